Context: an optimization exercise on an open-source flow, tuned for small area and a short achievable clock period. The choices shown serve that exercise and are no tape-out recipe. At most, simulation tests tie the RTL to the original design; equivalence was not proved. The runs stand in the order in which they began. Some may have run side by side, so a run need not build on the results above it, and the first need not be the original design. Some runs may be left out. An edit can pass the tests and still lose a function that they never use. For runs 1, 4, 5 and 13, only the layout was checked, not whether the RTL still works.

### flow/run.sh
#!/bin/bash
# synth_recipe.tcl (not shown) runs the flow's synth.tcl, then flattens the netlist and writes it again
# the make line also repeats each setting of config.mk as NAME=value (left out here)
make -C /OpenROAD-flow-scripts/flow DESIGN_CONFIG=/design/flow/config.mk WORK_HOME=/design/flow/orfs CLKGATE_MAP_FILE= SYNTH_SCRIPT=/design/flow/synth_recipe.tcl finish
### flow/config.mk
export PLATFORM = sky130hd
export DESIGN_NAME = fma
export DESIGN_NICKNAME = fma
export VERILOG_FILES = /design/flow/design.v
export SDC_FILE = /design/flow/constraint.sdc
export NUM_CORES = 4
export LEC_CHECK = 0
export CAP_MARGIN = 20
export CORE_MARGIN = 2
export CORE_UTILIZATION = 40
export SLEW_MARGIN = 20
### flow/constraint.sdc
create_clock -name core_clock -period 55.0 [get_ports {clk}]
set_input_delay 11.0000 -clock core_clock [delete_from_list [all_inputs] [get_ports {clk}]]
set_output_delay 11.0000 -clock core_clock [all_outputs]
set_load 0.01 [all_outputs]
### flow/design.v
module flop #(
                parameter int DATA_WIDTH = 32
            )(
                input logic clk,
                input logic [DATA_WIDTH - 1 : 0] data_i,
                output logic [DATA_WIDTH - 1 : 0] data_o
            );
            always_ff @(posedge clk) data_o <= data_i;
endmodule
module delay    #(
                    parameter int DATA_WIDTH    = 32,
                    parameter int DELAY         = 1
                )(
                    input logic clk,
                    input logic [DATA_WIDTH - 1 : 0] data_i,
                    output logic [DATA_WIDTH - 1 : 0] data_o
                );
    logic [DELAY : 0][DATA_WIDTH - 1 : 0] data;
    genvar i;
    generate
        assign data_o = data[DELAY];
        assign data[0] = data_i;
        if (DELAY > 0) begin
            for (i = 0; i < DELAY; ++i) begin
                flop #(.DATA_WIDTH(DATA_WIDTH)) flop (.clk(clk), .data_i(data[i]), .data_o(data[i + 1]));
            end
        end else begin
            assign data_o = data_i;
        end
    endgenerate
endmodule
module fpre #(
                parameter int FW = 23,
                parameter int EW = 8
            )(
                input logic clk,
                input logic [EW + FW : 0]  opA,
                input logic [EW + FW : 0]  opB,
                input logic [EW + FW : 0]  opC,
                input logic [3:0] op,
                output logic sign1,
                output logic sign2,
                output logic sign3,
                output logic [EW - 1 : 0] exponent1,
                output logic [EW - 1 : 0] exponent2,
                output logic [EW - 1 : 0] exponent3,
                output logic [FW : 0] significant1,
                output logic [FW : 0] significant2,
                output logic [FW : 0] significant3,
                output logic inf1,
                output logic inf2,
                output logic inf3,
                output logic nan1,
                output logic nan2,
                output logic nan3,
                output logic zero1,
                output logic zero2,
                output logic zero3
            );
    localparam BIAS = 2**(EW - 1) - 1;
    logic [EW + FW : 0] op1;  
    logic [EW + FW : 0] op2;  
    logic [EW + FW : 0] op3;  
    always_comb begin
        case (op[1:0])
            2'b01: begin
                op1 = opA;
                op2 = op[2] ? {~opB[EW + FW], opB[EW + FW - 1:0]} : opB;
                op3 = 0;
            end
            2'b10: begin
                op1 = {1'b0, 1'b0, {(EW - 1){1'b1}}, {FW{1'b0}}};
                op2 = opA;
                op3 = op[3] ? {~opB[EW + FW], opB[EW + FW - 1:0]} : opB;
            end
            2'b11: begin
                op1 = opA;
                op2 = op[2] ? {~opB[EW + FW], opB[EW + FW - 1:0]} : opB;
                op3 = op[3] ? {~opC[EW + FW], opC[EW + FW - 1:0]} : opC;
            end
            default: begin
                op1 = 0;
                op2 = 0;
                op3 = 0;
            end
        endcase
    end
    logic sign1_temp;
    logic sign2_temp;
    logic sign3_temp;
    logic [EW - 1 : 0] exponent1_temp;
    logic [EW - 1 : 0] exponent2_temp;
    logic [EW - 1 : 0] exponent3_temp;
    logic [FW - 1 : 0] fraction1;
    logic [FW - 1 : 0] fraction2;
    logic [FW - 1 : 0] fraction3;
    assign {sign1_temp, exponent1_temp, fraction1} = op1;
    assign {sign2_temp, exponent2_temp, fraction2} = op2;
    assign {sign3_temp, exponent3_temp, fraction3} = op3;
    always_comb begin
        sign1 = sign1_temp;
        sign2 = sign2_temp;
        sign3 = sign3_temp;
        exponent1 = exponent1_temp;
        exponent2 = exponent2_temp;
        exponent3 = exponent3_temp;
        significant1 = {|exponent1_temp, fraction1};
        significant2 = {|exponent2_temp, fraction2};
        significant3 = {|exponent3_temp, fraction3};
        inf1 = &exponent1_temp & ~|fraction1;
        inf2 = &exponent2_temp & ~|fraction2;
        inf3 = &exponent3_temp & ~|fraction3;
        nan1 = &exponent1_temp & |fraction1;
        nan2 = &exponent2_temp & |fraction2;
        nan3 = &exponent3_temp & |fraction3;
        zero1 = ~|exponent1_temp & ~|fraction1;
        zero2 = ~|exponent2_temp & ~|fraction2;
        zero3 = ~|exponent3_temp & ~|fraction3;
    end
endmodule
module fmul #(
                parameter int FW = 23,
                parameter int EW = 8
            )(
                input logic clk,
                input logic [EW - 1 : 0]    exponentA,
                input logic [FW : 0]        significantA,
                input logic signA,
                input logic infA,
                input logic nanA,
                input logic zeroA,
                input logic [EW - 1 : 0]    exponentB,
                input logic [FW : 0]        significantB,
                input logic signB,
                input logic infB,
                input logic nanB,
                input logic zeroB,
                output logic [EW + 1 : 0]    exponentR,
                output logic [2*FW + 1 : 0]  significantR,
                output logic signR,
                output logic infR,
                output logic nanR,
                output logic zeroR
            );
    localparam BIAS = 2**(EW - 1) - 1;
    logic [EW + 1 : 0]    exponent_temp;
    logic [2*FW + 1 : 0]  significant_temp;
    assign exponent_temp = {2'b0, exponentA} + {2'b0, exponentB} - {2'b0, (EW)'(BIAS)};
    assign significant_temp = significantA*significantB;
    always_ff @( posedge clk ) begin
        nanR <= nanA | nanB | (zeroA & infB) | (infA & zeroB);
        infR <= (infA & ~(zeroB | nanB)) | (infB & ~(zeroA | nanA));
        zeroR <= (zeroA & ~(infB | nanB)) | (zeroB & ~(infA | nanA));
        signR <= signA ^ signB;
        exponentR <= exponent_temp + significant_temp[2*FW + 1];
        significantR <= significant_temp[2*FW + 1] ? significant_temp : {significant_temp[2*FW : 0], 1'b0};
    end
endmodule
module fexp #(
                parameter int FW1   = 23,
                parameter int FW2   = 40,
                parameter int EW1    = 8,
                parameter int EW2    = 10
            )(
                input logic clk,
                input logic [EW1 - 1 : 0]   exponentA,
                input logic [FW1 : 0]       significantA,
                input logic signA,
                input logic infA,
                input logic nanA,
                input logic zeroA,
                output logic [EW2 - 1 : 0]   exponentR,
                output logic [FW2 : 0]       significantR,
                output logic signR,
                output logic infR,
                output logic nanR,
                output logic zeroR
            );
    always_ff @( posedge clk ) begin
        significantR    <= {significantA, {FW2 - FW1{1'b0}}};
        exponentR       <= {{EW2 - EW1{1'b0}}, exponentA};
        signR           <= signA;
        infR            <= infA;
        nanR            <= nanA;
        zeroR           <= zeroA;
    end
endmodule
module fadd #(
                parameter int FW = 23,
                parameter int EW = 8
            )(
                input logic clk,
                input logic [EW - 1 : 0]    exponentA,
                input logic [FW : 0]        significantA,
                input logic signA,
                input logic infA,
                input logic nanA,
                input logic zeroA,
                input logic [EW - 1 : 0]    exponentB,
                input logic [FW : 0]        significantB,
                input logic signB,
                input logic infB,
                input logic nanB,
                input logic zeroB,
                output logic [EW - 1 : 0]   exponentR,
                output logic [FW  : 0]      significantR,
                output logic signR,
                output logic infR,
                output logic nanR,
                output logic zeroR
            );
    logic comp;
    assign comp = exponentA > exponentB;
    logic [EW : 0] shamt;
    assign shamt = comp ? exponentA - exponentB : exponentB - exponentA;
    logic [FW : 0] shifted_signigicantA;
    logic [FW : 0] shifted_signigicantB;
    assign shifted_signigicantA = comp ? significantA : significantA >> shamt;
    assign shifted_signigicantB = comp ? significantB >> shamt : significantB;
    logic [FW + 1 : 0] add_signigicant;
    logic [FW + 1 : 0] sub_signigicant;
    assign add_signigicant = shifted_signigicantA + shifted_signigicantB;
    logic a_ge_b;
    assign a_ge_b = shifted_signigicantA >= shifted_signigicantB;
    assign sub_signigicant = a_ge_b ? shifted_signigicantA - shifted_signigicantB : shifted_signigicantB - shifted_signigicantA;
    logic [FW + 1: 0] significant_temp;
    logic [EW - 1 : 0] exponent_temp;
    assign significant_temp = signA ^ signB ? sub_signigicant : add_signigicant;
    assign exponent_temp = comp ? exponentA : exponentB;
    always_ff @( posedge clk ) begin
        nanR            <= nanA | nanB | (infA & infB & (signA ^ signB));
        infR            <= (infA | infB) & ~(nanA | nanB | (infA & infB & (signA ^ signB)));
        zeroR           <= (zeroA & zeroB) | (~|significant_temp & ~(nanA | nanB));
        signR           <= (signA ^ signB) ? (a_ge_b ? signA : signB) : signA;
        exponentR <= exponent_temp + significant_temp[FW + 1];
        significantR <= significant_temp[FW + 1] ? significant_temp[FW + 1:1] : significant_temp[FW:0];
    end
endmodule
module fnorm #(
                parameter int FW1   = 26,
                parameter int FW2   = 23,
                parameter int EW1   = 10,
                parameter int EW2   = 8
            )(
                input logic clk,
                input logic [2 : 0] rm,
                input logic [EW1 - 1 : 0]   exponentA,
                input logic [FW1 : 0]       significantA,
                input logic signA,
                input logic infA,
                input logic nanA,
                input logic zeroA,
                output logic [EW2 - 1 : 0]   exponentR,
                output logic [FW2 : 0]       significantR,
                output logic signR,
                output logic infR,
                output logic nanR,
                output logic zeroR
            );
    logic [FW1 : 0] norm_significant;
    logic [EW1 : 0] exponent_temp;
    always_comb begin : arbiter
        exponent_temp       = exponentA;
        norm_significant    = significantA;
        for (int i = 0; i < FW1 + 1; i++) begin
            if (!norm_significant[FW1] && exponent_temp != 0) begin
                exponent_temp       -= 1;
                norm_significant    <<= 1;
            end
        end
    end
    logic [FW1 - FW2 - 3 : 0] sticky_temp;
    logic [FW2 : 0] significant_temp;
    logic guard;
    logic round;
    logic sticky;
    assign {significant_temp, guard, round, sticky_temp} = norm_significant;
    assign sticky = |sticky_temp;
    logic plus_one;
    assign plus_one =   (rm == 3'b000 && guard && (round  || sticky || significant_temp[0])) ||
                        (rm == 3'b010 && signA && (guard  || round  || sticky)) ||
                        (rm == 3'b011 && !signA && (guard || round  || sticky)) ||
                        (rm == 3'b100 && guard);
    always_ff @( posedge clk ) begin
        significantR    <= significant_temp + plus_one;
        exponentR       <= exponent_temp[EW2 - 1:0];
        signR           <= signA;
        infR            <= infA;
        nanR            <= nanA;
        zeroR           <= zeroA;
    end
endmodule
module fpost #(
                parameter int FW   = 23,
                parameter int EW   = 8
            )(
                input logic [EW - 1 : 0]   exponentA,
                input logic [FW : 0]       significantA,
                input logic signA,
                input logic infA,
                input logic nanA,
                input logic zeroA,
                output logic [EW + FW : 0]  result
            );
    assign result = nanA    ? {signA, {EW + FW{1'b1}}} :
                    infA    ? {signA, {EW{1'b1}}, {FW{1'b0}}} :
                    zeroA   ? {signA, {EW + FW{1'b0}}} :
                    {signA,  exponentA, significantA[FW - 1 : 0]};
endmodule
module fma #(
                parameter int FW = 23,
                parameter int EW = 8
            )(
                input logic clk,
                input logic [2 : 0] rm,
                input logic [3:0] op,
                input logic [EW + FW : 0]  opA,
                input logic [EW + FW : 0]  opB,
                input logic [EW + FW : 0]  opC,
                output logic [EW + FW : 0]  result
            );
    logic sign1_pre;
    logic sign2_pre;
    logic sign3_pre;
    logic [EW - 1 : 0] exponent1_pre;
    logic [EW - 1 : 0] exponent2_pre;
    logic [EW - 1 : 0] exponent3_pre;
    logic [FW : 0] significant1_pre;
    logic [FW : 0] significant2_pre;
    logic [FW : 0] significant3_pre;
    logic inf1_pre;
    logic inf2_pre;
    logic inf3_pre;
    logic nan1_pre;
    logic nan2_pre;
    logic nan3_pre;
    logic zero1_pre;
    logic zero2_pre;
    logic zero3_pre;
    logic [2 : 0] rm_o;
    delay #(.DATA_WIDTH(3), .DELAY(2)) delay (.clk(clk), .data_i(rm), .data_o(rm_o));
    fpre #(.FW(FW),.EW(EW)) fpre    (
                                        .clk            (clk),
                                        .opA            (opA),
                                        .opB            (opB),
                                        .opC            (opC),
                                        .op             (op),
                                        .sign1          (sign1_pre),
                                        .sign2          (sign2_pre),
                                        .sign3          (sign3_pre),
                                        .exponent1      (exponent1_pre),
                                        .exponent2      (exponent2_pre),
                                        .exponent3      (exponent3_pre),
                                        .significant1   (significant1_pre),
                                        .significant2   (significant2_pre),
                                        .significant3   (significant3_pre),
                                        .inf1           (inf1_pre),
                                        .inf2           (inf2_pre),
                                        .inf3           (inf3_pre),
                                        .nan1           (nan1_pre),
                                        .nan2           (nan2_pre),
                                        .nan3           (nan3_pre),
                                        .zero1          (zero1_pre),
                                        .zero2          (zero2_pre),
                                        .zero3          (zero3_pre)
                                    );
    logic [EW + 1 : 0]    exponent_mul;
    logic [2*FW + 1 : 0]  significant_mul;
    logic sign_mul;
    logic inf_mul;
    logic nan_mul;
    logic zero_mul;
    fmul #(.FW(FW),.EW(EW)) fmul    (
                                        .clk            (clk),
                                        .exponentA      (exponent1_pre),
                                        .significantA   (significant1_pre),
                                        .signA          (sign1_pre),
                                        .infA           (inf1_pre),
                                        .nanA           (nan1_pre),
                                        .zeroA          (zero1_pre),
                                        .exponentB      (exponent2_pre),
                                        .significantB   (significant2_pre),
                                        .signB          (sign2_pre),
                                        .infB           (inf2_pre),
                                        .nanB           (nan2_pre),
                                        .zeroB          (zero2_pre),
                                        .exponentR      (exponent_mul),
                                        .significantR   (significant_mul),
                                        .signR          (sign_mul),
                                        .infR           (inf_mul),
                                        .nanR           (nan_mul),
                                        .zeroR          (zero_mul)
                                    );
    logic [EW + 1 : 0]    exponent_exp;
    logic [2*FW + 1 : 0]  significant_exp;
    logic sign_exp;
    logic inf_exp;
    logic nan_exp;
    logic zero_exp;
    fexp #(.FW1(FW),.FW2(2*FW + 1),.EW1(EW),.EW2(EW + 2)) fexp  (
                                                                    .clk            (clk),
                                                                    .exponentA      (exponent3_pre),
                                                                    .significantA   (significant3_pre),
                                                                    .signA          (sign3_pre),
                                                                    .infA           (inf3_pre),
                                                                    .nanA           (nan3_pre),
                                                                    .zeroA          (zero3_pre),
                                                                    .exponentR      (exponent_exp),
                                                                    .significantR   (significant_exp),
                                                                    .signR          (sign_exp),
                                                                    .infR           (inf_exp),
                                                                    .nanR           (nan_exp),
                                                                    .zeroR          (zero_exp)
                                                                );
    logic [EW + 1 : 0]      exponent_add;
    logic [2*FW + 1: 0]     significant_add;
    logic sign_add;
    logic inf_add;
    logic nan_add;
    logic zero_add;
    fadd #(.FW(2*FW + 1),.EW(EW + 2)) fadd  (
                                                .clk            (clk),
                                                .exponentA      (exponent_mul),
                                                .significantA   (significant_mul),
                                                .signA          (sign_mul),
                                                .infA           (inf_mul),
                                                .nanA           (nan_mul),
                                                .zeroA          (zero_mul),
                                                .exponentB      (exponent_exp),
                                                .significantB   (significant_exp),
                                                .signB          (sign_exp),
                                                .infB           (inf_exp),
                                                .nanB           (nan_exp),
                                                .zeroB          (zero_exp),
                                                .exponentR      (exponent_add),
                                                .significantR   (significant_add),
                                                .signR          (sign_add),
                                                .infR           (inf_add),
                                                .nanR           (nan_add),
                                                .zeroR          (zero_add)
                                            );
    logic sign_norm;
    logic [EW - 1 : 0] exponent_norm;
    logic [FW : 0] significant_norm;
    logic inf_norm;
    logic nan_norm;
    logic zero_norm;
    fnorm #(.FW1(2*FW + 1),.FW2(FW),.EW1(EW + 2),.EW2(EW)) fnorm    (
                                                                                .clk            (clk),
                                                                                .rm             (rm_o),
                                                                                .exponentA      (exponent_add),
                                                                                .significantA   (significant_add),
                                                                                .signA          (sign_add),
                                                                                .infA           (inf_add),
                                                                                .nanA           (nan_add),
                                                                                .zeroA          (zero_add),
                                                                                .exponentR      (exponent_norm),
                                                                                .significantR   (significant_norm),
                                                                                .signR          (sign_norm),
                                                                                .infR           (inf_norm),
                                                                                .nanR           (nan_norm),
                                                                                .zeroR          (zero_norm)
                                                                            );
fpost #(.FW(FW),.EW(EW)) fpost  (
                                    .exponentA      (exponent_norm),
                                    .significantA   (significant_norm),
                                    .signA          (sign_norm),
                                    .infA           (inf_norm),
                                    .nanA           (nan_norm),
                                    .zeroA          (zero_norm),
                                    .result         (result)
                                );
endmodule
==> results of run 1 <==
-- synth_stat cells (28+ instances only) --
master        n
o31ai_1      59
o21ai_1      49
nand2b_1     28
nor4_2       28
o21a_1       39
nand2_1    1562
nor3_1      164
buf_6        86
or2_2        36
a31oi_1      75
and2_2       41
mux2i_1    1489
and2_1       89
o21bai_1    121
xor2_1       98
a21o_2       39
a211oi_1     79
a21oi_1     756
a21oi_2      35
xnor2_1     234
dfxtp_1     201
o22ai_1      28
mux2_2      183
a21o_1      107
or3_1        43
ha_1        373
nor2_1     1281
o2111ai_1    32
o211ai_1     71
or4_1        32
buf_1        95
and3_1       74
clkbuf_1    447
nand3_1     208
fa_1        488
nand4_1      73
o21ai_0     463
inv_1       799
a22o_1       57
a222oi_1     44
nor4_1       73
-- area by class of cell --
cell class	count	area, µm²	area share, %
Antenna cell	11	27.5	0.0286
Sequential cell	201	4030	4.18
Clock inverter	14	193	0.200
Timing Repair Buffer	773	6230	6.46
Inverter	810	3080	3.19
Clock buffer	33	727	0.754
Tap cell	2838	3550	3.68
Multi-Input combinational cell	9852	78500	81.5
-- routing by layer --
layer | vias up | share of wire (%) | wire [µm] | global-route usage [%]
met2 | 3349 | 43 | 141000 | 43.5
met1 | 42300 | 45 | 149000 | 40.1
met5 | - | 0.057 | 188 | 0
met4 | 28 | 3.6 | 12000 | 8.95
li1 | 41300 | - | - | -
met3 | 495 | 8.2 | 27000 | 4.74
-- worst max-delay path: cells and delay by family (launching register included) --
family | cells | cell delay [ns]
buffers and inverters | 29 | 3.71
adders and majority gates | 24 | 4.66
DFF | 1 | 0.37
and+or+nand+nor | 88 | 20.81
muxes | 7 | 1.80
xor gates and xnor gates | 13 | 2.57
AOI/OAI and AO/OA | 93 | 19.19
-- registers in the layout, summed over array words and instances, names as in the netlist, 6 cells and up --
signal	cells
fexp.exponentR	8
fadd.exponentR	10
fmul.significantR	48
fnorm.significantR	23
fmul.exponentR	10
fadd.significantR	48
delay.genblk1.genblk1.flop.data_o	6
fexp.significantR	24
fnorm.exponentR	8
-- worst min path at each step --
stage | from | to | slack [ns] | cells after the start
after floorplan | delay.genblk1.genblk1[0].flop.data_o[0] | delay.genblk1.genblk1[1].flop.data_o[0] | 0.31 | 0
after global placement | fadd.nanR | fnorm.nanR | 0.32 | 0
after detailed placement | fadd.nanR | fnorm.nanR | 0.32 | 0
after CTS | fadd.nanR | fnorm.nanR | 0.34 | 0
after global routing | delay.genblk1.genblk1[0].flop.data_o[1] | delay.genblk1.genblk1[1].flop.data_o[1] | 0.35 | 0
final | delay.genblk1.genblk1[0].flop.data_o[2] | delay.genblk1.genblk1[1].flop.data_o[2] | 0.34 | 0
-- logic make-up (layout without fill, tap and decap cells) --
logic type / count (synthesis) / in the layout
AO/OA/AOI/OAI: 2729 / 2733
flip-flops: 201 / 201
multiplexers: 1711 / 1711
other: 0 / 11
XOR/XNOR: 365 / 365
buffers and inverters: 1509 / 1630
adder cells (fa/ha/maj): 863 / 863
AND/OR/NAND/NOR: 4177 / 4180
-- metrics by stage --
stage | worst slack [ns] | std cells | TNS [ns] | util, % | hold slack (ns)
after floorplan | 0.00474 | 11600 | 0 | - | 0.310
after global placement | -0.791 | 14300 | -8.58 | 43.2 | 0.316
after detailed placement | -1.80 | 14300 | -29.03 | 43.2 | 0.319
after CTS | 0.0277 | 14400 | 0 | 43.8 | 0.340
after global routing | -0.352 | 14500 | -2.20 | 44.8 | 0.346
final | 1.70 | 14500 | 0 | 44.8 | 0.338
-- repair_timing --
item,CTS,global route
endpoints found under the hold margin,0,0
cloned,5,3
resized for setup,23,181
endpoints found under the setup margin,23,31
setup buffers,5,157
pin swaps,9,149
==> flow_metrics.env, run 1 <==
export IMPL_synth_top_family_by_area="simple AND/OR/NAND/NOR gates"
export IMPL_crit_reg2reg_capture="fnorm.significantR[22]"
export IMPL_finalCritPeriodShare_pct=96.9
export IMPL_arrival_ns=53.79
export IMPL_min_period_ns=53.30
export IMPL_clock_sinks=201
export IMPL_critPathCaptureType="flop"
export IMPL_synth_area_leader_cell="mux2i_1"
export IMPL_grt_pass1_wl_um=502000
export IMPL_drcViolationCount=0
export IMPL_insertion_delay_ns=0.63
export IMPL_ys_async_sr_fraction_pct=0
export IMPL_hold_viol_final=0
export IMPL_path_clk_slew_ns=0.06
export IMPL_yosysSeqAreaShare_pct=4.64
export IMPL_postPlaceCellArea_um2=93000
export IMPL_synth_top_cell_area_share_pct=17.2
export IMPL_grt_pass1_vias=83700
export IMPL_r2r_start="fadd.exponentR[7]"
export IMPL_finalWirelength_um=329000
export IMPL_final_cell_mix="nand2_1 (1554), mux2i_1 (1479), nor2_1 (1267)"
export IMPL_syn_area_um2=86800
export IMPL_slew_headroom_pct=24.6
export IMPL_drt_antenna_violating_nets=0
export IMPL_cts_tree="yes"
export IMPL_muxShareOfSynthArea_pct=20.2
export IMPL_final_area_um2=96400
export IMPL_ctsHtreeMaxLevel=1
export IMPL_synth_edf_count=0
export IMPL_hold_buffers=0
export IMPL_clk_path_buf_depth=3
export IMPL_routabilityCongestion=1.00
export IMPL_synthAdderAreaFrac_pct=16.7
export IMPL_vias=87400
export IMPL_die_area_um2=221000
export IMPL_slew_violations=0
export IMPL_fillers=21700
export IMPL_fmax_mhz=18.8
export IMPL_yosys_area_share_simple_pct=23.4
export IMPL_dp_hpwl_um=266000
export IMPL_ys_flop_type="dfxtp_1"
export IMPL_overflow=0
export IMPL_avgViaCountPerCell=6.02
export IMPL_first_iter_violations=8501
export IMPL_rrSetupSlack_ns=1.70
export IMPL_num_io_pins=136
export IMPL_area_growth_pct=11.1
export IMPL_ys_ff_latch=201
export IMPL_crit_type="flop to flop"
export IMPL_crit_slowest_cell="or4_4"
export IMPL_drtPass1Iterations=10
export IMPL_start_util_pct=40.4
export IMPL_r2r_cells=254
export IMPL_final_nets=12600
export IMPL_cap_violations=0
export IMPL_crit_end="fnorm.significantR[22]"
export IMPL_setup_violations=0
export IMPL_ys_types=218
export IMPL_required_ns=55.49
export IMPL_die_h_um=470
export IMPL_synth_xor_area_share_pct=4.01
export IMPL_layout_commonest_cell="nand2_1"
export IMPL_critPathLaunch="fadd.exponentR[7]"
export IMPL_worst_pin_slew_ns=1.12
export IMPL_syn_avg_cell_area_um2=7.51
export IMPL_hp_class="flop to flop"
export IMPL_crit_top_cell="ha_4"
export IMPL_cts_root_buf="clkbuf_16"
export IMPL_rows=170
export IMPL_core_area_um2=215000
export IMPL_synthCells=11600
export IMPL_io_buffers=135
export IMPL_run_status="finished clean"
export IMPL_synth_compound_area_share_pct=23.1
export IMPL_fp_dieW_um=470
export IMPL_antenna_found_initial=30
export IMPL_grt_max_degree=93
export IMPL_cp_max_fo=32
export IMPL_slowest_delay_ns=0.60
export IMPL_synth_area_leaders="mux2i_1 (17%), fa_1 (11%), nand2_1 (6.8%)"
export IMPL_globalRouteTotalUtil_pct=28.3
export IMPL_ys_warn_count=6
export IMPL_skew_ns=0.0512
export IMPL_wire_per_inst_um=22.6
export IMPL_tritoncts_num_buffers=26
export IMPL_drive_gt1_share_pct=17.4
export IMPL_crit_path_start_kind="flop"
Power of run 1 is not shown: default switching activity piles up to over one toggle a cycle in this logic, so the estimate is an artifact.
==> run 2, diff against run 1 <==
==> flow/design.v (replaced) <==
module fma #(
                parameter int FW = 23,
                parameter int EW = 8
            )(
                input logic clk,
                input logic [2 : 0] rm,
                input logic [3:0] op,
                input logic [EW + FW : 0]  opA,
                input logic [EW + FW : 0]  opB,
                input logic [EW + FW : 0]  opC,
                output logic [EW + FW : 0]  result
            );
    logic [2:0]  rm1;
    logic [3:0]  op1r;
    logic [31:0] a1, b1, c1;
    always_ff @(posedge clk) begin
        rm1  <= rm;
        op1r <= op;
        a1   <= opA;
        b1   <= opB;
        c1   <= opC;
    end
    logic [31:0] x1, x2, x3;
    always_comb begin
        case (op1r[1:0])
            2'b01: begin
                x1 = a1;
                x2 = {b1[31] ^ op1r[2], b1[30:0]};
                x3 = 32'h0;
            end
            2'b10: begin
                x1 = 32'h3f800000;
                x2 = a1;
                x3 = {b1[31] ^ op1r[3], b1[30:0]};
            end
            2'b11: begin
                x1 = a1;
                x2 = {b1[31] ^ op1r[2], b1[30:0]};
                x3 = {c1[31] ^ op1r[3], c1[30:0]};
            end
            default: begin
                x1 = 32'h0;
                x2 = 32'h0;
                x3 = 32'h0;
            end
        endcase
    end
    logic [7:0] e1, e2, e3;
    logic [22:0] f1, f2, f3;
    assign e1 = x1[30:23];
    assign e2 = x2[30:23];
    assign e3 = x3[30:23];
    assign f1 = x1[22:0];
    assign f2 = x2[22:0];
    assign f3 = x3[22:0];
    logic ez1, ez2, ez3, eo1, eo2, eo3, fz1, fz2, fz3;
    assign ez1 = ~|e1;  assign eo1 = &e1;  assign fz1 = ~|f1;
    assign ez2 = ~|e2;  assign eo2 = &e2;  assign fz2 = ~|f2;
    assign ez3 = ~|e3;  assign eo3 = &e3;  assign fz3 = ~|f3;
    logic inf1, inf2, inf3, nan1, nan2, nan3, zero1, zero2, zero3;
    assign inf1 = eo1 & fz1;  assign nan1 = eo1 & ~fz1;  assign zero1 = ez1 & fz1;
    assign inf2 = eo2 & fz2;  assign nan2 = eo2 & ~fz2;  assign zero2 = ez2 & fz2;
    assign inf3 = eo3 & fz3;  assign nan3 = eo3 & ~fz3;  assign zero3 = ez3 & fz3;
    logic nanM, infM, zeroM, sM, s3;
    assign nanM  = nan1 | nan2 | (zero1 & inf2) | (inf1 & zero2);
    assign infM  = (inf1 & ~(zero2 | nan2)) | (inf2 & ~(zero1 | nan1));
    assign zeroM = (zero1 & ~(inf2 | nan2)) | (zero2 & ~(inf1 | nan1));
    assign sM    = x1[31] ^ x2[31];
    assign s3    = x3[31];
    logic [47:0] prod;
    assign prod = {~ez1, f1} * {~ez2, f2};
    logic pm;
    assign pm = prod[47];
    logic [9:0] e12, expM, expC;
    assign e12  = {2'b0, e1} + {2'b0, e2} - 10'd127;
    assign expM = e12 + {9'd0, pm};
    assign expC = {2'b0, e3};
    logic [47:0] sigM, sigC;
    assign sigM = pm ? prod : {prod[46:0], 1'b0};
    assign sigC = {~ez3, f3, 24'd0};
    logic comp;
    logic [9:0] shamt;
    assign comp  = expM > expC;
    assign shamt = comp ? expM - expC : expC - expM;
    logic [47:0] big, sml0, sml;
    assign big    = comp ? sigM : sigC;
    assign sml0 = comp ? sigC : sigM;
    assign sml  = (shamt >= 10'd48) ? 48'd0 : sml0 >> shamt[5:0];
    logic eff, gt, ge, a_ge_b;
    logic [47:0] mag;
    logic [48:0] sum;
    assign eff    = sM ^ s3;
    assign gt     = big > sml;
    assign ge     = big >= sml;
    assign a_ge_b = comp ? ge : ~gt;
    assign mag    = gt ? big - sml : sml - big;
    assign sum    = eff ? {1'b0, mag} : {1'b0, big} + {1'b0, sml};
    logic [9:0] expT;
    assign expT = comp ? expM : expC;
    logic sign2, nan2r, inf2r, zp2;
    assign sign2 = eff ? (a_ge_b ? sM : s3) : sM;
    assign nan2r = nanM | nan3 | (infM & inf3 & eff);
    assign inf2r = infM | inf3;
    assign zp2   = zeroM & zero3;
    logic [48:0] S;
    logic [9:0]  E;
    logic        sgn, nanq, infq, zpq;
    logic [2:0]  rm2;
    always_ff @(posedge clk) begin
        S    <= sum;
        E    <= expT;
        sgn  <= sign2;
        nanq <= nan2r;
        infq <= inf2r;
        zpq  <= zp2;
        rm2  <= rm1;
    end
    logic [48:0] Sx, T;
    assign Sx = {S[48:1], S[0] & ~S[48]};
    logic [47:0] sent;
    assign sent = (E < 10'd48) ? (48'd1 << (6'd47 - E[5:0])) : 48'd0;
    assign T = Sx | {1'b0, sent};
    logic [5:0] lz;
    always_comb begin
        lz = 6'd49;
        for (int i = 0; i < 49; i++)
            if (T[i]) lz = 6'(48 - i);
    end
    logic [48:0] N;
    assign N = Sx << lz;
    logic guard, rnd, sticky, lsb, plus_one;
    assign lsb    = N[25];
    assign guard  = N[24];
    assign rnd    = N[23];
    assign sticky = |N[22:0];
    assign plus_one = (rm2 == 3'b000 && guard && (rnd || sticky || lsb)) ||
                      (rm2 == 3'b010 && sgn && (guard || rnd || sticky)) ||
                      (rm2 == 3'b011 && !sgn && (guard || rnd || sticky)) ||
                      (rm2 == 3'b100 && guard);
    logic [22:0] frac;
    logic [7:0]  expo;
    assign frac = N[47:25] + {22'd0, plus_one};
    assign expo = E[7:0] + 8'd1 - {2'b0, lz};
    logic zero3r;
    assign zero3r = zpq | ~|S;
    logic [31:0] res;
    assign res = nanq   ? {sgn, 31'h7fffffff} :
                 infq   ? {sgn, 8'hff, 23'h0} :
                 zero3r ? {sgn, 31'h0} :
                          {sgn, expo, frac};
    always_ff @(posedge clk) result <= res;
endmodule
==> flow_metrics.env, run 2 <==
export IMPL_synth_area_leaders="fa_1 (22%), ha_1 (10%), dfxtp_1 (9.1%)"
export IMPL_num_io_pins=136
export IMPL_vias=43600
export IMPL_synth_edf_count=0
export IMPL_tritoncts_num_buffers=24
export IMPL_synth_area_leader_cell="fa_1"
export IMPL_overflow=0
export IMPL_required_ns=55.50
export IMPL_fp_dieW_um=336
export IMPL_finalCritPeriodShare_pct=43.7
export IMPL_ys_warn_count=1
export IMPL_cap_violations=0
export IMPL_globalRouteTotalUtil_pct=31.8
export IMPL_skew_ns=0.0213
export IMPL_final_nets=6628
export IMPL_cts_setup_buffers=0
export IMPL_grt_pass1_wl_um=273000
export IMPL_muxShareOfSynthArea_pct=6.71
export IMPL_ys_async_sr_fraction_pct=0
export IMPL_crit_family="simple AND/OR/NAND/NOR gates"
export IMPL_layout_commonest_cell="nand2_1"
export IMPL_critPathCaptureType="flop"
export IMPL_ys_types=110
export IMPL_clk_path_buf_depth=3
export IMPL_critPathBufInv=13
export IMPL_routabilityCongestion=1.04
export IMPL_cts_resized=0
export IMPL_drt_antenna_violating_nets=0
export IMPL_arrival_ns=24.51
export IMPL_drcViolationCount=0
export IMPL_final_setup_tns_ns=0
export IMPL_synth_top_family_by_area="adder cells"
export IMPL_grt_pass1_vias=42600
export IMPL_yosys_area_share_simple_pct=20.1
export IMPL_synthCells=5753
export IMPL_yosysSeqAreaShare_pct=9.11
export IMPL_hold_viol_final=0
export IMPL_crit_slowest_cell="and2_1"
export IMPL_clock_sinks=201
export IMPL_synth_xor_area_share_pct=2.42
export IMPL_ctsHtreeMaxLevel=1
export IMPL_final_cell_mix="nand2_1 (763), inv_1 (704), nor2_1 (531)"
export IMPL_dp_hpwl_um=148000
export IMPL_rows=121
export IMPL_path_clk_slew_ns=0.08
export IMPL_yosysMostFrequentCell="nand2_1"
export IMPL_regMostFlops="S"
export IMPL_drive_gt1_share_pct=5.57
export IMPL_crit_type="flop to flop"
export IMPL_slowest_delay_ns=0.98
export IMPL_syn_area_um2=44200
export IMPL_hold_buffers=0
export IMPL_antenna_found_initial=5
export IMPL_worst_pin_slew_ns=1.20
export IMPL_rrSetupSlack_ns=30.99
export IMPL_run_status="finished clean"
export IMPL_grt_max_degree=79
export IMPL_cp_max_fo=78
export IMPL_hp_class="flop to flop"
export IMPL_fmax_mhz=41.6
export IMPL_ys_flop_type="dfxtp_1"
export IMPL_die_h_um=336
export IMPL_slew_violations=0
export IMPL_finalWirelength_um=183000
export IMPL_drtPass1Iterations=9
export IMPL_first_iter_violations=5114
export IMPL_synth_compound_area_share_pct=20.0
export IMPL_synthAdderAreaFrac_pct=32.5
export IMPL_io_buffers=135
export IMPL_ys_ff_latch=201
export IMPL_core_area_um2=109000
export IMPL_min_period_ns=24.01
export IMPL_syn_avg_cell_area_um2=7.68
export IMPL_crit_path_start_kind="flop"
export IMPL_cts_root_buf="clkbuf_16"
export IMPL_cts_tree="yes"
export IMPL_netlist_top_cells_count="nand2_1 (763), inv_1 (704), nor2_1 (532)"
export IMPL_utilization_pct=43.8
export IMPL_setup_violations=0
export IMPL_start_util_pct=40.5
export IMPL_area_growth_pct=8.30
export IMPL_insertion_delay_ns=0.59
export IMPL_die_area_um2=113000
export IMPL_rsz0062_at_grt="false"
export IMPL_synth_top_cell_area_share_pct=22.2
export IMPL_avgViaCountPerCell=6.08
export IMPL_largest_reg_flops=49
export IMPL_wire_per_inst_um=25.5
export IMPL_slew_headroom_pct=19.8
run 2: cell count changes after synthesis, moves of 95 or more:
cell | previous run | this run
clkbuf_1 | 447 | 279
mux2_2 | 183 | 63
mux2i_1 | 1489 | 201
o21ai_0 | 463 | 228
a21oi_1 | 756 | 311
nor2_1 | 1281 | 532
xnor2_1 | 234 | 88
nand2_1 | 1562 | 763
inv_1 | 799 | 704
nand3_1 | 208 | 104
run 2: metal layers:
metal,vias up,wire length [µm],GRT usage (%)
met1,21200,72700,40.9
li1,19500,-,-
met3,433,18500,6.83
met5,-,47,0
met4,6,9970,14.6
met2,2486,81400,51.1
run 2: stage by stage:
step,hold WS [ns],instance area [µm²],std cells,setup WS (ns)
6_report,0.342,47800,7166,30.99
2_1_floorplan,0.310,44200,5753,35.94
4_1_cts,0.344,47800,7164,31.54
3_3_place_gp,0.316,46900,7120,32.11
5_1_grt,0.347,47800,7164,30.01
3_5_place_dp,0.319,46900,7120,31.60
run 2: area by class of cell:
type	instances	area, µm²
Fill cell	11100	61300
Clock inverter	19	287
Sequential cell	201	4030
Timing Repair Buffer	235	2100
Inverter	712	2680
Clock buffer	25	604
Antenna cell	2	5.00
Multi-Input combinational cell	4496	36300
Tap cell	1476	1850
run 2: kinds of logic (layout without fill, tap and decap cells):
logic type	Yosys count	count (layout)
DFF	201	201
AOI/OAI and AO/OA	1292	1292
xor gates and xnor gates	122	122
and+or+nand+nor	1952	1952
muxes	276	276
other	0	2
adders and majority gates	854	854
buffers and inverters	1056	991
run 2: path summary, 6_finish.rpt:
kind                               from      to  cells past startpoint
worst max-delay path            op1r[0]   S[45]                     66
worst min-delay path             rm1[2]  rm2[2]                      0
worst max register to register  op1r[0]   S[45]                     66
worst min register to register   rm1[2]  rm2[2]                      0
Power of run 2 is left out for the same reason.
==> run 3, diff against run 2 <==
==> flow/design.v (replaced) <==
module mul24 (
    input  logic [23:0] a,
    input  logic [23:0] b,
    output logic [47:0] p
);
    logic pp1, pp2, pp3, pp4, pp5, pp6, pp7, pp8;
    logic pp9, pp10, pp11, pp12, pp13, pp14, pp15, pp16;
    logic pp17, pp18, pp19, pp20, pp21, pp22, pp23, pp24;
    logic pp25, nn26, pp27, pp28, pp29, pp30, pp31, pp32;
    logic pp33, pp34, pp35, pp36, pp37, pp38, pp39, pp40;
    logic pp41, pp42, pp43, pp44, pp45, pp46, pp47, pp48;
    logic pp49, pp50, pp51, nn52, pp53, pp54, pp55, pp56;
    logic pp57, pp58, pp59, pp60, pp61, pp62, pp63, pp64;
    logic pp65, pp66, pp67, pp68, pp69, pp70, pp71, pp72;
    logic pp73, pp74, pp75, pp76, pp77, nn78, pp79, pp80;
    logic pp81, pp82, pp83, pp84, pp85, pp86, pp87, pp88;
    logic pp89, pp90, pp91, pp92, pp93, pp94, pp95, pp96;
    logic pp97, pp98, pp99, pp100, pp101, pp102, pp103, nn104;
    logic pp105, pp106, pp107, pp108, pp109, pp110, pp111, pp112;
    logic pp113, pp114, pp115, pp116, pp117, pp118, pp119, pp120;
    logic pp121, pp122, pp123, pp124, pp125, pp126, pp127, pp128;
    logic pp129, nn130, pp131, pp132, pp133, pp134, pp135, pp136;
    logic pp137, pp138, pp139, pp140, pp141, pp142, pp143, pp144;
    logic pp145, pp146, pp147, pp148, pp149, pp150, pp151, pp152;
    logic pp153, pp154, pp155, nn156, pp157, pp158, pp159, pp160;
    logic pp161, pp162, pp163, pp164, pp165, pp166, pp167, pp168;
    logic pp169, pp170, pp171, pp172, pp173, pp174, pp175, pp176;
    logic pp177, pp178, pp179, pp180, pp181, nn182, pp183, pp184;
    logic pp185, pp186, pp187, pp188, pp189, pp190, pp191, pp192;
    logic pp193, pp194, pp195, pp196, pp197, pp198, pp199, pp200;
    logic pp201, pp202, pp203, pp204, pp205, pp206, pp207, nn208;
    logic pp209, pp210, pp211, pp212, pp213, pp214, pp215, pp216;
    logic pp217, pp218, pp219, pp220, pp221, pp222, pp223, pp224;
    logic pp225, pp226, pp227, pp228, pp229, pp230, pp231, pp232;
    logic pp233, nn234, pp235, pp236, pp237, pp238, pp239, pp240;
    logic pp241, pp242, pp243, pp244, pp245, pp246, pp247, pp248;
    logic pp249, pp250, pp251, pp252, pp253, pp254, pp255, pp256;
    logic pp257, pp258, pp259, nn260, pp261, pp262, pp263, pp264;
    logic pp265, pp266, pp267, pp268, pp269, pp270, pp271, pp272;
    logic pp273, pp274, pp275, pp276, pp277, pp278, pp279, pp280;
    logic pp281, pp282, pp283, pp284, pp285, nn286, pp287, pp288;
    logic pp289, pp290, pp291, pp292, pp293, pp294, pp295, pp296;
    logic pp297, pp298, pp299, pp300, pp301, pp302, pp303, pp304;
    logic pp305, pp306, pp307, pp308, pp309, pp310, pp311, nn312;
    logic pp313, pp314, pp315, pp316, pp317, pp318, pp319, pp320;
    logic pp321, pp322, pp323, pp324, pp325, pp326, pp327, pp328;
    logic pp329, pp330, pp331, pp332, pp333, pp334, pp335, pp336;
    logic s337, c338, s339, c340, s341, c342, s343, c344;
    logic s345, c346, s347, c348, s349, c350, s351, c352;
    logic s353, c354, s355, c356, s357, c358, s359, c360;
    logic s361, c362, s363, c364, s365, c366, s367, c368;
    logic s369, c370, s371, c372, s373, c374, s375, c376;
    logic s377, c378, s379, c380, s381, c382, s383, c384;
    logic s385, c386, s387, c388, s389, c390, s391, c392;
    logic s393, c394, s395, c396, s397, c398, s399, c400;
    logic s401, c402, s403, c404, s405, c406, s407, c408;
    logic s409, c410, s411, c412, s413, c414, s415, c416;
    logic s417, c418, s419, c420, s421, c422, s423, c424;
    logic s425, c426, s427, c428, s429, c430, s431, c432;
    logic s433, c434, s435, c436, s437, c438, s439, c440;
    logic s441, c442, s443, c444, s445, c446, s447, c448;
    logic s449, c450, s451, c452, s453, c454, s455, c456;
    logic s457, c458, s459, c460, s461, c462, s463, c464;
    logic s465, c466, s467, c468, s469, c470, s471, c472;
    logic s473, c474, s475, c476, s477, c478, s479, c480;
    logic s481, c482, s483, c484, s485, c486, s487, c488;
    logic s489, c490, s491, c492, s493, c494, s495, c496;
    logic s497, c498, s499, c500, s501, c502, s503, c504;
    logic s505, c506, s507, c508, s509, c510, s511, c512;
    logic s513, c514, s515, c516, s517, c518, s519, c520;
    logic s521, c522, s523, c524, s525, c526, s527, c528;
    logic s529, c530, s531, c532, s533, c534, s535, c536;
    logic s537, c538, s539, c540, s541, c542, s543, c544;
    logic s545, c546, s547, c548, s549, c550, s551, c552;
    logic s553, c554, s555, c556, s557, c558, s559, c560;
    logic s561, c562, s563, c564, s565, c566, s567, c568;
    logic s569, c570, s571, c572, s573, c574, s575, c576;
    logic s577, c578, s579, c580, s581, c582, s583, c584;
    logic s585, c586, s587, c588, s589, c590, s591, c592;
    logic s593, c594, s595, c596, s597, c598, s599, c600;
    logic s601, c602, s603, c604, s605, c606, s607, c608;
    logic s609, c610, s611, c612, s613, c614, s615, c616;
    logic s617, c618, s619, c620, s621, c622, s623, c624;
    logic s625, c626, s627, c628, s629, c630, s631, c632;
    logic s633, c634, s635, c636, s637, c638, s639, c640;
    logic s641, c642, s643, c644, s645, c646, s647, c648;
    logic s649, c650, s651, c652, s653, c654, s655, c656;
    logic s657, c658, s659, c660, s661, c662, s663, c664;
    logic s665, c666, s667, c668, s669, c670, s671, c672;
    logic s673, c674, s675, c676, s677, c678, s679, c680;
    logic s681, c682, s683, c684, s685, c686, s687, c688;
    logic s689, c690, s691, c692, s693, c694, s695, c696;
    logic s697, c698, s699, c700, s701, c702, s703, c704;
    logic s705, c706, s707, c708, s709, c710, s711, c712;
    logic s713, c714, s715, c716, s717, c718, s719, c720;
    logic s721, c722, s723, c724, s725, c726, s727, c728;
    logic s729, c730, s731, c732, s733, c734, s735, c736;
    logic s737, c738, s739, c740, s741, c742, s743, c744;
    logic s745, c746, s747, c748, s749, c750, s751, c752;
    logic s753, c754, s755, c756, s757, c758, s759, c760;
    logic s761, c762, s763, c764, s765, c766, s767, c768;
    logic s769, c770, s771, c772, s773, c774, s775, c776;
    logic s777, c778, s779, c780, s781, c782, s783, c784;
    logic s785, c786, s787, c788, s789, c790, s791, c792;
    logic s793, c794, s795, c796, s797, c798, s799, c800;
    logic s801, c802, s803, c804, s805, c806, s807, c808;
    logic s809, c810, s811, c812, s813, c814, s815, c816;
    logic s817, c818, s819, c820, s821, c822, s823, c824;
    logic s825, c826, s827, c828, s829, c830, s831, c832;
    logic s833, c834, s835, c836, s837, c838, s839, c840;
    logic s841, c842, s843, c844, s845, c846, s847, c848;
    logic s849, c850, s851, c852, s853, c854, s855, c856;
    logic s857, c858, s859, c860, s861, c862, s863, c864;
    logic s865, c866, s867, c868, s869, c870, s871, c872;
    logic s873, c874, s875, c876, s877, c878, s879, c880;
    logic s881, c882, s883, c884, s885, c886, s887, c888;
    logic s889, c890, s891, c892, s893, c894, s895, c896;
    logic s897, c898, s899, c900, s901, c902, s903, c904;
    logic s905, c906, s907, c908, s909, c910, s911, c912;
    logic s913, c914, s915, c916, s917, c918, s919, c920;
    logic s921, c922, s923, c924, s925, c926, s927, c928;
    logic s929, c930, s931, c932;
    logic [25:0] bx;
    assign bx = {2'b00, b, 1'b0};
    logic neg0, one0, two0;
    assign neg0 = bx[2];
    assign one0 = bx[1] ^ bx[0];
    assign two0 = (bx[2] & ~bx[1] & ~bx[0]) | (~bx[2] & bx[1] & bx[0]);
    assign pp1 = ((one0 & a[0]) | 1'b0) ^ neg0;
    assign pp2 = ((one0 & a[1]) | (two0 & a[0])) ^ neg0;
    assign pp3 = ((one0 & a[2]) | (two0 & a[1])) ^ neg0;
    assign pp4 = ((one0 & a[3]) | (two0 & a[2])) ^ neg0;
    assign pp5 = ((one0 & a[4]) | (two0 & a[3])) ^ neg0;
    assign pp6 = ((one0 & a[5]) | (two0 & a[4])) ^ neg0;
    assign pp7 = ((one0 & a[6]) | (two0 & a[5])) ^ neg0;
    assign pp8 = ((one0 & a[7]) | (two0 & a[6])) ^ neg0;
    assign pp9 = ((one0 & a[8]) | (two0 & a[7])) ^ neg0;
    assign pp10 = ((one0 & a[9]) | (two0 & a[8])) ^ neg0;
    assign pp11 = ((one0 & a[10]) | (two0 & a[9])) ^ neg0;
    assign pp12 = ((one0 & a[11]) | (two0 & a[10])) ^ neg0;
    assign pp13 = ((one0 & a[12]) | (two0 & a[11])) ^ neg0;
    assign pp14 = ((one0 & a[13]) | (two0 & a[12])) ^ neg0;
    assign pp15 = ((one0 & a[14]) | (two0 & a[13])) ^ neg0;
    assign pp16 = ((one0 & a[15]) | (two0 & a[14])) ^ neg0;
    assign pp17 = ((one0 & a[16]) | (two0 & a[15])) ^ neg0;
    assign pp18 = ((one0 & a[17]) | (two0 & a[16])) ^ neg0;
    assign pp19 = ((one0 & a[18]) | (two0 & a[17])) ^ neg0;
    assign pp20 = ((one0 & a[19]) | (two0 & a[18])) ^ neg0;
    assign pp21 = ((one0 & a[20]) | (two0 & a[19])) ^ neg0;
    assign pp22 = ((one0 & a[21]) | (two0 & a[20])) ^ neg0;
    assign pp23 = ((one0 & a[22]) | (two0 & a[21])) ^ neg0;
    assign pp24 = ((one0 & a[23]) | (two0 & a[22])) ^ neg0;
    assign pp25 = (1'b0 | (two0 & a[23])) ^ neg0;
    assign nn26 = ~neg0;
    logic neg1, one1, two1;
    assign neg1 = bx[4];
    assign one1 = bx[3] ^ bx[2];
    assign two1 = (bx[4] & ~bx[3] & ~bx[2]) | (~bx[4] & bx[3] & bx[2]);
    assign pp27 = ((one1 & a[0]) | 1'b0) ^ neg1;
    assign pp28 = ((one1 & a[1]) | (two1 & a[0])) ^ neg1;
    assign pp29 = ((one1 & a[2]) | (two1 & a[1])) ^ neg1;
    assign pp30 = ((one1 & a[3]) | (two1 & a[2])) ^ neg1;
    assign pp31 = ((one1 & a[4]) | (two1 & a[3])) ^ neg1;
    assign pp32 = ((one1 & a[5]) | (two1 & a[4])) ^ neg1;
    assign pp33 = ((one1 & a[6]) | (two1 & a[5])) ^ neg1;
    assign pp34 = ((one1 & a[7]) | (two1 & a[6])) ^ neg1;
    assign pp35 = ((one1 & a[8]) | (two1 & a[7])) ^ neg1;
    assign pp36 = ((one1 & a[9]) | (two1 & a[8])) ^ neg1;
    assign pp37 = ((one1 & a[10]) | (two1 & a[9])) ^ neg1;
    assign pp38 = ((one1 & a[11]) | (two1 & a[10])) ^ neg1;
    assign pp39 = ((one1 & a[12]) | (two1 & a[11])) ^ neg1;
    assign pp40 = ((one1 & a[13]) | (two1 & a[12])) ^ neg1;
    assign pp41 = ((one1 & a[14]) | (two1 & a[13])) ^ neg1;
    assign pp42 = ((one1 & a[15]) | (two1 & a[14])) ^ neg1;
    assign pp43 = ((one1 & a[16]) | (two1 & a[15])) ^ neg1;
    assign pp44 = ((one1 & a[17]) | (two1 & a[16])) ^ neg1;
    assign pp45 = ((one1 & a[18]) | (two1 & a[17])) ^ neg1;
    assign pp46 = ((one1 & a[19]) | (two1 & a[18])) ^ neg1;
    assign pp47 = ((one1 & a[20]) | (two1 & a[19])) ^ neg1;
    assign pp48 = ((one1 & a[21]) | (two1 & a[20])) ^ neg1;
    assign pp49 = ((one1 & a[22]) | (two1 & a[21])) ^ neg1;
    assign pp50 = ((one1 & a[23]) | (two1 & a[22])) ^ neg1;
    assign pp51 = (1'b0 | (two1 & a[23])) ^ neg1;
    assign nn52 = ~neg1;
    logic neg2, one2, two2;
    assign neg2 = bx[6];
    assign one2 = bx[5] ^ bx[4];
    assign two2 = (bx[6] & ~bx[5] & ~bx[4]) | (~bx[6] & bx[5] & bx[4]);
    assign pp53 = ((one2 & a[0]) | 1'b0) ^ neg2;
    assign pp54 = ((one2 & a[1]) | (two2 & a[0])) ^ neg2;
    assign pp55 = ((one2 & a[2]) | (two2 & a[1])) ^ neg2;
    assign pp56 = ((one2 & a[3]) | (two2 & a[2])) ^ neg2;
    assign pp57 = ((one2 & a[4]) | (two2 & a[3])) ^ neg2;
    assign pp58 = ((one2 & a[5]) | (two2 & a[4])) ^ neg2;
    assign pp59 = ((one2 & a[6]) | (two2 & a[5])) ^ neg2;
    assign pp60 = ((one2 & a[7]) | (two2 & a[6])) ^ neg2;
    assign pp61 = ((one2 & a[8]) | (two2 & a[7])) ^ neg2;
    assign pp62 = ((one2 & a[9]) | (two2 & a[8])) ^ neg2;
    assign pp63 = ((one2 & a[10]) | (two2 & a[9])) ^ neg2;
    assign pp64 = ((one2 & a[11]) | (two2 & a[10])) ^ neg2;
    assign pp65 = ((one2 & a[12]) | (two2 & a[11])) ^ neg2;
    assign pp66 = ((one2 & a[13]) | (two2 & a[12])) ^ neg2;
    assign pp67 = ((one2 & a[14]) | (two2 & a[13])) ^ neg2;
    assign pp68 = ((one2 & a[15]) | (two2 & a[14])) ^ neg2;
    assign pp69 = ((one2 & a[16]) | (two2 & a[15])) ^ neg2;
    assign pp70 = ((one2 & a[17]) | (two2 & a[16])) ^ neg2;
    assign pp71 = ((one2 & a[18]) | (two2 & a[17])) ^ neg2;
    assign pp72 = ((one2 & a[19]) | (two2 & a[18])) ^ neg2;
    assign pp73 = ((one2 & a[20]) | (two2 & a[19])) ^ neg2;
    assign pp74 = ((one2 & a[21]) | (two2 & a[20])) ^ neg2;
    assign pp75 = ((one2 & a[22]) | (two2 & a[21])) ^ neg2;
    assign pp76 = ((one2 & a[23]) | (two2 & a[22])) ^ neg2;
    assign pp77 = (1'b0 | (two2 & a[23])) ^ neg2;
    assign nn78 = ~neg2;
    logic neg3, one3, two3;
    assign neg3 = bx[8];
    assign one3 = bx[7] ^ bx[6];
    assign two3 = (bx[8] & ~bx[7] & ~bx[6]) | (~bx[8] & bx[7] & bx[6]);
    assign pp79 = ((one3 & a[0]) | 1'b0) ^ neg3;
    assign pp80 = ((one3 & a[1]) | (two3 & a[0])) ^ neg3;
    assign pp81 = ((one3 & a[2]) | (two3 & a[1])) ^ neg3;
    assign pp82 = ((one3 & a[3]) | (two3 & a[2])) ^ neg3;
    assign pp83 = ((one3 & a[4]) | (two3 & a[3])) ^ neg3;
    assign pp84 = ((one3 & a[5]) | (two3 & a[4])) ^ neg3;
    assign pp85 = ((one3 & a[6]) | (two3 & a[5])) ^ neg3;
    assign pp86 = ((one3 & a[7]) | (two3 & a[6])) ^ neg3;
    assign pp87 = ((one3 & a[8]) | (two3 & a[7])) ^ neg3;
    assign pp88 = ((one3 & a[9]) | (two3 & a[8])) ^ neg3;
    assign pp89 = ((one3 & a[10]) | (two3 & a[9])) ^ neg3;
    assign pp90 = ((one3 & a[11]) | (two3 & a[10])) ^ neg3;
    assign pp91 = ((one3 & a[12]) | (two3 & a[11])) ^ neg3;
    assign pp92 = ((one3 & a[13]) | (two3 & a[12])) ^ neg3;
    assign pp93 = ((one3 & a[14]) | (two3 & a[13])) ^ neg3;
    assign pp94 = ((one3 & a[15]) | (two3 & a[14])) ^ neg3;
    assign pp95 = ((one3 & a[16]) | (two3 & a[15])) ^ neg3;
    assign pp96 = ((one3 & a[17]) | (two3 & a[16])) ^ neg3;
    assign pp97 = ((one3 & a[18]) | (two3 & a[17])) ^ neg3;
    assign pp98 = ((one3 & a[19]) | (two3 & a[18])) ^ neg3;
    assign pp99 = ((one3 & a[20]) | (two3 & a[19])) ^ neg3;
    assign pp100 = ((one3 & a[21]) | (two3 & a[20])) ^ neg3;
    assign pp101 = ((one3 & a[22]) | (two3 & a[21])) ^ neg3;
    assign pp102 = ((one3 & a[23]) | (two3 & a[22])) ^ neg3;
    assign pp103 = (1'b0 | (two3 & a[23])) ^ neg3;
    assign nn104 = ~neg3;
    logic neg4, one4, two4;
    assign neg4 = bx[10];
    assign one4 = bx[9] ^ bx[8];
    assign two4 = (bx[10] & ~bx[9] & ~bx[8]) | (~bx[10] & bx[9] & bx[8]);
    assign pp105 = ((one4 & a[0]) | 1'b0) ^ neg4;
    assign pp106 = ((one4 & a[1]) | (two4 & a[0])) ^ neg4;
    assign pp107 = ((one4 & a[2]) | (two4 & a[1])) ^ neg4;
    assign pp108 = ((one4 & a[3]) | (two4 & a[2])) ^ neg4;
    assign pp109 = ((one4 & a[4]) | (two4 & a[3])) ^ neg4;
    assign pp110 = ((one4 & a[5]) | (two4 & a[4])) ^ neg4;
    assign pp111 = ((one4 & a[6]) | (two4 & a[5])) ^ neg4;
    assign pp112 = ((one4 & a[7]) | (two4 & a[6])) ^ neg4;
    assign pp113 = ((one4 & a[8]) | (two4 & a[7])) ^ neg4;
    assign pp114 = ((one4 & a[9]) | (two4 & a[8])) ^ neg4;
    assign pp115 = ((one4 & a[10]) | (two4 & a[9])) ^ neg4;
    assign pp116 = ((one4 & a[11]) | (two4 & a[10])) ^ neg4;
    assign pp117 = ((one4 & a[12]) | (two4 & a[11])) ^ neg4;
    assign pp118 = ((one4 & a[13]) | (two4 & a[12])) ^ neg4;
    assign pp119 = ((one4 & a[14]) | (two4 & a[13])) ^ neg4;
    assign pp120 = ((one4 & a[15]) | (two4 & a[14])) ^ neg4;
    assign pp121 = ((one4 & a[16]) | (two4 & a[15])) ^ neg4;
    assign pp122 = ((one4 & a[17]) | (two4 & a[16])) ^ neg4;
    assign pp123 = ((one4 & a[18]) | (two4 & a[17])) ^ neg4;
    assign pp124 = ((one4 & a[19]) | (two4 & a[18])) ^ neg4;
    assign pp125 = ((one4 & a[20]) | (two4 & a[19])) ^ neg4;
    assign pp126 = ((one4 & a[21]) | (two4 & a[20])) ^ neg4;
    assign pp127 = ((one4 & a[22]) | (two4 & a[21])) ^ neg4;
    assign pp128 = ((one4 & a[23]) | (two4 & a[22])) ^ neg4;
    assign pp129 = (1'b0 | (two4 & a[23])) ^ neg4;
    assign nn130 = ~neg4;
    logic neg5, one5, two5;
    assign neg5 = bx[12];
    assign one5 = bx[11] ^ bx[10];
    assign two5 = (bx[12] & ~bx[11] & ~bx[10]) | (~bx[12] & bx[11] & bx[10]);
    assign pp131 = ((one5 & a[0]) | 1'b0) ^ neg5;
    assign pp132 = ((one5 & a[1]) | (two5 & a[0])) ^ neg5;
    assign pp133 = ((one5 & a[2]) | (two5 & a[1])) ^ neg5;
    assign pp134 = ((one5 & a[3]) | (two5 & a[2])) ^ neg5;
    assign pp135 = ((one5 & a[4]) | (two5 & a[3])) ^ neg5;
    assign pp136 = ((one5 & a[5]) | (two5 & a[4])) ^ neg5;
    assign pp137 = ((one5 & a[6]) | (two5 & a[5])) ^ neg5;
    assign pp138 = ((one5 & a[7]) | (two5 & a[6])) ^ neg5;
    assign pp139 = ((one5 & a[8]) | (two5 & a[7])) ^ neg5;
    assign pp140 = ((one5 & a[9]) | (two5 & a[8])) ^ neg5;
    assign pp141 = ((one5 & a[10]) | (two5 & a[9])) ^ neg5;
    assign pp142 = ((one5 & a[11]) | (two5 & a[10])) ^ neg5;
    assign pp143 = ((one5 & a[12]) | (two5 & a[11])) ^ neg5;
    assign pp144 = ((one5 & a[13]) | (two5 & a[12])) ^ neg5;
    assign pp145 = ((one5 & a[14]) | (two5 & a[13])) ^ neg5;
    assign pp146 = ((one5 & a[15]) | (two5 & a[14])) ^ neg5;
    assign pp147 = ((one5 & a[16]) | (two5 & a[15])) ^ neg5;
    assign pp148 = ((one5 & a[17]) | (two5 & a[16])) ^ neg5;
    assign pp149 = ((one5 & a[18]) | (two5 & a[17])) ^ neg5;
    assign pp150 = ((one5 & a[19]) | (two5 & a[18])) ^ neg5;
    assign pp151 = ((one5 & a[20]) | (two5 & a[19])) ^ neg5;
    assign pp152 = ((one5 & a[21]) | (two5 & a[20])) ^ neg5;
    assign pp153 = ((one5 & a[22]) | (two5 & a[21])) ^ neg5;
    assign pp154 = ((one5 & a[23]) | (two5 & a[22])) ^ neg5;
    assign pp155 = (1'b0 | (two5 & a[23])) ^ neg5;
    assign nn156 = ~neg5;
    logic neg6, one6, two6;
    assign neg6 = bx[14];
    assign one6 = bx[13] ^ bx[12];
    assign two6 = (bx[14] & ~bx[13] & ~bx[12]) | (~bx[14] & bx[13] & bx[12]);
    assign pp157 = ((one6 & a[0]) | 1'b0) ^ neg6;
    assign pp158 = ((one6 & a[1]) | (two6 & a[0])) ^ neg6;
    assign pp159 = ((one6 & a[2]) | (two6 & a[1])) ^ neg6;
    assign pp160 = ((one6 & a[3]) | (two6 & a[2])) ^ neg6;
    assign pp161 = ((one6 & a[4]) | (two6 & a[3])) ^ neg6;
    assign pp162 = ((one6 & a[5]) | (two6 & a[4])) ^ neg6;
    assign pp163 = ((one6 & a[6]) | (two6 & a[5])) ^ neg6;
    assign pp164 = ((one6 & a[7]) | (two6 & a[6])) ^ neg6;
    assign pp165 = ((one6 & a[8]) | (two6 & a[7])) ^ neg6;
    assign pp166 = ((one6 & a[9]) | (two6 & a[8])) ^ neg6;
    assign pp167 = ((one6 & a[10]) | (two6 & a[9])) ^ neg6;
    assign pp168 = ((one6 & a[11]) | (two6 & a[10])) ^ neg6;
    assign pp169 = ((one6 & a[12]) | (two6 & a[11])) ^ neg6;
    assign pp170 = ((one6 & a[13]) | (two6 & a[12])) ^ neg6;
    assign pp171 = ((one6 & a[14]) | (two6 & a[13])) ^ neg6;
    assign pp172 = ((one6 & a[15]) | (two6 & a[14])) ^ neg6;
    assign pp173 = ((one6 & a[16]) | (two6 & a[15])) ^ neg6;
    assign pp174 = ((one6 & a[17]) | (two6 & a[16])) ^ neg6;
    assign pp175 = ((one6 & a[18]) | (two6 & a[17])) ^ neg6;
    assign pp176 = ((one6 & a[19]) | (two6 & a[18])) ^ neg6;
    assign pp177 = ((one6 & a[20]) | (two6 & a[19])) ^ neg6;
    assign pp178 = ((one6 & a[21]) | (two6 & a[20])) ^ neg6;
    assign pp179 = ((one6 & a[22]) | (two6 & a[21])) ^ neg6;
    assign pp180 = ((one6 & a[23]) | (two6 & a[22])) ^ neg6;
    assign pp181 = (1'b0 | (two6 & a[23])) ^ neg6;
    assign nn182 = ~neg6;
    logic neg7, one7, two7;
    assign neg7 = bx[16];
    assign one7 = bx[15] ^ bx[14];
    assign two7 = (bx[16] & ~bx[15] & ~bx[14]) | (~bx[16] & bx[15] & bx[14]);
    assign pp183 = ((one7 & a[0]) | 1'b0) ^ neg7;
    assign pp184 = ((one7 & a[1]) | (two7 & a[0])) ^ neg7;
    assign pp185 = ((one7 & a[2]) | (two7 & a[1])) ^ neg7;
    assign pp186 = ((one7 & a[3]) | (two7 & a[2])) ^ neg7;
    assign pp187 = ((one7 & a[4]) | (two7 & a[3])) ^ neg7;
    assign pp188 = ((one7 & a[5]) | (two7 & a[4])) ^ neg7;
    assign pp189 = ((one7 & a[6]) | (two7 & a[5])) ^ neg7;
    assign pp190 = ((one7 & a[7]) | (two7 & a[6])) ^ neg7;
    assign pp191 = ((one7 & a[8]) | (two7 & a[7])) ^ neg7;
    assign pp192 = ((one7 & a[9]) | (two7 & a[8])) ^ neg7;
    assign pp193 = ((one7 & a[10]) | (two7 & a[9])) ^ neg7;
    assign pp194 = ((one7 & a[11]) | (two7 & a[10])) ^ neg7;
    assign pp195 = ((one7 & a[12]) | (two7 & a[11])) ^ neg7;
    assign pp196 = ((one7 & a[13]) | (two7 & a[12])) ^ neg7;
    assign pp197 = ((one7 & a[14]) | (two7 & a[13])) ^ neg7;
    assign pp198 = ((one7 & a[15]) | (two7 & a[14])) ^ neg7;
    assign pp199 = ((one7 & a[16]) | (two7 & a[15])) ^ neg7;
    assign pp200 = ((one7 & a[17]) | (two7 & a[16])) ^ neg7;
    assign pp201 = ((one7 & a[18]) | (two7 & a[17])) ^ neg7;
    assign pp202 = ((one7 & a[19]) | (two7 & a[18])) ^ neg7;
    assign pp203 = ((one7 & a[20]) | (two7 & a[19])) ^ neg7;
    assign pp204 = ((one7 & a[21]) | (two7 & a[20])) ^ neg7;
    assign pp205 = ((one7 & a[22]) | (two7 & a[21])) ^ neg7;
    assign pp206 = ((one7 & a[23]) | (two7 & a[22])) ^ neg7;
    assign pp207 = (1'b0 | (two7 & a[23])) ^ neg7;
    assign nn208 = ~neg7;
    logic neg8, one8, two8;
    assign neg8 = bx[18];
    assign one8 = bx[17] ^ bx[16];
    assign two8 = (bx[18] & ~bx[17] & ~bx[16]) | (~bx[18] & bx[17] & bx[16]);
    assign pp209 = ((one8 & a[0]) | 1'b0) ^ neg8;
    assign pp210 = ((one8 & a[1]) | (two8 & a[0])) ^ neg8;
    assign pp211 = ((one8 & a[2]) | (two8 & a[1])) ^ neg8;
    assign pp212 = ((one8 & a[3]) | (two8 & a[2])) ^ neg8;
    assign pp213 = ((one8 & a[4]) | (two8 & a[3])) ^ neg8;
    assign pp214 = ((one8 & a[5]) | (two8 & a[4])) ^ neg8;
    assign pp215 = ((one8 & a[6]) | (two8 & a[5])) ^ neg8;
    assign pp216 = ((one8 & a[7]) | (two8 & a[6])) ^ neg8;
    assign pp217 = ((one8 & a[8]) | (two8 & a[7])) ^ neg8;
    assign pp218 = ((one8 & a[9]) | (two8 & a[8])) ^ neg8;
    assign pp219 = ((one8 & a[10]) | (two8 & a[9])) ^ neg8;
    assign pp220 = ((one8 & a[11]) | (two8 & a[10])) ^ neg8;
    assign pp221 = ((one8 & a[12]) | (two8 & a[11])) ^ neg8;
    assign pp222 = ((one8 & a[13]) | (two8 & a[12])) ^ neg8;
    assign pp223 = ((one8 & a[14]) | (two8 & a[13])) ^ neg8;
    assign pp224 = ((one8 & a[15]) | (two8 & a[14])) ^ neg8;
    assign pp225 = ((one8 & a[16]) | (two8 & a[15])) ^ neg8;
    assign pp226 = ((one8 & a[17]) | (two8 & a[16])) ^ neg8;
    assign pp227 = ((one8 & a[18]) | (two8 & a[17])) ^ neg8;
    assign pp228 = ((one8 & a[19]) | (two8 & a[18])) ^ neg8;
    assign pp229 = ((one8 & a[20]) | (two8 & a[19])) ^ neg8;
    assign pp230 = ((one8 & a[21]) | (two8 & a[20])) ^ neg8;
    assign pp231 = ((one8 & a[22]) | (two8 & a[21])) ^ neg8;
    assign pp232 = ((one8 & a[23]) | (two8 & a[22])) ^ neg8;
    assign pp233 = (1'b0 | (two8 & a[23])) ^ neg8;
    assign nn234 = ~neg8;
    logic neg9, one9, two9;
    assign neg9 = bx[20];
    assign one9 = bx[19] ^ bx[18];
    assign two9 = (bx[20] & ~bx[19] & ~bx[18]) | (~bx[20] & bx[19] & bx[18]);
    assign pp235 = ((one9 & a[0]) | 1'b0) ^ neg9;
    assign pp236 = ((one9 & a[1]) | (two9 & a[0])) ^ neg9;
    assign pp237 = ((one9 & a[2]) | (two9 & a[1])) ^ neg9;
    assign pp238 = ((one9 & a[3]) | (two9 & a[2])) ^ neg9;
    assign pp239 = ((one9 & a[4]) | (two9 & a[3])) ^ neg9;
    assign pp240 = ((one9 & a[5]) | (two9 & a[4])) ^ neg9;
    assign pp241 = ((one9 & a[6]) | (two9 & a[5])) ^ neg9;
    assign pp242 = ((one9 & a[7]) | (two9 & a[6])) ^ neg9;
    assign pp243 = ((one9 & a[8]) | (two9 & a[7])) ^ neg9;
    assign pp244 = ((one9 & a[9]) | (two9 & a[8])) ^ neg9;
    assign pp245 = ((one9 & a[10]) | (two9 & a[9])) ^ neg9;
    assign pp246 = ((one9 & a[11]) | (two9 & a[10])) ^ neg9;
    assign pp247 = ((one9 & a[12]) | (two9 & a[11])) ^ neg9;
    assign pp248 = ((one9 & a[13]) | (two9 & a[12])) ^ neg9;
    assign pp249 = ((one9 & a[14]) | (two9 & a[13])) ^ neg9;
    assign pp250 = ((one9 & a[15]) | (two9 & a[14])) ^ neg9;
    assign pp251 = ((one9 & a[16]) | (two9 & a[15])) ^ neg9;
    assign pp252 = ((one9 & a[17]) | (two9 & a[16])) ^ neg9;
    assign pp253 = ((one9 & a[18]) | (two9 & a[17])) ^ neg9;
    assign pp254 = ((one9 & a[19]) | (two9 & a[18])) ^ neg9;
    assign pp255 = ((one9 & a[20]) | (two9 & a[19])) ^ neg9;
    assign pp256 = ((one9 & a[21]) | (two9 & a[20])) ^ neg9;
    assign pp257 = ((one9 & a[22]) | (two9 & a[21])) ^ neg9;
    assign pp258 = ((one9 & a[23]) | (two9 & a[22])) ^ neg9;
    assign pp259 = (1'b0 | (two9 & a[23])) ^ neg9;
    assign nn260 = ~neg9;
    logic neg10, one10, two10;
    assign neg10 = bx[22];
    assign one10 = bx[21] ^ bx[20];
    assign two10 = (bx[22] & ~bx[21] & ~bx[20]) | (~bx[22] & bx[21] & bx[20]);
    assign pp261 = ((one10 & a[0]) | 1'b0) ^ neg10;
    assign pp262 = ((one10 & a[1]) | (two10 & a[0])) ^ neg10;
    assign pp263 = ((one10 & a[2]) | (two10 & a[1])) ^ neg10;
    assign pp264 = ((one10 & a[3]) | (two10 & a[2])) ^ neg10;
    assign pp265 = ((one10 & a[4]) | (two10 & a[3])) ^ neg10;
    assign pp266 = ((one10 & a[5]) | (two10 & a[4])) ^ neg10;
    assign pp267 = ((one10 & a[6]) | (two10 & a[5])) ^ neg10;
    assign pp268 = ((one10 & a[7]) | (two10 & a[6])) ^ neg10;
    assign pp269 = ((one10 & a[8]) | (two10 & a[7])) ^ neg10;
    assign pp270 = ((one10 & a[9]) | (two10 & a[8])) ^ neg10;
    assign pp271 = ((one10 & a[10]) | (two10 & a[9])) ^ neg10;
    assign pp272 = ((one10 & a[11]) | (two10 & a[10])) ^ neg10;
    assign pp273 = ((one10 & a[12]) | (two10 & a[11])) ^ neg10;
    assign pp274 = ((one10 & a[13]) | (two10 & a[12])) ^ neg10;
    assign pp275 = ((one10 & a[14]) | (two10 & a[13])) ^ neg10;
    assign pp276 = ((one10 & a[15]) | (two10 & a[14])) ^ neg10;
    assign pp277 = ((one10 & a[16]) | (two10 & a[15])) ^ neg10;
    assign pp278 = ((one10 & a[17]) | (two10 & a[16])) ^ neg10;
    assign pp279 = ((one10 & a[18]) | (two10 & a[17])) ^ neg10;
    assign pp280 = ((one10 & a[19]) | (two10 & a[18])) ^ neg10;
    assign pp281 = ((one10 & a[20]) | (two10 & a[19])) ^ neg10;
    assign pp282 = ((one10 & a[21]) | (two10 & a[20])) ^ neg10;
    assign pp283 = ((one10 & a[22]) | (two10 & a[21])) ^ neg10;
    assign pp284 = ((one10 & a[23]) | (two10 & a[22])) ^ neg10;
    assign pp285 = (1'b0 | (two10 & a[23])) ^ neg10;
    assign nn286 = ~neg10;
    logic neg11, one11, two11;
    assign neg11 = bx[24];
    assign one11 = bx[23] ^ bx[22];
    assign two11 = (bx[24] & ~bx[23] & ~bx[22]) | (~bx[24] & bx[23] & bx[22]);
    assign pp287 = ((one11 & a[0]) | 1'b0) ^ neg11;
    assign pp288 = ((one11 & a[1]) | (two11 & a[0])) ^ neg11;
    assign pp289 = ((one11 & a[2]) | (two11 & a[1])) ^ neg11;
    assign pp290 = ((one11 & a[3]) | (two11 & a[2])) ^ neg11;
    assign pp291 = ((one11 & a[4]) | (two11 & a[3])) ^ neg11;
    assign pp292 = ((one11 & a[5]) | (two11 & a[4])) ^ neg11;
    assign pp293 = ((one11 & a[6]) | (two11 & a[5])) ^ neg11;
    assign pp294 = ((one11 & a[7]) | (two11 & a[6])) ^ neg11;
    assign pp295 = ((one11 & a[8]) | (two11 & a[7])) ^ neg11;
    assign pp296 = ((one11 & a[9]) | (two11 & a[8])) ^ neg11;
    assign pp297 = ((one11 & a[10]) | (two11 & a[9])) ^ neg11;
    assign pp298 = ((one11 & a[11]) | (two11 & a[10])) ^ neg11;
    assign pp299 = ((one11 & a[12]) | (two11 & a[11])) ^ neg11;
    assign pp300 = ((one11 & a[13]) | (two11 & a[12])) ^ neg11;
    assign pp301 = ((one11 & a[14]) | (two11 & a[13])) ^ neg11;
    assign pp302 = ((one11 & a[15]) | (two11 & a[14])) ^ neg11;
    assign pp303 = ((one11 & a[16]) | (two11 & a[15])) ^ neg11;
    assign pp304 = ((one11 & a[17]) | (two11 & a[16])) ^ neg11;
    assign pp305 = ((one11 & a[18]) | (two11 & a[17])) ^ neg11;
    assign pp306 = ((one11 & a[19]) | (two11 & a[18])) ^ neg11;
    assign pp307 = ((one11 & a[20]) | (two11 & a[19])) ^ neg11;
    assign pp308 = ((one11 & a[21]) | (two11 & a[20])) ^ neg11;
    assign pp309 = ((one11 & a[22]) | (two11 & a[21])) ^ neg11;
    assign pp310 = ((one11 & a[23]) | (two11 & a[22])) ^ neg11;
    assign pp311 = (1'b0 | (two11 & a[23])) ^ neg11;
    assign nn312 = ~neg11;
    assign pp313 = a[0] & b[23];
    assign pp314 = a[1] & b[23];
    assign pp315 = a[2] & b[23];
    assign pp316 = a[3] & b[23];
    assign pp317 = a[4] & b[23];
    assign pp318 = a[5] & b[23];
    assign pp319 = a[6] & b[23];
    assign pp320 = a[7] & b[23];
    assign pp321 = a[8] & b[23];
    assign pp322 = a[9] & b[23];
    assign pp323 = a[10] & b[23];
    assign pp324 = a[11] & b[23];
    assign pp325 = a[12] & b[23];
    assign pp326 = a[13] & b[23];
    assign pp327 = a[14] & b[23];
    assign pp328 = a[15] & b[23];
    assign pp329 = a[16] & b[23];
    assign pp330 = a[17] & b[23];
    assign pp331 = a[18] & b[23];
    assign pp332 = a[19] & b[23];
    assign pp333 = a[20] & b[23];
    assign pp334 = a[21] & b[23];
    assign pp335 = a[22] & b[23];
    assign pp336 = a[23] & b[23];
    ha2 us337 (.a(nn26), .b(pp50), .s(s337), .co(c338));
    ha2 us339 (.a(pp51), .b(pp75), .s(s339), .co(c340));
    ha2 us341 (.a(pp17), .b(pp41), .s(s341), .co(c342));
    ha2 us343 (.a(pp18), .b(pp42), .s(s343), .co(c344));
    fa3 us345 (.a(pp19), .b(pp43), .c(pp67), .s(s345), .co(c346));
    ha2 us347 (.a(pp91), .b(pp115), .s(s347), .co(c348));
    fa3 us349 (.a(pp20), .b(pp44), .c(pp68), .s(s349), .co(c350));
    ha2 us351 (.a(pp92), .b(pp116), .s(s351), .co(c352));
    fa3 us353 (.a(pp21), .b(pp45), .c(pp69), .s(s353), .co(c354));
    fa3 us355 (.a(pp93), .b(pp117), .c(pp141), .s(s355), .co(c356));
    ha2 us357 (.a(pp165), .b(pp189), .s(s357), .co(c358));
    fa3 us359 (.a(pp22), .b(pp46), .c(pp70), .s(s359), .co(c360));
    fa3 us361 (.a(pp94), .b(pp118), .c(pp142), .s(s361), .co(c362));
    ha2 us363 (.a(pp166), .b(pp190), .s(s363), .co(c364));
    fa3 us365 (.a(pp23), .b(pp47), .c(pp71), .s(s365), .co(c366));
    fa3 us367 (.a(pp95), .b(pp119), .c(pp143), .s(s367), .co(c368));
    fa3 us369 (.a(pp167), .b(pp191), .c(pp215), .s(s369), .co(c370));
    ha2 us371 (.a(pp239), .b(pp263), .s(s371), .co(c372));
    fa3 us373 (.a(pp24), .b(pp48), .c(pp72), .s(s373), .co(c374));
    fa3 us375 (.a(pp96), .b(pp120), .c(pp144), .s(s375), .co(c376));
    fa3 us377 (.a(pp168), .b(pp192), .c(pp216), .s(s377), .co(c378));
    ha2 us379 (.a(pp240), .b(pp264), .s(s379), .co(c380));
    fa3 us381 (.a(pp25), .b(pp49), .c(pp73), .s(s381), .co(c382));
    fa3 us383 (.a(pp97), .b(pp121), .c(pp145), .s(s383), .co(c384));
    fa3 us385 (.a(pp169), .b(pp193), .c(pp217), .s(s385), .co(c386));
    fa3 us387 (.a(pp241), .b(pp265), .c(pp289), .s(s387), .co(c388));
    fa3 us389 (.a(s337), .b(pp74), .c(pp98), .s(s389), .co(c390));
    fa3 us391 (.a(pp122), .b(pp146), .c(pp170), .s(s391), .co(c392));
    fa3 us393 (.a(pp194), .b(pp218), .c(pp242), .s(s393), .co(c394));
    fa3 us395 (.a(pp266), .b(pp290), .c(pp314), .s(s395), .co(c396));
    fa3 us397 (.a(c338), .b(s339), .c(pp99), .s(s397), .co(c398));
    fa3 us399 (.a(pp123), .b(pp147), .c(pp171), .s(s399), .co(c400));
    fa3 us401 (.a(pp195), .b(pp219), .c(pp243), .s(s401), .co(c402));
    fa3 us403 (.a(pp267), .b(pp291), .c(pp315), .s(s403), .co(c404));
    fa3 us405 (.a(c340), .b(nn52), .c(pp76), .s(s405), .co(c406));
    fa3 us407 (.a(pp100), .b(pp124), .c(pp148), .s(s407), .co(c408));
    fa3 us409 (.a(pp172), .b(pp196), .c(pp220), .s(s409), .co(c410));
    fa3 us411 (.a(pp244), .b(pp268), .c(pp292), .s(s411), .co(c412));
    fa3 us413 (.a(pp77), .b(pp101), .c(pp125), .s(s413), .co(c414));
    fa3 us415 (.a(pp149), .b(pp173), .c(pp197), .s(s415), .co(c416));
    fa3 us417 (.a(pp221), .b(pp245), .c(pp269), .s(s417), .co(c418));
    ha2 us419 (.a(pp293), .b(pp317), .s(s419), .co(c420));
    fa3 us421 (.a(nn78), .b(pp102), .c(pp126), .s(s421), .co(c422));
    fa3 us423 (.a(pp150), .b(pp174), .c(pp198), .s(s423), .co(c424));
    fa3 us425 (.a(pp222), .b(pp246), .c(pp270), .s(s425), .co(c426));
    fa3 us427 (.a(pp103), .b(pp127), .c(pp151), .s(s427), .co(c428));
    fa3 us429 (.a(pp175), .b(pp199), .c(pp223), .s(s429), .co(c430));
    ha2 us431 (.a(pp247), .b(pp271), .s(s431), .co(c432));
    fa3 us433 (.a(nn104), .b(pp128), .c(pp152), .s(s433), .co(c434));
    fa3 us435 (.a(pp176), .b(pp200), .c(pp224), .s(s435), .co(c436));
    fa3 us437 (.a(pp129), .b(pp153), .c(pp177), .s(s437), .co(c438));
    ha2 us439 (.a(pp201), .b(pp225), .s(s439), .co(c440));
    fa3 us441 (.a(nn130), .b(pp154), .c(pp178), .s(s441), .co(c442));
    ha2 us443 (.a(pp155), .b(pp179), .s(s443), .co(c444));
    ha2 us445 (.a(pp11), .b(pp35), .s(s445), .co(c446));
    ha2 us447 (.a(pp12), .b(pp36), .s(s447), .co(c448));
    fa3 us449 (.a(pp13), .b(pp37), .c(pp61), .s(s449), .co(c450));
    ha2 us451 (.a(pp85), .b(pp109), .s(s451), .co(c452));
    fa3 us453 (.a(pp14), .b(pp38), .c(pp62), .s(s453), .co(c454));
    ha2 us455 (.a(pp86), .b(pp110), .s(s455), .co(c456));
    fa3 us457 (.a(pp15), .b(pp39), .c(pp63), .s(s457), .co(c458));
    fa3 us459 (.a(pp87), .b(pp111), .c(pp135), .s(s459), .co(c460));
    ha2 us461 (.a(pp159), .b(pp183), .s(s461), .co(c462));
    fa3 us463 (.a(pp16), .b(pp40), .c(pp64), .s(s463), .co(c464));
    fa3 us465 (.a(pp88), .b(pp112), .c(pp136), .s(s465), .co(c466));
    ha2 us467 (.a(pp160), .b(pp184), .s(s467), .co(c468));
    fa3 us469 (.a(s341), .b(pp65), .c(pp89), .s(s469), .co(c470));
    fa3 us471 (.a(pp113), .b(pp137), .c(pp161), .s(s471), .co(c472));
    fa3 us473 (.a(pp185), .b(pp209), .c(neg8), .s(s473), .co(c474));
    fa3 us475 (.a(c342), .b(s343), .c(pp66), .s(s475), .co(c476));
    fa3 us477 (.a(pp90), .b(pp114), .c(pp138), .s(s477), .co(c478));
    fa3 us479 (.a(pp162), .b(pp186), .c(pp210), .s(s479), .co(c480));
    fa3 us481 (.a(c344), .b(s345), .c(s347), .s(s481), .co(c482));
    fa3 us483 (.a(pp139), .b(pp163), .c(pp187), .s(s483), .co(c484));
    fa3 us485 (.a(pp211), .b(pp235), .c(neg9), .s(s485), .co(c486));
    fa3 us487 (.a(c346), .b(c348), .c(s349), .s(s487), .co(c488));
    fa3 us489 (.a(s351), .b(pp140), .c(pp164), .s(s489), .co(c490));
    fa3 us491 (.a(pp188), .b(pp212), .c(pp236), .s(s491), .co(c492));
    fa3 us493 (.a(c350), .b(c352), .c(s353), .s(s493), .co(c494));
    fa3 us495 (.a(s355), .b(s357), .c(pp213), .s(s495), .co(c496));
    fa3 us497 (.a(pp237), .b(pp261), .c(neg10), .s(s497), .co(c498));
    fa3 us499 (.a(c354), .b(c356), .c(c358), .s(s499), .co(c500));
    fa3 us501 (.a(s359), .b(s361), .c(s363), .s(s501), .co(c502));
    fa3 us503 (.a(pp214), .b(pp238), .c(pp262), .s(s503), .co(c504));
    fa3 us505 (.a(c360), .b(c362), .c(c364), .s(s505), .co(c506));
    fa3 us507 (.a(s365), .b(s367), .c(s369), .s(s507), .co(c508));
    fa3 us509 (.a(s371), .b(pp287), .c(neg11), .s(s509), .co(c510));
    fa3 us511 (.a(c366), .b(c368), .c(c370), .s(s511), .co(c512));
    fa3 us513 (.a(c372), .b(s373), .c(s375), .s(s513), .co(c514));
    fa3 us515 (.a(s377), .b(s379), .c(pp288), .s(s515), .co(c516));
    fa3 us517 (.a(c374), .b(c376), .c(c378), .s(s517), .co(c518));
    fa3 us519 (.a(c380), .b(s381), .c(s383), .s(s519), .co(c520));
    fa3 us521 (.a(s385), .b(s387), .c(pp313), .s(s521), .co(c522));
    fa3 us523 (.a(c382), .b(c384), .c(c386), .s(s523), .co(c524));
    fa3 us525 (.a(c388), .b(s389), .c(s391), .s(s525), .co(c526));
    fa3 us527 (.a(s393), .b(s395), .c(1'b1), .s(s527), .co(c528));
    fa3 us529 (.a(c390), .b(c392), .c(c394), .s(s529), .co(c530));
    fa3 us531 (.a(c396), .b(s397), .c(s399), .s(s531), .co(c532));
    fa3 us533 (.a(s401), .b(s403), .c(1'b1), .s(s533), .co(c534));
    fa3 us535 (.a(c398), .b(c400), .c(c402), .s(s535), .co(c536));
    fa3 us537 (.a(c404), .b(s405), .c(s407), .s(s537), .co(c538));
    fa3 us539 (.a(s409), .b(s411), .c(pp316), .s(s539), .co(c540));
    fa3 us541 (.a(c406), .b(c408), .c(c410), .s(s541), .co(c542));
    fa3 us543 (.a(c412), .b(s413), .c(s415), .s(s543), .co(c544));
    fa3 us545 (.a(s417), .b(s419), .c(1'b1), .s(s545), .co(c546));
    fa3 us547 (.a(c414), .b(c416), .c(c418), .s(s547), .co(c548));
    fa3 us549 (.a(c420), .b(s421), .c(s423), .s(s549), .co(c550));
    fa3 us551 (.a(s425), .b(pp294), .c(pp318), .s(s551), .co(c552));
    fa3 us553 (.a(c422), .b(c424), .c(c426), .s(s553), .co(c554));
    fa3 us555 (.a(s427), .b(s429), .c(s431), .s(s555), .co(c556));
    fa3 us557 (.a(pp295), .b(pp319), .c(1'b1), .s(s557), .co(c558));
    fa3 us559 (.a(c428), .b(c430), .c(c432), .s(s559), .co(c560));
    fa3 us561 (.a(s433), .b(s435), .c(pp248), .s(s561), .co(c562));
    fa3 us563 (.a(pp272), .b(pp296), .c(pp320), .s(s563), .co(c564));
    fa3 us565 (.a(c434), .b(c436), .c(s437), .s(s565), .co(c566));
    fa3 us567 (.a(s439), .b(pp249), .c(pp273), .s(s567), .co(c568));
    fa3 us569 (.a(pp297), .b(pp321), .c(1'b1), .s(s569), .co(c570));
    fa3 us571 (.a(c438), .b(c440), .c(s441), .s(s571), .co(c572));
    fa3 us573 (.a(pp202), .b(pp226), .c(pp250), .s(s573), .co(c574));
    fa3 us575 (.a(pp274), .b(pp298), .c(pp322), .s(s575), .co(c576));
    fa3 us577 (.a(c442), .b(s443), .c(pp203), .s(s577), .co(c578));
    fa3 us579 (.a(pp227), .b(pp251), .c(pp275), .s(s579), .co(c580));
    fa3 us581 (.a(pp299), .b(pp323), .c(1'b1), .s(s581), .co(c582));
    fa3 us583 (.a(c444), .b(nn156), .c(pp180), .s(s583), .co(c584));
    fa3 us585 (.a(pp204), .b(pp228), .c(pp252), .s(s585), .co(c586));
    fa3 us587 (.a(pp276), .b(pp300), .c(pp324), .s(s587), .co(c588));
    fa3 us589 (.a(pp181), .b(pp205), .c(pp229), .s(s589), .co(c590));
    fa3 us591 (.a(pp253), .b(pp277), .c(pp301), .s(s591), .co(c592));
    ha2 us593 (.a(pp325), .b(1'b1), .s(s593), .co(c594));
    fa3 us595 (.a(nn182), .b(pp206), .c(pp230), .s(s595), .co(c596));
    fa3 us597 (.a(pp254), .b(pp278), .c(pp302), .s(s597), .co(c598));
    fa3 us599 (.a(pp207), .b(pp231), .c(pp255), .s(s599), .co(c600));
    ha2 us601 (.a(pp279), .b(pp303), .s(s601), .co(c602));
    fa3 us603 (.a(nn208), .b(pp232), .c(pp256), .s(s603), .co(c604));
    ha2 us605 (.a(pp233), .b(pp257), .s(s605), .co(c606));
    ha2 us607 (.a(pp7), .b(pp31), .s(s607), .co(c608));
    ha2 us609 (.a(pp8), .b(pp32), .s(s609), .co(c610));
    fa3 us611 (.a(pp9), .b(pp33), .c(pp57), .s(s611), .co(c612));
    ha2 us613 (.a(pp81), .b(pp105), .s(s613), .co(c614));
    fa3 us615 (.a(pp10), .b(pp34), .c(pp58), .s(s615), .co(c616));
    ha2 us617 (.a(pp82), .b(pp106), .s(s617), .co(c618));
    fa3 us619 (.a(s445), .b(pp59), .c(pp83), .s(s619), .co(c620));
    fa3 us621 (.a(pp107), .b(pp131), .c(neg5), .s(s621), .co(c622));
    fa3 us623 (.a(c446), .b(s447), .c(pp60), .s(s623), .co(c624));
    fa3 us625 (.a(pp84), .b(pp108), .c(pp132), .s(s625), .co(c626));
    fa3 us627 (.a(c448), .b(s449), .c(s451), .s(s627), .co(c628));
    fa3 us629 (.a(pp133), .b(pp157), .c(neg6), .s(s629), .co(c630));
    fa3 us631 (.a(c450), .b(c452), .c(s453), .s(s631), .co(c632));
    fa3 us633 (.a(s455), .b(pp134), .c(pp158), .s(s633), .co(c634));
    fa3 us635 (.a(c454), .b(c456), .c(s457), .s(s635), .co(c636));
    fa3 us637 (.a(s459), .b(s461), .c(neg7), .s(s637), .co(c638));
    fa3 us639 (.a(c458), .b(c460), .c(c462), .s(s639), .co(c640));
    fa3 us641 (.a(s463), .b(s465), .c(s467), .s(s641), .co(c642));
    fa3 us643 (.a(c464), .b(c466), .c(c468), .s(s643), .co(c644));
    fa3 us645 (.a(s469), .b(s471), .c(s473), .s(s645), .co(c646));
    fa3 us647 (.a(c470), .b(c472), .c(c474), .s(s647), .co(c648));
    fa3 us649 (.a(s475), .b(s477), .c(s479), .s(s649), .co(c650));
    fa3 us651 (.a(c476), .b(c478), .c(c480), .s(s651), .co(c652));
    fa3 us653 (.a(s481), .b(s483), .c(s485), .s(s653), .co(c654));
    fa3 us655 (.a(c482), .b(c484), .c(c486), .s(s655), .co(c656));
    fa3 us657 (.a(s487), .b(s489), .c(s491), .s(s657), .co(c658));
    fa3 us659 (.a(c488), .b(c490), .c(c492), .s(s659), .co(c660));
    fa3 us661 (.a(s493), .b(s495), .c(s497), .s(s661), .co(c662));
    fa3 us663 (.a(c494), .b(c496), .c(c498), .s(s663), .co(c664));
    fa3 us665 (.a(s499), .b(s501), .c(s503), .s(s665), .co(c666));
    fa3 us667 (.a(c500), .b(c502), .c(c504), .s(s667), .co(c668));
    fa3 us669 (.a(s505), .b(s507), .c(s509), .s(s669), .co(c670));
    fa3 us671 (.a(c506), .b(c508), .c(c510), .s(s671), .co(c672));
    fa3 us673 (.a(s511), .b(s513), .c(s515), .s(s673), .co(c674));
    fa3 us675 (.a(c512), .b(c514), .c(c516), .s(s675), .co(c676));
    fa3 us677 (.a(s517), .b(s519), .c(s521), .s(s677), .co(c678));
    fa3 us679 (.a(c518), .b(c520), .c(c522), .s(s679), .co(c680));
    fa3 us681 (.a(s523), .b(s525), .c(s527), .s(s681), .co(c682));
    fa3 us683 (.a(c524), .b(c526), .c(c528), .s(s683), .co(c684));
    fa3 us685 (.a(s529), .b(s531), .c(s533), .s(s685), .co(c686));
    fa3 us687 (.a(c530), .b(c532), .c(c534), .s(s687), .co(c688));
    fa3 us689 (.a(s535), .b(s537), .c(s539), .s(s689), .co(c690));
    fa3 us691 (.a(c536), .b(c538), .c(c540), .s(s691), .co(c692));
    fa3 us693 (.a(s541), .b(s543), .c(s545), .s(s693), .co(c694));
    fa3 us695 (.a(c542), .b(c544), .c(c546), .s(s695), .co(c696));
    fa3 us697 (.a(s547), .b(s549), .c(s551), .s(s697), .co(c698));
    fa3 us699 (.a(c548), .b(c550), .c(c552), .s(s699), .co(c700));
    fa3 us701 (.a(s553), .b(s555), .c(s557), .s(s701), .co(c702));
    fa3 us703 (.a(c554), .b(c556), .c(c558), .s(s703), .co(c704));
    fa3 us705 (.a(s559), .b(s561), .c(s563), .s(s705), .co(c706));
    fa3 us707 (.a(c560), .b(c562), .c(c564), .s(s707), .co(c708));
    fa3 us709 (.a(s565), .b(s567), .c(s569), .s(s709), .co(c710));
    fa3 us711 (.a(c566), .b(c568), .c(c570), .s(s711), .co(c712));
    fa3 us713 (.a(s571), .b(s573), .c(s575), .s(s713), .co(c714));
    fa3 us715 (.a(c572), .b(c574), .c(c576), .s(s715), .co(c716));
    fa3 us717 (.a(s577), .b(s579), .c(s581), .s(s717), .co(c718));
    fa3 us719 (.a(c578), .b(c580), .c(c582), .s(s719), .co(c720));
    fa3 us721 (.a(s583), .b(s585), .c(s587), .s(s721), .co(c722));
    fa3 us723 (.a(c584), .b(c586), .c(c588), .s(s723), .co(c724));
    fa3 us725 (.a(s589), .b(s591), .c(s593), .s(s725), .co(c726));
    fa3 us727 (.a(c590), .b(c592), .c(c594), .s(s727), .co(c728));
    fa3 us729 (.a(s595), .b(s597), .c(pp326), .s(s729), .co(c730));
    fa3 us731 (.a(c596), .b(c598), .c(s599), .s(s731), .co(c732));
    fa3 us733 (.a(s601), .b(pp327), .c(1'b1), .s(s733), .co(c734));
    fa3 us735 (.a(c600), .b(c602), .c(s603), .s(s735), .co(c736));
    fa3 us737 (.a(pp280), .b(pp304), .c(pp328), .s(s737), .co(c738));
    fa3 us739 (.a(c604), .b(s605), .c(pp281), .s(s739), .co(c740));
    fa3 us741 (.a(pp305), .b(pp329), .c(1'b1), .s(s741), .co(c742));
    fa3 us743 (.a(c606), .b(nn234), .c(pp258), .s(s743), .co(c744));
    fa3 us745 (.a(pp282), .b(pp306), .c(pp330), .s(s745), .co(c746));
    fa3 us747 (.a(pp259), .b(pp283), .c(pp307), .s(s747), .co(c748));
    ha2 us749 (.a(pp331), .b(1'b1), .s(s749), .co(c750));
    fa3 us751 (.a(nn260), .b(pp284), .c(pp308), .s(s751), .co(c752));
    ha2 us753 (.a(pp285), .b(pp309), .s(s753), .co(c754));
    ha2 us755 (.a(pp5), .b(pp29), .s(s755), .co(c756));
    ha2 us757 (.a(pp6), .b(pp30), .s(s757), .co(c758));
    fa3 us759 (.a(s607), .b(pp55), .c(pp79), .s(s759), .co(c760));
    fa3 us761 (.a(c608), .b(s609), .c(pp56), .s(s761), .co(c762));
    fa3 us763 (.a(c610), .b(s611), .c(s613), .s(s763), .co(c764));
    fa3 us765 (.a(c612), .b(c614), .c(s615), .s(s765), .co(c766));
    fa3 us767 (.a(c616), .b(c618), .c(s619), .s(s767), .co(c768));
    fa3 us769 (.a(c620), .b(c622), .c(s623), .s(s769), .co(c770));
    fa3 us771 (.a(c624), .b(c626), .c(s627), .s(s771), .co(c772));
    fa3 us773 (.a(c628), .b(c630), .c(s631), .s(s773), .co(c774));
    fa3 us775 (.a(c632), .b(c634), .c(s635), .s(s775), .co(c776));
    fa3 us777 (.a(c636), .b(c638), .c(s639), .s(s777), .co(c778));
    fa3 us779 (.a(c640), .b(c642), .c(s643), .s(s779), .co(c780));
    fa3 us781 (.a(c644), .b(c646), .c(s647), .s(s781), .co(c782));
    fa3 us783 (.a(c648), .b(c650), .c(s651), .s(s783), .co(c784));
    fa3 us785 (.a(c652), .b(c654), .c(s655), .s(s785), .co(c786));
    fa3 us787 (.a(c656), .b(c658), .c(s659), .s(s787), .co(c788));
    fa3 us789 (.a(c660), .b(c662), .c(s663), .s(s789), .co(c790));
    fa3 us791 (.a(c664), .b(c666), .c(s667), .s(s791), .co(c792));
    fa3 us793 (.a(c668), .b(c670), .c(s671), .s(s793), .co(c794));
    fa3 us795 (.a(c672), .b(c674), .c(s675), .s(s795), .co(c796));
    fa3 us797 (.a(c676), .b(c678), .c(s679), .s(s797), .co(c798));
    fa3 us799 (.a(c680), .b(c682), .c(s683), .s(s799), .co(c800));
    fa3 us801 (.a(c684), .b(c686), .c(s687), .s(s801), .co(c802));
    fa3 us803 (.a(c688), .b(c690), .c(s691), .s(s803), .co(c804));
    fa3 us805 (.a(c692), .b(c694), .c(s695), .s(s805), .co(c806));
    fa3 us807 (.a(c696), .b(c698), .c(s699), .s(s807), .co(c808));
    fa3 us809 (.a(c700), .b(c702), .c(s703), .s(s809), .co(c810));
    fa3 us811 (.a(c704), .b(c706), .c(s707), .s(s811), .co(c812));
    fa3 us813 (.a(c708), .b(c710), .c(s711), .s(s813), .co(c814));
    fa3 us815 (.a(c712), .b(c714), .c(s715), .s(s815), .co(c816));
    fa3 us817 (.a(c716), .b(c718), .c(s719), .s(s817), .co(c818));
    fa3 us819 (.a(c720), .b(c722), .c(s723), .s(s819), .co(c820));
    fa3 us821 (.a(c724), .b(c726), .c(s727), .s(s821), .co(c822));
    fa3 us823 (.a(c728), .b(c730), .c(s731), .s(s823), .co(c824));
    fa3 us825 (.a(c732), .b(c734), .c(s735), .s(s825), .co(c826));
    fa3 us827 (.a(c736), .b(c738), .c(s739), .s(s827), .co(c828));
    fa3 us829 (.a(c740), .b(c742), .c(s743), .s(s829), .co(c830));
    fa3 us831 (.a(c744), .b(c746), .c(s747), .s(s831), .co(c832));
    fa3 us833 (.a(c748), .b(c750), .c(s751), .s(s833), .co(c834));
    fa3 us835 (.a(c752), .b(s753), .c(pp333), .s(s835), .co(c836));
    fa3 us837 (.a(c754), .b(nn286), .c(pp310), .s(s837), .co(c838));
    ha2 us839 (.a(pp311), .b(pp335), .s(s839), .co(c840));
    ha2 us841 (.a(pp3), .b(pp27), .s(s841), .co(c842));
    ha2 us843 (.a(pp4), .b(pp28), .s(s843), .co(c844));
    fa3 us845 (.a(s755), .b(pp53), .c(neg2), .s(s845), .co(c846));
    fa3 us847 (.a(c756), .b(s757), .c(pp54), .s(s847), .co(c848));
    fa3 us849 (.a(c758), .b(s759), .c(neg3), .s(s849), .co(c850));
    fa3 us851 (.a(c760), .b(s761), .c(pp80), .s(s851), .co(c852));
    fa3 us853 (.a(c762), .b(s763), .c(neg4), .s(s853), .co(c854));
    fa3 us855 (.a(c764), .b(s765), .c(s617), .s(s855), .co(c856));
    fa3 us857 (.a(c766), .b(s767), .c(s621), .s(s857), .co(c858));
    fa3 us859 (.a(c768), .b(s769), .c(s625), .s(s859), .co(c860));
    fa3 us861 (.a(c770), .b(s771), .c(s629), .s(s861), .co(c862));
    fa3 us863 (.a(c772), .b(s773), .c(s633), .s(s863), .co(c864));
    fa3 us865 (.a(c774), .b(s775), .c(s637), .s(s865), .co(c866));
    fa3 us867 (.a(c776), .b(s777), .c(s641), .s(s867), .co(c868));
    fa3 us869 (.a(c778), .b(s779), .c(s645), .s(s869), .co(c870));
    fa3 us871 (.a(c780), .b(s781), .c(s649), .s(s871), .co(c872));
    fa3 us873 (.a(c782), .b(s783), .c(s653), .s(s873), .co(c874));
    fa3 us875 (.a(c784), .b(s785), .c(s657), .s(s875), .co(c876));
    fa3 us877 (.a(c786), .b(s787), .c(s661), .s(s877), .co(c878));
    fa3 us879 (.a(c788), .b(s789), .c(s665), .s(s879), .co(c880));
    fa3 us881 (.a(c790), .b(s791), .c(s669), .s(s881), .co(c882));
    fa3 us883 (.a(c792), .b(s793), .c(s673), .s(s883), .co(c884));
    fa3 us885 (.a(c794), .b(s795), .c(s677), .s(s885), .co(c886));
    fa3 us887 (.a(c796), .b(s797), .c(s681), .s(s887), .co(c888));
    fa3 us889 (.a(c798), .b(s799), .c(s685), .s(s889), .co(c890));
    fa3 us891 (.a(c800), .b(s801), .c(s689), .s(s891), .co(c892));
    fa3 us893 (.a(c802), .b(s803), .c(s693), .s(s893), .co(c894));
    fa3 us895 (.a(c804), .b(s805), .c(s697), .s(s895), .co(c896));
    fa3 us897 (.a(c806), .b(s807), .c(s701), .s(s897), .co(c898));
    fa3 us899 (.a(c808), .b(s809), .c(s705), .s(s899), .co(c900));
    fa3 us901 (.a(c810), .b(s811), .c(s709), .s(s901), .co(c902));
    fa3 us903 (.a(c812), .b(s813), .c(s713), .s(s903), .co(c904));
    fa3 us905 (.a(c814), .b(s815), .c(s717), .s(s905), .co(c906));
    fa3 us907 (.a(c816), .b(s817), .c(s721), .s(s907), .co(c908));
    fa3 us909 (.a(c818), .b(s819), .c(s725), .s(s909), .co(c910));
    fa3 us911 (.a(c820), .b(s821), .c(s729), .s(s911), .co(c912));
    fa3 us913 (.a(c822), .b(s823), .c(s733), .s(s913), .co(c914));
    fa3 us915 (.a(c824), .b(s825), .c(s737), .s(s915), .co(c916));
    fa3 us917 (.a(c826), .b(s827), .c(s741), .s(s917), .co(c918));
    fa3 us919 (.a(c828), .b(s829), .c(s745), .s(s919), .co(c920));
    fa3 us921 (.a(c830), .b(s831), .c(s749), .s(s921), .co(c922));
    fa3 us923 (.a(c832), .b(s833), .c(pp332), .s(s923), .co(c924));
    fa3 us925 (.a(c834), .b(s835), .c(1'b1), .s(s925), .co(c926));
    fa3 us927 (.a(c836), .b(s837), .c(pp334), .s(s927), .co(c928));
    fa3 us929 (.a(c838), .b(s839), .c(1'b1), .s(s929), .co(c930));
    fa3 us931 (.a(c840), .b(nn312), .c(pp336), .s(s931), .co(c932));
    logic [47:0] ra, rb;
    assign ra = {c930, c928, c926, c924, c922, c920, c918, c916, c914, c912, c910, c908, c906, c904, c902, c900, c898, c896, c894, c892, c890, c888, c886, c884, c882, c880, c878, c876, c874, c872, c870, c868, c866, c864, c862, c860, c858, c856, c854, c852, c850, c848, c846, c844, c842, s841, pp2, pp1};
    assign rb = {s931, s929, s927, s925, s923, s921, s919, s917, s915, s913, s911, s909, s907, s905, s903, s901, s899, s897, s895, s893, s891, s889, s887, s885, s883, s881, s879, s877, s875, s873, s871, s869, s867, s865, s863, s861, s859, s857, s855, s853, s851, s849, s847, s845, s843, neg1, 1'b0, neg0};
    logic [47:0] g, t, G, P;
    assign g = ra & rb;
    assign t = ra ^ rb;
    always_comb begin
        G = g;
        P = t;
        for (int l = 0; l < 6; l++)
            for (int i = 0; i < 48; i++)
                if (((i + 1) % (2 << l)) == 0) begin
                    G[i] = G[i] | (P[i] & G[i - (1 << l)]);
                    P[i] = P[i] & P[i - (1 << l)];
                end
        for (int l = 4; l >= 0; l--)
            for (int i = 0; i < 48; i++)
                if (((i + 1) % (2 << l)) == (1 << l) && i >= (2 << l)) begin
                    G[i] = G[i] | (P[i] & G[i - (1 << l)]);
                    P[i] = P[i] & P[i - (1 << l)];
                end
    end
    assign p = t ^ {G[46:0], 1'b0};
endmodule
module fa3 (input logic a, b, c, output logic s, co);
    assign s  = a ^ b ^ c;
    assign co = (a & b) | (a & c) | (b & c);
endmodule
module ha2 (input logic a, b, output logic s, co);
    assign s  = a ^ b;
    assign co = a & b;
endmodule
module fma #(
                parameter int FW = 23,
                parameter int EW = 8
            )(
                input logic clk,
                input logic [2 : 0] rm,
                input logic [3:0] op,
                input logic [EW + FW : 0]  opA,
                input logic [EW + FW : 0]  opB,
                input logic [EW + FW : 0]  opC,
                output logic [EW + FW : 0]  result
            );
    logic [2:0]  rm1;
    logic [3:0]  op1r;
    logic [31:0] a1, b1, c1;
    always_ff @(posedge clk) begin
        rm1  <= rm;
        op1r <= op;
        a1   <= opA;
        b1   <= opB;
        c1   <= opC;
    end
    logic [31:0] x1, x2, x3;
    always_comb begin
        case (op1r[1:0])
            2'b01: begin
                x1 = a1;
                x2 = {b1[31] ^ op1r[2], b1[30:0]};
                x3 = 32'h0;
            end
            2'b10: begin
                x1 = 32'h3f800000;
                x2 = a1;
                x3 = {b1[31] ^ op1r[3], b1[30:0]};
            end
            2'b11: begin
                x1 = a1;
                x2 = {b1[31] ^ op1r[2], b1[30:0]};
                x3 = {c1[31] ^ op1r[3], c1[30:0]};
            end
            default: begin
                x1 = 32'h0;
                x2 = 32'h0;
                x3 = 32'h0;
            end
        endcase
    end
    logic [7:0] e1, e2, e3;
    logic [22:0] f1, f2, f3;
    assign e1 = x1[30:23];
    assign e2 = x2[30:23];
    assign e3 = x3[30:23];
    assign f1 = x1[22:0];
    assign f2 = x2[22:0];
    assign f3 = x3[22:0];
    logic ez1, ez2, ez3, eo1, eo2, eo3, fz1, fz2, fz3;
    assign ez1 = ~|e1;  assign eo1 = &e1;  assign fz1 = ~|f1;
    assign ez2 = ~|e2;  assign eo2 = &e2;  assign fz2 = ~|f2;
    assign ez3 = ~|e3;  assign eo3 = &e3;  assign fz3 = ~|f3;
    logic inf1, inf2, inf3, nan1, nan2, nan3, zero1, zero2, zero3;
    assign inf1 = eo1 & fz1;  assign nan1 = eo1 & ~fz1;  assign zero1 = ez1 & fz1;
    assign inf2 = eo2 & fz2;  assign nan2 = eo2 & ~fz2;  assign zero2 = ez2 & fz2;
    assign inf3 = eo3 & fz3;  assign nan3 = eo3 & ~fz3;  assign zero3 = ez3 & fz3;
    logic nanM, infM, zeroM, sM, s3;
    assign nanM  = nan1 | nan2 | (zero1 & inf2) | (inf1 & zero2);
    assign infM  = (inf1 & ~(zero2 | nan2)) | (inf2 & ~(zero1 | nan1));
    assign zeroM = (zero1 & ~(inf2 | nan2)) | (zero2 & ~(inf1 | nan1));
    assign sM    = x1[31] ^ x2[31];
    assign s3    = x3[31];
    logic [47:0] prod;
    mul24 u_mul (.a({~ez1, f1}), .b({~ez2, f2}), .p(prod));
    logic pm;
    assign pm = prod[47];
    logic [9:0] e12, e12p, expC;
    assign e12  = {2'b0, e1} + {2'b0, e2} - 10'd127;
    assign e12p = e12 + 10'd1;
    assign expC = {2'b0, e3};
    logic comp0, comp1;
    logic [9:0] d0, d1;
    assign comp0 = e12 > expC;
    assign comp1 = e12p > expC;
    assign d0 = comp0 ? e12 - expC : expC - e12;
    assign d1 = comp1 ? e12p - expC : expC - e12p;
    logic comp;
    logic [9:0] shamt, expM;
    assign comp  = pm ? comp1 : comp0;
    assign shamt = pm ? d1 : d0;
    assign expM  = pm ? e12p : e12;
    logic [47:0] sigM;
    assign sigM = pm ? prod : {prod[46:0], 1'b0};
    logic [47:0] M2;
    logic [23:0] C2;
    logic [5:0]  sh2;
    logic        shz2, comp2, sM2, s32, nan2q, inf2q, zp2;
    logic [9:0]  E2;
    logic [2:0]  rm2;
    always_ff @(posedge clk) begin
        M2    <= sigM;
        C2    <= {~ez3, f3};
        sh2   <= shamt[5:0];
        shz2  <= shamt >= 10'd48;
        comp2 <= comp;
        E2    <= comp ? expM : expC;
        sM2   <= sM;
        s32   <= s3;
        nan2q <= nanM | nan3 | (infM & inf3 & (sM ^ s3));
        inf2q <= infM | inf3;
        zp2   <= zeroM & zero3;
        rm2   <= rm1;
    end
    logic eff;
    assign eff = sM2 ^ s32;
    logic [47:0] big, sml0;
    assign big  = comp2 ? M2 : {C2, 24'd0};
    assign sml0 = comp2 ? {C2, 24'd0} : M2;
    logic [47:0] rs [0:6];
    assign rs[0] = sml0;
    genvar k;
    generate
        for (k = 0; k < 6; k++) begin : g_rs
            assign rs[k + 1] = sh2[k] ? (rs[k] >> (1 << k)) : rs[k];
        end
    endgenerate
    logic [47:0] y, g, p, G, P;
    assign y = (rs[6] & {48{~shz2}}) ^ {48{eff}};
    assign g = big & y;
    assign p = big ^ y;
    always_comb begin
        G = g;
        P = p;
        for (int l = 0; l < 6; l++)
            for (int i = 0; i < 48; i++)
                if (((i + 1) % (2 << l)) == 0) begin
                    G[i] = G[i] | (P[i] & G[i - (1 << l)]);
                    P[i] = P[i] & P[i - (1 << l)];
                end
        for (int l = 4; l >= 0; l--)
            for (int i = 0; i < 48; i++)
                if (((i + 1) % (2 << l)) == (1 << l) && i >= (2 << l)) begin
                    G[i] = G[i] | (P[i] & G[i - (1 << l)]);
                    P[i] = P[i] & P[i - (1 << l)];
                end
    end
    logic gt, ge, a_ge_b;
    assign gt = G[47];
    assign ge = G[47] | P[47];
    assign a_ge_b = comp2 ? ge : ~gt;
    logic [47:0] cy0, cy1, cs;
    assign cy0 = {G[46:0], 1'b0};
    assign cy1 = {G[46:0] | P[46:0], 1'b1};
    assign cs = eff ? (gt ? cy1 : ~cy0) : cy0;
    logic [48:0] S;
    assign S = {~eff & G[47], p ^ cs};
    logic sgn;
    assign sgn = eff ? (a_ge_b ? sM2 : s32) : sM2;
    logic [48:0] Sx, T;
    assign Sx = {S[48:1], S[0] & ~S[48]};
    logic [47:0] sent;
    assign sent = (E2 < 10'd48) ? (48'd1 << (6'd47 - E2[5:0])) : 48'd0;
    assign T = Sx | {1'b0, sent};
    logic [63:0] t64;
    assign t64 = {T, 1'b1, 14'd0};
    logic [6:0] lzt [0:31];
    always_comb begin
        for (int i = 0; i < 32; i++)
            lzt[i] = t64[63 - 2 * i] ? 7'd0 : (t64[62 - 2 * i] ? 7'd1 : 7'd2);
        for (int l = 1; l < 6; l++)
            for (int i = 0; i < (32 >> l); i++)
                lzt[i] = ~lzt[2 * i][l] ? lzt[2 * i] :
                       lzt[2 * i + 1][l] ? 7'(2 << l) : 7'((1 << l) | lzt[2 * i + 1]);
    end
    logic [5:0] lz;
    assign lz = lzt[0][5:0];
    logic [48:0] ls [0:6];
    assign ls[6] = Sx;
    generate
        for (k = 5; k >= 0; k--) begin : g_ls
            assign ls[k] = lz[k] ? (ls[k + 1] << (1 << k)) : ls[k + 1];
        end
    endgenerate
    logic [22:0] po;
    always_comb begin
        po = Sx[22:0];
        for (int l = 0; l < 5; l++)
            for (int i = 0; i < 23; i++)
                if ((i >> l) & 1)
                    po[i] = po[i] | po[((i >> l) << l) - 1];
    end
    logic sticky;
    assign sticky = (lz <= 6'd22) ? po[5'd22 - lz[4:0]] : 1'b0;
    logic guard, rnd, lsb, plus_one;
    assign lsb    = ls[0][25];
    assign guard  = ls[0][24];
    assign rnd    = ls[0][23];
    assign plus_one = (rm2 == 3'b000 && guard && (rnd || sticky || lsb)) ||
                      (rm2 == 3'b010 && sgn && (guard || rnd || sticky)) ||
                      (rm2 == 3'b011 && !sgn && (guard || rnd || sticky)) ||
                      (rm2 == 3'b100 && guard);
    logic [22:0] fr, ap;
    assign fr = ls[0][47:25];
    always_comb begin
        ap = {fr[21:0], 1'b1};
        for (int l = 0; l < 5; l++)
            for (int i = 0; i < 23; i++)
                if ((i >> l) & 1)
                    ap[i] = ap[i] & ap[((i >> l) << l) - 1];
    end
    logic [22:0] frac;
    assign frac = fr ^ (ap & {23{plus_one}});
    logic [7:0] expo;
    assign expo = E2[7:0] + 8'd1 - {2'b0, lz};
    logic zero3r;
    assign zero3r = zp2 | ~|S;
    logic [31:0] res;
    assign res = nan2q  ? {sgn, 31'h7fffffff} :
                 inf2q  ? {sgn, 8'hff, 23'h0} :
                 zero3r ? {sgn, 31'h0} :
                          {sgn, expo, frac};
    always_ff @(posedge clk) result <= res;
endmodule
--- a/flow/config.mk
+++ b/flow/config.mk
@@ -5,7 +5,10 @@
 export SDC_FILE = /design/flow/constraint.sdc
 export NUM_CORES = 4
 export LEC_CHECK = 0
+export ABC_AREA = 1
 export CAP_MARGIN = 20
 export CORE_MARGIN = 2
 export CORE_UTILIZATION = 40
 export SLEW_MARGIN = 20
+export SYNTH_HIERARCHICAL = 1
+export SYNTH_MINIMUM_KEEP_SIZE = 0
==> flow_metrics.env, run 3 <==
export IMPL_core_area_um2=88000
export IMPL_ys_types=70
export IMPL_crit_slowest_cell="clkdlybuf4s50_1"
export IMPL_run_status="finished clean"
export IMPL_synth_area_leaders="fa_1 (17%), nand2_1 (15%), dfxtp_1 (13%)"
export IMPL_area_growth_pct=8.57
export IMPL_cts_setup_buffers=0
export IMPL_place_ws_ns=43.16
export IMPL_regMostFlops="M2"
export IMPL_yosysSeqAreaShare_pct=13.2
export IMPL_overflow=0
export IMPL_hp_class="flop to flop"
export IMPL_path_clk_slew_ns=0.07
export IMPL_fp_dieW_um=301
export IMPL_hold_viol_final=0
export IMPL_synth_edf_count=0
export IMPL_insertion_delay_ns=0.61
export IMPL_slew_headroom_pct=23.6
export IMPL_min_delay_start="rm1[1]"
export IMPL_ys_async_sr_fraction_pct=0
export IMPL_slew_violations=0
export IMPL_rsz0062_at_grt="false"
export IMPL_postPlaceCellArea_um2=37400
export IMPL_crit_type="flop to output port"
export IMPL_cts_resized=0
export IMPL_synth_compound_area_share_pct=14.7
export IMPL_tritoncts_num_buffers=28
export IMPL_crit_path_start_kind="flop"
export IMPL_drive_gt1_share_pct=6.04
export IMPL_synthAdderAreaFrac_pct=23.4
export IMPL_wire_per_inst_um=19.7
export IMPL_grt_pass1_vias=34000
export IMPL_ys_warn_count=11
export IMPL_routabilityCongestion=1.01
export IMPL_start_util_pct=40.2
export IMPL_vias=34900
export IMPL_drt_antenna_violating_nets=0
export IMPL_crit_chain="clkdlybuf4s50_1"
export IMPL_synth_xor_area_share_pct=9.56
export IMPL_skew_ns=0.0316
export IMPL_antenna_found_initial=0
export IMPL_utilization_pct=43.7
export IMPL_synth_top_family_by_area="simple AND/OR/NAND/NOR gates"
export IMPL_grt_pass1_wl_um=195000
export IMPL_r2r_start="comp2"
export IMPL_antenna_cells=0
export IMPL_clock_sinks=233
export IMPL_critPathCaptureType="output port"
export IMPL_slowest_delay_ns=0.54
export IMPL_die_area_um2=90800
export IMPL_final_area_um2=38400
export IMPL_synth_top_cell_area_share_pct=16.6
export IMPL_arrival_ns=1.46
export IMPL_fin_ws_ns=42.54
export IMPL_io_buffers=135
export IMPL_num_io_pins=136
export IMPL_drtPass1Iterations=6
export IMPL_layout_commonest_cell="nand2_1"
export IMPL_multiInputGateArea_um2=27300
export IMPL_final_cell_mix="nand2_1 (1409), inv_1 (551), xor2_1 (365)"
export IMPL_muxShareOfSynthArea_pct=0.651
export IMPL_ys_ff_latch=233
export IMPL_rows=109
export IMPL_synth_area_leader_cell="fa_1"
export IMPL_syn_avg_cell_area_um2=6.80
export IMPL_min_period_ns=12.46
export IMPL_critPathBufInv=1
export IMPL_seq_area_um2=4670
export IMPL_cap_violations=0
export IMPL_clk_path_buf_depth=3
export IMPL_hold_buffers=0
export IMPL_final_setup_tns_ns=0
export IMPL_globalRouteTotalUtil_pct=27.3
export IMPL_ctsHtreeMaxLevel=1
export IMPL_crit_family="buffers and inverters"
export IMPL_cts_tree="yes"
export IMPL_finalWirelength_um=125000
export IMPL_grt_max_degree=74
export IMPL_setup_violations=0
export IMPL_fillers=9284
export IMPL_syn_area_um2=35400
export IMPL_critPathLaunch="result[22]"
export IMPL_worst_pin_slew_ns=1.12
export IMPL_required_ns=44.00
export IMPL_finalCritPeriodShare_pct=22.7
export IMPL_final_nets=5738
export IMPL_die_h_um=301
export IMPL_dp_hpwl_um=96000
export IMPL_drcViolationCount=0
export IMPL_cts_root_buf="clkbuf_16"
export IMPL_yosysMostFrequentCell="nand2_1"
export IMPL_synthCells=5204
export IMPL_yosys_area_share_simple_pct=28.1
export IMPL_netlist_top_cells_count="nand2_1 (1411), inv_1 (555), xor2_1 (365)"
export IMPL_ys_flop_type="dfxtp_1"
export IMPL_fmax_mhz=80.2
export IMPL_first_iter_violations=3538
export IMPL_avgViaCountPerCell=5.51
export IMPL_cp_max_fo=1
export IMPL_largest_reg_flops=48
-- run 3: cell types whose count changed after synthesis, moves of 137 or more --
cell      delta
clkbuf_1   -137
nand3_1    +245
ha_1       -171
mux2i_1    -178
a21oi_1    -172
o22ai_1    +262
inv_1      -149
xor2_1     +331
fa_1       -196
nand2_1    +648
nor2_1     -277
-- run 3: layout make-up --
cell class                      count  share of cell area [%]
Timing Repair Buffer              198                    4.82
Multi-Input combinational cell   4094                    71.0
Tap cell                         1165                    3.80
Inverter                          592                    5.82
Sequential cell                   233                    12.2
Clock inverter                     19                   0.593
Clock buffer                       31                    1.85
-- run 3: cell families after synthesis --
| logic type | Yosys count |
|---|---|
| mux | 23 |
| other cells | 1 |
| flops | 233 |
| xor+xnor | 386 |
| fa+ha+maj | 487 |
| simple gates | 2292 |
| buf+inv | 888 |
| compound gates | 894 |
-- run 3: through the flow --
step / hold slack [ns] / instances
final: 0.334 / 6332
after detailed placement: 0.323 / 6280
after floorplan: 0.310 / 5215
after global placement: 0.325 / 6280
after global routing: 0.353 / 6332
after CTS: 0.343 / 6330
-- run 3: worst paths after layout --
path / to / slack, ns / cells past startpoint
setup / recovery: result[22] / 42.54 / 1
hold / removal: rm2[1] / 0.33 / 0
hold reg to reg: rm2[1] / 0.33 / 0
setup reg to reg: result[1] / 43.52 / 56
-- run 3: per-layer routing --
metal	wire, µm	GRT usage, %
met1	54100	36.2
met2	55800	44.1
met3	9100	4.05
met4	5620	11.6
met5	0	0
-- run 3: per-module statistics from Yosys (local to each module, per instance) --
module  area [µm²]  flops+latches  cells  times used
fma          21800            233   3724           1
mul24         7830              0   1182           1
fa3           20.0              0      1         264
ha2           12.5              0      1          34
Power of run 3 is left out for the same reason.
==> run 4, diff against run 3 <==
--- a/flow/design.v
+++ b/flow/design.v
@@ -836,6 +836,149 @@
     assign s  = a ^ b;
     assign co = a & b;
 endmodule
+module falign (
+    input  logic [47:0] M,       
+    input  logic [23:0] C,       
+    input  logic        comp,    
+    input  logic [5:0]  sh,
+    input  logic        shz,     
+    output logic [47:0] big,
+    output logic [47:0] sml
+);
+    logic [47:0] s0;
+    assign big = comp ? M : {C, 24'd0};
+    assign s0  = comp ? {C, 24'd0} : M;
+    logic [47:0] rs [0:6];
+    assign rs[0] = s0;
+    genvar k;
+    generate
+        for (k = 0; k < 6; k++) begin : g_rs
+            assign rs[k + 1] = sh[k] ? (rs[k] >> (1 << k)) : rs[k];
+        end
+    endgenerate
+    assign sml = rs[6] & {48{~shz}};
+endmodule
+module faddsub (
+    input  logic [47:0] big,
+    input  logic [47:0] sml,
+    input  logic        sub,
+    output logic [48:0] S,
+    output logic        gt,      
+    output logic        ge       
+);
+    logic [47:0] y, g, p, G, P;
+    assign y = sml ^ {48{sub}};
+    assign g = big & y;
+    assign p = big ^ y;
+    always_comb begin
+        G = g;
+        P = p;
+        for (int l = 0; l < 6; l++)
+            for (int i = 0; i < 48; i++)
+                if (((i + 1) % (2 << l)) == 0) begin
+                    G[i] = G[i] | (P[i] & G[i - (1 << l)]);
+                    P[i] = P[i] & P[i - (1 << l)];
+                end
+        for (int l = 4; l >= 0; l--)
+            for (int i = 0; i < 48; i++)
+                if (((i + 1) % (2 << l)) == (1 << l) && i >= (2 << l)) begin
+                    G[i] = G[i] | (P[i] & G[i - (1 << l)]);
+                    P[i] = P[i] & P[i - (1 << l)];
+                end
+    end
+    assign gt = G[47];
+    assign ge = G[47] | P[47];
+    logic [47:0] cy0, cy1, cs;
+    assign cy0 = {G[46:0], 1'b0};
+    assign cy1 = {G[46:0] | P[46:0], 1'b1};
+    assign cs  = sub ? (gt ? cy1 : ~cy0) : cy0;
+    assign S   = {~sub & G[47], p ^ cs};
+endmodule
+module fnorm (
+    input  logic [48:0] Sx,
+    input  logic [9:0]  E,       
+    output logic [5:0]  lz,
+    output logic [22:0] fr,      
+    output logic        lsb,
+    output logic        guard,
+    output logic        rnd,
+    output logic        sticky
+);
+    logic [47:0] sent;
+    logic [48:0] T;
+    assign sent = (E < 10'd48) ? (48'd1 << (6'd47 - E[5:0])) : 48'd0;
+    assign T = Sx | {1'b0, sent};
+    logic [63:0] t64;
+    assign t64 = {T, 1'b1, 14'd0};
+    logic [6:0] lzt [0:31];
+    always_comb begin
+        for (int i = 0; i < 32; i++)
+            lzt[i] = t64[63 - 2 * i] ? 7'd0 : (t64[62 - 2 * i] ? 7'd1 : 7'd2);
+        for (int l = 1; l < 6; l++)
+            for (int i = 0; i < (32 >> l); i++)
+                lzt[i] = ~lzt[2 * i][l] ? lzt[2 * i] :
+                         lzt[2 * i + 1][l] ? 7'(2 << l) : 7'((1 << l) | lzt[2 * i + 1]);
+    end
+    assign lz = lzt[0][5:0];
+    logic [48:0] ls [0:6];
+    assign ls[6] = Sx;
+    genvar k;
+    generate
+        for (k = 5; k >= 0; k--) begin : g_ls
+            assign ls[k] = lz[k] ? (ls[k + 1] << (1 << k)) : ls[k + 1];
+        end
+    endgenerate
+    logic [22:0] po;
+    always_comb begin
+        po = Sx[22:0];
+        for (int l = 0; l < 5; l++)
+            for (int i = 0; i < 23; i++)
+                if ((i >> l) & 1)
+                    po[i] = po[i] | po[((i >> l) << l) - 1];
+    end
+    assign sticky = (lz <= 6'd22) ? po[5'd22 - lz[4:0]] : 1'b0;
+    assign fr    = ls[0][47:25];
+    assign lsb   = ls[0][25];
+    assign guard = ls[0][24];
+    assign rnd   = ls[0][23];
+endmodule
+module fpost (
+    input  logic [22:0] fr,
+    input  logic        lsb,
+    input  logic        guard,
+    input  logic        rnd,
+    input  logic        sticky,
+    input  logic [2:0]  rm,
+    input  logic        sgn,
+    input  logic [7:0]  E,
+    input  logic [5:0]  lz,
+    input  logic        nan,
+    input  logic        inf,
+    input  logic        zero,
+    output logic [31:0] res
+);
+    logic plus_one;
+    assign plus_one = (rm == 3'b000 && guard && (rnd || sticky || lsb)) ||
+                      (rm == 3'b010 && sgn && (guard || rnd || sticky)) ||
+                      (rm == 3'b011 && !sgn && (guard || rnd || sticky)) ||
+                      (rm == 3'b100 && guard);
+    logic [22:0] ap;
+    always_comb begin
+        ap = {fr[21:0], 1'b1};
+        for (int l = 0; l < 5; l++)
+            for (int i = 0; i < 23; i++)
+                if ((i >> l) & 1)
+                    ap[i] = ap[i] & ap[((i >> l) << l) - 1];
+    end
+    logic [22:0] frac;
+    assign frac = fr ^ (ap & {23{plus_one}});
+    logic [7:0] expo;
+    assign expo = E + 8'd1 - {2'b0, lz};
+    assign res = nan  ? {sgn, 31'h7fffffff} :
+                 inf  ? {sgn, 8'hff, 23'h0} :
+                 zero ? {sgn, 31'h0} :
+                        {sgn, expo, frac};
+endmodule
 module fma #(
                 parameter int FW = 23,
                 parameter int EW = 8
@@ -848,33 +991,23 @@
                 input logic [EW + FW : 0]  opC,
                 output logic [EW + FW : 0]  result
             );
-    logic [2:0]  rm1;
-    logic [3:0]  op1r;
-    logic [31:0] a1, b1, c1;
-    always_ff @(posedge clk) begin
-        rm1  <= rm;
-        op1r <= op;
-        a1   <= opA;
-        b1   <= opB;
-        c1   <= opC;
-    end
     logic [31:0] x1, x2, x3;
     always_comb begin
-        case (op1r[1:0])
+        case (op[1:0])
             2'b01: begin
-                x1 = a1;
-                x2 = {b1[31] ^ op1r[2], b1[30:0]};
+                x1 = opA;
+                x2 = {opB[31] ^ op[2], opB[30:0]};
                 x3 = 32'h0;
             end
             2'b10: begin
                 x1 = 32'h3f800000;
-                x2 = a1;
-                x3 = {b1[31] ^ op1r[3], b1[30:0]};
+                x2 = opA;
+                x3 = {opB[31] ^ op[3], opB[30:0]};
             end
             2'b11: begin
-                x1 = a1;
-                x2 = {b1[31] ^ op1r[2], b1[30:0]};
-                x3 = {c1[31] ^ op1r[3], c1[30:0]};
+                x1 = opA;
+                x2 = {opB[31] ^ op[2], opB[30:0]};
+                x3 = {opC[31] ^ op[3], opC[30:0]};
             end
             default: begin
                 x1 = 32'h0;
@@ -883,14 +1016,25 @@
             end
         endcase
     end
+    logic [2:0]  rm1;
+    logic        sM1;
+    logic [30:0] a1, b1;
+    logic [31:0] c1;
+    always_ff @(posedge clk) begin
+        rm1 <= rm;
+        sM1 <= x1[31] ^ x2[31];
+        a1  <= x1[30:0];
+        b1  <= x2[30:0];
+        c1  <= x3;
+    end
     logic [7:0] e1, e2, e3;
     logic [22:0] f1, f2, f3;
-    assign e1 = x1[30:23];
-    assign e2 = x2[30:23];
-    assign e3 = x3[30:23];
-    assign f1 = x1[22:0];
-    assign f2 = x2[22:0];
-    assign f3 = x3[22:0];
+    assign e1 = a1[30:23];
+    assign e2 = b1[30:23];
+    assign e3 = c1[30:23];
+    assign f1 = a1[22:0];
+    assign f2 = b1[22:0];
+    assign f3 = c1[22:0];
     logic ez1, ez2, ez3, eo1, eo2, eo3, fz1, fz2, fz3;
     assign ez1 = ~|e1;  assign eo1 = &e1;  assign fz1 = ~|f1;
     assign ez2 = ~|e2;  assign eo2 = &e2;  assign fz2 = ~|f2;
@@ -899,30 +1043,31 @@
     assign inf1 = eo1 & fz1;  assign nan1 = eo1 & ~fz1;  assign zero1 = ez1 & fz1;
     assign inf2 = eo2 & fz2;  assign nan2 = eo2 & ~fz2;  assign zero2 = ez2 & fz2;
     assign inf3 = eo3 & fz3;  assign nan3 = eo3 & ~fz3;  assign zero3 = ez3 & fz3;
-    logic nanM, infM, zeroM, sM, s3;
+    logic nanM, infM, zeroM, s3;
     assign nanM  = nan1 | nan2 | (zero1 & inf2) | (inf1 & zero2);
     assign infM  = (inf1 & ~(zero2 | nan2)) | (inf2 & ~(zero1 | nan1));
     assign zeroM = (zero1 & ~(inf2 | nan2)) | (zero2 & ~(inf1 | nan1));
-    assign sM    = x1[31] ^ x2[31];
-    assign s3    = x3[31];
+    assign s3    = c1[31];
     logic [47:0] prod;
     mul24 u_mul (.a({~ez1, f1}), .b({~ez2, f2}), .p(prod));
     logic pm;
     assign pm = prod[47];
-    logic [9:0] e12, e12p, expC;
-    assign e12  = {2'b0, e1} + {2'b0, e2} - 10'd127;
+    logic [9:0] e12, e12p;
+    assign e12  = {2'b0, e1} + {2'b0, e2} + 10'd897;
     assign e12p = e12 + 10'd1;
-    assign expC = {2'b0, e3};
-    logic comp0, comp1;
-    logic [9:0] d0, d1;
-    assign comp0 = e12 > expC;
-    assign comp1 = e12p > expC;
-    assign d0 = comp0 ? e12 - expC : expC - e12;
-    assign d1 = comp1 ? e12p - expC : expC - e12p;
+    logic [10:0] d;                  
+    assign d = {1'b0, e12} - {3'b0, e3};
+    logic dneg, dz, wrap;
+    assign dneg = d[10];
+    assign dz   = ~|d;
+    assign wrap = &e12;              
+    logic [9:0] u, u1;
+    assign u  = d[9:0] ^ {10{dneg}};
+    assign u1 = u + 10'd1;
     logic comp;
     logic [9:0] shamt, expM;
-    assign comp  = pm ? comp1 : comp0;
-    assign shamt = pm ? d1 : d0;
+    assign comp  = pm ? (~dneg & ~wrap) : (~dneg & ~dz);
+    assign shamt = (pm & wrap) ? {2'b0, e3} : ((pm ^ dneg) ? u1 : u);
     assign expM  = pm ? e12p : e12;
     logic [47:0] sigM;
     assign sigM = pm ? prod : {prod[46:0], 1'b0};
@@ -938,121 +1083,32 @@
         sh2   <= shamt[5:0];
         shz2  <= shamt >= 10'd48;
         comp2 <= comp;
-        E2    <= comp ? expM : expC;
-        sM2   <= sM;
+        E2    <= comp ? expM : {2'b0, e3};
+        sM2   <= sM1;
         s32   <= s3;
-        nan2q <= nanM | nan3 | (infM & inf3 & (sM ^ s3));
+        nan2q <= nanM | nan3 | (infM & inf3 & (sM1 ^ s3));
         inf2q <= infM | inf3;
         zp2   <= zeroM & zero3;
         rm2   <= rm1;
     end
     logic eff;
     assign eff = sM2 ^ s32;
-    logic [47:0] big, sml0;
-    assign big  = comp2 ? M2 : {C2, 24'd0};
-    assign sml0 = comp2 ? {C2, 24'd0} : M2;
-    logic [47:0] rs [0:6];
-    assign rs[0] = sml0;
-    genvar k;
-    generate
-        for (k = 0; k < 6; k++) begin : g_rs
-            assign rs[k + 1] = sh2[k] ? (rs[k] >> (1 << k)) : rs[k];
-        end
-    endgenerate
-    logic [47:0] y, g, p, G, P;
-    assign y = (rs[6] & {48{~shz2}}) ^ {48{eff}};
-    assign g = big & y;
-    assign p = big ^ y;
-    always_comb begin
-        G = g;
-        P = p;
-        for (int l = 0; l < 6; l++)
-            for (int i = 0; i < 48; i++)
-                if (((i + 1) % (2 << l)) == 0) begin
-                    G[i] = G[i] | (P[i] & G[i - (1 << l)]);
-                    P[i] = P[i] & P[i - (1 << l)];
-                end
-        for (int l = 4; l >= 0; l--)
-            for (int i = 0; i < 48; i++)
-                if (((i + 1) % (2 << l)) == (1 << l) && i >= (2 << l)) begin
-                    G[i] = G[i] | (P[i] & G[i - (1 << l)]);
-                    P[i] = P[i] & P[i - (1 << l)];
-                end
-    end
-    logic gt, ge, a_ge_b;
-    assign gt = G[47];
-    assign ge = G[47] | P[47];
-    assign a_ge_b = comp2 ? ge : ~gt;
-    logic [47:0] cy0, cy1, cs;
-    assign cy0 = {G[46:0], 1'b0};
-    assign cy1 = {G[46:0] | P[46:0], 1'b1};
-    assign cs = eff ? (gt ? cy1 : ~cy0) : cy0;
+    logic [47:0] big, sml;
+    falign u_align (.M(M2), .C(C2), .comp(comp2), .sh(sh2), .shz(shz2), .big(big), .sml(sml));
     logic [48:0] S;
-    assign S = {~eff & G[47], p ^ cs};
-    logic sgn;
+    logic gt, ge;
+    faddsub u_add (.big(big), .sml(sml), .sub(eff), .S(S), .gt(gt), .ge(ge));
+    logic a_ge_b, sgn;
+    assign a_ge_b = comp2 ? ge : ~gt;
     assign sgn = eff ? (a_ge_b ? sM2 : s32) : sM2;
-    logic [48:0] Sx, T;
+    logic [48:0] Sx;
     assign Sx = {S[48:1], S[0] & ~S[48]};
-    logic [47:0] sent;
-    assign sent = (E2 < 10'd48) ? (48'd1 << (6'd47 - E2[5:0])) : 48'd0;
-    assign T = Sx | {1'b0, sent};
-    logic [63:0] t64;
-    assign t64 = {T, 1'b1, 14'd0};
-    logic [6:0] lzt [0:31];
-    always_comb begin
-        for (int i = 0; i < 32; i++)
-            lzt[i] = t64[63 - 2 * i] ? 7'd0 : (t64[62 - 2 * i] ? 7'd1 : 7'd2);
-        for (int l = 1; l < 6; l++)
-            for (int i = 0; i < (32 >> l); i++)
-                lzt[i] = ~lzt[2 * i][l] ? lzt[2 * i] :
-                       lzt[2 * i + 1][l] ? 7'(2 << l) : 7'((1 << l) | lzt[2 * i + 1]);
-    end
     logic [5:0] lz;
-    assign lz = lzt[0][5:0];
-    logic [48:0] ls [0:6];
-    assign ls[6] = Sx;
-    generate
-        for (k = 5; k >= 0; k--) begin : g_ls
-            assign ls[k] = lz[k] ? (ls[k + 1] << (1 << k)) : ls[k + 1];
-        end
-    endgenerate
-    logic [22:0] po;
-    always_comb begin
-        po = Sx[22:0];
-        for (int l = 0; l < 5; l++)
-            for (int i = 0; i < 23; i++)
-                if ((i >> l) & 1)
-                    po[i] = po[i] | po[((i >> l) << l) - 1];
-    end
-    logic sticky;
-    assign sticky = (lz <= 6'd22) ? po[5'd22 - lz[4:0]] : 1'b0;
-    logic guard, rnd, lsb, plus_one;
-    assign lsb    = ls[0][25];
-    assign guard  = ls[0][24];
-    assign rnd    = ls[0][23];
-    assign plus_one = (rm2 == 3'b000 && guard && (rnd || sticky || lsb)) ||
-                      (rm2 == 3'b010 && sgn && (guard || rnd || sticky)) ||
-                      (rm2 == 3'b011 && !sgn && (guard || rnd || sticky)) ||
-                      (rm2 == 3'b100 && guard);
-    logic [22:0] fr, ap;
-    assign fr = ls[0][47:25];
-    always_comb begin
-        ap = {fr[21:0], 1'b1};
-        for (int l = 0; l < 5; l++)
-            for (int i = 0; i < 23; i++)
-                if ((i >> l) & 1)
-                    ap[i] = ap[i] & ap[((i >> l) << l) - 1];
-    end
-    logic [22:0] frac;
-    assign frac = fr ^ (ap & {23{plus_one}});
-    logic [7:0] expo;
-    assign expo = E2[7:0] + 8'd1 - {2'b0, lz};
-    logic zero3r;
-    assign zero3r = zp2 | ~|S;
+    logic [22:0] fr;
+    logic lsb, guard, rnd, sticky;
+    fnorm u_norm (.Sx(Sx), .E(E2), .lz(lz), .fr(fr), .lsb(lsb), .guard(guard), .rnd(rnd), .sticky(sticky));
     logic [31:0] res;
-    assign res = nan2q  ? {sgn, 31'h7fffffff} :
-                 inf2q  ? {sgn, 8'hff, 23'h0} :
-                 zero3r ? {sgn, 31'h0} :
-                          {sgn, expo, frac};
+    fpost u_post (.fr(fr), .lsb(lsb), .guard(guard), .rnd(rnd), .sticky(sticky), .rm(rm2), .sgn(sgn),
+                  .E(E2[7:0]), .lz(lz), .nan(nan2q), .inf(inf2q), .zero(zp2 | ~|S), .res(res));
     always_ff @(posedge clk) result <= res;
 endmodule
==> flow/flow/run.sh (new file) <==
#!/bin/bash
# The standard layout (bash standard.sh), with plain buffers on the ports
# instead of the delay buffers buffer_ports picks by default.
set -euo pipefail
export BUFFER_PORTS_ARGS="-buffer_cell sky130_fd_sc_hd__buf_1"
bash standard.sh > standard.log 2>&1
==> flow/standard.sh (new file) <==
#!/bin/bash
# synth_recipe.tcl (not shown) runs the flow's synth.tcl, then flattens the netlist and writes it again
# the make line also repeats each setting of config.mk as NAME=value (left out here)
make -C /OpenROAD-flow-scripts/flow DESIGN_CONFIG=/design/flow/config.mk WORK_HOME=/design/flow/orfs CLKGATE_MAP_FILE= SYNTH_SCRIPT=/design/flow/synth_recipe.tcl "${@:-finish}"
removed: flow/run.sh
==> flow_metrics.env, run 4 <==
export IMPL_drtPass1Iterations=9
export IMPL_synth_area_leaders="fa_1 (17%), dfxtp_1 (13%), nand2_1 (12%)"
export IMPL_final_setup_tns_ns=0
export IMPL_drt_antenna_violating_nets=0
export IMPL_start_util_pct=40.5
export IMPL_syn_area_um2=34600
export IMPL_die_area_um2=89000
export IMPL_ctsHtreeMaxLevel=1
export IMPL_slew_headroom_pct=20.8
export IMPL_hp_class="flop to flop"
export IMPL_required_ns=55.41
export IMPL_layout_commonest_cell="nand2_1"
export IMPL_finalCritPeriodShare_pct=22.4
export IMPL_drcViolationCount=0
export IMPL_clk_path_buf_depth=3
export IMPL_setup_violations=0
export IMPL_grt_pass1_vias=32900
export IMPL_fmax_mhz=81.0
export IMPL_hold_viol_final=0
export IMPL_rsz0062_at_grt="false"
export IMPL_overflow=0
export IMPL_avgViaCountPerCell=5.62
export IMPL_synthCells=4984
export IMPL_grt_max_degree=94
export IMPL_largest_reg_flops=48
export IMPL_crit_family="buffers and inverters"
export IMPL_ys_ff_latch=228
export IMPL_core_area_um2=85500
export IMPL_crit_top_cell="buf_4"
export IMPL_synth_edf_count=0
export IMPL_fp_dieW_um=298
export IMPL_ys_types=70
export IMPL_crit_slowest_cell="buf_4"
export IMPL_vias=34200
export IMPL_first_iter_violations=3586
export IMPL_reg_top3="M2: 48 flops, c1: 32 flops, result: 32 flops"
export IMPL_cts_tree="yes"
export IMPL_yosysSeqAreaShare_pct=13.2
export IMPL_grt_busiest_layer="met2"
export IMPL_critPathCaptureType="flop"
export IMPL_cts_setup_buffers=0
export IMPL_crit_type="input port to flop"
export IMPL_hold_buffers=0
export IMPL_drive_gt1_share_pct=6.81
export IMPL_finalWirelength_um=121000
export IMPL_rows=107
export IMPL_regMostFlops="M2"
export IMPL_slowest_delay_ns=0.55
export IMPL_ys_flop_type="dfxtp_1"
export IMPL_path_clk_slew_ns=0.06
export IMPL_gr_usage_met3_pct=4.03
export IMPL_slew_violations=0
export IMPL_routabilityCongestion=0.980
export IMPL_worst_pin_slew_ns=1.19
export IMPL_skew_ns=0.0204
export IMPL_grt_pass1_wl_um=189000
export IMPL_cts_root_buf="clkbuf_16"
export IMPL_final_nets=5479
export IMPL_cap_violations=0
export IMPL_netlist_top_cells_count="nand2_1 (1119), nand3_1 (621), inv_1 (495)"
export IMPL_crit_path_start_kind="input port"
export IMPL_num_io_pins=136
export IMPL_ys_async_sr_fraction_pct=0
export IMPL_cts_resized=0
export IMPL_rrSetupSlack_ns=43.84
export IMPL_cp_max_fo=65
export IMPL_final_cell_mix="nand2_1 (1119), nand3_1 (620), inv_1 (492)"
export IMPL_crit_chain="clkbuf_2, buf_4, inv_1, nand2_1, buf_4, o21ai_0"
export IMPL_syn_avg_cell_area_um2=6.95
export IMPL_global_route_usage_met2_pct=41.7
export IMPL_arrival_ns=12.75
export IMPL_clock_sinks=228
export IMPL_area_growth_pct=5.17
export IMPL_synth_top_cell_area_share_pct=16.8
export IMPL_run_status="finished clean"
export IMPL_ys_warn_count=15
export IMPL_yosysMostFrequentCell="nand2_1"
export IMPL_min_period_ns=12.34
export IMPL_gr_usage_met1_pct=36.5
export IMPL_io_buffers=135
export IMPL_antenna_found_initial=1
export IMPL_utilization_pct=42.6
export IMPL_wire_per_inst_um=19.9
export IMPL_insertion_delay_ns=0.56
export IMPL_dp_hpwl_um=92400
export IMPL_die_h_um=298
export IMPL_critPathBufInv=4
export IMPL_synth_area_leader_cell="fa_1"
export IMPL_globalRouteTotalUtil_pct=26.4
export IMPL_tritoncts_num_buffers=25
run 4: changes by cell type in the layout (fill, tap and decap cells not counted), moves of 20 or more:
cell             previous run  this run
buf_1                       0       133
xor2_1                    365       397
nand3_1                   349       620
o21ai_1                    15        44
nand2_1                  1409      1119
o21ai_0                   313       182
inv_1                     551       492
ha_1                      194       169
o211ai_1                   29         9
clkdlybuf4s50_1           135         0
run 4: area by class of cell:
| type | instances | area (µm²) |
|---|---|---|
| fill | 9016 | 49100 |
| multi-input combinational | 3927 | 26600 |
| sequential | 228 | 4580 |
| inverter | 533 | 2000 |
| tap | 1144 | 1430 |
| timing repair buffer | 201 | 1010 |
| clock buffer | 32 | 682 |
| clock inverter | 11 | 126 |
| antenna | 1 | 2.50 |
run 4: kinds of logic after synthesis:
group                      Yosys count  share of synthesized area [%]
buffers and inverters              840                           10.3
muxes                               11                          0.321
AOI/OAI and AO/OA                  754                           12.8
xor gates and xnor gates           426                           10.8
and+or+nand+nor                   2265                           29.7
other                                1                         0.0108
adders and majority gates          459                           22.9
DFF                                228                           13.2
run 4: final timing paths:
kind,cells after the start,endpoint,start
max,6,c1[17],op[0]
min reg2reg,0,rm2[2],rm1[2]
max reg2reg,57,result[1],comp2
min,0,rm2[2],rm1[2]
run 4: modules after synthesis, one instance, submodules excluded:
| module | times used | cell area, µm² | flops+latches |
|---|---|---|---|
| fa3 | 264 | 20.0 | 0 |
| faddsub | 1 | 3510 | 0 |
| falign | 1 | 3830 | 0 |
| fma | 1 | 8630 | 228 |
| fnorm | 1 | 3870 | 0 |
| fpost | 1 | 1260 | 0 |
| ha2 | 34 | 12.5 | 0 |
| mul24 | 1 | 7830 | 0 |
run 4: metrics by stage:
stage / instances / worst slack, ns / area (µm²) / hold slack, ns
5_1_grt: 6076 / 42.51 / 36400 / 0.333
3_3_place_gp: 6032 / 42.18 / 35600 / 0.310
6_report: 6077 / 42.66 / 36400 / 0.327
2_1_floorplan: 4995 / 43.17 / 34700 / 0.310
4_1_cts: 6075 / 42.71 / 36400 / 0.328
3_5_place_dp: 6032 / 42.13 / 35600 / 0.313
run 4: per-layer routing:
metal / vias up / part of all wire, %
met5: - / 0
met2: 1577 / 44
met4: 0 / 3.7
li1: 16200 / -
met1: 16100 / 44
met3: 283 / 8.3
Power of run 4 is left out for the same reason.
==> run 5, diff against run 4 <==
--- a/flow/config.mk
+++ b/flow/config.mk
@@ -8,7 +8,8 @@
 export ABC_AREA = 1
 export CAP_MARGIN = 20
 export CORE_MARGIN = 2
-export CORE_UTILIZATION = 40
+export CORE_UTILIZATION = 70
+export PLACE_DENSITY = 0.8
 export SLEW_MARGIN = 20
 export SYNTH_HIERARCHICAL = 1
 export SYNTH_MINIMUM_KEEP_SIZE = 0
==> flow_metrics.env, run 5 <==
export IMPL_run_status="finished clean"
export IMPL_setup_violations=0
export IMPL_grt_pass1_vias=32600
export IMPL_ys_async_sr_fraction_pct=0
export IMPL_antenna_found_initial=4
export IMPL_crit_path_start_kind="input port"
export IMPL_routabilityCongestion=1.07
export IMPL_rows=81
export IMPL_fp_dieW_um=226
export IMPL_critPathLaunch="op[0]"
export IMPL_start_util_pct=70.8
export IMPL_hold_viol_final=0
export IMPL_ys_ff_latch=228
export IMPL_synth_area_leaders="fa_1 (17%), dfxtp_1 (13%), nand2_1 (12%)"
export IMPL_min_period_ns=12.16
export IMPL_insertion_delay_ns=0.56
export IMPL_drt_antenna_violating_nets=0
export IMPL_hold_buffers=0
export IMPL_drive_gt1_share_pct=6.72
export IMPL_cts_tree="yes"
export IMPL_die_area_um2=51300
export IMPL_cts_setup_buffers=0
export IMPL_regMostFlops="M2"
export IMPL_slew_headroom_pct=21.1
export IMPL_cap_violations=0
export IMPL_globalRouteTotalUtil_pct=44.7
export IMPL_r2r_start="comp2"
export IMPL_area_growth_pct=3.24
export IMPL_rsz0062_at_grt="false"
export IMPL_finalCritPeriodShare_pct=22.1
export IMPL_io_buffers=135
export IMPL_grt_pass1_wl_um=179000
export IMPL_cts_resized=0
export IMPL_slew_violations=0
export IMPL_final_nets=5472
export IMPL_syn_avg_cell_area_um2=6.95
export IMPL_arrival_ns=12.60
export IMPL_clock_sinks=228
export IMPL_wire_per_inst_um=20.9
export IMPL_fin_cells=5592
export IMPL_final_setup_tns_ns=0
export IMPL_fillers=4239
export IMPL_hp_class="flop to flop"
export IMPL_cts_root_buf="clkbuf_16"
export IMPL_first_iter_violations=4869
export IMPL_ctsHtreeMaxLevel=1
export IMPL_largest_reg_flops=48
export IMPL_yosysMostFrequentCell="nand2_1"
export IMPL_yosysSeqAreaShare_pct=13.2
export IMPL_postPlaceCellArea_um2=35000
export IMPL_finalWirelength_um=117000
export IMPL_grt_max_degree=94
export IMPL_ys_warn_count=15
export IMPL_ys_flop_type="dfxtp_1"
export IMPL_syn_area_um2=34600
export IMPL_cp_max_fo=65
export IMPL_num_io_pins=136
export IMPL_worst_pin_slew_ns=1.18
export IMPL_placed_cells=5547
export IMPL_min_delay_start="rm1[0]"
export IMPL_layout_commonest_cell="nand2_1"
export IMPL_final_area_um2=35800
export IMPL_netlist_top_cells_count="nand2_1 (1119), nand3_1 (621), inv_1 (495)"
export IMPL_reg_top3="M2: 48 flops, c1: 32 flops, result: 32 flops"
export IMPL_path_clk_slew_ns=0.07
export IMPL_synth_top_cell_area_share_pct=16.8
export IMPL_holdWs_ns=0.331
export IMPL_dp_hpwl_um=87800
export IMPL_required_ns=55.45
export IMPL_die_h_um=226
export IMPL_vias=35400
export IMPL_avgViaCountPerCell=6.34
export IMPL_skew_ns=0.0340
export IMPL_final_cell_mix="nand2_1 (1119), nand3_1 (620), inv_1 (495)"
export IMPL_core_area_um2=49000
export IMPL_synth_edf_count=0
export IMPL_drcViolationCount=0
export IMPL_synthCells=4984
export IMPL_clk_path_buf_depth=3
export IMPL_tritoncts_num_buffers=24
export IMPL_crit_type="input port to flop"
export IMPL_ys_types=70
export IMPL_critPathCaptureType="flop"
export IMPL_overflow=0
export IMPL_synth_area_leader_cell="fa_1"
export IMPL_fmax_mhz=82.3
export IMPL_drtPass1Iterations=9
-- run 5: cell counts after synthesis --
No cell type changed its count.
-- run 5: stage by stage --
stage          utilization [%]  setup slack, ns
2_1_floorplan                -            43.17
3_3_place_gp              71.4            42.32
3_5_place_dp              71.4            42.33
4_1_cts                   73.0            42.91
5_1_grt                   73.1            42.63
6_report                  73.1            42.84
-- run 5: layout make-up --
cell class / count / area (µm²) / share of cell area, %
sequential: 228 / 4580 / 12.8
inverter: 533 / 2000 / 5.60
tap: 664 / 831 / 2.32
clock inverter: 12 / 126 / 0.353
clock buffer: 31 / 667 / 1.86
antenna: 2 / 5.00 / 0.0140
timing repair buffer: 195 / 960 / 2.68
multi-input combinational: 3927 / 26600 / 74.4
-- run 5: per-layer routing --
metal | global-route usage, % | part of all wire, %
met5 | 0 | 0.044
met2 | 69.7 | 44
met4 | 27.1 | 7.1
met3 | 10.7 | 12
met1 | 56.1 | 37
-- run 5: per-module statistics from Yosys, one instance, submodules excluded --
module	cells inside	times used	flip-flops and latches	cell area [µm²]
mul24	1182	1	0	7830
fma	1036	1	228	8630
fa3	1	264	0	20.0
falign	844	1	0	3830
faddsub	589	1	0	3510
fnorm	799	1	0	3870
fpost	236	1	0	1260
ha2	1	34	0	12.5
-- run 5: path summary, 6_finish.rpt --
path / to / slack [ns] / cells past startpoint
max: sM1 / 42.84 / 8
max reg2reg: result[2] / 43.59 / 54
min reg2reg: rm2[0] / 0.33 / 0
min: rm2[0] / 0.33 / 0
-- run 5: cells by family after synthesis --
family | Yosys count | share of synthesized area, %
other | 1 | 0.0108
DFF | 228 | 13.2
muxes | 11 | 0.321
xor gates and xnor gates | 426 | 10.8
AOI/OAI and AO/OA | 754 | 12.8
adders and majority gates | 459 | 22.9
and+or+nand+nor | 2265 | 29.7
buffers and inverters | 840 | 10.3
-- run 5: worst max-delay path, stage by stage --
cell	delay [ns]
clkbuf_2	0.08
buf_4	0.56
inv_1	0.12
buf_4	0.33
a21oi_1	0.18
o21ai_0	0.11
nand3b_1	0.09
o21ai_0	0.07
Power of run 5 is left out for the same reason.
==> run 6, diff against run 5 <==
--- a/flow/design.v
+++ b/flow/design.v
@@ -896,7 +896,8 @@
 endmodule
 module fnorm (
     input  logic [48:0] Sx,
-    input  logic [9:0]  E,       
+    input  logic [5:0]  E,       
+    input  logic        Elt48,   
     output logic [5:0]  lz,
     output logic [22:0] fr,      
     output logic        lsb,
@@ -906,7 +907,7 @@
 );
     logic [47:0] sent;
     logic [48:0] T;
-    assign sent = (E < 10'd48) ? (48'd1 << (6'd47 - E[5:0])) : 48'd0;
+    assign sent = Elt48 ? (48'd1 << (6'd47 - E)) : 48'd0;
     assign T = Sx | {1'b0, sent};
     logic [63:0] t64;
     assign t64 = {T, 1'b1, 14'd0};
@@ -991,23 +992,33 @@
                 input logic [EW + FW : 0]  opC,
                 output logic [EW + FW : 0]  result
             );
+    logic [2:0]  rm1;
+    logic [3:0]  op1;
+    logic [31:0] a1r, b1r, c1r;
+    always_ff @(posedge clk) begin
+        rm1 <= rm;
+        op1 <= op;
+        a1r <= opA;
+        b1r <= opB;
+        c1r <= opC;
+    end
     logic [31:0] x1, x2, x3;
     always_comb begin
-        case (op[1:0])
+        case (op1[1:0])
             2'b01: begin
-                x1 = opA;
-                x2 = {opB[31] ^ op[2], opB[30:0]};
+                x1 = a1r;
+                x2 = {b1r[31] ^ op1[2], b1r[30:0]};
                 x3 = 32'h0;
             end
             2'b10: begin
                 x1 = 32'h3f800000;
-                x2 = opA;
-                x3 = {opB[31] ^ op[3], opB[30:0]};
+                x2 = a1r;
+                x3 = {b1r[31] ^ op1[3], b1r[30:0]};
             end
             2'b11: begin
-                x1 = opA;
-                x2 = {opB[31] ^ op[2], opB[30:0]};
-                x3 = {opC[31] ^ op[3], opC[30:0]};
+                x1 = a1r;
+                x2 = {b1r[31] ^ op1[2], b1r[30:0]};
+                x3 = {c1r[31] ^ op1[3], c1r[30:0]};
             end
             default: begin
                 x1 = 32'h0;
@@ -1016,17 +1027,13 @@
             end
         endcase
     end
-    logic [2:0]  rm1;
     logic        sM1;
     logic [30:0] a1, b1;
     logic [31:0] c1;
-    always_ff @(posedge clk) begin
-        rm1 <= rm;
-        sM1 <= x1[31] ^ x2[31];
-        a1  <= x1[30:0];
-        b1  <= x2[30:0];
-        c1  <= x3;
-    end
+    assign sM1 = x1[31] ^ x2[31];
+    assign a1  = x1[30:0];
+    assign b1  = x2[30:0];
+    assign c1  = x3;
     logic [7:0] e1, e2, e3;
     logic [22:0] f1, f2, f3;
     assign e1 = a1[30:23];
@@ -1075,7 +1082,8 @@
     logic [23:0] C2;
     logic [5:0]  sh2;
     logic        shz2, comp2, sM2, s32, nan2q, inf2q, zp2;
-    logic [9:0]  E2;
+    logic [7:0]  E2;
+    logic        El2;
     logic [2:0]  rm2;
     always_ff @(posedge clk) begin
         M2    <= sigM;
@@ -1083,7 +1091,8 @@
         sh2   <= shamt[5:0];
         shz2  <= shamt >= 10'd48;
         comp2 <= comp;
-        E2    <= comp ? expM : {2'b0, e3};
+        E2    <= comp ? expM[7:0] : e3;
+        El2   <= comp ? (expM < 10'd48) : (e3 < 8'd48);
         sM2   <= sM1;
         s32   <= s3;
         nan2q <= nanM | nan3 | (infM & inf3 & (sM1 ^ s3));
@@ -1106,9 +1115,9 @@
     logic [5:0] lz;
     logic [22:0] fr;
     logic lsb, guard, rnd, sticky;
-    fnorm u_norm (.Sx(Sx), .E(E2), .lz(lz), .fr(fr), .lsb(lsb), .guard(guard), .rnd(rnd), .sticky(sticky));
+    fnorm u_norm (.Sx(Sx), .E(E2[5:0]), .Elt48(El2), .lz(lz), .fr(fr), .lsb(lsb), .guard(guard), .rnd(rnd), .sticky(sticky));
     logic [31:0] res;
     fpost u_post (.fr(fr), .lsb(lsb), .guard(guard), .rnd(rnd), .sticky(sticky), .rm(rm2), .sgn(sgn),
-                  .E(E2[7:0]), .lz(lz), .nan(nan2q), .inf(inf2q), .zero(zp2 | ~|S), .res(res));
+                  .E(E2), .lz(lz), .nan(nan2q), .inf(inf2q), .zero(zp2 | ~|S), .res(res));
     always_ff @(posedge clk) result <= res;
 endmodule
--- a/flow/config.mk
+++ b/flow/config.mk
@@ -8,8 +8,7 @@
 export ABC_AREA = 1
 export CAP_MARGIN = 20
 export CORE_MARGIN = 2
-export CORE_UTILIZATION = 70
-export PLACE_DENSITY = 0.8
+export CORE_UTILIZATION = 40
 export SLEW_MARGIN = 20
 export SYNTH_HIERARCHICAL = 1
 export SYNTH_MINIMUM_KEEP_SIZE = 0
==> flow_metrics.env, run 6 <==
export IMPL_insertion_delay_ns=0.56
export IMPL_drive_gt1_share_pct=6.59
export IMPL_clk_path_buf_depth=3
export IMPL_final_nets=5473
export IMPL_slowest_delay_ns=0.30
export IMPL_synth_edf_count=0
export IMPL_drcViolationCount=0
export IMPL_critPathCaptureType="output port"
export IMPL_synthCells=4979
export IMPL_area_growth_pct=5.69
export IMPL_yosysMostFrequentCell="nand2_1"
export IMPL_regMostFlops="M2"
export IMPL_avgViaCountPerCell=5.59
export IMPL_finalWirelength_um=121000
export IMPL_antenna_cells=0
export IMPL_path_clk_slew_ns=0.06
export IMPL_synth_area_leader_cell="fa_1"
export IMPL_final_cell_mix="nand2_1 (1133), nand3_1 (600), inv_1 (503)"
export IMPL_ys_flop_type="dfxtp_1"
export IMPL_holdWs_ns=0.336
export IMPL_critPathLaunch="result[27]"
export IMPL_layout_commonest_cell="nand2_1"
export IMPL_grt_max_degree=94
export IMPL_vias=33900
export IMPL_crit_reg2reg_capture="E2[1]"
export IMPL_run_status="finished clean"
export IMPL_slew_headroom_pct=24.9
export IMPL_globalRouteTotalUtil_pct=26.5
export IMPL_rsz0062_at_grt="false"
export IMPL_crit_family="flip-flops"
export IMPL_skew_ns=0.0163
export IMPL_required_ns=44.00
export IMPL_grt_pass1_wl_um=188000
export IMPL_clock_sinks=232
export IMPL_fin_ws_ns=42.98
export IMPL_ys_warn_count=15
export IMPL_die_h_um=298
export IMPL_fmax_mhz=83.2
export IMPL_largest_reg_flops=48
export IMPL_core_area_um2=85400
export IMPL_ys_ff_latch=232
export IMPL_hold_viol_final=0
export IMPL_min_delay_start="rm1[2]"
export IMPL_seq_area_um2=4650
export IMPL_crit_chain="buf_1"
export IMPL_fp_dieW_um=298
export IMPL_fillers=9083
export IMPL_num_io_pins=136
export IMPL_crit_slowest_cell="dfxtp_1"
export IMPL_cts_tree="yes"
export IMPL_rrSetupSlack_ns=43.56
export IMPL_cts_resized=0
export IMPL_die_area_um2=88900
export IMPL_drtPass1Iterations=6
export IMPL_crit_path_start_kind="flop"
export IMPL_r2r_start="op1[0]"
export IMPL_rows=107
export IMPL_first_iter_violations=3305
export IMPL_ys_async_sr_fraction_pct=0
export IMPL_netlist_top_cells_count="nand2_1 (1133), nand3_1 (600), inv_1 (504)"
export IMPL_cp_max_fo=1
export IMPL_antenna_found_initial=0
export IMPL_crit_end="result[27]"
export IMPL_slew_violations=0
export IMPL_ctsHtreeMaxLevel=1
export IMPL_synth_top_cell_area_share_pct=16.8
export IMPL_min_period_ns=12.02
export IMPL_yosysSeqAreaShare_pct=13.4
export IMPL_arrival_ns=1.02
export IMPL_routabilityCongestion=1.01
export IMPL_syn_area_um2=34600
export IMPL_setup_violations=0
export IMPL_final_setup_tns_ns=0
export IMPL_finalCritPeriodShare_pct=21.9
export IMPL_tritoncts_num_buffers=24
export IMPL_overflow=0
export IMPL_hold_buffers=0
export IMPL_cts_setup_buffers=0
export IMPL_start_util_pct=40.5
export IMPL_io_buffers=135
export IMPL_hp_class="flop to flop"
export IMPL_cap_violations=0
export IMPL_r2r_cells=50
export IMPL_cts_root_buf="clkbuf_16"
export IMPL_synth_area_leaders="fa_1 (17%), dfxtp_1 (13%), nand2_1 (12%)"
export IMPL_grt_pass1_vias=32800
export IMPL_crit_type="flop to output port"
export IMPL_syn_avg_cell_area_um2=6.95
export IMPL_multiInputGateArea_um2=26600
export IMPL_dp_hpwl_um=92000
export IMPL_place_ws_ns=43.54
export IMPL_path_depth=1
export IMPL_ys_types=68
export IMPL_drt_antenna_violating_nets=0
export IMPL_critPathBufInv=1
export IMPL_worst_pin_slew_ns=1.12
export IMPL_wire_per_inst_um=19.8
==> run 6: modules after synthesis, one instance, submodules excluded <==
module | flops+latches | area [µm²] | cells
fa3 | 0 | 20.0 | 1
faddsub | 0 | 3510 | 589
falign | 0 | 3830 | 844
fma | 232 | 8710 | 1041
fnorm | 0 | 3730 | 789
fpost | 0 | 1260 | 236
ha2 | 0 | 12.5 | 1
mul24 | 0 | 7830 | 1182
==> run 6: worst min path at each step <==
stage	endpoint	slack [ns]	cells after the start
floorplan	rm2[0]	0.31	0
CTS	rm2[2]	0.34	0
detailed placement	rm2[2]	0.31	0
finish	rm2[2]	0.34	0
global placement	rm2[2]	0.31	0
global route	rm2[2]	0.37	0
==> run 6: metrics by stage <==
step | std cells | util, % | instance area (µm²)
4_1_cts | 6075 | 42.8 | 36600
3_3_place_gp | 6032 | 41.8 | 35700
5_1_grt | 6075 | 42.8 | 36600
6_report | 6075 | 42.8 | 36600
3_5_place_dp | 6032 | 41.8 | 35700
2_1_floorplan | 4990 | - | 34600
==> run 6: cells by family after synthesis <==
| kind of cell | count (synthesis) | synth area share [%] |
|---|---|---|
| and+or+nand+nor | 2232 | 29.0 |
| buffers and inverters | 850 | 10.5 |
| AOI/OAI and AO/OA | 780 | 13.4 |
| adders and majority gates | 455 | 22.7 |
| xor gates and xnor gates | 425 | 10.8 |
| DFF | 232 | 13.4 |
| muxes | 4 | 0.119 |
| other | 1 | 0.0108 |
==> run 6: area by class of cell <==
cell class / instances / share of cell area, %
repair buffers: 203 / 2.78
clock inverters: 15 / 0.595
multi-input cells: 3908 / 72.6
inverters: 545 / 5.60
well taps: 1144 / 3.91
flip-flops and latches: 232 / 12.7
clock buffers: 28 / 1.77
==> run 6: worst reg2reg max path: cells and delay by family, from the launching register on <==
kind                     cells  cell delay [ns]
AND/OR/NAND/NOR             24             3.43
buffers and inverters       11             3.22
adder cells (fa/ha/maj)      7             3.16
AO/OA/AOI/OAI                6             0.81
XOR/XNOR                     2             0.37
flip-flops                   1             0.33
==> run 6: metal layers <==
| layer | track usage [%] | up-vias | routed length (µm) |
|---|---|---|---|
| li1 | - | 16200 | - |
| met5 | 0 | - | 0 |
| met1 | 36.4 | 15900 | 53000 |
| met2 | 42.4 | 1556 | 53300 |
| met4 | 9.38 | 0 | 4770 |
| met3 | 3.52 | 312 | 9400 |
Power of run 6 is left out for the same reason.
==> run 7, diff against run 6 <==
--- a/flow/config.mk
+++ b/flow/config.mk
@@ -9,6 +9,7 @@
 export CAP_MARGIN = 20
 export CORE_MARGIN = 2
 export CORE_UTILIZATION = 40
+export CTS_BUF_LIST = sky130_fd_sc_hd__clkbuf_8
 export SLEW_MARGIN = 20
 export SYNTH_HIERARCHICAL = 1
 export SYNTH_MINIMUM_KEEP_SIZE = 0
==> flow_metrics.env, run 7 <==
export IMPL_final_setup_tns_ns=0
export IMPL_grt_pass1_wl_um=189000
export IMPL_path_depth=1
export IMPL_hold_viol_final=0
export IMPL_syn_area_um2=34600
export IMPL_area_growth_pct=5.84
export IMPL_crit_chain="buf_1"
export IMPL_netlist_top_cells_count="nand2_1 (1133), nand3_1 (600), inv_1 (504)"
export IMPL_avgViaCountPerCell=5.58
export IMPL_insertion_delay_ns=0.62
export IMPL_clock_sinks=232
export IMPL_ys_flop_type="dfxtp_1"
export IMPL_cts_setup_buffers=0
export IMPL_drtPass1Iterations=8
export IMPL_arrival_ns=1.07
export IMPL_core_area_um2=85400
export IMPL_cts_root_buf="clkbuf_8"
export IMPL_ctsHtreeMaxLevel=2
export IMPL_crit_path_start_kind="flop"
export IMPL_overflow=0
export IMPL_cp_max_fo=1
export IMPL_ys_warn_count=15
export IMPL_fillers=9094
export IMPL_final_cell_mix="nand2_1 (1133), nand3_1 (600), inv_1 (507)"
export IMPL_crit_family="flip-flops"
export IMPL_regMostFlops="M2"
export IMPL_final_nets=5490
export IMPL_yosysMostFrequentCell="nand2_1"
export IMPL_drt_antenna_violating_nets=0
export IMPL_rows=107
export IMPL_hold_buffers=0
export IMPL_first_iter_violations=3297
export IMPL_setup_violations=0
export IMPL_drcViolationCount=0
export IMPL_synth_area_leader_cell="fa_1"
export IMPL_r2r_start="op1[0]"
export IMPL_grt_pass1_vias=33000
export IMPL_run_status="finished clean"
export IMPL_die_h_um=298
export IMPL_cts_tree="yes"
export IMPL_globalRouteTotalUtil_pct=26.7
export IMPL_crit_slowest_cell="dfxtp_1"
export IMPL_yosysSeqAreaShare_pct=13.4
export IMPL_dp_hpwl_um=92000
export IMPL_synthCells=4979
export IMPL_synth_edf_count=0
export IMPL_ys_async_sr_fraction_pct=0
export IMPL_synth_area_leaders="fa_1 (17%), dfxtp_1 (13%), nand2_1 (12%)"
export IMPL_crit_end="result[27]"
export IMPL_ys_types=68
export IMPL_crit_reg2reg_capture="E2[1]"
export IMPL_cts_resized=0
export IMPL_fp_dieW_um=298
export IMPL_critPathLaunch="result[27]"
export IMPL_clk_path_buf_depth=3
export IMPL_tritoncts_num_buffers=41
export IMPL_io_buffers=135
export IMPL_critPathBufInv=1
export IMPL_ys_ff_latch=232
export IMPL_grt_max_degree=94
export IMPL_finalWirelength_um=121000
export IMPL_fmax_mhz=82.8
export IMPL_finalCritPeriodShare_pct=22.0
export IMPL_start_util_pct=40.5
export IMPL_critPathCaptureType="output port"
export IMPL_largest_reg_flops=48
export IMPL_hp_class="flop to flop"
export IMPL_crit_type="flop to output port"
export IMPL_rrSetupSlack_ns=43.58
export IMPL_slew_headroom_pct=21.4
export IMPL_skew_ns=0.0332
export IMPL_antenna_found_initial=1
export IMPL_worst_pin_slew_ns=1.17
export IMPL_vias=34100
export IMPL_synth_top_cell_area_share_pct=16.8
export IMPL_layout_commonest_cell="nand2_1"
export IMPL_r2r_cells=49
export IMPL_routabilityCongestion=1.01
export IMPL_drive_gt1_share_pct=7.10
export IMPL_num_io_pins=136
export IMPL_wire_per_inst_um=19.8
export IMPL_slowest_delay_ns=0.31
export IMPL_syn_avg_cell_area_um2=6.95
export IMPL_die_area_um2=88900
export IMPL_required_ns=44.00
export IMPL_rsz0062_at_grt="false"
export IMPL_cap_violations=0
export IMPL_slew_violations=0
export IMPL_min_period_ns=12.07
export IMPL_path_clk_slew_ns=0.07
-- run 7: cell families after synthesis --
group           Yosys count  synth area share (%)
simple gates           2232                  29.0
buf+inv                 850                  10.5
compound gates          780                  13.4
fa+ha+maj               455                  22.7
xor+xnor                425                  10.8
flops                   232                  13.4
mux                       4                 0.119
other cells               1                0.0108
-- run 7: final cells by class --
type,count,area [µm²],area share [%]
multi-input combinational,3908,26600,72.5
sequential,232,4650,12.7
inverter,545,2050,5.60
tap,1144,1430,3.91
timing repair buffer,203,1020,2.78
clock buffer,47,647,1.77
clock inverter,26,267,0.728
antenna,1,2.50,0.00683
-- run 7: per-stage QoR --
step | hold slack, ns | cells | setup WS (ns) | utilization, % | area, µm²
finish | 0.326 | 6106 | 42.93 | 42.9 | 36600
global route | 0.358 | 6106 | 42.74 | 42.9 | 36600
CTS | 0.326 | 6105 | 42.88 | 42.9 | 36600
detailed placement | 0.312 | 6032 | 43.54 | 41.8 | 35700
global placement | 0.312 | 6032 | 43.55 | 41.8 | 35700
floorplan | 0.310 | 4990 | 43.67 | - | 34600
-- run 7: worst min-delay path by stage --
| stage | from | endpoint | slack, ns | cells past startpoint |
|---|---|---|---|---|
| after floorplan | rm1[0] | rm2[0] | 0.31 | 0 |
| after global placement | rm1[2] | rm2[2] | 0.31 | 0 |
| after detailed placement | rm1[2] | rm2[2] | 0.31 | 0 |
| after CTS | rm1[2] | rm2[2] | 0.33 | 0 |
| after global routing | rm1[2] | rm2[2] | 0.36 | 0 |
| final | rm1[2] | rm2[2] | 0.33 | 0 |
-- run 7: per-layer routing --
layer / vias to the layer above / global-route usage (%) / share of wire [%]
met5: - / 0 / 0
met4: 0 / 10.3 / 4.1
met3: 323 / 4.03 / 8.1
met2: 1575 / 42.4 / 44
met1: 15900 / 36.4 / 44
li1: 16200 / - / -
-- run 7: Yosys stat by module, one instance, submodules excluded --
| module | flip-flops and latches | cells inside | times used | cell area [µm²] |
|---|---|---|---|---|
| ha2 | 0 | 1 | 34 | 12.5 |
| faddsub | 0 | 589 | 1 | 3510 |
| fma | 232 | 1041 | 1 | 8710 |
| mul24 | 0 | 1182 | 1 | 7830 |
| fnorm | 0 | 789 | 1 | 3730 |
| fa3 | 0 | 1 | 264 | 20.0 |
| fpost | 0 | 236 | 1 | 1260 |
| falign | 0 | 844 | 1 | 3830 |
-- run 7: worst reg2reg max path: cells and delay by family, from the launching register on --
| kind | cells | cell delay, ns |
|---|---|---|
| buffers and inverters | 11 | 3.34 |
| and+or+nand+nor | 23 | 3.04 |
| AOI/OAI and AO/OA | 6 | 1.07 |
| adders and majority gates | 7 | 3.14 |
| xor gates and xnor gates | 2 | 0.37 |
| DFF | 1 | 0.32 |
Power of run 7 is left out for the same reason.
==> run 8, diff against run 7 <==
--- a/flow/design.v
+++ b/flow/design.v
@@ -1004,27 +1004,16 @@
     end
     logic [31:0] x1, x2, x3;
     always_comb begin
+        x1 = (op1[1] | op1[0]) ? a1r : 32'h0;
         case (op1[1:0])
-            2'b01: begin
-                x1 = a1r;
-                x2 = {b1r[31] ^ op1[2], b1r[30:0]};
-                x3 = 32'h0;
-            end
-            2'b10: begin
-                x1 = 32'h3f800000;
-                x2 = a1r;
-                x3 = {b1r[31] ^ op1[3], b1r[30:0]};
-            end
-            2'b11: begin
-                x1 = a1r;
-                x2 = {b1r[31] ^ op1[2], b1r[30:0]};
-                x3 = {c1r[31] ^ op1[3], c1r[30:0]};
-            end
-            default: begin
-                x1 = 32'h0;
-                x2 = 32'h0;
-                x3 = 32'h0;
-            end
+            2'b01, 2'b11: x2 = {b1r[31] ^ op1[2], b1r[30:0]};
+            2'b10:        x2 = 32'h3f800000;
+            default:      x2 = 32'h0;
+        endcase
+        case (op1[1:0])
+            2'b10:   x3 = {b1r[31] ^ op1[3], b1r[30:0]};
+            2'b11:   x3 = {c1r[31] ^ op1[3], c1r[30:0]};
+            default: x3 = 32'h0;
         endcase
     end
     logic        sM1;
--- a/flow/config.mk
+++ b/flow/config.mk
@@ -9,7 +9,6 @@
 export CAP_MARGIN = 20
 export CORE_MARGIN = 2
 export CORE_UTILIZATION = 40
-export CTS_BUF_LIST = sky130_fd_sc_hd__clkbuf_8
 export SLEW_MARGIN = 20
 export SYNTH_HIERARCHICAL = 1
 export SYNTH_MINIMUM_KEEP_SIZE = 0
==> flow_metrics.env, run 8 <==
export IMPL_clk_path_buf_depth=3
export IMPL_r2r_cells=51
export IMPL_core_area_um2=85100
export IMPL_crit_path_start_kind="flop"
export IMPL_antenna_cells=0
export IMPL_final_setup_tns_ns=0
export IMPL_holdPathStages=0
export IMPL_num_io_pins=136
export IMPL_grt_pass1_vias=31900
export IMPL_seq_area_um2=4650
export IMPL_final_nets=5455
export IMPL_crit_type="flop to output port"
export IMPL_area_growth_pct=5.46
export IMPL_multiInputGateArea_um2=26200
export IMPL_fp_dieW_um=297
export IMPL_crit_chain="buf_1"
export IMPL_rows=107
export IMPL_overflow=0
export IMPL_slew_violations=0
export IMPL_min_delay_start="rm1[1]"
export IMPL_start_util_pct=40.4
export IMPL_final_cell_mix="nand2_1 (1144), nand3_1 (596), inv_1 (497)"
export IMPL_synth_top_family_by_area="simple AND/OR/NAND/NOR gates"
export IMPL_grt_pass1_wl_um=184000
export IMPL_synth_area_leader_cell="fa_1"
export IMPL_syn_area_um2=34400
export IMPL_ys_async_sr_fraction_pct=0
export IMPL_tritoncts_num_buffers=26
export IMPL_worst_pin_slew_ns=1.20
export IMPL_slew_headroom_pct=19.8
export IMPL_postPlaceCellArea_um2=35300
export IMPL_hp_class="flop to flop"
export IMPL_globalRouteTotalUtil_pct=26.0
export IMPL_synth_area_leaders="fa_1 (17%), dfxtp_1 (14%), nand2_1 (12%)"
export IMPL_drcViolationCount=0
export IMPL_dp_hpwl_um=91200
export IMPL_yosysMostFrequentCell="nand2_1"
export IMPL_critPathCaptureType="output port"
export IMPL_syn_avg_cell_area_um2=6.94
export IMPL_rsz0062_at_grt="false"
export IMPL_finalWirelength_um=117000
export IMPL_ys_warn_count=15
export IMPL_cap_violations=0
export IMPL_critPathLaunch="result[22]"
export IMPL_ys_flop_type="dfxtp_1"
export IMPL_min_period_ns=12.06
export IMPL_drive_gt1_share_pct=6.45
export IMPL_synth_top_cell_area_share_pct=16.9
export IMPL_die_area_um2=88400
export IMPL_final_area_um2=36300
export IMPL_arrival_ns=1.06
export IMPL_ctsHtreeMaxLevel=1
export IMPL_fmax_mhz=82.9
export IMPL_path_clk_slew_ns=0.06
export IMPL_skew_ns=0.0173
export IMPL_r2r_start="sh2[0]"
export IMPL_first_iter_violations=3553
export IMPL_cts_setup_buffers=0
export IMPL_cts_root_buf="clkbuf_16"
export IMPL_drt_antenna_violating_nets=0
export IMPL_insertion_delay_ns=0.59
export IMPL_cts_tree="yes"
export IMPL_avgViaCountPerCell=5.52
export IMPL_ys_types=68
export IMPL_antenna_found_initial=0
export IMPL_cts_resized=0
export IMPL_synth_xor_area_share_pct=10.9
export IMPL_wire_per_inst_um=19.4
export IMPL_largest_reg_flops=48
export IMPL_crit_slowest_cell="dfxtp_1"
export IMPL_vias=33400
export IMPL_finalCritPeriodShare_pct=21.9
export IMPL_clock_sinks=232
export IMPL_routabilityCongestion=1.01
export IMPL_slowest_delay_ns=0.31
export IMPL_fillers=9071
export IMPL_yosys_area_share_simple_pct=29.2
export IMPL_fin_ws_ns=42.94
export IMPL_synth_edf_count=0
export IMPL_synth_compound_area_share_pct=12.7
export IMPL_die_h_um=297
export IMPL_hold_buffers=0
export IMPL_regMostFlops="M2"
export IMPL_io_buffers=135
export IMPL_muxShareOfSynthArea_pct=0.120
export IMPL_yosysSeqAreaShare_pct=13.5
export IMPL_path_depth=1
export IMPL_netlist_top_cells_count="nand2_1 (1144), nand3_1 (596), inv_1 (498)"
export IMPL_grt_max_degree=94
export IMPL_layout_commonest_cell="nand2_1"
export IMPL_run_status="finished clean"
export IMPL_drtPass1Iterations=8
export IMPL_critPathBufInv=1
export IMPL_hold_viol_final=0
export IMPL_setup_violations=0
export IMPL_cp_max_fo=1
export IMPL_required_ns=44.00
export IMPL_place_ws_ns=43.54
export IMPL_crit_family="flip-flops"
export IMPL_synthCells=4954
export IMPL_ys_ff_latch=232
export IMPL_synthAdderAreaFrac_pct=23.0
run 8: cell types whose count changed after synthesis, sizes merged, moves of 6 or more:
| cell | previous run | this run |
|---|---|---|
| nand3 | 614 | 608 |
| a21oi | 145 | 138 |
| o21ai | 236 | 192 |
| nand2 | 1190 | 1201 |
| nor2 | 296 | 315 |
| o22ai | 311 | 305 |
run 8: final timing paths:
kind / to / slack, ns
max: result[22] / 42.94
min reg2reg: rm2[1] / 0.38
max reg2reg: result[1] / 43.84
min: rm2[1] / 0.38
run 8: stage by stage:
step                      hold WS [ns]  util (%)  instances
final                            0.384      42.6       6056
after global routing             0.396      42.6       6056
after CTS                        0.392      42.6       6055
after detailed placement         0.368      41.5       6008
after global placement           0.376      41.5       6008
after floorplan                  0.310         -       4965
run 8: cell families after synthesis:
group	count (synthesis)
xor gates and xnor gates	429
muxes	4
adders and majority gates	458
buffers and inverters	845
DFF	232
other	1
and+or+nand+nor	2257
AOI/OAI and AO/OA	728
run 8: area by class of cell:
cell class | instances | share of cell area [%]
tap | 1144 | 3.95
clock inverter | 16 | 0.590
multi-input combinational | 3888 | 72.3
timing repair buffer | 202 | 2.80
inverter | 543 | 5.62
sequential | 232 | 12.8
clock buffer | 31 | 1.93
run 8: modules after synthesis, one instance, submodules excluded, excerpt:
module | cells | times used
ha2 | 1 | 34
fma | 1016 | 1
fpost | 236 | 1
falign | 844 | 1
fa3 | 1 | 264
fnorm | 789 | 1
faddsub | 589 | 1
run 8: routing by layer:
| metal | wire length, µm | vias to the layer above | part of all wire [%] | GRT usage [%] |
|---|---|---|---|---|
| li1 | - | 16100 | - | - |
| met5 | 0 | - | 0 | 0 |
| met4 | 5590 | 0 | 4.8 | 11.1 |
| met1 | 50300 | 15500 | 43 | 35.1 |
| met2 | 52800 | 1537 | 45 | 42.3 |
| met3 | 8660 | 296 | 7.4 | 2.83 |
Power of run 8 is left out for the same reason.
==> run 9, diff against run 8 <==
--- a/flow/config.mk
+++ b/flow/config.mk
@@ -9,6 +9,8 @@
 export CAP_MARGIN = 20
 export CORE_MARGIN = 2
 export CORE_UTILIZATION = 40
+export CTS_CLUSTER_DIAMETER = 120
+export CTS_CLUSTER_SIZE = 20
 export SLEW_MARGIN = 20
 export SYNTH_HIERARCHICAL = 1
 export SYNTH_MINIMUM_KEEP_SIZE = 0
==> flow_metrics.env, run 9 <==
export IMPL_final_area_um2=35900
export IMPL_path_clk_slew_ns=0.08
export IMPL_highest_layer="met4"
export IMPL_path_depth=1
export IMPL_antenna_found_initial=0
export IMPL_fp_dieW_um=297
export IMPL_io_buffers=135
export IMPL_wl_met2_um=52900
export IMPL_synth_area_leader_cell="fa_1"
export IMPL_cts_root_buf="clkbuf_16"
export IMPL_slew_headroom_pct=15.7
export IMPL_postPlaceCellArea_um2=35300
export IMPL_routabilityCongestion=1.01
export IMPL_finalCritPeriodShare_pct=21.9
export IMPL_r2r_cells=51
export IMPL_drcViolationCount=0
export IMPL_ys_flop_type="dfxtp_1"
export IMPL_yosysMostFrequentCell="nand2_1"
export IMPL_ys_types=68
export IMPL_grt_pass1_vias=31800
export IMPL_area_growth_pct=4.49
export IMPL_wire_per_inst_um=19.5
export IMPL_hold_buffers=0
export IMPL_final_setup_tns_ns=0
export IMPL_fin_cells=6036
export IMPL_dp_hpwl_um=91200
export IMPL_holdPathEnd="rm2[0]"
export IMPL_skew_ns=0.0424
export IMPL_start_util_pct=40.4
export IMPL_ys_async_sr_fraction_pct=0
export IMPL_ys_warn_count=15
export IMPL_cts_resized=0
export IMPL_final_cell_mix="nand2_1 (1144), nand3_1 (596), inv_1 (497)"
export IMPL_grt_max_degree=94
export IMPL_wl_met3_um=8560
export IMPL_cp_max_fo=1
export IMPL_drtPass1Iterations=6
export IMPL_insertion_delay_ns=0.56
export IMPL_critPathBufInv=1
export IMPL_cap_violations=0
export IMPL_synth_top_cell_area_share_pct=16.9
export IMPL_run_status="finished clean"
export IMPL_wl_met1_um=50700
export IMPL_worst_pin_slew_ns=1.26
export IMPL_holdPathStages=0
export IMPL_crit_slowest_cell="dfxtp_1"
export IMPL_synthCells=4954
export IMPL_die_area_um2=88400
export IMPL_tritoncts_num_buffers=18
export IMPL_globalRouteTotalUtil_pct=26.0
export IMPL_regMostFlops="M2"
export IMPL_num_io_pins=136
export IMPL_syn_area_um2=34400
export IMPL_rsz0062_at_grt="false"
export IMPL_fmax_mhz=83.0
export IMPL_syn_avg_cell_area_um2=6.94
export IMPL_drive_gt1_share_pct=6.09
export IMPL_arrival_ns=1.05
export IMPL_critPathCaptureType="output port"
export IMPL_clock_sinks=232
export IMPL_rrSetupSlack_ns=43.78
export IMPL_ys_ff_latch=232
export IMPL_antenna_cells=0
export IMPL_overflow=0
export IMPL_finalWirelength_um=118000
export IMPL_largest_reg_flops=48
export IMPL_hp_class="flop to flop"
export IMPL_ctsHtreeMaxLevel=1
export IMPL_drt_antenna_violating_nets=0
export IMPL_rows=107
export IMPL_vias=33400
export IMPL_yosysSeqAreaShare_pct=13.5
export IMPL_crit_chain="buf_1"
export IMPL_synth_edf_count=0
export IMPL_final_nets=5447
export IMPL_critPathLaunch="result[16]"
export IMPL_crit_type="flop to output port"
export IMPL_cts_setup_buffers=0
export IMPL_grt_pass1_wl_um=184000
export IMPL_r2r_start="sh2[0]"
export IMPL_cts_tree="yes"
export IMPL_clk_path_buf_depth=3
export IMPL_die_h_um=297
export IMPL_min_period_ns=12.05
export IMPL_core_area_um2=85100
export IMPL_setup_violations=0
export IMPL_hold_viol_final=0
export IMPL_crit_reg2reg_capture="result[1]"
export IMPL_min_delay_start="rm1[0]"
export IMPL_layout_commonest_cell="nand2_1"
export IMPL_slowest_delay_ns=0.32
export IMPL_netlist_top_cells_count="nand2_1 (1144), nand3_1 (596), inv_1 (498)"
export IMPL_required_ns=44.00
export IMPL_placed_cells=6008
export IMPL_first_iter_violations=3617
export IMPL_crit_path_start_kind="flop"
export IMPL_slew_violations=0
export IMPL_synth_area_leaders="fa_1 (17%), dfxtp_1 (14%), nand2_1 (12%)"
export IMPL_crit_family="flip-flops"
export IMPL_avgViaCountPerCell=5.53
## run 9: cell counts after synthesis
No cell type changed its count.
## run 9: cells by family (layout without fill, tap and decap cells)
family          count (synthesis)  count (layout)  share of synthesized area, %
simple gates                 2257            2257                          29.2
buf+inv                       845             772                          10.5
compound gates                728             728                          12.7
fa+ha+maj                     458             458                          23.0
xor+xnor                      429             429                          10.9
flops                         232             232                          13.5
mux                             4               4                         0.120
other cells                     1              12                        0.0109
## run 9: final cells by class
type / count / area (µm²)
clock buffer: 19 / 454
clock inverter: 8 / 128
fill: 9102 / 49200
inverter: 543 / 2040
multi-input combinational: 3888 / 26200
sequential: 232 / 4650
tap: 1144 / 1430
timing repair buffer: 202 / 1020
## run 9: how the worst max path moves through the flow
stage	endpoint	slack, ns
global placement	result[28]	43.55
floorplan	result[0]	43.67
finish	result[16]	42.95
global route	result[6]	42.90
detailed placement	result[16]	43.54
CTS	result[16]	42.93
## run 9: Yosys stat by module, one instance, submodules excluded
module   times used  cells
fma               1   1016
mul24             1   1182
falign            1    844
fnorm             1    789
faddsub           1    589
fpost             1    236
fa3             264      1
ha2              34      1
## run 9: routing by layer
metal / track usage (%) / vias up
met2: 42.4 / 1506
met5: 0 / -
met4: 10.7 / 0
met1: 35.2 / 15500
met3: 2.75 / 270
li1: - / 16100
## run 9: per-stage QoR
stage	setup WS (ns)	util, %	hold slack (ns)
global placement	43.55	41.5	0.376
global route	42.90	42.2	0.411
finish	42.95	42.2	0.396
CTS	42.93	42.2	0.400
detailed placement	43.54	41.5	0.368
floorplan	43.67	-	0.310
Power of run 9 is left out for the same reason.
==> run 10, diff against run 9 <==
--- a/flow/config.mk
+++ b/flow/config.mk
@@ -8,7 +8,7 @@
 export ABC_AREA = 1
 export CAP_MARGIN = 20
 export CORE_MARGIN = 2
-export CORE_UTILIZATION = 40
+export CORE_UTILIZATION = 60
 export CTS_CLUSTER_DIAMETER = 120
 export CTS_CLUSTER_SIZE = 20
 export SLEW_MARGIN = 20
==> flow_metrics.env, run 10 <==
export IMPL_required_ns=44.00
export IMPL_start_util_pct=60.9
export IMPL_crit_type="flop to output port"
export IMPL_avgViaCountPerCell=6.01
export IMPL_crit_reg2reg_capture="result[1]"
export IMPL_synth_top_cell_area_share_pct=16.9
export IMPL_fin_cells=5650
export IMPL_rows=87
export IMPL_wire_per_inst_um=20.3
export IMPL_yosysMostFrequentCell="nand2_1"
export IMPL_insertion_delay_ns=0.54
export IMPL_ctsHtreeMaxLevel=1
export IMPL_critPathBufInv=1
export IMPL_yosysSeqAreaShare_pct=13.5
export IMPL_final_nets=5450
export IMPL_largest_reg_flops=48
export IMPL_setup_violations=0
export IMPL_area_growth_pct=3.02
export IMPL_placed_cells=5624
export IMPL_cap_violations=0
export IMPL_grt_max_degree=94
export IMPL_final_cell_mix="nand2_1 (1144), nand3_1 (596), inv_1 (497)"
export IMPL_holdPathStages=0
export IMPL_antenna_found_initial=0
export IMPL_final_setup_tns_ns=0
export IMPL_cts_tree="yes"
export IMPL_synth_edf_count=0
export IMPL_r2r_cells=53
export IMPL_cp_max_fo=1
export IMPL_num_io_pins=136
export IMPL_overflow=0
export IMPL_grt_pass1_vias=31900
export IMPL_synth_area_leaders="fa_1 (17%), dfxtp_1 (14%), nand2_1 (12%)"
export IMPL_fmax_mhz=83.3
export IMPL_drive_gt1_share_pct=6.13
export IMPL_die_h_um=243
export IMPL_run_status="finished clean"
export IMPL_globalRouteTotalUtil_pct=37.8
export IMPL_vias=34000
export IMPL_cts_setup_buffers=0
export IMPL_worst_pin_slew_ns=1.11
export IMPL_slowest_delay_ns=0.31
export IMPL_rsz0062_at_grt="false"
export IMPL_core_area_um2=56500
export IMPL_drtPass1Iterations=7
export IMPL_regMostFlops="M2"
export IMPL_ys_types=68
export IMPL_skew_ns=0.0236
export IMPL_ys_async_sr_fraction_pct=0
export IMPL_ys_flop_type="dfxtp_1"
export IMPL_r2r_start="comp2"
export IMPL_finalCritPeriodShare_pct=21.8
export IMPL_final_area_um2=35400
export IMPL_io_buffers=135
export IMPL_netlist_top_cells_count="nand2_1 (1144), nand3_1 (596), inv_1 (498)"
export IMPL_ys_warn_count=15
export IMPL_rrSetupSlack_ns=44.24
export IMPL_cts_resized=0
export IMPL_drt_antenna_violating_nets=0
export IMPL_critPathCaptureType="output port"
export IMPL_hold_buffers=0
export IMPL_routabilityCongestion=1.06
export IMPL_first_iter_violations=3368
export IMPL_arrival_ns=1.01
export IMPL_postPlaceCellArea_um2=34900
export IMPL_clk_path_buf_depth=3
export IMPL_clock_sinks=232
export IMPL_layout_commonest_cell="nand2_1"
export IMPL_crit_family="flip-flops"
export IMPL_dp_hpwl_um=87800
export IMPL_path_clk_slew_ns=0.08
export IMPL_hp_class="flop to flop"
export IMPL_slew_headroom_pct=26.0
export IMPL_crit_slowest_cell="dfxtp_1"
export IMPL_hold_viol_final=0
export IMPL_synth_area_leader_cell="fa_1"
export IMPL_finalWirelength_um=114000
export IMPL_drcViolationCount=0
export IMPL_holdPathEnd="rm2[0]"
export IMPL_ys_ff_latch=232
export IMPL_slew_violations=0
export IMPL_min_period_ns=12.01
export IMPL_min_delay_start="rm1[0]"
export IMPL_critPathLaunch="result[27]"
export IMPL_syn_area_um2=34400
export IMPL_syn_avg_cell_area_um2=6.94
export IMPL_die_area_um2=59300
export IMPL_tritoncts_num_buffers=18
export IMPL_crit_path_start_kind="flop"
export IMPL_crit_chain="buf_1"
export IMPL_synthCells=4954
export IMPL_cts_root_buf="clkbuf_16"
export IMPL_fp_dieW_um=243
export IMPL_grt_pass1_wl_um=178000
run 10: through the flow:
| stage | util [%] | setup WS [ns] | hold slack (ns) |
|---|---|---|---|
| floorplan | - | 43.67 | 0.310 |
| global placement | 61.7 | 43.55 | 0.324 |
| detailed placement | 61.7 | 43.54 | 0.328 |
| CTS | 62.7 | 42.96 | 0.346 |
| global route | 62.7 | 42.93 | 0.357 |
| finish | 62.7 | 42.99 | 0.345 |
run 10: layout make-up:
class | count | area (µm²)
diodes | 1 | 2.50
clock buffers | 18 | 450
clock inverters | 7 | 100
fillers | 5471 | 21100
inverters | 543 | 2040
multi-input cells | 3888 | 26200
flip-flops and latches | 232 | 4650
well taps | 756 | 946
repair buffers | 205 | 1030
run 10: worst reg2reg max path: cells and delay by family, from the launching register on:
kind | cells | cell delay [ns]
buffers and inverters | 6 | 2.28
XOR/XNOR | 2 | 0.34
AO/OA/AOI/OAI | 5 | 0.92
AND/OR/NAND/NOR | 37 | 5.86
flip-flops | 1 | 0.32
adder cells (fa/ha/maj) | 3 | 0.95
run 10: per-module statistics from Yosys, one instance, submodules excluded:
module	flip-flops and latches	cells
fa3	0	1
faddsub	0	589
falign	0	844
fma	232	1016
fnorm	0	789
fpost	0	236
ha2	0	1
mul24	0	1182
run 10: how the worst max path moves through the flow:
stage            endpoint  cells past startpoint  slack, ns
3_3_place_gp   result[27]                      1      43.55
5_1_grt        result[27]                      1      42.93
6_report       result[27]                      1      42.99
4_1_cts        result[30]                      1      42.96
3_5_place_dp   result[30]                      1      43.54
2_1_floorplan   result[0]                      0      43.67
run 10: cells by family after synthesis:
family / Yosys count / share of synthesized area (%)
AOI/OAI and AO/OA: 728 / 12.7
xor gates and xnor gates: 429 / 10.9
adders and majority gates: 458 / 23.0
buffers and inverters: 845 / 10.5
DFF: 232 / 13.5
muxes: 4 / 0.120
other: 1 / 0.0109
and+or+nand+nor: 2257 / 29.2
run 10: metal layers:
layer / share of wire, % / global-route usage [%] / up-vias
met5: 0 / 0 / -
met4: 5.3 / 18.0 / 0
met3: 9.1 / 6.47 / 368
met2: 46 / 61.2 / 1770
met1: 40 / 49.1 / 15800
li1: - / - / 16100
Power of run 10 is left out for the same reason.
==> run 11, diff against run 10 <==
--- a/flow/config.mk
+++ b/flow/config.mk
@@ -10,7 +10,7 @@
 export CORE_MARGIN = 2
 export CORE_UTILIZATION = 60
 export CTS_CLUSTER_DIAMETER = 120
-export CTS_CLUSTER_SIZE = 20
+export CTS_CLUSTER_SIZE = 28
 export SLEW_MARGIN = 20
 export SYNTH_HIERARCHICAL = 1
 export SYNTH_MINIMUM_KEEP_SIZE = 0
==> flow_metrics.env, run 11 <==
export IMPL_run_status="finished clean"
export IMPL_ys_ff_latch=232
export IMPL_vias=33900
export IMPL_crit_slowest_cell="dfxtp_1"
export IMPL_synth_top_family_by_area="simple AND/OR/NAND/NOR gates"
export IMPL_synthCells=4954
export IMPL_drt_antenna_violating_nets=0
export IMPL_clock_sinks=232
export IMPL_netlist_top_cells_count="nand2_1 (1144), nand3_1 (596), inv_1 (498)"
export IMPL_synth_xor_area_share_pct=10.9
export IMPL_finalWirelength_um=114000
export IMPL_global_route_usage_met2_pct=60.9
export IMPL_routabilityCongestion=1.06
export IMPL_synth_compound_area_share_pct=12.7
export IMPL_crit_path_start_kind="flop"
export IMPL_cp_max_fo=1
export IMPL_rows=87
export IMPL_tritoncts_num_buffers=15
export IMPL_grt_max_degree=94
export IMPL_critPathCaptureType="output port"
export IMPL_crit_chain="buf_1"
export IMPL_min_delay_start="rm1[0]"
export IMPL_synth_top_cell_area_share_pct=16.9
export IMPL_crit_family="flip-flops"
export IMPL_r2r_cells=55
export IMPL_yosysMostFrequentCell="nand2_1"
export IMPL_critPathBufInv=1
export IMPL_ys_types=68
export IMPL_synth_area_leader_cell="fa_1"
export IMPL_core_area_um2=56500
export IMPL_yosys_area_share_simple_pct=29.2
export IMPL_ys_async_sr_fraction_pct=0
export IMPL_fp_dieW_um=243
export IMPL_crit_reg2reg_capture="result[1]"
export IMPL_ys_warn_count=15
export IMPL_drcViolationCount=0
export IMPL_avgViaCountPerCell=5.99
export IMPL_slowest_delay_ns=0.32
export IMPL_gr_usage_met3_pct=6.46
export IMPL_yosysSeqAreaShare_pct=13.5
export IMPL_synthAdderAreaFrac_pct=23.0
export IMPL_die_h_um=243
export IMPL_drtPass1Iterations=7
export IMPL_cts_root_buf="clkbuf_16"
export IMPL_grt_pass1_vias=31800
export IMPL_slew_headroom_pct=26.5
export IMPL_regMostFlops="M2"
export IMPL_crit_type="flop to output port"
export IMPL_finalCritPeriodShare_pct=21.9
export IMPL_overflow=0
export IMPL_syn_area_um2=34400
export IMPL_largest_reg_flops=48
export IMPL_cts_tree="yes"
export IMPL_path_depth=1
export IMPL_holdPathEnd="rm2[0]"
export IMPL_setup_violations=0
export IMPL_globalRouteTotalUtil_pct=37.7
export IMPL_area_growth_pct=2.91
export IMPL_ys_flop_type="dfxtp_1"
export IMPL_dp_hpwl_um=87800
export IMPL_fmax_mhz=83.1
export IMPL_insertion_delay_ns=0.55
export IMPL_ctsHtreeMaxLevel=1
export IMPL_grt_pass1_wl_um=178000
export IMPL_first_iter_violations=3482
export IMPL_final_nets=5447
export IMPL_layout_commonest_cell="nand2_1"
export IMPL_hold_buffers=0
export IMPL_hp_class="flop to flop"
export IMPL_slew_violations=0
export IMPL_start_util_pct=60.9
export IMPL_die_area_um2=59300
export IMPL_path_clk_slew_ns=0.09
export IMPL_muxShareOfSynthArea_pct=0.120
export IMPL_antenna_found_initial=0
export IMPL_r2r_start="comp2"
export IMPL_hold_viol_final=0
export IMPL_clk_path_buf_depth=3
export IMPL_num_io_pins=136
export IMPL_drive_gt1_share_pct=6.07
export IMPL_final_setup_tns_ns=0
export IMPL_cts_resized=0
export IMPL_grt_busiest_layer="met2"
export IMPL_synth_edf_count=0
export IMPL_gr_usage_met1_pct=49.2
export IMPL_skew_ns=0.0570
export IMPL_holdPathStages=0
export IMPL_min_period_ns=12.03
export IMPL_cts_setup_buffers=0
export IMPL_wire_per_inst_um=20.2
export IMPL_final_cell_mix="nand2_1 (1144), nand3_1 (596), inv_1 (497)"
export IMPL_synth_area_leaders="fa_1 (17%), dfxtp_1 (14%), nand2_1 (12%)"
export IMPL_rrSetupSlack_ns=44.20
export IMPL_worst_pin_slew_ns=1.10
export IMPL_arrival_ns=1.03
export IMPL_rsz0062_at_grt="false"
export IMPL_io_buffers=135
export IMPL_required_ns=44.00
export IMPL_cap_violations=0
export IMPL_syn_avg_cell_area_um2=6.94
==> run 11: cell counts after synthesis <==
Identical to the previous run, type by type.
==> run 11: modules after synthesis (local to each module, per instance), excerpt <==
| module | area [µm²] | times used |
|---|---|---|
| ha2 | 12.5 | 34 |
| fa3 | 20.0 | 264 |
| fpost | 1260 | 1 |
| faddsub | 3510 | 1 |
| mul24 | 7830 | 1 |
| falign | 3830 | 1 |
==> run 11: layer usage <==
| metal | wire, µm | vias up |
|---|---|---|
| li1 | - | 16100 |
| met1 | 46100 | 15700 |
| met2 | 51700 | 1678 |
| met3 | 10500 | 365 |
| met4 | 5980 | 0 |
| met5 | 0 | - |
==> run 11: worst max path at each step <==
stage | start | endpoint | slack (ns)
5_1_grt | result[27] | result[27] | 42.90
3_5_place_dp | result[30] | result[30] | 43.54
4_1_cts | result[30] | result[30] | 42.94
3_3_place_gp | result[27] | result[27] | 43.55
6_report | result[27] | result[27] | 42.97
2_1_floorplan | result[0] | result[0] | 43.67
==> run 11: logic make-up (layout without fill, tap and decap cells) <==
kind of cell | count (synthesis) | count (layout)
simple gates | 2257 | 2257
flops | 232 | 232
other cells | 1 | 13
buf+inv | 845 | 770
xor+xnor | 429 | 429
mux | 4 | 4
fa+ha+maj | 458 | 458
compound gates | 728 | 728
==> run 11: cell type report <==
class / instances / area [µm²]
Multi-Input combinational cell: 3888 / 26200
Fill cell: 5464 / 21100
Sequential cell: 232 / 4650
Inverter: 543 / 2040
Timing Repair Buffer: 205 / 1030
Tap cell: 756 / 946
Clock buffer: 16 / 389
Clock inverter: 6 / 125
Antenna cell: 1 / 2.50
==> run 11: metrics by stage <==
step | hold slack [ns] | worst slack [ns] | utilization (%) | cell area (µm²) | std cells
global route | 0.362 | 42.90 | 62.7 | 35400 | 5646
detailed placement | 0.328 | 43.54 | 61.7 | 34900 | 5624
finish | 0.350 | 42.97 | 62.7 | 35400 | 5647
CTS | 0.351 | 42.94 | 62.7 | 35400 | 5646
floorplan | 0.310 | 43.67 | - | 34400 | 4965
global placement | 0.324 | 43.55 | 61.7 | 34900 | 5624
Power of run 11 is left out for the same reason.
==> run 12, diff against run 11 <==
--- a/flow/config.mk
+++ b/flow/config.mk
@@ -8,7 +8,7 @@
 export ABC_AREA = 1
 export CAP_MARGIN = 20
 export CORE_MARGIN = 2
-export CORE_UTILIZATION = 60
+export CORE_UTILIZATION = 40
 export CTS_CLUSTER_DIAMETER = 120
 export CTS_CLUSTER_SIZE = 28
 export SLEW_MARGIN = 20
==> flow_metrics.env, run 12 <==
export IMPL_run_status="finished clean"
export IMPL_cts_tree="yes"
export IMPL_tritoncts_num_buffers=14
export IMPL_layout_commonest_cell="nand2_1"
export IMPL_worst_pin_slew_ns=1.23
export IMPL_crit_path_start_kind="flop"
export IMPL_avgViaCountPerCell=5.54
export IMPL_ctsHtreeMaxLevel=1
export IMPL_regMostFlops="M2"
export IMPL_drcViolationCount=0
export IMPL_synth_top_cell_area_share_pct=16.9
export IMPL_synth_area_leaders="fa_1 (17%), dfxtp_1 (14%), nand2_1 (12%)"
export IMPL_core_area_um2=85100
export IMPL_ys_types=68
export IMPL_num_io_pins=136
export IMPL_globalRouteTotalUtil_pct=25.9
export IMPL_io_buffers=135
export IMPL_synthCells=4954
export IMPL_fin_ws_ns=42.98
export IMPL_min_delay_start="rm1[0]"
export IMPL_cts_root_buf="clkbuf_16"
export IMPL_wire_per_inst_um=19.4
export IMPL_yosysMostFrequentCell="nand2_1"
export IMPL_r2r_start="sh2[0]"
export IMPL_crit_chain="buf_1"
export IMPL_skew_ns=0.0245
export IMPL_die_h_um=297
export IMPL_critPathBufInv=1
export IMPL_path_clk_slew_ns=0.10
export IMPL_finalWirelength_um=117000
export IMPL_crit_family="flip-flops"
export IMPL_hold_viol_final=0
export IMPL_synth_edf_count=0
export IMPL_grt_max_degree=94
export IMPL_final_setup_tns_ns=0
export IMPL_final_cell_mix="nand2_1 (1144), nand3_1 (596), inv_1 (497)"
export IMPL_rows=107
export IMPL_finalCritPeriodShare_pct=21.9
export IMPL_netlist_top_cells_count="nand2_1 (1144), nand3_1 (596), inv_1 (498)"
export IMPL_r2r_cells=51
export IMPL_holdPathStages=0
export IMPL_first_iter_violations=3672
export IMPL_yosysSeqAreaShare_pct=13.5
export IMPL_grt_pass1_wl_um=184000
export IMPL_ys_warn_count=15
export IMPL_syn_avg_cell_area_um2=6.94
export IMPL_overflow=0
export IMPL_cp_max_fo=1
export IMPL_slew_headroom_pct=17.7
export IMPL_crit_slowest_cell="dfxtp_1"
export IMPL_grt_pass1_vias=31800
export IMPL_die_area_um2=88400
export IMPL_slowest_delay_ns=0.32
export IMPL_drive_gt1_share_pct=6.00
export IMPL_cts_resized=0
export IMPL_clock_sinks=232
export IMPL_antenna_found_initial=0
export IMPL_fp_dieW_um=297
export IMPL_syn_area_um2=34400
export IMPL_vias=33400
export IMPL_ys_async_sr_fraction_pct=0
export IMPL_cap_violations=0
export IMPL_area_growth_pct=4.19
export IMPL_required_ns=44.00
export IMPL_cts_setup_buffers=0
export IMPL_arrival_ns=1.02
export IMPL_fmax_mhz=83.2
export IMPL_setup_violations=0
export IMPL_largest_reg_flops=48
export IMPL_insertion_delay_ns=0.54
export IMPL_dp_hpwl_um=91200
export IMPL_start_util_pct=40.4
export IMPL_final_nets=5443
export IMPL_clk_path_buf_depth=3
export IMPL_crit_type="flop to output port"
export IMPL_routabilityCongestion=1.01
export IMPL_synth_area_leader_cell="fa_1"
export IMPL_place_ws_ns=43.54
export IMPL_drtPass1Iterations=8
export IMPL_ys_flop_type="dfxtp_1"
export IMPL_ys_ff_latch=232
export IMPL_critPathLaunch="result[16]"
export IMPL_critPathCaptureType="output port"
export IMPL_min_period_ns=12.02
export IMPL_hp_class="flop to flop"
export IMPL_slew_violations=0
export IMPL_rsz0062_at_grt="false"
export IMPL_hold_buffers=0
export IMPL_path_depth=1
export IMPL_drt_antenna_violating_nets=0
==> run 12: cell types whose count changed in the layout (fill, tap and decap cells not counted), sizes merged <==
cell	change
buf	-3
clkinv	-2
clkbuf	+1
inv	+1
==> run 12: path summary, 6_finish.rpt <==
path | to | slack (ns)
max | result[16] | 42.98
min | rm2[0] | 0.41
max reg2reg | result[1] | 43.74
min reg2reg | rm2[0] | 0.41
==> run 12: kinds of logic after synthesis <==
logic type,share of synthesized area (%)
muxes,0.120
xor gates and xnor gates,10.9
buffers and inverters,10.5
AOI/OAI and AO/OA,12.7
and+or+nand+nor,29.2
adders and majority gates,23.0
DFF,13.5
other,0.0109
==> run 12: metal layers <==
metal	share of wire, %	track usage, %	vias to the layer above
met5	0	0	-
met4	4.9	11.1	0
met3	7.1	2.66	278
met2	45	42.0	1568
met1	43	35.1	15500
li1	-	-	16100
==> run 12: cell type report <==
class | instances | area [µm²]
flip-flops and latches | 232 | 4650
clock buffers | 17 | 393
repair buffers | 202 | 1020
fillers | 9108 | 49300
multi-input cells | 3888 | 26200
diodes | 1 | 2.50
inverters | 543 | 2040
well taps | 1144 | 1430
clock inverters | 5 | 83.8
==> run 12: per-module statistics from Yosys (local to each module, per instance) <==
module,cells inside,copies in the design,flops+latches
fa3,1,264,0
mul24,1182,1,0
faddsub,589,1,0
fma,1016,1,232
ha2,1,34,0
fnorm,789,1,0
fpost,236,1,0
falign,844,1,0
==> run 12: metrics by stage <==
stage          instances  util [%]  area, µm²  hold WS (ns)
2_1_floorplan       4965         -      34400         0.310
3_3_place_gp        6008      41.5      35300         0.376
3_5_place_dp        6008      41.5      35300         0.368
4_1_cts             6030      42.1      35800         0.406
5_1_grt             6031      42.1      35800         0.415
6_report            6032      42.1      35800         0.409
Power of run 12 is left out for the same reason.
==> run 13, diff against run 12 <==
--- a/flow/design.v
+++ b/flow/design.v
@@ -992,37 +992,33 @@
                 input logic [EW + FW : 0]  opC,
                 output logic [EW + FW : 0]  result
             );
+    logic g1d, selBd, sel1d, s3Bd, s3Cd;
+    assign g1d   = op[1] | op[0];            
+    assign selBd = op[0];                    
+    assign sel1d = op[1] & ~op[0];           
+    assign s3Bd  = op[1] & ~op[0];           
+    assign s3Cd  = op[1] & op[0];            
     logic [2:0]  rm1;
-    logic [3:0]  op1;
-    logic [31:0] a1r, b1r, c1r;
+    logic        g1, selB, sel1, s3B, s3C, sM1, s31;
+    logic [30:0] a1r, b1r, c1r;
     always_ff @(posedge clk) begin
-        rm1 <= rm;
-        op1 <= op;
-        a1r <= opA;
-        b1r <= opB;
-        c1r <= opC;
+        rm1  <= rm;
+        g1   <= g1d;
+        selB <= selBd;
+        sel1 <= sel1d;
+        s3B  <= s3Bd;
+        s3C  <= s3Cd;
+        sM1  <= (g1d & opA[31]) ^ (selBd & (opB[31] ^ op[2]));
+        s31  <= (s3Bd & (opB[31] ^ op[3])) | (s3Cd & (opC[31] ^ op[3]));
+        a1r  <= opA[30:0];
+        b1r  <= opB[30:0];
+        c1r  <= opC[30:0];
     end
-    logic [31:0] x1, x2, x3;
-    always_comb begin
-        x1 = (op1[1] | op1[0]) ? a1r : 32'h0;
-        case (op1[1:0])
-            2'b01, 2'b11: x2 = {b1r[31] ^ op1[2], b1r[30:0]};
-            2'b10:        x2 = 32'h3f800000;
-            default:      x2 = 32'h0;
-        endcase
-        case (op1[1:0])
-            2'b10:   x3 = {b1r[31] ^ op1[3], b1r[30:0]};
-            2'b11:   x3 = {c1r[31] ^ op1[3], c1r[30:0]};
-            default: x3 = 32'h0;
-        endcase
-    end
-    logic        sM1;
     logic [30:0] a1, b1;
     logic [31:0] c1;
-    assign sM1 = x1[31] ^ x2[31];
-    assign a1  = x1[30:0];
-    assign b1  = x2[30:0];
-    assign c1  = x3;
+    assign a1 = a1r & {31{g1}};
+    assign b1 = (b1r & {31{selB}}) | ({8'h7f, 23'h0} & {31{sel1}});
+    assign c1 = {s31, (b1r & {31{s3B}}) | (c1r & {31{s3C}})};
     logic [7:0] e1, e2, e3;
     logic [22:0] f1, f2, f3;
     assign e1 = a1[30:23];
==> flow_metrics.env, run 13 <==
export IMPL_drtPass1Iterations=6
export IMPL_fin_ws_ns=42.96
export IMPL_final_cell_mix="nand2_1 (1191), nand3_1 (547), inv_1 (511)"
export IMPL_crit_type="flop to output port"
export IMPL_crit_reg2reg_capture="result[1]"
export IMPL_crit_slowest_cell="dfxtp_1"
export IMPL_ys_types=68
export IMPL_cp_max_fo=1
export IMPL_fmax_mhz=83.1
export IMPL_synth_edf_count=0
export IMPL_holdPathStages=0
export IMPL_slew_violations=0
export IMPL_regMostFlops="M2"
export IMPL_min_delay_start="rm1[1]"
export IMPL_run_status="finished clean"
export IMPL_cap_violations=0
export IMPL_fp_dieW_um=297
export IMPL_finalCritPeriodShare_pct=21.9
export IMPL_cts_root_buf="clkbuf_16"
export IMPL_cts_tree="yes"
export IMPL_crit_chain="buf_1"
export IMPL_cts_resized=0
export IMPL_reg_top3="M2: 48 flops, result: 32 flops"
export IMPL_slowest_delay_ns=0.35
export IMPL_drt_antenna_violating_nets=0
export IMPL_hold_viol_final=0
export IMPL_insertion_delay_ns=0.54
export IMPL_tritoncts_num_buffers=14
export IMPL_syn_area_um2=34400
export IMPL_hold_buffers=0
export IMPL_core_area_um2=85100
export IMPL_rows=107
export IMPL_routabilityCongestion=0.966
export IMPL_holdPathEnd="rm2[1]"
export IMPL_cts_setup_buffers=0
export IMPL_yosysMostFrequentCell="nand2_1"
export IMPL_critPathBufInv=1
export IMPL_first_iter_violations=3153
export IMPL_rrSetupSlack_ns=43.92
export IMPL_synth_area_leader_cell="fa_1"
export IMPL_crit_family="flip-flops"
export IMPL_die_h_um=297
export IMPL_yosysSeqAreaShare_pct=13.5
export IMPL_arrival_ns=1.04
export IMPL_largest_reg_flops=48
export IMPL_hp_class="flop to flop"
export IMPL_seq_area_um2=4630
export IMPL_layout_commonest_cell="nand2_1"
export IMPL_area_growth_pct=4.30
export IMPL_fillers=9140
export IMPL_die_area_um2=88300
export IMPL_grt_pass1_vias=31700
export IMPL_ys_warn_count=15
export IMPL_antenna_cells=0
export IMPL_avgViaCountPerCell=5.54
export IMPL_drcViolationCount=0
export IMPL_drive_gt1_share_pct=5.85
export IMPL_path_depth=1
export IMPL_crit_path_start_kind="flop"
export IMPL_clk_path_buf_depth=3
export IMPL_min_period_ns=12.04
export IMPL_netlist_top_cells_count="nand2_1 (1191), nand3_1 (547), inv_1 (512)"
export IMPL_final_setup_tns_ns=0
export IMPL_required_ns=44.00
export IMPL_utilization_pct=42.1
export IMPL_globalRouteTotalUtil_pct=26.2
export IMPL_ys_async_sr_fraction_pct=0
export IMPL_multiInputGateArea_um2=26300
export IMPL_io_buffers=135
export IMPL_syn_avg_cell_area_um2=6.96
export IMPL_synthCells=4935
export IMPL_r2r_cells=51
export IMPL_ctsHtreeMaxLevel=1
export IMPL_final_nets=5424
export IMPL_slew_headroom_pct=16.2
export IMPL_worst_pin_slew_ns=1.26
export IMPL_dp_hpwl_um=90700
export IMPL_synth_top_cell_area_share_pct=16.9
export IMPL_vias=33300
export IMPL_r2r_start="sh2[1]"
export IMPL_overflow=0
export IMPL_ys_ff_latch=231
export IMPL_num_io_pins=136
export IMPL_start_util_pct=40.4
export IMPL_finalWirelength_um=119000
export IMPL_clock_sinks=231
export IMPL_grt_pass1_wl_um=185000
export IMPL_wire_per_inst_um=19.8
export IMPL_rsz0062_at_grt="false"
export IMPL_skew_ns=0.0379
export IMPL_place_ws_ns=43.26
export IMPL_ys_flop_type="dfxtp_1"
export IMPL_critPathCaptureType="output port"
export IMPL_grt_max_degree=94
export IMPL_path_clk_slew_ns=0.11
export IMPL_setup_violations=0
export IMPL_antenna_found_initial=1
export IMPL_synth_area_leaders="fa_1 (17%), dfxtp_1 (13%), nand2_1 (13%)"
run 13: cell count changes after synthesis, sizes merged, moves of 9 or more:
cell,before,now
nand3,608,565
buf,214,204
a21oi,138,147
nor2,315,281
a22o,0,20
o21ai,192,174
inv,539,549
nand2,1201,1243
nand4,42,62
run 13: area by class of cell:
class / count / area share [%]
multi-input cells: 3868 / 73.2
flip-flops and latches: 231 / 12.9
inverters: 552 / 5.78
well taps: 1144 / 3.99
repair buffers: 197 / 2.73
clock buffers: 16 / 1.09
clock inverters: 5 / 0.251
run 13: worst max path at each step:
stage          startpoint          to  slack (ns)
2_1_floorplan       op[3]         s31       43.49
3_3_place_gp        op[0]         sM1       43.28
3_5_place_dp        op[0]         sM1       43.26
4_1_cts        result[31]  result[31]       42.93
5_1_grt        result[15]  result[15]       42.92
6_report       result[31]  result[31]       42.96
run 13: layer usage:
metal	part of all wire, %	track usage [%]	vias to the layer above
li1	-	-	16000
met1	43	35.4	15500
met2	45	42.4	1496
met3	7.8	3.59	290
met4	4.4	10.2	2
met5	0.012	0	-
run 13: logic make-up after synthesis:
kind of cell | count (synthesis) | synth area share [%]
flip-flops | 231 | 13.5
adder cells (fa/ha/maj) | 456 | 22.9
XOR/XNOR | 425 | 10.9
AND/OR/NAND/NOR | 2239 | 29.2
buffers and inverters | 847 | 10.5
multiplexers | 3 | 0.0910
other | 1 | 0.0109
AO/OA/AOI/OAI | 733 | 13.0
run 13: Yosys stat by module (local to each module, per instance):
module / flip-flops and latches / area (µm²)
falign: 0 / 3830
fma: 231 / 8470
ha2: 0 / 12.5
fa3: 0 / 20.0
fpost: 0 / 1260
mul24: 0 / 7830
fnorm: 0 / 3730
faddsub: 0 / 3510
run 13: worst reg2reg max path: cells and delay by family, from the launching register on:
kind / cells / cell delay (ns)
compound gates: 4 / 0.71
xor+xnor: 2 / 0.24
fa+ha+maj: 3 / 1.02
buf+inv: 7 / 2.60
flops: 1 / 0.31
simple gates: 35 / 6.09
run 13: metrics by stage:
step	cell area (µm²)	hold WS, ns	cells
floorplan	34400	0.310	4946
global placement	35300	0.325	5991
detailed placement	35300	0.327	5991
CTS	35800	0.331	6012
global route	35800	0.334	6013
finish	35800	0.330	6013
Power of run 13 is left out for the same reason.
==> run 14, diff against run 13 <==
==> flow/design.v (replaced) <==
module mul24 (
    input  logic [23:0] a,
    input  logic [23:0] b,
    output logic [47:0] p
);
    logic pp1, pp2, pp3, pp4, pp5, pp6, pp7, pp8;
    logic pp9, pp10, pp11, pp12, pp13, pp14, pp15, pp16;
    logic pp17, pp18, pp19, pp20, pp21, pp22, pp23, pp24;
    logic pp25, pp26, nn27, pp28, pp29, pp30, pp31, pp32;
    logic pp33, pp34, pp35, pp36, pp37, pp38, pp39, pp40;
    logic pp41, pp42, pp43, pp44, pp45, pp46, pp47, pp48;
    logic pp49, pp50, pp51, pp52, pp53, nn54, pp55, pp56;
    logic pp57, pp58, pp59, pp60, pp61, pp62, pp63, pp64;
    logic pp65, pp66, pp67, pp68, pp69, pp70, pp71, pp72;
    logic pp73, pp74, pp75, pp76, pp77, pp78, pp79, pp80;
    logic nn81, pp82, pp83, pp84, pp85, pp86, pp87, pp88;
    logic pp89, pp90, pp91, pp92, pp93, pp94, pp95, pp96;
    logic pp97, pp98, pp99, pp100, pp101, pp102, pp103, pp104;
    logic pp105, pp106, pp107, nn108, pp109, pp110, pp111, pp112;
    logic pp113, pp114, pp115, pp116, pp117, pp118, pp119, pp120;
    logic pp121, pp122, pp123, pp124, pp125, pp126, pp127, pp128;
    logic pp129, pp130, pp131, pp132, pp133, pp134, nn135, pp136;
    logic pp137, pp138, pp139, pp140, pp141, pp142, pp143, pp144;
    logic pp145, pp146, pp147, pp148, pp149, pp150, pp151, pp152;
    logic pp153, pp154, pp155, pp156, pp157, pp158, pp159, pp160;
    logic pp161, nn162, pp163, pp164, pp165, pp166, pp167, pp168;
    logic pp169, pp170, pp171, pp172, pp173, pp174, pp175, pp176;
    logic pp177, pp178, pp179, pp180, pp181, pp182, pp183, pp184;
    logic pp185, pp186, pp187, pp188, nn189, pp190, pp191, pp192;
    logic pp193, pp194, pp195, pp196, pp197, pp198, pp199, pp200;
    logic pp201, pp202, pp203, pp204, pp205, pp206, pp207, pp208;
    logic pp209, pp210, pp211, pp212, pp213, pp214, pp215, nn216;
    logic pp217, pp218, pp219, pp220, pp221, pp222, pp223, pp224;
    logic pp225, pp226, pp227, pp228, pp229, pp230, pp231, pp232;
    logic pp233, pp234, pp235, pp236, pp237, pp238, pp239, pp240;
    logic s241, c242, s243, c244, s245, c246, s247, c248;
    logic s249, c250, s251, c252, s253, c254, s255, c256;
    logic s257, c258, s259, c260, s261, c262, s263, c264;
    logic s265, c266, s267, c268, s269, c270, s271, c272;
    logic s273, c274, s275, c276, s277, c278, s279, c280;
    logic s281, c282, s283, c284, s285, c286, s287, c288;
    logic s289, c290, s291, c292, s293, c294, s295, c296;
    logic s297, c298, s299, c300, s301, c302, s303, c304;
    logic s305, c306, s307, c308, s309, c310, s311, c312;
    logic s313, c314, s315, c316, s317, c318, s319, c320;
    logic s321, c322, s323, c324, s325, c326, s327, c328;
    logic s329, c330, s331, c332, s333, c334, s335, c336;
    logic s337, c338, s339, c340, s341, c342, s343, c344;
    logic s345, c346, s347, c348, s349, c350, s351, c352;
    logic s353, c354, s355, c356, s357, c358, s359, c360;
    logic s361, c362, s363, c364, s365, c366, s367, c368;
    logic s369, c370, s371, c372, s373, c374, s375, c376;
    logic s377, c378, s379, c380, s381, c382, s383, c384;
    logic s385, c386, s387, c388, s389, c390, s391, c392;
    logic s393, c394, s395, c396, s397, c398, s399, c400;
    logic s401, c402, s403, c404, s405, c406, s407, c408;
    logic s409, c410, s411, c412, s413, c414, s415, c416;
    logic s417, c418, s419, c420, s421, c422, s423, c424;
    logic s425, c426, s427, c428, s429, c430, s431, c432;
    logic s433, c434, s435, c436, s437, c438, s439, c440;
    logic s441, c442, s443, c444, s445, c446, s447, c448;
    logic s449, c450, s451, c452, s453, c454, s455, c456;
    logic s457, c458, s459, c460, s461, c462, s463, c464;
    logic s465, c466, s467, c468, s469, c470, s471, c472;
    logic s473, c474, s475, c476, s477, c478, s479, c480;
    logic s481, c482, s483, c484, s485, c486, s487, c488;
    logic s489, c490, s491, c492, s493, c494, s495, c496;
    logic s497, c498, s499, c500, s501, c502, s503, c504;
    logic s505, c506, s507, c508, s509, c510, s511, c512;
    logic s513, c514, s515, c516, s517, c518, s519, c520;
    logic s521, c522, s523, c524, s525, c526, s527, c528;
    logic s529, c530, s531, c532, s533, c534, s535, c536;
    logic s537, c538, s539, c540, s541, c542, s543, c544;
    logic s545, c546, s547, c548, s549, c550, s551, c552;
    logic s553, c554, s555, c556, s557, c558, s559, c560;
    logic s561, c562, s563, c564, s565, c566, s567, c568;
    logic s569, c570, s571, c572, s573, c574, s575, c576;
    logic s577, c578, s579, c580, s581, c582, s583, c584;
    logic s585, c586, s587, c588, s589, c590, s591, c592;
    logic s593, c594, s595, c596, s597, c598, s599, c600;
    logic s601, c602, s603, c604, s605, c606, s607, c608;
    logic s609, c610, s611, c612, s613, c614, s615, c616;
    logic s617, c618, s619, c620, s621, c622, s623, c624;
    logic s625, c626, s627, c628, s629, c630, s631, c632;
    logic s633, c634, s635, c636, s637, c638, s639, c640;
    logic s641, c642, s643, c644, s645, c646, s647, c648;
    logic [27:0] bx;
    assign bx = {3'b000, b, 1'b0};
    logic [25:0] a3;
    logic [25:0] t3_g, t3_t, t3_G, t3_P;
    assign t3_g = {2'b00, a} & {1'b0, a, 1'b0};
    assign t3_t = {2'b00, a} ^ {1'b0, a, 1'b0};
    always_comb begin
        t3_G = t3_g;
        t3_P = t3_t;
        for (int l = 0; (1 << l) < 26; l++)
            for (int i = 0; i < 26; i++)
                if (((i + 1) % (2 << l)) == 0) begin
                    t3_G[i] = t3_G[i] | (t3_P[i] & t3_G[i - (1 << l)]);
                    t3_P[i] = t3_P[i] & t3_P[i - (1 << l)];
                end
        for (int l = 5; l >= 0; l--)
            for (int i = 0; i < 26; i++)
                if (((i + 1) % (2 << l)) == (1 << l) && i >= (2 << l)) begin
                    t3_G[i] = t3_G[i] | (t3_P[i] & t3_G[i - (1 << l)]);
                    t3_P[i] = t3_P[i] & t3_P[i - (1 << l)];
                end
    end
    assign a3 = t3_t ^ {t3_G[24:0], 1'b0};
    logic [26:0] ax;
    assign ax = {1'b0, 2'b00, a};
    logic s1_0, s2_0, s3_0, s4_0, ng0;
    assign s1_0 = (~bx[3] & ~bx[2] & ~bx[1] & bx[0]) | (~bx[3] & ~bx[2] & bx[1] & ~bx[0]) | (bx[3] & bx[2] & ~bx[1] & bx[0]) | (bx[3] & bx[2] & bx[1] & ~bx[0]);
    assign s2_0 = (~bx[3] & ~bx[2] & bx[1] & bx[0]) | (~bx[3] & bx[2] & ~bx[1] & ~bx[0]) | (bx[3] & ~bx[2] & bx[1] & bx[0]) | (bx[3] & bx[2] & ~bx[1] & ~bx[0]);
    assign s3_0 = (~bx[3] & bx[2] & ~bx[1] & bx[0]) | (~bx[3] & bx[2] & bx[1] & ~bx[0]) | (bx[3] & ~bx[2] & ~bx[1] & bx[0]) | (bx[3] & ~bx[2] & bx[1] & ~bx[0]);
    assign s4_0 = (~bx[3] & bx[2] & bx[1] & bx[0]) | (bx[3] & ~bx[2] & ~bx[1] & ~bx[0]);
    assign ng0 = (bx[3] & ~bx[2] & ~bx[1] & ~bx[0]) | (bx[3] & ~bx[2] & ~bx[1] & bx[0]) | (bx[3] & ~bx[2] & bx[1] & ~bx[0]) | (bx[3] & ~bx[2] & bx[1] & bx[0]) | (bx[3] & bx[2] & ~bx[1] & ~bx[0]) | (bx[3] & bx[2] & ~bx[1] & bx[0]) | (bx[3] & bx[2] & bx[1] & ~bx[0]);
    assign pp1 = ((s1_0 & a[0]) | (s3_0 & a3[0])) ^ ng0;
    assign pp2 = ((s1_0 & a[1]) | (s2_0 & a[0]) | (s3_0 & a3[1])) ^ ng0;
    assign pp3 = ((s1_0 & a[2]) | (s2_0 & a[1]) | (s3_0 & a3[2]) | (s4_0 & a[0])) ^ ng0;
    assign pp4 = ((s1_0 & a[3]) | (s2_0 & a[2]) | (s3_0 & a3[3]) | (s4_0 & a[1])) ^ ng0;
    assign pp5 = ((s1_0 & a[4]) | (s2_0 & a[3]) | (s3_0 & a3[4]) | (s4_0 & a[2])) ^ ng0;
    assign pp6 = ((s1_0 & a[5]) | (s2_0 & a[4]) | (s3_0 & a3[5]) | (s4_0 & a[3])) ^ ng0;
    assign pp7 = ((s1_0 & a[6]) | (s2_0 & a[5]) | (s3_0 & a3[6]) | (s4_0 & a[4])) ^ ng0;
    assign pp8 = ((s1_0 & a[7]) | (s2_0 & a[6]) | (s3_0 & a3[7]) | (s4_0 & a[5])) ^ ng0;
    assign pp9 = ((s1_0 & a[8]) | (s2_0 & a[7]) | (s3_0 & a3[8]) | (s4_0 & a[6])) ^ ng0;
    assign pp10 = ((s1_0 & a[9]) | (s2_0 & a[8]) | (s3_0 & a3[9]) | (s4_0 & a[7])) ^ ng0;
    assign pp11 = ((s1_0 & a[10]) | (s2_0 & a[9]) | (s3_0 & a3[10]) | (s4_0 & a[8])) ^ ng0;
    assign pp12 = ((s1_0 & a[11]) | (s2_0 & a[10]) | (s3_0 & a3[11]) | (s4_0 & a[9])) ^ ng0;
    assign pp13 = ((s1_0 & a[12]) | (s2_0 & a[11]) | (s3_0 & a3[12]) | (s4_0 & a[10])) ^ ng0;
    assign pp14 = ((s1_0 & a[13]) | (s2_0 & a[12]) | (s3_0 & a3[13]) | (s4_0 & a[11])) ^ ng0;
    assign pp15 = ((s1_0 & a[14]) | (s2_0 & a[13]) | (s3_0 & a3[14]) | (s4_0 & a[12])) ^ ng0;
    assign pp16 = ((s1_0 & a[15]) | (s2_0 & a[14]) | (s3_0 & a3[15]) | (s4_0 & a[13])) ^ ng0;
    assign pp17 = ((s1_0 & a[16]) | (s2_0 & a[15]) | (s3_0 & a3[16]) | (s4_0 & a[14])) ^ ng0;
    assign pp18 = ((s1_0 & a[17]) | (s2_0 & a[16]) | (s3_0 & a3[17]) | (s4_0 & a[15])) ^ ng0;
    assign pp19 = ((s1_0 & a[18]) | (s2_0 & a[17]) | (s3_0 & a3[18]) | (s4_0 & a[16])) ^ ng0;
    assign pp20 = ((s1_0 & a[19]) | (s2_0 & a[18]) | (s3_0 & a3[19]) | (s4_0 & a[17])) ^ ng0;
    assign pp21 = ((s1_0 & a[20]) | (s2_0 & a[19]) | (s3_0 & a3[20]) | (s4_0 & a[18])) ^ ng0;
    assign pp22 = ((s1_0 & a[21]) | (s2_0 & a[20]) | (s3_0 & a3[21]) | (s4_0 & a[19])) ^ ng0;
    assign pp23 = ((s1_0 & a[22]) | (s2_0 & a[21]) | (s3_0 & a3[22]) | (s4_0 & a[20])) ^ ng0;
    assign pp24 = ((s1_0 & a[23]) | (s2_0 & a[22]) | (s3_0 & a3[23]) | (s4_0 & a[21])) ^ ng0;
    assign pp25 = ((s2_0 & a[23]) | (s3_0 & a3[24]) | (s4_0 & a[22])) ^ ng0;
    assign pp26 = ((s3_0 & a3[25]) | (s4_0 & a[23])) ^ ng0;
    assign nn27 = ~ng0;
    logic s1_1, s2_1, s3_1, s4_1, ng1;
    assign s1_1 = (~bx[6] & ~bx[5] & ~bx[4] & bx[3]) | (~bx[6] & ~bx[5] & bx[4] & ~bx[3]) | (bx[6] & bx[5] & ~bx[4] & bx[3]) | (bx[6] & bx[5] & bx[4] & ~bx[3]);
    assign s2_1 = (~bx[6] & ~bx[5] & bx[4] & bx[3]) | (~bx[6] & bx[5] & ~bx[4] & ~bx[3]) | (bx[6] & ~bx[5] & bx[4] & bx[3]) | (bx[6] & bx[5] & ~bx[4] & ~bx[3]);
    assign s3_1 = (~bx[6] & bx[5] & ~bx[4] & bx[3]) | (~bx[6] & bx[5] & bx[4] & ~bx[3]) | (bx[6] & ~bx[5] & ~bx[4] & bx[3]) | (bx[6] & ~bx[5] & bx[4] & ~bx[3]);
    assign s4_1 = (~bx[6] & bx[5] & bx[4] & bx[3]) | (bx[6] & ~bx[5] & ~bx[4] & ~bx[3]);
    assign ng1 = (bx[6] & ~bx[5] & ~bx[4] & ~bx[3]) | (bx[6] & ~bx[5] & ~bx[4] & bx[3]) | (bx[6] & ~bx[5] & bx[4] & ~bx[3]) | (bx[6] & ~bx[5] & bx[4] & bx[3]) | (bx[6] & bx[5] & ~bx[4] & ~bx[3]) | (bx[6] & bx[5] & ~bx[4] & bx[3]) | (bx[6] & bx[5] & bx[4] & ~bx[3]);
    assign pp28 = ((s1_1 & a[0]) | (s3_1 & a3[0])) ^ ng1;
    assign pp29 = ((s1_1 & a[1]) | (s2_1 & a[0]) | (s3_1 & a3[1])) ^ ng1;
    assign pp30 = ((s1_1 & a[2]) | (s2_1 & a[1]) | (s3_1 & a3[2]) | (s4_1 & a[0])) ^ ng1;
    assign pp31 = ((s1_1 & a[3]) | (s2_1 & a[2]) | (s3_1 & a3[3]) | (s4_1 & a[1])) ^ ng1;
    assign pp32 = ((s1_1 & a[4]) | (s2_1 & a[3]) | (s3_1 & a3[4]) | (s4_1 & a[2])) ^ ng1;
    assign pp33 = ((s1_1 & a[5]) | (s2_1 & a[4]) | (s3_1 & a3[5]) | (s4_1 & a[3])) ^ ng1;
    assign pp34 = ((s1_1 & a[6]) | (s2_1 & a[5]) | (s3_1 & a3[6]) | (s4_1 & a[4])) ^ ng1;
    assign pp35 = ((s1_1 & a[7]) | (s2_1 & a[6]) | (s3_1 & a3[7]) | (s4_1 & a[5])) ^ ng1;
    assign pp36 = ((s1_1 & a[8]) | (s2_1 & a[7]) | (s3_1 & a3[8]) | (s4_1 & a[6])) ^ ng1;
    assign pp37 = ((s1_1 & a[9]) | (s2_1 & a[8]) | (s3_1 & a3[9]) | (s4_1 & a[7])) ^ ng1;
    assign pp38 = ((s1_1 & a[10]) | (s2_1 & a[9]) | (s3_1 & a3[10]) | (s4_1 & a[8])) ^ ng1;
    assign pp39 = ((s1_1 & a[11]) | (s2_1 & a[10]) | (s3_1 & a3[11]) | (s4_1 & a[9])) ^ ng1;
    assign pp40 = ((s1_1 & a[12]) | (s2_1 & a[11]) | (s3_1 & a3[12]) | (s4_1 & a[10])) ^ ng1;
    assign pp41 = ((s1_1 & a[13]) | (s2_1 & a[12]) | (s3_1 & a3[13]) | (s4_1 & a[11])) ^ ng1;
    assign pp42 = ((s1_1 & a[14]) | (s2_1 & a[13]) | (s3_1 & a3[14]) | (s4_1 & a[12])) ^ ng1;
    assign pp43 = ((s1_1 & a[15]) | (s2_1 & a[14]) | (s3_1 & a3[15]) | (s4_1 & a[13])) ^ ng1;
    assign pp44 = ((s1_1 & a[16]) | (s2_1 & a[15]) | (s3_1 & a3[16]) | (s4_1 & a[14])) ^ ng1;
    assign pp45 = ((s1_1 & a[17]) | (s2_1 & a[16]) | (s3_1 & a3[17]) | (s4_1 & a[15])) ^ ng1;
    assign pp46 = ((s1_1 & a[18]) | (s2_1 & a[17]) | (s3_1 & a3[18]) | (s4_1 & a[16])) ^ ng1;
    assign pp47 = ((s1_1 & a[19]) | (s2_1 & a[18]) | (s3_1 & a3[19]) | (s4_1 & a[17])) ^ ng1;
    assign pp48 = ((s1_1 & a[20]) | (s2_1 & a[19]) | (s3_1 & a3[20]) | (s4_1 & a[18])) ^ ng1;
    assign pp49 = ((s1_1 & a[21]) | (s2_1 & a[20]) | (s3_1 & a3[21]) | (s4_1 & a[19])) ^ ng1;
    assign pp50 = ((s1_1 & a[22]) | (s2_1 & a[21]) | (s3_1 & a3[22]) | (s4_1 & a[20])) ^ ng1;
    assign pp51 = ((s1_1 & a[23]) | (s2_1 & a[22]) | (s3_1 & a3[23]) | (s4_1 & a[21])) ^ ng1;
    assign pp52 = ((s2_1 & a[23]) | (s3_1 & a3[24]) | (s4_1 & a[22])) ^ ng1;
    assign pp53 = ((s3_1 & a3[25]) | (s4_1 & a[23])) ^ ng1;
    assign nn54 = ~ng1;
    logic s1_2, s2_2, s3_2, s4_2, ng2;
    assign s1_2 = (~bx[9] & ~bx[8] & ~bx[7] & bx[6]) | (~bx[9] & ~bx[8] & bx[7] & ~bx[6]) | (bx[9] & bx[8] & ~bx[7] & bx[6]) | (bx[9] & bx[8] & bx[7] & ~bx[6]);
    assign s2_2 = (~bx[9] & ~bx[8] & bx[7] & bx[6]) | (~bx[9] & bx[8] & ~bx[7] & ~bx[6]) | (bx[9] & ~bx[8] & bx[7] & bx[6]) | (bx[9] & bx[8] & ~bx[7] & ~bx[6]);
    assign s3_2 = (~bx[9] & bx[8] & ~bx[7] & bx[6]) | (~bx[9] & bx[8] & bx[7] & ~bx[6]) | (bx[9] & ~bx[8] & ~bx[7] & bx[6]) | (bx[9] & ~bx[8] & bx[7] & ~bx[6]);
    assign s4_2 = (~bx[9] & bx[8] & bx[7] & bx[6]) | (bx[9] & ~bx[8] & ~bx[7] & ~bx[6]);
    assign ng2 = (bx[9] & ~bx[8] & ~bx[7] & ~bx[6]) | (bx[9] & ~bx[8] & ~bx[7] & bx[6]) | (bx[9] & ~bx[8] & bx[7] & ~bx[6]) | (bx[9] & ~bx[8] & bx[7] & bx[6]) | (bx[9] & bx[8] & ~bx[7] & ~bx[6]) | (bx[9] & bx[8] & ~bx[7] & bx[6]) | (bx[9] & bx[8] & bx[7] & ~bx[6]);
    assign pp55 = ((s1_2 & a[0]) | (s3_2 & a3[0])) ^ ng2;
    assign pp56 = ((s1_2 & a[1]) | (s2_2 & a[0]) | (s3_2 & a3[1])) ^ ng2;
    assign pp57 = ((s1_2 & a[2]) | (s2_2 & a[1]) | (s3_2 & a3[2]) | (s4_2 & a[0])) ^ ng2;
    assign pp58 = ((s1_2 & a[3]) | (s2_2 & a[2]) | (s3_2 & a3[3]) | (s4_2 & a[1])) ^ ng2;
    assign pp59 = ((s1_2 & a[4]) | (s2_2 & a[3]) | (s3_2 & a3[4]) | (s4_2 & a[2])) ^ ng2;
    assign pp60 = ((s1_2 & a[5]) | (s2_2 & a[4]) | (s3_2 & a3[5]) | (s4_2 & a[3])) ^ ng2;
    assign pp61 = ((s1_2 & a[6]) | (s2_2 & a[5]) | (s3_2 & a3[6]) | (s4_2 & a[4])) ^ ng2;
    assign pp62 = ((s1_2 & a[7]) | (s2_2 & a[6]) | (s3_2 & a3[7]) | (s4_2 & a[5])) ^ ng2;
    assign pp63 = ((s1_2 & a[8]) | (s2_2 & a[7]) | (s3_2 & a3[8]) | (s4_2 & a[6])) ^ ng2;
    assign pp64 = ((s1_2 & a[9]) | (s2_2 & a[8]) | (s3_2 & a3[9]) | (s4_2 & a[7])) ^ ng2;
    assign pp65 = ((s1_2 & a[10]) | (s2_2 & a[9]) | (s3_2 & a3[10]) | (s4_2 & a[8])) ^ ng2;
    assign pp66 = ((s1_2 & a[11]) | (s2_2 & a[10]) | (s3_2 & a3[11]) | (s4_2 & a[9])) ^ ng2;
    assign pp67 = ((s1_2 & a[12]) | (s2_2 & a[11]) | (s3_2 & a3[12]) | (s4_2 & a[10])) ^ ng2;
    assign pp68 = ((s1_2 & a[13]) | (s2_2 & a[12]) | (s3_2 & a3[13]) | (s4_2 & a[11])) ^ ng2;
    assign pp69 = ((s1_2 & a[14]) | (s2_2 & a[13]) | (s3_2 & a3[14]) | (s4_2 & a[12])) ^ ng2;
    assign pp70 = ((s1_2 & a[15]) | (s2_2 & a[14]) | (s3_2 & a3[15]) | (s4_2 & a[13])) ^ ng2;
    assign pp71 = ((s1_2 & a[16]) | (s2_2 & a[15]) | (s3_2 & a3[16]) | (s4_2 & a[14])) ^ ng2;
    assign pp72 = ((s1_2 & a[17]) | (s2_2 & a[16]) | (s3_2 & a3[17]) | (s4_2 & a[15])) ^ ng2;
    assign pp73 = ((s1_2 & a[18]) | (s2_2 & a[17]) | (s3_2 & a3[18]) | (s4_2 & a[16])) ^ ng2;
    assign pp74 = ((s1_2 & a[19]) | (s2_2 & a[18]) | (s3_2 & a3[19]) | (s4_2 & a[17])) ^ ng2;
    assign pp75 = ((s1_2 & a[20]) | (s2_2 & a[19]) | (s3_2 & a3[20]) | (s4_2 & a[18])) ^ ng2;
    assign pp76 = ((s1_2 & a[21]) | (s2_2 & a[20]) | (s3_2 & a3[21]) | (s4_2 & a[19])) ^ ng2;
    assign pp77 = ((s1_2 & a[22]) | (s2_2 & a[21]) | (s3_2 & a3[22]) | (s4_2 & a[20])) ^ ng2;
    assign pp78 = ((s1_2 & a[23]) | (s2_2 & a[22]) | (s3_2 & a3[23]) | (s4_2 & a[21])) ^ ng2;
    assign pp79 = ((s2_2 & a[23]) | (s3_2 & a3[24]) | (s4_2 & a[22])) ^ ng2;
    assign pp80 = ((s3_2 & a3[25]) | (s4_2 & a[23])) ^ ng2;
    assign nn81 = ~ng2;
    logic s1_3, s2_3, s3_3, s4_3, ng3;
    assign s1_3 = (~bx[12] & ~bx[11] & ~bx[10] & bx[9]) | (~bx[12] & ~bx[11] & bx[10] & ~bx[9]) | (bx[12] & bx[11] & ~bx[10] & bx[9]) | (bx[12] & bx[11] & bx[10] & ~bx[9]);
    assign s2_3 = (~bx[12] & ~bx[11] & bx[10] & bx[9]) | (~bx[12] & bx[11] & ~bx[10] & ~bx[9]) | (bx[12] & ~bx[11] & bx[10] & bx[9]) | (bx[12] & bx[11] & ~bx[10] & ~bx[9]);
    assign s3_3 = (~bx[12] & bx[11] & ~bx[10] & bx[9]) | (~bx[12] & bx[11] & bx[10] & ~bx[9]) | (bx[12] & ~bx[11] & ~bx[10] & bx[9]) | (bx[12] & ~bx[11] & bx[10] & ~bx[9]);
    assign s4_3 = (~bx[12] & bx[11] & bx[10] & bx[9]) | (bx[12] & ~bx[11] & ~bx[10] & ~bx[9]);
    assign ng3 = (bx[12] & ~bx[11] & ~bx[10] & ~bx[9]) | (bx[12] & ~bx[11] & ~bx[10] & bx[9]) | (bx[12] & ~bx[11] & bx[10] & ~bx[9]) | (bx[12] & ~bx[11] & bx[10] & bx[9]) | (bx[12] & bx[11] & ~bx[10] & ~bx[9]) | (bx[12] & bx[11] & ~bx[10] & bx[9]) | (bx[12] & bx[11] & bx[10] & ~bx[9]);
    assign pp82 = ((s1_3 & a[0]) | (s3_3 & a3[0])) ^ ng3;
    assign pp83 = ((s1_3 & a[1]) | (s2_3 & a[0]) | (s3_3 & a3[1])) ^ ng3;
    assign pp84 = ((s1_3 & a[2]) | (s2_3 & a[1]) | (s3_3 & a3[2]) | (s4_3 & a[0])) ^ ng3;
    assign pp85 = ((s1_3 & a[3]) | (s2_3 & a[2]) | (s3_3 & a3[3]) | (s4_3 & a[1])) ^ ng3;
    assign pp86 = ((s1_3 & a[4]) | (s2_3 & a[3]) | (s3_3 & a3[4]) | (s4_3 & a[2])) ^ ng3;
    assign pp87 = ((s1_3 & a[5]) | (s2_3 & a[4]) | (s3_3 & a3[5]) | (s4_3 & a[3])) ^ ng3;
    assign pp88 = ((s1_3 & a[6]) | (s2_3 & a[5]) | (s3_3 & a3[6]) | (s4_3 & a[4])) ^ ng3;
    assign pp89 = ((s1_3 & a[7]) | (s2_3 & a[6]) | (s3_3 & a3[7]) | (s4_3 & a[5])) ^ ng3;
    assign pp90 = ((s1_3 & a[8]) | (s2_3 & a[7]) | (s3_3 & a3[8]) | (s4_3 & a[6])) ^ ng3;
    assign pp91 = ((s1_3 & a[9]) | (s2_3 & a[8]) | (s3_3 & a3[9]) | (s4_3 & a[7])) ^ ng3;
    assign pp92 = ((s1_3 & a[10]) | (s2_3 & a[9]) | (s3_3 & a3[10]) | (s4_3 & a[8])) ^ ng3;
    assign pp93 = ((s1_3 & a[11]) | (s2_3 & a[10]) | (s3_3 & a3[11]) | (s4_3 & a[9])) ^ ng3;
    assign pp94 = ((s1_3 & a[12]) | (s2_3 & a[11]) | (s3_3 & a3[12]) | (s4_3 & a[10])) ^ ng3;
    assign pp95 = ((s1_3 & a[13]) | (s2_3 & a[12]) | (s3_3 & a3[13]) | (s4_3 & a[11])) ^ ng3;
    assign pp96 = ((s1_3 & a[14]) | (s2_3 & a[13]) | (s3_3 & a3[14]) | (s4_3 & a[12])) ^ ng3;
    assign pp97 = ((s1_3 & a[15]) | (s2_3 & a[14]) | (s3_3 & a3[15]) | (s4_3 & a[13])) ^ ng3;
    assign pp98 = ((s1_3 & a[16]) | (s2_3 & a[15]) | (s3_3 & a3[16]) | (s4_3 & a[14])) ^ ng3;
    assign pp99 = ((s1_3 & a[17]) | (s2_3 & a[16]) | (s3_3 & a3[17]) | (s4_3 & a[15])) ^ ng3;
    assign pp100 = ((s1_3 & a[18]) | (s2_3 & a[17]) | (s3_3 & a3[18]) | (s4_3 & a[16])) ^ ng3;
    assign pp101 = ((s1_3 & a[19]) | (s2_3 & a[18]) | (s3_3 & a3[19]) | (s4_3 & a[17])) ^ ng3;
    assign pp102 = ((s1_3 & a[20]) | (s2_3 & a[19]) | (s3_3 & a3[20]) | (s4_3 & a[18])) ^ ng3;
    assign pp103 = ((s1_3 & a[21]) | (s2_3 & a[20]) | (s3_3 & a3[21]) | (s4_3 & a[19])) ^ ng3;
    assign pp104 = ((s1_3 & a[22]) | (s2_3 & a[21]) | (s3_3 & a3[22]) | (s4_3 & a[20])) ^ ng3;
    assign pp105 = ((s1_3 & a[23]) | (s2_3 & a[22]) | (s3_3 & a3[23]) | (s4_3 & a[21])) ^ ng3;
    assign pp106 = ((s2_3 & a[23]) | (s3_3 & a3[24]) | (s4_3 & a[22])) ^ ng3;
    assign pp107 = ((s3_3 & a3[25]) | (s4_3 & a[23])) ^ ng3;
    assign nn108 = ~ng3;
    logic s1_4, s2_4, s3_4, s4_4, ng4;
    assign s1_4 = (~bx[15] & ~bx[14] & ~bx[13] & bx[12]) | (~bx[15] & ~bx[14] & bx[13] & ~bx[12]) | (bx[15] & bx[14] & ~bx[13] & bx[12]) | (bx[15] & bx[14] & bx[13] & ~bx[12]);
    assign s2_4 = (~bx[15] & ~bx[14] & bx[13] & bx[12]) | (~bx[15] & bx[14] & ~bx[13] & ~bx[12]) | (bx[15] & ~bx[14] & bx[13] & bx[12]) | (bx[15] & bx[14] & ~bx[13] & ~bx[12]);
    assign s3_4 = (~bx[15] & bx[14] & ~bx[13] & bx[12]) | (~bx[15] & bx[14] & bx[13] & ~bx[12]) | (bx[15] & ~bx[14] & ~bx[13] & bx[12]) | (bx[15] & ~bx[14] & bx[13] & ~bx[12]);
    assign s4_4 = (~bx[15] & bx[14] & bx[13] & bx[12]) | (bx[15] & ~bx[14] & ~bx[13] & ~bx[12]);
    assign ng4 = (bx[15] & ~bx[14] & ~bx[13] & ~bx[12]) | (bx[15] & ~bx[14] & ~bx[13] & bx[12]) | (bx[15] & ~bx[14] & bx[13] & ~bx[12]) | (bx[15] & ~bx[14] & bx[13] & bx[12]) | (bx[15] & bx[14] & ~bx[13] & ~bx[12]) | (bx[15] & bx[14] & ~bx[13] & bx[12]) | (bx[15] & bx[14] & bx[13] & ~bx[12]);
    assign pp109 = ((s1_4 & a[0]) | (s3_4 & a3[0])) ^ ng4;
    assign pp110 = ((s1_4 & a[1]) | (s2_4 & a[0]) | (s3_4 & a3[1])) ^ ng4;
    assign pp111 = ((s1_4 & a[2]) | (s2_4 & a[1]) | (s3_4 & a3[2]) | (s4_4 & a[0])) ^ ng4;
    assign pp112 = ((s1_4 & a[3]) | (s2_4 & a[2]) | (s3_4 & a3[3]) | (s4_4 & a[1])) ^ ng4;
    assign pp113 = ((s1_4 & a[4]) | (s2_4 & a[3]) | (s3_4 & a3[4]) | (s4_4 & a[2])) ^ ng4;
    assign pp114 = ((s1_4 & a[5]) | (s2_4 & a[4]) | (s3_4 & a3[5]) | (s4_4 & a[3])) ^ ng4;
    assign pp115 = ((s1_4 & a[6]) | (s2_4 & a[5]) | (s3_4 & a3[6]) | (s4_4 & a[4])) ^ ng4;
    assign pp116 = ((s1_4 & a[7]) | (s2_4 & a[6]) | (s3_4 & a3[7]) | (s4_4 & a[5])) ^ ng4;
    assign pp117 = ((s1_4 & a[8]) | (s2_4 & a[7]) | (s3_4 & a3[8]) | (s4_4 & a[6])) ^ ng4;
    assign pp118 = ((s1_4 & a[9]) | (s2_4 & a[8]) | (s3_4 & a3[9]) | (s4_4 & a[7])) ^ ng4;
    assign pp119 = ((s1_4 & a[10]) | (s2_4 & a[9]) | (s3_4 & a3[10]) | (s4_4 & a[8])) ^ ng4;
    assign pp120 = ((s1_4 & a[11]) | (s2_4 & a[10]) | (s3_4 & a3[11]) | (s4_4 & a[9])) ^ ng4;
    assign pp121 = ((s1_4 & a[12]) | (s2_4 & a[11]) | (s3_4 & a3[12]) | (s4_4 & a[10])) ^ ng4;
    assign pp122 = ((s1_4 & a[13]) | (s2_4 & a[12]) | (s3_4 & a3[13]) | (s4_4 & a[11])) ^ ng4;
    assign pp123 = ((s1_4 & a[14]) | (s2_4 & a[13]) | (s3_4 & a3[14]) | (s4_4 & a[12])) ^ ng4;
    assign pp124 = ((s1_4 & a[15]) | (s2_4 & a[14]) | (s3_4 & a3[15]) | (s4_4 & a[13])) ^ ng4;
    assign pp125 = ((s1_4 & a[16]) | (s2_4 & a[15]) | (s3_4 & a3[16]) | (s4_4 & a[14])) ^ ng4;
    assign pp126 = ((s1_4 & a[17]) | (s2_4 & a[16]) | (s3_4 & a3[17]) | (s4_4 & a[15])) ^ ng4;
    assign pp127 = ((s1_4 & a[18]) | (s2_4 & a[17]) | (s3_4 & a3[18]) | (s4_4 & a[16])) ^ ng4;
    assign pp128 = ((s1_4 & a[19]) | (s2_4 & a[18]) | (s3_4 & a3[19]) | (s4_4 & a[17])) ^ ng4;
    assign pp129 = ((s1_4 & a[20]) | (s2_4 & a[19]) | (s3_4 & a3[20]) | (s4_4 & a[18])) ^ ng4;
    assign pp130 = ((s1_4 & a[21]) | (s2_4 & a[20]) | (s3_4 & a3[21]) | (s4_4 & a[19])) ^ ng4;
    assign pp131 = ((s1_4 & a[22]) | (s2_4 & a[21]) | (s3_4 & a3[22]) | (s4_4 & a[20])) ^ ng4;
    assign pp132 = ((s1_4 & a[23]) | (s2_4 & a[22]) | (s3_4 & a3[23]) | (s4_4 & a[21])) ^ ng4;
    assign pp133 = ((s2_4 & a[23]) | (s3_4 & a3[24]) | (s4_4 & a[22])) ^ ng4;
    assign pp134 = ((s3_4 & a3[25]) | (s4_4 & a[23])) ^ ng4;
    assign nn135 = ~ng4;
    logic s1_5, s2_5, s3_5, s4_5, ng5;
    assign s1_5 = (~bx[18] & ~bx[17] & ~bx[16] & bx[15]) | (~bx[18] & ~bx[17] & bx[16] & ~bx[15]) | (bx[18] & bx[17] & ~bx[16] & bx[15]) | (bx[18] & bx[17] & bx[16] & ~bx[15]);
    assign s2_5 = (~bx[18] & ~bx[17] & bx[16] & bx[15]) | (~bx[18] & bx[17] & ~bx[16] & ~bx[15]) | (bx[18] & ~bx[17] & bx[16] & bx[15]) | (bx[18] & bx[17] & ~bx[16] & ~bx[15]);
    assign s3_5 = (~bx[18] & bx[17] & ~bx[16] & bx[15]) | (~bx[18] & bx[17] & bx[16] & ~bx[15]) | (bx[18] & ~bx[17] & ~bx[16] & bx[15]) | (bx[18] & ~bx[17] & bx[16] & ~bx[15]);
    assign s4_5 = (~bx[18] & bx[17] & bx[16] & bx[15]) | (bx[18] & ~bx[17] & ~bx[16] & ~bx[15]);
    assign ng5 = (bx[18] & ~bx[17] & ~bx[16] & ~bx[15]) | (bx[18] & ~bx[17] & ~bx[16] & bx[15]) | (bx[18] & ~bx[17] & bx[16] & ~bx[15]) | (bx[18] & ~bx[17] & bx[16] & bx[15]) | (bx[18] & bx[17] & ~bx[16] & ~bx[15]) | (bx[18] & bx[17] & ~bx[16] & bx[15]) | (bx[18] & bx[17] & bx[16] & ~bx[15]);
    assign pp136 = ((s1_5 & a[0]) | (s3_5 & a3[0])) ^ ng5;
    assign pp137 = ((s1_5 & a[1]) | (s2_5 & a[0]) | (s3_5 & a3[1])) ^ ng5;
    assign pp138 = ((s1_5 & a[2]) | (s2_5 & a[1]) | (s3_5 & a3[2]) | (s4_5 & a[0])) ^ ng5;
    assign pp139 = ((s1_5 & a[3]) | (s2_5 & a[2]) | (s3_5 & a3[3]) | (s4_5 & a[1])) ^ ng5;
    assign pp140 = ((s1_5 & a[4]) | (s2_5 & a[3]) | (s3_5 & a3[4]) | (s4_5 & a[2])) ^ ng5;
    assign pp141 = ((s1_5 & a[5]) | (s2_5 & a[4]) | (s3_5 & a3[5]) | (s4_5 & a[3])) ^ ng5;
    assign pp142 = ((s1_5 & a[6]) | (s2_5 & a[5]) | (s3_5 & a3[6]) | (s4_5 & a[4])) ^ ng5;
    assign pp143 = ((s1_5 & a[7]) | (s2_5 & a[6]) | (s3_5 & a3[7]) | (s4_5 & a[5])) ^ ng5;
    assign pp144 = ((s1_5 & a[8]) | (s2_5 & a[7]) | (s3_5 & a3[8]) | (s4_5 & a[6])) ^ ng5;
    assign pp145 = ((s1_5 & a[9]) | (s2_5 & a[8]) | (s3_5 & a3[9]) | (s4_5 & a[7])) ^ ng5;
    assign pp146 = ((s1_5 & a[10]) | (s2_5 & a[9]) | (s3_5 & a3[10]) | (s4_5 & a[8])) ^ ng5;
    assign pp147 = ((s1_5 & a[11]) | (s2_5 & a[10]) | (s3_5 & a3[11]) | (s4_5 & a[9])) ^ ng5;
    assign pp148 = ((s1_5 & a[12]) | (s2_5 & a[11]) | (s3_5 & a3[12]) | (s4_5 & a[10])) ^ ng5;
    assign pp149 = ((s1_5 & a[13]) | (s2_5 & a[12]) | (s3_5 & a3[13]) | (s4_5 & a[11])) ^ ng5;
    assign pp150 = ((s1_5 & a[14]) | (s2_5 & a[13]) | (s3_5 & a3[14]) | (s4_5 & a[12])) ^ ng5;
    assign pp151 = ((s1_5 & a[15]) | (s2_5 & a[14]) | (s3_5 & a3[15]) | (s4_5 & a[13])) ^ ng5;
    assign pp152 = ((s1_5 & a[16]) | (s2_5 & a[15]) | (s3_5 & a3[16]) | (s4_5 & a[14])) ^ ng5;
    assign pp153 = ((s1_5 & a[17]) | (s2_5 & a[16]) | (s3_5 & a3[17]) | (s4_5 & a[15])) ^ ng5;
    assign pp154 = ((s1_5 & a[18]) | (s2_5 & a[17]) | (s3_5 & a3[18]) | (s4_5 & a[16])) ^ ng5;
    assign pp155 = ((s1_5 & a[19]) | (s2_5 & a[18]) | (s3_5 & a3[19]) | (s4_5 & a[17])) ^ ng5;
    assign pp156 = ((s1_5 & a[20]) | (s2_5 & a[19]) | (s3_5 & a3[20]) | (s4_5 & a[18])) ^ ng5;
    assign pp157 = ((s1_5 & a[21]) | (s2_5 & a[20]) | (s3_5 & a3[21]) | (s4_5 & a[19])) ^ ng5;
    assign pp158 = ((s1_5 & a[22]) | (s2_5 & a[21]) | (s3_5 & a3[22]) | (s4_5 & a[20])) ^ ng5;
    assign pp159 = ((s1_5 & a[23]) | (s2_5 & a[22]) | (s3_5 & a3[23]) | (s4_5 & a[21])) ^ ng5;
    assign pp160 = ((s2_5 & a[23]) | (s3_5 & a3[24]) | (s4_5 & a[22])) ^ ng5;
    assign pp161 = ((s3_5 & a3[25]) | (s4_5 & a[23])) ^ ng5;
    assign nn162 = ~ng5;
    logic s1_6, s2_6, s3_6, s4_6, ng6;
    assign s1_6 = (~bx[21] & ~bx[20] & ~bx[19] & bx[18]) | (~bx[21] & ~bx[20] & bx[19] & ~bx[18]) | (bx[21] & bx[20] & ~bx[19] & bx[18]) | (bx[21] & bx[20] & bx[19] & ~bx[18]);
    assign s2_6 = (~bx[21] & ~bx[20] & bx[19] & bx[18]) | (~bx[21] & bx[20] & ~bx[19] & ~bx[18]) | (bx[21] & ~bx[20] & bx[19] & bx[18]) | (bx[21] & bx[20] & ~bx[19] & ~bx[18]);
    assign s3_6 = (~bx[21] & bx[20] & ~bx[19] & bx[18]) | (~bx[21] & bx[20] & bx[19] & ~bx[18]) | (bx[21] & ~bx[20] & ~bx[19] & bx[18]) | (bx[21] & ~bx[20] & bx[19] & ~bx[18]);
    assign s4_6 = (~bx[21] & bx[20] & bx[19] & bx[18]) | (bx[21] & ~bx[20] & ~bx[19] & ~bx[18]);
    assign ng6 = (bx[21] & ~bx[20] & ~bx[19] & ~bx[18]) | (bx[21] & ~bx[20] & ~bx[19] & bx[18]) | (bx[21] & ~bx[20] & bx[19] & ~bx[18]) | (bx[21] & ~bx[20] & bx[19] & bx[18]) | (bx[21] & bx[20] & ~bx[19] & ~bx[18]) | (bx[21] & bx[20] & ~bx[19] & bx[18]) | (bx[21] & bx[20] & bx[19] & ~bx[18]);
    assign pp163 = ((s1_6 & a[0]) | (s3_6 & a3[0])) ^ ng6;
    assign pp164 = ((s1_6 & a[1]) | (s2_6 & a[0]) | (s3_6 & a3[1])) ^ ng6;
    assign pp165 = ((s1_6 & a[2]) | (s2_6 & a[1]) | (s3_6 & a3[2]) | (s4_6 & a[0])) ^ ng6;
    assign pp166 = ((s1_6 & a[3]) | (s2_6 & a[2]) | (s3_6 & a3[3]) | (s4_6 & a[1])) ^ ng6;
    assign pp167 = ((s1_6 & a[4]) | (s2_6 & a[3]) | (s3_6 & a3[4]) | (s4_6 & a[2])) ^ ng6;
    assign pp168 = ((s1_6 & a[5]) | (s2_6 & a[4]) | (s3_6 & a3[5]) | (s4_6 & a[3])) ^ ng6;
    assign pp169 = ((s1_6 & a[6]) | (s2_6 & a[5]) | (s3_6 & a3[6]) | (s4_6 & a[4])) ^ ng6;
    assign pp170 = ((s1_6 & a[7]) | (s2_6 & a[6]) | (s3_6 & a3[7]) | (s4_6 & a[5])) ^ ng6;
    assign pp171 = ((s1_6 & a[8]) | (s2_6 & a[7]) | (s3_6 & a3[8]) | (s4_6 & a[6])) ^ ng6;
    assign pp172 = ((s1_6 & a[9]) | (s2_6 & a[8]) | (s3_6 & a3[9]) | (s4_6 & a[7])) ^ ng6;
    assign pp173 = ((s1_6 & a[10]) | (s2_6 & a[9]) | (s3_6 & a3[10]) | (s4_6 & a[8])) ^ ng6;
    assign pp174 = ((s1_6 & a[11]) | (s2_6 & a[10]) | (s3_6 & a3[11]) | (s4_6 & a[9])) ^ ng6;
    assign pp175 = ((s1_6 & a[12]) | (s2_6 & a[11]) | (s3_6 & a3[12]) | (s4_6 & a[10])) ^ ng6;
    assign pp176 = ((s1_6 & a[13]) | (s2_6 & a[12]) | (s3_6 & a3[13]) | (s4_6 & a[11])) ^ ng6;
    assign pp177 = ((s1_6 & a[14]) | (s2_6 & a[13]) | (s3_6 & a3[14]) | (s4_6 & a[12])) ^ ng6;
    assign pp178 = ((s1_6 & a[15]) | (s2_6 & a[14]) | (s3_6 & a3[15]) | (s4_6 & a[13])) ^ ng6;
    assign pp179 = ((s1_6 & a[16]) | (s2_6 & a[15]) | (s3_6 & a3[16]) | (s4_6 & a[14])) ^ ng6;
    assign pp180 = ((s1_6 & a[17]) | (s2_6 & a[16]) | (s3_6 & a3[17]) | (s4_6 & a[15])) ^ ng6;
    assign pp181 = ((s1_6 & a[18]) | (s2_6 & a[17]) | (s3_6 & a3[18]) | (s4_6 & a[16])) ^ ng6;
    assign pp182 = ((s1_6 & a[19]) | (s2_6 & a[18]) | (s3_6 & a3[19]) | (s4_6 & a[17])) ^ ng6;
    assign pp183 = ((s1_6 & a[20]) | (s2_6 & a[19]) | (s3_6 & a3[20]) | (s4_6 & a[18])) ^ ng6;
    assign pp184 = ((s1_6 & a[21]) | (s2_6 & a[20]) | (s3_6 & a3[21]) | (s4_6 & a[19])) ^ ng6;
    assign pp185 = ((s1_6 & a[22]) | (s2_6 & a[21]) | (s3_6 & a3[22]) | (s4_6 & a[20])) ^ ng6;
    assign pp186 = ((s1_6 & a[23]) | (s2_6 & a[22]) | (s3_6 & a3[23]) | (s4_6 & a[21])) ^ ng6;
    assign pp187 = ((s2_6 & a[23]) | (s3_6 & a3[24]) | (s4_6 & a[22])) ^ ng6;
    assign pp188 = ((s3_6 & a3[25]) | (s4_6 & a[23])) ^ ng6;
    assign nn189 = ~ng6;
    logic s1_7, s2_7, s3_7, s4_7, ng7;
    assign s1_7 = (~bx[24] & ~bx[23] & ~bx[22] & bx[21]) | (~bx[24] & ~bx[23] & bx[22] & ~bx[21]) | (bx[24] & bx[23] & ~bx[22] & bx[21]) | (bx[24] & bx[23] & bx[22] & ~bx[21]);
    assign s2_7 = (~bx[24] & ~bx[23] & bx[22] & bx[21]) | (~bx[24] & bx[23] & ~bx[22] & ~bx[21]) | (bx[24] & ~bx[23] & bx[22] & bx[21]) | (bx[24] & bx[23] & ~bx[22] & ~bx[21]);
    assign s3_7 = (~bx[24] & bx[23] & ~bx[22] & bx[21]) | (~bx[24] & bx[23] & bx[22] & ~bx[21]) | (bx[24] & ~bx[23] & ~bx[22] & bx[21]) | (bx[24] & ~bx[23] & bx[22] & ~bx[21]);
    assign s4_7 = (~bx[24] & bx[23] & bx[22] & bx[21]) | (bx[24] & ~bx[23] & ~bx[22] & ~bx[21]);
    assign ng7 = (bx[24] & ~bx[23] & ~bx[22] & ~bx[21]) | (bx[24] & ~bx[23] & ~bx[22] & bx[21]) | (bx[24] & ~bx[23] & bx[22] & ~bx[21]) | (bx[24] & ~bx[23] & bx[22] & bx[21]) | (bx[24] & bx[23] & ~bx[22] & ~bx[21]) | (bx[24] & bx[23] & ~bx[22] & bx[21]) | (bx[24] & bx[23] & bx[22] & ~bx[21]);
    assign pp190 = ((s1_7 & a[0]) | (s3_7 & a3[0])) ^ ng7;
    assign pp191 = ((s1_7 & a[1]) | (s2_7 & a[0]) | (s3_7 & a3[1])) ^ ng7;
    assign pp192 = ((s1_7 & a[2]) | (s2_7 & a[1]) | (s3_7 & a3[2]) | (s4_7 & a[0])) ^ ng7;
    assign pp193 = ((s1_7 & a[3]) | (s2_7 & a[2]) | (s3_7 & a3[3]) | (s4_7 & a[1])) ^ ng7;
    assign pp194 = ((s1_7 & a[4]) | (s2_7 & a[3]) | (s3_7 & a3[4]) | (s4_7 & a[2])) ^ ng7;
    assign pp195 = ((s1_7 & a[5]) | (s2_7 & a[4]) | (s3_7 & a3[5]) | (s4_7 & a[3])) ^ ng7;
    assign pp196 = ((s1_7 & a[6]) | (s2_7 & a[5]) | (s3_7 & a3[6]) | (s4_7 & a[4])) ^ ng7;
    assign pp197 = ((s1_7 & a[7]) | (s2_7 & a[6]) | (s3_7 & a3[7]) | (s4_7 & a[5])) ^ ng7;
    assign pp198 = ((s1_7 & a[8]) | (s2_7 & a[7]) | (s3_7 & a3[8]) | (s4_7 & a[6])) ^ ng7;
    assign pp199 = ((s1_7 & a[9]) | (s2_7 & a[8]) | (s3_7 & a3[9]) | (s4_7 & a[7])) ^ ng7;
    assign pp200 = ((s1_7 & a[10]) | (s2_7 & a[9]) | (s3_7 & a3[10]) | (s4_7 & a[8])) ^ ng7;
    assign pp201 = ((s1_7 & a[11]) | (s2_7 & a[10]) | (s3_7 & a3[11]) | (s4_7 & a[9])) ^ ng7;
    assign pp202 = ((s1_7 & a[12]) | (s2_7 & a[11]) | (s3_7 & a3[12]) | (s4_7 & a[10])) ^ ng7;
    assign pp203 = ((s1_7 & a[13]) | (s2_7 & a[12]) | (s3_7 & a3[13]) | (s4_7 & a[11])) ^ ng7;
    assign pp204 = ((s1_7 & a[14]) | (s2_7 & a[13]) | (s3_7 & a3[14]) | (s4_7 & a[12])) ^ ng7;
    assign pp205 = ((s1_7 & a[15]) | (s2_7 & a[14]) | (s3_7 & a3[15]) | (s4_7 & a[13])) ^ ng7;
    assign pp206 = ((s1_7 & a[16]) | (s2_7 & a[15]) | (s3_7 & a3[16]) | (s4_7 & a[14])) ^ ng7;
    assign pp207 = ((s1_7 & a[17]) | (s2_7 & a[16]) | (s3_7 & a3[17]) | (s4_7 & a[15])) ^ ng7;
    assign pp208 = ((s1_7 & a[18]) | (s2_7 & a[17]) | (s3_7 & a3[18]) | (s4_7 & a[16])) ^ ng7;
    assign pp209 = ((s1_7 & a[19]) | (s2_7 & a[18]) | (s3_7 & a3[19]) | (s4_7 & a[17])) ^ ng7;
    assign pp210 = ((s1_7 & a[20]) | (s2_7 & a[19]) | (s3_7 & a3[20]) | (s4_7 & a[18])) ^ ng7;
    assign pp211 = ((s1_7 & a[21]) | (s2_7 & a[20]) | (s3_7 & a3[21]) | (s4_7 & a[19])) ^ ng7;
    assign pp212 = ((s1_7 & a[22]) | (s2_7 & a[21]) | (s3_7 & a3[22]) | (s4_7 & a[20])) ^ ng7;
    assign pp213 = ((s1_7 & a[23]) | (s2_7 & a[22]) | (s3_7 & a3[23]) | (s4_7 & a[21])) ^ ng7;
    assign pp214 = ((s2_7 & a[23]) | (s3_7 & a3[24]) | (s4_7 & a[22])) ^ ng7;
    assign pp215 = ((s3_7 & a3[25]) | (s4_7 & a[23])) ^ ng7;
    assign nn216 = ~ng7;
    assign pp217 = a[0] & b[23];
    assign pp218 = a[1] & b[23];
    assign pp219 = a[2] & b[23];
    assign pp220 = a[3] & b[23];
    assign pp221 = a[4] & b[23];
    assign pp222 = a[5] & b[23];
    assign pp223 = a[6] & b[23];
    assign pp224 = a[7] & b[23];
    assign pp225 = a[8] & b[23];
    assign pp226 = a[9] & b[23];
    assign pp227 = a[10] & b[23];
    assign pp228 = a[11] & b[23];
    assign pp229 = a[12] & b[23];
    assign pp230 = a[13] & b[23];
    assign pp231 = a[14] & b[23];
    assign pp232 = a[15] & b[23];
    assign pp233 = a[16] & b[23];
    assign pp234 = a[17] & b[23];
    assign pp235 = a[18] & b[23];
    assign pp236 = a[19] & b[23];
    assign pp237 = a[20] & b[23];
    assign pp238 = a[21] & b[23];
    assign pp239 = a[22] & b[23];
    assign pp240 = a[23] & b[23];
    ha2 us241 (.a(nn27), .b(pp51), .s(s241), .co(c242));
    ha2 us243 (.a(pp52), .b(pp76), .s(s243), .co(c244));
    ha2 us245 (.a(pp53), .b(pp77), .s(s245), .co(c246));
    ha2 us247 (.a(pp16), .b(pp40), .s(s247), .co(c248));
    ha2 us249 (.a(pp17), .b(pp41), .s(s249), .co(c250));
    ha2 us251 (.a(pp18), .b(pp42), .s(s251), .co(c252));
    fa3 us253 (.a(pp19), .b(pp43), .c(pp67), .s(s253), .co(c254));
    ha2 us255 (.a(pp91), .b(pp115), .s(s255), .co(c256));
    fa3 us257 (.a(pp20), .b(pp44), .c(pp68), .s(s257), .co(c258));
    ha2 us259 (.a(pp92), .b(pp116), .s(s259), .co(c260));
    fa3 us261 (.a(pp21), .b(pp45), .c(pp69), .s(s261), .co(c262));
    ha2 us263 (.a(pp93), .b(pp117), .s(s263), .co(c264));
    fa3 us265 (.a(pp22), .b(pp46), .c(pp70), .s(s265), .co(c266));
    fa3 us267 (.a(pp94), .b(pp118), .c(pp142), .s(s267), .co(c268));
    ha2 us269 (.a(pp166), .b(pp190), .s(s269), .co(c270));
    fa3 us271 (.a(pp23), .b(pp47), .c(pp71), .s(s271), .co(c272));
    fa3 us273 (.a(pp95), .b(pp119), .c(pp143), .s(s273), .co(c274));
    ha2 us275 (.a(pp167), .b(pp191), .s(s275), .co(c276));
    fa3 us277 (.a(pp24), .b(pp48), .c(pp72), .s(s277), .co(c278));
    fa3 us279 (.a(pp96), .b(pp120), .c(pp144), .s(s279), .co(c280));
    ha2 us281 (.a(pp168), .b(pp192), .s(s281), .co(c282));
    fa3 us283 (.a(pp25), .b(pp49), .c(pp73), .s(s283), .co(c284));
    fa3 us285 (.a(pp97), .b(pp121), .c(pp145), .s(s285), .co(c286));
    fa3 us287 (.a(pp169), .b(pp193), .c(pp217), .s(s287), .co(c288));
    fa3 us289 (.a(pp26), .b(pp50), .c(pp74), .s(s289), .co(c290));
    fa3 us291 (.a(pp98), .b(pp122), .c(pp146), .s(s291), .co(c292));
    fa3 us293 (.a(pp170), .b(pp194), .c(pp218), .s(s293), .co(c294));
    fa3 us295 (.a(s241), .b(pp75), .c(pp99), .s(s295), .co(c296));
    fa3 us297 (.a(pp123), .b(pp147), .c(pp171), .s(s297), .co(c298));
    fa3 us299 (.a(pp195), .b(pp219), .c(1'b1), .s(s299), .co(c300));
    fa3 us301 (.a(c242), .b(s243), .c(pp100), .s(s301), .co(c302));
    fa3 us303 (.a(pp124), .b(pp148), .c(pp172), .s(s303), .co(c304));
    fa3 us305 (.a(pp196), .b(pp220), .c(1'b1), .s(s305), .co(c306));
    fa3 us307 (.a(c244), .b(s245), .c(pp101), .s(s307), .co(c308));
    fa3 us309 (.a(pp125), .b(pp149), .c(pp173), .s(s309), .co(c310));
    fa3 us311 (.a(pp197), .b(pp221), .c(1'b1), .s(s311), .co(c312));
    fa3 us313 (.a(c246), .b(nn54), .c(pp78), .s(s313), .co(c314));
    fa3 us315 (.a(pp102), .b(pp126), .c(pp150), .s(s315), .co(c316));
    fa3 us317 (.a(pp174), .b(pp198), .c(pp222), .s(s317), .co(c318));
    fa3 us319 (.a(pp79), .b(pp103), .c(pp127), .s(s319), .co(c320));
    fa3 us321 (.a(pp151), .b(pp175), .c(pp199), .s(s321), .co(c322));
    ha2 us323 (.a(pp223), .b(1'b1), .s(s323), .co(c324));
    fa3 us325 (.a(pp80), .b(pp104), .c(pp128), .s(s325), .co(c326));
    fa3 us327 (.a(pp152), .b(pp176), .c(pp200), .s(s327), .co(c328));
    ha2 us329 (.a(pp224), .b(1'b1), .s(s329), .co(c330));
    fa3 us331 (.a(nn81), .b(pp105), .c(pp129), .s(s331), .co(c332));
    fa3 us333 (.a(pp153), .b(pp177), .c(pp201), .s(s333), .co(c334));
    fa3 us335 (.a(pp106), .b(pp130), .c(pp154), .s(s335), .co(c336));
    ha2 us337 (.a(pp178), .b(pp202), .s(s337), .co(c338));
    fa3 us339 (.a(pp107), .b(pp131), .c(pp155), .s(s339), .co(c340));
    ha2 us341 (.a(pp179), .b(pp203), .s(s341), .co(c342));
    fa3 us343 (.a(nn108), .b(pp132), .c(pp156), .s(s343), .co(c344));
    ha2 us345 (.a(pp133), .b(pp157), .s(s345), .co(c346));
    ha2 us347 (.a(pp134), .b(pp158), .s(s347), .co(c348));
    ha2 us349 (.a(pp10), .b(pp34), .s(s349), .co(c350));
    ha2 us351 (.a(pp11), .b(pp35), .s(s351), .co(c352));
    ha2 us353 (.a(pp12), .b(pp36), .s(s353), .co(c354));
    fa3 us355 (.a(pp13), .b(pp37), .c(pp61), .s(s355), .co(c356));
    ha2 us357 (.a(pp85), .b(pp109), .s(s357), .co(c358));
    fa3 us359 (.a(pp14), .b(pp38), .c(pp62), .s(s359), .co(c360));
    ha2 us361 (.a(pp86), .b(pp110), .s(s361), .co(c362));
    fa3 us363 (.a(pp15), .b(pp39), .c(pp63), .s(s363), .co(c364));
    ha2 us365 (.a(pp87), .b(pp111), .s(s365), .co(c366));
    fa3 us367 (.a(s247), .b(pp64), .c(pp88), .s(s367), .co(c368));
    fa3 us369 (.a(pp112), .b(pp136), .c(ng5), .s(s369), .co(c370));
    fa3 us371 (.a(c248), .b(s249), .c(pp65), .s(s371), .co(c372));
    fa3 us373 (.a(pp89), .b(pp113), .c(pp137), .s(s373), .co(c374));
    fa3 us375 (.a(c250), .b(s251), .c(pp66), .s(s375), .co(c376));
    fa3 us377 (.a(pp90), .b(pp114), .c(pp138), .s(s377), .co(c378));
    fa3 us379 (.a(c252), .b(s253), .c(s255), .s(s379), .co(c380));
    fa3 us381 (.a(pp139), .b(pp163), .c(ng6), .s(s381), .co(c382));
    fa3 us383 (.a(c254), .b(c256), .c(s257), .s(s383), .co(c384));
    fa3 us385 (.a(s259), .b(pp140), .c(pp164), .s(s385), .co(c386));
    fa3 us387 (.a(c258), .b(c260), .c(s261), .s(s387), .co(c388));
    fa3 us389 (.a(s263), .b(pp141), .c(pp165), .s(s389), .co(c390));
    fa3 us391 (.a(c262), .b(c264), .c(s265), .s(s391), .co(c392));
    fa3 us393 (.a(s267), .b(s269), .c(ng7), .s(s393), .co(c394));
    fa3 us395 (.a(c266), .b(c268), .c(c270), .s(s395), .co(c396));
    fa3 us397 (.a(s271), .b(s273), .c(s275), .s(s397), .co(c398));
    fa3 us399 (.a(c272), .b(c274), .c(c276), .s(s399), .co(c400));
    fa3 us401 (.a(s277), .b(s279), .c(s281), .s(s401), .co(c402));
    fa3 us403 (.a(c278), .b(c280), .c(c282), .s(s403), .co(c404));
    fa3 us405 (.a(s283), .b(s285), .c(s287), .s(s405), .co(c406));
    fa3 us407 (.a(c284), .b(c286), .c(c288), .s(s407), .co(c408));
    fa3 us409 (.a(s289), .b(s291), .c(s293), .s(s409), .co(c410));
    fa3 us411 (.a(c290), .b(c292), .c(c294), .s(s411), .co(c412));
    fa3 us413 (.a(s295), .b(s297), .c(s299), .s(s413), .co(c414));
    fa3 us415 (.a(c296), .b(c298), .c(c300), .s(s415), .co(c416));
    fa3 us417 (.a(s301), .b(s303), .c(s305), .s(s417), .co(c418));
    fa3 us419 (.a(c302), .b(c304), .c(c306), .s(s419), .co(c420));
    fa3 us421 (.a(s307), .b(s309), .c(s311), .s(s421), .co(c422));
    fa3 us423 (.a(c308), .b(c310), .c(c312), .s(s423), .co(c424));
    fa3 us425 (.a(s313), .b(s315), .c(s317), .s(s425), .co(c426));
    fa3 us427 (.a(c314), .b(c316), .c(c318), .s(s427), .co(c428));
    fa3 us429 (.a(s319), .b(s321), .c(s323), .s(s429), .co(c430));
    fa3 us431 (.a(c320), .b(c322), .c(c324), .s(s431), .co(c432));
    fa3 us433 (.a(s325), .b(s327), .c(s329), .s(s433), .co(c434));
    fa3 us435 (.a(c326), .b(c328), .c(c330), .s(s435), .co(c436));
    fa3 us437 (.a(s331), .b(s333), .c(pp225), .s(s437), .co(c438));
    fa3 us439 (.a(c332), .b(c334), .c(s335), .s(s439), .co(c440));
    fa3 us441 (.a(s337), .b(pp226), .c(1'b1), .s(s441), .co(c442));
    fa3 us443 (.a(c336), .b(c338), .c(s339), .s(s443), .co(c444));
    fa3 us445 (.a(s341), .b(pp227), .c(1'b1), .s(s445), .co(c446));
    fa3 us447 (.a(c340), .b(c342), .c(s343), .s(s447), .co(c448));
    fa3 us449 (.a(pp180), .b(pp204), .c(pp228), .s(s449), .co(c450));
    fa3 us451 (.a(c344), .b(s345), .c(pp181), .s(s451), .co(c452));
    fa3 us453 (.a(pp205), .b(pp229), .c(1'b1), .s(s453), .co(c454));
    fa3 us455 (.a(c346), .b(s347), .c(pp182), .s(s455), .co(c456));
    fa3 us457 (.a(pp206), .b(pp230), .c(1'b1), .s(s457), .co(c458));
    fa3 us459 (.a(c348), .b(nn135), .c(pp159), .s(s459), .co(c460));
    fa3 us461 (.a(pp183), .b(pp207), .c(pp231), .s(s461), .co(c462));
    fa3 us463 (.a(pp160), .b(pp184), .c(pp208), .s(s463), .co(c464));
    ha2 us465 (.a(pp232), .b(1'b1), .s(s465), .co(c466));
    fa3 us467 (.a(pp161), .b(pp185), .c(pp209), .s(s467), .co(c468));
    ha2 us469 (.a(pp233), .b(1'b1), .s(s469), .co(c470));
    fa3 us471 (.a(nn162), .b(pp186), .c(pp210), .s(s471), .co(c472));
    ha2 us473 (.a(pp187), .b(pp211), .s(s473), .co(c474));
    ha2 us475 (.a(pp188), .b(pp212), .s(s475), .co(c476));
    ha2 us477 (.a(pp7), .b(pp31), .s(s477), .co(c478));
    ha2 us479 (.a(pp8), .b(pp32), .s(s479), .co(c480));
    ha2 us481 (.a(pp9), .b(pp33), .s(s481), .co(c482));
    fa3 us483 (.a(s349), .b(pp58), .c(pp82), .s(s483), .co(c484));
    fa3 us485 (.a(c350), .b(s351), .c(pp59), .s(s485), .co(c486));
    fa3 us487 (.a(c352), .b(s353), .c(pp60), .s(s487), .co(c488));
    fa3 us489 (.a(c354), .b(s355), .c(s357), .s(s489), .co(c490));
    fa3 us491 (.a(c356), .b(c358), .c(s359), .s(s491), .co(c492));
    fa3 us493 (.a(c360), .b(c362), .c(s363), .s(s493), .co(c494));
    fa3 us495 (.a(c364), .b(c366), .c(s367), .s(s495), .co(c496));
    fa3 us497 (.a(c368), .b(c370), .c(s371), .s(s497), .co(c498));
    fa3 us499 (.a(c372), .b(c374), .c(s375), .s(s499), .co(c500));
    fa3 us501 (.a(c376), .b(c378), .c(s379), .s(s501), .co(c502));
    fa3 us503 (.a(c380), .b(c382), .c(s383), .s(s503), .co(c504));
    fa3 us505 (.a(c384), .b(c386), .c(s387), .s(s505), .co(c506));
    fa3 us507 (.a(c388), .b(c390), .c(s391), .s(s507), .co(c508));
    fa3 us509 (.a(c392), .b(c394), .c(s395), .s(s509), .co(c510));
    fa3 us511 (.a(c396), .b(c398), .c(s399), .s(s511), .co(c512));
    fa3 us513 (.a(c400), .b(c402), .c(s403), .s(s513), .co(c514));
    fa3 us515 (.a(c404), .b(c406), .c(s407), .s(s515), .co(c516));
    fa3 us517 (.a(c408), .b(c410), .c(s411), .s(s517), .co(c518));
    fa3 us519 (.a(c412), .b(c414), .c(s415), .s(s519), .co(c520));
    fa3 us521 (.a(c416), .b(c418), .c(s419), .s(s521), .co(c522));
    fa3 us523 (.a(c420), .b(c422), .c(s423), .s(s523), .co(c524));
    fa3 us525 (.a(c424), .b(c426), .c(s427), .s(s525), .co(c526));
    fa3 us527 (.a(c428), .b(c430), .c(s431), .s(s527), .co(c528));
    fa3 us529 (.a(c432), .b(c434), .c(s435), .s(s529), .co(c530));
    fa3 us531 (.a(c436), .b(c438), .c(s439), .s(s531), .co(c532));
    fa3 us533 (.a(c440), .b(c442), .c(s443), .s(s533), .co(c534));
    fa3 us535 (.a(c444), .b(c446), .c(s447), .s(s535), .co(c536));
    fa3 us537 (.a(c448), .b(c450), .c(s451), .s(s537), .co(c538));
    fa3 us539 (.a(c452), .b(c454), .c(s455), .s(s539), .co(c540));
    fa3 us541 (.a(c456), .b(c458), .c(s459), .s(s541), .co(c542));
    fa3 us543 (.a(c460), .b(c462), .c(s463), .s(s543), .co(c544));
    fa3 us545 (.a(c464), .b(c466), .c(s467), .s(s545), .co(c546));
    fa3 us547 (.a(c468), .b(c470), .c(s471), .s(s547), .co(c548));
    fa3 us549 (.a(c472), .b(s473), .c(pp235), .s(s549), .co(c550));
    fa3 us551 (.a(c474), .b(s475), .c(pp236), .s(s551), .co(c552));
    fa3 us553 (.a(c476), .b(nn189), .c(pp213), .s(s553), .co(c554));
    ha2 us555 (.a(pp214), .b(pp238), .s(s555), .co(c556));
    ha2 us557 (.a(pp215), .b(pp239), .s(s557), .co(c558));
    ha2 us559 (.a(pp4), .b(pp28), .s(s559), .co(c560));
    ha2 us561 (.a(pp5), .b(pp29), .s(s561), .co(c562));
    ha2 us563 (.a(pp6), .b(pp30), .s(s563), .co(c564));
    fa3 us565 (.a(s477), .b(pp55), .c(ng2), .s(s565), .co(c566));
    fa3 us567 (.a(c478), .b(s479), .c(pp56), .s(s567), .co(c568));
    fa3 us569 (.a(c480), .b(s481), .c(pp57), .s(s569), .co(c570));
    fa3 us571 (.a(c482), .b(s483), .c(ng3), .s(s571), .co(c572));
    fa3 us573 (.a(c484), .b(s485), .c(pp83), .s(s573), .co(c574));
    fa3 us575 (.a(c486), .b(s487), .c(pp84), .s(s575), .co(c576));
    fa3 us577 (.a(c488), .b(s489), .c(ng4), .s(s577), .co(c578));
    fa3 us579 (.a(c490), .b(s491), .c(s361), .s(s579), .co(c580));
    fa3 us581 (.a(c492), .b(s493), .c(s365), .s(s581), .co(c582));
    fa3 us583 (.a(c494), .b(s495), .c(s369), .s(s583), .co(c584));
    fa3 us585 (.a(c496), .b(s497), .c(s373), .s(s585), .co(c586));
    fa3 us587 (.a(c498), .b(s499), .c(s377), .s(s587), .co(c588));
    fa3 us589 (.a(c500), .b(s501), .c(s381), .s(s589), .co(c590));
    fa3 us591 (.a(c502), .b(s503), .c(s385), .s(s591), .co(c592));
    fa3 us593 (.a(c504), .b(s505), .c(s389), .s(s593), .co(c594));
    fa3 us595 (.a(c506), .b(s507), .c(s393), .s(s595), .co(c596));
    fa3 us597 (.a(c508), .b(s509), .c(s397), .s(s597), .co(c598));
    fa3 us599 (.a(c510), .b(s511), .c(s401), .s(s599), .co(c600));
    fa3 us601 (.a(c512), .b(s513), .c(s405), .s(s601), .co(c602));
    fa3 us603 (.a(c514), .b(s515), .c(s409), .s(s603), .co(c604));
    fa3 us605 (.a(c516), .b(s517), .c(s413), .s(s605), .co(c606));
    fa3 us607 (.a(c518), .b(s519), .c(s417), .s(s607), .co(c608));
    fa3 us609 (.a(c520), .b(s521), .c(s421), .s(s609), .co(c610));
    fa3 us611 (.a(c522), .b(s523), .c(s425), .s(s611), .co(c612));
    fa3 us613 (.a(c524), .b(s525), .c(s429), .s(s613), .co(c614));
    fa3 us615 (.a(c526), .b(s527), .c(s433), .s(s615), .co(c616));
    fa3 us617 (.a(c528), .b(s529), .c(s437), .s(s617), .co(c618));
    fa3 us619 (.a(c530), .b(s531), .c(s441), .s(s619), .co(c620));
    fa3 us621 (.a(c532), .b(s533), .c(s445), .s(s621), .co(c622));
    fa3 us623 (.a(c534), .b(s535), .c(s449), .s(s623), .co(c624));
    fa3 us625 (.a(c536), .b(s537), .c(s453), .s(s625), .co(c626));
    fa3 us627 (.a(c538), .b(s539), .c(s457), .s(s627), .co(c628));
    fa3 us629 (.a(c540), .b(s541), .c(s461), .s(s629), .co(c630));
    fa3 us631 (.a(c542), .b(s543), .c(s465), .s(s631), .co(c632));
    fa3 us633 (.a(c544), .b(s545), .c(s469), .s(s633), .co(c634));
    fa3 us635 (.a(c546), .b(s547), .c(pp234), .s(s635), .co(c636));
    fa3 us637 (.a(c548), .b(s549), .c(1'b1), .s(s637), .co(c638));
    fa3 us639 (.a(c550), .b(s551), .c(1'b1), .s(s639), .co(c640));
    fa3 us641 (.a(c552), .b(s553), .c(pp237), .s(s641), .co(c642));
    fa3 us643 (.a(c554), .b(s555), .c(1'b1), .s(s643), .co(c644));
    fa3 us645 (.a(c556), .b(s557), .c(1'b1), .s(s645), .co(c646));
    fa3 us647 (.a(c558), .b(nn216), .c(pp240), .s(s647), .co(c648));
    logic [47:0] ra, rb;
    assign ra = {c646, c644, c642, c640, c638, c636, c634, c632, c630, c628, c626, c624, c622, c620, c618, c616, c614, c612, c610, c608, c606, c604, c602, c600, c598, c596, c594, c592, c590, c588, c586, c584, c582, c580, c578, c576, c574, c572, c570, c568, c566, c564, c562, c560, s559, pp3, pp2, pp1};
    assign rb = {s647, s645, s643, s641, s639, s637, s635, s633, s631, s629, s627, s625, s623, s621, s619, s617, s615, s613, s611, s609, s607, s605, s603, s601, s599, s597, s595, s593, s591, s589, s587, s585, s583, s581, s579, s577, s575, s573, s571, s569, s567, s565, s563, s561, ng1, 1'b0, 1'b0, ng0};
    logic [47:0] fin_g, fin_t, fin_G, fin_P;
    assign fin_g = ra & rb;
    assign fin_t = ra ^ rb;
    always_comb begin
        fin_G = fin_g;
        fin_P = fin_t;
        for (int l = 0; (1 << l) < 48; l++)
            for (int i = 0; i < 48; i++)
                if (((i + 1) % (2 << l)) == 0) begin
                    fin_G[i] = fin_G[i] | (fin_P[i] & fin_G[i - (1 << l)]);
                    fin_P[i] = fin_P[i] & fin_P[i - (1 << l)];
                end
        for (int l = 5; l >= 0; l--)
            for (int i = 0; i < 48; i++)
                if (((i + 1) % (2 << l)) == (1 << l) && i >= (2 << l)) begin
                    fin_G[i] = fin_G[i] | (fin_P[i] & fin_G[i - (1 << l)]);
                    fin_P[i] = fin_P[i] & fin_P[i - (1 << l)];
                end
    end
    assign p = fin_t ^ {fin_G[46:0], 1'b0};
endmodule
module fa3 (input logic a, b, c, output logic s, co);
    assign s  = a ^ b ^ c;
    assign co = (a & b) | (a & c) | (b & c);
endmodule
module ha2 (input logic a, b, output logic s, co);
    assign s  = a ^ b;
    assign co = a & b;
endmodule
module falign (
    input  logic [47:0] M,       
    input  logic [23:0] C,       
    input  logic        comp,    
    input  logic [5:0]  sh,
    input  logic        shz,     
    output logic [47:0] big,
    output logic [47:0] sml
);
    logic [47:0] s0;
    assign big = comp ? M : {C, 24'd0};
    assign s0  = comp ? {C, 24'd0} : M;
    logic [47:0] rs [0:6];
    assign rs[0] = s0;
    genvar k;
    generate
        for (k = 0; k < 6; k++) begin : g_rs
            assign rs[k + 1] = sh[k] ? (rs[k] >> (1 << k)) : rs[k];
        end
    endgenerate
    assign sml = rs[6] & {48{~shz}};
endmodule
module faddsub (
    input  logic [47:0] big,
    input  logic [47:0] sml,
    input  logic        sub,
    output logic [48:0] S,
    output logic        gt,      
    output logic        ge       
);
    logic [47:0] y, g, p, G, P;
    assign y = sml ^ {48{sub}};
    assign g = big & y;
    assign p = big ^ y;
    always_comb begin
        G = g;
        P = p;
        for (int l = 0; l < 6; l++)
            for (int i = 0; i < 48; i++)
                if (((i + 1) % (2 << l)) == 0) begin
                    G[i] = G[i] | (P[i] & G[i - (1 << l)]);
                    P[i] = P[i] & P[i - (1 << l)];
                end
        for (int l = 4; l >= 0; l--)
            for (int i = 0; i < 48; i++)
                if (((i + 1) % (2 << l)) == (1 << l) && i >= (2 << l)) begin
                    G[i] = G[i] | (P[i] & G[i - (1 << l)]);
                    P[i] = P[i] & P[i - (1 << l)];
                end
    end
    assign gt = G[47];
    assign ge = G[47] | P[47];
    logic [47:0] cy0, cy1, cs;
    assign cy0 = {G[46:0], 1'b0};
    assign cy1 = {G[46:0] | P[46:0], 1'b1};
    assign cs  = sub ? (gt ? cy1 : ~cy0) : cy0;
    assign S   = {~sub & G[47], p ^ cs};
endmodule
module fnorm (
    input  logic [48:0] Sx,
    input  logic [5:0]  E,       
    input  logic        Elt48,   
    output logic [5:0]  lz,
    output logic [22:0] fr,      
    output logic        lsb,
    output logic        guard,
    output logic        rnd,
    output logic        sticky
);
    logic [47:0] sent;
    logic [48:0] T;
    assign sent = Elt48 ? (48'd1 << (6'd47 - E)) : 48'd0;
    assign T = Sx | {1'b0, sent};
    logic [63:0] t64;
    assign t64 = {T, 1'b1, 14'd0};
    logic [6:0] lzt [0:31];
    always_comb begin
        for (int i = 0; i < 32; i++)
            lzt[i] = t64[63 - 2 * i] ? 7'd0 : (t64[62 - 2 * i] ? 7'd1 : 7'd2);
        for (int l = 1; l < 6; l++)
            for (int i = 0; i < (32 >> l); i++)
                lzt[i] = ~lzt[2 * i][l] ? lzt[2 * i] :
                         lzt[2 * i + 1][l] ? 7'(2 << l) : 7'((1 << l) | lzt[2 * i + 1]);
    end
    assign lz = lzt[0][5:0];
    logic [48:0] ls [0:6];
    assign ls[6] = Sx;
    genvar k;
    generate
        for (k = 5; k >= 0; k--) begin : g_ls
            assign ls[k] = lz[k] ? (ls[k + 1] << (1 << k)) : ls[k + 1];
        end
    endgenerate
    logic [22:0] po;
    always_comb begin
        po = Sx[22:0];
        for (int l = 0; l < 5; l++)
            for (int i = 0; i < 23; i++)
                if ((i >> l) & 1)
                    po[i] = po[i] | po[((i >> l) << l) - 1];
    end
    assign sticky = (lz <= 6'd22) ? po[5'd22 - lz[4:0]] : 1'b0;
    assign fr    = ls[0][47:25];
    assign lsb   = ls[0][25];
    assign guard = ls[0][24];
    assign rnd   = ls[0][23];
endmodule
module fpost (
    input  logic [22:0] fr,
    input  logic        lsb,
    input  logic        guard,
    input  logic        rnd,
    input  logic        sticky,
    input  logic [2:0]  rm,
    input  logic        sgn,
    input  logic [7:0]  E,
    input  logic [5:0]  lz,
    input  logic        nan,
    input  logic        inf,
    input  logic        zero,
    output logic [31:0] res
);
    logic plus_one;
    assign plus_one = (rm == 3'b000 && guard && (rnd || sticky || lsb)) ||
                      (rm == 3'b010 && sgn && (guard || rnd || sticky)) ||
                      (rm == 3'b011 && !sgn && (guard || rnd || sticky)) ||
                      (rm == 3'b100 && guard);
    logic [22:0] ap;
    always_comb begin
        ap = {fr[21:0], 1'b1};
        for (int l = 0; l < 5; l++)
            for (int i = 0; i < 23; i++)
                if ((i >> l) & 1)
                    ap[i] = ap[i] & ap[((i >> l) << l) - 1];
    end
    logic [22:0] frac;
    assign frac = fr ^ (ap & {23{plus_one}});
    logic [7:0] expo;
    assign expo = E + 8'd1 - {2'b0, lz};
    assign res = nan  ? {sgn, 31'h7fffffff} :
                 inf  ? {sgn, 8'hff, 23'h0} :
                 zero ? {sgn, 31'h0} :
                        {sgn, expo, frac};
endmodule
module fma #(
                parameter int FW = 23,
                parameter int EW = 8
            )(
                input logic clk,
                input logic [2 : 0] rm,
                input logic [3:0] op,
                input logic [EW + FW : 0]  opA,
                input logic [EW + FW : 0]  opB,
                input logic [EW + FW : 0]  opC,
                output logic [EW + FW : 0]  result
            );
    logic g1d, selBd, sel1d, s3Bd, s3Cd;
    assign g1d   = op[1] | op[0];            
    assign selBd = op[0];                    
    assign sel1d = op[1] & ~op[0];           
    assign s3Bd  = op[1] & ~op[0];           
    assign s3Cd  = op[1] & op[0];            
    logic [2:0]  rm1;
    logic        g1, selB, sel1, s3B, s3C, sM1, s31;
    logic [30:0] a1r, b1r, c1r;
    always_ff @(posedge clk) begin
        rm1  <= rm;
        g1   <= g1d;
        selB <= selBd;
        sel1 <= sel1d;
        s3B  <= s3Bd;
        s3C  <= s3Cd;
        sM1  <= (g1d & opA[31]) ^ (selBd & (opB[31] ^ op[2]));
        s31  <= (s3Bd & (opB[31] ^ op[3])) | (s3Cd & (opC[31] ^ op[3]));
        a1r  <= opA[30:0];
        b1r  <= opB[30:0];
        c1r  <= opC[30:0];
    end
    logic [30:0] a1, b1;
    logic [31:0] c1;
    assign a1 = a1r & {31{g1}};
    assign b1 = (b1r & {31{selB}}) | ({8'h7f, 23'h0} & {31{sel1}});
    assign c1 = {s31, (b1r & {31{s3B}}) | (c1r & {31{s3C}})};
    logic [7:0] e1, e2, e3;
    logic [22:0] f1, f2, f3;
    assign e1 = a1[30:23];
    assign e2 = b1[30:23];
    assign e3 = c1[30:23];
    assign f1 = a1[22:0];
    assign f2 = b1[22:0];
    assign f3 = c1[22:0];
    logic ez1, ez2, ez3, eo1, eo2, eo3, fz1, fz2, fz3;
    assign ez1 = ~|e1;  assign eo1 = &e1;  assign fz1 = ~|f1;
    assign ez2 = ~|e2;  assign eo2 = &e2;  assign fz2 = ~|f2;
    assign ez3 = ~|e3;  assign eo3 = &e3;  assign fz3 = ~|f3;
    logic inf1, inf2, inf3, nan1, nan2, nan3, zero1, zero2, zero3;
    assign inf1 = eo1 & fz1;  assign nan1 = eo1 & ~fz1;  assign zero1 = ez1 & fz1;
    assign inf2 = eo2 & fz2;  assign nan2 = eo2 & ~fz2;  assign zero2 = ez2 & fz2;
    assign inf3 = eo3 & fz3;  assign nan3 = eo3 & ~fz3;  assign zero3 = ez3 & fz3;
    logic nanM, infM, zeroM, s3;
    assign nanM  = nan1 | nan2 | (zero1 & inf2) | (inf1 & zero2);
    assign infM  = (inf1 & ~(zero2 | nan2)) | (inf2 & ~(zero1 | nan1));
    assign zeroM = (zero1 & ~(inf2 | nan2)) | (zero2 & ~(inf1 | nan1));
    assign s3    = c1[31];
    logic [47:0] prod;
    mul24 u_mul (.a({~ez1, f1}), .b({~ez2, f2}), .p(prod));
    logic pm;
    assign pm = prod[47];
    logic [9:0] e12, e12p;
    assign e12  = {2'b0, e1} + {2'b0, e2} + 10'd897;
    assign e12p = e12 + 10'd1;
    logic [10:0] d;                  
    assign d = {1'b0, e12} - {3'b0, e3};
    logic dneg, dz, wrap;
    assign dneg = d[10];
    assign dz   = ~|d;
    assign wrap = &e12;              
    logic [9:0] u, u1;
    assign u  = d[9:0] ^ {10{dneg}};
    assign u1 = u + 10'd1;
    logic comp;
    logic [9:0] shamt, expM;
    assign comp  = pm ? (~dneg & ~wrap) : (~dneg & ~dz);
    assign shamt = (pm & wrap) ? {2'b0, e3} : ((pm ^ dneg) ? u1 : u);
    assign expM  = pm ? e12p : e12;
    logic [47:0] sigM;
    assign sigM = pm ? prod : {prod[46:0], 1'b0};
    logic [47:0] M2;
    logic [23:0] C2;
    logic [5:0]  sh2;
    logic        shz2, comp2, sM2, s32, nan2q, inf2q, zp2;
    logic [7:0]  E2;
    logic        El2;
    logic [2:0]  rm2;
    always_ff @(posedge clk) begin
        M2    <= sigM;
        C2    <= {~ez3, f3};
        sh2   <= shamt[5:0];
        shz2  <= shamt >= 10'd48;
        comp2 <= comp;
        E2    <= comp ? expM[7:0] : e3;
        El2   <= comp ? (expM < 10'd48) : (e3 < 8'd48);
        sM2   <= sM1;
        s32   <= s3;
        nan2q <= nanM | nan3 | (infM & inf3 & (sM1 ^ s3));
        inf2q <= infM | inf3;
        zp2   <= zeroM & zero3;
        rm2   <= rm1;
    end
    logic eff;
    assign eff = sM2 ^ s32;
    logic [47:0] big, sml;
    falign u_align (.M(M2), .C(C2), .comp(comp2), .sh(sh2), .shz(shz2), .big(big), .sml(sml));
    logic [48:0] S;
    logic gt, ge;
    faddsub u_add (.big(big), .sml(sml), .sub(eff), .S(S), .gt(gt), .ge(ge));
    logic a_ge_b, sgn;
    assign a_ge_b = comp2 ? ge : ~gt;
    assign sgn = eff ? (a_ge_b ? sM2 : s32) : sM2;
    logic [48:0] Sx;
    assign Sx = {S[48:1], S[0] & ~S[48]};
    logic [5:0] lz;
    logic [22:0] fr;
    logic lsb, guard, rnd, sticky;
    fnorm u_norm (.Sx(Sx), .E(E2[5:0]), .Elt48(El2), .lz(lz), .fr(fr), .lsb(lsb), .guard(guard), .rnd(rnd), .sticky(sticky));
    logic [31:0] res;
    fpost u_post (.fr(fr), .lsb(lsb), .guard(guard), .rnd(rnd), .sticky(sticky), .rm(rm2), .sgn(sgn),
                  .E(E2), .lz(lz), .nan(nan2q), .inf(inf2q), .zero(zp2 | ~|S), .res(res));
    always_ff @(posedge clk) result <= res;
endmodule
==> flow_metrics.env, run 14 <==
export IMPL_run_status="finished clean"
export IMPL_cts_tree="yes"
export IMPL_area_growth_pct=4.90
export IMPL_crit_family="flip-flops"
export IMPL_final_cell_mix="nand2_1 (1157), nand3_1 (549), inv_1 (481)"
export IMPL_final_nets=5435
export IMPL_ys_flop_type="dfxtp_1"
export IMPL_rows=106
export IMPL_insertion_delay_ns=0.56
export IMPL_reg_top3="M2: 48 flops, result: 32 flops"
export IMPL_largest_reg_flops=48
export IMPL_globalRouteTotalUtil_pct=29.6
export IMPL_avgViaCountPerCell=5.78
export IMPL_synth_top_cell_area_share_pct=13.8
export IMPL_crit_path_start_kind="flop"
export IMPL_finalWirelength_um=130000
export IMPL_setup_violations=0
export IMPL_tritoncts_num_buffers=16
export IMPL_crit_slowest_cell="dfxtp_1"
export IMPL_grt_max_degree=94
export IMPL_finalCritPeriodShare_pct=21.9
export IMPL_crit_reg2reg_capture="El2"
export IMPL_ctsHtreeMaxLevel=1
export IMPL_skew_ns=0.0236
export IMPL_ys_warn_count=15
export IMPL_hold_viol_final=0
export IMPL_io_buffers=135
export IMPL_first_iter_violations=3674
export IMPL_regMostFlops="M2"
export IMPL_clock_sinks=231
export IMPL_drt_antenna_violating_nets=0
export IMPL_fin_cells=6022
export IMPL_drive_gt1_share_pct=5.77
export IMPL_final_setup_tns_ns=0
export IMPL_wire_per_inst_um=21.7
export IMPL_cap_violations=0
export IMPL_layout_commonest_cell="nand2_1"
export IMPL_utilization_pct=42.2
export IMPL_place_ws_ns=43.28
export IMPL_syn_area_um2=33600
export IMPL_slew_violations=0
export IMPL_die_h_um=294
export IMPL_netlist_top_cells_count="nand2_1 (1157), nand3_1 (549), inv_1 (483)"
export IMPL_synth_area_leader_cell="dfxtp_1"
export IMPL_critPathBufInv=1
export IMPL_critPathCaptureType="output port"
export IMPL_hold_buffers=0
export IMPL_slowest_delay_ns=0.33
export IMPL_crit_chain="buf_1"
export IMPL_syn_avg_cell_area_um2=6.72
export IMPL_arrival_ns=1.04
export IMPL_min_delay_start="rm1[1]"
export IMPL_die_area_um2=86300
export IMPL_yosysMostFrequentCell="nand2_1"
export IMPL_rrSetupSlack_ns=43.79
export IMPL_slew_headroom_pct=23.2
export IMPL_hp_class="flop to flop"
export IMPL_synth_area_leaders="dfxtp_1 (14%), nand2_1 (13%), fa_1 (12%)"
export IMPL_required_ns=44.00
export IMPL_holdPathStages=0
export IMPL_ys_async_sr_fraction_pct=0
export IMPL_placed_cells=5998
export IMPL_cts_resized=0
export IMPL_antenna_cells=0
export IMPL_num_io_pins=136
export IMPL_yosysSeqAreaShare_pct=13.8
export IMPL_r2r_cells=46
export IMPL_grt_pass1_wl_um=199000
export IMPL_crit_type="flop to output port"
export IMPL_r2r_start="g1"
export IMPL_ys_types=71
export IMPL_fmax_mhz=83.0
export IMPL_cts_setup_buffers=0
export IMPL_core_area_um2=83400
export IMPL_rsz0062_at_grt="false"
export IMPL_drcViolationCount=0
export IMPL_antenna_found_initial=1
export IMPL_cts_root_buf="clkbuf_16"
export IMPL_start_util_pct=40.3
export IMPL_ys_ff_latch=231
export IMPL_path_clk_slew_ns=0.10
export IMPL_fin_ws_ns=42.96
export IMPL_overflow=0
export IMPL_routabilityCongestion=1.03
export IMPL_holdPathEnd="rm2[1]"
export IMPL_dp_hpwl_um=102000
export IMPL_drtPass1Iterations=6
export IMPL_fillers=8828
export IMPL_multiInputGateArea_um2=25700
export IMPL_synth_edf_count=0
export IMPL_worst_pin_slew_ns=1.14
export IMPL_synthCells=4995
export IMPL_vias=34800
export IMPL_grt_pass1_vias=33200
export IMPL_seq_area_um2=4630
export IMPL_cp_max_fo=1
export IMPL_fp_dieW_um=294
export IMPL_min_period_ns=12.04
export IMPL_clk_path_buf_depth=3
[run 14: cell count changes after synthesis, moves of 19 or more]
cell,previous run,this run
nor2_1,229,340
nand2_1,1191,1157
o22ai_1,303,273
ha_1,166,191
fa_1,290,204
clkbuf_1,91,151
buf_1,44,23
inv_1,512,483
buf_2,105,78
xor2_1,401,337
nor2_2,40,21
a221oi_1,2,89
[run 14: final cells by class]
| class | instances | share of cell area [%] |
|---|---|---|
| Timing Repair Buffer | 210 | 3.04 |
| Tap cell | 1080 | 3.84 |
| Clock buffer | 17 | 1.21 |
| Clock inverter | 7 | 0.419 |
| Multi-Input combinational cell | 3958 | 72.8 |
| Inverter | 519 | 5.54 |
| Sequential cell | 231 | 13.1 |
[run 14: cell families (layout without fill, tap and decap cells)]
kind of cell | after synthesis | in the layout | synth area share (%)
xor gates and xnor gates | 360 | 360 | 9.41
muxes | 3 | 3 | 0.0931
DFF | 231 | 231 | 13.8
other | 1 | 15 | 0.0112
AOI/OAI and AO/OA | 868 | 868 | 16.5
buffers and inverters | 820 | 753 | 10.2
adders and majority gates | 395 | 395 | 19.3
and+or+nand+nor | 2317 | 2317 | 30.7
[run 14: how the worst max path moves through the flow]
stage          cells past startpoint  slack, ns         end        from
2_1_floorplan                      3      43.46         sM1       op[1]
3_3_place_gp                       4      43.29         sM1       op[0]
3_5_place_dp                       4      43.28         sM1       op[0]
4_1_cts                            1      42.92  result[23]  result[23]
5_1_grt                            1      42.90  result[23]  result[23]
6_report                           1      42.96  result[23]  result[23]
[run 14: through the flow]
step / hold slack (ns) / instance area [µm²]
finish: 0.344 / 35200
detailed placement: 0.318 / 34700
floorplan: 0.310 / 33600
global placement: 0.326 / 34600
global route: 0.355 / 35200
CTS: 0.342 / 35200
[run 14: per-layer routing]
| layer | part of all wire [%] | global-route usage [%] | routed length (µm) |
|---|---|---|---|
| met3 | 9.3 | 6.27 | 12100 |
| met2 | 44 | 46.8 | 56800 |
| met1 | 41 | 37.7 | 53500 |
| met5 | 0 | 0 | 0 |
| met4 | 6.2 | 15.9 | 8040 |
[run 14: Yosys stat by module, one instance, submodules excluded]
module / cells inside / flip-flops and latches / times used
mul24: 1365 / 0 / 1
falign: 844 / 0 / 1
fma: 968 / 231 / 1
fpost: 236 / 0 / 1
fa3: 1 / 0 / 168
ha2: 1 / 0 / 36
fnorm: 789 / 0 / 1
faddsub: 589 / 0 / 1
Power of run 14 is left out for the same reason.
==> run 15, diff against run 14 <==
--- a/flow/config.mk
+++ b/flow/config.mk
@@ -8,7 +8,7 @@
 export ABC_AREA = 1
 export CAP_MARGIN = 20
 export CORE_MARGIN = 2
-export CORE_UTILIZATION = 40
+export CORE_UTILIZATION = 55
 export CTS_CLUSTER_DIAMETER = 120
 export CTS_CLUSTER_SIZE = 28
 export SLEW_MARGIN = 20
==> flow_metrics.env, run 15 <==
export IMPL_finalCritPeriodShare_pct=21.9
export IMPL_path_clk_slew_ns=0.10
export IMPL_largest_reg_flops=48
export IMPL_r2r_start="g1"
export IMPL_clk_path_buf_depth=3
export IMPL_ys_warn_count=15
export IMPL_reg_top3="M2: 48 flops, result: 32 flops"
export IMPL_crit_family="flip-flops"
export IMPL_globalRouteTotalUtil_pct=40.4
export IMPL_slew_headroom_pct=16.0
export IMPL_crit_chain="buf_1"
export IMPL_syn_avg_cell_area_um2=6.72
export IMPL_hold_buffers=0
export IMPL_min_period_ns=12.04
export IMPL_cap_violations=0
export IMPL_final_cell_mix="nand2_1 (1157), nand3_1 (549), inv_1 (483)"
export IMPL_core_area_um2=60400
export IMPL_drt_antenna_violating_nets=0
export IMPL_wire_per_inst_um=22.9
export IMPL_skew_ns=0.0291
export IMPL_run_status="finished clean"
export IMPL_r2r_cells=48
export IMPL_required_ns=44.00
export IMPL_vias=35700
export IMPL_ys_async_sr_fraction_pct=0
export IMPL_grt_max_degree=94
export IMPL_num_io_pins=136
export IMPL_routabilityCongestion=1.06
export IMPL_synth_edf_count=0
export IMPL_setup_violations=0
export IMPL_avgViaCountPerCell=6.22
export IMPL_final_area_um2=35000
export IMPL_critPathCaptureType="output port"
export IMPL_fillers=6082
export IMPL_drcViolationCount=0
export IMPL_hold_viol_final=0
export IMPL_holdPathStages=0
export IMPL_io_buffers=135
export IMPL_fmax_mhz=83.1
export IMPL_final_setup_tns_ns=0
export IMPL_min_delay_start="rm1[1]"
export IMPL_cts_resized=0
export IMPL_crit_type="flop to output port"
export IMPL_grt_pass1_vias=33400
export IMPL_crit_reg2reg_capture="El2"
export IMPL_hp_class="flop to flop"
export IMPL_cts_root_buf="clkbuf_16"
export IMPL_regMostFlops="M2"
export IMPL_cp_max_fo=1
export IMPL_slowest_delay_ns=0.34
export IMPL_insertion_delay_ns=0.57
export IMPL_netlist_top_cells_count="nand2_1 (1157), nand3_1 (549), inv_1 (483)"
export IMPL_syn_area_um2=33600
export IMPL_yosysSeqAreaShare_pct=13.8
export IMPL_rrSetupSlack_ns=43.48
export IMPL_layout_commonest_cell="nand2_1"
export IMPL_yosysMostFrequentCell="nand2_1"
export IMPL_start_util_pct=55.6
export IMPL_cts_setup_buffers=0
export IMPL_antenna_found_initial=4
export IMPL_first_iter_violations=4737
export IMPL_ctsHtreeMaxLevel=1
export IMPL_ys_ff_latch=231
export IMPL_tritoncts_num_buffers=16
export IMPL_synth_top_cell_area_share_pct=13.8
export IMPL_synthCells=4995
export IMPL_fp_dieW_um=251
export IMPL_critPathBufInv=1
export IMPL_die_h_um=251
export IMPL_ys_types=71
export IMPL_rsz0062_at_grt="false"
export IMPL_dp_hpwl_um=102000
export IMPL_worst_pin_slew_ns=1.25
export IMPL_die_area_um2=63100
export IMPL_crit_path_start_kind="flop"
export IMPL_antenna_cells=0
export IMPL_drive_gt1_share_pct=6.09
export IMPL_area_growth_pct=4.28
export IMPL_synth_area_leaders="dfxtp_1 (14%), nand2_1 (13%), fa_1 (12%)"
export IMPL_grt_pass1_wl_um=197000
export IMPL_drtPass1Iterations=14
export IMPL_holdPathEnd="rm2[1]"
export IMPL_final_nets=5452
export IMPL_ys_flop_type="dfxtp_1"
export IMPL_synth_area_leader_cell="dfxtp_1"
export IMPL_arrival_ns=1.04
export IMPL_clock_sinks=231
export IMPL_rows=90
export IMPL_finalWirelength_um=131000
export IMPL_crit_slowest_cell="dfxtp_1"
export IMPL_postPlaceCellArea_um2=34400
export IMPL_cts_tree="yes"
export IMPL_overflow=0
export IMPL_slew_violations=0
## run 15: cell counts after synthesis
Identical to the previous run, type by type.
## run 15: cell type report
class	instances	area, µm²	area share (%)
Multi-Input combinational cell	3958	25700	73.3
Sequential cell	231	4630	13.2
Inverter	519	1950	5.57
Timing Repair Buffer	227	1200	3.42
Tap cell	782	978	2.79
Clock buffer	17	425	1.21
Clock inverter	8	170	0.486
## run 15: metrics by stage
step / setup WS, ns / hold WS (ns) / util, % / instances
after floorplan: 43.46 / 0.310 / - / 5009
after global placement: 43.29 / 0.315 / 57.0 / 5717
after detailed placement: 43.29 / 0.313 / 57.0 / 5717
after CTS: 42.93 / 0.337 / 58.0 / 5742
after global routing: 42.65 / 0.347 / 58.0 / 5742
final: 42.96 / 0.336 / 58.0 / 5742
## run 15: cells by family (layout without fill, tap and decap cells)
family	after synthesis	after routing	share of synthesized area, %
mux	3	3	0.0931
flops	231	231	13.8
compound gates	868	868	16.5
buf+inv	820	771	10.2
xor+xnor	360	360	9.41
simple gates	2317	2317	30.7
other cells	1	15	0.0112
fa+ha+maj	395	395	19.3
## run 15: how the worst max path moves through the flow
| stage | startpoint | endpoint | slack [ns] | cells after the start |
|---|---|---|---|---|
| 6_report | result[19] | result[19] | 42.96 | 1 |
| 2_1_floorplan | op[1] | sM1 | 43.46 | 3 |
| 4_1_cts | result[19] | result[19] | 42.93 | 1 |
| 5_1_grt | g1 | El2 | 42.65 | 49 |
| 3_5_place_dp | op[0] | sM1 | 43.29 | 4 |
| 3_3_place_gp | op[0] | sM1 | 43.29 | 4 |
## run 15: layer usage
layer	GRT usage [%]	part of all wire (%)
met1	50.0	38
met2	63.7	44
met3	9.46	11
met4	25.4	7.8
met5	0	0.034
## run 15: per-module statistics from Yosys (local to each module, per instance)
module,times used,flops+latches,cell area (µm²)
mul24,1,0,9080
fma,1,231,8350
falign,1,0,3830
fnorm,1,0,3730
faddsub,1,0,3510
fpost,1,0,1260
fa3,168,0,20.0
ha2,36,0,12.5
Power of run 15 is left out for the same reason.

==> static timing again, ports no longer ideal <==
The results above use ideal ports. As a check the final layouts listed here were re-extracted and re-timed, cells and wires unchanged.
Step 1, drivers: a clkbuf_16 drives clk and a buf_2 each remaining input, both assumed.
Step 2 times the ports against the registers' clock, not the clock port: input delays grow and output delays shrink by t, the midpoint of the rising clock arrivals with the driver on.
a / b / c = ideal ports / drivers / drivers and shift; a / b = the first two.
run	t, ns	setup slack, ns	pins driven straight from the clock port
run 1	0.674	1.698 / 1.698 / 1.698	1
run 2	0.661	30.987 / 30.987 / 30.987	1
run 3	0.660	42.539 / 42.471 / 43.131	1
run 4	0.613	42.660 / 42.702 / 42.089	1
run 5	0.597	42.844 / 42.872 / 42.276	1
run 6	0.605	42.980 / 42.920 / 43.526	1
run 7	0.665	42.926 / 42.865 / 43.530	1
run 8	0.643	42.944 / 42.878 / 43.521	1
run 9	0.609	42.949 / 42.880 / 43.489	1
run 10	0.589	42.994 / 42.928 / 43.518	1
run 11	0.579	42.968 / 42.911 / 43.489	1
run 12	0.587	42.975 / 42.915 / 43.502	1
run 13	0.594	42.964 / 42.896 / 43.273	1
run 14	0.617	42.957 / 42.889 / 43.282	1
run 15	0.610	42.959 / 42.895 / 43.293	1
After both steps setup and hold are still met in every run listed. The setup slack of run 4, which loses most, moves by +0.042 ns with the drivers and by -0.571 ns with both steps.
